From an optimization exercise on the open Yosys and OpenROAD flow, aimed at small area and a short achievable clock period; shortcuts taken in it are not production practice.
RTL that was checked went through simulation tests only; none was proved equivalent to the original.
The runs stand in the order in which they began. Some may have run side by side, so a run need not build on the results above it, and the first need not be the original design.
Not every run is shown, and edits may drop behaviour that the tests do not exercise.
No functional check of the RTL was part of runs 2 to 5, 9, 10, 17, 24, 25 and 29.
No activity file was given, so power comes from the tool's default toggle rates.

<file path="flow/config.mk">
export PLATFORM = sky130hd
export DESIGN_NAME = hdc1080_readings_to_ascii
export DESIGN_NICKNAME = hdc1080_readings_to_ascii
export VERILOG_FILES = /design/flow/design.v
export SDC_FILE = /design/flow/constraint.sdc
export NUM_CORES = 4
export LEC_CHECK = 0
export CAP_MARGIN = 20
export CORE_MARGIN = 2
export CORE_UTILIZATION = 40
export SLEW_MARGIN = 20
</file>
<file path="flow/constraint.sdc">
create_clock -name core_clock -period 17.0 [get_ports {i_clk}]
set_input_delay 3.4000 -clock core_clock [delete_from_list [all_inputs] [get_ports {i_clk}]]
set_output_delay 3.4000 -clock core_clock [all_outputs]
set_load 0.01 [all_outputs]
</file>
<file path="flow/design.v">
module hdc1080_readings_to_ascii(
    i_clk, i_srst,
    i_display_temp, i_display_humid,
    i_hygro_op_mode, i_hygro_display_mode,
    o_txt_ascii_line1, o_txt_ascii_line2);
input wire i_clk;
input wire i_srst;
input wire [15:0] i_display_temp;
input wire [15:0] i_display_humid;
input wire [0:0] i_hygro_op_mode;
input wire [2:0] i_hygro_display_mode;
output reg [(16*8-1):0] o_txt_ascii_line1;
output reg [(16*8-1):0] o_txt_ascii_line2;
localparam [0:0] OP_NONE = 0;
localparam [0:0] OP_POLL_HYGRO = 1;
localparam [2:0] DISP_NONE = 0;
localparam [2:0] DISP_BOTH_CELCIUS = 1;
localparam [2:0] DISP_BOTH_FARH = 2;
localparam [2:0] DISP_ONLY_TEMP_C = 3;
localparam [2:0] DISP_ONLY_TEMP_F = 4;
localparam [2:0] DISP_ONLY_HUMID = 5;
localparam [2:0] DISP_UNKNOWN_A = 6;
localparam [2:0] DISP_UNKNOWN_B = 7;
function automatic [7:0] ascii_of_hdigit(input [3:0] bchex_val);
	begin
		if (bchex_val < 10) ascii_of_hdigit = 8'h30 + {4'h0, bchex_val};
		else ascii_of_hdigit = 8'h37 + {4'h0, bchex_val};
	end
endfunction
integer s_temperature_c;
integer s_temperature_f;
integer s_humidity_p;
wire [15:0] s_val_tempc_m2;
wire [15:0] s_val_tempc_m1;
wire [15:0] s_val_tempc_m0;
wire [15:0] s_val_tempc_f0;
wire [15:0] s_val_tempc_f1;
wire [15:0] s_val_tempf_m2;
wire [15:0] s_val_tempf_m1;
wire [15:0] s_val_tempf_m0;
wire [15:0] s_val_tempf_f0;
wire [15:0] s_val_tempf_f1;
wire [15:0] s_val_humidp_m2;
wire [15:0] s_val_humidp_m1;
wire [15:0] s_val_humidp_m0;
wire [15:0] s_val_humidp_f0;
wire [15:0] s_val_humidp_f1;
wire [(16*8-1):0] s_txt_ascii_line1_no_op;
wire [(16*8-1):0] s_txt_ascii_line1_no_display;
wire [(16*8-1):0] s_txt_ascii_line1_tempc;
wire [(16*8-1):0] s_txt_ascii_line1_tempf;
wire [(16*8-1):0] s_txt_ascii_line1_blank;
wire [(16*8-1):0] s_txt_ascii_line2_no_op;
wire [(16*8-1):0] s_txt_ascii_line2_no_display;
wire [(16*8-1):0] s_txt_ascii_line2_humidp;
wire [(16*8-1):0] s_txt_ascii_line2_blank;
always @(posedge i_clk)
begin: p_calc_temp_c
    s_temperature_c <= (((i_display_temp - 16384) * 125) >> 9);
end
assign s_val_tempc_m2 = (s_temperature_c / 10000) % 10;
assign s_val_tempc_m1 = (s_temperature_c / 1000) % 10;
assign s_val_tempc_m0 = (s_temperature_c / 100) % 10;
assign s_val_tempc_f0 = (s_temperature_c / 10) % 10;
assign s_val_tempc_f1 = (s_temperature_c / 1) % 10;
assign s_txt_ascii_line1_tempc = {
    8'h54, 8'h65, 8'h6D, 8'h70, 8'h20, 8'h3A, 8'h20,
    (s_val_tempc_m2[3-:4] == 4'h0) ? 8'h20 : ascii_of_hdigit(s_val_tempc_m2[3-:4]),
    ((s_val_tempc_m2[3-:4] == 4'h0) && (s_val_tempc_m1[3-:4] == 4'h0)) ? 8'h20 : ascii_of_hdigit(s_val_tempc_m1[3-:4]),
    ascii_of_hdigit(s_val_tempc_m0[3-:4]),
    8'h2E,
    ascii_of_hdigit(s_val_tempc_f0[3-:4]),
    ascii_of_hdigit(s_val_tempc_f1[3-:4]),
    8'h30, 8'h30, 8'h43
    };
always @(posedge i_clk)
begin: p_calc_temp_f
    s_temperature_f <= ((225 * i_display_temp) >> 9) - 4000;
end
assign s_val_tempf_m2 = (s_temperature_f / 10000) % 10;
assign s_val_tempf_m1 = (s_temperature_f / 1000) % 10;
assign s_val_tempf_m0 = (s_temperature_f / 100) % 10;
assign s_val_tempf_f0 = (s_temperature_f / 10) % 10;
assign s_val_tempf_f1 = (s_temperature_f / 1) % 10;
assign s_txt_ascii_line1_tempf = {
    8'h54, 8'h65, 8'h6D, 8'h70, 8'h20, 8'h3A, 8'h20,
    (s_val_tempf_m2[3-:4] == 4'h0) ? 8'h20 : ascii_of_hdigit(s_val_tempf_m2[3-:4]),
    ((s_val_tempf_m2[3-:4] == 4'h0) && (s_val_tempf_m1[3-:4] == 4'h0)) ? 8'h20 : ascii_of_hdigit(s_val_tempf_m1[3-:4]),
    ascii_of_hdigit(s_val_tempf_m0[3-:4]),
    8'h2E,
    ascii_of_hdigit(s_val_tempf_f0[3-:4]),
    ascii_of_hdigit(s_val_tempf_f1[3-:4]),
    8'h30, 8'h30, 8'h46
    };
assign s_txt_ascii_line1_blank = {
    8'h20, 8'h20, 8'h20, 8'h20, 8'h20, 8'h20, 8'h20, 8'h20,
    8'h20, 8'h20, 8'h20, 8'h20, 8'h20, 8'h20, 8'h20, 8'h20};
assign s_txt_ascii_line1_no_op = {
    8'h49, 8'h64, 8'h6C, 8'h65, 8'h2E,
    8'h20,
    8'h45, 8'h6E, 8'h61, 8'h62, 8'h6C, 8'h65,
    8'h20, 8'h20, 8'h20, 8'h20
};
assign s_txt_ascii_line1_no_display = {
    8'h49, 8'h64, 8'h6C, 8'h65, 8'h2E,
    8'h20,
    8'h50, 8'h72, 8'h65, 8'h73, 8'h73,
    8'h20, 8'h20, 8'h20, 8'h20, 8'h20
};
always @(posedge i_clk)
begin: p_choose_line1
    if (i_hygro_op_mode != OP_POLL_HYGRO)
        o_txt_ascii_line1 <= s_txt_ascii_line1_no_op;
    else
        case (i_hygro_display_mode)
            DISP_BOTH_CELCIUS: o_txt_ascii_line1 <= s_txt_ascii_line1_tempc;
            DISP_ONLY_TEMP_C: o_txt_ascii_line1 <= s_txt_ascii_line1_tempc;
            DISP_BOTH_FARH: o_txt_ascii_line1 <= s_txt_ascii_line1_tempf;
            DISP_ONLY_TEMP_F: o_txt_ascii_line1 <= s_txt_ascii_line1_tempf;
            DISP_ONLY_HUMID: o_txt_ascii_line1 <= s_txt_ascii_line1_blank;
            default: o_txt_ascii_line1 <= s_txt_ascii_line1_no_display;
        endcase
end
always @(posedge i_clk)
begin: p_calc_humidp
    s_humidity_p <= ((i_display_humid * 625) >> 12);
end
assign s_val_humidp_m2 = (s_humidity_p / 10000) % 10;
assign s_val_humidp_m1 = (s_humidity_p / 1000) % 10;
assign s_val_humidp_m0 = (s_humidity_p / 100) % 10;
assign s_val_humidp_f0 = (s_humidity_p / 10) % 10;
assign s_val_humidp_f1 = (s_humidity_p / 1) % 10;
assign s_txt_ascii_line2_humidp = {
    8'h48, 8'h75, 8'h6D, 8'h69, 8'h64, 8'h3A, 8'h20,
    (s_val_humidp_m2[3-:4] == 4'h0) ? 8'h20 : ascii_of_hdigit(s_val_humidp_m2[3-:4]),
    ((s_val_humidp_m2[3-:4] == 4'h0) && (s_val_humidp_m1[3-:4] == 4'h0)) ? 8'h20 : ascii_of_hdigit(s_val_humidp_m1[3-:4]),
    ascii_of_hdigit(s_val_humidp_m0[3-:4]),
    8'h2E,
    ascii_of_hdigit(s_val_humidp_f0[3-:4]),
    ascii_of_hdigit(s_val_humidp_f1[3-:4]),
    8'h30, 8'h30, 8'h25
    };
assign s_txt_ascii_line2_blank = {
    8'h20, 8'h20, 8'h20, 8'h20, 8'h20, 8'h20, 8'h20, 8'h20,
    8'h20, 8'h20, 8'h20, 8'h20, 8'h20, 8'h20, 8'h20, 8'h20};
assign s_txt_ascii_line2_no_op = {
    8'h73, 8'h77, 8'h69, 8'h74, 8'h63, 8'h68,
    8'h20,
    8'h7A, 8'h65, 8'h72, 8'h6F, 8'h2E,
    8'h20, 8'h20, 8'h20, 8'h20};
assign s_txt_ascii_line2_no_display = {
    8'h61,
    8'h20,
    8'h62, 8'h75, 8'h74, 8'h74, 8'h6F, 8'h6E, 8'h2E,
    8'h20, 8'h20, 8'h20, 8'h20, 8'h20, 8'h20, 8'h20};
always @(posedge i_clk)
begin: p_choose_line2
    if (i_hygro_op_mode != OP_POLL_HYGRO)
        o_txt_ascii_line2 <= s_txt_ascii_line2_no_op;
    else
        case (i_hygro_display_mode)
            DISP_BOTH_CELCIUS: o_txt_ascii_line2 <= s_txt_ascii_line2_humidp;
            DISP_ONLY_TEMP_C: o_txt_ascii_line2 <= s_txt_ascii_line2_blank;
            DISP_BOTH_FARH: o_txt_ascii_line2 <= s_txt_ascii_line2_humidp;
            DISP_ONLY_TEMP_F: o_txt_ascii_line2 <= s_txt_ascii_line2_blank;
            DISP_ONLY_HUMID: o_txt_ascii_line2 <= s_txt_ascii_line2_humidp;
            default: o_txt_ascii_line2 <= s_txt_ascii_line2_no_display;
        endcase
end
endmodule
</file>
<file path="flow/run.sh">
#!/bin/bash
# synth_recipe.tcl (not shown) runs the flow's synth.tcl, then flattens the netlist and writes it again
# the make line also repeats each setting of config.mk as NAME=value (left out here)
make -C /OpenROAD-flow-scripts/flow DESIGN_CONFIG=/design/flow/config.mk WORK_HOME=/design/flow/orfs CLKGATE_MAP_FILE= SYNTH_SCRIPT=/design/flow/synth_recipe.tcl finish
</file>
==> results of run 1 <==
==> tightest hold or removal path: cells and delay by family, from the launching register on <==
family	cells	cell delay (ns)
XOR/XNOR	1	0.17
flip-flops	1	0.38
AND/OR/NAND/NOR	1	0.08
==> Yosys cell counts (62+ instances only) <==
library cell,count
nor2_1,406
nand2_1,346
o21ai_0,290
inv_1,279
a21oi_1,252
ha_1,241
xnor2_1,201
buf_4,193
clkbuf_1,153
nor3_1,140
dfxtp_1,130
nand3_1,108
fa_1,103
o21a_1,76
xor2_1,75
a211oi_1,63
a31oi_1,63
mux2i_1,62
==> through the flow <==
stage	hold WS [ns]	setup slack, ns
after floorplan	0.5065	4.930
after global placement	0.6454	1.819
after detailed placement	0.6555	1.861
after CTS	0.6710	1.799
after global routing	0.6916	0.3263
final	0.6718	1.565
==> path summary, 6_finish.rpt <==
check,end,slack (ns)
min reg2reg,o_txt_ascii_line2[24],0.67
max,o_txt_ascii_line1[36],1.57
min,o_txt_ascii_line2[24],0.67
max reg2reg,o_txt_ascii_line1[36],1.57
==> routing by layer <==
layer / global-route usage [%] / wire length [µm] / vias to the layer above
met4: 5.714 / 1853 / 0
li1: - / - / 15520
met1: 30.07 / 42390 / 14700
met5: 0 / 0 / -
met3: 2.645 / 4736 / 109
met2: 34.79 / 40650 / 921
==> cell type report <==
class / count / area (µm²)
diodes: 1 / 2.502
clock buffers: 17 / 425.4
clock inverters: 14 / 203.9
fillers: 8030 / 43880
inverters: 287 / 1077
multi-input cells: 3604 / 25620
flip-flops and latches: 130 / 2604
well taps: 1040 / 1301
repair buffers: 250 / 2355
==> logic make-up after synthesis <==
logic type      after synthesis  synth area share [%]
simple gates               1380                 21.38
fa+ha+maj                   372                 17.13
mux                          88                 2.992
other cells                   2               0.02401
flops                       130                 8.319
xor+xnor                    282                 8.039
buf+inv                     687                 11.18
compound gates             1381                 30.95
==> flip-flops by register name, summed over array words and instances, names as in the netlist <==
name,cells
o_txt_ascii_line1,47
o_txt_ascii_line2,37
s_temperature_c,16
s_temperature_f,16
s_humidity_p,14
==> reports/metrics.yaml, run 1 <==
clk_pin_slew_ns: 0.07
critPathBufInv: 4
drc: 0
required_ns: 17.38
viasPerCell: 5.848
worstSetupPathDepth: 49
cts_tree: "yes"
syn_area_per_cell_um2: 7.239
critPathLaunchType: "register"
min_period_over_period_pct: 90.79
grt_pass1_wl_mm: 146.8
first_iter_violations: 2517
rsz0062_at_grt: "no"
ys_ff_latch: 130
crit-reg2reg-launch: "s_temperature_f[0]"
clockBufferDepth: 2
postSynth.asyncResetShare_pct: 0
synth_area_um2: 31290
yosysUniqueCellTypes: 136
design_area_um2: 33590
groute.usage.overall_pct: 21.52
fin_cells: 5343
io_buffers: 191
die-area_um2: 80470
dp_cells: 5311
areaGrowthSynthToFinish_pct: 7.367
status: "no timing/DRC/antenna violations"
worstPathArrival_ns: 15.82
num_rows: 102
mostFrequentLayoutCells: "nor2_1, nand2_1, o21ai_0"
min_from: "s_humidity_p[0]"
hp-class: "reg -> reg"
die_y_um: 283.7
avgRoutedWirePerCell_um: 16.78
max_freq_ghz: 0.06479
post-route-util_pct: 43.36
yosysTopAreaCell: "ha_1"
cts.htree.levels: 4
timing.final.max_slew_violations: 0
drive_above_1_share_pct: 6.113
grt_pass1_vias: 28080
finalHoldViolCount: 0
synth_top_area_share_pct: 9.638
synth_cells: 4322
ctsHoldBuffers: 0
root_buffer: "clkbuf_16"
dr.pass1.iters: 6
place_area_um2: 32940
crit_path_frequent_cell: "ha_1"
cts_buffers: 17
dp.final_hpwl_mm: 69.29
drt_wl_total_mm: 89.63
io_pins: 294
grt_max_degree: 61
crit_start: "s_temperature_f[0]"
cp_slowest_cell: "a21oi_1"
overflow: 0
worstSetupPathType: "reg -> reg"
ant_nets: 0
cts_resized: 0
chipWidth_um: 283.7
max_stage_delay_ns: 0.81
nets: 4672
crit_family: "compound AO/OA/AOI/OAI gates"
core_um2: 77470
final_common_cell: "nor2_1"
start_util_pct: 40.39
maxCapViolCount: 0
clock_latency_ns: 0.49
rr_worst_depth: 49
gp_congestion: 0.9133
post_cts_buffers: 0
synth_edf_count: 0
skew_ns: 0.01467
yosysSeqAreaShare_pct: 8.319
clkSinkCount: 130
min_path_cells: 2
critPathMaxFanout: 21
finalSetupTns_ns: 0
tightestPinTransition_ns: 1.068
worstSetupEndpointType: "register"
antenna_found_initial: 2
num_vias: 31250
setup_viol: 0
synth_ff_type: "dfxtp_1"
relSlewSlack_pct: 28.33
synth.area.top_cells: "ha_1, dfxtp_1, fa_1"
fin_crit_ns: 15.43
yosys_warnings: 1
Power of run 1 is not shown: default switching activity piles up to over one toggle a cycle in this logic, so the estimate is an artifact.
==> run 2, diff against run 1 <==
==> flow/design.v (replaced) <==
module hdc1080_readings_to_ascii(
    i_clk, i_srst,
    i_display_temp, i_display_humid,
    i_hygro_op_mode, i_hygro_display_mode,
    o_txt_ascii_line1, o_txt_ascii_line2);
input wire i_clk;
input wire i_srst;
input wire [15:0] i_display_temp;
input wire [15:0] i_display_humid;
input wire [0:0] i_hygro_op_mode;
input wire [2:0] i_hygro_display_mode;
output reg [(16*8-1):0] o_txt_ascii_line1;
output reg [(16*8-1):0] o_txt_ascii_line2;
localparam [0:0] OP_POLL_HYGRO = 1;
localparam [2:0] DISP_BOTH_CELCIUS = 1;
localparam [2:0] DISP_BOTH_FARH = 2;
localparam [2:0] DISP_ONLY_TEMP_C = 3;
localparam [2:0] DISP_ONLY_TEMP_F = 4;
localparam [2:0] DISP_ONLY_HUMID = 5;
function automatic [7:0] ascii_of_hdigit(input [3:0] v);
    ascii_of_hdigit = (v < 4'd10) ? {4'h3, v} : (8'h37 + {4'h0, v});
endfunction
function automatic [3:0] dig(input [3:0] a, input [2:0] b);
    dig = a - {b, 1'b0} - {b[0], 3'b000};
endfunction
function automatic [11:0] bcd_9x(input [4:0] x);
    case (x)
        5'd0: bcd_9x = 12'h000;
        5'd1: bcd_9x = 12'h009;
        5'd2: bcd_9x = 12'h018;
        5'd3: bcd_9x = 12'h027;
        5'd4: bcd_9x = 12'h036;
        5'd5: bcd_9x = 12'h045;
        5'd6: bcd_9x = 12'h054;
        5'd7: bcd_9x = 12'h063;
        5'd8: bcd_9x = 12'h072;
        5'd9: bcd_9x = 12'h081;
        5'd10: bcd_9x = 12'h090;
        5'd11: bcd_9x = 12'h099;
        5'd12: bcd_9x = 12'h108;
        5'd13: bcd_9x = 12'h117;
        5'd14: bcd_9x = 12'h126;
        5'd15: bcd_9x = 12'h135;
        5'd16: bcd_9x = 12'h144;
        5'd17: bcd_9x = 12'h153;
        5'd18: bcd_9x = 12'h162;
        5'd19: bcd_9x = 12'h171;
        5'd20: bcd_9x = 12'h180;
        5'd21: bcd_9x = 12'h189;
        5'd22: bcd_9x = 12'h198;
        5'd23: bcd_9x = 12'h207;
        5'd24: bcd_9x = 12'h216;
        5'd25: bcd_9x = 12'h225;
        5'd26: bcd_9x = 12'h234;
        5'd27: bcd_9x = 12'h243;
        5'd28: bcd_9x = 12'h252;
        5'd29: bcd_9x = 12'h261;
        5'd30: bcd_9x = 12'h270;
        5'd31: bcd_9x = 12'h279;
        default: bcd_9x = 12'h000;
    endcase
endfunction
function automatic [3:0] neg_code(input [4:0] x);
    neg_code = (x == 5'd0 || x == 5'd10) ? 4'd0 : x[3:0] + 4'd6;
endfunction
function automatic [127:0] temp_line(input [3:0] d4, input [3:0] d3, input [3:0] d2,
                                     input [3:0] d1, input [3:0] d0, input [7:0] unit);
    temp_line = {
        8'h54, 8'h65, 8'h6D, 8'h70, 8'h20, 8'h3A, 8'h20,
        (d4 == 4'h0) ? 8'h20 : ascii_of_hdigit(d4),
        ((d4 == 4'h0) && (d3 == 4'h0)) ? 8'h20 : ascii_of_hdigit(d3),
        ascii_of_hdigit(d2), 8'h2E, ascii_of_hdigit(d1), ascii_of_hdigit(d0),
        8'h30, 8'h30, unit};
endfunction
reg [15:0] r_t;
reg [15:0] r_h;
always @(posedge i_clk) begin
    r_t <= i_display_temp;
    r_h <= i_display_humid;
end
wire [11:0] c_y    = r_t[11:0];
wire [14:0] c_p1   = {c_y, 2'b00} + c_y;                   
wire [13:0] c_p2   = {c_y, 4'h0} + {c_y, 3'b000} + c_y;     
wire [12:0] c_p3   = {c_y, 7'h00} - {c_y, 2'b00} + c_y;     
wire [3:0]  c_w2   = c_p1[14:11];
wire [3:0]  c_w1   = dig(c_p2[13:10], c_p1[13:11]);
wire [3:0]  c_w0   = dig(c_p3[12:9],  c_p2[12:10]);
wire        c_pos  = r_t[15] | r_t[14];
wire [3:0]  c_th   = r_t[15:12] - 4'd4;
wire        c_ge10 = (c_th >= 4'd10);
wire        c_k0 = (c_w0 >= 4'd2);
wire [3:0]  c_n0 = c_k0 ? c_w0 - 4'd2 : c_w0 + 4'd8;
wire        c_k1 = c_k0 && (c_w1 == 4'd9);
wire [3:0]  c_n1 = c_k1 ? 4'd0 : c_w1 + {3'b000, c_k0};
wire [4:0]  c_s2 = c_w2 + 5'd6 + c_k1;
wire        c_k2 = (c_s2 >= 5'd10);
wire [3:0]  c_n2 = c_k2 ? c_s2 - 5'd10 : c_s2[3:0];
wire [3:0]  c_d4 = c_pos ? {3'b000, c_ge10} : 4'd8;
wire [3:0]  c_d3 = c_pos ? (c_ge10 ? c_th - 4'd10 : c_th)
                         : (4'd4 + {2'b00, r_t[13:12]} + {3'b000, c_k2});
wire [3:0]  c_d2 = c_pos ? c_w2 : c_n2;
wire [3:0]  c_d1 = c_pos ? c_w1 : c_n1;
wire [3:0]  c_d0 = c_pos ? c_w0 : c_n0;
wire [14:0] f_p1 = {r_t[10:0], 3'b000} + r_t[10:0];            
wire [13:0] f_p2 = {r_t, 5'h00} + {r_t, 3'b000} + {r_t, 2'b00} + r_t;  
wire [12:0] f_p3 = {r_t, 8'h00} - {r_t, 5'h00} + r_t;          
wire [3:0]  f_k  = f_p1[14:11];
wire [2:0]  f_a  = r_t[13:11] + f_k[2:0];                     
wire [11:0] f_u  = bcd_9x(r_t[15:11]);
wire [4:0]  f_s2 = f_u[3:0] + f_k;
wire        f_c2 = (f_s2 >= 5'd10);
wire        f_c3 = f_c2 && (f_u[7:4] == 4'd9);
wire [3:0]  f_v4 = f_u[11:8] + {3'b000, f_c3};
wire [3:0]  f_v3 = f_c3 ? 4'd0 : f_u[7:4] + {3'b000, f_c2};
wire [3:0]  f_v2 = f_c2 ? f_s2 - 5'd10 : f_s2[3:0];
wire [3:0]  f_v1 = dig(f_p2[13:10], f_a);
wire [3:0]  f_v0 = dig(f_p3[12:9],  f_p2[12:10]);
wire        f_neg = (f_v4 == 4'd0) && (f_v3 < 4'd4);
wire        f_ge4 = (f_v3 >= 4'd4);
wire [3:0]  f_p4 = f_ge4 ? f_v4 : f_v4 - 4'd1;
wire [3:0]  f_p3d = f_ge4 ? f_v3 - 4'd4 : f_v3 + 4'd6;
wire        f_b0 = (f_v0 != 4'd0);
wire        f_b1 = f_b0 || (f_v1 != 4'd0);
wire        f_b2 = f_b1 || (f_v2 != 4'd0);
wire [3:0]  f_n3 = f_v3 + {3'b000, f_b2} - 4'd4;
wire [3:0]  f_d4 = f_neg ? 4'd0 : f_p4;
wire [3:0]  f_d3 = f_neg ? f_n3 : f_p3d;
wire [3:0]  f_d2 = f_neg ? neg_code(f_v2 + f_b1) : f_v2;
wire [3:0]  f_d1 = f_neg ? neg_code(f_v1 + f_b0) : f_v1;
wire [3:0]  f_d0 = f_neg ? neg_code({1'b0, f_v0}) : f_v0;
wire [18:0] h_p1 = {r_h, 2'b00} + r_h;                                
wire [17:0] h_p2 = {r_h, 4'h0} + {r_h, 3'b000} + r_h;                 
wire [16:0] h_p3 = {r_h, 7'h00} - {r_h, 2'b00} + r_h;                 
wire [15:0] h_p4 = {r_h, 9'h000} + {r_h, 7'h00} - {r_h, 4'h0} + r_h;  
wire [3:0]  h_d3 = h_p1[18:15];
wire [3:0]  h_d2 = dig(h_p2[17:14], h_p1[17:15]);
wire [3:0]  h_d1 = dig(h_p3[16:13], h_p2[16:14]);
wire [3:0]  h_d0 = dig(h_p4[15:12], h_p3[15:13]);
wire [(16*8-1):0] s_txt_ascii_line1_tempc = temp_line(c_d4, c_d3, c_d2, c_d1, c_d0, 8'h43);
wire [(16*8-1):0] s_txt_ascii_line1_tempf = temp_line(f_d4, f_d3, f_d2, f_d1, f_d0, 8'h46);
wire [(16*8-1):0] s_txt_ascii_line2_humidp = {
    8'h48, 8'h75, 8'h6D, 8'h69, 8'h64, 8'h3A, 8'h20, 8'h20,
    (h_d3 == 4'h0) ? 8'h20 : ascii_of_hdigit(h_d3),
    ascii_of_hdigit(h_d2), 8'h2E, ascii_of_hdigit(h_d1), ascii_of_hdigit(h_d0),
    8'h30, 8'h30, 8'h25};
localparam [(16*8-1):0] s_txt_ascii_line1_no_op      = "Idle. Enable    ";
localparam [(16*8-1):0] s_txt_ascii_line1_no_display = "Idle. Press     ";
localparam [(16*8-1):0] s_txt_ascii_line2_no_op      = "switch zero.    ";
localparam [(16*8-1):0] s_txt_ascii_line2_no_display = "a button.       ";
localparam [(16*8-1):0] s_txt_ascii_blank            = "                ";
always @(posedge i_clk)
begin: p_choose_line1
    if (i_hygro_op_mode != OP_POLL_HYGRO)
        o_txt_ascii_line1 <= s_txt_ascii_line1_no_op;
    else
        case (i_hygro_display_mode)
            DISP_BOTH_CELCIUS: o_txt_ascii_line1 <= s_txt_ascii_line1_tempc;
            DISP_ONLY_TEMP_C: o_txt_ascii_line1 <= s_txt_ascii_line1_tempc;
            DISP_BOTH_FARH: o_txt_ascii_line1 <= s_txt_ascii_line1_tempf;
            DISP_ONLY_TEMP_F: o_txt_ascii_line1 <= s_txt_ascii_line1_tempf;
            DISP_ONLY_HUMID: o_txt_ascii_line1 <= s_txt_ascii_blank;
            default: o_txt_ascii_line1 <= s_txt_ascii_line1_no_display;
        endcase
end
always @(posedge i_clk)
begin: p_choose_line2
    if (i_hygro_op_mode != OP_POLL_HYGRO)
        o_txt_ascii_line2 <= s_txt_ascii_line2_no_op;
    else
        case (i_hygro_display_mode)
            DISP_BOTH_CELCIUS: o_txt_ascii_line2 <= s_txt_ascii_line2_humidp;
            DISP_ONLY_TEMP_C: o_txt_ascii_line2 <= s_txt_ascii_blank;
            DISP_BOTH_FARH: o_txt_ascii_line2 <= s_txt_ascii_line2_humidp;
            DISP_ONLY_TEMP_F: o_txt_ascii_line2 <= s_txt_ascii_blank;
            DISP_ONLY_HUMID: o_txt_ascii_line2 <= s_txt_ascii_line2_humidp;
            default: o_txt_ascii_line2 <= s_txt_ascii_line2_no_display;
        endcase
end
endmodule
==> run 2 against run 1 <==
Effect of this change: sequential share of layout area increased by 7.7 points; global-route usage shrank 3.1 points; setup slack better by 6.8 ns; clock-buffer cell count increased by 2; clock skew shrank 0.0070 ns; largest cell class unchanged; still clean on timing, DRC and antenna; fmax increased by 78%; worst hold slack improved by 0.089 ns.
==> reports/metrics.yaml, run 2 <==
clockBufferDepth: 2
tightestPinTransition_ns: 0.8297
largest_reg_flops: 46
yosys-top-cells-count: "ha_1, buf_4, inv_1"
synth_top_area_share_pct: 19.28
cts_resized: 0
finalSetupTns_ns: 0
areaGrowthSynthToFinish_pct: 15.07
ys_ff_latch: 123
dp.final_hpwl_mm: 25.87
ctsHoldBuffers: 0
clk_pin_slew_ns: 0.06
timing.final.max_slew_violations: 0
ir_worst_vdd_mv: 0.09758
cts.htree.levels: 4
yosysUniqueCellTypes: 97
core_um2: 34370
switching_share_pct: 46.37
fillers: 3351
pwr-share-comb_pct: 68.4
critPathLaunchType: "register"
grt_pass1_vias: 10490
synth_edf_count: 0
ant_nets: 0
synthSimpleGateAreaFrac_pct: 11.70
avgRoutedWirePerCell_um: 15.24
overflow: 0
cts_tree: "yes"
postSynth.asyncResetShare_pct: 0
num_vias: 10710
synth_cells: 1578
rr_worst_depth: 31
crit_path_frequent_cell: "ha_1"
power_density_nw_per_um2: 152.3
drive_above_1_share_pct: 4.642
final_common_cell: "ha_1"
num_rows: 68
relSlewSlack_pct: 44.61
gp_congestion: 0.8628
dr.pass1.iters: 6
p_int_mw: 1.305
synth_top_family_by_area: "adder cells"
synth_compound_area_share_pct: 15.66
yosysTopAreaCell: "ha_1"
clkSinkCount: 123
worstSetupPathType: "reg -> reg"
io_buffers: 190
power.leakage_nw: 7.383
clock_latency_ns: 0.44
diodes: 0
die_y_um: 190.3
maxCapViolCount: 0
drt_wl_total_mm: 32.87
hp-class: "reg -> reg"
rsz0062_at_grt: "no"
max_stage_delay_ns: 0.71
cts_buffers: 17
seqPwrFrac_pct: 15.0
synth_xor_area_share_pct: 7.912
min_path_cells: 2
antenna_found_initial: 0
largest_register: "o_txt_ascii_line1"
fin_cells: 2157
clkPwrFrac_pct: 16.6
root_buffer: "clkbuf_16"
synth.area.mux_share_pct: 2.226
dp_cells: 2125
worstSetupEndpointType: "register"
status: "no timing/DRC/antenna violations"
groute.usage.overall_pct: 18.39
synth.most_common_cell: "ha_1"
drc: 0
p_switching_mw: 1.129
mostFrequentLayoutCells: "ha_1, clkdlybuf4s50_1, inv_1"
cp_slowest_cell: "dfxtp_1"
required_ns: 17.32
synth.area.top_cells: "ha_1, dfxtp_1, fa_1"
yosysSeqAreaShare_pct: 17.73
yosys_warnings: 1
synth_area_um2: 13880
grt_pass1_wl_mm: 53.29
start_util_pct: 40.39
die-area_um2: 36220
post-route-util_pct: 46.48
synth_fa_ha_area_share_pct: 29.67
reg_top3: "o_txt_ascii_line1: 46 flops, o_txt_ascii_line2: 36 flops"
synth_ff_type: "dfxtp_1"
io_pins: 294
chipWidth_um: 190.3
viasPerCell: 4.967
finalHoldViolCount: 0
setup_viol: 0
fin_crit_ns: 8.648
max_freq_ghz: 0.1156
critPathMaxFanout: 11
post_cts_buffers: 0
min_period_over_period_pct: 50.87
nets: 2013
worstPathArrival_ns: 8.97
syn_area_per_cell_um2: 8.799
grt_max_degree: 36
skew_ns: 0.007649
first_iter_violations: 429
run 2: through the flow:
step	hold WS [ns]	area, µm²	setup WS (ns)	total power [mW]
2_1_floorplan	0.6148	14260	9.458	1.657
3_3_place_gp	0.7344	15340	8.568	1.984
3_5_place_dp	0.7454	15340	8.422	2.020
4_1_cts	0.7647	15980	8.404	2.443
5_1_grt	0.7966	15980	7.853	2.663
6_report	0.7609	15980	8.352	2.434
run 2: final cells by class:
class                      count  area [µm²]  share of cell area, %
tap                          455       569.3                  3.563
multi-input combinational   1176        9712                  60.79
sequential                   123        2462                  15.41
clock buffer                  19       442.9                  2.772
inverter                     176       660.6                  4.135
timing repair buffer         195        1939                  12.14
clock inverter                13       190.2                  1.190
run 2: worst max-delay path: cells and delay by family, from the launching register on:
kind,cells,cell delay [ns]
buffers and inverters,2,0.51
xor gates and xnor gates,4,0.78
and+or+nand+nor,11,2.35
adders and majority gates,7,2.34
DFF,1,0.71
muxes,1,0.24
AOI/OAI and AO/OA,6,1.59
run 2: path summary, 6_finish.rpt:
path / from / endpoint / slack [ns]
max: r_t[3] / o_txt_ascii_line1[52] / 8.35
min: r_h[15] / o_txt_ascii_line2[59] / 0.76
max reg2reg: r_t[3] / o_txt_ascii_line1[52] / 8.35
min reg2reg: r_h[15] / o_txt_ascii_line2[59] / 0.76
run 2: power by group through the flow:
stage               Clock [mW]  Combinational (mW)  Sequential [mW]
floorplan                    0                1.27            0.383
global placement             0                1.61            0.372
detailed placement           0                1.65            0.372
CTS                      0.415                1.66            0.366
global route             0.425                1.87            0.372
finish                   0.404                1.66            0.365
run 2: logic make-up after synthesis:
kind of cell,after synthesis
flops,123
fa+ha+maj,286
simple gates,329
buf+inv,380
compound gates,322
other cells,2
mux,29
xor+xnor,107
run 2: routing by layer:
metal	global-route usage, %	vias to the layer above	share of wire, %	wire length [µm]
li1	-	5331	-	-
met3	3.478	30	3.7	1231
met2	32.57	208	51	16600
met5	0	-	0	0
met4	4.741	0	1.5	505
met1	22.83	5145	44	14530
==> run 3, diff against run 2 <==
==> flow/flow/run.sh (new file) <==
#!/bin/bash
# Standard layout, with synthesis leaving adders to ABC (no full/half adder
# cell extraction).
set -euo pipefail
bash standard.sh ADDER_MAP_FILE= finish > standard_flow.log 2>&1
==> flow/standard.sh (new file) <==
#!/bin/bash
# synth_recipe.tcl (not shown) runs the flow's synth.tcl, then flattens the netlist and writes it again
# the make line also repeats each setting of config.mk as NAME=value (left out here)
make -C /OpenROAD-flow-scripts/flow DESIGN_CONFIG=/design/flow/config.mk WORK_HOME=/design/flow/orfs CLKGATE_MAP_FILE= SYNTH_SCRIPT=/design/flow/synth_recipe.tcl "${@:-finish}"
removed: flow/run.sh
==> run 3 against run 2 <==
Effect of this change: flip-flop and latch count is the same; critical path depth shrank 15; core utilization shrank 1.2 points; setup slack gained 2.3 ns; non-clock buffer count grew 21; highest routed layer is now met5; worst hold slack lost 0.26 ns; routed wire length grew 24%; still clean.
==> reports/metrics.yaml, run 3 <==
cts.htree.levels: 4
synth_fa_ha_area_share_pct: 1.834
crit_path_frequent_cell: "nor2_1"
viasPerCell: 5.683
regArea_um2: 2470
clock_latency_ns: 0.45
dp_cells: 2450
place_area_um2: 15370
groute.usage.overall_pct: 21.23
rrSetupSlack_ns: 10.66
root_buffer: "clkbuf_16"
cp_slowest_cell: "nor2_1"
cts_buffers: 17
synth.area.mux_share_pct: 1.079
fillers: 3565
min_from: "f_u[9]"
fin_crit_ns: 6.337
synth_top_family_by_area: "compound AO/OA/AOI/OAI gates"
hold_ws_ns: 0.5053
final_common_cell: "clkdlybuf4s50_1"
crit-reg2reg-launch: "r_t[5]"
min_path_cells: 2
crit_family: "simple AND/OR/NAND/NOR gates"
grt_pass1_wl_mm: 63.92
yosysTopAreaCell: "dfxtp_1"
ant_nets: 0
critPathLaunchType: "register"
ctsHoldBuffers: 0
drc: 0
gp_congestion: 0.8923
rsz0062_at_grt: "no"
max_stage_delay_ns: 0.78
clkSinkCount: 123
io_pins: 294
critPathMaxFanout: 62
worstSetupEndpointType: "register"
die_y_um: 192.8
clk_pin_slew_ns: 0.06
fin_cells: 2484
yosys-top-cells-count: "buf_4, o21ai_0, nor2_1"
timing.final.max_slew_violations: 0
multi_input_area_um2: 9990
max_freq_ghz: 0.1578
r2r-end: "o_txt_ascii_line1[33]"
syn_area_per_cell_um2: 7.169
areaGrowthSynthToFinish_pct: 12.11
hp-class: "reg -> reg"
dp_slack_ns: 10.82
power.leakage_nw: 6.003
largest_register: "o_txt_ascii_line1"
critPathBufInv: 2
largest_reg_flops: 46
relSlewSlack_pct: 39.54
avgRoutedWirePerCell_um: 16.42
dr.pass1.iters: 5
cts_tree: "yes"
grt_max_degree: 71
synth_edf_count: 0
skew_ns: 0.01815
tightestPinTransition_ns: 0.9057
antenna_found_initial: 3
yosysUniqueCellTypes: 97
total_power_mw: 1.621
core_um2: 35310
post_cts_buffers: 0
dp.final_hpwl_mm: 28.99
cts_resized: 0
synth_cells: 1989
power_density_nw_per_um2: 101.4
ys_ff_latch: 123
finalHoldViolCount: 0
grt_pass1_vias: 12230
synth.most_common_cell: "buf_4"
min_period_over_period_pct: 37.28
synth.area.top_cells: "dfxtp_1, buf_4, xnor2_1"
drive_above_1_share_pct: 5.938
maxCapViolCount: 0
yosys_warnings: 1
worst_slack_ns: 10.66
finalSetupTns_ns: 0
synth_xor_area_share_pct: 13.98
die-area_um2: 37170
ir_worst_vdd_mv: 0.08118
post-route-util_pct: 45.27
synth_ff_type: "dfxtp_1"
rr_worst_depth: 16
setup_viol: 0
io_buffers: 190
start_util_pct: 40.38
first_iter_violations: 1345
synthSimpleGateAreaFrac_pct: 21.01
nets: 2046
yosysSeqAreaShare_pct: 17.27
mostFrequentLayoutCells: "clkdlybuf4s50_1, o21ai_0, nor2_1"
required_ns: 17.38
design_area_um2: 15990
worstPathArrival_ns: 6.72
status: "no timing/DRC/antenna violations"
postSynth.asyncResetShare_pct: 0
min_to: "o_txt_ascii_line1[65]"
num_vias: 14120
num_rows: 69
reg_top3: "o_txt_ascii_line1: 46 flops, o_txt_ascii_line2: 36 flops"
synth_area_um2: 14260
chipWidth_um: 192.8
worstSetupPathType: "reg -> reg"
path_cells: "buf_4, inv_1, o22ai_2, a211oi_1, nor4_1, a2111oi_0, nor2_1, o22ai_1, nor3_1, a21boi_0, nor2_1, a31oi_1, xnor2_1, or3_1, o21ai_0, a22o_1"
synth_top_area_share_pct: 17.27
synth_compound_area_share_pct: 29.34
drt_wl_total_mm: 40.80
overflow: 0
clockBufferDepth: 2
## run 3: final cells by class
type	count	share of cell area [%]
inverters	62	1.456
repair buffers	216	13.12
well taps	461	3.608
clock inverters	14	1.158
flip-flops and latches	123	15.45
multi-input cells	1588	62.49
clock buffers	18	2.685
diodes	2	0.03131
## run 3: power by group
| part | switching, mW | internal (mW) |
|---|---|---|
| combinational | 0.506 | 0.379 |
| sequential | 0.0214 | 0.322 |
| clock | 0.159 | 0.234 |
| total | 0.686 | 0.935 |
## run 3: worst max path at each step
stage / startpoint / endpoint / slack, ns / depth (start not counted)
after CTS: r_t[5] / o_txt_ascii_line1[33] / 10.81 / 16
after global routing: r_t[5] / o_txt_ascii_line1[33] / 10.21 / 16
final: r_t[5] / o_txt_ascii_line1[33] / 10.66 / 16
after floorplan: i_hygro_display_mode[2] / o_txt_ascii_line1[57] / 11.72 / 7
after global placement: r_t[5] / o_txt_ascii_line1[33] / 10.93 / 16
after detailed placement: r_t[5] / o_txt_ascii_line1[33] / 10.82 / 16
## run 3: cells by family after synthesis
family | count (synthesis)
xor gates and xnor gates | 196
buffers and inverters | 383
other | 2
adders and majority gates | 26
AOI/OAI and AO/OA | 632
and+or+nand+nor | 612
DFF | 123
muxes | 15
## run 3: worst min-delay path: stages (launching register included)
cell and delay, ns:
dfxtp_1 0.34, nand2_1 0.06, o21ai_0 0.06
## run 3: layer usage
metal | share of wire, % | vias to the layer above | track usage, %
met2 | 44 | 619 | 33.04
met3 | 8.0 | 51 | 3.619
li1 | - | 6886 | -
met4 | 2.1 | 2 | 7.810
met5 | 0.029 | - | 0
met1 | 46 | 6559 | 29.24
==> run 4, diff against run 3 <==
--- a/flow/design.v
+++ b/flow/design.v
@@ -10,12 +10,6 @@
 input wire [0:0] i_hygro_op_mode;
 input wire [2:0] i_hygro_display_mode;
-output reg [(16*8-1):0] o_txt_ascii_line1;
-output reg [(16*8-1):0] o_txt_ascii_line2;
-localparam [0:0] OP_POLL_HYGRO = 1;
-localparam [2:0] DISP_BOTH_CELCIUS = 1;
-localparam [2:0] DISP_BOTH_FARH = 2;
-localparam [2:0] DISP_ONLY_TEMP_C = 3;
-localparam [2:0] DISP_ONLY_TEMP_F = 4;
-localparam [2:0] DISP_ONLY_HUMID = 5;
+output wire [(16*8-1):0] o_txt_ascii_line1;
+output wire [(16*8-1):0] o_txt_ascii_line2;
 function automatic [7:0] ascii_of_hdigit(input [3:0] v);
     ascii_of_hdigit = (v < 4'd10) ? {4'h3, v} : (8'h37 + {4'h0, v});
@@ -63,13 +57,4 @@
 function automatic [3:0] neg_code(input [4:0] x);
     neg_code = (x == 5'd0 || x == 5'd10) ? 4'd0 : x[3:0] + 4'd6;
-endfunction
-function automatic [127:0] temp_line(input [3:0] d4, input [3:0] d3, input [3:0] d2,
-                                     input [3:0] d1, input [3:0] d0, input [7:0] unit);
-    temp_line = {
-        8'h54, 8'h65, 8'h6D, 8'h70, 8'h20, 8'h3A, 8'h20,
-        (d4 == 4'h0) ? 8'h20 : ascii_of_hdigit(d4),
-        ((d4 == 4'h0) && (d3 == 4'h0)) ? 8'h20 : ascii_of_hdigit(d3),
-        ascii_of_hdigit(d2), 8'h2E, ascii_of_hdigit(d1), ascii_of_hdigit(d0),
-        8'h30, 8'h30, unit};
 endfunction
 reg [15:0] r_t;
@@ -137,43 +122,127 @@
 wire [3:0]  h_d1 = dig(h_p3[16:13], h_p2[16:14]);
 wire [3:0]  h_d0 = dig(h_p4[15:12], h_p3[15:13]);
-wire [(16*8-1):0] s_txt_ascii_line1_tempc = temp_line(c_d4, c_d3, c_d2, c_d1, c_d0, 8'h43);
-wire [(16*8-1):0] s_txt_ascii_line1_tempf = temp_line(f_d4, f_d3, f_d2, f_d1, f_d0, 8'h46);
-wire [(16*8-1):0] s_txt_ascii_line2_humidp = {
-    8'h48, 8'h75, 8'h6D, 8'h69, 8'h64, 8'h3A, 8'h20, 8'h20,
-    (h_d3 == 4'h0) ? 8'h20 : ascii_of_hdigit(h_d3),
-    ascii_of_hdigit(h_d2), 8'h2E, ascii_of_hdigit(h_d1), ascii_of_hdigit(h_d0),
-    8'h30, 8'h30, 8'h25};
-localparam [(16*8-1):0] s_txt_ascii_line1_no_op      = "Idle. Enable    ";
-localparam [(16*8-1):0] s_txt_ascii_line1_no_display = "Idle. Press     ";
-localparam [(16*8-1):0] s_txt_ascii_line2_no_op      = "switch zero.    ";
-localparam [(16*8-1):0] s_txt_ascii_line2_no_display = "a button.       ";
-localparam [(16*8-1):0] s_txt_ascii_blank            = "                ";
-always @(posedge i_clk)
-begin: p_choose_line1
-    if (i_hygro_op_mode != OP_POLL_HYGRO)
-        o_txt_ascii_line1 <= s_txt_ascii_line1_no_op;
-    else
-        case (i_hygro_display_mode)
-            DISP_BOTH_CELCIUS: o_txt_ascii_line1 <= s_txt_ascii_line1_tempc;
-            DISP_ONLY_TEMP_C: o_txt_ascii_line1 <= s_txt_ascii_line1_tempc;
-            DISP_BOTH_FARH: o_txt_ascii_line1 <= s_txt_ascii_line1_tempf;
-            DISP_ONLY_TEMP_F: o_txt_ascii_line1 <= s_txt_ascii_line1_tempf;
-            DISP_ONLY_HUMID: o_txt_ascii_line1 <= s_txt_ascii_blank;
-            default: o_txt_ascii_line1 <= s_txt_ascii_line1_no_display;
-        endcase
+wire       s_op = i_hygro_op_mode[0];
+wire [2:0] s_dm = i_hygro_display_mode;
+wire k_noop = ~s_op;
+wire k_nd   = s_op & ((s_dm == 3'd0) | (s_dm == 3'd6) | (s_dm == 3'd7));
+wire k_m1   = s_op & (s_dm == 3'd1);
+wire k_m2   = s_op & (s_dm == 3'd2);
+wire k_m3   = s_op & (s_dm == 3'd3);
+wire k_m4   = s_op & (s_dm == 3'd4);
+wire k_m5   = s_op & (s_dm == 3'd5);
+wire       s_sel_f = ~s_dm[0];
+wire [3:0] s_td4 = s_sel_f ? f_d4 : c_d4;
+wire [3:0] s_td3 = s_sel_f ? f_d3 : c_d3;
+wire [3:0] s_td2 = s_sel_f ? f_d2 : c_d2;
+wire [3:0] s_td1 = s_sel_f ? f_d1 : c_d1;
+wire [3:0] s_td0 = s_sel_f ? f_d0 : c_d0;
+wire [7:0] s_t7  = (s_td4 == 4'h0) ? 8'h20 : ascii_of_hdigit(s_td4);
+wire [7:0] s_t8  = ((s_td4 == 4'h0) && (s_td3 == 4'h0)) ? 8'h20 : ascii_of_hdigit(s_td3);
+wire [7:0] s_t9  = ascii_of_hdigit(s_td2);
+wire [7:0] s_t11 = ascii_of_hdigit(s_td1);
+wire [7:0] s_t12 = ascii_of_hdigit(s_td0);
+wire [7:0] s_h8  = (h_d3 == 4'h0) ? 8'h20 : ascii_of_hdigit(h_d3);
+wire [7:0] s_h9  = ascii_of_hdigit(h_d2);
+wire [7:0] s_h11 = ascii_of_hdigit(h_d1);
+wire [7:0] s_h12 = ascii_of_hdigit(h_d0);
+reg [60:0] r_o;
+always @(posedge i_clk) begin
+    r_o[0] <= (k_m1 | k_m3);
+    r_o[1] <= (k_m1 | k_m2 | k_m3 | k_m4);
+    r_o[2] <= (k_m2 | k_m4);
+    r_o[3] <= ((k_m1 | k_m2 | k_m3 | k_m4) & s_t12[0]);
+    r_o[4] <= ((k_m1 | k_m2 | k_m3 | k_m4) & s_t12[1]);
+    r_o[5] <= ((k_m1 | k_m2 | k_m3 | k_m4) & s_t12[2]);
+    r_o[6] <= ((k_m1 | k_m2 | k_m3 | k_m4) & s_t12[3]);
+    r_o[7] <= ((k_m1 | k_m2 | k_m3 | k_m4) & s_t12[4]);
+    r_o[8] <= (k_noop | k_nd | k_m5) | ((k_m1 | k_m2 | k_m3 | k_m4) & s_t12[5]);
+    r_o[9] <= k_noop | ((k_m1 | k_m2 | k_m3 | k_m4) & s_t11[0]);
+    r_o[10] <= ((k_m1 | k_m2 | k_m3 | k_m4) & s_t11[1]);
+    r_o[11] <= k_noop | ((k_m1 | k_m2 | k_m3 | k_m4) & s_t11[2]);
+    r_o[12] <= ((k_m1 | k_m2 | k_m3 | k_m4) & s_t11[3]);
+    r_o[13] <= ((k_m1 | k_m2 | k_m3 | k_m4) & s_t11[4]);
+    r_o[14] <= (k_noop | k_nd | k_m5) | ((k_m1 | k_m2 | k_m3 | k_m4) & s_t11[5]);
+    r_o[15] <= k_noop | ((k_m1 | k_m2 | k_m3 | k_m4) & s_t11[6]);
+    r_o[16] <= k_nd;
+    r_o[17] <= (k_nd | k_m1 | k_m2 | k_m3 | k_m4);
+    r_o[18] <= (k_noop | k_m1 | k_m2 | k_m3 | k_m4);
+    r_o[19] <= (k_noop | k_nd);
+    r_o[20] <= k_nd | ((k_m1 | k_m2 | k_m3 | k_m4) & s_t9[0]);
+    r_o[21] <= (k_noop | k_nd) | ((k_m1 | k_m2 | k_m3 | k_m4) & s_t9[1]);
+    r_o[22] <= ((k_m1 | k_m2 | k_m3 | k_m4) & s_t9[2]);
+    r_o[23] <= ((k_m1 | k_m2 | k_m3 | k_m4) & s_t9[3]);
+    r_o[24] <= k_nd | ((k_m1 | k_m2 | k_m3 | k_m4) & s_t9[4]);
+    r_o[25] <= (k_noop | k_nd | k_m5) | ((k_m1 | k_m2 | k_m3 | k_m4) & s_t9[5]);
+    r_o[26] <= (k_noop | k_nd) | ((k_m1 | k_m2 | k_m3 | k_m4) & s_t9[6]);
+    r_o[27] <= (k_noop | k_nd) | ((k_m1 | k_m2 | k_m3 | k_m4) & s_t8[0]);
+    r_o[28] <= ((k_m1 | k_m2 | k_m3 | k_m4) & s_t8[1]);
+    r_o[29] <= k_nd | ((k_m1 | k_m2 | k_m3 | k_m4) & s_t8[2]);
+    r_o[30] <= ((k_m1 | k_m2 | k_m3 | k_m4) & s_t8[3]);
+    r_o[31] <= ((k_m1 | k_m2 | k_m3 | k_m4) & s_t8[4]);
+    r_o[32] <= (k_noop | k_nd | k_m5) | ((k_m1 | k_m2 | k_m3 | k_m4) & s_t8[5]);
+    r_o[33] <= (k_noop | k_nd) | ((k_m1 | k_m2 | k_m3 | k_m4) & s_t8[6]);
+    r_o[34] <= ((k_m1 | k_m2 | k_m3 | k_m4) & s_t7[0]);
+    r_o[35] <= (k_noop | k_nd) | ((k_m1 | k_m2 | k_m3 | k_m4) & s_t7[1]);
+    r_o[36] <= k_noop;
+    r_o[37] <= k_noop | ((k_m1 | k_m2 | k_m3 | k_m4) & s_t7[3]);
+    r_o[38] <= k_nd | ((k_m1 | k_m2 | k_m3 | k_m4) & s_t7[4]);
+    r_o[39] <= (k_noop | k_nd | k_m1 | k_m2 | k_m3 | k_m4);
+    r_o[40] <= (k_m1 | k_m2 | k_m5);
+    r_o[41] <= ((k_m1 | k_m2 | k_m5) & s_h12[0]);
+    r_o[42] <= ((k_m1 | k_m2 | k_m5) & s_h12[1]);
+    r_o[43] <= ((k_m1 | k_m2 | k_m5) & s_h12[2]);
+    r_o[44] <= ((k_m1 | k_m2 | k_m5) & s_h12[3]);
+    r_o[45] <= ((k_m1 | k_m2 | k_m5) & s_h11[0]);
+    r_o[46] <= k_noop | ((k_m1 | k_m2 | k_m5) & s_h11[1]);
+    r_o[47] <= k_noop | ((k_m1 | k_m2 | k_m5) & s_h11[2]);
+    r_o[48] <= k_noop | ((k_m1 | k_m2 | k_m5) & s_h11[3]);
+    r_o[49] <= (k_noop | k_m1 | k_m2 | k_m5);
+    r_o[50] <= ((k_m1 | k_m2 | k_m5) & s_h9[0]);
+    r_o[51] <= k_noop | ((k_m1 | k_m2 | k_m5) & s_h9[1]);
+    r_o[52] <= ((k_m1 | k_m2 | k_m5) & s_h9[2]);
+    r_o[53] <= ((k_m1 | k_m2 | k_m5) & s_h9[3]);
+    r_o[54] <= k_noop | ((k_m1 | k_m2 | k_m5) & s_h8[0]);
+    r_o[55] <= k_nd | ((k_m1 | k_m2 | k_m5) & s_h8[1]);
+    r_o[56] <= (k_noop | k_nd) | ((k_m1 | k_m2 | k_m5) & s_h8[2]);
+    r_o[57] <= k_nd | ((k_m1 | k_m2 | k_m5) & s_h8[3]);
+    r_o[58] <= ((k_m1 | k_m2 | k_m5) & s_h8[4]);
+    r_o[59] <= (k_nd | k_m1 | k_m2 | k_m5);
+    r_o[60] <= (k_noop | k_nd | k_m1 | k_m2 | k_m5);
 end
-always @(posedge i_clk)
-begin: p_choose_line2
-    if (i_hygro_op_mode != OP_POLL_HYGRO)
-        o_txt_ascii_line2 <= s_txt_ascii_line2_no_op;
-    else
-        case (i_hygro_display_mode)
-            DISP_BOTH_CELCIUS: o_txt_ascii_line2 <= s_txt_ascii_line2_humidp;
-            DISP_ONLY_TEMP_C: o_txt_ascii_line2 <= s_txt_ascii_blank;
-            DISP_BOTH_FARH: o_txt_ascii_line2 <= s_txt_ascii_line2_humidp;
-            DISP_ONLY_TEMP_F: o_txt_ascii_line2 <= s_txt_ascii_blank;
-            DISP_ONLY_HUMID: o_txt_ascii_line2 <= s_txt_ascii_line2_humidp;
-            default: o_txt_ascii_line2 <= s_txt_ascii_line2_no_display;
-        endcase
-end
+assign o_txt_ascii_line1 = {
+    1'b0, r_o[39], ~r_o[39], r_o[1], r_o[19], r_o[1], 1'b0, r_o[19],
+    1'b0, r_o[39], 1'b1, 1'b0, 1'b0, r_o[39], 1'b0, r_o[1],
+    1'b0, r_o[39], 1'b1, 1'b0, r_o[39], r_o[39], 1'b0, r_o[1],
+    1'b0, r_o[39], 1'b1, r_o[1], 1'b0, r_o[19], 1'b0, r_o[19],
+    1'b0, 1'b0, 1'b1, 1'b0, r_o[19], r_o[19], r_o[19], 1'b0,
+    1'b0, 1'b0, 1'b1, r_o[1], r_o[1], 1'b0, r_o[1], 1'b0,
+    1'b0, r_o[19], ~r_o[19], r_o[16], 1'b0, r_o[36], 1'b0, r_o[36],
+    1'b0, r_o[19], 1'b1, r_o[38], r_o[37], r_o[36], r_o[35], r_o[34],
+    1'b0, r_o[33], r_o[32], r_o[31], r_o[30], r_o[29], r_o[28], r_o[27],
+    1'b0, r_o[26], r_o[25], r_o[24], r_o[23], r_o[22], r_o[21], r_o[20],
+    1'b0, r_o[19], 1'b1, r_o[16], r_o[18], r_o[18], r_o[17], r_o[16],
+    1'b0, r_o[15], r_o[14], r_o[13], r_o[12], r_o[11], r_o[10], r_o[9],
+    1'b0, ~r_o[8], r_o[8], r_o[7], r_o[6], r_o[5], r_o[4], r_o[3],
+    1'b0, 1'b0, 1'b1, r_o[1], 1'b0, 1'b0, 1'b0, 1'b0,
+    1'b0, 1'b0, 1'b1, r_o[1], 1'b0, 1'b0, 1'b0, 1'b0,
+    1'b0, r_o[1], ~r_o[1], 1'b0, 1'b0, r_o[2], r_o[1], r_o[0]
+};
+assign o_txt_ascii_line2 = {
+    1'b0, r_o[60], ~r_o[40], r_o[36], r_o[40], 1'b0, r_o[36], r_o[19],
+    1'b0, r_o[49], 1'b1, r_o[49], 1'b0, r_o[49], r_o[36], r_o[49],
+    1'b0, r_o[60], 1'b1, 1'b0, r_o[49], r_o[40], r_o[16], r_o[49],
+    1'b0, r_o[60], 1'b1, r_o[19], r_o[40], r_o[19], 1'b0, r_o[59],
+    1'b0, r_o[60], 1'b1, r_o[16], 1'b0, r_o[59], r_o[36], r_o[36],
+    1'b0, r_o[19], 1'b1, r_o[59], r_o[49], r_o[16], r_o[40], 1'b0,
+    1'b0, r_o[16], 1'b1, 1'b0, r_o[16], r_o[16], r_o[16], r_o[16],
+    1'b0, r_o[19], 1'b1, r_o[36], r_o[19], r_o[16], r_o[19], 1'b0,
+    1'b0, r_o[36], 1'b1, r_o[58], r_o[57], r_o[56], r_o[55], r_o[54],
+    1'b0, r_o[36], 1'b1, r_o[49], r_o[53], r_o[52], r_o[51], r_o[50],
+    1'b0, r_o[36], 1'b1, 1'b0, r_o[49], r_o[49], r_o[49], r_o[36],
+    1'b0, 1'b0, 1'b1, r_o[40], r_o[48], r_o[47], r_o[46], r_o[45],
+    1'b0, 1'b0, 1'b1, r_o[40], r_o[44], r_o[43], r_o[42], r_o[41],
+    1'b0, 1'b0, 1'b1, r_o[40], 1'b0, 1'b0, 1'b0, 1'b0,
+    1'b0, 1'b0, 1'b1, r_o[40], 1'b0, 1'b0, 1'b0, 1'b0,
+    1'b0, 1'b0, 1'b1, 1'b0, 1'b0, r_o[40], 1'b0, r_o[40]
+};
 endmodule
==> flow/flow/run.sh (replaced) <==
#!/bin/bash
# Standard layout (standard.sh) with these changes:
#  - synthesis leaves adders to ABC (no full/half adder cell extraction),
#  - ports are buffered with sky130_fd_sc_hd__buf_1.
set -euo pipefail
bash standard.sh ADDER_MAP_FILE= 'BUFFER_PORTS_ARGS=-buffer_cell sky130_fd_sc_hd__buf_1' finish > standard_flow.log 2>&1
==> run 4 against run 3 <==
Effect of this change: still clean on timing, DRC and antenna; non-clock buffer count decreased by 11; total power is 17% lower; final cell count shrank 2.7%; die area up 0.57%; combinational power is 4.8% lower.
==> reports/metrics.yaml, run 4 <==
tightestPinTransition_ns: 1.073
p_int_uw: 697.2
ir_worst_vdd_mv: 0.06400
timing.final.max_slew_violations: 0
worstSetupPathType: "in -> reg"
fillers: 3733
core_um2: 35400
yosysTopAreaCell: "dfxtp_1"
largest_reg_flops: 61
rr_worst_depth: 16
setup_viol: 0
grt_max_degree: 60
synth_ff_type: "dfxtp_1"
critPathMaxFanout: 39
synth.most_common_cell: "buf_4"
yosys_warnings: 1
yosysSeqAreaShare_pct: 14.24
cp_slowest_cell: "clkinv_1"
power.leakage_nw: 5.295
hold_ws_ns: 0.6121
clkSinkCount: 102
max_freq_ghz: 0.1679
nets: 1989
status: "no timing/DRC/antenna violations"
skew_ns: 0.009365
drive_above_1_share_pct: 7.106
clockBufferDepth: 2
power_density_nw_per_um2: 93.80
r2r-end: "r_o[27]"
ys_ff_latch: 102
dr.pass1.iters: 6
ant_nets: 0
finalSetupTns_ns: 0
rrSetupSlack_ns: 11.40
clock_latency_ns: 0.38
finalHoldViolCount: 0
clkPwrFrac_pct: 15.4
fin_crit_ns: 5.957
critPathLaunchType: "input pin"
synth_area_um2: 14340
overflow: 0
cts_buffers: 9
drt_wl_total_mm: 39.35
antenna_found_initial: 3
cts_resized: 0
worstPathArrival_ns: 6.27
endpoint: "r_o[26]"
ctsHoldBuffers: 0
regArea_um2: 2049
drc: 0
post_cts_buffers: 0
start_util_pct: 40.52
min_period_over_period_pct: 35.04
largest_register: "r_o"
die_y_um: 193.4
synth_cells: 1959
required_ns: 17.32
relSlewSlack_pct: 28.39
hp-class: "reg -> reg"
clk_pin_slew_ns: 0.07
synth_top_area_share_pct: 14.24
maxCapViolCount: 0
p_switching_uw: 642.7
grt_pass1_wl_mm: 63.74
synth_edf_count: 0
reg_top3: "r_o: 61 flops, r_h: 16 flops, r_t: 16 flops"
die-area_um2: 37380
grt_pass1_vias: 12410
seqPwrFrac_pct: 21.7
first_iter_violations: 1121
cts_tree: "yes"
avgRoutedWirePerCell_um: 16.28
num_vias: 13770
synth.area.top_cells: "dfxtp_1, buf_4, xnor2_1"
io_buffers: 183
crit_start: "i_hygro_display_mode[0]"
dp.final_hpwl_mm: 28.23
yosys-top-cells-count: "buf_4, nand2_1, nor2_1"
switching_share_pct: 47.97
yosysUniqueCellTypes: 121
cts.htree.levels: 3
root_buffer: "clkbuf_16"
final_common_cell: "buf_1"
groute.usage.overall_pct: 20.10
chipWidth_um: 193.4
rsz0062_at_grt: "no"
areaGrowthSynthToFinish_pct: -0.3923
pwr-share-comb_pct: 62.8
crit-reg2reg-launch: "r_t[10]"
gp_congestion: 0.8703
multi_input_area_um2: 10320
io_pins: 294
post-route-util_pct: 40.36
postSynth.asyncResetShare_pct: 0
path_cells: "clkbuf_2, clkinv_1, nor3_1, nor2_1, buf_4, inv_1, o211ai_1, nand2_1"
worstSetupEndpointType: "register"
diodes: 0
mostFrequentLayoutCells: "buf_1, nand2_1, nor2_1"
num_rows: 69
syn_area_per_cell_um2: 7.321
viasPerCell: 5.695
max_stage_delay_ns: 0.80
==> run 4: cell count changes in the layout (fill, tap and decap cells not counted), moves of 17 or more <==
cell,previous run,this run
buf_1,0,182
clkdlybuf4s50_1,190,0
dfxtp_1,117,96
inv_1,56,39
mux2i_1,12,31
nand2_1,153,173
o21ai_0,163,104
xnor2_1,138,118
==> run 4: power by group through the flow <==
stage	sequential, mW	combinational, mW	clock (mW)
floorplan	0.296	0.703	0
global placement	0.297	0.817	0
detailed placement	0.297	0.832	0
CTS	0.291	0.836	0.214
global route	0.296	0.931	0.223
finish	0.291	0.842	0.207
==> run 4: worst min-delay path by stage <==
stage / slack, ns / cells past startpoint / endpoint / startpoint
2_1_floorplan: 0.53 / 2 / r_o[35] / f_u[9]
3_3_place_gp: 0.60 / 2 / r_o[34] / r_t[13]
3_5_place_dp: 0.59 / 2 / r_o[34] / r_t[13]
4_1_cts: 0.61 / 2 / r_o[34] / r_t[13]
5_1_grt: 0.65 / 2 / r_o[34] / r_t[13]
6_report: 0.61 / 2 / r_o[35] / f_u[9]
==> run 4: critical path, delay by kind of cell <==
kind / cells / cell delay, ns
buffers and inverters: 4 / 2.00
and+or+nand+nor: 3 / 0.64
AOI/OAI and AO/OA: 1 / 0.22
==> run 4: per-layer routing <==
| metal | GRT usage (%) | vias to the layer above | wire length, µm |
|---|---|---|---|
| li1 | - | 6772 | - |
| met1 | 24.45 | 6509 | 16990 |
| met2 | 36.11 | 409 | 19590 |
| met3 | 2.702 | 70 | 1778 |
| met4 | 7.040 | 6 | 956 |
| met5 | 0 | - | 41 |
==> run 4: cell families (layout without fill, tap and decap cells) <==
logic type	after synthesis	count (layout)	synth area share (%)
and+or+nand+nor	634	634	22.09
xor gates and xnor gates	180	180	12.68
DFF	102	102	14.24
buffers and inverters	382	272	16.58
AOI/OAI and AO/OA	593	593	29.58
adders and majority gates	24	24	1.693
muxes	42	42	3.097
other	2	109	0.05237
==> run 4: per-stage QoR <==
step | cell area [µm²] | setup slack, ns | instances | total power [mW]
2_1_floorplan | 14740 | 12.00 | 2066 | 0.9989
3_3_place_gp | 14000 | 10.66 | 2401 | 1.114
3_5_place_dp | 14000 | 10.60 | 2401 | 1.129
4_1_cts | 14290 | 11.02 | 2417 | 1.342
5_1_grt | 14290 | 10.76 | 2417 | 1.450
6_report | 14290 | 11.04 | 2417 | 1.340
==> run 4: final cells by class <==
class	instances	share of cell area (%)
timing repair buffer	205	5.974
clock inverter	7	0.4379
inverter	51	1.358
sequential	102	14.35
multi-input combinational	1582	72.27
clock buffer	9	1.577
tap	461	4.038
==> run 5, diff against run 4 <==
==> flow/flow/run.sh (replaced) <==
#!/bin/bash
# Standard layout (standard.sh) with these changes:
#  - synthesis leaves adders to ABC (no full/half adder cell extraction),
#  - ports are buffered with sky130_fd_sc_hd__buf_1,
#  - repair_timing aims for 11 ns of setup slack.
set -euo pipefail
bash standard.sh ADDER_MAP_FILE= 'BUFFER_PORTS_ARGS=-buffer_cell sky130_fd_sc_hd__buf_1' SETUP_SLACK_MARGIN=11 finish > standard_flow.log 2>&1
==> run 5 against run 4 <==
Effect of this change: routed wire length hardly changed; via count is 0.10% higher; critical path depth is 8 higher; clock-buffer cell count stayed put; combinational power hardly changed; fmax is 6.7% higher.
==> reports/metrics.yaml, run 5 <==
status: "no timing/DRC/antenna violations"
synth_ff_type: "dfxtp_1"
synth_top_area_share_pct: 14.24
cts_buffers: 9
fillers: 3731
rrSetupSlack_ns: 11.42
dp.final_hpwl_mm: 28.23
postSynth.asyncResetShare_pct: 0
syn_area_per_cell_um2: 7.321
min_path_cells: 2
first_iter_violations: 1100
grt_pass1_vias: 12410
skew_ns: 0.008936
io_pins: 294
yosys_warnings: 1
r2r-end: "r_o[27]"
drc: 0
critPathLaunchType: "register"
max_freq_ghz: 0.1791
die_y_um: 193.4
overflow: 0
worstSetupEndpointType: "register"
place_area_um2: 14000
chipWidth_um: 193.4
dr.pass1.iters: 6
ys_ff_latch: 102
diodes: 0
yosysTopAreaCell: "dfxtp_1"
core_um2: 35400
die-area_um2: 37380
clkPwrFrac_pct: 15.4
finalSetupTns_ns: 0
hold_ws_ns: 0.6085
max_stage_delay_ns: 0.76
path_cells: "buf_4, clkinv_1, a22oi_2, a22o_1, a22oi_1, o211ai_1, xor2_1, mux2i_1, a21oi_1, nor4_2, a311oi_1, or3b_1, nand3b_1, nand2_1, xnor2_1, o21ai_0"
avgRoutedWirePerCell_um: 16.24
synth_xor_area_share_pct: 12.68
final_common_cell: "buf_1"
timing.final.max_slew_violations: 0
design_area_um2: 14330
ir_worst_vdd_mv: 0.06400
clk_pin_slew_ns: 0.07
required_ns: 17.25
synth.most_common_cell: "buf_4"
drt_wl_total_mm: 39.34
antenna_found_initial: 3
groute.usage.overall_pct: 20.10
tightestPinTransition_ns: 1.088
largest_reg_flops: 61
num_rows: 69
rsz0062_at_grt: "no"
p_int_uw: 698.0
setup_viol: 0
crit-reg2reg-launch: "r_t[10]"
synth_top_family_by_area: "compound AO/OA/AOI/OAI gates"
mostFrequentLayoutCells: "buf_1, nand2_1, nor2_1"
gp_congestion: 0.8703
hp-class: "reg -> reg"
relSlewSlack_pct: 27.37
finalHoldViolCount: 0
grt_pass1_wl_mm: 63.74
num_vias: 13780
synth_compound_area_share_pct: 29.58
io_buffers: 183
crit_family: "compound AO/OA/AOI/OAI gates"
seqPwrFrac_pct: 21.7
reg_top3: "r_o: 61 flops, r_h: 16 flops, r_t: 16 flops"
critPathMaxFanout: 39
synth_cells: 1959
maxCapViolCount: 0
clockBufferDepth: 2
min_from: "f_u[9]"
total_power_mw: 1.340
synth_fa_ha_area_share_pct: 1.693
synth_area_um2: 14340
min_period_over_period_pct: 32.84
clkSinkCount: 102
largest_register: "r_o"
power_density_nw_per_um2: 93.54
power.leakage_nw: 5.317
drive_above_1_share_pct: 7.394
ctsHoldBuffers: 0
critPathBufInv: 2
clock_latency_ns: 0.38
p_switching_uw: 642.1
cts.htree.levels: 3
root_buffer: "clkbuf_16"
rr_worst_depth: 16
synthSimpleGateAreaFrac_pct: 22.09
worstPathArrival_ns: 5.83
min_to: "r_o[35]"
fin_crit_ns: 5.582
yosysSeqAreaShare_pct: 14.24
synth.area.mux_share_pct: 3.097
switching_share_pct: 47.92
viasPerCell: 5.690
ant_nets: 0
areaGrowthSynthToFinish_pct: -0.1050
grt_max_degree: 60
worstSetupPathType: "reg -> reg"
nets: 1994
synth_edf_count: 0
cp_slowest_cell: "clkinv_1"
cts_tree: "yes"
yosys-top-cells-count: "buf_4, nand2_1, nor2_1"
synth.area.top_cells: "dfxtp_1, buf_4, xnor2_1"
yosysUniqueCellTypes: 121
pwr-share-comb_pct: 62.9
start_util_pct: 40.52
-- run 5: cell count changes in the layout (fill, tap and decap cells not counted), sizes merged --
cell,previous run,this run
clkinv,11,10
clkinvlp,0,1
buf,204,209
-- run 5: worst register-to-register path, cell delays in order (launching register included) --
cell,delay (ns)
dfxtp_1,0.31
buf_4,0.40
clkinv_1,0.78
a22oi_2,0.60
a22o_1,0.31
a22oi_1,0.13
o211ai_1,0.42
xor2_1,0.36
mux2i_1,0.24
a21oi_1,0.19
nor4_2,0.58
a311oi_1,0.17
or3b_1,0.45
nand3b_1,0.20
nand2_1,0.11
xnor2_1,0.14
o21ai_0,0.09
-- run 5: logic make-up after synthesis --
family                   Yosys count
AO/OA/AOI/OAI                    593
multiplexers                      42
XOR/XNOR                         180
adder cells (fa/ha/maj)           24
other                              2
AND/OR/NAND/NOR                  634
buffers and inverters            382
flip-flops                       102
-- run 5: worst max path at each step --
stage,slack (ns),end,from,cells after the start
detailed placement,10.60,r_o[25],i_hygro_display_mode[0],7
finish,11.42,r_o[27],r_t[10],16
global route,11.00,r_o[10],r_t[10],16
CTS,11.02,r_o[26],i_hygro_display_mode[0],8
global placement,10.66,r_o[25],i_hygro_display_mode[0],7
floorplan,12.00,r_o[4],i_hygro_display_mode[0],7
-- run 5: cell type report --
type	instances	area, µm²	area share, %
clock buffers	9	225.2	1.572
clock inverters	7	62.56	0.4367
inverters	51	197.7	1.380
multi-input cells	1582	10320	72.06
flip-flops and latches	102	2049	14.31
well taps	461	576.8	4.026
repair buffers	210	890.9	6.218
-- run 5: what timing repair did --
action,4_1_cts,5_1_grt
buffers inserted,0,5
endpoints found under the setup margin,0,22
resized for setup,0,1
endpoints found under the hold margin,0,0
-- run 5: per-stage QoR --
| step | setup WS (ns) | cells | utilization, % |
|---|---|---|---|
| after global placement | 10.66 | 2401 | 39.54 |
| after floorplan | 12.00 | 2066 | - |
| after CTS | 11.02 | 2417 | 40.36 |
| final | 11.42 | 2422 | 40.47 |
| after detailed placement | 10.60 | 2401 | 39.54 |
| after global routing | 11.00 | 2422 | 40.47 |
-- run 5: power by group through the flow --
stage	clock network (mW)	logic [mW]	registers, mW
floorplan	0	0.703	0.296
global placement	0	0.817	0.297
detailed placement	0	0.832	0.297
CTS	0.214	0.836	0.291
global route	0.223	0.932	0.296
finish	0.207	0.842	0.291
-- run 5: metal layers --
metal	wire, µm	global-route usage (%)
met4	993	7.040
met1	17100	24.45
met3	1711	2.702
met5	41	0
met2	19500	36.11
==> run 6, diff against run 5 <==
--- a/flow/design.v
+++ b/flow/design.v
@@ -65,10 +65,10 @@
 end
 wire [11:0] c_y    = r_t[11:0];
-wire [14:0] c_p1   = {c_y, 2'b00} + c_y;                   
-wire [13:0] c_p2   = {c_y, 4'h0} + {c_y, 3'b000} + c_y;     
-wire [12:0] c_p3   = {c_y, 7'h00} - {c_y, 2'b00} + c_y;     
-wire [3:0]  c_w2   = c_p1[14:11];
-wire [3:0]  c_w1   = dig(c_p2[13:10], c_p1[13:11]);
-wire [3:0]  c_w0   = dig(c_p3[12:9],  c_p2[12:10]);
+wire [14:0] c_q2   = {c_y, 2'b00} + c_y;                       
+wire [13:0] c_q1   = {c_q2[10:0], 2'b00} + c_q2[10:0];         
+wire [12:0] c_q0   = {c_q1[9:0], 2'b00} + c_q1[9:0];           
+wire [3:0]  c_w2   = c_q2[14:11];
+wire [3:0]  c_w1   = c_q1[13:10];
+wire [3:0]  c_w0   = c_q0[12:9];
 wire        c_pos  = r_t[15] | r_t[14];
 wire [3:0]  c_th   = r_t[15:12] - 4'd4;
@@ -88,8 +88,7 @@
 wire [3:0]  c_d0 = c_pos ? c_w0 : c_n0;
 wire [14:0] f_p1 = {r_t[10:0], 3'b000} + r_t[10:0];            
-wire [13:0] f_p2 = {r_t, 5'h00} + {r_t, 3'b000} + {r_t, 2'b00} + r_t;  
-wire [12:0] f_p3 = {r_t, 8'h00} - {r_t, 5'h00} + r_t;          
+wire [13:0] f_q1 = {f_p1[10:0], 2'b00} + f_p1[10:0];         
+wire [12:0] f_q0 = {f_q1[9:0], 2'b00} + f_q1[9:0];           
 wire [3:0]  f_k  = f_p1[14:11];
-wire [2:0]  f_a  = r_t[13:11] + f_k[2:0];                     
 wire [11:0] f_u  = bcd_9x(r_t[15:11]);
 wire [4:0]  f_s2 = f_u[3:0] + f_k;
@@ -99,6 +98,6 @@
 wire [3:0]  f_v3 = f_c3 ? 4'd0 : f_u[7:4] + {3'b000, f_c2};
 wire [3:0]  f_v2 = f_c2 ? f_s2 - 5'd10 : f_s2[3:0];
-wire [3:0]  f_v1 = dig(f_p2[13:10], f_a);
-wire [3:0]  f_v0 = dig(f_p3[12:9],  f_p2[12:10]);
+wire [3:0]  f_v1 = f_q1[13:10];
+wire [3:0]  f_v0 = f_q0[12:9];
 wire        f_neg = (f_v4 == 4'd0) && (f_v3 < 4'd4);
 wire        f_ge4 = (f_v3 >= 4'd4);
@@ -114,12 +113,12 @@
 wire [3:0]  f_d1 = f_neg ? neg_code(f_v1 + f_b0) : f_v1;
 wire [3:0]  f_d0 = f_neg ? neg_code({1'b0, f_v0}) : f_v0;
-wire [18:0] h_p1 = {r_h, 2'b00} + r_h;                                
-wire [17:0] h_p2 = {r_h, 4'h0} + {r_h, 3'b000} + r_h;                 
-wire [16:0] h_p3 = {r_h, 7'h00} - {r_h, 2'b00} + r_h;                 
-wire [15:0] h_p4 = {r_h, 9'h000} + {r_h, 7'h00} - {r_h, 4'h0} + r_h;  
-wire [3:0]  h_d3 = h_p1[18:15];
-wire [3:0]  h_d2 = dig(h_p2[17:14], h_p1[17:15]);
-wire [3:0]  h_d1 = dig(h_p3[16:13], h_p2[16:14]);
-wire [3:0]  h_d0 = dig(h_p4[15:12], h_p3[15:13]);
+wire [18:0] h_q3 = {r_h, 2'b00} + r_h;                       
+wire [17:0] h_q2 = {h_q3[14:0], 2'b00} + h_q3[14:0];         
+wire [16:0] h_q1 = {h_q2[13:0], 2'b00} + h_q2[13:0];         
+wire [15:0] h_q0 = {h_q1[12:0], 2'b00} + h_q1[12:0];         
+wire [3:0]  h_d3 = h_q3[18:15];
+wire [3:0]  h_d2 = h_q2[17:14];
+wire [3:0]  h_d1 = h_q1[16:13];
+wire [3:0]  h_d0 = h_q0[15:12];
 wire       s_op = i_hygro_op_mode[0];
 wire [2:0] s_dm = i_hygro_display_mode;
@@ -131,15 +130,14 @@
 wire k_m4   = s_op & (s_dm == 3'd4);
 wire k_m5   = s_op & (s_dm == 3'd5);
-wire       s_sel_f = ~s_dm[0];
-wire [3:0] s_td4 = s_sel_f ? f_d4 : c_d4;
-wire [3:0] s_td3 = s_sel_f ? f_d3 : c_d3;
-wire [3:0] s_td2 = s_sel_f ? f_d2 : c_d2;
-wire [3:0] s_td1 = s_sel_f ? f_d1 : c_d1;
-wire [3:0] s_td0 = s_sel_f ? f_d0 : c_d0;
-wire [7:0] s_t7  = (s_td4 == 4'h0) ? 8'h20 : ascii_of_hdigit(s_td4);
-wire [7:0] s_t8  = ((s_td4 == 4'h0) && (s_td3 == 4'h0)) ? 8'h20 : ascii_of_hdigit(s_td3);
-wire [7:0] s_t9  = ascii_of_hdigit(s_td2);
-wire [7:0] s_t11 = ascii_of_hdigit(s_td1);
-wire [7:0] s_t12 = ascii_of_hdigit(s_td0);
+wire [7:0] s_c7  = (c_d4 == 4'h0) ? 8'h20 : ascii_of_hdigit(c_d4);
+wire [7:0] s_c8  = ((c_d4 == 4'h0) && (c_d3 == 4'h0)) ? 8'h20 : ascii_of_hdigit(c_d3);
+wire [7:0] s_c9  = ascii_of_hdigit(c_d2);
+wire [7:0] s_c11 = ascii_of_hdigit(c_d1);
+wire [7:0] s_c12 = ascii_of_hdigit(c_d0);
+wire [7:0] s_f7  = (f_d4 == 4'h0) ? 8'h20 : ascii_of_hdigit(f_d4);
+wire [7:0] s_f8  = ((f_d4 == 4'h0) && (f_d3 == 4'h0)) ? 8'h20 : ascii_of_hdigit(f_d3);
+wire [7:0] s_f9  = ascii_of_hdigit(f_d2);
+wire [7:0] s_f11 = ascii_of_hdigit(f_d1);
+wire [7:0] s_f12 = ascii_of_hdigit(f_d0);
 wire [7:0] s_h8  = (h_d3 == 4'h0) ? 8'h20 : ascii_of_hdigit(h_d3);
 wire [7:0] s_h9  = ascii_of_hdigit(h_d2);
@@ -151,40 +149,40 @@
     r_o[1] <= (k_m1 | k_m2 | k_m3 | k_m4);
     r_o[2] <= (k_m2 | k_m4);
-    r_o[3] <= ((k_m1 | k_m2 | k_m3 | k_m4) & s_t12[0]);
-    r_o[4] <= ((k_m1 | k_m2 | k_m3 | k_m4) & s_t12[1]);
-    r_o[5] <= ((k_m1 | k_m2 | k_m3 | k_m4) & s_t12[2]);
-    r_o[6] <= ((k_m1 | k_m2 | k_m3 | k_m4) & s_t12[3]);
-    r_o[7] <= ((k_m1 | k_m2 | k_m3 | k_m4) & s_t12[4]);
-    r_o[8] <= (k_noop | k_nd | k_m5) | ((k_m1 | k_m2 | k_m3 | k_m4) & s_t12[5]);
-    r_o[9] <= k_noop | ((k_m1 | k_m2 | k_m3 | k_m4) & s_t11[0]);
-    r_o[10] <= ((k_m1 | k_m2 | k_m3 | k_m4) & s_t11[1]);
-    r_o[11] <= k_noop | ((k_m1 | k_m2 | k_m3 | k_m4) & s_t11[2]);
-    r_o[12] <= ((k_m1 | k_m2 | k_m3 | k_m4) & s_t11[3]);
-    r_o[13] <= ((k_m1 | k_m2 | k_m3 | k_m4) & s_t11[4]);
-    r_o[14] <= (k_noop | k_nd | k_m5) | ((k_m1 | k_m2 | k_m3 | k_m4) & s_t11[5]);
-    r_o[15] <= k_noop | ((k_m1 | k_m2 | k_m3 | k_m4) & s_t11[6]);
+    r_o[3] <= ((k_m1 | k_m3) & s_c12[0]) | ((k_m2 | k_m4) & s_f12[0]);
+    r_o[4] <= ((k_m1 | k_m3) & s_c12[1]) | ((k_m2 | k_m4) & s_f12[1]);
+    r_o[5] <= ((k_m1 | k_m3) & s_c12[2]) | ((k_m2 | k_m4) & s_f12[2]);
+    r_o[6] <= ((k_m1 | k_m3) & s_c12[3]) | ((k_m2 | k_m4) & s_f12[3]);
+    r_o[7] <= ((k_m1 | k_m3) & s_c12[4]) | ((k_m2 | k_m4) & s_f12[4]);
+    r_o[8] <= (k_noop | k_nd | k_m5) | ((k_m1 | k_m3) & s_c12[5]) | ((k_m2 | k_m4) & s_f12[5]);
+    r_o[9] <= k_noop | ((k_m1 | k_m3) & s_c11[0]) | ((k_m2 | k_m4) & s_f11[0]);
+    r_o[10] <= ((k_m1 | k_m3) & s_c11[1]) | ((k_m2 | k_m4) & s_f11[1]);
+    r_o[11] <= k_noop | ((k_m1 | k_m3) & s_c11[2]) | ((k_m2 | k_m4) & s_f11[2]);
+    r_o[12] <= ((k_m1 | k_m3) & s_c11[3]) | ((k_m2 | k_m4) & s_f11[3]);
+    r_o[13] <= ((k_m1 | k_m3) & s_c11[4]) | ((k_m2 | k_m4) & s_f11[4]);
+    r_o[14] <= (k_noop | k_nd | k_m5) | ((k_m1 | k_m3) & s_c11[5]) | ((k_m2 | k_m4) & s_f11[5]);
+    r_o[15] <= k_noop | ((k_m1 | k_m3) & s_c11[6]) | ((k_m2 | k_m4) & s_f11[6]);
     r_o[16] <= k_nd;
     r_o[17] <= (k_nd | k_m1 | k_m2 | k_m3 | k_m4);
     r_o[18] <= (k_noop | k_m1 | k_m2 | k_m3 | k_m4);
     r_o[19] <= (k_noop | k_nd);
-    r_o[20] <= k_nd | ((k_m1 | k_m2 | k_m3 | k_m4) & s_t9[0]);
-    r_o[21] <= (k_noop | k_nd) | ((k_m1 | k_m2 | k_m3 | k_m4) & s_t9[1]);
-    r_o[22] <= ((k_m1 | k_m2 | k_m3 | k_m4) & s_t9[2]);
-    r_o[23] <= ((k_m1 | k_m2 | k_m3 | k_m4) & s_t9[3]);
-    r_o[24] <= k_nd | ((k_m1 | k_m2 | k_m3 | k_m4) & s_t9[4]);
-    r_o[25] <= (k_noop | k_nd | k_m5) | ((k_m1 | k_m2 | k_m3 | k_m4) & s_t9[5]);
-    r_o[26] <= (k_noop | k_nd) | ((k_m1 | k_m2 | k_m3 | k_m4) & s_t9[6]);
-    r_o[27] <= (k_noop | k_nd) | ((k_m1 | k_m2 | k_m3 | k_m4) & s_t8[0]);
-    r_o[28] <= ((k_m1 | k_m2 | k_m3 | k_m4) & s_t8[1]);
-    r_o[29] <= k_nd | ((k_m1 | k_m2 | k_m3 | k_m4) & s_t8[2]);
-    r_o[30] <= ((k_m1 | k_m2 | k_m3 | k_m4) & s_t8[3]);
-    r_o[31] <= ((k_m1 | k_m2 | k_m3 | k_m4) & s_t8[4]);
-    r_o[32] <= (k_noop | k_nd | k_m5) | ((k_m1 | k_m2 | k_m3 | k_m4) & s_t8[5]);
-    r_o[33] <= (k_noop | k_nd) | ((k_m1 | k_m2 | k_m3 | k_m4) & s_t8[6]);
-    r_o[34] <= ((k_m1 | k_m2 | k_m3 | k_m4) & s_t7[0]);
-    r_o[35] <= (k_noop | k_nd) | ((k_m1 | k_m2 | k_m3 | k_m4) & s_t7[1]);
+    r_o[20] <= k_nd | ((k_m1 | k_m3) & s_c9[0]) | ((k_m2 | k_m4) & s_f9[0]);
+    r_o[21] <= (k_noop | k_nd) | ((k_m1 | k_m3) & s_c9[1]) | ((k_m2 | k_m4) & s_f9[1]);
+    r_o[22] <= ((k_m1 | k_m3) & s_c9[2]) | ((k_m2 | k_m4) & s_f9[2]);
+    r_o[23] <= ((k_m1 | k_m3) & s_c9[3]) | ((k_m2 | k_m4) & s_f9[3]);
+    r_o[24] <= k_nd | ((k_m1 | k_m3) & s_c9[4]) | ((k_m2 | k_m4) & s_f9[4]);
+    r_o[25] <= (k_noop | k_nd | k_m5) | ((k_m1 | k_m3) & s_c9[5]) | ((k_m2 | k_m4) & s_f9[5]);
+    r_o[26] <= (k_noop | k_nd) | ((k_m1 | k_m3) & s_c9[6]) | ((k_m2 | k_m4) & s_f9[6]);
+    r_o[27] <= (k_noop | k_nd) | ((k_m1 | k_m3) & s_c8[0]) | ((k_m2 | k_m4) & s_f8[0]);
+    r_o[28] <= ((k_m1 | k_m3) & s_c8[1]) | ((k_m2 | k_m4) & s_f8[1]);
+    r_o[29] <= k_nd | ((k_m1 | k_m3) & s_c8[2]) | ((k_m2 | k_m4) & s_f8[2]);
+    r_o[30] <= ((k_m1 | k_m3) & s_c8[3]) | ((k_m2 | k_m4) & s_f8[3]);
+    r_o[31] <= ((k_m1 | k_m3) & s_c8[4]) | ((k_m2 | k_m4) & s_f8[4]);
+    r_o[32] <= (k_noop | k_nd | k_m5) | ((k_m1 | k_m3) & s_c8[5]) | ((k_m2 | k_m4) & s_f8[5]);
+    r_o[33] <= (k_noop | k_nd) | ((k_m1 | k_m3) & s_c8[6]) | ((k_m2 | k_m4) & s_f8[6]);
+    r_o[34] <= ((k_m1 | k_m3) & s_c7[0]) | ((k_m2 | k_m4) & s_f7[0]);
+    r_o[35] <= (k_noop | k_nd) | ((k_m1 | k_m3) & s_c7[1]) | ((k_m2 | k_m4) & s_f7[1]);
     r_o[36] <= k_noop;
-    r_o[37] <= k_noop | ((k_m1 | k_m2 | k_m3 | k_m4) & s_t7[3]);
-    r_o[38] <= k_nd | ((k_m1 | k_m2 | k_m3 | k_m4) & s_t7[4]);
+    r_o[37] <= k_noop | ((k_m1 | k_m3) & s_c7[3]) | ((k_m2 | k_m4) & s_f7[3]);
+    r_o[38] <= k_nd | ((k_m1 | k_m3) & s_c7[4]) | ((k_m2 | k_m4) & s_f7[4]);
     r_o[39] <= (k_noop | k_nd | k_m1 | k_m2 | k_m3 | k_m4);
     r_o[40] <= (k_m1 | k_m2 | k_m5);
==> flow/flow/run.sh (replaced) <==
#!/bin/bash
# Standard layout (standard.sh) with these changes:
#  - synthesis leaves adders to ABC (no full/half adder cell extraction) and
#    uses ABC's area script,
#  - ports are buffered with sky130_fd_sc_hd__buf_1,
#  - repair_timing aims for 13 ns of setup slack.
set -euo pipefail
bash standard.sh ADDER_MAP_FILE= ABC_AREA=1 'BUFFER_PORTS_ARGS=-buffer_cell sky130_fd_sc_hd__buf_1' SETUP_SLACK_MARGIN=13 finish > standard_flow.log 2>&1
==> run 6 against run 5 <==
Effect of this change: die area decreased by 26%; clock power increased by 3%; worst hold slack got worse by 0.032 ns; final cell count decreased by 5.3%; sequential power decreased by 2%; synthesized cell count decreased by 7.4%; first-iteration DRC count decreased by 52%; setup slack improved by 1.2 ns; flip-flop and latch count unchanged; sequential share of layout area increased by 2.9 points; largest cell class unchanged.
==> reports/metrics.yaml, run 6 <==
num_rows: 59
hp-class: "reg -> reg"
largest_register: "r_o"
finalHoldViolCount: 0
ys_ff_latch: 102
timing.final.max_slew_violations: 0
drc: 0
required_ns: 13.60
dr.pass1.iters: 5
dp_slack_ns: 11.68
chipWidth_um: 165.9
final_common_cell: "nand2_1"
antenna_found_initial: 0
switching_share_pct: 49.64
clock_latency_ns: 0.36
critPathMaxFanout: 18
setup_viol: 0
tightestPinTransition_ns: 0.6341
worstPathArrival_ns: 0.97
synth_ff_type: "dfxtp_1"
design_area_um2: 12390
fin_crit_ns: 4.369
grt_pass1_vias: 9723
drt_wl_total_mm: 27.36
io_pins: 294
die_y_um: 165.9
dp_cells: 2235
max_stage_delay_ns: 0.43
root_buffer: "clkbuf_16"
clockBufferDepth: 2
mostFrequentLayoutCells: "nand2_1, inv_1, nand3_1"
fin_cells: 2293
cts_buffers: 9
power_density_nw_per_um2: 100.1
drive_above_1_share_pct: 24.51
fillers: 2663
dp.final_hpwl_mm: 21.44
skew_ns: 0.009755
clkPwrFrac_pct: 17.3
synth_top_area_share_pct: 20.87
largest_reg_flops: 61
io_buffers: 183
crit_family: "flip-flops"
regArea_um2: 2130
synth_edf_count: 0
worstSetupEndpointType: "primary output"
clk_pin_slew_ns: 0.08
pwr-share-comb_pct: 59.8
finalSetupTns_ns: 0
ctsHoldBuffers: 0
num_vias: 10760
start_util_pct: 40.47
core_um2: 25910
yosys-top-cells-count: "nand2_1, inv_1, buf_4"
status: "no timing/DRC/antenna violations"
rsz0062_at_grt: "yes"
min_period_over_period_pct: 25.70
syn_area_per_cell_um2: 5.777
power.leakage_nw: 6.977
cts_tree: "yes"
die-area_um2: 27520
ant_nets: 0
gp_congestion: 0.8539
synth_area_um2: 10490
critPathBufInv: 1
synth_cells: 1815
seqPwrFrac_pct: 22.9
critPathLaunchType: "register"
cts.htree.levels: 3
overflow: 0
synth.most_common_cell: "nand2_1"
ir_worst_vdd_mv: 0.1082
maxCapViolCount: 0
hold_ws_ns: 0.5763
synth.area.top_cells: "nand2_1, dfxtp_1, buf_4"
multi_input_area_um2: 6713
nets: 1991
viasPerCell: 4.693
worstSetupPathType: "reg -> out"
p_switching_uw: 615.7
yosysSeqAreaShare_pct: 19.47
max_freq_ghz: 0.2289
yosysUniqueCellTypes: 57
avgRoutedWirePerCell_um: 11.93
relSlewSlack_pct: 57.59
postSynth.asyncResetShare_pct: 0
grt_max_degree: 22
path_cells: "buf_1"
worst_slack_ns: 12.63
cp_slowest_cell: "dfxtp_4"
clkSinkCount: 102
first_iter_violations: 529
grt_pass1_wl_mm: 45.35
reg_top3: "r_o: 61 flops, r_h: 16 flops, r_t: 16 flops"
areaGrowthSynthToFinish_pct: 18.16
place_area_um2: 10620
yosysTopAreaCell: "nand2_1"
yosys_warnings: 1
groute.usage.overall_pct: 19.28
diodes: 0
p_int_uw: 624.6
## run 6: cell count changes after synthesis, moves of 31 or more
cell,before,now
nand2_1,173,583
inv_1,39,225
nand3_1,48,194
xnor2_1,118,2
a21oi_1,118,42
nand2_2,1,68
clkbuf_1,66,5
o21ai_0,104,47
nor3_1,52,5
nand2b_1,43,0
mux2i_1,31,0
## run 6: worst paths after layout
kind	from	end	slack, ns	cells after the start
worst max register to register	r_t[8]	r_o[24]	13.29	25
worst min-delay path	r_h[15]	r_o[57]	0.58	4
worst max-delay path	r_o[19]	o_txt_ascii_line1[46]	12.63	1
worst min register to register	r_h[15]	r_o[57]	0.58	4
## run 6: area by class of cell
| class | instances | area share [%] |
|---|---|---|
| Tap cell | 335 | 3.383 |
| Clock buffer | 9 | 1.818 |
| Multi-Input combinational cell | 1356 | 54.18 |
| Inverter | 257 | 8.624 |
| Timing Repair inverter | 3 | 0.3232 |
| Timing Repair Buffer | 224 | 13.83 |
| Clock inverter | 7 | 0.6564 |
| Sequential cell | 102 | 17.19 |
## run 6: power groups by stage
stage / Combinational (mW) / Clock [mW] / Sequential (mW)
final: 0.741 / 0.214 / 0.285
after global routing: 0.851 / 0.231 / 0.287
after CTS: 0.719 / 0.222 / 0.283
after detailed placement: 0.680 / 0 / 0.287
after global placement: 0.670 / 0 / 0.286
after floorplan: 0.582 / 0 / 0.289
## run 6: worst reg2reg max path, cell delays in order (launching register included)
cell and delay [ns]:
dfxtp_2 0.47, inv_1 0.16, nand2_1 0.12, nand2_2 0.07
inv_2 0.09, nand2_2 0.06, nor2_1 0.14, nand3_1 0.11
nand4_1 0.12, nand3_2 0.12, nand3_1 0.14, nand2_1 0.07
nand2_1 0.09, nand2_2 0.08, nand2_2 0.08, nand3_2 0.10
nand2_4 0.12, nand2_1 0.11, nand2_2 0.11, nand3_4 0.22
inv_4 0.26, nand2_2 0.09, xor2_2 0.28, nand2_1 0.19
nand2_4 0.13, nand3_1 0.07
## run 6: repair_timing
action,4_1_cts,5_1_grt
gates cloned,4,1
pin swaps,21,19
setup buffers,29,8
gates resized for setup,298,91
endpoints found under the setup margin,213,206
hold endpoints to repair,0,0
## run 6: through the flow
stage | total power [mW] | util (%)
floorplan | 0.8704 | -
global placement | 0.9565 | 40.99
detailed placement | 0.9663 | 40.99
CTS | 1.225 | 46.27
global route | 1.369 | 47.82
finish | 1.240 | 47.82
## run 6: cell families (layout without fill, tap and decap cells)
group	count (synthesis)	after routing	synth area share [%]
buffers and inverters	464	500	23.95
and+or+nand+nor	1082	1082	46.25
AOI/OAI and AO/OA	144	144	8.091
other	2	109	0.07163
adders and majority gates	1	1	0.09547
DFF	102	102	19.47
xor gates and xnor gates	20	20	2.065
## run 6: routing by layer
layer	global-route usage, %	wire length, µm	vias to the layer above
met1	25.12	12560	4762
met5	0	0	-
met2	34.31	13220	262
li1	-	-	5699
met3	1.930	1099	37
met4	4.461	472	0
==> run 7, diff against run 6 <==
==> flow/flow/run.sh (replaced) <==
#!/bin/bash
# Standard layout (standard.sh) with these changes:
#  - synthesis leaves adders to ABC (no full/half adder cell extraction) and
#    uses ABC's area script,
#  - ports are buffered with sky130_fd_sc_hd__buf_1,
#  - repair_timing aims for 12 ns of setup slack.
set -euo pipefail
bash standard.sh ADDER_MAP_FILE= ABC_AREA=1 'BUFFER_PORTS_ARGS=-buffer_cell sky130_fd_sc_hd__buf_1' SETUP_SLACK_MARGIN=12 finish > standard_flow.log 2>&1
==> run 7 against run 6 <==
Effect of this change: still clean; clock-buffer cell count did not move; setup slack got worse by 0.45 ns; clock power increased by 5%; synthesized area did not move; die area did not move; clock skew decreased by 0.00085 ns; fmax down 9.2%; final cell count is 1.7% lower; combinational power decreased by 8.6%; largest cell class unchanged.
==> reports/metrics.yaml, run 7 <==
rrSetupSlack_ns: 13.11
power.leakage_nw: 6.070
fillers: 2846
p_int_uw: 585.9
drive_above_1_share_pct: 9.119
root_buffer: "clkbuf_16"
ctsHoldBuffers: 0
synth_ff_type: "dfxtp_1"
crit-reg2reg-launch: "r_t[8]"
power_density_nw_per_um2: 109.4
rsz0062_at_grt: "no"
final_common_cell: "nand2_1"
groute.usage.overall_pct: 18.52
endpoint: "r_o[34]"
design_area_um2: 10800
num_rows: 59
setup_viol: 0
cts.htree.levels: 3
p_switching_uw: 595.5
dp_slack_ns: 11.51
critPathLaunchType: "input pin"
total_power_mw: 1.181
timing.final.max_slew_violations: 0
maxCapViolCount: 0
yosys-top-cells-count: "nand2_1, inv_1, buf_4"
yosysSeqAreaShare_pct: 19.47
seqPwrFrac_pct: 23.8
skew_ns: 0.008908
finalSetupTns_ns: 0
r2r-end: "r_o[24]"
overflow: 0
worstSetupPathType: "in -> reg"
yosys_warnings: 1
mostFrequentLayoutCells: "nand2_1, inv_1, nand3_1"
max_freq_ghz: 0.2077
ant_nets: 0
finalHoldViolCount: 0
synth_edf_count: 0
status: "no timing/DRC/antenna violations"
clk_pin_slew_ns: 0.09
gp_congestion: 0.8832
hp-class: "reg -> reg"
core_um2: 25910
ys_ff_latch: 102
die-area_um2: 27520
pwr-share-comb_pct: 57.3
synth.area.top_cells: "nand2_1, dfxtp_1, buf_4"
synth_top_area_share_pct: 20.87
antenna_found_initial: 3
chipWidth_um: 165.9
rr_worst_depth: 25
avgRoutedWirePerCell_um: 11.51
reg_top3: "r_o: 61 flops, r_h: 16 flops, r_t: 16 flops"
areaGrowthSynthToFinish_pct: 3.031
worstPathArrival_ns: 5.07
dr.pass1.iters: 6
io_pins: 294
relSlewSlack_pct: 61.60
nets: 1952
critPathMaxFanout: 17
viasPerCell: 4.685
clkPwrFrac_pct: 18.9
tightestPinTransition_ns: 0.5752
min_period_over_period_pct: 28.32
clockBufferDepth: 2
cts_tree: "yes"
post-route-util_pct: 41.69
hold_ws_ns: 0.5748
crit_start: "i_hygro_op_mode[0]"
worstSetupEndpointType: "register"
num_vias: 10570
cts_buffers: 9
ir_worst_vdd_mv: 0.07427
largest_reg_flops: 61
synth_cells: 1815
fin_crit_ns: 4.814
clock_latency_ns: 0.36
grt_max_degree: 22
fin_cells: 2255
largest_register: "r_o"
grt_pass1_vias: 9009
drc: 0
dp_cells: 2237
grt_pass1_wl_mm: 42.93
clkSinkCount: 102
first_iter_violations: 529
synth_area_um2: 10490
io_buffers: 183
die_y_um: 165.9
required_ns: 17.26
syn_area_per_cell_um2: 5.777
yosysUniqueCellTypes: 57
yosysTopAreaCell: "nand2_1"
postSynth.asyncResetShare_pct: 0
dp.final_hpwl_mm: 21.58
place_area_um2: 10480
synth.most_common_cell: "nand2_1"
drt_wl_total_mm: 25.95
start_util_pct: 40.47
worst_slack_ns: 12.19
switching_share_pct: 50.40
-- run 7: cell families (layout without fill, tap and decap cells) --
kind of cell / count (synthesis) / count (layout) / share of synthesized area (%)
simple gates: 1082 / 1082 / 46.25
buf+inv: 464 / 461 / 23.95
compound gates: 144 / 144 / 8.091
flops: 102 / 102 / 19.47
xor+xnor: 20 / 20 / 2.065
other cells: 2 / 110 / 0.07163
fa+ha+maj: 1 / 1 / 0.09547
-- run 7: timing repair --
| action | in CTS | in global routing |
|---|---|---|
| cloned | 0 | 1 |
| endpoints found under the setup margin | 5 | 6 |
| gates resized for setup | 1 | 2 |
| buffers inserted | 0 | 0 |
-- run 7: metal layers --
metal  routed length, µm  global-route usage, %  vias up
met1               12720                  24.95     4564
met4                 505                  5.293        4
li1                    -                      -     5623
met3                1526                  3.289       26
met5                  26                      0        -
met2               11170                  30.36      348
-- run 7: area by class of cell --
class                   count  area [µm²]  share of cell area [%]
clock buffers               9       225.2                   2.085
diodes                      1       2.502                 0.02316
inverters                 257       977.2                   9.046
repair buffers            187       716.9                   6.637
flip-flops and latches    102        2042                   18.90
multi-input cells        1356        6336                   58.65
clock inverters             7       78.83                  0.7297
repair inverters            1       5.005                 0.04633
well taps                 335       419.2                   3.880
-- run 7: worst min path at each step --
stage,cells after the start,to,slack (ns),from
2_1_floorplan,2,r_o[34],0.50,r_t[15]
5_1_grt,2,r_o[34],0.62,r_t[15]
3_5_place_dp,3,r_o[31],0.56,r_t[14]
6_report,4,r_o[57],0.57,r_h[15]
4_1_cts,3,r_o[31],0.58,r_t[14]
3_3_place_gp,2,r_o[34],0.57,r_t[15]
-- run 7: worst max-delay path, stage by stage --
cell        delay (ns)
buf_1             0.07
buf_4             0.22
clkinv_1          0.29
nor3_1            0.22
buf_4             0.27
clkinvlp_4        0.26
o31ai_1           0.33
-- run 7: power groups by stage --
| stage | clock network (mW) | logic (mW) | registers (mW) |
|---|---|---|---|
| global route | 0.238 | 0.783 | 0.284 |
| detailed placement | 0 | 0.673 | 0.287 |
| CTS | 0.230 | 0.675 | 0.281 |
| finish | 0.224 | 0.677 | 0.281 |
| global placement | 0 | 0.661 | 0.287 |
| floorplan | 0 | 0.576 | 0.288 |
==> run 8, diff against run 7 <==
==> flow/flow/run.sh (replaced) <==
#!/bin/bash
# Standard layout (standard.sh) with these changes:
#  - synthesis leaves adders to ABC (no full/half adder cell extraction) and
#    uses ABC's area script,
#  - ports are buffered with sky130_fd_sc_hd__buf_1,
#  - repair_timing aims for 12.5 ns of setup slack.
set -euo pipefail
bash standard.sh ADDER_MAP_FILE= ABC_AREA=1 'BUFFER_PORTS_ARGS=-buffer_cell sky130_fd_sc_hd__buf_1' SETUP_SLACK_MARGIN=12.5 finish > standard_flow.log 2>&1
==> run 8 against run 7 <==
Effect of this change: still clean; non-clock buffer count up 3; critical path depth up 3; clock skew up 0.0024 ns; global-route usage up 0.27 points.
==> reports/metrics.yaml, run 8 <==
synth_cells: 1815
reg_top3: "r_o: 61 flops, r_h: 16 flops, r_t: 16 flops"
finalSetupTns_ns: 0
power.leakage_nw: 6.095
crit_path_frequent_cell: "nor2_1"
worst_slack_ns: 12.58
ys_ff_latch: 102
yosysSeqAreaShare_pct: 19.47
nets: 1955
clock_latency_ns: 0.36
drc: 0
synth_fa_ha_area_share_pct: 0.09547
worstPathArrival_ns: 4.67
drive_above_1_share_pct: 9.990
timing.final.max_slew_violations: 0
yosys-top-cells-count: "nand2_1, inv_1, buf_4"
synth.most_common_cell: "nand2_1"
start_util_pct: 40.47
synth_xor_area_share_pct: 2.064
cp_slowest_cell: "nor2_4"
largest_reg_flops: 61
crit-reg2reg-launch: "r_t[8]"
largest_register: "r_o"
grt_max_degree: 21
dr.pass1.iters: 5
core_um2: 25910
root_buffer: "clkbuf_16"
avgRoutedWirePerCell_um: 11.49
dp_slack_ns: 11.47
synth.area.mux_share_pct: 0
viasPerCell: 4.680
grt_pass1_vias: 9294
final_common_cell: "nand2_1"
ant_nets: 0
worstSetupEndpointType: "register"
min_period_over_period_pct: 26.01
die_y_um: 165.9
worstSetupPathType: "in -> reg"
mostFrequentLayoutCells: "nand2_1, inv_1, nand3_1"
drt_wl_total_mm: 25.93
dp.final_hpwl_mm: 21.61
total_power_mw: 1.176
min_from: "r_h[15]"
synth_top_area_share_pct: 20.87
relSlewSlack_pct: 61.78
crit_start: "i_hygro_display_mode[0]"
num_vias: 10560
ctsHoldBuffers: 0
yosys_warnings: 1
grt_pass1_wl_mm: 43.95
diodes: 0
hold_ws_ns: 0.5845
io_buffers: 183
fin_crit_ns: 4.422
setup_viol: 0
hp-class: "reg -> reg"
synth_ff_type: "dfxtp_1"
skew_ns: 0.01127
clkSinkCount: 102
critPathLaunchType: "input pin"
first_iter_violations: 765
rsz0062_at_grt: "yes"
maxCapViolCount: 0
design_area_um2: 10860
synth_edf_count: 0
synth_area_um2: 10490
synthSimpleGateAreaFrac_pct: 46.25
max_freq_ghz: 0.2261
postSynth.asyncResetShare_pct: 0
cts_tree: "yes"
critPathMaxFanout: 5
overflow: 0
power_density_nw_per_um2: 108.2
die-area_um2: 27520
synth_compound_area_share_pct: 8.091
synth.area.top_cells: "nand2_1, dfxtp_1, buf_4"
gp_congestion: 0.8700
syn_area_per_cell_um2: 5.777
antenna_found_initial: 0
yosysTopAreaCell: "nand2_1"
ir_worst_vdd_mv: 0.06552
finalHoldViolCount: 0
groute.usage.overall_pct: 18.79
num_rows: 59
required_ns: 17.24
io_pins: 294
clk_pin_slew_ns: 0.08
synth_top_family_by_area: "simple AND/OR/NAND/NOR gates"
path_cells: "buf_1, inv_1, nand3_1, nor2_1, nor2_4, clkinvlp_4, nand3_1, nor2_1, nor2_1, nand2_1"
status: "no timing/DRC/antenna violations"
tightestPinTransition_ns: 0.5726
chipWidth_um: 165.9
areaGrowthSynthToFinish_pct: 3.616
clockBufferDepth: 2
max_stage_delay_ns: 0.23
place_area_um2: 10490
yosysUniqueCellTypes: 57
cts_buffers: 9
cts.htree.levels: 3
[run 8: stage by stage]
stage          std cells  util (%)
2_1_floorplan       1922         -
6_report            2257     41.93
5_1_grt             2257     41.93
3_5_place_dp        2236     40.49
3_3_place_gp        2236     40.49
4_1_cts             2257     41.89
[run 8: worst paths after layout]
path         endpoint  slack, ns  depth (start not counted)
max           r_o[21]      12.58                         10
min           r_o[57]       0.58                          4
max reg2reg   r_o[24]      13.04                         25
min reg2reg   r_o[57]       0.58                          4
[run 8: cell families (layout without fill, tap and decap cells)]
logic type | count (synthesis) | in the layout
and+or+nand+nor | 1082 | 1082
buffers and inverters | 464 | 464
AOI/OAI and AO/OA | 144 | 144
DFF | 102 | 102
xor gates and xnor gates | 20 | 20
other | 2 | 109
adders and majority gates | 1 | 1
[run 8: repair_timing]
item	in CTS	in global routing
endpoints found under the setup margin	102	15
cloned	1	0
gates resized for setup	14	4
pin swaps	1	1
setup buffers	4	0
[run 8: worst max-delay path, delay by kind of cell]
| kind | cells | cell delay [ns] |
|---|---|---|
| buffers and inverters | 3 | 0.44 |
| AND/OR/NAND/NOR | 7 | 0.83 |
[run 8: cell type report]
cell class              count  area [µm²]
clock buffers               9       225.2
clock inverters             7       75.07
fillers                  2824       15050
inverters                 257       979.7
multi-input cells        1356        6361
flip-flops and latches    102        2052
well taps                 335       419.2
repair buffers            190       744.5
repair inverters            1       7.507
[run 8: report_power, final]
group,switching (mW),internal [mW]
Sequential,0.0182,0.262
Combinational,0.463,0.218
Clock,0.110,0.105
Total,0.591,0.585
[run 8: layer usage]
layer | GRT usage [%] | share of wire, %
met5 | 0 | 0
met4 | 4.764 | 1.9
met1 | 26.02 | 50
met2 | 30.40 | 43
met3 | 3.122 | 5.8
==> run 9, diff against run 8 <==
==> flow/design.v (replaced) <==
module hdc1080_readings_to_ascii(
    i_clk, i_srst,
    i_display_temp, i_display_humid,
    i_hygro_op_mode, i_hygro_display_mode,
    o_txt_ascii_line1, o_txt_ascii_line2);
input wire i_clk;
input wire i_srst;
input wire [15:0] i_display_temp;
input wire [15:0] i_display_humid;
input wire [0:0] i_hygro_op_mode;
input wire [2:0] i_hygro_display_mode;
output wire [(16*8-1):0] o_txt_ascii_line1;
output wire [(16*8-1):0] o_txt_ascii_line2;
function automatic [7:0] ascii_of_hdigit(input [3:0] v);
    ascii_of_hdigit = (v < 4'd10) ? {4'h3, v} : (8'h37 + {4'h0, v});
endfunction
function automatic [3:0] dig(input [3:0] a, input [2:0] b);
    dig = a - {b, 1'b0} - {b[0], 3'b000};
endfunction
function automatic [3:0] neg_code(input [4:0] x);
    neg_code = (x == 5'd0 || x == 5'd10) ? 4'd0 : x[3:0] + 4'd6;
endfunction
reg [15:0] r_t;
reg [15:0] r_h;
always @(posedge i_clk) begin
    r_t <= i_display_temp;
    r_h <= i_display_humid;
end
wire [11:0] c_y    = r_t[11:0];
wire [14:0] c_q2   = {c_y, 2'b00} + c_y;                       
wire [13:0] c_q1   = {c_q2[10:0], 2'b00} + c_q2[10:0];         
wire [12:0] c_q0   = {c_q1[9:0], 2'b00} + c_q1[9:0];           
wire [3:0]  c_w2   = c_q2[14:11];
wire [3:0]  c_w1   = c_q1[13:10];
wire [3:0]  c_w0   = c_q0[12:9];
wire        c_pos  = r_t[15] | r_t[14];
wire [3:0]  c_th   = r_t[15:12] - 4'd4;
wire        c_ge10 = (c_th >= 4'd10);
wire        c_k0 = (c_w0 >= 4'd2);
wire [3:0]  c_n0 = c_k0 ? c_w0 - 4'd2 : c_w0 + 4'd8;
wire        c_k1 = c_k0 && (c_w1 == 4'd9);
wire [3:0]  c_n1 = c_k1 ? 4'd0 : c_w1 + {3'b000, c_k0};
wire [4:0]  c_s2 = c_w2 + 5'd6 + c_k1;
wire        c_k2 = (c_s2 >= 5'd10);
wire [3:0]  c_n2 = c_k2 ? c_s2 - 5'd10 : c_s2[3:0];
wire [3:0]  c_d4 = c_pos ? {3'b000, c_ge10} : 4'd8;
wire [3:0]  c_d3 = c_pos ? (c_ge10 ? c_th - 4'd10 : c_th)
                         : (4'd4 + {2'b00, r_t[13:12]} + {3'b000, c_k2});
wire [3:0]  c_d2 = c_pos ? c_w2 : c_n2;
wire [3:0]  c_d1 = c_pos ? c_w1 : c_n1;
wire [3:0]  c_d0 = c_pos ? c_w0 : c_n0;
wire [14:0] f_p1 = {r_t[10:0], 3'b000} + r_t[10:0];            
wire [13:0] f_q1 = {f_p1[10:0], 2'b00} + f_p1[10:0];         
wire [12:0] f_q0 = {f_q1[9:0], 2'b00} + f_q1[9:0];           
wire [3:0]  f_k  = f_p1[14:11];
wire [11:0] f_u;
hdc_bcd9x u_bcd9x (.i_x(r_t[15:11]), .o_bcd(f_u));               
wire [4:0]  f_s2 = f_u[3:0] + f_k;
wire        f_c2 = (f_s2 >= 5'd10);
wire        f_c3 = f_c2 && (f_u[7:4] == 4'd9);
wire [3:0]  f_v4 = f_u[11:8] + {3'b000, f_c3};
wire [3:0]  f_v3 = f_c3 ? 4'd0 : f_u[7:4] + {3'b000, f_c2};
wire [3:0]  f_v2 = f_c2 ? f_s2 - 5'd10 : f_s2[3:0];
wire [3:0]  f_v1 = f_q1[13:10];
wire [3:0]  f_v0 = f_q0[12:9];
wire        f_neg = (f_v4 == 4'd0) && (f_v3 < 4'd4);
wire        f_ge4 = (f_v3 >= 4'd4);
wire [3:0]  f_p4 = f_ge4 ? f_v4 : f_v4 - 4'd1;
wire [3:0]  f_p3d = f_ge4 ? f_v3 - 4'd4 : f_v3 + 4'd6;
wire        f_b0 = (f_v0 != 4'd0);
wire        f_b1 = f_b0 || (f_v1 != 4'd0);
wire        f_b2 = f_b1 || (f_v2 != 4'd0);
wire [3:0]  f_n3 = f_v3 + {3'b000, f_b2} - 4'd4;
wire [3:0]  f_d4 = f_neg ? 4'd0 : f_p4;
wire [3:0]  f_d3 = f_neg ? f_n3 : f_p3d;
wire [3:0]  f_d2 = f_neg ? neg_code(f_v2 + f_b1) : f_v2;
wire [3:0]  f_d1 = f_neg ? neg_code(f_v1 + f_b0) : f_v1;
wire [3:0]  f_d0 = f_neg ? neg_code({1'b0, f_v0}) : f_v0;
wire [18:0] h_q3 = {r_h, 2'b00} + r_h;                       
wire [17:0] h_q2 = {h_q3[14:0], 2'b00} + h_q3[14:0];         
wire [16:0] h_q1 = {h_q2[13:0], 2'b00} + h_q2[13:0];         
wire [15:0] h_q0 = {h_q1[12:0], 2'b00} + h_q1[12:0];         
wire [3:0]  h_d3 = h_q3[18:15];
wire [3:0]  h_d2 = h_q2[17:14];
wire [3:0]  h_d1 = h_q1[16:13];
wire [3:0]  h_d0 = h_q0[15:12];
wire [7:0] s_c7  = (c_d4 == 4'h0) ? 8'h20 : ascii_of_hdigit(c_d4);
wire [7:0] s_c8  = ((c_d4 == 4'h0) && (c_d3 == 4'h0)) ? 8'h20 : ascii_of_hdigit(c_d3);
wire [7:0] s_c9  = ascii_of_hdigit(c_d2);
wire [7:0] s_c11 = ascii_of_hdigit(c_d1);
wire [7:0] s_c12 = ascii_of_hdigit(c_d0);
wire [7:0] s_f7  = (f_d4 == 4'h0) ? 8'h20 : ascii_of_hdigit(f_d4);
wire [7:0] s_f8  = ((f_d4 == 4'h0) && (f_d3 == 4'h0)) ? 8'h20 : ascii_of_hdigit(f_d3);
wire [7:0] s_f9  = ascii_of_hdigit(f_d2);
wire [7:0] s_f11 = ascii_of_hdigit(f_d1);
wire [7:0] s_f12 = ascii_of_hdigit(f_d0);
wire [7:0] s_h8  = (h_d3 == 4'h0) ? 8'h20 : ascii_of_hdigit(h_d3);
wire [7:0] s_h9  = ascii_of_hdigit(h_d2);
wire [7:0] s_h11 = ascii_of_hdigit(h_d1);
wire [7:0] s_h12 = ascii_of_hdigit(h_d0);
reg  [60:0] r_o;
wire [60:0] s_o;
hdc_sel u_sel (
    .i_op(i_hygro_op_mode[0]), .i_dm(i_hygro_display_mode),
    .i_c7(s_c7), .i_c8(s_c8), .i_c9(s_c9), .i_c11(s_c11), .i_c12(s_c12),
    .i_f7(s_f7), .i_f8(s_f8), .i_f9(s_f9), .i_f11(s_f11), .i_f12(s_f12),
    .i_h8(s_h8), .i_h9(s_h9), .i_h11(s_h11), .i_h12(s_h12),
    .o_d(s_o));
always @(posedge i_clk) r_o <= s_o;
assign o_txt_ascii_line1 = {
    1'b0, r_o[39], ~r_o[39], r_o[1], r_o[19], r_o[1], 1'b0, r_o[19],
    1'b0, r_o[39], 1'b1, 1'b0, 1'b0, r_o[39], 1'b0, r_o[1],
    1'b0, r_o[39], 1'b1, 1'b0, r_o[39], r_o[39], 1'b0, r_o[1],
    1'b0, r_o[39], 1'b1, r_o[1], 1'b0, r_o[19], 1'b0, r_o[19],
    1'b0, 1'b0, 1'b1, 1'b0, r_o[19], r_o[19], r_o[19], 1'b0,
    1'b0, 1'b0, 1'b1, r_o[1], r_o[1], 1'b0, r_o[1], 1'b0,
    1'b0, r_o[19], ~r_o[19], r_o[16], 1'b0, r_o[36], 1'b0, r_o[36],
    1'b0, r_o[19], 1'b1, r_o[38], r_o[37], r_o[36], r_o[35], r_o[34],
    1'b0, r_o[33], r_o[32], r_o[31], r_o[30], r_o[29], r_o[28], r_o[27],
    1'b0, r_o[26], r_o[25], r_o[24], r_o[23], r_o[22], r_o[21], r_o[20],
    1'b0, r_o[19], 1'b1, r_o[16], r_o[18], r_o[18], r_o[17], r_o[16],
    1'b0, r_o[15], r_o[14], r_o[13], r_o[12], r_o[11], r_o[10], r_o[9],
    1'b0, ~r_o[8], r_o[8], r_o[7], r_o[6], r_o[5], r_o[4], r_o[3],
    1'b0, 1'b0, 1'b1, r_o[1], 1'b0, 1'b0, 1'b0, 1'b0,
    1'b0, 1'b0, 1'b1, r_o[1], 1'b0, 1'b0, 1'b0, 1'b0,
    1'b0, r_o[1], ~r_o[1], 1'b0, 1'b0, r_o[2], r_o[1], r_o[0]
};
assign o_txt_ascii_line2 = {
    1'b0, r_o[60], ~r_o[40], r_o[36], r_o[40], 1'b0, r_o[36], r_o[19],
    1'b0, r_o[49], 1'b1, r_o[49], 1'b0, r_o[49], r_o[36], r_o[49],
    1'b0, r_o[60], 1'b1, 1'b0, r_o[49], r_o[40], r_o[16], r_o[49],
    1'b0, r_o[60], 1'b1, r_o[19], r_o[40], r_o[19], 1'b0, r_o[59],
    1'b0, r_o[60], 1'b1, r_o[16], 1'b0, r_o[59], r_o[36], r_o[36],
    1'b0, r_o[19], 1'b1, r_o[59], r_o[49], r_o[16], r_o[40], 1'b0,
    1'b0, r_o[16], 1'b1, 1'b0, r_o[16], r_o[16], r_o[16], r_o[16],
    1'b0, r_o[19], 1'b1, r_o[36], r_o[19], r_o[16], r_o[19], 1'b0,
    1'b0, r_o[36], 1'b1, r_o[58], r_o[57], r_o[56], r_o[55], r_o[54],
    1'b0, r_o[36], 1'b1, r_o[49], r_o[53], r_o[52], r_o[51], r_o[50],
    1'b0, r_o[36], 1'b1, 1'b0, r_o[49], r_o[49], r_o[49], r_o[36],
    1'b0, 1'b0, 1'b1, r_o[40], r_o[48], r_o[47], r_o[46], r_o[45],
    1'b0, 1'b0, 1'b1, r_o[40], r_o[44], r_o[43], r_o[42], r_o[41],
    1'b0, 1'b0, 1'b1, r_o[40], 1'b0, 1'b0, 1'b0, 1'b0,
    1'b0, 1'b0, 1'b1, r_o[40], 1'b0, 1'b0, 1'b0, 1'b0,
    1'b0, 1'b0, 1'b1, 1'b0, 1'b0, r_o[40], 1'b0, r_o[40]
};
endmodule
module hdc_sel(
    input  wire       i_op,
    input  wire [2:0] i_dm,
    input  wire [7:0] i_c7, i_c8, i_c9, i_c11, i_c12,
    input  wire [7:0] i_f7, i_f8, i_f9, i_f11, i_f12,
    input  wire [7:0] i_h8, i_h9, i_h11, i_h12,
    output reg  [60:0] o_d);
wire k_noop = ~i_op;
wire k_nd   = i_op & ((i_dm == 3'd0) | (i_dm == 3'd6) | (i_dm == 3'd7));
wire k_m1   = i_op & (i_dm == 3'd1);
wire k_m2   = i_op & (i_dm == 3'd2);
wire k_m3   = i_op & (i_dm == 3'd3);
wire k_m4   = i_op & (i_dm == 3'd4);
wire k_m5   = i_op & (i_dm == 3'd5);
always @* begin
    o_d[0] = (k_m1 | k_m3);
    o_d[1] = (k_m1 | k_m2 | k_m3 | k_m4);
    o_d[2] = (k_m2 | k_m4);
    o_d[3] = ((k_m1 | k_m3) & i_c12[0]) | ((k_m2 | k_m4) & i_f12[0]);
    o_d[4] = ((k_m1 | k_m3) & i_c12[1]) | ((k_m2 | k_m4) & i_f12[1]);
    o_d[5] = ((k_m1 | k_m3) & i_c12[2]) | ((k_m2 | k_m4) & i_f12[2]);
    o_d[6] = ((k_m1 | k_m3) & i_c12[3]) | ((k_m2 | k_m4) & i_f12[3]);
    o_d[7] = ((k_m1 | k_m3) & i_c12[4]) | ((k_m2 | k_m4) & i_f12[4]);
    o_d[8] = (k_noop | k_nd | k_m5) | ((k_m1 | k_m3) & i_c12[5]) | ((k_m2 | k_m4) & i_f12[5]);
    o_d[9] = k_noop | ((k_m1 | k_m3) & i_c11[0]) | ((k_m2 | k_m4) & i_f11[0]);
    o_d[10] = ((k_m1 | k_m3) & i_c11[1]) | ((k_m2 | k_m4) & i_f11[1]);
    o_d[11] = k_noop | ((k_m1 | k_m3) & i_c11[2]) | ((k_m2 | k_m4) & i_f11[2]);
    o_d[12] = ((k_m1 | k_m3) & i_c11[3]) | ((k_m2 | k_m4) & i_f11[3]);
    o_d[13] = ((k_m1 | k_m3) & i_c11[4]) | ((k_m2 | k_m4) & i_f11[4]);
    o_d[14] = (k_noop | k_nd | k_m5) | ((k_m1 | k_m3) & i_c11[5]) | ((k_m2 | k_m4) & i_f11[5]);
    o_d[15] = k_noop | ((k_m1 | k_m3) & i_c11[6]) | ((k_m2 | k_m4) & i_f11[6]);
    o_d[16] = k_nd;
    o_d[17] = (k_nd | k_m1 | k_m2 | k_m3 | k_m4);
    o_d[18] = (k_noop | k_m1 | k_m2 | k_m3 | k_m4);
    o_d[19] = (k_noop | k_nd);
    o_d[20] = k_nd | ((k_m1 | k_m3) & i_c9[0]) | ((k_m2 | k_m4) & i_f9[0]);
    o_d[21] = (k_noop | k_nd) | ((k_m1 | k_m3) & i_c9[1]) | ((k_m2 | k_m4) & i_f9[1]);
    o_d[22] = ((k_m1 | k_m3) & i_c9[2]) | ((k_m2 | k_m4) & i_f9[2]);
    o_d[23] = ((k_m1 | k_m3) & i_c9[3]) | ((k_m2 | k_m4) & i_f9[3]);
    o_d[24] = k_nd | ((k_m1 | k_m3) & i_c9[4]) | ((k_m2 | k_m4) & i_f9[4]);
    o_d[25] = (k_noop | k_nd | k_m5) | ((k_m1 | k_m3) & i_c9[5]) | ((k_m2 | k_m4) & i_f9[5]);
    o_d[26] = (k_noop | k_nd) | ((k_m1 | k_m3) & i_c9[6]) | ((k_m2 | k_m4) & i_f9[6]);
    o_d[27] = (k_noop | k_nd) | ((k_m1 | k_m3) & i_c8[0]) | ((k_m2 | k_m4) & i_f8[0]);
    o_d[28] = ((k_m1 | k_m3) & i_c8[1]) | ((k_m2 | k_m4) & i_f8[1]);
    o_d[29] = k_nd | ((k_m1 | k_m3) & i_c8[2]) | ((k_m2 | k_m4) & i_f8[2]);
    o_d[30] = ((k_m1 | k_m3) & i_c8[3]) | ((k_m2 | k_m4) & i_f8[3]);
    o_d[31] = ((k_m1 | k_m3) & i_c8[4]) | ((k_m2 | k_m4) & i_f8[4]);
    o_d[32] = (k_noop | k_nd | k_m5) | ((k_m1 | k_m3) & i_c8[5]) | ((k_m2 | k_m4) & i_f8[5]);
    o_d[33] = (k_noop | k_nd) | ((k_m1 | k_m3) & i_c8[6]) | ((k_m2 | k_m4) & i_f8[6]);
    o_d[34] = ((k_m1 | k_m3) & i_c7[0]) | ((k_m2 | k_m4) & i_f7[0]);
    o_d[35] = (k_noop | k_nd) | ((k_m1 | k_m3) & i_c7[1]) | ((k_m2 | k_m4) & i_f7[1]);
    o_d[36] = k_noop;
    o_d[37] = k_noop | ((k_m1 | k_m3) & i_c7[3]) | ((k_m2 | k_m4) & i_f7[3]);
    o_d[38] = k_nd | ((k_m1 | k_m3) & i_c7[4]) | ((k_m2 | k_m4) & i_f7[4]);
    o_d[39] = (k_noop | k_nd | k_m1 | k_m2 | k_m3 | k_m4);
    o_d[40] = (k_m1 | k_m2 | k_m5);
    o_d[41] = ((k_m1 | k_m2 | k_m5) & i_h12[0]);
    o_d[42] = ((k_m1 | k_m2 | k_m5) & i_h12[1]);
    o_d[43] = ((k_m1 | k_m2 | k_m5) & i_h12[2]);
    o_d[44] = ((k_m1 | k_m2 | k_m5) & i_h12[3]);
    o_d[45] = ((k_m1 | k_m2 | k_m5) & i_h11[0]);
    o_d[46] = k_noop | ((k_m1 | k_m2 | k_m5) & i_h11[1]);
    o_d[47] = k_noop | ((k_m1 | k_m2 | k_m5) & i_h11[2]);
    o_d[48] = k_noop | ((k_m1 | k_m2 | k_m5) & i_h11[3]);
    o_d[49] = (k_noop | k_m1 | k_m2 | k_m5);
    o_d[50] = ((k_m1 | k_m2 | k_m5) & i_h9[0]);
    o_d[51] = k_noop | ((k_m1 | k_m2 | k_m5) & i_h9[1]);
    o_d[52] = ((k_m1 | k_m2 | k_m5) & i_h9[2]);
    o_d[53] = ((k_m1 | k_m2 | k_m5) & i_h9[3]);
    o_d[54] = k_noop | ((k_m1 | k_m2 | k_m5) & i_h8[0]);
    o_d[55] = k_nd | ((k_m1 | k_m2 | k_m5) & i_h8[1]);
    o_d[56] = (k_noop | k_nd) | ((k_m1 | k_m2 | k_m5) & i_h8[2]);
    o_d[57] = k_nd | ((k_m1 | k_m2 | k_m5) & i_h8[3]);
    o_d[58] = ((k_m1 | k_m2 | k_m5) & i_h8[4]);
    o_d[59] = (k_nd | k_m1 | k_m2 | k_m5);
    o_d[60] = (k_noop | k_nd | k_m1 | k_m2 | k_m5);
end
endmodule
module hdc_bcd9x(input wire [4:0] i_x, output reg [11:0] o_bcd);
always @*
    case (i_x)
        5'd0: o_bcd = 12'h000;
        5'd1: o_bcd = 12'h009;
        5'd2: o_bcd = 12'h018;
        5'd3: o_bcd = 12'h027;
        5'd4: o_bcd = 12'h036;
        5'd5: o_bcd = 12'h045;
        5'd6: o_bcd = 12'h054;
        5'd7: o_bcd = 12'h063;
        5'd8: o_bcd = 12'h072;
        5'd9: o_bcd = 12'h081;
        5'd10: o_bcd = 12'h090;
        5'd11: o_bcd = 12'h099;
        5'd12: o_bcd = 12'h108;
        5'd13: o_bcd = 12'h117;
        5'd14: o_bcd = 12'h126;
        5'd15: o_bcd = 12'h135;
        5'd16: o_bcd = 12'h144;
        5'd17: o_bcd = 12'h153;
        5'd18: o_bcd = 12'h162;
        5'd19: o_bcd = 12'h171;
        5'd20: o_bcd = 12'h180;
        5'd21: o_bcd = 12'h189;
        5'd22: o_bcd = 12'h198;
        5'd23: o_bcd = 12'h207;
        5'd24: o_bcd = 12'h216;
        5'd25: o_bcd = 12'h225;
        5'd26: o_bcd = 12'h234;
        5'd27: o_bcd = 12'h243;
        5'd28: o_bcd = 12'h252;
        5'd29: o_bcd = 12'h261;
        5'd30: o_bcd = 12'h270;
        5'd31: o_bcd = 12'h279;
        default: o_bcd = 12'h000;
    endcase
endmodule
==> flow/flow/run.sh (replaced) <==
#!/bin/bash
# Standard layout (standard.sh, with config.mk's settings) with these changes:
#  - synthesis leaves adders to ABC (no full/half adder cell extraction),
#  - ports are buffered with sky130_fd_sc_hd__buf_1,
#  - repair_timing aims for 12.5 ns of setup slack.
set -euo pipefail
bash standard.sh ADDER_MAP_FILE= 'BUFFER_PORTS_ARGS=-buffer_cell sky130_fd_sc_hd__buf_1' SETUP_SLACK_MARGIN=12.5 finish > standard_flow.log 2>&1
--- a/flow/config.mk
+++ b/flow/config.mk
@@ -6,6 +6,8 @@
 export NUM_CORES = 4
 export LEC_CHECK = 0
+export ABC_AREA = 1
 export CAP_MARGIN = 20
 export CORE_MARGIN = 2
 export CORE_UTILIZATION = 40
 export SLEW_MARGIN = 20
+export SYNTH_HIERARCHICAL = 1
==> run 9 against run 8 <==
Effect of this change: setup slack better by 0.019 ns; clock skew is 0.0051 ns lower; total power rose by 0.97%; final area down 1.6%; synthesized area fell by 0.62%; critical path type is now reg -> out; critical endpoint is now o_txt_ascii_line2[54].
==> reports/metrics.yaml, run 9 <==
crit-reg2reg-launch: "r_t[7]"
hp-class: "reg -> reg"
io_buffers: 183
largest_reg_flops: 61
place_area_um2: 10340
antenna_found_initial: 0
yosys_warnings: 9
clk_pin_slew_ns: 0.08
power_density_nw_per_um2: 111.1
post-route-util_pct: 41.37
min_from: "r_h[15]"
grt_max_degree: 33
min_to: "r_o[57]"
cts.htree.levels: 3
tightestPinTransition_ns: 0.7873
status: "no timing/DRC/antenna violations"
num_vias: 10230
ctsHoldBuffers: 0
dp_slack_ns: 11.68
worstSetupPathType: "reg -> out"
io_pins: 294
skew_ns: 0.006143
die_y_um: 165.4
cp_slowest_cell: "dfxtp_2"
max_freq_ghz: 0.2271
mostFrequentLayoutCells: "nand2_1, inv_1, buf_1"
path_cells: "buf_1"
gp_congestion: 0.8412
drive_above_1_share_pct: 6.794
maxCapViolCount: 0
groute.usage.overall_pct: 17.83
dp.final_hpwl_mm: 19.78
synth_cells: 1844
root_buffer: "clkbuf_16"
cts_buffers: 9
fin_crit_ns: 4.404
worst_slack_ns: 12.60
fillers: 2867
core_um2: 25840
viasPerCell: 4.489
critPathBufInv: 1
ir_worst_vdd_mv: 0.05243
max_stage_delay_ns: 0.46
rr_worst_depth: 28
min_period_over_period_pct: 25.90
drc: 0
switching_share_pct: 50.91
clock_latency_ns: 0.36
crit_family: "flip-flops"
drt_wl_total_mm: 24.00
worstSetupPathDepth: 1
syn_area_per_cell_um2: 5.651
finalSetupTns_ns: 0
power.leakage_nw: 6.242
largest_register: "r_o"
clockBufferDepth: 2
dr.pass1.iters: 5
overflow: 0
areaGrowthSynthToFinish_pct: 2.570
clkSinkCount: 93
grt_pass1_vias: 8806
p_int_uw: 582.6
ant_nets: 0
critPathMaxFanout: 13
clkPwrFrac_pct: 18.1
timing.final.max_slew_violations: 0
setup_viol: 0
pwr-share-comb_pct: 59.6
rsz0062_at_grt: "yes"
rrSetupSlack_ns: 13.01
final_common_cell: "nand2_1"
diodes: 0
hold_ws_ns: 0.6351
synth_area_um2: 10420
chipWidth_um: 165.4
finalHoldViolCount: 0
critPathLaunchType: "register"
nets: 1976
required_ns: 13.60
p_switching_uw: 604.3
worstSetupEndpointType: "primary output"
seqPwrFrac_pct: 22.3
avgRoutedWirePerCell_um: 10.53
start_util_pct: 40.33
relSlewSlack_pct: 47.32
first_iter_violations: 438
num_rows: 59
r2r-end: "r_o[29]"
grt_pass1_wl_mm: 39.88
reg_top3: "r_o: 61 flops, r_h: 16 flops, r_t: 16 flops"
min_path_cells: 4
worstPathArrival_ns: 1.00
design_area_um2: 10690
die-area_um2: 27360
cts_tree: "yes"
run 9: how the worst max path moves through the flow:
stage | startpoint | endpoint | slack, ns
finish | r_o[36] | o_txt_ascii_line2[54] | 12.60
global route | r_t[4] | r_o[20] | 12.48
CTS | i_hygro_op_mode[0] | r_o[23] | 12.50
detailed placement | i_hygro_op_mode[0] | r_o[23] | 11.68
global placement | i_hygro_op_mode[0] | r_o[23] | 11.68
floorplan | r_o[19] | o_txt_ascii_line1[120] | 12.78
run 9: timing repair:
| item | in CTS | in global routing |
|---|---|---|
| resized for setup | 8 | 13 |
| buffers inserted | 0 | 0 |
| endpoints found under the setup margin | 89 | 93 |
run 9: routing by layer:
metal / routed length, µm / part of all wire [%] / up-vias / global-route usage, %
met5: 0 / 0 / - / 0
li1: - / - / 5582 / -
met4: 308 / 1.3 / 0 / 4.545
met3: 1043 / 4.3 / 23 / 2.373
met2: 11020 / 46 / 239 / 31.34
met1: 11620 / 48 / 4383 / 22.98
run 9: power groups by stage:
stage	clock, mW	sequential (mW)	combinational (mW)
2_1_floorplan	0	0.270	0.608
4_1_cts	0.223	0.266	0.708
6_report	0.214	0.265	0.708
5_1_grt	0.229	0.269	0.834
3_3_place_gp	0	0.271	0.695
3_5_place_dp	0	0.271	0.704
run 9: layout make-up:
class,count,area [µm²],area share [%]
Clock buffer,9,225.2,2.107
Multi-Input combinational cell,1377,6370,59.60
Timing Repair Buffer,183,688.2,6.439
Sequential cell,93,1882,17.61
Clock inverter,7,75.07,0.7024
Inverter,274,1028,9.623
Tap cell,335,419.2,3.922
run 9: worst min-delay path: cells and delay by family, from the launching register on:
kind	cells	cell delay (ns)
AND/OR/NAND/NOR	3	0.16
flip-flops	1	0.36
buffers and inverters	1	0.07
run 9: through the flow:
step | power, mW | instances
floorplan | 0.8779 | 1963
global placement | 0.9657 | 2262
detailed placement | 0.9754 | 2262
CTS | 1.197 | 2278
global route | 1.332 | 2278
finish | 1.187 | 2278
==> run 10, diff against run 9 <==
==> flow/flow/run.sh (replaced) <==
#!/bin/bash
# Standard layout (standard.sh, with config.mk's settings) with these changes:
#  - synthesis leaves adders to ABC (no full/half adder cell extraction),
#  - ports are buffered with sky130_fd_sc_hd__buf_1,
#  - repair_timing aims for 12.8 ns of setup slack.
set -euo pipefail
bash standard.sh ADDER_MAP_FILE= 'BUFFER_PORTS_ARGS=-buffer_cell sky130_fd_sc_hd__buf_1' SETUP_SLACK_MARGIN=12.8 finish > standard_flow.log 2>&1
==> run 10 against run 9 <==
Effect of this change: still clean; sequential power about the same; total power is 4.0% higher; synthesized cell count did not move; clock power about the same; sequential share of layout area shrank 0.57 points; non-clock buffer count increased by 14; flip-flop and latch count unchanged; setup slack improved by 0.0063 ns; critical path depth increased by 1; clock skew increased by 0.0025 ns; critical path type unchanged; largest cell class unchanged.
==> reports/metrics.yaml, run 10 <==
status: "no timing/DRC/antenna violations"
grt_max_degree: 33
cts_tree: "yes"
min_from: "r_h[15]"
required_ns: 13.60
fin_cells: 2296
clock_latency_ns: 0.36
grt_pass1_vias: 8859
cts.htree.levels: 3
maxCapViolCount: 0
seqPwrFrac_pct: 21.7
dr.pass1.iters: 5
max_freq_ghz: 0.2274
total_power_mw: 1.235
chipWidth_um: 165.4
drt_wl_total_mm: 25.85
clockBufferDepth: 2
cts_buffers: 9
clkPwrFrac_pct: 17.5
dp_slack_ns: 11.61
largest_reg_flops: 61
clk_pin_slew_ns: 0.08
synth_area_um2: 10420
die-area_um2: 27360
p_switching_uw: 614.7
rr_worst_depth: 30
worstSetupPathType: "reg -> out"
num_vias: 10350
max_stage_delay_ns: 0.38
rsz0062_at_grt: "yes"
finalHoldViolCount: 0
cp_slowest_cell: "dfxtp_4"
regArea_um2: 1989
fillers: 2766
tightestPinTransition_ns: 0.8220
ir_worst_vdd_mv: 0.05795
io_pins: 294
largest_register: "r_o"
reg_top3: "r_o: 61 flops, r_h: 16 flops, r_t: 16 flops"
min_path_cells: 4
io_buffers: 183
switching_share_pct: 49.79
timing.final.max_slew_violations: 0
gp_congestion: 0.8512
root_buffer: "clkbuf_16"
r2r-end: "r_o[9]"
ant_nets: 0
post-route-util_pct: 45.20
crit-reg2reg-launch: "r_t[7]"
viasPerCell: 4.507
final_common_cell: "nand2_1"
skew_ns: 0.008663
dp_cells: 2262
relSlewSlack_pct: 45.00
nets: 1994
design_area_um2: 11680
syn_area_per_cell_um2: 5.651
clkSinkCount: 93
groute.usage.overall_pct: 17.92
drc: 0
power.leakage_nw: 6.967
synth_cells: 1844
setup_viol: 0
place_area_um2: 10340
hold_ws_ns: 0.6037
critPathMaxFanout: 9
hp-class: "reg -> reg"
worstSetupEndpointType: "primary output"
finalSetupTns_ns: 0
min_to: "r_o[57]"
core_um2: 25840
overflow: 0
die_y_um: 165.4
avgRoutedWirePerCell_um: 11.26
multi_input_area_um2: 6530
dp.final_hpwl_mm: 19.91
mostFrequentLayoutCells: "nand2_1, inv_1, nand3_1"
start_util_pct: 40.33
yosys_warnings: 9
worst_slack_ns: 12.60
worstPathArrival_ns: 1.00
diodes: 0
p_int_uw: 619.9
power_density_nw_per_um2: 105.7
path_cells: "buf_8, clkbuf_2"
drive_above_1_share_pct: 18.97
num_rows: 59
antenna_found_initial: 0
min_period_over_period_pct: 25.87
pwr-share-comb_pct: 60.7
areaGrowthSynthToFinish_pct: 12.08
grt_pass1_wl_mm: 40.40
fin_crit_ns: 4.397
rrSetupSlack_ns: 13.23
first_iter_violations: 527
critPathLaunchType: "register"
==> run 10: how the worst max path moves through the flow <==
stage	to	depth (start not counted)	start
floorplan	r_o[14]	7	i_hygro_display_mode[0]
global placement	r_o[23]	5	i_hygro_op_mode[0]
detailed placement	r_o[23]	5	i_hygro_op_mode[0]
CTS	o_txt_ascii_line2[67]	1	r_o[19]
global route	o_txt_ascii_line1[46]	2	r_o[19]
finish	o_txt_ascii_line1[46]	2	r_o[19]
==> run 10: timing repair <==
| action | in CTS | in global routing |
|---|---|---|
| endpoints found under the setup margin | 202 | 197 |
| resized for setup | 235 | 125 |
| hold buffers | 0 | 0 |
| setup buffers | 0 | 14 |
| pin swaps | 0 | 9 |
| cloned | 0 | 4 |
==> run 10: power groups by stage <==
stage | clock network [mW] | registers, mW | logic (mW)
CTS | 0.224 | 0.269 | 0.732
global placement | 0 | 0.270 | 0.696
global route | 0.232 | 0.272 | 0.871
detailed placement | 0 | 0.270 | 0.705
floorplan | 0 | 0.270 | 0.608
finish | 0.216 | 0.268 | 0.750
==> run 10: critical path, delay by kind of cell (launching register included) <==
kind / cells / cell delay [ns]
buffers and inverters: 2 / 0.25
DFF: 1 / 0.38
==> run 10: cell type report <==
class | instances | share of cell area [%]
flip-flops and latches | 93 | 17.03
repair buffers | 197 | 12.04
clock inverters | 7 | 0.6428
clock buffers | 9 | 1.928
multi-input cells | 1381 | 55.91
inverters | 274 | 8.849
well taps | 335 | 3.589
==> run 10: routing by layer <==
layer / part of all wire, % / track usage, %
met1: 47 / 23.36
met5: 0 / 0
met4: 1.1 / 3.683
met2: 47 / 32.03
met3: 4.6 / 1.823
==> run 11, diff against run 10 <==
--- a/flow/design.v
+++ b/flow/design.v
@@ -18,4 +18,32 @@
     dig = a - {b, 1'b0} - {b[0], 3'b000};
 endfunction
+function automatic [18:0] x5(input [15:0] x);
+    reg [18:0] a, b;
+    reg c;
+    integer i;
+    begin
+        a = {3'b000, x};
+        b = {1'b0, x, 2'b00};
+        c = 1'b0;
+        for (i = 0; i < 19; i = i + 1) begin
+            x5[i] = a[i] ^ b[i] ^ c;
+            c = (a[i] & b[i]) | (a[i] & c) | (b[i] & c);
+        end
+    end
+endfunction
+function automatic [19:0] x9(input [15:0] x);
+    reg [19:0] a, b;
+    reg c;
+    integer i;
+    begin
+        a = {4'b0000, x};
+        b = {1'b0, x, 3'b000};
+        c = 1'b0;
+        for (i = 0; i < 20; i = i + 1) begin
+            x9[i] = a[i] ^ b[i] ^ c;
+            c = (a[i] & b[i]) | (a[i] & c) | (b[i] & c);
+        end
+    end
+endfunction
 function automatic [3:0] neg_code(input [4:0] x);
     neg_code = (x == 5'd0 || x == 5'd10) ? 4'd0 : x[3:0] + 4'd6;
@@ -28,7 +56,7 @@
 end
 wire [11:0] c_y    = r_t[11:0];
-wire [14:0] c_q2   = {c_y, 2'b00} + c_y;                       
-wire [13:0] c_q1   = {c_q2[10:0], 2'b00} + c_q2[10:0];         
-wire [12:0] c_q0   = {c_q1[9:0], 2'b00} + c_q1[9:0];           
+wire [14:0] c_q2   = x5({4'h0, c_y});                    
+wire [13:0] c_q1   = x5({5'h00, c_q2[10:0]});            
+wire [12:0] c_q0   = x5({6'h00, c_q1[9:0]});             
 wire [3:0]  c_w2   = c_q2[14:11];
 wire [3:0]  c_w1   = c_q1[13:10];
@@ -50,7 +78,7 @@
 wire [3:0]  c_d1 = c_pos ? c_w1 : c_n1;
 wire [3:0]  c_d0 = c_pos ? c_w0 : c_n0;
-wire [14:0] f_p1 = {r_t[10:0], 3'b000} + r_t[10:0];            
-wire [13:0] f_q1 = {f_p1[10:0], 2'b00} + f_p1[10:0];         
-wire [12:0] f_q0 = {f_q1[9:0], 2'b00} + f_q1[9:0];           
+wire [14:0] f_p1 = x9({5'h00, r_t[10:0]});                
+wire [13:0] f_q1 = x5({5'h00, f_p1[10:0]});               
+wire [12:0] f_q0 = x5({6'h00, f_q1[9:0]});                
 wire [3:0]  f_k  = f_p1[14:11];
 wire [11:0] f_u;
@@ -77,8 +105,8 @@
 wire [3:0]  f_d1 = f_neg ? neg_code(f_v1 + f_b0) : f_v1;
 wire [3:0]  f_d0 = f_neg ? neg_code({1'b0, f_v0}) : f_v0;
-wire [18:0] h_q3 = {r_h, 2'b00} + r_h;                       
-wire [17:0] h_q2 = {h_q3[14:0], 2'b00} + h_q3[14:0];         
-wire [16:0] h_q1 = {h_q2[13:0], 2'b00} + h_q2[13:0];         
-wire [15:0] h_q0 = {h_q1[12:0], 2'b00} + h_q1[12:0];         
+wire [18:0] h_q3 = x5(r_h);                               
+wire [17:0] h_q2 = x5({1'b0, h_q3[14:0]});                
+wire [16:0] h_q1 = x5({2'b00, h_q2[13:0]});               
+wire [15:0] h_q0 = x5({3'b000, h_q1[12:0]});              
 wire [3:0]  h_d3 = h_q3[18:15];
 wire [3:0]  h_d2 = h_q2[17:14];
==> flow/flow/run.sh (replaced) <==
#!/bin/bash
# Standard layout (standard.sh, with config.mk's settings) with these changes:
#  - synthesis leaves adders to ABC (no full/half adder cell extraction),
#  - ports are buffered with sky130_fd_sc_hd__buf_1,
#  - repair_timing aims for 12.5 ns of setup slack.
set -euo pipefail
bash standard.sh ADDER_MAP_FILE= 'BUFFER_PORTS_ARGS=-buffer_cell sky130_fd_sc_hd__buf_1' SETUP_SLACK_MARGIN=12.5 finish > standard_flow.log 2>&1
==> run 11 against run 10 <==
Effect of this change: still clean on timing, DRC and antenna; combinational power up 3%; synthesized area down 11%; worst hold slack better by 0.0057 ns; fmax down 0.18%; largest cell class unchanged; largest power group unchanged.
==> reports/metrics.yaml, run 11 <==
max_freq_ghz: 0.2270
num_rows: 55
yosys_warnings: 9
cts_buffers: 9
rrSetupSlack_ns: 12.99
avgRoutedWirePerCell_um: 10.32
maxCapViolCount: 0
hold_ws_ns: 0.6094
nets: 1707
reg_top3: "r_o: 61 flops, r_h: 16 flops, r_t: 16 flops"
grt_max_degree: 33
fin_crit_ns: 4.405
io_pins: 294
dp_cells: 1933
max_stage_delay_ns: 0.47
syn_area_per_cell_um2: 5.919
ir_worst_vdd_mv: 0.07808
power_density_nw_per_um2: 129.3
io_buffers: 183
required_ns: 13.60
tightestPinTransition_ns: 0.8129
die-area_um2: 24330
power.leakage_nw: 5.484
drc: 0
cp_slowest_cell: "dfxtp_2"
die_y_um: 156.0
cts.htree.levels: 3
start_util_pct: 40.81
synth_cells: 1561
clockBufferDepth: 2
dr.pass1.iters: 5
setup_viol: 0
gp_congestion: 0.8220
overflow: 0
largest_reg_flops: 61
core_um2: 22640
hp-class: "reg -> reg"
timing.final.max_slew_violations: 0
clkSinkCount: 93
dp.final_hpwl_mm: 16.27
finalHoldViolCount: 0
min_path_cells: 4
drive_above_1_share_pct: 8.423
grt_pass1_wl_mm: 32.51
areaGrowthSynthToFinish_pct: 4.171
min_period_over_period_pct: 25.91
total_power_mw: 1.245
status: "no timing/DRC/antenna violations"
cts_tree: "yes"
largest_register: "r_o"
r2r-end: "r_o[27]"
synth_area_um2: 9239
worstPathArrival_ns: 1.01
crit-reg2reg-launch: "r_t[2]"
finalSetupTns_ns: 0
rr_worst_depth: 38
num_vias: 8493
worstSetupEndpointType: "primary output"
antenna_found_initial: 0
path_cells: "buf_1"
place_area_um2: 9121
min_to: "r_o[57]"
critPathMaxFanout: 18
groute.usage.overall_pct: 16.21
worstSetupPathType: "reg -> out"
drt_wl_total_mm: 20.22
ant_nets: 0
design_area_um2: 9624
fin_cells: 1959
clk_pin_slew_ns: 0.07
skew_ns: 0.01031
critPathLaunchType: "register"
rsz0062_at_grt: "no"
viasPerCell: 4.335
mostFrequentLayoutCells: "nand2_1, inv_1, buf_1"
final_common_cell: "nand2_1"
root_buffer: "clkbuf_16"
critPathBufInv: 1
worstSetupPathDepth: 1
crit_family: "flip-flops"
grt_pass1_vias: 7239
chipWidth_um: 156.0
diodes: 0
min_from: "r_h[15]"
relSlewSlack_pct: 45.60
clock_latency_ns: 0.36
first_iter_violations: 277
-- run 11: what timing repair did --
| action | in CTS | in global routing |
|---|---|---|
| pin swaps | 0 | 4 |
| setup endpoints to repair | 79 | 66 |
| hold buffers | 0 | 0 |
| gates cloned | 0 | 2 |
| setup buffers | 0 | 8 |
| resized for setup | 7 | 25 |
-- run 11: how the worst max path moves through the flow --
stage                       startpoint                endpoint  slack (ns)
floorplan                      r_o[19]  o_txt_ascii_line1[120]       12.78
global placement    i_hygro_op_mode[0]                 r_o[20]       11.56
detailed placement  i_hygro_op_mode[0]                 r_o[22]       11.92
CTS                            r_o[49]   o_txt_ascii_line2[83]       12.52
global route                    r_h[2]                 r_o[43]       12.49
finish                         r_o[19]   o_txt_ascii_line2[98]       12.59
-- run 11: metal layers --
layer / wire length, µm / vias to the layer above / global-route usage, %
met3: 681 / 23 / 2.583
met2: 9885 / 172 / 29.77
li1: - / 4629 / -
met1: 9318 / 3669 / 19.48
met4: 338 / 0 / 4.500
met5: 0 / - / 0
-- run 11: final cells by class --
type | instances | area [µm²]
inverters | 223 | 837.1
clock buffers | 10 | 239.0
clock inverters | 6 | 71.32
well taps | 285 | 356.6
multi-input cells | 1151 | 5494
repair buffers | 191 | 748.2
flip-flops and latches | 93 | 1878
fillers | 2446 | 13020
-- run 11: metrics by stage --
step / utilization [%] / setup slack (ns)
after floorplan: - / 12.78
after global placement: 40.28 / 11.56
after detailed placement: 40.29 / 11.92
after CTS: 41.75 / 12.52
after global routing: 42.51 / 12.49
final: 42.51 / 12.59
-- run 11: report_power, final --
part	internal (mW)	switching [mW]
Sequential	0.244	0.0171
Combinational	0.267	0.503
Clock	0.119	0.0947
==> run 12, diff against run 11 <==
==> flow/flow/run.sh (replaced) <==
#!/bin/bash
# Standard layout (standard.sh, with config.mk's settings) with these changes:
#  - synthesis is the standard flow's script with ABC mapping by flow/abc.script (area
#    recovery under a delay target), and adders are left to ABC (no full/half
#    adder cell extraction),
#  - ports are buffered with sky130_fd_sc_hd__buf_1,
#  - constant outputs share one tie cell per value,
#  - repair_timing aims for 12.5 ns of setup slack.
set -euo pipefail
W=$PWD
export FLOW_ABC_SCRIPT=$W/flow/abc.script
bash standard.sh SYNTH_SCRIPT=$W/flow/synth.tcl ADDER_MAP_FILE= \
  'BUFFER_PORTS_ARGS=-buffer_cell sky130_fd_sc_hd__buf_1' \
  SETUP_SLACK_MARGIN=12.5 SKIP_REPAIR_TIE_FANOUT=1 finish > standard_flow.log 2>&1
==> flow/flow/abc.script (new file) <==
strash
dch
map -D 3000
topo
stime -c
buffer -c
upsize -c
dnsize -c
==> flow/flow/synth.tcl (new file) <==
# The standard flow's synthesis script (synth_recipe.tcl), with ABC run on this flow's own
# mapping script (flow/abc.script) in place of ORFS's.
proc synth {args} { yosys synth -nofsm -noshare {*}$args }
proc abc {args} {
  set i [lsearch -exact $args -script]
  if {$i >= 0} { lset args [expr {$i + 1}] $::env(FLOW_ABC_SCRIPT) }
  yosys abc {*}$args
}
source $::env(SCRIPTS_DIR)/synth.tcl
# left out here: clear keep_hierarchy, flatten, clean up, hide names made inside functions, write 1_2_yosys.v
==> run 12 against run 11 <==
Effect of this change: sequential share of layout area decreased by 0.51 points; largest power group unchanged; critical endpoint is now r_o[21]; non-clock buffer count increased by 32; clock-buffer cell count decreased by 1; register-to-register slack got worse by 0.61 ns; synthesized cell count decreased by 8.6%.
==> reports/metrics.yaml, run 12 <==
multi_input_area_um2: 5680
worst_slack_ns: 12.38
dp.final_hpwl_mm: 17.16
critPathBufInv: 1
crit_path_frequent_cell: "nand2_2"
rrSetupSlack_ns: 12.38
die-area_um2: 24410
drt_wl_total_mm: 22.37
pwr-share-comb_pct: 66.8
synth_area_um2: 9270
worstSetupPathDepth: 29
syn_area_per_cell_um2: 6.501
antenna_found_initial: 1
synth_cells: 1426
grt_pass1_vias: 6809
largest_register: "r_o"
power.leakage_nw: 4.846
root_buffer: "clkbuf_16"
hp-class: "reg -> reg"
post-route-util_pct: 44.04
rr_worst_depth: 29
max_freq_ghz: 0.2165
seqPwrFrac_pct: 18.0
critPathLaunchType: "register"
crit_family: "simple AND/OR/NAND/NOR gates"
overflow: 0
relSlewSlack_pct: 60.70
drive_above_1_share_pct: 17.79
skew_ns: 0.008703
grt_pass1_wl_mm: 33.73
cts_buffers: 9
viasPerCell: 4.780
rsz0062_at_grt: "yes"
final_common_cell: "nand2_1"
setup_viol: 0
ctsHoldBuffers: 0
timing.final.max_slew_violations: 0
fin_crit_ns: 4.619
required_ns: 17.24
hold_ws_ns: 0.6020
clock_latency_ns: 0.35
chipWidth_um: 156.2
reg_top3: "r_o: 61 flops, r_h: 16 flops, r_t: 16 flops"
cts.htree.levels: 3
total_power_mw: 1.438
regArea_um2: 1901
clk_pin_slew_ns: 0.07
min_path_cells: 4
gp_congestion: 0.8796
grt_max_degree: 90
power_density_nw_per_um2: 143.8
largest_reg_flops: 61
areaGrowthSynthToFinish_pct: 7.882
switching_share_pct: 49.03
drc: 0
ir_worst_vdd_mv: 0.1293
num_vias: 8327
finalSetupTns_ns: 0
avgRoutedWirePerCell_um: 12.84
nets: 1489
cp_slowest_cell: "nor3_1"
ant_nets: 0
status: "no timing/DRC/antenna violations"
tightestPinTransition_ns: 0.5874
first_iter_violations: 362
finalHoldViolCount: 0
start_util_pct: 40.82
dp_slack_ns: 11.83
mostFrequentLayoutCells: "nand2_1, buf_1, nor2_1"
min_period_over_period_pct: 27.17
worstSetupPathType: "reg -> reg"
groute.usage.overall_pct: 17.28
cts_tree: "yes"
clockBufferDepth: 2
max_stage_delay_ns: 0.39
worstPathArrival_ns: 4.86
io_pins: 294
p_switching_uw: 704.9
core_um2: 22710
p_int_uw: 732.8
worstSetupEndpointType: "register"
clkSinkCount: 93
maxCapViolCount: 0
fillers: 2337
io_buffers: 183
num_rows: 55
dr.pass1.iters: 8
clkPwrFrac_pct: 15.2
die_y_um: 156.2
critPathMaxFanout: 7
yosys_warnings: 9
[run 12: repair_timing]
| action | 4_1_cts | 5_1_grt |
|---|---|---|
| cloned | 1 | 0 |
| resized for setup | 45 | 102 |
| setup buffers | 13 | 26 |
| setup endpoints to repair | 93 | 67 |
| pin swaps | 16 | 44 |
[run 12: power groups by stage]
stage	clock network, mW	registers, mW	logic, mW
2_1_floorplan	0	0.268	0.710
3_3_place_gp	0	0.265	0.817
3_5_place_dp	0	0.265	0.828
4_1_cts	0.227	0.260	0.865
5_1_grt	0.237	0.263	1.08
6_report	0.218	0.259	0.960
[run 12: path summary, 6_finish.rpt]
check | startpoint | endpoint
worst max-delay path | r_t[3] | r_o[21]
worst min-delay path | r_h[15] | r_o[56]
worst max register to register | r_t[3] | r_o[21]
worst min register to register | r_h[15] | r_o[56]
[run 12: through the flow]
stage | cell area (µm²) | instances
after floorplan | 9270 | 1426
after global placement | 8748 | 1685
after detailed placement | 8748 | 1685
after CTS | 9365 | 1715
after global routing | 10000 | 1742
final | 10000 | 1742
[run 12: final cells by class]
class / count / area share, %
Multi-Input combinational cell: 936 / 56.80
Timing Repair Buffer: 223 / 10.30
Antenna cell: 1 / 0.02502
Clock inverter: 7 / 0.9759
Tap cell: 285 / 3.566
Sequential cell: 93 / 19.00
Clock buffer: 9 / 2.252
Inverter: 188 / 7.081
[run 12: worst register-to-register path, delay by kind of cell (launching register included)]
family,cells,cell delay (ns)
simple gates,16,2.10
compound gates,12,1.84
flops,1,0.38
buf+inv,1,0.17
[run 12: per-layer routing]
metal  wire, µm  track usage (%)
met1      10510            23.49
met5          0                0
met2      10380            28.02
met4        482            5.679
met3       1001            2.659
==> run 13, diff against run 12 <==
==> flow/flow/abc.script (replaced) <==
strash
dch
map -D 3500
topo
stime -c
buffer -c
upsize -c
dnsize -c
==> run 13 against run 12 <==
Effect of this change: clock power grew 6%; non-clock buffer count is 36 higher; sequential share of layout area down 0.37 points; final area rose by 1.9%; flip-flop and latch count unchanged; total power increased by 3.7%; register-to-register slack hardly changed; synthesized area decreased by 4.4%; critical path depth grew 4; synthesized cell count decreased by 2.0%.
==> reports/metrics.yaml, run 13 <==
min_period_over_period_pct: 27.25
synth_cells: 1397
tightestPinTransition_ns: 0.6292
io_buffers: 183
power_density_nw_per_um2: 146.3
root_buffer: "clkbuf_16"
final_common_cell: "nand2_1"
grt_pass1_wl_mm: 33.83
drt_wl_total_mm: 21.98
reg_top3: "r_o: 61 flops, r_h: 16 flops, r_t: 16 flops"
fillers: 2212
power.leakage_nw: 4.872
skew_ns: 0.005020
start_util_pct: 40.73
finalHoldViolCount: 0
worstPathArrival_ns: 4.86
crit_family: "simple AND/OR/NAND/NOR gates"
status: "no timing/DRC/antenna violations"
dp.final_hpwl_mm: 15.83
critPathMaxFanout: 16
grt_max_degree: 90
yosys_warnings: 9
die-area_um2: 23360
chipWidth_um: 152.8
clock_latency_ns: 0.35
dr.pass1.iters: 5
avgRoutedWirePerCell_um: 12.64
drc: 0
max_freq_ghz: 0.2159
drive_above_1_share_pct: 23.71
critPathBufInv: 7
setup_viol: 0
dp_slack_ns: 11.73
mostFrequentLayoutCells: "nand2_1, nor2_1, buf_1"
cts_tree: "yes"
r2r-end: "r_o[21]"
rr_worst_depth: 33
syn_area_per_cell_um2: 6.343
nets: 1492
hold_ws_ns: 0.6174
worstSetupEndpointType: "register"
hp-class: "reg -> reg"
cp_slowest_cell: "dfxtp_2"
crit-reg2reg-launch: "r_t[14]"
viasPerCell: 4.755
required_ns: 17.23
min_to: "r_o[56]"
antenna_found_initial: 0
synth_area_um2: 8861
grt_pass1_vias: 7191
timing.final.max_slew_violations: 0
rsz0062_at_grt: "yes"
total_power_mw: 1.491
min_path_cells: 4
first_iter_violations: 410
crit_path_frequent_cell: "nor2_4"
cts.htree.levels: 3
clk_pin_slew_ns: 0.07
min_from: "r_h[15]"
critPathLaunchType: "register"
clockBufferDepth: 2
ir_worst_vdd_mv: 0.08948
diodes: 0
clkSinkCount: 93
largest_reg_flops: 61
rrSetupSlack_ns: 12.37
num_vias: 8269
largest_register: "r_o"
worst_slack_ns: 12.37
areaGrowthSynthToFinish_pct: 15.02
fin_crit_ns: 4.632
die_y_um: 152.8
max_stage_delay_ns: 0.53
relSlewSlack_pct: 57.83
finalSetupTns_ns: 0
gp_congestion: 0.8393
core_um2: 21760
cts_buffers: 9
maxCapViolCount: 0
io_pins: 294
groute.usage.overall_pct: 17.42
worstSetupPathType: "reg -> reg"
num_rows: 54
overflow: 0
ant_nets: 0
[run 13: layer usage]
metal | GRT usage [%] | wire length, µm | up-vias
li1 | - | - | 4247
met1 | 21.93 | 9728 | 3748
met2 | 31.50 | 10900 | 246
met3 | 2.580 | 944 | 28
met4 | 3.748 | 407 | 0
met5 | 0 | 0 | -
[run 13: cell type report]
type                       count  area, µm²  area share, %
sequential                    93       1899          18.63
clock inverter                 6      91.34         0.8961
clock buffer                  10      239.0          2.345
multi-input combinational    889       5519          54.15
timing repair buffer         259       1326          13.01
tap                          280      350.3          3.437
inverter                     202      767.0          7.525
[run 13: worst max path at each step]
stage | from | endpoint | cells after the start
final | r_t[14] | r_o[21] | 33
after global routing | r_t[0] | r_o[12] | 37
after global placement | r_t[5] | r_o[38] | 33
after CTS | r_t[5] | r_o[21] | 37
after detailed placement | r_t[14] | r_o[38] | 27
after floorplan | r_t[3] | r_o[29] | 35
[run 13: repair_timing]
item	in CTS	in global routing
hold buffers	0	0
gates resized for setup	74	172
setup endpoints to repair	58	100
pin swaps	37	62
hold endpoints to repair	0	0
buffers inserted	32	43
gates cloned	1	0
[run 13: stage by stage]
| step | utilization (%) | cells | cell area, µm² |
|---|---|---|---|
| 2_1_floorplan | - | 1397 | 8861 |
| 4_1_cts | 42.07 | 1696 | 9153 |
| 3_3_place_gp | 38.21 | 1647 | 8313 |
| 6_report | 46.85 | 1739 | 10190 |
| 5_1_grt | 46.85 | 1739 | 10190 |
| 3_5_place_dp | 38.21 | 1647 | 8313 |
[run 13: report_power, final]
| group | internal, mW | switching, mW |
|---|---|---|
| sequential | 0.242 | 0.0155 |
| combinational | 0.405 | 0.598 |
| clock | 0.134 | 0.0958 |
| total | 0.782 | 0.710 |
[run 13: tightest hold or removal path, cell delays in order, from the launching register on]
cell	delay [ns]
dfxtp_1	0.33
nor2_1	0.10
nor2_1	0.04
nand2_1	0.05
nand2_1	0.04
==> run 14, diff against run 13 <==
==> flow/flow/run.sh (replaced) <==
#!/bin/bash
# Standard layout (standard.sh, with config.mk's settings) with these changes:
#  - synthesis leaves adders to ABC (no full/half adder cell extraction),
#  - ports are buffered with sky130_fd_sc_hd__buf_1,
#  - constant outputs share one tie cell per value,
#  - repair_timing aims for 12.5 ns of setup slack.
set -euo pipefail
bash standard.sh ADDER_MAP_FILE= 'BUFFER_PORTS_ARGS=-buffer_cell sky130_fd_sc_hd__buf_1' SETUP_SLACK_MARGIN=12.5 SKIP_REPAIR_TIE_FANOUT=1 finish > standard_flow.log 2>&1
removed: flow/flow/abc.script
removed: flow/flow/synth.tcl
==> run 14 against run 13 <==
Effect of this change: first-iteration DRC count is 3.4% lower; flip-flop and latch count stayed put; still clean; sequential share of layout area is 1.6 points higher; global-route usage is 0.10 points lower; worst hold slack better by 0.026 ns; critical path type is now reg -> out; combinational power is 22% lower; sequential power is 2% higher; setup slack better by 0.22 ns; routed wire length is 3.7% lower.
==> reports/metrics.yaml, run 14 <==
num_vias: 8381
min_to: "r_o[57]"
largest_reg_flops: 61
maxCapViolCount: 0
root_buffer: "clkbuf_16"
final_common_cell: "nand2_1"
synth_area_um2: 9239
clkSinkCount: 93
clockBufferDepth: 2
ant_nets: 0
min_path_cells: 4
finalHoldViolCount: 0
overflow: 0
gp_congestion: 0.8583
critPathMaxFanout: 11
hp-class: "reg -> reg"
fin_crit_ns: 4.409
die-area_um2: 24330
worst_slack_ns: 12.59
design_area_um2: 9288
antenna_found_initial: 0
nets: 1591
dp.final_hpwl_mm: 17.13
max_freq_ghz: 0.2268
groute.usage.overall_pct: 17.32
cp_slowest_cell: "dfxtp_2"
io_pins: 294
grt_pass1_vias: 7275
die_y_um: 156.0
cts.htree.levels: 3
syn_area_per_cell_um2: 5.919
grt_pass1_wl_mm: 34.07
required_ns: 13.60
use_met1_pct: 21.57
grt_max_degree: 90
finalSetupTns_ns: 0
timing.final.max_slew_violations: 0
fillers: 2492
cts_buffers: 9
clk_pin_slew_ns: 0.07
viasPerCell: 4.547
dr.pass1.iters: 5
worstSetupEndpointType: "primary output"
mostFrequentLayoutCells: "nand2_1, inv_1, buf_1"
reg_top3: "r_o: 61 flops, r_h: 16 flops, r_t: 16 flops"
clock_latency_ns: 0.36
crit_family: "flip-flops"
chipWidth_um: 156.0
yosys_warnings: 9
drc: 0
met2_usage_pct: 30.28
cts_tree: "yes"
min_from: "r_h[15]"
dp_slack_ns: 11.63
areaGrowthSynthToFinish_pct: 0.5282
min_period_over_period_pct: 25.93
drive_above_1_share_pct: 10.27
ir_worst_vdd_mv: 0.09148
rsz0062_at_grt: "yes"
worstPathArrival_ns: 1.01
ctsHoldBuffers: 0
power.leakage_nw: 5.129
io_buffers: 183
skew_ns: 0.01331
crit-reg2reg-launch: "r_t[1]"
power_density_nw_per_um2: 136.2
core_um2: 22640
critPathBufInv: 1
path_cells: "buf_1"
tightestPinTransition_ns: 0.8032
critPathLaunchType: "register"
rrSetupSlack_ns: 12.93
top_usage_layer: "met2"
largest_register: "r_o"
rr_worst_depth: 40
diodes: 0
place_area_um2: 8687
first_iter_violations: 396
drt_wl_total_mm: 21.17
start_util_pct: 40.81
post-route-util_pct: 41.02
crit_start: "r_o[49]"
relSlewSlack_pct: 46.25
num_rows: 55
status: "no timing/DRC/antenna violations"
worstSetupPathType: "reg -> out"
r2r-end: "r_o[21]"
avgRoutedWirePerCell_um: 11.49
max_stage_delay_ns: 0.44
synth_cells: 1561
grt_util_met3_pct: 2.472
setup_viol: 0
## run 14: per-layer routing
layer | wire length (µm) | vias up
met5 | 0 | -
met4 | 525 | 0
met3 | 861 | 28
met2 | 9929 | 195
met1 | 9854 | 3641
li1 | - | 4517
## run 14: worst max-delay path by stage
stage                                   to  slack, ns  depth (start not counted)
floorplan           o_txt_ascii_line1[120]      12.78                          1
global placement                   r_o[14]      11.60                          4
detailed placement                 r_o[14]      11.63                          4
CTS                 o_txt_ascii_line2[125]      12.50                          2
global route                       r_o[29]      12.47                         28
finish              o_txt_ascii_line2[104]      12.59                          1
## run 14: where the power goes
part           internal, mW  switching, mW  total [mW]  leakage [nW]
registers             0.244         0.0184       0.262         0.777
logic                 0.271          0.513       0.783          4.20
clock network         0.118          0.101       0.220         0.149
## run 14: final cells by class
type	count	area (µm²)	share of cell area [%]
sequential	93	1883	20.27
timing repair buffer	195	779.5	8.393
clock inverter	7	92.59	0.9969
multi-input combinational	1031	5114	55.06
tap	285	356.6	3.839
clock buffer	9	225.2	2.425
inverter	223	837.1	9.013
## run 14: timing repair
item,CTS,global route
buffers inserted,0,10
endpoints found under the setup margin,104,55
gates resized for setup,9,42
gates cloned,0,1
pin swaps,0,7
## run 14: per-stage QoR
stage	total power [mW]	hold slack [ns]	instances
finish	1.265	0.6430	1843
global route	1.412	0.6904	1843
CTS	1.253	0.6371	1832
detailed placement	1.027	0.6232	1816
global placement	1.015	0.6076	1816
floorplan	0.9230	0.5431	1561
==> run 15, diff against run 14 <==
==> flow/flow/run.sh (replaced) <==
#!/bin/bash
# Standard layout (standard.sh, with config.mk's settings) with these changes:
#  - synthesis leaves adders to ABC (no full/half adder cell extraction),
#  - ports are buffered with sky130_fd_sc_hd__buf_1,
#  - repair_timing aims for 12.5 ns of setup slack.
set -euo pipefail
bash standard.sh ADDER_MAP_FILE= 'BUFFER_PORTS_ARGS=-buffer_cell sky130_fd_sc_hd__buf_1' SETUP_SLACK_MARGIN=12.5 SKIP_REPAIR_TIE_FANOUT=1 'CTS_BUF_LIST=sky130_fd_sc_hd__clkbuf_4 sky130_fd_sc_hd__clkbuf_8' finish > standard_flow.log 2>&1
==> run 15 against run 14 <==
Effect of this change: global-route usage about the same; synthesized area unchanged; routed wire length up 0.37%; flip-flop and latch count unchanged; largest cell class unchanged; largest power group unchanged.
==> reports/metrics.yaml, run 15 <==
status: "no timing/DRC/antenna violations"
areaGrowthSynthToFinish_pct: -0.4605
min_period_over_period_pct: 25.97
finalSetupTns_ns: 0
diodes: 0
io_buffers: 183
place_area_um2: 8687
core_um2: 22640
use_met1_pct: 21.50
dr.pass1.iters: 5
drive_above_1_share_pct: 10.40
cp_slowest_cell: "dfxtp_4"
viasPerCell: 4.546
groute.usage.overall_pct: 17.33
reg_top3: "r_o: 61 flops, r_h: 16 flops, r_t: 16 flops"
tightestPinTransition_ns: 0.8072
worstSetupPathType: "reg -> out"
rsz0062_at_grt: "yes"
chipWidth_um: 156.0
top_usage_layer: "met2"
synth_cells: 1561
power.leakage_nw: 5.084
critPathBufInv: 1
syn_area_per_cell_um2: 5.919
critPathLaunchType: "register"
num_rows: 55
timing.final.max_slew_violations: 0
grt_util_met3_pct: 3.222
grt_pass1_wl_mm: 34.05
maxCapViolCount: 0
mostFrequentLayoutCells: "nand2_1, inv_1, buf_1"
fillers: 2506
largest_reg_flops: 61
yosys_warnings: 9
fin_cells: 1843
start_util_pct: 40.81
num_vias: 8379
clock_latency_ns: 0.40
nets: 1591
ant_nets: 0
final_common_cell: "nand2_1"
die-area_um2: 24330
power_density_nw_per_um2: 132.0
die_y_um: 156.0
drc: 0
finalHoldViolCount: 0
gp_congestion: 0.8583
cts_tree: "yes"
max_freq_ghz: 0.2265
worstSetupEndpointType: "primary output"
ctsHoldBuffers: 0
dp_cells: 1816
met2_usage_pct: 30.34
setup_viol: 0
regArea_um2: 1896
synth_area_um2: 9239
ir_worst_vdd_mv: 0.08626
relSlewSlack_pct: 45.99
clockBufferDepth: 2
overflow: 0
skew_ns: 0.02254
root_buffer: "clkbuf_8"
drt_wl_total_mm: 21.25
multi_input_area_um2: 5111
crit_family: "flip-flops"
clk_pin_slew_ns: 0.10
critPathMaxFanout: 18
max_stage_delay_ns: 0.44
antenna_found_initial: 0
hp-class: "reg -> reg"
first_iter_violations: 431
avgRoutedWirePerCell_um: 11.53
worstPathArrival_ns: 1.02
largest_register: "r_o"
cts.htree.levels: 3
grt_max_degree: 90
dp.final_hpwl_mm: 17.13
io_pins: 294
required_ns: 13.60
grt_pass1_vias: 7297
clkSinkCount: 93
path_cells: "buf_1"
design_area_um2: 9196
fin_crit_ns: 4.415
cts_buffers: 9
[run 15: final timing paths]
kind | startpoint | to | slack (ns) | depth (start not counted)
hold reg to reg | r_h[15] | r_o[57] | 0.65 | 4
setup / recovery | r_o[19] | o_txt_ascii_line2[70] | 12.58 | 1
setup reg to reg | r_t[1] | r_o[21] | 12.92 | 40
hold / removal | r_h[15] | r_o[57] | 0.65 | 4
[run 15: layer usage]
metal | routed length [µm] | part of all wire, %
met5 | 0 | 0
met4 | 475 | 2.2
met3 | 926 | 4.4
met2 | 9990 | 47
met1 | 9857 | 46
[run 15: repair_timing]
item                       4_1_cts  5_1_grt
cloned                           0        1
gates resized for setup         12       44
setup endpoints to repair      130       72
pin swaps                        0        6
buffers inserted                 0       10
[run 15: metrics by stage]
step,setup slack (ns),util [%],power [mW],hold slack (ns)
final,12.58,40.62,1.214,0.6462
after global routing,12.49,40.62,1.361,0.6897
after CTS,12.51,39.42,1.202,0.6379
after detailed placement,11.63,38.37,1.027,0.6232
after global placement,11.60,38.37,1.015,0.6076
after floorplan,12.78,-,0.9230,0.5431
[run 15: area by class of cell]
| cell class | instances | area share [%] |
|---|---|---|
| multi-input combinational | 1031 | 55.58 |
| clock buffer | 9 | 1.347 |
| timing repair buffer | 195 | 8.476 |
| inverter | 223 | 9.102 |
| sequential | 93 | 20.61 |
| clock inverter | 7 | 1.007 |
| tap | 285 | 3.878 |
[run 15: worst reg2reg max path, delay by kind of cell, from the launching register on]
kind                   cells  cell delay [ns]
buffers and inverters      4             0.36
DFF                        1             0.40
and+or+nand+nor           36             3.18
[run 15: power by group]
part / total (mW) / internal (mW) / leakage (nW) / switching (mW)
Sequential: 0.262 / 0.243 / 0.779 / 0.0183
Combinational: 0.784 / 0.271 / 4.20 / 0.513
Clock: 0.168 / 0.0718 / 0.103 / 0.0964
==> run 16, diff against run 15 <==
==> flow/flow/run.sh (replaced) <==
#!/bin/bash
# Standard layout (standard.sh, with config.mk's settings) with these changes:
#  - synthesis leaves adders to ABC (no full/half adder cell extraction),
#  - ports are buffered with sky130_fd_sc_hd__buf_1,
#  - constant outputs share one tie cell per value,
#  - repair_timing aims for 12.5 ns of setup slack.
set -euo pipefail
bash standard.sh ADDER_MAP_FILE= 'BUFFER_PORTS_ARGS=-buffer_cell sky130_fd_sc_hd__buf_1' SETUP_SLACK_MARGIN=12.5 SKIP_REPAIR_TIE_FANOUT=1 finish > standard_flow.log 2>&1
--- a/flow/config.mk
+++ b/flow/config.mk
@@ -9,5 +9,5 @@
 export CAP_MARGIN = 20
 export CORE_MARGIN = 2
-export CORE_UTILIZATION = 40
+export CORE_UTILIZATION = 65
 export SLEW_MARGIN = 20
 export SYNTH_HIERARCHICAL = 1
==> run 16 against run 15 <==
Effect of this change: still clean; core utilization grew 25 points; die area down 38%; final cell count is 5.8% lower; via count grew 2.3%; critical endpoint is now o_txt_ascii_line2[83]; largest cell class unchanged; largest power group unchanged.
==> reports/metrics.yaml, run 16 <==
fin_cells: 1736
die_y_um: 123.2
drive_above_1_share_pct: 9.062
min_period_over_period_pct: 26.14
total_power_mw: 1.254
multi_input_area_um2: 5012
rsz0062_at_grt: "no"
overflow: 0
drc: 0
hp-class: "reg -> reg"
antenna_found_initial: 0
clk_pin_slew_ns: 0.07
wl_met2_mm: 10.18
cts_tree: "yes"
mostFrequentLayoutCells: "nand2_1, inv_1, buf_1"
setup_viol: 0
post-route-util_pct: 65.18
clockBufferDepth: 2
root_buffer: "clkbuf_16"
dp_cells: 1710
start_util_pct: 66.56
detailroute.wirelength.met3_mm: 1.456
tightestPinTransition_ns: 0.9856
num_rows: 43
largest_register: "r_o"
critPathLaunchType: "register"
crit_family: "flip-flops"
drt_wl_total_mm: 21.66
first_iter_violations: 448
finalHoldViolCount: 0
reg_top3: "r_o: 61 flops, r_h: 16 flops, r_t: 16 flops"
fillers: 1387
design_area_um2: 9047
die-area_um2: 15180
yosys_warnings: 9
grt_max_degree: 90
timing.final.max_slew_violations: 0
regArea_um2: 1891
num_vias: 8575
diodes: 0
status: "no timing/DRC/antenna violations"
io_buffers: 183
ir_worst_vdd_mv: 0.1023
largest_reg_flops: 61
final_common_cell: "nand2_1"
synth_area_um2: 9239
max_freq_ghz: 0.2250
clock_latency_ns: 0.37
synth_cells: 1561
met1Wirelength_mm: 9.490
path_cells: "buf_2"
cts.htree.levels: 3
power.leakage_nw: 5.105
viasPerCell: 4.940
skew_ns: 0.01071
power_density_nw_per_um2: 138.6
grt_pass1_vias: 7357
dr.pass1.iters: 6
maxUsedRoutingLayer: "met4"
gp_congestion: 0.9202
max_stage_delay_ns: 0.45
io_pins: 294
relSlewSlack_pct: 33.69
fin_crit_ns: 4.445
cp_slowest_cell: "dfxtp_2"
critPathBufInv: 1
nets: 1589
dp.final_hpwl_mm: 17.22
worstPathArrival_ns: 1.04
grt_pass1_wl_mm: 33.54
worstSetupPathType: "reg -> out"
chipWidth_um: 123.2
groute.usage.overall_pct: 28.37
ant_nets: 0
required_ns: 13.60
areaGrowthSynthToFinish_pct: -2.072
finalSetupTns_ns: 0
maxCapViolCount: 0
clkSinkCount: 93
core_um2: 13880
worstSetupEndpointType: "primary output"
cts_buffers: 9
avgRoutedWirePerCell_um: 12.48
ctsHoldBuffers: 0
syn_area_per_cell_um2: 5.919
place_area_um2: 8556
critPathMaxFanout: 11
-- run 16: stage by stage --
step	hold WS, ns	setup slack [ns]
2_1_floorplan	0.5431	12.78
4_1_cts	0.6237	12.51
3_3_place_gp	0.6035	11.60
5_1_grt	0.6908	12.49
3_5_place_dp	0.6107	11.86
6_report	0.6330	12.56
-- run 16: layout make-up --
| cell class | instances | area share (%) |
|---|---|---|
| multi-input cells | 1031 | 55.40 |
| flip-flops and latches | 93 | 20.90 |
| inverters | 223 | 9.252 |
| repair buffers | 193 | 8.560 |
| clock buffers | 10 | 2.641 |
| well taps | 180 | 2.489 |
| clock inverters | 6 | 0.7606 |
-- run 16: layer usage --
layer / GRT usage (%) / up-vias
li1: - / 4515
met1: 35.13 / 3751
met2: 49.59 / 280
met3: 4.613 / 29
met4: 9.943 / 0
met5: 0 / -
-- run 16: repair_timing --
item,in CTS,in global routing
buffers inserted,0,9
resized for setup,14,21
endpoints found under the setup margin,119,53
pin swaps,0,3
gates cloned,0,1
-- run 16: where the power goes --
group          switching, mW  internal [mW]  leakage [nW]
Sequential            0.0194          0.244         0.779
Combinational          0.512          0.266          4.18
Clock                 0.0938          0.119         0.149
Total                  0.625          0.629          5.10
-- run 16: path summary, 6_finish.rpt --
| path | start | to | slack, ns | cells after the start |
|---|---|---|---|---|
| hold reg to reg | r_h[15] | r_o[57] | 0.63 | 4 |
| setup reg to reg | r_t[14] | r_o[20] | 12.82 | 21 |
| hold / removal | r_h[15] | r_o[57] | 0.63 | 4 |
| setup / recovery | r_o[49] | o_txt_ascii_line2[83] | 12.56 | 1 |
==> run 17, diff against run 16 <==
--- a/flow/design.v
+++ b/flow/design.v
@@ -83,24 +83,20 @@
 wire [3:0]  f_k  = f_p1[14:11];
 wire [11:0] f_u;
-hdc_bcd9x u_bcd9x (.i_x(r_t[15:11]), .o_bcd(f_u));               
-wire [4:0]  f_s2 = f_u[3:0] + f_k;
-wire        f_c2 = (f_s2 >= 5'd10);
-wire        f_c3 = f_c2 && (f_u[7:4] == 4'd9);
-wire [3:0]  f_v4 = f_u[11:8] + {3'b000, f_c3};
-wire [3:0]  f_v3 = f_c3 ? 4'd0 : f_u[7:4] + {3'b000, f_c2};
-wire [3:0]  f_v2 = f_c2 ? f_s2 - 5'd10 : f_s2[3:0];
+hdc_bcd9x u_bcd9x (.i_x(r_t[15:11]), .o_bcd(f_u));         
+wire [4:0]  f_s0 = f_u[3:0] + f_k;
+wire        f_c0 = (f_s0 >= 5'd10);
+wire        f_c1 = f_c0 && (f_u[7:4] == 4'd9);
+wire [3:0]  f_h2 = f_c1 ? ((f_u[11:8] == 4'd9) ? 4'd0 : f_u[11:8] + 4'd1) : f_u[11:8];
+wire [3:0]  f_h1 = f_c1 ? 4'd0 : f_u[7:4] + {3'b000, f_c0};
+wire [3:0]  f_h0 = f_c0 ? f_s0 - 5'd10 : f_s0[3:0];
 wire [3:0]  f_v1 = f_q1[13:10];
 wire [3:0]  f_v0 = f_q0[12:9];
-wire        f_neg = (f_v4 == 4'd0) && (f_v3 < 4'd4);
-wire        f_ge4 = (f_v3 >= 4'd4);
-wire [3:0]  f_p4 = f_ge4 ? f_v4 : f_v4 - 4'd1;
-wire [3:0]  f_p3d = f_ge4 ? f_v3 - 4'd4 : f_v3 + 4'd6;
+wire        f_neg = (r_t < 16'd9103);
 wire        f_b0 = (f_v0 != 4'd0);
 wire        f_b1 = f_b0 || (f_v1 != 4'd0);
-wire        f_b2 = f_b1 || (f_v2 != 4'd0);
-wire [3:0]  f_n3 = f_v3 + {3'b000, f_b2} - 4'd4;
-wire [3:0]  f_d4 = f_neg ? 4'd0 : f_p4;
-wire [3:0]  f_d3 = f_neg ? f_n3 : f_p3d;
-wire [3:0]  f_d2 = f_neg ? neg_code(f_v2 + f_b1) : f_v2;
+wire        f_b2 = f_b1 || (f_h0 != 4'd0);
+wire [3:0]  f_d4 = f_neg ? 4'd0 : f_h2;
+wire [3:0]  f_d3 = f_neg ? f_h1 + 4'd6 + {3'b000, f_b2} : f_h1;
+wire [3:0]  f_d2 = f_neg ? neg_code(f_h0 + f_b1) : f_h0;
 wire [3:0]  f_d1 = f_neg ? neg_code(f_v1 + f_b0) : f_v1;
 wire [3:0]  f_d0 = f_neg ? neg_code({1'b0, f_v0}) : f_v0;
@@ -254,36 +250,36 @@
 always @*
     case (i_x)
-        5'd0: o_bcd = 12'h000;
-        5'd1: o_bcd = 12'h009;
-        5'd2: o_bcd = 12'h018;
-        5'd3: o_bcd = 12'h027;
-        5'd4: o_bcd = 12'h036;
-        5'd5: o_bcd = 12'h045;
-        5'd6: o_bcd = 12'h054;
-        5'd7: o_bcd = 12'h063;
-        5'd8: o_bcd = 12'h072;
-        5'd9: o_bcd = 12'h081;
-        5'd10: o_bcd = 12'h090;
-        5'd11: o_bcd = 12'h099;
-        5'd12: o_bcd = 12'h108;
-        5'd13: o_bcd = 12'h117;
-        5'd14: o_bcd = 12'h126;
-        5'd15: o_bcd = 12'h135;
-        5'd16: o_bcd = 12'h144;
-        5'd17: o_bcd = 12'h153;
-        5'd18: o_bcd = 12'h162;
-        5'd19: o_bcd = 12'h171;
-        5'd20: o_bcd = 12'h180;
-        5'd21: o_bcd = 12'h189;
-        5'd22: o_bcd = 12'h198;
-        5'd23: o_bcd = 12'h207;
-        5'd24: o_bcd = 12'h216;
-        5'd25: o_bcd = 12'h225;
-        5'd26: o_bcd = 12'h234;
-        5'd27: o_bcd = 12'h243;
-        5'd28: o_bcd = 12'h252;
-        5'd29: o_bcd = 12'h261;
-        5'd30: o_bcd = 12'h270;
-        5'd31: o_bcd = 12'h279;
+        5'd0: o_bcd = 12'h960;
+        5'd1: o_bcd = 12'h969;
+        5'd2: o_bcd = 12'h978;
+        5'd3: o_bcd = 12'h987;
+        5'd4: o_bcd = 12'h996;
+        5'd5: o_bcd = 12'h005;
+        5'd6: o_bcd = 12'h014;
+        5'd7: o_bcd = 12'h023;
+        5'd8: o_bcd = 12'h032;
+        5'd9: o_bcd = 12'h041;
+        5'd10: o_bcd = 12'h050;
+        5'd11: o_bcd = 12'h059;
+        5'd12: o_bcd = 12'h068;
+        5'd13: o_bcd = 12'h077;
+        5'd14: o_bcd = 12'h086;
+        5'd15: o_bcd = 12'h095;
+        5'd16: o_bcd = 12'h104;
+        5'd17: o_bcd = 12'h113;
+        5'd18: o_bcd = 12'h122;
+        5'd19: o_bcd = 12'h131;
+        5'd20: o_bcd = 12'h140;
+        5'd21: o_bcd = 12'h149;
+        5'd22: o_bcd = 12'h158;
+        5'd23: o_bcd = 12'h167;
+        5'd24: o_bcd = 12'h176;
+        5'd25: o_bcd = 12'h185;
+        5'd26: o_bcd = 12'h194;
+        5'd27: o_bcd = 12'h203;
+        5'd28: o_bcd = 12'h212;
+        5'd29: o_bcd = 12'h221;
+        5'd30: o_bcd = 12'h230;
+        5'd31: o_bcd = 12'h239;
         default: o_bcd = 12'h000;
     endcase
--- a/flow/config.mk
+++ b/flow/config.mk
@@ -9,5 +9,5 @@
 export CAP_MARGIN = 20
 export CORE_MARGIN = 2
-export CORE_UTILIZATION = 65
+export CORE_UTILIZATION = 40
 export SLEW_MARGIN = 20
 export SYNTH_HIERARCHICAL = 1
==> run 17 against run 16 <==
Effect of this change: synthesized area up 3.1%; sequential power about the same; largest cell class unchanged; core utilization down 25 points; largest power group unchanged; critical path depth unchanged; final cell count up 5.8%; global-route usage down 12 points.
==> reports/metrics.yaml, run 17 <==
status: "no timing/DRC/antenna violations"
rsz0062_at_grt: "no"
timing.final.max_slew_violations: 0
dp_slack_ns: 11.90
dp_cells: 1821
mostFrequentLayoutCells: "nand2_1, buf_1, inv_1"
largest_register: "r_o"
crit_family: "flip-flops"
dr.pass1.iters: 5
groute.usage.overall_pct: 15.99
dp.final_hpwl_mm: 16.40
grt_max_degree: 90
fin_crit_ns: 4.387
finalHoldViolCount: 0
post_cts_buffers: 0
cp_slowest_cell: "dfxtp_4"
min_path_cells: 4
post-route-util_pct: 40.02
worstPathArrival_ns: 0.99
antenna_found_initial: 0
die-area_um2: 25060
worstSetupPathType: "reg -> out"
setup_viol: 0
overflow: 0
avgRoutedWirePerCell_um: 11.07
start_util_pct: 40.70
path_cells: "buf_1"
drt_wl_total_mm: 20.34
clockBufferDepth: 2
relSlewSlack_pct: 32.04
clkSinkCount: 93
regArea_um2: 1874
num_rows: 56
grt_pass1_vias: 6705
total_power_mw: 1.263
viasPerCell: 4.457
fillers: 2527
areaGrowthSynthToFinish_pct: -1.668
clock_latency_ns: 0.36
worst_slack_ns: 12.61
gp_congestion: 0.8636
core_um2: 23400
skew_ns: 0.009827
ctsHoldBuffers: 0
min_period_over_period_pct: 25.81
drive_above_1_share_pct: 13.70
chipWidth_um: 158.3
max_stage_delay_ns: 0.45
hp-class: "reg -> reg"
synth_cells: 1529
io_pins: 294
critPathMaxFanout: 18
cts.htree.levels: 3
power.leakage_nw: 4.962
syn_area_per_cell_um2: 6.230
root_buffer: "clkbuf_16"
fin_cells: 1837
reg_top3: "r_o: 61 flops, r_h: 16 flops, r_t: 16 flops"
rr_worst_depth: 24
power_density_nw_per_um2: 134.9
diodes: 0
die_y_um: 158.3
maxCapViolCount: 0
max_freq_ghz: 0.2279
yosys_warnings: 9
cts_buffers: 9
critPathBufInv: 1
multi_input_area_um2: 5346
place_area_um2: 9059
clk_pin_slew_ns: 0.07
ant_nets: 0
first_iter_violations: 472
grt_pass1_wl_mm: 32.13
tightestPinTransition_ns: 1.016
final_common_cell: "nand2_1"
critPathLaunchType: "register"
worstSetupPathDepth: 1
design_area_um2: 9366
io_buffers: 183
nets: 1551
drc: 0
largest_reg_flops: 61
required_ns: 13.60
finalSetupTns_ns: 0
synth_area_um2: 9525
ir_worst_vdd_mv: 0.06566
worstSetupEndpointType: "primary output"
cts_tree: "yes"
hold_ws_ns: 0.6231
num_vias: 8188
run 17: final timing paths:
| kind | from | endpoint | slack [ns] |
|---|---|---|---|
| max | r_o[19] | o_txt_ascii_line2[98] | 12.61 |
| min | r_h[15] | r_o[57] | 0.62 |
| max reg2reg | r_t[2] | r_o[29] | 13.15 |
| min reg2reg | r_h[15] | r_o[57] | 0.62 |
run 17: layer usage:
layer	global-route usage [%]	part of all wire (%)
met1	21.73	49
met4	3.089	0.81
met5	0	0
met3	2.504	4.4
met2	26.96	45
run 17: final cells by class:
cell class | instances | share of cell area (%)
Clock buffer | 10 | 2.445
Timing Repair Buffer | 185 | 7.521
Clock inverter | 6 | 0.5744
Multi-Input combinational cell | 1023 | 57.08
Sequential cell | 93 | 20.01
Tap cell | 319 | 4.261
Inverter | 201 | 8.108
run 17: report_power, final:
part | total (mW) | internal [mW] | switching [mW]
logic | 0.798 | 0.274 | 0.524
clock network | 0.204 | 0.102 | 0.102
registers | 0.261 | 0.243 | 0.0178
total | 1.26 | 0.620 | 0.643
run 17: timing repair:
action	CTS	global route
pin swaps	0	0
endpoints found under the setup margin	89	57
gates resized for setup	6	6
==> run 18, diff against run 17 <==
==> flow/design.v: back to that of run 11 <==
==> flow/flow/run.sh (replaced) <==
#!/bin/bash
# Standard layout (standard.sh, with config.mk's settings) with these changes:
#  - synthesis is the standard flow's script with ABC mapping by flow/abc.script (area
#    recovery under a delay target), and adders are left to ABC (no full/half
#    adder cell extraction),
#  - ports are buffered with sky130_fd_sc_hd__buf_1,
#  - constant outputs share one tie cell per value,
#  - repair_timing aims for 12.5 ns of setup slack.
set -euo pipefail
W=$PWD
export FLOW_ABC_SCRIPT=$W/flow/abc.script
bash standard.sh SYNTH_SCRIPT=$W/flow/synth.tcl ADDER_MAP_FILE= \
  'BUFFER_PORTS_ARGS=-buffer_cell sky130_fd_sc_hd__buf_1' \
  SETUP_SLACK_MARGIN=12.5 SKIP_REPAIR_TIE_FANOUT=1 finish > standard_flow.log 2>&1
==> flow/flow/abc.script (new file) <==
strash
dc2
dch
map -B 0.9
topo
stime -c
buffer -c
upsize -c
dnsize -c
==> flow/flow/synth.tcl (new file) <==
# The standard flow's synthesis script (synth_recipe.tcl), with ABC run on this flow's own
# mapping script (flow/abc.script) in place of ORFS's.
proc synth {args} { yosys synth -nofsm -noshare {*}$args }
proc abc {args} {
  set i [lsearch -exact $args -script]
  if {$i >= 0} { lset args [expr {$i + 1}] $::env(FLOW_ABC_SCRIPT) }
  yosys abc {*}$args
}
source $::env(SCRIPTS_DIR)/synth.tcl
# left out here: clear keep_hierarchy, flatten, clean up, hide names made inside functions, write 1_2_yosys.v
==> run 18 against run 17 <==
Effect of this change: global-route usage grew 1.3 points; routed wire length is 4.1% higher; sequential share of layout area grew 0.28 points; final area is 1.2% lower; critical endpoint is now o_txt_ascii_line2[126]; largest cell class unchanged; largest power group unchanged.
==> reports/metrics.yaml, run 18 <==
critPathBufInv: 1
power.leakage_nw: 5.069
yosys_warnings: 9
worstSetupEndpointType: "primary output"
place_area_um2: 8860
first_iter_violations: 333
ctsHoldBuffers: 0
drc: 0
overflow: 0
grt_pass1_wl_mm: 34.52
rsz0062_at_grt: "no"
num_vias: 8388
design_area_um2: 9250
required_ns: 13.60
io_buffers: 183
hp-class: "reg -> reg"
die-area_um2: 24690
cts_tree: "yes"
cts_buffers: 9
clkSinkCount: 93
max_freq_ghz: 0.2248
ant_nets: 0
largest_reg_flops: 61
antenna_found_initial: 0
timing.final.max_slew_violations: 0
status: "no timing/DRC/antenna violations"
areaGrowthSynthToFinish_pct: -1.400
finalHoldViolCount: 0
clockBufferDepth: 2
die_y_um: 157.1
reg_top3: "r_o: 61 flops, r_h: 16 flops, r_t: 16 flops"
cts.htree.levels: 3
root_buffer: "clkbuf_16"
critPathLaunchType: "register"
syn_area_per_cell_um2: 5.957
largest_register: "r_o"
worstPathArrival_ns: 1.05
final_common_cell: "nand2_1"
power_density_nw_per_um2: 127.1
drt_wl_total_mm: 21.17
io_pins: 294
cp_slowest_cell: "dfxtp_1"
grt_max_degree: 90
min_period_over_period_pct: 26.16
groute.usage.overall_pct: 17.28
ir_worst_vdd_mv: 0.06765
mostFrequentLayoutCells: "nand2_1, buf_1, inv_1"
skew_ns: 0.01309
synth_cells: 1575
max_stage_delay_ns: 0.49
clock_latency_ns: 0.37
dr.pass1.iters: 5
fin_crit_ns: 4.448
diodes: 0
hold_ws_ns: 0.6555
finalSetupTns_ns: 0
path_cells: "buf_1"
grt_pass1_vias: 7289
core_um2: 23260
nets: 1596
tightestPinTransition_ns: 0.5475
crit_family: "flip-flops"
worstSetupPathType: "reg -> out"
dp.final_hpwl_mm: 16.94
avgRoutedWirePerCell_um: 11.25
num_rows: 56
maxCapViolCount: 0
setup_viol: 0
chipWidth_um: 157.1
gp_congestion: 0.8610
critPathMaxFanout: 4
relSlewSlack_pct: 63.45
synth_area_um2: 9381
clk_pin_slew_ns: 0.07
drive_above_1_share_pct: 9.533
start_util_pct: 40.33
viasPerCell: 4.457
run 18: layout make-up:
class | count | area (µm²)
timing repair buffer | 186 | 710.7
clock inverter | 7 | 71.32
sequential | 93 | 1877
multi-input combinational | 1063 | 5190
fill | 2586 | 14010
clock buffer | 9 | 225.2
inverter | 205 | 777.0
tap | 319 | 399.1
run 18: path summary, 6_finish.rpt:
path | slack (ns) | start | end | cells past startpoint
worst max-delay path | 12.55 | r_o[60] | o_txt_ascii_line2[126] | 1
worst min-delay path | 0.66 | r_h[15] | r_o[57] | 4
worst max register to register | 13.02 | r_t[14] | r_o[21] | 24
worst min register to register | 0.66 | r_h[15] | r_o[57] | 4
run 18: power breakdown:
group	switching [mW]	internal (mW)	leakage, nW
sequential	0.0177	0.242	0.777
clock	0.103	0.103	0.138
combinational	0.465	0.245	4.15
run 18: per-stage QoR:
stage	worst slack, ns	std cells	total power [mW]	utilization [%]
2_1_floorplan	12.78	1575	0.8803	-
3_3_place_gp	11.92	1863	0.9645	38.09
3_5_place_dp	11.93	1863	0.9698	38.09
4_1_cts	12.51	1882	1.182	39.52
5_1_grt	12.48	1882	1.312	39.76
6_report	12.55	1882	1.175	39.76
run 18: timing repair:
action,4_1_cts,5_1_grt
setup endpoints to repair,92,57
buffers inserted,2,0
pin swaps,1,0
gates cloned,1,0
gates resized for setup,8,12
run 18: routing by layer:
layer  routed length, µm  GRT usage (%)  share of wire (%)
met3                 771          3.056                3.6
met1                9922          22.10                 47
met5                   0              0                  0
met2               10150          29.91                 48
met4                 325          4.675                1.5
==> run 19, diff against run 18 <==
==> flow/flow/abc.script (replaced) <==
strash
dc2
dch
map -B 0.9
strash
dch
map -B 0.9
topo
stime -c
buffer -c
upsize -c
dnsize -c
==> run 19 against run 18 <==
Effect of this change: synthesized area is essentially flat; sequential share of layout area up 0.20 points; routed wire length about the same; first-iteration DRC count decreased by 18%; total power rose by 5.4%; critical path type unchanged; critical endpoint is now o_txt_ascii_line2[94]; largest cell class unchanged.
==> reports/metrics.yaml, run 19 <==
finalHoldViolCount: 0
finalSetupTns_ns: 0
clkSinkCount: 93
root_buffer: "clkbuf_16"
largest_register: "r_o"
syn_area_per_cell_um2: 6.049
worstSetupEndpointType: "primary output"
chipWidth_um: 157.1
crit_family: "flip-flops"
hp-class: "reg -> reg"
rr_worst_depth: 31
power_density_nw_per_um2: 134.7
critPathMaxFanout: 4
clock_latency_ns: 0.36
maxCapViolCount: 0
start_util_pct: 40.31
mostFrequentLayoutCells: "nand2_1, buf_1, inv_1"
tightestPinTransition_ns: 0.7548
groute.usage.overall_pct: 17.26
grt_max_degree: 90
synth_cells: 1550
die-area_um2: 24680
drc: 0
relSlewSlack_pct: 49.49
overflow: 0
areaGrowthSynthToFinish_pct: -1.868
clk_pin_slew_ns: 0.08
cts_tree: "yes"
io_pins: 294
timing.final.max_slew_violations: 0
required_ns: 13.60
dr.pass1.iters: 4
ctsHoldBuffers: 0
gp_congestion: 0.8117
viasPerCell: 4.443
dp.final_hpwl_mm: 17.47
power.leakage_nw: 4.946
largest_reg_flops: 61
max_freq_ghz: 0.2260
max_stage_delay_ns: 0.43
min_path_cells: 4
path_cells: "buf_1"
num_vias: 8241
reg_top3: "r_o: 61 flops, r_h: 16 flops, r_t: 16 flops"
skew_ns: 0.01253
fin_crit_ns: 4.425
avgRoutedWirePerCell_um: 11.41
min_period_over_period_pct: 26.03
num_rows: 56
first_iter_violations: 274
die_y_um: 157.1
worstPathArrival_ns: 1.02
yosys_warnings: 9
total_power_mw: 1.239
diodes: 0
core_um2: 23260
grt_pass1_vias: 7271
worstSetupPathType: "reg -> out"
critPathLaunchType: "register"
grt_pass1_wl_mm: 34.22
cp_slowest_cell: "dfxtp_1"
setup_viol: 0
worstSetupPathDepth: 1
drt_wl_total_mm: 21.16
nets: 1569
synth_area_um2: 9376
ir_worst_vdd_mv: 0.08213
cts.htree.levels: 3
antenna_found_initial: 0
ant_nets: 0
critPathBufInv: 1
final_common_cell: "nand2_1"
cts_buffers: 9
drive_above_1_share_pct: 10.35
status: "no timing/DRC/antenna violations"
io_buffers: 183
clockBufferDepth: 2
rsz0062_at_grt: "yes"
-- run 19: where the power goes --
part | internal, mW | leakage, nW | switching [mW]
Clock | 0.106 | 0.152 | 0.108
Sequential | 0.243 | 0.777 | 0.0178
Combinational | 0.259 | 4.02 | 0.504
-- run 19: metrics by stage --
stage	instances	setup slack [ns]	utilization, %	hold WS (ns)	cell area [µm²]
2_1_floorplan	1550	12.78	-	0.5320	9376
3_3_place_gp	1837	12.06	38.03	0.6313	8846
3_5_place_dp	1837	12.05	38.03	0.6162	8846
4_1_cts	1853	12.47	39.43	0.6336	9171
5_1_grt	1855	12.48	39.55	0.6916	9201
6_report	1855	12.58	39.55	0.6164	9201
-- run 19: worst paths after layout --
check	end	startpoint	slack [ns]
worst max-delay path	o_txt_ascii_line2[94]	r_o[60]	12.58
worst min-delay path	r_o[57]	r_h[15]	0.62
worst max register to register	r_o[4]	r_t[5]	13.04
worst min register to register	r_o[57]	r_h[15]	0.62
-- run 19: layer usage --
layer  vias to the layer above  track usage, %  wire (µm)
met2                       170           30.87      10040
met5                         -               0          0
li1                       4504               -          -
met1                      3554           21.92      10100
met4                         0           4.069        227
met3                        13           2.395        797
-- run 19: final cells by class --
type / count / area (µm²)
fill: 2578 / 14060
multi-input combinational: 1038 / 5129
sequential: 93 / 1886
inverter: 204 / 769.5
timing repair buffer: 185 / 704.4
tap: 319 / 399.1
clock buffer: 9 / 225.2
clock inverter: 7 / 88.84
-- run 19: timing repair --
action	4_1_cts	5_1_grt
setup endpoints to repair	76	31
gates resized for setup	8	10
pin swaps	0	1
hold endpoints to repair	0	0
buffers inserted	0	2
==> run 20, diff against run 19 <==
==> flow/flow/run.sh (replaced) <==
#!/bin/bash
# Standard layout (standard.sh, with config.mk's settings) with these changes:
#  - synthesis leaves adders to ABC (no full/half adder cell extraction),
#  - ports are buffered with sky130_fd_sc_hd__buf_1,
#  - constant outputs share one tie cell per value,
#  - the clock tree uses sky130_fd_sc_hd__clkbuf_8,
#  - repair_timing aims for 12.5 ns of setup slack.
set -euo pipefail
bash standard.sh ADDER_MAP_FILE= 'BUFFER_PORTS_ARGS=-buffer_cell sky130_fd_sc_hd__buf_1' SETUP_SLACK_MARGIN=12.5 SKIP_REPAIR_TIE_FANOUT=1 CTS_BUF_LIST=sky130_fd_sc_hd__clkbuf_8 finish > standard_flow.log 2>&1
--- a/flow/config.mk
+++ b/flow/config.mk
@@ -9,5 +9,5 @@
 export CAP_MARGIN = 20
 export CORE_MARGIN = 2
-export CORE_UTILIZATION = 40
+export CORE_UTILIZATION = 65
 export SLEW_MARGIN = 20
 export SYNTH_HIERARCHICAL = 1
removed: flow/flow/abc.script
removed: flow/flow/synth.tcl
==> run 20 against run 19 <==
Effect of this change: worst hold slack better by 0.016 ns; register-to-register slack worse by 0.20 ns; total power decreased by 3.3%; critical path type unchanged; critical endpoint is now o_txt_ascii_line2[28]; largest cell class unchanged.
==> reports/metrics.yaml, run 20 <==
drc: 0
areaGrowthSynthToFinish_pct: -2.858
num_rows: 43
crit_family: "flip-flops"
total_power_mw: 1.199
critPathMaxFanout: 11
skew_ns: 0.01902
min_period_over_period_pct: 26.26
setup_viol: 0
nets: 1590
timing.final.max_slew_violations: 0
yosys_warnings: 9
grt_pass1_vias: 7281
io_pins: 294
path_cells: "buf_1"
drive_above_1_share_pct: 9.249
final_common_cell: "nand2_1"
power.leakage_nw: 5.072
synth_cells: 1561
critPathBufInv: 1
largest_register: "r_o"
max_freq_ghz: 0.2240
power_density_nw_per_um2: 133.6
clock_latency_ns: 0.40
grt_pass1_wl_mm: 33.14
die-area_um2: 15180
synth_area_um2: 9239
mostFrequentLayoutCells: "nand2_1, inv_1, buf_1"
status: "no timing/DRC/antenna violations"
largest_reg_flops: 61
grt_max_degree: 90
worstSetupPathType: "reg -> out"
cp_slowest_cell: "dfxtp_4"
rsz0062_at_grt: "yes"
avgRoutedWirePerCell_um: 12.34
worstSetupEndpointType: "primary output"
num_vias: 8542
dr.pass1.iters: 4
first_iter_violations: 427
antenna_found_initial: 1
fin_crit_ns: 4.464
syn_area_per_cell_um2: 5.919
required_ns: 13.60
critPathLaunchType: "register"
reg_top3: "r_o: 61 flops, r_h: 16 flops, r_t: 16 flops"
finalSetupTns_ns: 0
groute.usage.overall_pct: 28.02
ant_nets: 0
tightestPinTransition_ns: 1.022
clockBufferDepth: 2
gp_congestion: 0.9202
hold_ws_ns: 0.6328
hp-class: "reg -> reg"
dp.final_hpwl_mm: 17.22
cts_buffers: 9
clkSinkCount: 93
post-route-util_pct: 64.66
ctsHoldBuffers: 0
cts_tree: "yes"
ir_worst_vdd_mv: 0.1042
finalHoldViolCount: 0
overflow: 0
viasPerCell: 4.915
relSlewSlack_pct: 31.25
root_buffer: "clkbuf_8"
maxCapViolCount: 0
cts.htree.levels: 3
clk_pin_slew_ns: 0.10
io_buffers: 183
start_util_pct: 66.56
core_um2: 13880
max_stage_delay_ns: 0.46
chipWidth_um: 123.2
drt_wl_total_mm: 21.45
die_y_um: 123.2
worstPathArrival_ns: 1.06
==> run 20: power by group <==
group	total (mW)	leakage [nW]	switching [mW]	internal [mW]
Clock	0.159	0.103	0.0861	0.0730
Sequential	0.263	0.779	0.0192	0.244
Combinational	0.777	4.19	0.512	0.265
Total	1.20	5.07	0.617	0.582
==> run 20: path summary, 6_finish.rpt <==
check,start,to,slack (ns),cells after the start
min reg2reg,r_h[15],r_o[57],0.63,4
max,r_o[40],o_txt_ascii_line2[28],12.54,1
min,r_h[15],r_o[57],0.63,4
max reg2reg,r_t[14],r_o[33],12.84,21
==> run 20: repair_timing <==
| item | CTS | global route |
|---|---|---|
| endpoints found under the setup margin | 110 | 74 |
| gates cloned | 0 | 1 |
| buffers inserted | 0 | 10 |
| pin swaps | 0 | 4 |
| resized for setup | 16 | 24 |
==> run 20: layout make-up <==
class	instances	area [µm²]
clock inverters	6	68.82
flip-flops and latches	93	1894
fillers	1412	4906
inverters	223	837.1
repair buffers	194	795.8
clock buffers	10	137.6
diodes	1	2.502
well taps	180	225.2
multi-input cells	1031	5014
==> run 20: per-stage QoR <==
stage / setup WS (ns) / instance area [µm²] / cells
5_1_grt: 12.45 / 8975 / 1738
2_1_floorplan: 12.78 / 9239 / 1561
3_5_place_dp: 11.86 / 8556 / 1710
6_report: 12.54 / 8975 / 1738
3_3_place_gp: 11.60 / 8541 / 1709
4_1_cts: 12.50 / 8793 / 1726
==> run 20: per-layer routing <==
layer	up-vias	global-route usage, %	routed length [µm]
met3	27	5.258	1237
met1	3730	35.10	9649
met4	0	8.523	511
li1	4524	-	-
met2	261	48.59	10050
met5	-	0	0
==> run 21, diff against run 20 <==
==> flow/flow/run.sh (replaced) <==
#!/bin/bash
# Standard layout (standard.sh, with config.mk's settings) with these changes:
#  - synthesis is the standard flow's script with ABC mapping by flow/abc.script (dc2
#    restructuring, then area-oriented mapping twice), and adders are left to
#    ABC (no full/half adder cell extraction),
#  - ports are buffered with sky130_fd_sc_hd__buf_1,
#  - constant outputs share one tie cell per value,
#  - the clock tree uses sky130_fd_sc_hd__clkbuf_8,
#  - repair_timing aims for 12.5 ns of setup slack.
set -euo pipefail
W=$PWD
export FLOW_ABC_SCRIPT=$W/flow/abc.script
bash standard.sh SYNTH_SCRIPT=$W/flow/synth.tcl ADDER_MAP_FILE= \
  'BUFFER_PORTS_ARGS=-buffer_cell sky130_fd_sc_hd__buf_1' \
  SETUP_SLACK_MARGIN=12.5 SKIP_REPAIR_TIE_FANOUT=1 \
  CTS_BUF_LIST=sky130_fd_sc_hd__clkbuf_8 finish > standard_flow.log 2>&1
==> flow/flow/abc.script (new file) <==
strash
dc2
dch
map -B 0.9
strash
dch
map -B 0.9
topo
stime -c
buffer -c
upsize -c
dnsize -c
==> flow/flow/synth.tcl (new file) <==
# The standard flow's synthesis script (synth_recipe.tcl), with ABC run on this flow's own
# mapping script (flow/abc.script) in place of ORFS's.
proc synth {args} { yosys synth -nofsm -noshare {*}$args }
proc abc {args} {
  set i [lsearch -exact $args -script]
  if {$i >= 0} { lset args [expr {$i + 1}] $::env(FLOW_ABC_SCRIPT) }
  yosys abc {*}$args
}
source $::env(SCRIPTS_DIR)/synth.tcl
# left out here: clear keep_hierarchy, flatten, clean up, hide names made inside functions, write 1_2_yosys.v
==> run 21 against run 20 <==
Effect of this change: still clean; non-clock buffer count decreased by 5; final cell count decreased by 0.92%; synthesized area increased by 1.5%; via count decreased by 2.9%; flip-flop and latch count unchanged; critical endpoint is now o_txt_ascii_line1[77].
==> reports/metrics.yaml, run 21 <==
min_period_over_period_pct: 26.35
clkPwrFrac_pct: 13.3
maxCapViolCount: 0
clkSinkCount: 93
nets: 1573
core_um2: 13990
rsz0062_at_grt: "yes"
first_iter_violations: 503
reg_top3: "r_o: 61 flops, r_h: 16 flops, r_t: 16 flops"
finalHoldViolCount: 0
clockBufferDepth: 2
num_vias: 8293
tightestPinTransition_ns: 0.6777
ctsHoldBuffers: 0
grt_max_degree: 90
clock_latency_ns: 0.40
status: "no timing/DRC/antenna violations"
avgRoutedWirePerCell_um: 12.15
mostFrequentLayoutCells: "nand2_1, inv_1, buf_1"
viasPerCell: 4.816
seqPwrFrac_pct: 22.3
pwr-share-comb_pct: 64.4
gp_congestion: 0.8843
yosys_warnings: 9
critPathLaunchType: "register"
grt_pass1_wl_mm: 32.43
syn_area_per_cell_um2: 6.049
dr.pass1.iters: 5
setup_viol: 0
io_buffers: 183
skew_ns: 0.01244
synth_area_um2: 9376
root_buffer: "clkbuf_8"
p_int_uw: 562.5
die_y_um: 124.1
timing.final.max_slew_violations: 0
design_area_um2: 8984
power_density_nw_per_um2: 130.4
ant_nets: 0
cts_tree: "yes"
total_power_mw: 1.171
worstPathArrival_ns: 1.08
drive_above_1_share_pct: 11.04
io_pins: 294
drc: 0
power.leakage_nw: 4.945
largest_register: "r_o"
overflow: 0
synth_cells: 1550
die-area_um2: 15400
ir_worst_vdd_mv: 0.06096
areaGrowthSynthToFinish_pct: -4.190
grt_pass1_vias: 6999
dp.final_hpwl_mm: 16.77
start_util_pct: 67.03
p_switching_uw: 608.9
max_freq_ghz: 0.2232
final_common_cell: "nand2_1"
chipWidth_um: 124.1
worstSetupPathType: "reg -> out"
relSlewSlack_pct: 54.65
clk_pin_slew_ns: 0.11
largest_reg_flops: 61
switching_share_pct: 51.98
cts_buffers: 9
fin_crit_ns: 4.480
finalSetupTns_ns: 0
critPathMaxFanout: 9
worstSetupEndpointType: "primary output"
groute.usage.overall_pct: 26.96
post-route-util_pct: 64.22
num_rows: 43
cts.htree.levels: 3
required_ns: 13.60
place_area_um2: 8680
drt_wl_total_mm: 20.92
hp-class: "reg -> reg"
antenna_found_initial: 2
==> run 21: layer usage <==
metal  vias up  part of all wire (%)  GRT usage [%]  wire length, µm
met4         0                   3.4          12.01              706
met3        34                   4.2          4.762              882
met5         -                     0              0                0
li1       4500                     -              -                -
met1      3580                    44          32.67             9270
met2       179                    48          46.48            10050
==> run 21: stage by stage <==
step	hold slack [ns]	std cells	worst slack [ns]
global placement	0.5753	1699	12.19
floorplan	0.5320	1550	12.78
detailed placement	0.5724	1699	12.16
finish	0.6045	1722	12.52
global route	0.6579	1722	12.47
CTS	0.5978	1715	12.51
==> run 21: area by class of cell <==
class                           instances  area [µm²]
Fill cell                            1385        5005
Sequential cell                        93        1891
Inverter                              204       769.5
Multi-Input combinational cell       1038        5129
Clock buffer                            9       123.9
Clock inverter                          7       75.07
Tap cell                              180       225.2
Timing Repair Buffer                  189       765.7
Antenna cell                            2       5.005
==> run 21: worst paths after layout <==
path / start / to / slack, ns / depth (start not counted)
max: r_o[19] / o_txt_ascii_line1[77] / 12.52 / 3
min: r_h[15] / r_o[57] / 0.60 / 4
max reg2reg: r_t[12] / r_o[4] / 12.97 / 31
min reg2reg: r_h[15] / r_o[57] / 0.60 / 4
==> run 21: what timing repair did <==
action / CTS / global route
setup buffers: 0 / 5
endpoints found under the setup margin: 90 / 64
resized for setup: 12 / 18
pin swaps: 0 / 1
==> run 21: worst max-delay path, stage by stage, from the launching register on <==
cell and delay (ns):
dfxtp_4 0.37, buf_12 0.13, inv_1 0.04, buf_1 0.14
==> run 21: power groups by stage <==
stage	registers [mW]	logic, mW	clock network, mW
6_report	0.261	0.755	0.155
5_1_grt	0.265	0.876	0.166
4_1_cts	0.262	0.749	0.160
3_5_place_dp	0.267	0.746	0
3_3_place_gp	0.267	0.738	0
2_1_floorplan	0.269	0.650	0
==> run 22, diff against run 21 <==
==> flow/flow/run.sh (replaced) <==
#!/bin/bash
# Standard layout (standard.sh, with config.mk's settings) with these changes:
#  - synthesis is the standard flow's script with ABC mapping by flow/abc.script (area
#    recovery under a delay target), and adders are left to ABC (no full/half
#    adder cell extraction),
#  - ports are buffered with sky130_fd_sc_hd__buf_1,
#  - constant outputs share one tie cell per value,
#  - repair_timing aims for 12.6 ns of setup slack.
set -euo pipefail
W=$PWD
export FLOW_ABC_SCRIPT=$W/flow/abc.script
bash standard.sh SYNTH_SCRIPT=$W/flow/synth.tcl ADDER_MAP_FILE= \
  'BUFFER_PORTS_ARGS=-buffer_cell sky130_fd_sc_hd__buf_1' \
  SETUP_SLACK_MARGIN=12.6 SKIP_REPAIR_TIE_FANOUT=1 finish > standard_flow.log 2>&1
--- a/flow/config.mk
+++ b/flow/config.mk
@@ -9,5 +9,5 @@
 export CAP_MARGIN = 20
 export CORE_MARGIN = 2
-export CORE_UTILIZATION = 65
+export CORE_UTILIZATION = 40
 export SLEW_MARGIN = 20
 export SYNTH_HIERARCHICAL = 1
==> run 22 against run 21 <==
Effect of this change: clock-buffer cell count did not move; flip-flop and latch count did not move; sequential share of layout area fell by 0.99 points; clock power rose by 39%; core utilization fell by 24 points; via count rose by 0.30%; critical endpoint unchanged; non-clock buffer count rose by 2; fmax rose by 1.3%; largest cell class unchanged; register-to-register slack improved by 0.16 ns; critical path depth did not move; routed wire length rose by 4.6%.
==> reports/metrics.yaml, run 22 <==
status: "no timing/DRC/antenna violations"
worstSetupEndpointType: "primary output"
setup_viol: 0
timing.final.max_slew_violations: 0
die_y_um: 157.1
fin_crit_ns: 4.423
fillers: 2550
avgRoutedWirePerCell_um: 11.74
ir_worst_vdd_mv: 0.08226
multi_input_area_um2: 5149
start_util_pct: 40.31
power_density_nw_per_um2: 131.8
crit_start: "r_o[19]"
finalHoldViolCount: 0
grt_pass1_wl_mm: 34.22
ant_nets: 0
synth_cells: 1550
clk_pin_slew_ns: 0.08
chipWidth_um: 157.1
hp-class: "reg -> reg"
clkSinkCount: 93
gp_congestion: 0.8117
num_rows: 56
dp.final_hpwl_mm: 17.47
die-area_um2: 24680
final_common_cell: "nand2_1"
root_buffer: "clkbuf_16"
relSlewSlack_pct: 49.74
grt_max_degree: 90
cts_buffers: 9
first_iter_violations: 333
max_freq_ghz: 0.2261
antenna_found_initial: 0
largest_register: "r_o"
critPathLaunchType: "register"
dr.pass1.iters: 4
min_from: "r_h[15]"
core_um2: 23260
drive_above_1_share_pct: 13.55
clockBufferDepth: 2
io_buffers: 183
grt_pass1_vias: 7273
overflow: 0
maxCapViolCount: 0
drt_wl_total_mm: 21.87
mostFrequentLayoutCells: "nand2_1, inv_1, buf_1"
groute.usage.overall_pct: 17.26
required_ns: 13.60
diodes: 0
drc: 0
worstSetupPathType: "reg -> out"
worstPathArrival_ns: 1.02
min_period_over_period_pct: 26.02
areaGrowthSynthToFinish_pct: 0.9874
num_vias: 8318
tightestPinTransition_ns: 0.7511
io_pins: 294
viasPerCell: 4.467
yosys_warnings: 9
clock_latency_ns: 0.36
reg_top3: "r_o: 61 flops, r_h: 16 flops, r_t: 16 flops"
nets: 1576
synth_area_um2: 9376
largest_reg_flops: 61
rsz0062_at_grt: "yes"
critPathMaxFanout: 9
post-route-util_pct: 40.71
finalSetupTns_ns: 0
crit-reg2reg-launch: "r_t[15]"
power.leakage_nw: 5.133
regArea_um2: 1899
syn_area_per_cell_um2: 6.049
cts.htree.levels: 3
skew_ns: 0.01144
rrSetupSlack_ns: 13.13
cts_tree: "yes"
## run 22: critical path, cell delays in order, from the launching register on
cell,delay (ns)
dfxtp_4,0.37
buf_12,0.12
inv_1,0.04
buf_2,0.13
## run 22: worst paths after layout
path | endpoint | depth (start not counted)
setup / recovery | o_txt_ascii_line1[77] | 3
hold / removal | r_o[57] | 4
setup reg to reg | r_o[4] | 27
hold reg to reg | r_o[57] | 4
## run 22: layout make-up
class,instances,area share (%)
multi-input cells,1039,54.37
repair buffers,191,9.910
inverters,204,8.126
clock buffers,9,2.378
clock inverters,7,0.9382
well taps,319,4.215
flip-flops and latches,93,20.06
## run 22: timing repair
| action | 4_1_cts | 5_1_grt |
|---|---|---|
| hold buffers | 0 | 0 |
| setup endpoints to repair | 98 | 92 |
| gates resized for setup | 15 | 93 |
| pin swaps | 0 | 2 |
| hold endpoints to repair | 0 | 0 |
| gates cloned | 0 | 1 |
| buffers inserted | 0 | 8 |
## run 22: layer usage
metal / global-route usage, % / share of wire (%) / vias to the layer above
met5: 0 / 0 / -
met4: 4.069 / 1.2 / 0
met3: 2.395 / 3.5 / 15
met2: 30.87 / 48 / 174
met1: 21.92 / 47 / 3609
li1: - / - / 4520
## run 22: per-stage QoR
stage	worst slack, ns	instances	hold slack, ns	total power [mW]	instance area (µm²)
after floorplan	12.78	1550	0.5320	0.9197	9376
after global placement	12.06	1837	0.6313	1.022	8846
after detailed placement	12.05	1837	0.6162	1.029	8846
after CTS	12.55	1853	0.6336	1.249	9184
after global routing	12.53	1862	0.6916	1.389	9469
final	12.58	1862	0.6210	1.248	9469
## run 22: power by group
group	internal (mW)	total, mW	switching, mW
Combinational	0.266	0.774	0.508
Sequential	0.243	0.260	0.0170
Clock	0.106	0.215	0.109
Total	0.615	1.25	0.633
==> run 23, diff against run 22 <==
--- a/flow/flow/run.sh
+++ b/flow/flow/run.sh
@@ -6,5 +6,5 @@
 #  - ports are buffered with sky130_fd_sc_hd__buf_1,
 #  - constant outputs share one tie cell per value,
-#  - repair_timing aims for 12.6 ns of setup slack.
+#  - repair_timing aims for 12.7 ns of setup slack.
 set -euo pipefail
 W=$PWD
@@ -12,3 +12,3 @@
 bash standard.sh SYNTH_SCRIPT=$W/flow/synth.tcl ADDER_MAP_FILE= \
   'BUFFER_PORTS_ARGS=-buffer_cell sky130_fd_sc_hd__buf_1' \
-  SETUP_SLACK_MARGIN=12.6 SKIP_REPAIR_TIE_FANOUT=1 finish > standard_flow.log 2>&1
+  SETUP_SLACK_MARGIN=12.7 SKIP_REPAIR_TIE_FANOUT=1 finish > standard_flow.log 2>&1
==> run 23 against run 22 <==
Effect of this change: critical path type unchanged; first-iteration DRC count down 7.5%; flip-flop and latch count unchanged; final cell count up 0.43%; global-route usage up 0.37 points; sequential power about the same.
==> reports/metrics.yaml, run 23 <==
rsz0062_at_grt: "yes"
first_iter_violations: 308
finalHoldViolCount: 0
overflow: 0
largest_reg_flops: 61
timing.final.max_slew_violations: 0
ir_worst_vdd_mv: 0.08198
largest_register: "r_o"
worst_slack_ns: 12.56
areaGrowthSynthToFinish_pct: 6.312
groute.usage.overall_pct: 17.63
relSlewSlack_pct: 49.06
diodes: 0
ant_nets: 0
worstPathArrival_ns: 1.04
dr.pass1.iters: 8
min_period_over_period_pct: 26.11
grt_max_degree: 90
switching_share_pct: 50.31
clk_pin_slew_ns: 0.08
nets: 1584
cp_slowest_cell: "dfxtp_4"
drt_wl_total_mm: 22.30
io_pins: 294
antenna_found_initial: 0
maxCapViolCount: 0
cts_buffers: 9
yosys_warnings: 9
place_area_um2: 8846
design_area_um2: 9968
core_um2: 23260
setup_viol: 0
worstSetupEndpointType: "primary output"
max_freq_ghz: 0.2253
final_common_cell: "nand2_1"
cts_tree: "yes"
finalSetupTns_ns: 0
start_util_pct: 40.31
cts.htree.levels: 3
required_ns: 13.60
power.leakage_nw: 5.487
num_vias: 8383
fin_crit_ns: 4.438
worstSetupPathType: "reg -> out"
total_power_mw: 1.266
hp-class: "reg -> reg"
critPathLaunchType: "register"
clkSinkCount: 93
root_buffer: "clkbuf_16"
status: "no timing/DRC/antenna violations"
synth_area_um2: 9376
reg_top3: "r_o: 61 flops, r_h: 16 flops, r_t: 16 flops"
p_int_uw: 629.0
syn_area_per_cell_um2: 6.049
seqPwrFrac_pct: 20.5
die-area_um2: 24680
grt_pass1_wl_mm: 34.85
grt_pass1_vias: 7385
gp_congestion: 0.8117
power_density_nw_per_um2: 127.0
num_rows: 56
tightestPinTransition_ns: 0.7613
viasPerCell: 4.483
p_switching_uw: 636.8
clockBufferDepth: 2
io_buffers: 183
skew_ns: 0.01197
dp.final_hpwl_mm: 17.47
clkPwrFrac_pct: 17.0
dp_slack_ns: 12.05
critPathMaxFanout: 5
synth_cells: 1550
mostFrequentLayoutCells: "nand2_1, inv_1, nor2_1"
die_y_um: 157.1
drive_above_1_share_pct: 19.28
clock_latency_ns: 0.36
avgRoutedWirePerCell_um: 11.93
ctsHoldBuffers: 0
max_stage_delay_ns: 0.40
drc: 0
chipWidth_um: 157.1
pwr-share-comb_pct: 62.5
path_cells: "buf_8, buf_4"
## run 23: area by class of cell
class                   instances  area (µm²)
flip-flops and latches         93        1913
clock inverters                 7       88.84
inverters                     204       770.7
fillers                      2468       13290
multi-input cells            1039        5182
repair buffers                199        1389
well taps                     319       399.1
clock buffers                   9       225.2
## run 23: worst paths after layout
kind,cells after the start,from,end,slack (ns)
hold reg to reg,4,r_h[15],r_o[57],0.62
setup reg to reg,32,r_t[0],r_o[9],13.10
setup / recovery,2,r_o[19],o_txt_ascii_line1[91],12.56
hold / removal,4,r_h[15],r_o[57],0.62
## run 23: per-layer routing
metal	vias to the layer above	track usage, %	part of all wire (%)
met5	-	0	0
met4	0	4.589	1.8
met3	19	2.395	3.6
met2	181	31.77	48
met1	3640	22.05	46
li1	4543	-	-
## run 23: power by group through the flow
| stage | clock network, mW | logic (mW) | registers, mW |
|---|---|---|---|
| 2_1_floorplan | 0 | 0.650 | 0.269 |
| 3_3_place_gp | 0 | 0.755 | 0.266 |
| 3_5_place_dp | 0 | 0.762 | 0.266 |
| 4_1_cts | 0.223 | 0.781 | 0.259 |
| 5_1_grt | 0.229 | 0.915 | 0.262 |
| 6_report | 0.215 | 0.792 | 0.259 |
## run 23: through the flow
stage	std cells	utilization, %	hold WS, ns
after floorplan	1550	-	0.5320
after global routing	1870	42.85	0.6916
final	1870	42.85	0.6215
after global placement	1837	38.03	0.6313
after detailed placement	1837	38.03	0.6162
after CTS	1860	41.44	0.6336
## run 23: repair_timing
action,CTS,global route
setup buffers,6,8
gates resized for setup,176,63
endpoints found under the setup margin,150,128
pin swaps,0,2
cloned,1,2
## run 23: critical path, delay by kind of cell, from the launching register on
family,cells,cell delay (ns)
DFF,1,0.40
buffers and inverters,2,0.27
==> run 24, diff against run 23 <==
--- a/flow/design.v
+++ b/flow/design.v
@@ -127,6 +127,6 @@
 wire [7:0] s_h11 = ascii_of_hdigit(h_d1);
 wire [7:0] s_h12 = ascii_of_hdigit(h_d0);
-reg  [60:0] r_o;
-wire [60:0] s_o;
+reg  [74:0] r_o;
+wire [74:0] s_o;
 hdc_sel u_sel (
     .i_op(i_hygro_op_mode[0]), .i_dm(i_hygro_display_mode),
@@ -137,38 +137,38 @@
 always @(posedge i_clk) r_o <= s_o;
 assign o_txt_ascii_line1 = {
-    1'b0, r_o[39], ~r_o[39], r_o[1], r_o[19], r_o[1], 1'b0, r_o[19],
-    1'b0, r_o[39], 1'b1, 1'b0, 1'b0, r_o[39], 1'b0, r_o[1],
-    1'b0, r_o[39], 1'b1, 1'b0, r_o[39], r_o[39], 1'b0, r_o[1],
-    1'b0, r_o[39], 1'b1, r_o[1], 1'b0, r_o[19], 1'b0, r_o[19],
-    1'b0, 1'b0, 1'b1, 1'b0, r_o[19], r_o[19], r_o[19], 1'b0,
-    1'b0, 1'b0, 1'b1, r_o[1], r_o[1], 1'b0, r_o[1], 1'b0,
-    1'b0, r_o[19], ~r_o[19], r_o[16], 1'b0, r_o[36], 1'b0, r_o[36],
-    1'b0, r_o[19], 1'b1, r_o[38], r_o[37], r_o[36], r_o[35], r_o[34],
-    1'b0, r_o[33], r_o[32], r_o[31], r_o[30], r_o[29], r_o[28], r_o[27],
-    1'b0, r_o[26], r_o[25], r_o[24], r_o[23], r_o[22], r_o[21], r_o[20],
-    1'b0, r_o[19], 1'b1, r_o[16], r_o[18], r_o[18], r_o[17], r_o[16],
-    1'b0, r_o[15], r_o[14], r_o[13], r_o[12], r_o[11], r_o[10], r_o[9],
-    1'b0, ~r_o[8], r_o[8], r_o[7], r_o[6], r_o[5], r_o[4], r_o[3],
+    1'b0, r_o[49], r_o[50], r_o[2], r_o[24], r_o[2], 1'b0, r_o[24],
+    1'b0, r_o[48], 1'b1, 1'b0, 1'b0, r_o[48], 1'b0, r_o[2],
+    1'b0, r_o[48], 1'b1, 1'b0, r_o[48], r_o[48], 1'b0, r_o[2],
+    1'b0, r_o[48], 1'b1, r_o[2], 1'b0, r_o[24], 1'b0, r_o[24],
+    1'b0, 1'b0, 1'b1, 1'b0, r_o[23], r_o[23], r_o[23], 1'b0,
+    1'b0, 1'b0, 1'b1, r_o[2], r_o[1], 1'b0, r_o[1], 1'b0,
+    1'b0, r_o[23], r_o[47], r_o[19], 1'b0, r_o[42], 1'b0, r_o[42],
+    1'b0, r_o[23], 1'b1, r_o[46], r_o[45], r_o[42], r_o[41], r_o[40],
+    1'b0, r_o[39], r_o[38], r_o[37], r_o[36], r_o[35], r_o[34], r_o[33],
+    1'b0, r_o[32], r_o[31], r_o[30], r_o[29], r_o[28], r_o[27], r_o[26],
+    1'b0, r_o[23], 1'b1, r_o[19], r_o[22], r_o[22], r_o[21], r_o[19],
+    1'b0, r_o[18], r_o[17], r_o[16], r_o[15], r_o[14], r_o[13], r_o[12],
+    1'b0, r_o[11], r_o[10], r_o[9], r_o[8], r_o[7], r_o[6], r_o[5],
     1'b0, 1'b0, 1'b1, r_o[1], 1'b0, 1'b0, 1'b0, 1'b0,
     1'b0, 1'b0, 1'b1, r_o[1], 1'b0, 1'b0, 1'b0, 1'b0,
-    1'b0, r_o[1], ~r_o[1], 1'b0, 1'b0, r_o[2], r_o[1], r_o[0]
+    1'b0, r_o[1], r_o[4], 1'b0, 1'b0, r_o[3], r_o[1], r_o[0]
 };
 assign o_txt_ascii_line2 = {
-    1'b0, r_o[60], ~r_o[40], r_o[36], r_o[40], 1'b0, r_o[36], r_o[19],
-    1'b0, r_o[49], 1'b1, r_o[49], 1'b0, r_o[49], r_o[36], r_o[49],
-    1'b0, r_o[60], 1'b1, 1'b0, r_o[49], r_o[40], r_o[16], r_o[49],
-    1'b0, r_o[60], 1'b1, r_o[19], r_o[40], r_o[19], 1'b0, r_o[59],
-    1'b0, r_o[60], 1'b1, r_o[16], 1'b0, r_o[59], r_o[36], r_o[36],
-    1'b0, r_o[19], 1'b1, r_o[59], r_o[49], r_o[16], r_o[40], 1'b0,
-    1'b0, r_o[16], 1'b1, 1'b0, r_o[16], r_o[16], r_o[16], r_o[16],
-    1'b0, r_o[19], 1'b1, r_o[36], r_o[19], r_o[16], r_o[19], 1'b0,
-    1'b0, r_o[36], 1'b1, r_o[58], r_o[57], r_o[56], r_o[55], r_o[54],
-    1'b0, r_o[36], 1'b1, r_o[49], r_o[53], r_o[52], r_o[51], r_o[50],
-    1'b0, r_o[36], 1'b1, 1'b0, r_o[49], r_o[49], r_o[49], r_o[36],
-    1'b0, 1'b0, 1'b1, r_o[40], r_o[48], r_o[47], r_o[46], r_o[45],
-    1'b0, 1'b0, 1'b1, r_o[40], r_o[44], r_o[43], r_o[42], r_o[41],
-    1'b0, 1'b0, 1'b1, r_o[40], 1'b0, 1'b0, 1'b0, 1'b0,
-    1'b0, 1'b0, 1'b1, r_o[40], 1'b0, 1'b0, 1'b0, 1'b0,
-    1'b0, 1'b0, 1'b1, 1'b0, 1'b0, r_o[40], 1'b0, r_o[40]
+    1'b0, r_o[73], r_o[74], r_o[44], r_o[52], 1'b0, r_o[43], r_o[25],
+    1'b0, r_o[62], 1'b1, r_o[62], 1'b0, r_o[62], r_o[43], r_o[62],
+    1'b0, r_o[73], 1'b1, 1'b0, r_o[62], r_o[52], r_o[20], r_o[61],
+    1'b0, r_o[73], 1'b1, r_o[25], r_o[52], r_o[25], 1'b0, r_o[72],
+    1'b0, r_o[73], 1'b1, r_o[20], 1'b0, r_o[72], r_o[43], r_o[43],
+    1'b0, r_o[25], 1'b1, r_o[72], r_o[61], r_o[20], r_o[52], 1'b0,
+    1'b0, r_o[20], 1'b1, 1'b0, r_o[20], r_o[20], r_o[19], r_o[19],
+    1'b0, r_o[25], 1'b1, r_o[43], r_o[24], r_o[19], r_o[24], 1'b0,
+    1'b0, r_o[43], 1'b1, r_o[71], r_o[70], r_o[69], r_o[68], r_o[67],
+    1'b0, r_o[42], 1'b1, r_o[61], r_o[66], r_o[65], r_o[64], r_o[63],
+    1'b0, r_o[42], 1'b1, 1'b0, r_o[61], r_o[61], r_o[61], r_o[42],
+    1'b0, 1'b0, 1'b1, r_o[51], r_o[60], r_o[59], r_o[58], r_o[57],
+    1'b0, 1'b0, 1'b1, r_o[51], r_o[56], r_o[55], r_o[54], r_o[53],
+    1'b0, 1'b0, 1'b1, r_o[51], 1'b0, 1'b0, 1'b0, 1'b0,
+    1'b0, 1'b0, 1'b1, r_o[51], 1'b0, 1'b0, 1'b0, 1'b0,
+    1'b0, 1'b0, 1'b1, 1'b0, 1'b0, r_o[51], 1'b0, r_o[51]
 };
 endmodule
@@ -179,5 +179,5 @@
     input  wire [7:0] i_f7, i_f8, i_f9, i_f11, i_f12,
     input  wire [7:0] i_h8, i_h9, i_h11, i_h12,
-    output reg  [60:0] o_d);
+    output reg  [74:0] o_d);
 wire k_noop = ~i_op;
 wire k_nd   = i_op & ((i_dm == 3'd0) | (i_dm == 3'd6) | (i_dm == 3'd7));
@@ -190,63 +190,77 @@
     o_d[0] = (k_m1 | k_m3);
     o_d[1] = (k_m1 | k_m2 | k_m3 | k_m4);
-    o_d[2] = (k_m2 | k_m4);
-    o_d[3] = ((k_m1 | k_m3) & i_c12[0]) | ((k_m2 | k_m4) & i_f12[0]);
-    o_d[4] = ((k_m1 | k_m3) & i_c12[1]) | ((k_m2 | k_m4) & i_f12[1]);
-    o_d[5] = ((k_m1 | k_m3) & i_c12[2]) | ((k_m2 | k_m4) & i_f12[2]);
-    o_d[6] = ((k_m1 | k_m3) & i_c12[3]) | ((k_m2 | k_m4) & i_f12[3]);
-    o_d[7] = ((k_m1 | k_m3) & i_c12[4]) | ((k_m2 | k_m4) & i_f12[4]);
-    o_d[8] = (k_noop | k_nd | k_m5) | ((k_m1 | k_m3) & i_c12[5]) | ((k_m2 | k_m4) & i_f12[5]);
-    o_d[9] = k_noop | ((k_m1 | k_m3) & i_c11[0]) | ((k_m2 | k_m4) & i_f11[0]);
-    o_d[10] = ((k_m1 | k_m3) & i_c11[1]) | ((k_m2 | k_m4) & i_f11[1]);
-    o_d[11] = k_noop | ((k_m1 | k_m3) & i_c11[2]) | ((k_m2 | k_m4) & i_f11[2]);
-    o_d[12] = ((k_m1 | k_m3) & i_c11[3]) | ((k_m2 | k_m4) & i_f11[3]);
-    o_d[13] = ((k_m1 | k_m3) & i_c11[4]) | ((k_m2 | k_m4) & i_f11[4]);
-    o_d[14] = (k_noop | k_nd | k_m5) | ((k_m1 | k_m3) & i_c11[5]) | ((k_m2 | k_m4) & i_f11[5]);
-    o_d[15] = k_noop | ((k_m1 | k_m3) & i_c11[6]) | ((k_m2 | k_m4) & i_f11[6]);
-    o_d[16] = k_nd;
-    o_d[17] = (k_nd | k_m1 | k_m2 | k_m3 | k_m4);
-    o_d[18] = (k_noop | k_m1 | k_m2 | k_m3 | k_m4);
-    o_d[19] = (k_noop | k_nd);
-    o_d[20] = k_nd | ((k_m1 | k_m3) & i_c9[0]) | ((k_m2 | k_m4) & i_f9[0]);
-    o_d[21] = (k_noop | k_nd) | ((k_m1 | k_m3) & i_c9[1]) | ((k_m2 | k_m4) & i_f9[1]);
-    o_d[22] = ((k_m1 | k_m3) & i_c9[2]) | ((k_m2 | k_m4) & i_f9[2]);
-    o_d[23] = ((k_m1 | k_m3) & i_c9[3]) | ((k_m2 | k_m4) & i_f9[3]);
-    o_d[24] = k_nd | ((k_m1 | k_m3) & i_c9[4]) | ((k_m2 | k_m4) & i_f9[4]);
-    o_d[25] = (k_noop | k_nd | k_m5) | ((k_m1 | k_m3) & i_c9[5]) | ((k_m2 | k_m4) & i_f9[5]);
-    o_d[26] = (k_noop | k_nd) | ((k_m1 | k_m3) & i_c9[6]) | ((k_m2 | k_m4) & i_f9[6]);
-    o_d[27] = (k_noop | k_nd) | ((k_m1 | k_m3) & i_c8[0]) | ((k_m2 | k_m4) & i_f8[0]);
-    o_d[28] = ((k_m1 | k_m3) & i_c8[1]) | ((k_m2 | k_m4) & i_f8[1]);
-    o_d[29] = k_nd | ((k_m1 | k_m3) & i_c8[2]) | ((k_m2 | k_m4) & i_f8[2]);
-    o_d[30] = ((k_m1 | k_m3) & i_c8[3]) | ((k_m2 | k_m4) & i_f8[3]);
-    o_d[31] = ((k_m1 | k_m3) & i_c8[4]) | ((k_m2 | k_m4) & i_f8[4]);
-    o_d[32] = (k_noop | k_nd | k_m5) | ((k_m1 | k_m3) & i_c8[5]) | ((k_m2 | k_m4) & i_f8[5]);
-    o_d[33] = (k_noop | k_nd) | ((k_m1 | k_m3) & i_c8[6]) | ((k_m2 | k_m4) & i_f8[6]);
-    o_d[34] = ((k_m1 | k_m3) & i_c7[0]) | ((k_m2 | k_m4) & i_f7[0]);
-    o_d[35] = (k_noop | k_nd) | ((k_m1 | k_m3) & i_c7[1]) | ((k_m2 | k_m4) & i_f7[1]);
-    o_d[36] = k_noop;
-    o_d[37] = k_noop | ((k_m1 | k_m3) & i_c7[3]) | ((k_m2 | k_m4) & i_f7[3]);
-    o_d[38] = k_nd | ((k_m1 | k_m3) & i_c7[4]) | ((k_m2 | k_m4) & i_f7[4]);
-    o_d[39] = (k_noop | k_nd | k_m1 | k_m2 | k_m3 | k_m4);
-    o_d[40] = (k_m1 | k_m2 | k_m5);
-    o_d[41] = ((k_m1 | k_m2 | k_m5) & i_h12[0]);
-    o_d[42] = ((k_m1 | k_m2 | k_m5) & i_h12[1]);
-    o_d[43] = ((k_m1 | k_m2 | k_m5) & i_h12[2]);
-    o_d[44] = ((k_m1 | k_m2 | k_m5) & i_h12[3]);
-    o_d[45] = ((k_m1 | k_m2 | k_m5) & i_h11[0]);
-    o_d[46] = k_noop | ((k_m1 | k_m2 | k_m5) & i_h11[1]);
-    o_d[47] = k_noop | ((k_m1 | k_m2 | k_m5) & i_h11[2]);
-    o_d[48] = k_noop | ((k_m1 | k_m2 | k_m5) & i_h11[3]);
-    o_d[49] = (k_noop | k_m1 | k_m2 | k_m5);
-    o_d[50] = ((k_m1 | k_m2 | k_m5) & i_h9[0]);
-    o_d[51] = k_noop | ((k_m1 | k_m2 | k_m5) & i_h9[1]);
-    o_d[52] = ((k_m1 | k_m2 | k_m5) & i_h9[2]);
-    o_d[53] = ((k_m1 | k_m2 | k_m5) & i_h9[3]);
-    o_d[54] = k_noop | ((k_m1 | k_m2 | k_m5) & i_h8[0]);
-    o_d[55] = k_nd | ((k_m1 | k_m2 | k_m5) & i_h8[1]);
-    o_d[56] = (k_noop | k_nd) | ((k_m1 | k_m2 | k_m5) & i_h8[2]);
-    o_d[57] = k_nd | ((k_m1 | k_m2 | k_m5) & i_h8[3]);
-    o_d[58] = ((k_m1 | k_m2 | k_m5) & i_h8[4]);
-    o_d[59] = (k_nd | k_m1 | k_m2 | k_m5);
-    o_d[60] = (k_noop | k_nd | k_m1 | k_m2 | k_m5);
+    o_d[2] = (k_m1 | k_m2 | k_m3 | k_m4);
+    o_d[3] = (k_m2 | k_m4);
+    o_d[4] = (k_noop | k_nd | k_m5);
+    o_d[5] = ((k_m1 | k_m3) & i_c12[0]) | ((k_m2 | k_m4) & i_f12[0]);
+    o_d[6] = ((k_m1 | k_m3) & i_c12[1]) | ((k_m2 | k_m4) & i_f12[1]);
+    o_d[7] = ((k_m1 | k_m3) & i_c12[2]) | ((k_m2 | k_m4) & i_f12[2]);
+    o_d[8] = ((k_m1 | k_m3) & i_c12[3]) | ((k_m2 | k_m4) & i_f12[3]);
+    o_d[9] = ((k_m1 | k_m3) & i_c12[4]) | ((k_m2 | k_m4) & i_f12[4]);
+    o_d[10] = (k_noop | k_nd | k_m5) | ((k_m1 | k_m3) & i_c12[5]) | ((k_m2 | k_m4) & i_f12[5]);
+    o_d[11] = ((k_m1 | k_m3) & i_c12[6]) | ((k_m2 | k_m4) & i_f12[6]);
+    o_d[12] = k_noop | ((k_m1 | k_m3) & i_c11[0]) | ((k_m2 | k_m4) & i_f11[0]);
+    o_d[13] = ((k_m1 | k_m3) & i_c11[1]) | ((k_m2 | k_m4) & i_f11[1]);
+    o_d[14] = k_noop | ((k_m1 | k_m3) & i_c11[2]) | ((k_m2 | k_m4) & i_f11[2]);
+    o_d[15] = ((k_m1 | k_m3) & i_c11[3]) | ((k_m2 | k_m4) & i_f11[3]);
+    o_d[16] = ((k_m1 | k_m3) & i_c11[4]) | ((k_m2 | k_m4) & i_f11[4]);
+    o_d[17] = (k_noop | k_nd | k_m5) | ((k_m1 | k_m3) & i_c11[5]) | ((k_m2 | k_m4) & i_f11[5]);
+    o_d[18] = k_noop | ((k_m1 | k_m3) & i_c11[6]) | ((k_m2 | k_m4) & i_f11[6]);
+    o_d[19] = k_nd;
+    o_d[20] = k_nd;
+    o_d[21] = (k_nd | k_m1 | k_m2 | k_m3 | k_m4);
+    o_d[22] = (k_noop | k_m1 | k_m2 | k_m3 | k_m4);
+    o_d[23] = (k_noop | k_nd);
+    o_d[24] = (k_noop | k_nd);
+    o_d[25] = (k_noop | k_nd);
+    o_d[26] = k_nd | ((k_m1 | k_m3) & i_c9[0]) | ((k_m2 | k_m4) & i_f9[0]);
+    o_d[27] = (k_noop | k_nd) | ((k_m1 | k_m3) & i_c9[1]) | ((k_m2 | k_m4) & i_f9[1]);
+    o_d[28] = ((k_m1 | k_m3) & i_c9[2]) | ((k_m2 | k_m4) & i_f9[2]);
+    o_d[29] = ((k_m1 | k_m3) & i_c9[3]) | ((k_m2 | k_m4) & i_f9[3]);
+    o_d[30] = k_nd | ((k_m1 | k_m3) & i_c9[4]) | ((k_m2 | k_m4) & i_f9[4]);
+    o_d[31] = (k_noop | k_nd | k_m5) | ((k_m1 | k_m3) & i_c9[5]) | ((k_m2 | k_m4) & i_f9[5]);
+    o_d[32] = (k_noop | k_nd) | ((k_m1 | k_m3) & i_c9[6]) | ((k_m2 | k_m4) & i_f9[6]);
+    o_d[33] = (k_noop | k_nd) | ((k_m1 | k_m3) & i_c8[0]) | ((k_m2 | k_m4) & i_f8[0]);
+    o_d[34] = ((k_m1 | k_m3) & i_c8[1]) | ((k_m2 | k_m4) & i_f8[1]);
+    o_d[35] = k_nd | ((k_m1 | k_m3) & i_c8[2]) | ((k_m2 | k_m4) & i_f8[2]);
+    o_d[36] = ((k_m1 | k_m3) & i_c8[3]) | ((k_m2 | k_m4) & i_f8[3]);
+    o_d[37] = ((k_m1 | k_m3) & i_c8[4]) | ((k_m2 | k_m4) & i_f8[4]);
+    o_d[38] = (k_noop | k_nd | k_m5) | ((k_m1 | k_m3) & i_c8[5]) | ((k_m2 | k_m4) & i_f8[5]);
+    o_d[39] = (k_noop | k_nd) | ((k_m1 | k_m3) & i_c8[6]) | ((k_m2 | k_m4) & i_f8[6]);
+    o_d[40] = ((k_m1 | k_m3) & i_c7[0]) | ((k_m2 | k_m4) & i_f7[0]);
+    o_d[41] = (k_noop | k_nd) | ((k_m1 | k_m3) & i_c7[1]) | ((k_m2 | k_m4) & i_f7[1]);
+    o_d[42] = k_noop;
+    o_d[43] = k_noop;
+    o_d[44] = k_noop;
+    o_d[45] = k_noop | ((k_m1 | k_m3) & i_c7[3]) | ((k_m2 | k_m4) & i_f7[3]);
+    o_d[46] = k_nd | ((k_m1 | k_m3) & i_c7[4]) | ((k_m2 | k_m4) & i_f7[4]);
+    o_d[47] = (k_m1 | k_m2 | k_m3 | k_m4 | k_m5);
+    o_d[48] = (k_noop | k_nd | k_m1 | k_m2 | k_m3 | k_m4);
+    o_d[49] = (k_noop | k_nd | k_m1 | k_m2 | k_m3 | k_m4);
+    o_d[50] = k_m5;
+    o_d[51] = (k_m1 | k_m2 | k_m5);
+    o_d[52] = (k_m1 | k_m2 | k_m5);
+    o_d[53] = ((k_m1 | k_m2 | k_m5) & i_h12[0]);
+    o_d[54] = ((k_m1 | k_m2 | k_m5) & i_h12[1]);
+    o_d[55] = ((k_m1 | k_m2 | k_m5) & i_h12[2]);
+    o_d[56] = ((k_m1 | k_m2 | k_m5) & i_h12[3]);
+    o_d[57] = ((k_m1 | k_m2 | k_m5) & i_h11[0]);
+    o_d[58] = k_noop | ((k_m1 | k_m2 | k_m5) & i_h11[1]);
+    o_d[59] = k_noop | ((k_m1 | k_m2 | k_m5) & i_h11[2]);
+    o_d[60] = k_noop | ((k_m1 | k_m2 | k_m5) & i_h11[3]);
+    o_d[61] = (k_noop | k_m1 | k_m2 | k_m5);
+    o_d[62] = (k_noop | k_m1 | k_m2 | k_m5);
+    o_d[63] = ((k_m1 | k_m2 | k_m5) & i_h9[0]);
+    o_d[64] = k_noop | ((k_m1 | k_m2 | k_m5) & i_h9[1]);
+    o_d[65] = ((k_m1 | k_m2 | k_m5) & i_h9[2]);
+    o_d[66] = ((k_m1 | k_m2 | k_m5) & i_h9[3]);
+    o_d[67] = k_noop | ((k_m1 | k_m2 | k_m5) & i_h8[0]);
+    o_d[68] = k_nd | ((k_m1 | k_m2 | k_m5) & i_h8[1]);
+    o_d[69] = (k_noop | k_nd) | ((k_m1 | k_m2 | k_m5) & i_h8[2]);
+    o_d[70] = k_nd | ((k_m1 | k_m2 | k_m5) & i_h8[3]);
+    o_d[71] = ((k_m1 | k_m2 | k_m5) & i_h8[4]);
+    o_d[72] = (k_nd | k_m1 | k_m2 | k_m5);
+    o_d[73] = (k_noop | k_nd | k_m1 | k_m2 | k_m5);
+    o_d[74] = (k_noop | k_nd | k_m3 | k_m4);
 end
 endmodule
==> flow/flow/run.sh (replaced) <==
#!/bin/bash
# Standard layout (standard.sh, with config.mk's settings) with these changes:
#  - synthesis leaves adders to ABC (no full/half adder cell extraction),
#  - ports are buffered with sky130_fd_sc_hd__buf_1,
#  - constant outputs share one tie cell per value,
#  - repair_timing aims for 12.7 ns of setup slack.
set -euo pipefail
bash standard.sh ADDER_MAP_FILE= 'BUFFER_PORTS_ARGS=-buffer_cell sky130_fd_sc_hd__buf_1' SETUP_SLACK_MARGIN=12.7 SKIP_REPAIR_TIE_FANOUT=1 finish > standard_flow.log 2>&1
removed: flow/flow/abc.script
removed: flow/flow/synth.tcl
==> run 24 against run 23 <==
Effect of this change: clock power rose by 6%; largest cell class unchanged; fmax rose by 2.9%; critical endpoint is now o_txt_ascii_line2[118]; core utilization rose by 1.4 points; largest power group unchanged.
==> reports/metrics.yaml, run 24 <==
status: "no timing/DRC/antenna violations"
design_area_um2: 10660
critPathMaxFanout: 5
min_period_over_period_pct: 25.36
drc: 0
nets: 1646
viasPerCell: 4.491
groute.usage.overall_pct: 16.56
worstSetupEndpointType: "primary output"
seqPwrFrac_pct: 20.3
crit_family: "flip-flops"
io_buffers: 183
worstSetupPathType: "reg -> out"
grt_pass1_wl_mm: 34.93
maxCapViolCount: 0
rrSetupSlack_ns: 12.96
ant_nets: 0
drive_above_1_share_pct: 22.13
die_y_um: 160.2
areaGrowthSynthToFinish_pct: 9.312
avgRoutedWirePerCell_um: 11.55
power.leakage_nw: 5.815
critPathBufInv: 1
start_util_pct: 40.47
gp_congestion: 0.8606
final_common_cell: "nand2_1"
grt_pass1_vias: 7522
cts_buffers: 9
finalSetupTns_ns: 0
core_um2: 24110
antenna_found_initial: 1
drt_wl_total_mm: 22.39
skew_ns: 0.01371
rr_worst_depth: 42
hp-class: "reg -> reg"
num_rows: 57
worstSetupPathDepth: 1
grt_max_degree: 91
power_density_nw_per_um2: 137.6
p_int_uw: 730.3
fillers: 2488
relSlewSlack_pct: 56.94
multi_input_area_um2: 5667
fin_crit_ns: 4.311
clk_pin_slew_ns: 0.09
syn_area_per_cell_um2: 6.089
ir_worst_vdd_mv: 0.1038
critPathLaunchType: "register"
dp.final_hpwl_mm: 17.24
clock_latency_ns: 0.37
finalHoldViolCount: 0
p_switching_uw: 736.7
switching_share_pct: 50.22
tightestPinTransition_ns: 0.6450
cp_slowest_cell: "dfxtp_4"
overflow: 0
max_freq_ghz: 0.2320
largest_reg_flops: 75
num_vias: 8704
dr.pass1.iters: 5
path_cells: "buf_6"
chipWidth_um: 160.2
regArea_um2: 2231
min_path_cells: 4
timing.final.max_slew_violations: 0
worstPathArrival_ns: 0.91
rsz0062_at_grt: "yes"
pwr-share-comb_pct: 64.2
synth_cells: 1602
synth_area_um2: 9754
largest_register: "r_o"
mostFrequentLayoutCells: "nand2_1, inv_1, nor2_1"
clockBufferDepth: 2
hold_ws_ns: 0.5849
place_area_um2: 9246
first_iter_violations: 417
required_ns: 13.60
die-area_um2: 25650
root_buffer: "clkbuf_16"
cts_tree: "yes"
max_stage_delay_ns: 0.43
clkPwrFrac_pct: 15.5
yosys_warnings: 9
io_pins: 294
reg_top3: "r_o: 75 flops, r_h: 16 flops, r_t: 16 flops"
cts.htree.levels: 3
setup_viol: 0
clkSinkCount: 107
==> run 24: repair_timing <==
action,CTS,global route
endpoints found under the setup margin,127,127
endpoints found under the hold margin,0,0
cloned,0,3
pin swaps,0,30
resized for setup,110,179
hold buffers,0,0
setup buffers,0,21
==> run 24: cell type report <==
| type | instances | area share [%] |
|---|---|---|
| Tap cell | 324 | 3.802 |
| Antenna cell | 1 | 0.02347 |
| Clock buffer | 9 | 2.112 |
| Sequential cell | 107 | 20.92 |
| Timing Repair Buffer | 205 | 11.02 |
| Multi-Input combinational cell | 1061 | 53.14 |
| Clock inverter | 7 | 0.9740 |
| Inverter | 224 | 8.003 |
==> run 24: final timing paths <==
kind	to	from
worst max-delay path	o_txt_ascii_line2[118]	r_o[62]
worst min-delay path	r_o[70]	r_h[15]
worst max register to register	r_o[5]	r_t[1]
worst min register to register	r_o[70]	r_h[15]
==> run 24: power groups by stage <==
stage	Combinational (mW)	Clock, mW	Sequential (mW)
after floorplan	0.725	0	0.308
after global placement	0.833	0	0.303
after detailed placement	0.845	0	0.303
after CTS	0.852	0.235	0.297
after global routing	1.08	0.244	0.301
final	0.941	0.228	0.298
==> run 24: metal layers <==
metal	global-route usage [%]	up-vias	wire length, µm
li1	-	4672	-
met1	19.90	3782	9588
met2	30.62	227	11250
met3	2.649	23	1082
met4	4.177	0	461
met5	0	-	0
==> run 24: stage by stage <==
stage               instances  setup slack, ns  utilization [%]  power (mW)
global placement         1897            12.09            38.36       1.136
CTS                      1913            12.62            40.42       1.385
finish                   1938            12.69            44.23       1.467
floorplan                1602            12.91                -       1.033
detailed placement       1897            12.05            38.36       1.148
global route             1938            12.62            44.23       1.625
==> run 25, diff against run 24 <==
--- a/flow/design.v
+++ b/flow/design.v
@@ -127,6 +127,6 @@
 wire [7:0] s_h11 = ascii_of_hdigit(h_d1);
 wire [7:0] s_h12 = ascii_of_hdigit(h_d0);
-reg  [74:0] r_o;
-wire [74:0] s_o;
+reg  [72:0] r_o;
+wire [72:0] s_o;
 hdc_sel u_sel (
     .i_op(i_hygro_op_mode[0]), .i_dm(i_hygro_display_mode),
@@ -137,12 +137,12 @@
 always @(posedge i_clk) r_o <= s_o;
 assign o_txt_ascii_line1 = {
-    1'b0, r_o[49], r_o[50], r_o[2], r_o[24], r_o[2], 1'b0, r_o[24],
-    1'b0, r_o[48], 1'b1, 1'b0, 1'b0, r_o[48], 1'b0, r_o[2],
-    1'b0, r_o[48], 1'b1, 1'b0, r_o[48], r_o[48], 1'b0, r_o[2],
-    1'b0, r_o[48], 1'b1, r_o[2], 1'b0, r_o[24], 1'b0, r_o[24],
+    1'b0, r_o[47], r_o[48], r_o[2], r_o[24], r_o[2], 1'b0, r_o[24],
+    1'b0, r_o[47], 1'b1, 1'b0, 1'b0, r_o[47], 1'b0, r_o[2],
+    1'b0, r_o[47], 1'b1, 1'b0, r_o[47], r_o[47], 1'b0, r_o[2],
+    1'b0, r_o[47], 1'b1, r_o[1], 1'b0, r_o[23], 1'b0, r_o[23],
     1'b0, 1'b0, 1'b1, 1'b0, r_o[23], r_o[23], r_o[23], 1'b0,
-    1'b0, 1'b0, 1'b1, r_o[2], r_o[1], 1'b0, r_o[1], 1'b0,
-    1'b0, r_o[23], r_o[47], r_o[19], 1'b0, r_o[42], 1'b0, r_o[42],
-    1'b0, r_o[23], 1'b1, r_o[46], r_o[45], r_o[42], r_o[41], r_o[40],
+    1'b0, 1'b0, 1'b1, r_o[1], r_o[1], 1'b0, r_o[1], 1'b0,
+    1'b0, r_o[23], r_o[46], r_o[19], 1'b0, r_o[42], 1'b0, r_o[42],
+    1'b0, r_o[23], 1'b1, r_o[45], r_o[44], r_o[42], r_o[41], r_o[40],
     1'b0, r_o[39], r_o[38], r_o[37], r_o[36], r_o[35], r_o[34], r_o[33],
     1'b0, r_o[32], r_o[31], r_o[30], r_o[29], r_o[28], r_o[27], r_o[26],
@@ -155,20 +155,20 @@
 };
 assign o_txt_ascii_line2 = {
-    1'b0, r_o[73], r_o[74], r_o[44], r_o[52], 1'b0, r_o[43], r_o[25],
-    1'b0, r_o[62], 1'b1, r_o[62], 1'b0, r_o[62], r_o[43], r_o[62],
-    1'b0, r_o[73], 1'b1, 1'b0, r_o[62], r_o[52], r_o[20], r_o[61],
-    1'b0, r_o[73], 1'b1, r_o[25], r_o[52], r_o[25], 1'b0, r_o[72],
-    1'b0, r_o[73], 1'b1, r_o[20], 1'b0, r_o[72], r_o[43], r_o[43],
-    1'b0, r_o[25], 1'b1, r_o[72], r_o[61], r_o[20], r_o[52], 1'b0,
-    1'b0, r_o[20], 1'b1, 1'b0, r_o[20], r_o[20], r_o[19], r_o[19],
-    1'b0, r_o[25], 1'b1, r_o[43], r_o[24], r_o[19], r_o[24], 1'b0,
-    1'b0, r_o[43], 1'b1, r_o[71], r_o[70], r_o[69], r_o[68], r_o[67],
-    1'b0, r_o[42], 1'b1, r_o[61], r_o[66], r_o[65], r_o[64], r_o[63],
-    1'b0, r_o[42], 1'b1, 1'b0, r_o[61], r_o[61], r_o[61], r_o[42],
-    1'b0, 1'b0, 1'b1, r_o[51], r_o[60], r_o[59], r_o[58], r_o[57],
-    1'b0, 1'b0, 1'b1, r_o[51], r_o[56], r_o[55], r_o[54], r_o[53],
-    1'b0, 1'b0, 1'b1, r_o[51], 1'b0, 1'b0, 1'b0, 1'b0,
-    1'b0, 1'b0, 1'b1, r_o[51], 1'b0, 1'b0, 1'b0, 1'b0,
-    1'b0, 1'b0, 1'b1, 1'b0, 1'b0, r_o[51], 1'b0, r_o[51]
+    1'b0, r_o[71], r_o[72], r_o[43], r_o[50], 1'b0, r_o[43], r_o[25],
+    1'b0, r_o[60], 1'b1, r_o[60], 1'b0, r_o[60], r_o[43], r_o[59],
+    1'b0, r_o[71], 1'b1, 1'b0, r_o[59], r_o[50], r_o[20], r_o[59],
+    1'b0, r_o[71], 1'b1, r_o[24], r_o[49], r_o[24], 1'b0, r_o[70],
+    1'b0, r_o[71], 1'b1, r_o[20], 1'b0, r_o[70], r_o[43], r_o[43],
+    1'b0, r_o[24], 1'b1, r_o[70], r_o[59], r_o[20], r_o[49], 1'b0,
+    1'b0, r_o[20], 1'b1, 1'b0, r_o[19], r_o[19], r_o[19], r_o[19],
+    1'b0, r_o[24], 1'b1, r_o[42], r_o[24], r_o[19], r_o[24], 1'b0,
+    1'b0, r_o[42], 1'b1, r_o[69], r_o[68], r_o[67], r_o[66], r_o[65],
+    1'b0, r_o[42], 1'b1, r_o[59], r_o[64], r_o[63], r_o[62], r_o[61],
+    1'b0, r_o[42], 1'b1, 1'b0, r_o[59], r_o[59], r_o[59], r_o[42],
+    1'b0, 1'b0, 1'b1, r_o[49], r_o[58], r_o[57], r_o[56], r_o[55],
+    1'b0, 1'b0, 1'b1, r_o[49], r_o[54], r_o[53], r_o[52], r_o[51],
+    1'b0, 1'b0, 1'b1, r_o[49], 1'b0, 1'b0, 1'b0, 1'b0,
+    1'b0, 1'b0, 1'b1, r_o[49], 1'b0, 1'b0, 1'b0, 1'b0,
+    1'b0, 1'b0, 1'b1, 1'b0, 1'b0, r_o[49], 1'b0, r_o[49]
 };
 endmodule
@@ -179,5 +179,5 @@
     input  wire [7:0] i_f7, i_f8, i_f9, i_f11, i_f12,
     input  wire [7:0] i_h8, i_h9, i_h11, i_h12,
-    output reg  [74:0] o_d);
+    output reg  [72:0] o_d);
 wire k_noop = ~i_op;
 wire k_nd   = i_op & ((i_dm == 3'd0) | (i_dm == 3'd6) | (i_dm == 3'd7));
@@ -232,35 +232,33 @@
     o_d[42] = k_noop;
     o_d[43] = k_noop;
-    o_d[44] = k_noop;
-    o_d[45] = k_noop | ((k_m1 | k_m3) & i_c7[3]) | ((k_m2 | k_m4) & i_f7[3]);
-    o_d[46] = k_nd | ((k_m1 | k_m3) & i_c7[4]) | ((k_m2 | k_m4) & i_f7[4]);
-    o_d[47] = (k_m1 | k_m2 | k_m3 | k_m4 | k_m5);
-    o_d[48] = (k_noop | k_nd | k_m1 | k_m2 | k_m3 | k_m4);
-    o_d[49] = (k_noop | k_nd | k_m1 | k_m2 | k_m3 | k_m4);
-    o_d[50] = k_m5;
-    o_d[51] = (k_m1 | k_m2 | k_m5);
-    o_d[52] = (k_m1 | k_m2 | k_m5);
-    o_d[53] = ((k_m1 | k_m2 | k_m5) & i_h12[0]);
-    o_d[54] = ((k_m1 | k_m2 | k_m5) & i_h12[1]);
-    o_d[55] = ((k_m1 | k_m2 | k_m5) & i_h12[2]);
-    o_d[56] = ((k_m1 | k_m2 | k_m5) & i_h12[3]);
-    o_d[57] = ((k_m1 | k_m2 | k_m5) & i_h11[0]);
-    o_d[58] = k_noop | ((k_m1 | k_m2 | k_m5) & i_h11[1]);
-    o_d[59] = k_noop | ((k_m1 | k_m2 | k_m5) & i_h11[2]);
-    o_d[60] = k_noop | ((k_m1 | k_m2 | k_m5) & i_h11[3]);
-    o_d[61] = (k_noop | k_m1 | k_m2 | k_m5);
-    o_d[62] = (k_noop | k_m1 | k_m2 | k_m5);
-    o_d[63] = ((k_m1 | k_m2 | k_m5) & i_h9[0]);
-    o_d[64] = k_noop | ((k_m1 | k_m2 | k_m5) & i_h9[1]);
-    o_d[65] = ((k_m1 | k_m2 | k_m5) & i_h9[2]);
-    o_d[66] = ((k_m1 | k_m2 | k_m5) & i_h9[3]);
-    o_d[67] = k_noop | ((k_m1 | k_m2 | k_m5) & i_h8[0]);
-    o_d[68] = k_nd | ((k_m1 | k_m2 | k_m5) & i_h8[1]);
-    o_d[69] = (k_noop | k_nd) | ((k_m1 | k_m2 | k_m5) & i_h8[2]);
-    o_d[70] = k_nd | ((k_m1 | k_m2 | k_m5) & i_h8[3]);
-    o_d[71] = ((k_m1 | k_m2 | k_m5) & i_h8[4]);
-    o_d[72] = (k_nd | k_m1 | k_m2 | k_m5);
-    o_d[73] = (k_noop | k_nd | k_m1 | k_m2 | k_m5);
-    o_d[74] = (k_noop | k_nd | k_m3 | k_m4);
+    o_d[44] = k_noop | ((k_m1 | k_m3) & i_c7[3]) | ((k_m2 | k_m4) & i_f7[3]);
+    o_d[45] = k_nd | ((k_m1 | k_m3) & i_c7[4]) | ((k_m2 | k_m4) & i_f7[4]);
+    o_d[46] = (k_m1 | k_m2 | k_m3 | k_m4 | k_m5);
+    o_d[47] = (k_noop | k_nd | k_m1 | k_m2 | k_m3 | k_m4);
+    o_d[48] = k_m5;
+    o_d[49] = (k_m1 | k_m2 | k_m5);
+    o_d[50] = (k_m1 | k_m2 | k_m5);
+    o_d[51] = ((k_m1 | k_m2 | k_m5) & i_h12[0]);
+    o_d[52] = ((k_m1 | k_m2 | k_m5) & i_h12[1]);
+    o_d[53] = ((k_m1 | k_m2 | k_m5) & i_h12[2]);
+    o_d[54] = ((k_m1 | k_m2 | k_m5) & i_h12[3]);
+    o_d[55] = ((k_m1 | k_m2 | k_m5) & i_h11[0]);
+    o_d[56] = k_noop | ((k_m1 | k_m2 | k_m5) & i_h11[1]);
+    o_d[57] = k_noop | ((k_m1 | k_m2 | k_m5) & i_h11[2]);
+    o_d[58] = k_noop | ((k_m1 | k_m2 | k_m5) & i_h11[3]);
+    o_d[59] = (k_noop | k_m1 | k_m2 | k_m5);
+    o_d[60] = (k_noop | k_m1 | k_m2 | k_m5);
+    o_d[61] = ((k_m1 | k_m2 | k_m5) & i_h9[0]);
+    o_d[62] = k_noop | ((k_m1 | k_m2 | k_m5) & i_h9[1]);
+    o_d[63] = ((k_m1 | k_m2 | k_m5) & i_h9[2]);
+    o_d[64] = ((k_m1 | k_m2 | k_m5) & i_h9[3]);
+    o_d[65] = k_noop | ((k_m1 | k_m2 | k_m5) & i_h8[0]);
+    o_d[66] = k_nd | ((k_m1 | k_m2 | k_m5) & i_h8[1]);
+    o_d[67] = (k_noop | k_nd) | ((k_m1 | k_m2 | k_m5) & i_h8[2]);
+    o_d[68] = k_nd | ((k_m1 | k_m2 | k_m5) & i_h8[3]);
+    o_d[69] = ((k_m1 | k_m2 | k_m5) & i_h8[4]);
+    o_d[70] = (k_nd | k_m1 | k_m2 | k_m5);
+    o_d[71] = (k_noop | k_nd | k_m1 | k_m2 | k_m5);
+    o_d[72] = (k_noop | k_nd | k_m3 | k_m4);
 end
 endmodule
==> run 25 against run 24 <==
Effect of this change: synthesized cell count fell by 0.12%; synthesized area fell by 0.41%; core utilization rose by 1.1 points; first-iteration DRC count fell by 14%; flip-flop and latch count fell by 2; largest power group unchanged; setup slack got worse by 0.034 ns; routed wire length rose by 4.2%; largest cell class unchanged; clock power fell by 2%; non-clock buffer count rose by 8; clock-buffer cell count did not move; global-route usage rose by 0.64 points; worst hold slack improved by 0.0095 ns; critical endpoint is now o_txt_ascii_line2[99]; still clean on timing, DRC and antenna.
==> reports/metrics.yaml, run 25 <==
dp.final_hpwl_mm: 17.65
first_iter_violations: 358
p_int_uw: 718.7
ctsHoldBuffers: 0
max_freq_ghz: 0.2302
num_vias: 8929
worstSetupEndpointType: "primary output"
largest_reg_flops: 73
r2r-end: "r_o[26]"
rrSetupSlack_ns: 12.89
cts_tree: "yes"
root_buffer: "clkbuf_16"
drc: 0
status: "no timing/DRC/antenna violations"
wl_met2_mm: 11.92
syn_area_per_cell_um2: 6.071
clockBufferDepth: 2
antenna_found_initial: 0
tightestPinTransition_ns: 0.8670
switching_share_pct: 50.67
seqPwrFrac_pct: 20.1
crit_family: "flip-flops"
maxUsedRoutingLayer: "met4"
drt_wl_total_mm: 23.33
min_period_over_period_pct: 25.56
final_common_cell: "nand2_1"
met1Wirelength_mm: 9.771
fin_crit_ns: 4.345
crit-reg2reg-launch: "r_t[3]"
timing.final.max_slew_violations: 0
reg_top3: "r_o: 73 flops, r_h: 16 flops, r_t: 16 flops"
gp_congestion: 0.8457
critPathBufInv: 1
io_buffers: 183
worstSetupPathType: "reg -> out"
hp-class: "reg -> reg"
min_from: "r_h[15]"
rsz0062_at_grt: "yes"
synth_cells: 1600
start_util_pct: 40.30
required_ns: 13.60
setup_viol: 0
num_rows: 57
mostFrequentLayoutCells: "nand2_1, inv_1, nor2_1"
detailroute.wirelength.met3_mm: 1.052
place_area_um2: 9199
pwr-share-comb_pct: 64.5
worstPathArrival_ns: 0.94
core_um2: 24110
power_density_nw_per_um2: 133.3
critPathLaunchType: "register"
io_pins: 294
worstSetupPathDepth: 1
grt_pass1_wl_mm: 35.98
ant_nets: 0
p_switching_uw: 738.2
overflow: 0
dr.pass1.iters: 8
finalHoldViolCount: 0
clkPwrFrac_pct: 15.4
rr_worst_depth: 39
relSlewSlack_pct: 41.98
clock_latency_ns: 0.37
cts.htree.levels: 3
avgRoutedWirePerCell_um: 11.99
design_area_um2: 10930
fillers: 2493
drive_above_1_share_pct: 22.89
nets: 1654
path_cells: "buf_6"
die-area_um2: 25550
grt_pass1_vias: 7786
critPathMaxFanout: 8
power.leakage_nw: 5.921
largest_register: "r_o"
ir_worst_vdd_mv: 0.08211
finalSetupTns_ns: 0
max_stage_delay_ns: 0.44
skew_ns: 0.01282
clk_pin_slew_ns: 0.09
viasPerCell: 4.591
yosys_warnings: 9
endpoint: "o_txt_ascii_line2[99]"
synth_area_um2: 9714
maxCapViolCount: 0
chipWidth_um: 159.8
cp_slowest_cell: "dfxtp_4"
crit_start: "r_o[49]"
areaGrowthSynthToFinish_pct: 12.52
clkSinkCount: 105
groute.usage.overall_pct: 17.20
grt_max_degree: 91
cts_buffers: 9
die_y_um: 159.8
diodes: 0
==> run 25: cell types whose count changed in the layout (fill, tap and decap cells not counted), moves of 4 or more <==
cell      change
dfxtp_4       -5
inv_2         -4
buf_6        +23
nand2_4      +10
buf_2        -12
clkbuf_2     -13
nand2_1       -6
xor2_2        +4
buf_4        +11
nand3_4       +4
==> run 25: area by class of cell <==
| type | count | area (µm²) | area share (%) |
|---|---|---|---|
| multi-input combinational | 1063 | 5821 | 53.25 |
| clock inverter | 7 | 93.84 | 0.8585 |
| timing repair buffer | 213 | 1355 | 12.40 |
| tap | 324 | 405.4 | 3.709 |
| sequential | 105 | 2175 | 19.89 |
| inverter | 224 | 855.8 | 7.830 |
| clock buffer | 9 | 225.2 | 2.060 |
==> run 25: worst min path at each step <==
stage | cells after the start | slack, ns | endpoint
global placement | 4 | 0.56 | r_o[68]
detailed placement | 4 | 0.57 | r_o[68]
global route | 4 | 0.65 | r_o[68]
floorplan | 4 | 0.53 | r_o[68]
CTS | 4 | 0.59 | r_o[68]
finish | 4 | 0.59 | r_o[68]
==> run 25: power groups by stage <==
| stage | Combinational [mW] | Clock, mW | Sequential (mW) |
|---|---|---|---|
| after floorplan | 0.725 | 0 | 0.303 |
| after global placement | 0.834 | 0 | 0.298 |
| after detailed placement | 0.846 | 0 | 0.297 |
| after CTS | 0.859 | 0.232 | 0.292 |
| after global routing | 1.07 | 0.243 | 0.296 |
| final | 0.940 | 0.224 | 0.293 |
==> run 25: per-stage QoR <==
| step | hold WS, ns | std cells | util, % | worst slack, ns | power [mW] |
|---|---|---|---|---|---|
| after floorplan | 0.5331 | 1600 | - | 12.91 | 1.028 |
| after detailed placement | 0.5675 | 1894 | 38.16 | 12.09 | 1.143 |
| after global routing | 0.6537 | 1945 | 45.34 | 12.58 | 1.613 |
| final | 0.5944 | 1945 | 45.34 | 12.66 | 1.457 |
| after CTS | 0.5892 | 1911 | 41.13 | 12.59 | 1.383 |
| after global placement | 0.5650 | 1894 | 38.16 | 12.12 | 1.132 |
==> run 25: tightest hold or removal path, delay by kind of cell (launching register included) <==
kind	cells	cell delay, ns
flip-flops	1	0.36
AND/OR/NAND/NOR	3	0.13
buffers and inverters	1	0.07
==> run 25: routing by layer <==
layer / GRT usage, % / up-vias
li1: - / 4686
met1: 19.76 / 3968
met2: 31.94 / 237
met3: 2.987 / 38
met4: 6.102 / 0
met5: 0 / -
==> run 25: timing repair <==
| item | CTS | global route |
|---|---|---|
| cloned | 1 | 4 |
| endpoints found under the setup margin | 135 | 109 |
| pin swaps | 1 | 39 |
| resized for setup | 153 | 172 |
| setup buffers | 0 | 30 |
==> run 26, diff against run 25 <==
==> flow/design.v: back to that of run 11 <==
==> flow/flow/run.sh (replaced) <==
#!/bin/bash
# Standard layout (standard.sh, with config.mk's settings) with these changes:
#  - synthesis is the standard flow's script with ABC mapping by flow/abc.script (dc2
#    restructuring, then area-oriented mapping twice), and adders are left to
#    ABC (no full/half adder cell extraction),
#  - ports are buffered with sky130_fd_sc_hd__buf_1,
#  - constant outputs share one tie cell per value,
#  - repair_timing aims for 12.5 ns of setup slack.
set -euo pipefail
W=$PWD
export FLOW_ABC_SCRIPT=$W/flow/abc.script
bash standard.sh SYNTH_SCRIPT=$W/flow/synth.tcl ADDER_MAP_FILE= \
  'BUFFER_PORTS_ARGS=-buffer_cell sky130_fd_sc_hd__buf_1' \
  SETUP_SLACK_MARGIN=12.5 SKIP_REPAIR_TIE_FANOUT=1 finish > standard_flow.log 2>&1
==> flow/flow/abc.script (new file) <==
strash
dc2
dch
map -B 0.9
strash
dch
map -B 0.9
topo
stime -c
buffer -c
upsize -c
dnsize -c
==> flow/flow/synth.tcl (new file) <==
# The standard flow's synthesis script (synth_recipe.tcl), with ABC run on this flow's own
# mapping script (flow/abc.script) in place of ORFS's.
proc synth {args} { yosys synth -nofsm -noshare {*}$args }
proc abc {args} {
  set i [lsearch -exact $args -script]
  if {$i >= 0} { lset args [expr {$i + 1}] $::env(FLOW_ABC_SCRIPT) }
  yosys abc {*}$args
}
source $::env(SCRIPTS_DIR)/synth.tcl
# left out here: clear keep_hierarchy, flatten, clean up, hide names made inside functions, write 1_2_yosys.v
==> run 26 against run 25 <==
Effect of this change: still clean; non-clock buffer count fell by 28; synthesized cell count fell by 3.1%; fmax fell by 1.8%.
==> reports/metrics.yaml, run 26 <==
critPathMaxFanout: 4
timing.final.max_slew_violations: 0
dr.pass1.iters: 4
io_buffers: 183
clock_latency_ns: 0.36
max_freq_ghz: 0.2260
max_stage_delay_ns: 0.43
cts_buffers: 9
r2r-end: "r_o[4]"
die_y_um: 157.1
largest_register: "r_o"
rrSetupSlack_ns: 13.04
drive_above_1_share_pct: 10.35
io_pins: 294
ant_nets: 0
cp_slowest_cell: "dfxtp_1"
relSlewSlack_pct: 49.49
cts_tree: "yes"
start_util_pct: 40.31
grt_max_degree: 90
groute.usage.overall_pct: 17.26
min_to: "r_o[57]"
gp_congestion: 0.8117
path_cells: "buf_1"
reg_top3: "r_o: 61 flops, r_h: 16 flops, r_t: 16 flops"
grt_pass1_wl_mm: 34.22
worstSetupEndpointType: "primary output"
maxCapViolCount: 0
min_from: "r_h[15]"
clk_pin_slew_ns: 0.08
worstSetupPathType: "reg -> out"
required_ns: 13.60
critPathLaunchType: "register"
drt_wl_total_mm: 21.16
core_um2: 23260
rr_worst_depth: 31
rsz0062_at_grt: "yes"
die-area_um2: 24680
synth_cells: 1550
dp_cells: 1837
power.leakage_nw: 4.946
avgRoutedWirePerCell_um: 11.41
clkSinkCount: 93
dp.final_hpwl_mm: 17.47
finalHoldViolCount: 0
clockBufferDepth: 2
diodes: 0
tightestPinTransition_ns: 0.7548
cts.htree.levels: 3
mostFrequentLayoutCells: "nand2_1, buf_1, inv_1"
critPathBufInv: 1
syn_area_per_cell_um2: 6.049
place_area_um2: 8846
antenna_found_initial: 0
chipWidth_um: 157.1
grt_pass1_vias: 7271
power_density_nw_per_um2: 134.7
viasPerCell: 4.443
drc: 0
largest_reg_flops: 61
fillers: 2578
num_rows: 56
hold_ws_ns: 0.6164
worstPathArrival_ns: 1.02
yosys_warnings: 9
worst_slack_ns: 12.58
post-route-util_pct: 39.55
min_period_over_period_pct: 26.03
synth_area_um2: 9376
num_vias: 8241
min_path_cells: 4
first_iter_violations: 274
crit_family: "flip-flops"
final_common_cell: "nand2_1"
crit-reg2reg-launch: "r_t[5]"
dp_slack_ns: 12.05
nets: 1569
fin_crit_ns: 4.425
total_power_mw: 1.239
status: "no timing/DRC/antenna violations"
fin_cells: 1855
root_buffer: "clkbuf_16"
setup_viol: 0
areaGrowthSynthToFinish_pct: -1.868
hp-class: "reg -> reg"
ir_worst_vdd_mv: 0.08213
finalSetupTns_ns: 0
overflow: 0
design_area_um2: 9201
skew_ns: 0.01253
-- run 26: power breakdown --
part / total [mW] / switching (mW) / internal [mW]
combinational: 0.764 / 0.504 / 0.259
clock: 0.215 / 0.108 / 0.106
sequential: 0.261 / 0.0178 / 0.243
-- run 26: final cells by class --
class	instances	area (µm²)	area share, %
clock inverter	7	88.84	0.9655
multi-input combinational	1038	5129	55.74
timing repair buffer	185	704.4	7.656
sequential	93	1886	20.49
tap	319	399.1	4.338
clock buffer	9	225.2	2.448
inverter	204	769.5	8.363
-- run 26: worst max path at each step --
stage | endpoint | depth (start not counted) | from
after floorplan | o_txt_ascii_line1[120] | 1 | r_o[19]
after global placement | r_o[56] | 8 | i_hygro_op_mode[0]
after CTS | o_txt_ascii_line1[91] | 1 | r_o[19]
after detailed placement | r_o[56] | 8 | i_hygro_op_mode[0]
after global routing | r_o[3] | 32 | r_t[5]
final | o_txt_ascii_line2[94] | 1 | r_o[60]
-- run 26: what timing repair did --
item | in CTS | in global routing
hold buffers | 0 | 0
pin swaps | 0 | 1
gates resized for setup | 8 | 10
hold endpoints to repair | 0 | 0
setup buffers | 0 | 2
setup endpoints to repair | 76 | 31
-- run 26: routing by layer --
layer	global-route usage (%)	up-vias	routed length [µm]
li1	-	4504	-
met1	21.92	3554	10100
met2	30.87	170	10040
met3	2.395	13	797
met4	4.069	0	227
met5	0	-	0
-- run 26: worst register-to-register path, delay by kind of cell, from the launching register on --
kind,cells,cell delay [ns]
AOI/OAI and AO/OA,4,0.64
buffers and inverters,4,0.36
and+or+nand+nor,23,2.38
DFF,1,0.49
==> run 27, diff against run 26 <==
--- a/flow/config.mk
+++ b/flow/config.mk
@@ -10,4 +10,6 @@
 export CORE_MARGIN = 2
 export CORE_UTILIZATION = 40
+export CTS_CLUSTER_DIAMETER = 200
+export CTS_CLUSTER_SIZE = 50
 export SLEW_MARGIN = 20
 export SYNTH_HIERARCHICAL = 1
==> run 27 against run 26 <==
Effect of this change: still clean; sequential power about the same; setup slack unchanged; clock power hardly changed; worst hold slack did not move; via count unchanged; final area unchanged; synthesized cell count is the same; flip-flop and latch count is the same; register-to-register slack hardly changed; global-route usage unchanged; die area did not move; largest power group unchanged; highest routed layer unchanged.
==> reports/metrics.yaml, run 27 <==
status: "no timing/DRC/antenna violations"
synth_area_um2: 9376
finalSetupTns_ns: 0
groute.usage.overall_pct: 17.26
synth_cells: 1550
seqPwrFrac_pct: 21.0
root_buffer: "clkbuf_16"
power_density_nw_per_um2: 134.7
grt_pass1_wl_mm: 34.22
worstPathArrival_ns: 1.02
worstSetupPathType: "reg -> out"
skew_ns: 0.01253
max_stage_delay_ns: 0.43
final_common_cell: "nand2_1"
clockBufferDepth: 2
drive_above_1_share_pct: 10.35
relSlewSlack_pct: 49.49
crit_family: "flip-flops"
maxCapViolCount: 0
yosys_warnings: 9
timing.final.max_slew_violations: 0
first_iter_violations: 274
overflow: 0
fin_cells: 1855
tightestPinTransition_ns: 0.7548
grt_pass1_vias: 7271
io_buffers: 183
grt_max_degree: 90
core_um2: 23260
power.leakage_nw: 4.946
avgRoutedWirePerCell_um: 11.41
critPathMaxFanout: 4
cp_slowest_cell: "dfxtp_1"
start_util_pct: 40.31
pwr-share-comb_pct: 61.7
path_cells: "buf_1"
clkPwrFrac_pct: 17.3
switching_share_pct: 50.89
ir_worst_vdd_mv: 0.08213
drt_wl_total_mm: 21.16
design_area_um2: 9201
required_ns: 13.60
setup_viol: 0
nets: 1569
fillers: 2578
cts_buffers: 9
fin_crit_ns: 4.425
p_switching_uw: 630.6
chipWidth_um: 157.1
largest_register: "r_o"
mostFrequentLayoutCells: "nand2_1, buf_1, inv_1"
dp_cells: 1837
rsz0062_at_grt: "yes"
cts.htree.levels: 3
dr.pass1.iters: 4
syn_area_per_cell_um2: 6.049
cts_tree: "yes"
critPathBufInv: 1
num_rows: 56
critPathLaunchType: "register"
io_pins: 294
place_area_um2: 8846
num_vias: 8241
dp.final_hpwl_mm: 17.47
largest_reg_flops: 61
drc: 0
gp_congestion: 0.8117
reg_top3: "r_o: 61 flops, r_h: 16 flops, r_t: 16 flops"
die-area_um2: 24680
viasPerCell: 4.443
min_period_over_period_pct: 26.03
clk_pin_slew_ns: 0.08
p_int_uw: 608.4
finalHoldViolCount: 0
max_freq_ghz: 0.2260
diodes: 0
hp-class: "reg -> reg"
areaGrowthSynthToFinish_pct: -1.868
clkSinkCount: 93
worstSetupEndpointType: "primary output"
die_y_um: 157.1
ctsHoldBuffers: 0
antenna_found_initial: 0
clock_latency_ns: 0.36
ant_nets: 0
## run 27: metal layers
layer | vias up | wire length [µm] | share of wire, % | GRT usage [%]
met5 | - | 0 | 0 | 0
met4 | 0 | 227 | 1.1 | 4.069
met3 | 13 | 797 | 3.8 | 2.395
met2 | 170 | 10040 | 47 | 30.87
met1 | 3554 | 10100 | 48 | 21.92
li1 | 4504 | - | - | -
## run 27: path summary, 6_finish.rpt
| kind | from | end | slack [ns] | cells after the start |
|---|---|---|---|---|
| worst min register to register | r_h[15] | r_o[57] | 0.62 | 4 |
| worst min-delay path | r_h[15] | r_o[57] | 0.62 | 4 |
| worst max-delay path | r_o[60] | o_txt_ascii_line2[94] | 12.58 | 1 |
| worst max register to register | r_t[5] | r_o[4] | 13.04 | 31 |
## run 27: power groups by stage
stage | Combinational, mW | Sequential, mW | Clock, mW
2_1_floorplan | 0.650 | 0.269 | 0
3_3_place_gp | 0.755 | 0.266 | 0
3_5_place_dp | 0.762 | 0.266 | 0
4_1_cts | 0.765 | 0.261 | 0.223
5_1_grt | 0.887 | 0.264 | 0.229
6_report | 0.764 | 0.261 | 0.215
## run 27: worst min-delay path, stage by stage (launching register included)
cell     delay [ns]
dfxtp_1        0.35
inv_1          0.06
nor2_1         0.04
nand2_1        0.05
nand2_1        0.06
## run 27: area by class of cell
class | instances | area, µm² | share of cell area (%)
Clock buffer | 9 | 225.2 | 2.448
Clock inverter | 7 | 88.84 | 0.9655
Inverter | 204 | 769.5 | 8.363
Multi-Input combinational cell | 1038 | 5129 | 55.74
Sequential cell | 93 | 1886 | 20.49
Tap cell | 319 | 399.1 | 4.338
Timing Repair Buffer | 185 | 704.4 | 7.656
## run 27: through the flow
step                power (mW)  hold WS, ns  setup slack [ns]  utilization (%)
floorplan               0.9197       0.5320             12.78                -
global placement         1.022       0.6313             12.06            38.03
detailed placement       1.029       0.6162             12.05            38.03
CTS                      1.249       0.6336             12.47            39.43
global route             1.380       0.6916             12.48            39.55
finish                   1.239       0.6164             12.58            39.55
## run 27: timing repair
action / CTS / global route
resized for setup: 8 / 10
setup buffers: 0 / 2
pin swaps: 0 / 1
setup endpoints to repair: 76 / 31
==> run 28, diff against run 27 <==
--- a/flow/config.mk
+++ b/flow/config.mk
@@ -9,7 +9,5 @@
 export CAP_MARGIN = 20
 export CORE_MARGIN = 2
-export CORE_UTILIZATION = 40
-export CTS_CLUSTER_DIAMETER = 200
-export CTS_CLUSTER_SIZE = 50
+export CORE_UTILIZATION = 65
 export SLEW_MARGIN = 20
 export SYNTH_HIERARCHICAL = 1
==> run 28 against run 27 <==
Effect of this change: die area fell by 38%; fmax shrank 0.70%; setup slack lost 0.031 ns; combinational power down 1%; global-route usage up 9.9 points; routed wire length down 1.6%; first-iteration DRC count up 75%; critical path depth is the same; synthesized cell count is the same; core utilization increased by 25 points; total power is 1.4% lower; critical path type unchanged; largest power group unchanged; highest routed layer unchanged.
==> reports/metrics.yaml, run 28 <==
synth_cells: 1550
fillers: 1383
drt_wl_total_mm: 20.82
fin_cells: 1720
cts.htree.levels: 3
gp_congestion: 0.8843
clockBufferDepth: 2
grt_pass1_wl_mm: 32.75
path_cells: "buf_1"
areaGrowthSynthToFinish_pct: -3.736
num_rows: 43
setup_viol: 0
num_vias: 8290
root_buffer: "clkbuf_16"
io_pins: 294
crit_family: "flip-flops"
core_um2: 13990
dp_slack_ns: 12.16
ir_worst_vdd_mv: 0.06594
place_area_um2: 8680
mostFrequentLayoutCells: "nand2_1, buf_1, inv_1"
required_ns: 13.60
worstSetupPathType: "reg -> out"
critPathMaxFanout: 4
worstPathArrival_ns: 1.06
design_area_um2: 9026
power_density_nw_per_um2: 135.4
finalSetupTns_ns: 0
power.leakage_nw: 4.946
groute.usage.overall_pct: 27.19
regArea_um2: 1879
wl_met2_mm: 10.01
first_iter_violations: 479
start_util_pct: 67.03
syn_area_per_cell_um2: 6.049
avgRoutedWirePerCell_um: 12.10
post-route-util_pct: 64.53
drc: 0
skew_ns: 0.009412
max_stage_delay_ns: 0.50
max_freq_ghz: 0.2244
chipWidth_um: 124.1
finalHoldViolCount: 0
maxCapViolCount: 0
worstSetupEndpointType: "primary output"
die-area_um2: 15400
critPathBufInv: 1
grt_max_degree: 90
worst_slack_ns: 12.54
cts_tree: "yes"
antenna_found_initial: 1
clk_pin_slew_ns: 0.08
final_common_cell: "nand2_1"
dp_cells: 1699
dr.pass1.iters: 5
nets: 1571
yosys_warnings: 9
met1Wirelength_mm: 9.181
synth_area_um2: 9376
status: "no timing/DRC/antenna violations"
grt_pass1_vias: 7079
viasPerCell: 4.820
min_period_over_period_pct: 26.21
largest_reg_flops: 61
fin_crit_ns: 4.456
relSlewSlack_pct: 55.28
reg_top3: "r_o: 61 flops, r_h: 16 flops, r_t: 16 flops"
die_y_um: 124.1
dp.final_hpwl_mm: 16.77
maxUsedRoutingLayer: "met4"
timing.final.max_slew_violations: 0
multi_input_area_um2: 5129
io_buffers: 183
largest_register: "r_o"
ctsHoldBuffers: 0
rrSetupSlack_ns: 12.98
clkSinkCount: 93
overflow: 0
detailroute.wirelength.met3_um: 858
drive_above_1_share_pct: 10.21
tightestPinTransition_ns: 0.6684
clock_latency_ns: 0.36
cts_buffers: 9
hp-class: "reg -> reg"
ant_nets: 0
rsz0062_at_grt: "no"
critPathLaunchType: "register"
cp_slowest_cell: "dfxtp_1"
-- run 28: area by class of cell --
type                    instances  area share, %
clock inverters                 7         0.8317
flip-flops and latches         93          20.82
inverters                     204          8.525
multi-input cells            1038          56.82
diodes                          2        0.05545
clock buffers                   9          2.495
well taps                     180          2.495
repair buffers                187          7.957
-- run 28: worst min-delay path, stage by stage (launching register included) --
cell and delay (ns):
dfxtp_1 0.36, inv_1 0.07, nor2_1 0.04, nand2_1 0.06
nand2_1 0.04
-- run 28: power breakdown --
group          switching (mW)  internal, mW
Combinational           0.494         0.260
Clock                   0.101         0.105
Sequential             0.0196         0.243
Total                   0.615         0.607
-- run 28: final timing paths --
kind,from,endpoint,cells past startpoint
setup / recovery,r_o[60],o_txt_ascii_line2[102],1
hold / removal,r_h[15],r_o[57],4
setup reg to reg,r_t[12],r_o[4],31
hold reg to reg,r_h[15],r_o[57],4
-- run 28: layer usage --
metal  vias up  global-route usage, %
met5         -                      0
met4         0                  12.15
met3        39                  4.670
met2       192                  47.23
met1      3565                  32.73
li1       4494                      -
-- run 28: timing repair --
item	4_1_cts	5_1_grt
setup buffers	0	3
pin swaps	0	1
gates cloned	0	0
gates resized for setup	7	6
setup endpoints to repair	68	29
-- run 28: metrics by stage --
stage | total power [mW] | hold WS, ns
after global placement | 1.005 | 0.5753
after global routing | 1.359 | 0.6456
after detailed placement | 1.013 | 0.5724
after floorplan | 0.9197 | 0.5320
final | 1.222 | 0.5933
after CTS | 1.225 | 0.5927
==> run 29, diff against run 28 <==
--- a/flow/design.v
+++ b/flow/design.v
@@ -127,6 +127,6 @@
 wire [7:0] s_h11 = ascii_of_hdigit(h_d1);
 wire [7:0] s_h12 = ascii_of_hdigit(h_d0);
-reg  [60:0] r_o;
-wire [60:0] s_o;
+reg  [65:0] r_o;
+wire [65:0] s_o;
 hdc_sel u_sel (
     .i_op(i_hygro_op_mode[0]), .i_dm(i_hygro_display_mode),
@@ -137,38 +137,38 @@
 always @(posedge i_clk) r_o <= s_o;
 assign o_txt_ascii_line1 = {
-    1'b0, r_o[39], ~r_o[39], r_o[1], r_o[19], r_o[1], 1'b0, r_o[19],
-    1'b0, r_o[39], 1'b1, 1'b0, 1'b0, r_o[39], 1'b0, r_o[1],
-    1'b0, r_o[39], 1'b1, 1'b0, r_o[39], r_o[39], 1'b0, r_o[1],
-    1'b0, r_o[39], 1'b1, r_o[1], 1'b0, r_o[19], 1'b0, r_o[19],
-    1'b0, 1'b0, 1'b1, 1'b0, r_o[19], r_o[19], r_o[19], 1'b0,
+    1'b0, r_o[42], r_o[43], r_o[1], r_o[21], r_o[1], 1'b0, r_o[21],
+    1'b0, r_o[42], 1'b1, 1'b0, 1'b0, r_o[42], 1'b0, r_o[1],
+    1'b0, r_o[42], 1'b1, 1'b0, r_o[42], r_o[42], 1'b0, r_o[1],
+    1'b0, r_o[42], 1'b1, r_o[1], 1'b0, r_o[21], 1'b0, r_o[21],
+    1'b0, 1'b0, 1'b1, 1'b0, r_o[21], r_o[21], r_o[21], 1'b0,
     1'b0, 1'b0, 1'b1, r_o[1], r_o[1], 1'b0, r_o[1], 1'b0,
-    1'b0, r_o[19], ~r_o[19], r_o[16], 1'b0, r_o[36], 1'b0, r_o[36],
-    1'b0, r_o[19], 1'b1, r_o[38], r_o[37], r_o[36], r_o[35], r_o[34],
-    1'b0, r_o[33], r_o[32], r_o[31], r_o[30], r_o[29], r_o[28], r_o[27],
-    1'b0, r_o[26], r_o[25], r_o[24], r_o[23], r_o[22], r_o[21], r_o[20],
-    1'b0, r_o[19], 1'b1, r_o[16], r_o[18], r_o[18], r_o[17], r_o[16],
-    1'b0, r_o[15], r_o[14], r_o[13], r_o[12], r_o[11], r_o[10], r_o[9],
-    1'b0, ~r_o[8], r_o[8], r_o[7], r_o[6], r_o[5], r_o[4], r_o[3],
+    1'b0, r_o[21], r_o[41], r_o[18], 1'b0, r_o[38], 1'b0, r_o[38],
+    1'b0, r_o[21], 1'b1, r_o[40], r_o[39], r_o[38], r_o[37], r_o[36],
+    1'b0, r_o[35], r_o[34], r_o[33], r_o[32], r_o[31], r_o[30], r_o[29],
+    1'b0, r_o[28], r_o[27], r_o[26], r_o[25], r_o[24], r_o[23], r_o[22],
+    1'b0, r_o[21], 1'b1, r_o[18], r_o[20], r_o[20], r_o[19], r_o[18],
+    1'b0, r_o[17], r_o[16], r_o[15], r_o[14], r_o[13], r_o[12], r_o[11],
+    1'b0, r_o[10], r_o[9], r_o[8], r_o[7], r_o[6], r_o[5], r_o[4],
     1'b0, 1'b0, 1'b1, r_o[1], 1'b0, 1'b0, 1'b0, 1'b0,
     1'b0, 1'b0, 1'b1, r_o[1], 1'b0, 1'b0, 1'b0, 1'b0,
-    1'b0, r_o[1], ~r_o[1], 1'b0, 1'b0, r_o[2], r_o[1], r_o[0]
+    1'b0, r_o[1], r_o[3], 1'b0, 1'b0, r_o[2], r_o[1], r_o[0]
 };
 assign o_txt_ascii_line2 = {
-    1'b0, r_o[60], ~r_o[40], r_o[36], r_o[40], 1'b0, r_o[36], r_o[19],
-    1'b0, r_o[49], 1'b1, r_o[49], 1'b0, r_o[49], r_o[36], r_o[49],
-    1'b0, r_o[60], 1'b1, 1'b0, r_o[49], r_o[40], r_o[16], r_o[49],
-    1'b0, r_o[60], 1'b1, r_o[19], r_o[40], r_o[19], 1'b0, r_o[59],
-    1'b0, r_o[60], 1'b1, r_o[16], 1'b0, r_o[59], r_o[36], r_o[36],
-    1'b0, r_o[19], 1'b1, r_o[59], r_o[49], r_o[16], r_o[40], 1'b0,
-    1'b0, r_o[16], 1'b1, 1'b0, r_o[16], r_o[16], r_o[16], r_o[16],
-    1'b0, r_o[19], 1'b1, r_o[36], r_o[19], r_o[16], r_o[19], 1'b0,
-    1'b0, r_o[36], 1'b1, r_o[58], r_o[57], r_o[56], r_o[55], r_o[54],
-    1'b0, r_o[36], 1'b1, r_o[49], r_o[53], r_o[52], r_o[51], r_o[50],
-    1'b0, r_o[36], 1'b1, 1'b0, r_o[49], r_o[49], r_o[49], r_o[36],
-    1'b0, 1'b0, 1'b1, r_o[40], r_o[48], r_o[47], r_o[46], r_o[45],
-    1'b0, 1'b0, 1'b1, r_o[40], r_o[44], r_o[43], r_o[42], r_o[41],
-    1'b0, 1'b0, 1'b1, r_o[40], 1'b0, 1'b0, 1'b0, 1'b0,
-    1'b0, 1'b0, 1'b1, r_o[40], 1'b0, 1'b0, 1'b0, 1'b0,
-    1'b0, 1'b0, 1'b1, 1'b0, 1'b0, r_o[40], 1'b0, r_o[40]
+    1'b0, r_o[64], r_o[65], r_o[38], r_o[44], 1'b0, r_o[38], r_o[21],
+    1'b0, r_o[53], 1'b1, r_o[53], 1'b0, r_o[53], r_o[38], r_o[53],
+    1'b0, r_o[64], 1'b1, 1'b0, r_o[53], r_o[44], r_o[18], r_o[53],
+    1'b0, r_o[64], 1'b1, r_o[21], r_o[44], r_o[21], 1'b0, r_o[63],
+    1'b0, r_o[64], 1'b1, r_o[18], 1'b0, r_o[63], r_o[38], r_o[38],
+    1'b0, r_o[21], 1'b1, r_o[63], r_o[53], r_o[18], r_o[44], 1'b0,
+    1'b0, r_o[18], 1'b1, 1'b0, r_o[18], r_o[18], r_o[18], r_o[18],
+    1'b0, r_o[21], 1'b1, r_o[38], r_o[21], r_o[18], r_o[21], 1'b0,
+    1'b0, r_o[38], 1'b1, r_o[62], r_o[61], r_o[60], r_o[59], r_o[58],
+    1'b0, r_o[38], 1'b1, r_o[53], r_o[57], r_o[56], r_o[55], r_o[54],
+    1'b0, r_o[38], 1'b1, 1'b0, r_o[53], r_o[53], r_o[53], r_o[38],
+    1'b0, 1'b0, 1'b1, r_o[44], r_o[52], r_o[51], r_o[50], r_o[49],
+    1'b0, 1'b0, 1'b1, r_o[44], r_o[48], r_o[47], r_o[46], r_o[45],
+    1'b0, 1'b0, 1'b1, r_o[44], 1'b0, 1'b0, 1'b0, 1'b0,
+    1'b0, 1'b0, 1'b1, r_o[44], 1'b0, 1'b0, 1'b0, 1'b0,
+    1'b0, 1'b0, 1'b1, 1'b0, 1'b0, r_o[44], 1'b0, r_o[44]
 };
 endmodule
@@ -179,5 +179,5 @@
     input  wire [7:0] i_f7, i_f8, i_f9, i_f11, i_f12,
     input  wire [7:0] i_h8, i_h9, i_h11, i_h12,
-    output reg  [60:0] o_d);
+    output reg  [65:0] o_d);
 wire k_noop = ~i_op;
 wire k_nd   = i_op & ((i_dm == 3'd0) | (i_dm == 3'd6) | (i_dm == 3'd7));
@@ -191,62 +191,67 @@
     o_d[1] = (k_m1 | k_m2 | k_m3 | k_m4);
     o_d[2] = (k_m2 | k_m4);
-    o_d[3] = ((k_m1 | k_m3) & i_c12[0]) | ((k_m2 | k_m4) & i_f12[0]);
-    o_d[4] = ((k_m1 | k_m3) & i_c12[1]) | ((k_m2 | k_m4) & i_f12[1]);
-    o_d[5] = ((k_m1 | k_m3) & i_c12[2]) | ((k_m2 | k_m4) & i_f12[2]);
-    o_d[6] = ((k_m1 | k_m3) & i_c12[3]) | ((k_m2 | k_m4) & i_f12[3]);
-    o_d[7] = ((k_m1 | k_m3) & i_c12[4]) | ((k_m2 | k_m4) & i_f12[4]);
-    o_d[8] = (k_noop | k_nd | k_m5) | ((k_m1 | k_m3) & i_c12[5]) | ((k_m2 | k_m4) & i_f12[5]);
-    o_d[9] = k_noop | ((k_m1 | k_m3) & i_c11[0]) | ((k_m2 | k_m4) & i_f11[0]);
-    o_d[10] = ((k_m1 | k_m3) & i_c11[1]) | ((k_m2 | k_m4) & i_f11[1]);
-    o_d[11] = k_noop | ((k_m1 | k_m3) & i_c11[2]) | ((k_m2 | k_m4) & i_f11[2]);
-    o_d[12] = ((k_m1 | k_m3) & i_c11[3]) | ((k_m2 | k_m4) & i_f11[3]);
-    o_d[13] = ((k_m1 | k_m3) & i_c11[4]) | ((k_m2 | k_m4) & i_f11[4]);
-    o_d[14] = (k_noop | k_nd | k_m5) | ((k_m1 | k_m3) & i_c11[5]) | ((k_m2 | k_m4) & i_f11[5]);
-    o_d[15] = k_noop | ((k_m1 | k_m3) & i_c11[6]) | ((k_m2 | k_m4) & i_f11[6]);
-    o_d[16] = k_nd;
-    o_d[17] = (k_nd | k_m1 | k_m2 | k_m3 | k_m4);
-    o_d[18] = (k_noop | k_m1 | k_m2 | k_m3 | k_m4);
-    o_d[19] = (k_noop | k_nd);
-    o_d[20] = k_nd | ((k_m1 | k_m3) & i_c9[0]) | ((k_m2 | k_m4) & i_f9[0]);
-    o_d[21] = (k_noop | k_nd) | ((k_m1 | k_m3) & i_c9[1]) | ((k_m2 | k_m4) & i_f9[1]);
-    o_d[22] = ((k_m1 | k_m3) & i_c9[2]) | ((k_m2 | k_m4) & i_f9[2]);
-    o_d[23] = ((k_m1 | k_m3) & i_c9[3]) | ((k_m2 | k_m4) & i_f9[3]);
-    o_d[24] = k_nd | ((k_m1 | k_m3) & i_c9[4]) | ((k_m2 | k_m4) & i_f9[4]);
-    o_d[25] = (k_noop | k_nd | k_m5) | ((k_m1 | k_m3) & i_c9[5]) | ((k_m2 | k_m4) & i_f9[5]);
-    o_d[26] = (k_noop | k_nd) | ((k_m1 | k_m3) & i_c9[6]) | ((k_m2 | k_m4) & i_f9[6]);
-    o_d[27] = (k_noop | k_nd) | ((k_m1 | k_m3) & i_c8[0]) | ((k_m2 | k_m4) & i_f8[0]);
-    o_d[28] = ((k_m1 | k_m3) & i_c8[1]) | ((k_m2 | k_m4) & i_f8[1]);
-    o_d[29] = k_nd | ((k_m1 | k_m3) & i_c8[2]) | ((k_m2 | k_m4) & i_f8[2]);
-    o_d[30] = ((k_m1 | k_m3) & i_c8[3]) | ((k_m2 | k_m4) & i_f8[3]);
-    o_d[31] = ((k_m1 | k_m3) & i_c8[4]) | ((k_m2 | k_m4) & i_f8[4]);
-    o_d[32] = (k_noop | k_nd | k_m5) | ((k_m1 | k_m3) & i_c8[5]) | ((k_m2 | k_m4) & i_f8[5]);
-    o_d[33] = (k_noop | k_nd) | ((k_m1 | k_m3) & i_c8[6]) | ((k_m2 | k_m4) & i_f8[6]);
-    o_d[34] = ((k_m1 | k_m3) & i_c7[0]) | ((k_m2 | k_m4) & i_f7[0]);
-    o_d[35] = (k_noop | k_nd) | ((k_m1 | k_m3) & i_c7[1]) | ((k_m2 | k_m4) & i_f7[1]);
-    o_d[36] = k_noop;
-    o_d[37] = k_noop | ((k_m1 | k_m3) & i_c7[3]) | ((k_m2 | k_m4) & i_f7[3]);
-    o_d[38] = k_nd | ((k_m1 | k_m3) & i_c7[4]) | ((k_m2 | k_m4) & i_f7[4]);
-    o_d[39] = (k_noop | k_nd | k_m1 | k_m2 | k_m3 | k_m4);
-    o_d[40] = (k_m1 | k_m2 | k_m5);
-    o_d[41] = ((k_m1 | k_m2 | k_m5) & i_h12[0]);
-    o_d[42] = ((k_m1 | k_m2 | k_m5) & i_h12[1]);
-    o_d[43] = ((k_m1 | k_m2 | k_m5) & i_h12[2]);
-    o_d[44] = ((k_m1 | k_m2 | k_m5) & i_h12[3]);
-    o_d[45] = ((k_m1 | k_m2 | k_m5) & i_h11[0]);
-    o_d[46] = k_noop | ((k_m1 | k_m2 | k_m5) & i_h11[1]);
-    o_d[47] = k_noop | ((k_m1 | k_m2 | k_m5) & i_h11[2]);
-    o_d[48] = k_noop | ((k_m1 | k_m2 | k_m5) & i_h11[3]);
-    o_d[49] = (k_noop | k_m1 | k_m2 | k_m5);
-    o_d[50] = ((k_m1 | k_m2 | k_m5) & i_h9[0]);
-    o_d[51] = k_noop | ((k_m1 | k_m2 | k_m5) & i_h9[1]);
-    o_d[52] = ((k_m1 | k_m2 | k_m5) & i_h9[2]);
-    o_d[53] = ((k_m1 | k_m2 | k_m5) & i_h9[3]);
-    o_d[54] = k_noop | ((k_m1 | k_m2 | k_m5) & i_h8[0]);
-    o_d[55] = k_nd | ((k_m1 | k_m2 | k_m5) & i_h8[1]);
-    o_d[56] = (k_noop | k_nd) | ((k_m1 | k_m2 | k_m5) & i_h8[2]);
-    o_d[57] = k_nd | ((k_m1 | k_m2 | k_m5) & i_h8[3]);
-    o_d[58] = ((k_m1 | k_m2 | k_m5) & i_h8[4]);
-    o_d[59] = (k_nd | k_m1 | k_m2 | k_m5);
-    o_d[60] = (k_noop | k_nd | k_m1 | k_m2 | k_m5);
+    o_d[3] = (k_noop | k_nd | k_m5);
+    o_d[4] = ((k_m1 | k_m3) & i_c12[0]) | ((k_m2 | k_m4) & i_f12[0]);
+    o_d[5] = ((k_m1 | k_m3) & i_c12[1]) | ((k_m2 | k_m4) & i_f12[1]);
+    o_d[6] = ((k_m1 | k_m3) & i_c12[2]) | ((k_m2 | k_m4) & i_f12[2]);
+    o_d[7] = ((k_m1 | k_m3) & i_c12[3]) | ((k_m2 | k_m4) & i_f12[3]);
+    o_d[8] = ((k_m1 | k_m3) & i_c12[4]) | ((k_m2 | k_m4) & i_f12[4]);
+    o_d[9] = (k_noop | k_nd | k_m5) | ((k_m1 | k_m3) & i_c12[5]) | ((k_m2 | k_m4) & i_f12[5]);
+    o_d[10] = ((k_m1 | k_m3) & i_c12[6]) | ((k_m2 | k_m4) & i_f12[6]);
+    o_d[11] = k_noop | ((k_m1 | k_m3) & i_c11[0]) | ((k_m2 | k_m4) & i_f11[0]);
+    o_d[12] = ((k_m1 | k_m3) & i_c11[1]) | ((k_m2 | k_m4) & i_f11[1]);
+    o_d[13] = k_noop | ((k_m1 | k_m3) & i_c11[2]) | ((k_m2 | k_m4) & i_f11[2]);
+    o_d[14] = ((k_m1 | k_m3) & i_c11[3]) | ((k_m2 | k_m4) & i_f11[3]);
+    o_d[15] = ((k_m1 | k_m3) & i_c11[4]) | ((k_m2 | k_m4) & i_f11[4]);
+    o_d[16] = (k_noop | k_nd | k_m5) | ((k_m1 | k_m3) & i_c11[5]) | ((k_m2 | k_m4) & i_f11[5]);
+    o_d[17] = k_noop | ((k_m1 | k_m3) & i_c11[6]) | ((k_m2 | k_m4) & i_f11[6]);
+    o_d[18] = k_nd;
+    o_d[19] = (k_nd | k_m1 | k_m2 | k_m3 | k_m4);
+    o_d[20] = (k_noop | k_m1 | k_m2 | k_m3 | k_m4);
+    o_d[21] = (k_noop | k_nd);
+    o_d[22] = k_nd | ((k_m1 | k_m3) & i_c9[0]) | ((k_m2 | k_m4) & i_f9[0]);
+    o_d[23] = (k_noop | k_nd) | ((k_m1 | k_m3) & i_c9[1]) | ((k_m2 | k_m4) & i_f9[1]);
+    o_d[24] = ((k_m1 | k_m3) & i_c9[2]) | ((k_m2 | k_m4) & i_f9[2]);
+    o_d[25] = ((k_m1 | k_m3) & i_c9[3]) | ((k_m2 | k_m4) & i_f9[3]);
+    o_d[26] = k_nd | ((k_m1 | k_m3) & i_c9[4]) | ((k_m2 | k_m4) & i_f9[4]);
+    o_d[27] = (k_noop | k_nd | k_m5) | ((k_m1 | k_m3) & i_c9[5]) | ((k_m2 | k_m4) & i_f9[5]);
+    o_d[28] = (k_noop | k_nd) | ((k_m1 | k_m3) & i_c9[6]) | ((k_m2 | k_m4) & i_f9[6]);
+    o_d[29] = (k_noop | k_nd) | ((k_m1 | k_m3) & i_c8[0]) | ((k_m2 | k_m4) & i_f8[0]);
+    o_d[30] = ((k_m1 | k_m3) & i_c8[1]) | ((k_m2 | k_m4) & i_f8[1]);
+    o_d[31] = k_nd | ((k_m1 | k_m3) & i_c8[2]) | ((k_m2 | k_m4) & i_f8[2]);
+    o_d[32] = ((k_m1 | k_m3) & i_c8[3]) | ((k_m2 | k_m4) & i_f8[3]);
+    o_d[33] = ((k_m1 | k_m3) & i_c8[4]) | ((k_m2 | k_m4) & i_f8[4]);
+    o_d[34] = (k_noop | k_nd | k_m5) | ((k_m1 | k_m3) & i_c8[5]) | ((k_m2 | k_m4) & i_f8[5]);
+    o_d[35] = (k_noop | k_nd) | ((k_m1 | k_m3) & i_c8[6]) | ((k_m2 | k_m4) & i_f8[6]);
+    o_d[36] = ((k_m1 | k_m3) & i_c7[0]) | ((k_m2 | k_m4) & i_f7[0]);
+    o_d[37] = (k_noop | k_nd) | ((k_m1 | k_m3) & i_c7[1]) | ((k_m2 | k_m4) & i_f7[1]);
+    o_d[38] = k_noop;
+    o_d[39] = k_noop | ((k_m1 | k_m3) & i_c7[3]) | ((k_m2 | k_m4) & i_f7[3]);
+    o_d[40] = k_nd | ((k_m1 | k_m3) & i_c7[4]) | ((k_m2 | k_m4) & i_f7[4]);
+    o_d[41] = (k_m1 | k_m2 | k_m3 | k_m4 | k_m5);
+    o_d[42] = (k_noop | k_nd | k_m1 | k_m2 | k_m3 | k_m4);
+    o_d[43] = k_m5;
+    o_d[44] = (k_m1 | k_m2 | k_m5);
+    o_d[45] = ((k_m1 | k_m2 | k_m5) & i_h12[0]);
+    o_d[46] = ((k_m1 | k_m2 | k_m5) & i_h12[1]);
+    o_d[47] = ((k_m1 | k_m2 | k_m5) & i_h12[2]);
+    o_d[48] = ((k_m1 | k_m2 | k_m5) & i_h12[3]);
+    o_d[49] = ((k_m1 | k_m2 | k_m5) & i_h11[0]);
+    o_d[50] = k_noop | ((k_m1 | k_m2 | k_m5) & i_h11[1]);
+    o_d[51] = k_noop | ((k_m1 | k_m2 | k_m5) & i_h11[2]);
+    o_d[52] = k_noop | ((k_m1 | k_m2 | k_m5) & i_h11[3]);
+    o_d[53] = (k_noop | k_m1 | k_m2 | k_m5);
+    o_d[54] = ((k_m1 | k_m2 | k_m5) & i_h9[0]);
+    o_d[55] = k_noop | ((k_m1 | k_m2 | k_m5) & i_h9[1]);
+    o_d[56] = ((k_m1 | k_m2 | k_m5) & i_h9[2]);
+    o_d[57] = ((k_m1 | k_m2 | k_m5) & i_h9[3]);
+    o_d[58] = k_noop | ((k_m1 | k_m2 | k_m5) & i_h8[0]);
+    o_d[59] = k_nd | ((k_m1 | k_m2 | k_m5) & i_h8[1]);
+    o_d[60] = (k_noop | k_nd) | ((k_m1 | k_m2 | k_m5) & i_h8[2]);
+    o_d[61] = k_nd | ((k_m1 | k_m2 | k_m5) & i_h8[3]);
+    o_d[62] = ((k_m1 | k_m2 | k_m5) & i_h8[4]);
+    o_d[63] = (k_nd | k_m1 | k_m2 | k_m5);
+    o_d[64] = (k_noop | k_nd | k_m1 | k_m2 | k_m5);
+    o_d[65] = (k_noop | k_nd | k_m3 | k_m4);
 end
 endmodule
--- a/flow/config.mk
+++ b/flow/config.mk
@@ -9,5 +9,5 @@
 export CAP_MARGIN = 20
 export CORE_MARGIN = 2
-export CORE_UTILIZATION = 65
+export CORE_UTILIZATION = 40
 export SLEW_MARGIN = 20
 export SYNTH_HIERARCHICAL = 1
==> run 29 against run 28 <==
Effect of this change: still clean; first-iteration DRC count grew 6.1%; critical path depth grew 3; highest routed layer is now met5; synthesized cell count grew 1.4%.
==> reports/metrics.yaml, run 29 <==
status: "no timing/DRC/antenna violations"
worstPathArrival_ns: 4.60
ctsHoldBuffers: 0
io_pins: 294
core_um2: 23400
drive_above_1_share_pct: 9.487
rrSetupSlack_ns: 12.92
cts_tree: "yes"
critPathLaunchType: "input pin"
critPathMaxFanout: 8
min_period_over_period_pct: 25.93
grt_pass1_wl_mm: 34.13
cts.htree.levels: 3
total_power_mw: 1.270
diodes: 0
die-area_um2: 24980
min_path_cells: 4
hp-class: "reg -> reg"
drc: 0
relSlewSlack_pct: 50.70
timing.final.max_slew_violations: 0
cts_buffers: 9
num_vias: 8383
antenna_found_initial: 1
grt_max_degree: 91
drt_wl_total_mm: 21.51
power.leakage_nw: 5.036
synth_cells: 1572
skew_ns: 0.01539
start_util_pct: 40.57
worstSetupEndpointType: "register"
dr.pass1.iters: 6
mostFrequentLayoutCells: "nand2_1, inv_1, buf_1"
rr_worst_depth: 26
rsz0062_at_grt: "no"
largest_register: "r_o"
clkSinkCount: 98
maxCapViolCount: 0
root_buffer: "clkbuf_16"
finalSetupTns_ns: 0
first_iter_violations: 508
viasPerCell: 4.461
fillers: 2572
num_rows: 56
tightestPinTransition_ns: 0.7367
worstSetupPathType: "in -> reg"
ir_worst_vdd_mv: 0.08153
grt_pass1_vias: 7200
post-route-util_pct: 40.04
io_buffers: 183
chipWidth_um: 158.1
reg_top3: "r_o: 66 flops, r_h: 16 flops, r_t: 16 flops"
groute.usage.overall_pct: 16.91
setup_viol: 0
largest_reg_flops: 66
die_y_um: 158.1
clockBufferDepth: 2
areaGrowthSynthToFinish_pct: -1.291
finalHoldViolCount: 0
clk_pin_slew_ns: 0.08
hold_ws_ns: 0.5753
ant_nets: 0
fin_crit_ns: 4.408
yosys_warnings: 9
max_freq_ghz: 0.2268
gp_congestion: 0.8581
dp.final_hpwl_mm: 16.99
synth_area_um2: 9494
clock_latency_ns: 0.37
avgRoutedWirePerCell_um: 11.45
final_common_cell: "nand2_1"
power_density_nw_per_um2: 135.5
overflow: 0
required_ns: 17.19
syn_area_per_cell_um2: 6.040
nets: 1593
[run 29: final timing paths]
path,from,endpoint
worst max register to register,r_t[2],r_o[23]
worst min-delay path,r_h[15],r_o[61]
worst min register to register,r_h[15],r_o[61]
worst max-delay path,i_hygro_display_mode[0],r_o[23]
[run 29: critical path: stages]
cell and delay, ns:
buf_1 0.31, o21ai_0 0.22, a21oi_2 0.45, nand3_1 0.21
[run 29: area by class of cell]
class	instances	area [µm²]	area share (%)
clock buffers	10	239.0	2.550
flip-flops and latches	98	1978	21.11
well taps	319	399.1	4.259
inverters	203	764.5	8.158
clock inverters	6	57.56	0.6142
multi-input cells	1052	5184	55.31
repair buffers	191	749.5	7.997
[run 29: report_power, final]
| group | leakage (nW) | internal (mW) | switching [mW] | total, mW |
|---|---|---|---|---|
| clock | 0.141 | 0.107 | 0.106 | 0.213 |
| combinational | 4.08 | 0.261 | 0.526 | 0.787 |
| sequential | 0.818 | 0.253 | 0.0172 | 0.270 |
| total | 5.04 | 0.621 | 0.649 | 1.27 |
[run 29: per-stage QoR]
stage / setup slack [ns] / cell area, µm² / cells
after detailed placement: 11.81 / 8960 / 1854
after global routing: 12.50 / 9371 / 1879
final: 12.59 / 9371 / 1879
after floorplan: 12.78 / 9494 / 1572
after CTS: 12.51 / 9273 / 1871
after global placement: 11.84 / 8960 / 1854
[run 29: what timing repair did]
| action | 4_1_cts | 5_1_grt |
|---|---|---|
| setup buffers | 0 | 8 |
| gates resized for setup | 7 | 13 |
| endpoints found under the hold margin | 0 | 0 |
| endpoints found under the setup margin | 89 | 50 |
| pin swaps | 1 | 4 |
| cloned | 1 | 0 |
[run 29: routing by layer]
metal / vias up / part of all wire (%) / global-route usage [%]
met5: - / 0.060 / 0
met2: 185 / 46 / 28.53
met1: 3585 / 48 / 21.99
met3: 15 / 4.9 / 3.668
li1: 4596 / - / -
met4: 2 / 1.1 / 3.947
==> run 30, diff against run 29 <==
==> flow/design.v: back to that of run 11 <==
--- a/flow/config.mk
+++ b/flow/config.mk
@@ -7,7 +7,7 @@
 export LEC_CHECK = 0
 export ABC_AREA = 1
-export CAP_MARGIN = 20
+export CAP_MARGIN = 0
 export CORE_MARGIN = 2
 export CORE_UTILIZATION = 40
-export SLEW_MARGIN = 20
+export SLEW_MARGIN = 0
 export SYNTH_HIERARCHICAL = 1
==> run 30 against run 29 <==
Effect of this change: clock-buffer cell count is 1 lower; via count is 1.7% lower; total power is 2.4% lower; global-route usage is 0.36 points higher; flip-flop and latch count is 5 lower; clock skew is 0.0029 ns lower; highest routed layer is now met4; final area is 1.8% lower.
==> reports/metrics.yaml, run 30 <==
max_stage_delay_ns: 0.43
num_rows: 56
worstPathArrival_ns: 1.02
avgRoutedWirePerCell_um: 11.41
root_buffer: "clkbuf_16"
place_area_um2: 8846
largest_reg_flops: 61
syn_area_per_cell_um2: 6.049
power_density_nw_per_um2: 134.7
p_switching_uw: 630.6
fin_crit_ns: 4.425
start_util_pct: 40.31
largest_register: "r_o"
grt_pass1_vias: 7271
io_pins: 294
post-route-util_pct: 39.55
min_from: "r_h[15]"
maxCapViolCount: 0
max_freq_ghz: 0.2260
rr_worst_depth: 31
top_usage_layer: "met2"
viasPerCell: 4.443
setup_viol: 0
drc: 0
die-area_um2: 24680
first_iter_violations: 274
clkSinkCount: 93
dp_cells: 1837
cts_buffers: 9
finalHoldViolCount: 0
dp.final_hpwl_mm: 17.47
critPathBufInv: 1
areaGrowthSynthToFinish_pct: -1.868
total_power_mw: 1.239
fillers: 2578
hp-class: "reg -> reg"
dp_slack_ns: 12.05
clkPwrFrac_pct: 17.3
met2_usage_pct: 30.87
num_vias: 8241
dr.pass1.iters: 4
finalSetupTns_ns: 0
yosys_warnings: 9
overflow: 0
min_to: "r_o[57]"
synth_area_um2: 9376
tightestPinTransition_ns: 0.7548
path_cells: "buf_1"
antenna_found_initial: 0
use_met1_pct: 21.92
core_um2: 23260
io_buffers: 183
clk_pin_slew_ns: 0.08
min_path_cells: 4
relSlewSlack_pct: 49.49
grt_util_met3_pct: 2.395
grt_max_degree: 90
critPathMaxFanout: 4
rrSetupSlack_ns: 13.04
ir_worst_vdd_mv: 0.08213
cts.htree.levels: 3
fin_cells: 1855
hold_ws_ns: 0.6164
worstSetupPathType: "reg -> out"
synth_cells: 1550
groute.usage.overall_pct: 17.26
p_int_uw: 608.4
status: "no timing/DRC/antenna violations"
crit_family: "flip-flops"
drt_wl_total_mm: 21.16
drive_above_1_share_pct: 10.35
worstSetupEndpointType: "primary output"
reg_top3: "r_o: 61 flops, r_h: 16 flops, r_t: 16 flops"
switching_share_pct: 50.89
ant_nets: 0
diodes: 0
min_period_over_period_pct: 26.03
chipWidth_um: 157.1
pwr-share-comb_pct: 61.7
power.leakage_nw: 4.946
r2r-end: "r_o[4]"
skew_ns: 0.01253
mostFrequentLayoutCells: "nand2_1, buf_1, inv_1"
design_area_um2: 9201
cts_tree: "yes"
gp_congestion: 0.8117
clockBufferDepth: 2
cp_slowest_cell: "dfxtp_1"
nets: 1569
grt_pass1_wl_mm: 34.22
crit-reg2reg-launch: "r_t[5]"
required_ns: 13.60
die_y_um: 157.1
seqPwrFrac_pct: 21.0
final_common_cell: "nand2_1"
rsz0062_at_grt: "yes"
worst_slack_ns: 12.58
clock_latency_ns: 0.36
timing.final.max_slew_violations: 0
critPathLaunchType: "register"
run 30: changes by cell type in the layout (fill, tap and decap cells not counted), sizes merged, moves of 4 or more:
cell    change
nand3b      +6
nor2       +21
or2         +7
nand2      -14
a31oi       -4
nand4       -6
dfxtp       -5
nand3      -15
o21ai       -5
clkinv      +6
buf         -6
xnor2       +6
run 30: final cells by class:
class	count	area, µm²	area share (%)
multi-input combinational	1038	5129	55.74
sequential	93	1886	20.49
inverter	204	769.5	8.363
timing repair buffer	185	704.4	7.656
tap	319	399.1	4.338
clock buffer	9	225.2	2.448
clock inverter	7	88.84	0.9655
run 30: per-layer routing:
layer / part of all wire [%] / wire [µm]
met2: 47 / 10040
met4: 1.1 / 227
met1: 48 / 10100
met5: 0 / 0
met3: 3.8 / 797
run 30: worst max-delay path by stage:
stage	start	endpoint	slack [ns]	depth (start not counted)
after floorplan	r_o[19]	o_txt_ascii_line1[120]	12.78	1
after global placement	i_hygro_op_mode[0]	r_o[56]	12.06	8
after detailed placement	i_hygro_op_mode[0]	r_o[56]	12.05	8
after CTS	r_o[19]	o_txt_ascii_line1[91]	12.47	1
after global routing	r_t[5]	r_o[3]	12.48	32
final	r_o[60]	o_txt_ascii_line2[94]	12.58	1
run 30: power groups by stage:
stage / logic (mW) / registers, mW / clock network, mW
global route: 0.887 / 0.264 / 0.229
detailed placement: 0.762 / 0.266 / 0
CTS: 0.765 / 0.261 / 0.223
finish: 0.764 / 0.261 / 0.215
global placement: 0.755 / 0.266 / 0
floorplan: 0.650 / 0.269 / 0
run 30: what timing repair did:
action,4_1_cts,5_1_grt
buffers inserted,0,2
gates resized for setup,8,10
hold buffers,0,0
pin swaps,0,1
endpoints found under the setup margin,76,31
==> run 31, diff against run 30 <==
--- a/flow/config.mk
+++ b/flow/config.mk
@@ -7,7 +7,7 @@
 export LEC_CHECK = 0
 export ABC_AREA = 1
-export CAP_MARGIN = 0
+export CAP_MARGIN = 10
 export CORE_MARGIN = 2
 export CORE_UTILIZATION = 40
-export SLEW_MARGIN = 0
+export SLEW_MARGIN = 10
 export SYNTH_HIERARCHICAL = 1
==> run 31 against run 30 <==
Effect of this change: synthesized cell count stayed put; still clean on timing, DRC and antenna; fmax stayed put; combinational power hardly changed; synthesized area stayed put; critical endpoint unchanged; critical path depth stayed put; via count stayed put; flip-flop and latch count stayed put.
==> reports/metrics.yaml, run 31 <==
cts_buffers: 9
areaGrowthSynthToFinish_pct: -1.868
worst_slack_ns: 12.58
max_stage_delay_ns: 0.43
largest_register: "r_o"
critPathLaunchType: "register"
critPathBufInv: 1
dp.final_hpwl_mm: 17.47
grt_pass1_vias: 7271
drt_wl_total_mm: 21.16
diodes: 0
root_buffer: "clkbuf_16"
clkSinkCount: 93
tightestPinTransition_ns: 0.7548
cts_tree: "yes"
dp_slack_ns: 12.05
avgRoutedWirePerCell_um: 11.41
antenna_found_initial: 0
critPathMaxFanout: 4
num_rows: 56
die-area_um2: 24680
status: "no timing/DRC/antenna violations"
finalHoldViolCount: 0
syn_area_per_cell_um2: 6.049
min_from: "r_h[15]"
worstPathArrival_ns: 1.02
power_density_nw_per_um2: 134.7
ant_nets: 0
required_ns: 13.60
worstSetupEndpointType: "primary output"
path_cells: "buf_1"
min_period_over_period_pct: 26.03
fin_crit_ns: 4.425
chipWidth_um: 157.1
setup_viol: 0
crit-reg2reg-launch: "r_t[5]"
start_util_pct: 40.31
grt_max_degree: 90
largest_reg_flops: 61
skew_ns: 0.01253
grt_pass1_wl_mm: 34.22
clk_pin_slew_ns: 0.08
core_um2: 23260
drive_above_1_share_pct: 10.35
io_pins: 294
ctsHoldBuffers: 0
cp_slowest_cell: "dfxtp_1"
gp_congestion: 0.8117
crit_family: "flip-flops"
yosys_warnings: 9
max_freq_ghz: 0.2260
rsz0062_at_grt: "yes"
final_common_cell: "nand2_1"
crit_start: "r_o[60]"
synth_area_um2: 9376
viasPerCell: 4.443
finalSetupTns_ns: 0
worstSetupPathType: "reg -> out"
synth_cells: 1550
groute.usage.overall_pct: 17.26
overflow: 0
power.leakage_nw: 4.946
dr.pass1.iters: 4
maxCapViolCount: 0
fillers: 2578
cts.htree.levels: 3
timing.final.max_slew_violations: 0
die_y_um: 157.1
clockBufferDepth: 2
ir_worst_vdd_mv: 0.08213
first_iter_violations: 274
reg_top3: "r_o: 61 flops, r_h: 16 flops, r_t: 16 flops"
io_buffers: 183
hp-class: "reg -> reg"
fin_cells: 1855
num_vias: 8241
relSlewSlack_pct: 49.49
mostFrequentLayoutCells: "nand2_1, buf_1, inv_1"
dp_cells: 1837
clock_latency_ns: 0.36
drc: 0
nets: 1569
[run 31: cell counts in the layout (fill, tap and decap cells not counted)]
No cell type changed its count.
[run 31: report_power, final]
part | switching (mW) | internal, mW
registers | 0.0178 | 0.243
clock network | 0.108 | 0.106
logic | 0.504 | 0.259
total | 0.631 | 0.608
[run 31: final timing paths]
check	cells after the start	slack, ns	endpoint
worst min register to register	4	0.62	r_o[57]
worst max register to register	31	13.04	r_o[4]
worst min-delay path	4	0.62	r_o[57]
worst max-delay path	1	12.58	o_txt_ascii_line2[94]
[run 31: cell type report]
| class | count | area, µm² | share of cell area [%] |
|---|---|---|---|
| Multi-Input combinational cell | 1038 | 5129 | 55.74 |
| Clock inverter | 7 | 88.84 | 0.9655 |
| Timing Repair Buffer | 185 | 704.4 | 7.656 |
| Tap cell | 319 | 399.1 | 4.338 |
| Clock buffer | 9 | 225.2 | 2.448 |
| Sequential cell | 93 | 1886 | 20.49 |
| Inverter | 204 | 769.5 | 8.363 |
[run 31: metrics by stage]
stage / util (%) / hold slack, ns / cell area [µm²] / total power [mW]
6_report: 39.55 / 0.6164 / 9201 / 1.239
3_3_place_gp: 38.03 / 0.6313 / 8846 / 1.022
3_5_place_dp: 38.03 / 0.6162 / 8846 / 1.029
5_1_grt: 39.55 / 0.6916 / 9201 / 1.380
2_1_floorplan: - / 0.5320 / 9376 / 0.9197
4_1_cts: 39.43 / 0.6336 / 9171 / 1.249
[run 31: repair_timing]
item                                    in CTS  in global routing
endpoints found under the setup margin      76                 31
pin swaps                                    0                  1
resized for setup                            8                 10
buffers inserted                             0                  2
[run 31: per-layer routing]
layer  GRT usage [%]  share of wire [%]  vias up
met2           30.87                 47      170
met3           2.395                3.8       13
met5               0                  0        -
li1                -                  -     4504
met4           4.069                1.1        0
met1           21.92                 48     3554
==> run 32, diff against run 31 <==
--- a/flow/design.v
+++ b/flow/design.v
@@ -14,4 +14,7 @@
 function automatic [7:0] ascii_of_hdigit(input [3:0] v);
     ascii_of_hdigit = (v < 4'd10) ? {4'h3, v} : (8'h37 + {4'h0, v});
+endfunction
+function automatic [7:0] ascii_of_digit(input [3:0] v);
+    ascii_of_digit = {4'h3, v};
 endfunction
 function automatic [3:0] dig(input [3:0] a, input [2:0] b);
@@ -113,18 +116,18 @@
 wire [3:0]  h_d1 = h_q1[16:13];
 wire [3:0]  h_d0 = h_q0[15:12];
-wire [7:0] s_c7  = (c_d4 == 4'h0) ? 8'h20 : ascii_of_hdigit(c_d4);
-wire [7:0] s_c8  = ((c_d4 == 4'h0) && (c_d3 == 4'h0)) ? 8'h20 : ascii_of_hdigit(c_d3);
-wire [7:0] s_c9  = ascii_of_hdigit(c_d2);
-wire [7:0] s_c11 = ascii_of_hdigit(c_d1);
-wire [7:0] s_c12 = ascii_of_hdigit(c_d0);
-wire [7:0] s_f7  = (f_d4 == 4'h0) ? 8'h20 : ascii_of_hdigit(f_d4);
+wire [7:0] s_c7  = (c_d4 == 4'h0) ? 8'h20 : ascii_of_digit(c_d4);
+wire [7:0] s_c8  = ((c_d4 == 4'h0) && (c_d3 == 4'h0)) ? 8'h20 : ascii_of_digit(c_d3);
+wire [7:0] s_c9  = ascii_of_digit(c_d2);
+wire [7:0] s_c11 = ascii_of_digit(c_d1);
+wire [7:0] s_c12 = ascii_of_digit(c_d0);
+wire [7:0] s_f7  = (f_d4 == 4'h0) ? 8'h20 : ascii_of_digit(f_d4);
 wire [7:0] s_f8  = ((f_d4 == 4'h0) && (f_d3 == 4'h0)) ? 8'h20 : ascii_of_hdigit(f_d3);
 wire [7:0] s_f9  = ascii_of_hdigit(f_d2);
 wire [7:0] s_f11 = ascii_of_hdigit(f_d1);
 wire [7:0] s_f12 = ascii_of_hdigit(f_d0);
-wire [7:0] s_h8  = (h_d3 == 4'h0) ? 8'h20 : ascii_of_hdigit(h_d3);
-wire [7:0] s_h9  = ascii_of_hdigit(h_d2);
-wire [7:0] s_h11 = ascii_of_hdigit(h_d1);
-wire [7:0] s_h12 = ascii_of_hdigit(h_d0);
+wire [7:0] s_h8  = (h_d3 == 4'h0) ? 8'h20 : ascii_of_digit(h_d3);
+wire [7:0] s_h9  = ascii_of_digit(h_d2);
+wire [7:0] s_h11 = ascii_of_digit(h_d1);
+wire [7:0] s_h12 = ascii_of_digit(h_d0);
 reg  [60:0] r_o;
 wire [60:0] s_o;
==> flow/flow/run.sh (replaced) <==
#!/bin/bash
# Standard layout (standard.sh, with config.mk's settings) with these changes:
#  - synthesis leaves adders to ABC (no full/half adder cell extraction),
#  - ports are buffered with sky130_fd_sc_hd__buf_1,
#  - constant outputs share one tie cell per value,
#  - repair_timing aims for 12.5 ns of setup slack.
set -euo pipefail
bash standard.sh ADDER_MAP_FILE= 'BUFFER_PORTS_ARGS=-buffer_cell sky130_fd_sc_hd__buf_1' SETUP_SLACK_MARGIN=12.5 SKIP_REPAIR_TIE_FANOUT=1 finish > standard_flow.log 2>&1
--- a/flow/config.mk
+++ b/flow/config.mk
@@ -7,7 +7,7 @@
 export LEC_CHECK = 0
 export ABC_AREA = 1
-export CAP_MARGIN = 10
+export CAP_MARGIN = 20
 export CORE_MARGIN = 2
 export CORE_UTILIZATION = 40
-export SLEW_MARGIN = 10
+export SLEW_MARGIN = 20
 export SYNTH_HIERARCHICAL = 1
removed: flow/flow/abc.script
removed: flow/flow/synth.tcl
==> run 32 against run 31 <==
Effect of this change: routed wire length increased by 4.8%; setup slack got worse by 0.0021 ns; global-route usage increased by 0.79 points; sequential share of layout area increased by 0.11 points; clock power decreased by 8%; largest power group unchanged; highest routed layer is now met5.
==> reports/metrics.yaml, run 32 <==
max_stage_delay_ns: 0.43
grt_pass1_vias: 7510
die-area_um2: 24410
critPathLaunchType: "register"
min_from: "r_h[14]"
crit_start: "r_o[60]"
ant_nets: 0
min_to: "r_o[55]"
rr_worst_depth: 39
start_util_pct: 40.82
synth_cells: 1556
root_buffer: "clkbuf_16"
overflow: 0
hold_ws_ns: 0.6671
dp.final_hpwl_mm: 17.50
largest_register: "r_o"
clock_latency_ns: 0.36
fin_crit_ns: 4.427
worstPathArrival_ns: 1.03
finalSetupTns_ns: 0
dp_slack_ns: 12.21
yosys_warnings: 9
required_ns: 13.60
dr.pass1.iters: 4
min_path_cells: 3
cts.htree.levels: 3
mostFrequentLayoutCells: "nand2_1, inv_1, buf_1"
relSlewSlack_pct: 41.72
maxCapViolCount: 0
hp-class: "reg -> reg"
areaGrowthSynthToFinish_pct: -1.336
die_y_um: 156.2
crit-reg2reg-launch: "r_t[1]"
grt_pass1_wl_mm: 35.37
rrSetupSlack_ns: 12.95
final_common_cell: "nand2_1"
setup_viol: 0
critPathMaxFanout: 4
drc: 0
skew_ns: 0.01269
tightestPinTransition_ns: 0.8662
power.leakage_nw: 5.065
diodes: 0
max_freq_ghz: 0.2259
largest_reg_flops: 61
clk_pin_slew_ns: 0.07
path_cells: "buf_1"
syn_area_per_cell_um2: 5.957
num_rows: 55
worstSetupPathType: "reg -> out"
rsz0062_at_grt: "yes"
critPathBufInv: 1
core_um2: 22710
status: "no timing/DRC/antenna violations"
finalHoldViolCount: 0
grt_max_degree: 90
r2r-end: "r_o[21]"
total_power_mw: 1.201
cp_slowest_cell: "dfxtp_2"
reg_top3: "r_o: 61 flops, r_h: 16 flops, r_t: 16 flops"
crit_family: "flip-flops"
nets: 1582
worst_slack_ns: 12.57
chipWidth_um: 156.2
antenna_found_initial: 2
num_vias: 8437
timing.final.max_slew_violations: 0
power_density_nw_per_um2: 131.4
cts_tree: "yes"
clkSinkCount: 93
groute.usage.overall_pct: 18.05
worstSetupEndpointType: "primary output"
clockBufferDepth: 2
first_iter_violations: 338
ir_worst_vdd_mv: 0.05767
min_period_over_period_pct: 26.04
synth_area_um2: 9269
design_area_um2: 9145
drt_wl_total_mm: 22.18
worstSetupPathDepth: 1
avgRoutedWirePerCell_um: 12.09
place_area_um2: 8711
gp_congestion: 0.8316
cts_buffers: 9
io_buffers: 183
drive_above_1_share_pct: 10.39
viasPerCell: 4.600
io_pins: 294
run 32: timing repair:
item                       in CTS  in global routing
hold buffers                    0                  0
gates cloned                    0                  3
setup buffers                   0                  5
pin swaps                       0                  2
setup endpoints to repair      56                 67
resized for setup               6                 23
run 32: per-layer routing:
layer	global-route usage [%]	wire (µm)
met1	23.42	10610
met2	31.54	10320
met3	2.548	961
met4	4.500	286
met5	0	12
run 32: stage by stage:
step / instances / utilization (%)
2_1_floorplan: 1556 / -
3_3_place_gp: 1810 / 38.35
3_5_place_dp: 1810 / 38.36
4_1_cts: 1826 / 39.61
5_1_grt: 1834 / 40.27
6_report: 1834 / 40.27
run 32: worst max path at each step:
| stage | endpoint |
|---|---|
| floorplan | o_txt_ascii_line1[120] |
| global placement | r_o[21] |
| detailed placement | r_o[21] |
| CTS | o_txt_ascii_line2[70] |
| global route | r_o[31] |
| finish | o_txt_ascii_line2[126] |
run 32: layout make-up:
cell class	count	area (µm²)
fillers	2469	13560
flip-flops and latches	93	1884
clock buffers	10	229.0
inverters	208	780.7
repair buffers	190	739.5
clock inverters	6	47.55
well taps	285	356.6
multi-input cells	1042	5107
run 32: power by group:
part           leakage, nW  total, mW  internal, mW  switching (mW)
clock network        0.127      0.197         0.101          0.0960
logic                 4.16      0.742         0.254           0.488
registers            0.777      0.262         0.244          0.0187
==> run 33, diff against run 32 <==
==> flow/flow/run.sh (replaced) <==
#!/bin/bash
# Standard layout (standard.sh, with config.mk's settings) with these changes:
#  - synthesis is the standard flow's script with ABC mapping by flow/abc.script (dc2
#    restructuring, then area-oriented mapping twice), and adders are left to
#    ABC (no full/half adder cell extraction),
#  - ports are buffered with sky130_fd_sc_hd__buf_1,
#  - constant outputs share one tie cell per value,
#  - repair_timing aims for 12.5 ns of setup slack.
set -euo pipefail
W=$PWD
export FLOW_ABC_SCRIPT=$W/flow/abc.script
bash standard.sh SYNTH_SCRIPT=$W/flow/synth.tcl ADDER_MAP_FILE= \
  'BUFFER_PORTS_ARGS=-buffer_cell sky130_fd_sc_hd__buf_1' \
  SETUP_SLACK_MARGIN=12.5 SKIP_REPAIR_TIE_FANOUT=1 finish > standard_flow.log 2>&1
==> flow/flow/abc.script (new file) <==
strash
dc2
dch
map -B 0.9
strash
dch
map -B 0.9
topo
stime -c
buffer -c
upsize -c
dnsize -c
==> flow/flow/synth.tcl (new file) <==
# The standard flow's synthesis script (synth_recipe.tcl), with ABC run on this flow's own
# mapping script (flow/abc.script) in place of ORFS's.
proc synth {args} { yosys synth -nofsm -noshare {*}$args }
proc abc {args} {
  set i [lsearch -exact $args -script]
  if {$i >= 0} { lset args [expr {$i + 1}] $::env(FLOW_ABC_SCRIPT) }
  yosys abc {*}$args
}
source $::env(SCRIPTS_DIR)/synth.tcl
# left out here: clear keep_hierarchy, flatten, clean up, hide names made inside functions, write 1_2_yosys.v
==> run 33 against run 32 <==
Effect of this change: first-iteration DRC count is 45% higher; synthesized area is 0.31% higher; via count is 1.1% lower; still clean on timing, DRC and antenna; setup slack better by 0.019 ns; largest power group unchanged; critical path type unchanged; critical path depth stayed put; combinational power is 2% lower; final area is 0.53% lower; clock power is 9% higher.
==> reports/metrics.yaml, run 33 <==
reg_top3: "r_o: 61 flops, r_h: 16 flops, r_t: 16 flops"
multi_input_area_um2: 5059
path_cells: "buf_1"
regArea_um2: 1883
hp-class: "reg -> reg"
num_rows: 55
fillers: 2492
skew_ns: 0.01582
io_pins: 294
clock_latency_ns: 0.35
power_density_nw_per_um2: 132.2
cp_slowest_cell: "dfxtp_2"
dr.pass1.iters: 5
largest_reg_flops: 61
start_util_pct: 40.94
post_cts_buffers: 0
worstSetupPathType: "reg -> out"
overflow: 0
drc: 0
core_um2: 22710
clk_pin_slew_ns: 0.07
crit_family: "flip-flops"
cts_buffers: 9
worstPathArrival_ns: 1.01
groute.usage.overall_pct: 17.64
final_common_cell: "nand2_1"
diodes: 0
antenna_found_initial: 0
tightestPinTransition_ns: 0.8575
critPathBufInv: 1
power.leakage_nw: 5.054
setup_viol: 0
cts_tree: "yes"
timing.final.max_slew_violations: 0
cts_resized: 5
ir_worst_vdd_mv: 0.07283
first_iter_violations: 490
die-area_um2: 24480
io_buffers: 183
ctsHoldBuffers: 0
finalSetupTns_ns: 0
grt_pass1_vias: 7221
maxCapViolCount: 0
grt_pass1_wl_mm: 34.90
status: "no timing/DRC/antenna violations"
min_period_over_period_pct: 25.93
crit_start: "r_o[49]"
clockBufferDepth: 2
nets: 1596
areaGrowthSynthToFinish_pct: -2.167
grt_max_degree: 90
critPathLaunchType: "register"
mostFrequentLayoutCells: "nand2_1, inv_1, buf_1"
drive_above_1_share_pct: 8.573
cts.htree.levels: 3
finalHoldViolCount: 0
largest_register: "r_o"
dp.final_hpwl_mm: 17.64
worstSetupEndpointType: "primary output"
die_y_um: 156.5
root_buffer: "clkbuf_16"
clkSinkCount: 93
gp_congestion: 0.8505
avgRoutedWirePerCell_um: 11.78
yosys_warnings: 9
total_power_mw: 1.203
max_stage_delay_ns: 0.46
synth_cells: 1574
chipWidth_um: 156.5
relSlewSlack_pct: 42.62
drt_wl_total_mm: 21.78
max_freq_ghz: 0.2269
required_ns: 13.60
synth_area_um2: 9298
ant_nets: 0
rsz0062_at_grt: "no"
fin_crit_ns: 4.407
critPathMaxFanout: 11
crit-reg2reg-launch: "r_t[13]"
min_from: "r_h[15]"
viasPerCell: 4.516
num_vias: 8345
syn_area_per_cell_um2: 5.907
run 33: layer usage:
metal / routed length, µm / vias up / part of all wire (%) / global-route usage, %
met1: 11690 / 3628 / 54 / 26.08
li1: - / 4556 / - / -
met4: 192 / 0 / 0.88 / 3.626
met3: 733 / 8 / 3.4 / 2.409
met2: 9165 / 153 / 42 / 27.23
met5: 0 / - / 0 / 0
run 33: where the power goes:
part           total [mW]  internal, mW  switching, mW  leakage, nW
logic               0.726         0.239          0.488         4.13
clock network       0.215         0.119         0.0960        0.149
registers           0.261         0.242         0.0184        0.777
total                1.20         0.600          0.602         5.05
run 33: cell type report:
| class | count | area share [%] |
|---|---|---|
| clock buffer | 10 | 2.627 |
| clock inverter | 6 | 0.7565 |
| inverter | 213 | 8.817 |
| multi-input combinational | 1058 | 55.61 |
| sequential | 93 | 20.70 |
| tap | 285 | 3.920 |
| timing repair buffer | 183 | 7.565 |
run 33: path summary, 6_finish.rpt:
check                            to  slack (ns)  cells after the start
max          o_txt_ascii_line2[107]       12.59                      1
min                         r_o[57]        0.59                      4
max reg2reg                 r_o[20]       12.97                     25
min reg2reg                 r_o[57]        0.59                      4
run 33: tightest hold or removal path: stages (launching register included):
cell     delay (ns)
dfxtp_1        0.36
inv_1          0.07
nor2_1         0.04
nand2_1        0.05
nand2_1        0.04
run 33: through the flow:
step | setup WS, ns | cells | hold slack (ns) | area, µm² | utilization [%]
after floorplan | 12.78 | 1574 | 0.5342 | 9298 | -
after global placement | 12.17 | 1832 | 0.5720 | 8758 | 38.57
after detailed placement | 12.15 | 1832 | 0.5807 | 8758 | 38.57
after CTS | 12.49 | 1848 | 0.5962 | 9072 | 39.95
after global routing | 12.52 | 1848 | 0.6597 | 9096 | 40.06
final | 12.59 | 1848 | 0.5930 | 9096 | 40.06
==> run 34, diff against run 33 <==
--- a/flow/config.mk
+++ b/flow/config.mk
@@ -9,5 +9,5 @@
 export CAP_MARGIN = 20
 export CORE_MARGIN = 2
-export CORE_UTILIZATION = 40
+export CORE_UTILIZATION = 65
 export SLEW_MARGIN = 20
 export SYNTH_HIERARCHICAL = 1
==> run 34 against run 33 <==
Effect of this change: non-clock buffer count unchanged; setup slack worse by 0.061 ns; critical path depth stayed put; sequential share of layout area is 0.27 points higher; largest power group unchanged; worst hold slack improved by 0.00074 ns; critical endpoint is now o_txt_ascii_line2[94]; via count grew 1.5%; largest cell class unchanged; register-to-register slack better by 0.08 ns; synthesized cell count is the same; flip-flop and latch count unchanged; die area decreased by 38%; global-route usage up 11 points.
==> reports/metrics.yaml, run 34 <==
status: "no timing/DRC/antenna violations"
crit_family: "flip-flops"
start_util_pct: 66.72
root_buffer: "clkbuf_16"
post-route-util_pct: 64.31
reg_top3: "r_o: 61 flops, r_h: 16 flops, r_t: 16 flops"
drc: 0
relSlewSlack_pct: 32.62
num_vias: 8471
yosys_warnings: 9
finalSetupTns_ns: 0
rr_worst_depth: 28
maxCapViolCount: 0
critPathBufInv: 1
worstSetupPathType: "reg -> out"
drive_above_1_share_pct: 8.637
fin_crit_ns: 4.469
areaGrowthSynthToFinish_pct: -3.620
groute.usage.overall_pct: 28.90
first_iter_violations: 496
largest_register: "r_o"
max_stage_delay_ns: 0.42
final_common_cell: "nand2_1"
syn_area_per_cell_um2: 5.907
path_cells: "buf_1"
worstPathArrival_ns: 1.07
clock_latency_ns: 0.36
critPathMaxFanout: 4
dp.final_hpwl_mm: 17.43
power_density_nw_per_um2: 132.1
setup_viol: 0
timing.final.max_slew_violations: 0
cts_tree: "yes"
dr.pass1.iters: 5
die_y_um: 123.6
power.leakage_nw: 5.058
mostFrequentLayoutCells: "nand2_1, inv_1, buf_1"
clk_pin_slew_ns: 0.08
num_rows: 43
diodes: 0
post_cts_buffers: 0
nets: 1596
worstSetupPathDepth: 1
ir_worst_vdd_mv: 0.1071
finalHoldViolCount: 0
avgRoutedWirePerCell_um: 12.39
max_freq_ghz: 0.2238
overflow: 0
ant_nets: 0
r2r-end: "r_o[9]"
cts_buffers: 9
core_um2: 13930
crit-reg2reg-launch: "r_t[12]"
rsz0062_at_grt: "yes"
skew_ns: 0.008225
grt_pass1_wl_mm: 34.56
min_period_over_period_pct: 26.29
critPathLaunchType: "register"
required_ns: 13.60
drt_wl_total_mm: 21.59
io_pins: 294
worstSetupEndpointType: "primary output"
cts.htree.levels: 3
grt_pass1_vias: 7403
largest_reg_flops: 61
gp_congestion: 0.8809
chipWidth_um: 123.6
rrSetupSlack_ns: 13.05
min_path_cells: 4
tightestPinTransition_ns: 1.007
io_buffers: 183
clockBufferDepth: 2
synth_area_um2: 9298
grt_max_degree: 90
min_from: "r_h[15]"
cp_slowest_cell: "dfxtp_1"
hp-class: "reg -> reg"
antenna_found_initial: 0
synth_cells: 1574
die-area_um2: 15280
clkSinkCount: 93
hold_ws_ns: 0.5938
viasPerCell: 4.860
min_to: "r_o[57]"
## run 34: changes by cell type in the layout (fill, tap and decap cells not counted), sizes merged
cell	previous run	this run
clkinv	5	3
inv	212	215
buf	182	181
## run 34: stage by stage
stage | setup slack [ns] | instance area, µm² | instances | total power, mW
floorplan | 12.78 | 9298 | 1574 | 0.8738
global placement | 12.00 | 8627 | 1727 | 0.9560
detailed placement | 12.00 | 8627 | 1727 | 0.9613
CTS | 12.43 | 8949 | 1743 | 1.181
global route | 12.47 | 8961 | 1743 | 1.308
finish | 12.53 | 8961 | 1743 | 1.184
## run 34: area by class of cell
class | count | area, µm²
clock buffer | 9 | 225.2
timing repair buffer | 183 | 691.9
multi-input combinational | 1058 | 5051
inverter | 213 | 802.0
sequential | 93 | 1879
tap | 180 | 225.2
clock inverter | 7 | 86.33
fill | 1420 | 4974
## run 34: tightest hold or removal path: stages (launching register included)
cell and delay [ns]:
dfxtp_1 0.36, inv_1 0.07, nor2_1 0.04, nand2_1 0.05, nand2_1 0.04
## run 34: per-layer routing
layer	wire length, µm	global-route usage, %	share of wire [%]	up-vias
li1	-	-	-	4570
met1	10220	38.18	47	3647
met2	9916	48.59	46	222
met3	903	3.526	4.2	32
met4	544	10.16	2.5	0
met5	0	0	0	-
## run 34: what timing repair did
item / CTS / global route
endpoints found under the hold margin: 0 / 0
endpoints found under the setup margin: 76 / 50
pin swaps: 0 / 0
hold buffers: 0 / 0
resized for setup: 8 / 7
## run 34: worst max path at each step
stage,start,slack [ns],to
2_1_floorplan,r_o[19],12.78,o_txt_ascii_line1[120]
3_3_place_gp,i_hygro_op_mode[0],12.00,r_o[56]
3_5_place_dp,i_hygro_op_mode[0],12.00,r_o[56]
4_1_cts,r_o[16],12.43,o_txt_ascii_line2[66]
5_1_grt,r_o[16],12.47,o_txt_ascii_line2[66]
6_report,r_o[60],12.53,o_txt_ascii_line2[94]
## run 34: report_power, final
group	switching, mW	leakage [nW]	total [mW]	internal [mW]
clock network	0.0971	0.151	0.215	0.118
logic	0.471	4.13	0.709	0.238
registers	0.0177	0.777	0.260	0.242
total	0.585	5.06	1.18	0.598
==> run 35, diff against run 34 <==
--- a/flow/flow/run.sh
+++ b/flow/flow/run.sh
@@ -6,5 +6,5 @@
 #  - ports are buffered with sky130_fd_sc_hd__buf_1,
 #  - constant outputs share one tie cell per value,
-#  - repair_timing aims for 12.5 ns of setup slack.
+#  - repair_timing aims for 12.6 ns of setup slack.
 set -euo pipefail
 W=$PWD
@@ -12,3 +12,3 @@
 bash standard.sh SYNTH_SCRIPT=$W/flow/synth.tcl ADDER_MAP_FILE= \
   'BUFFER_PORTS_ARGS=-buffer_cell sky130_fd_sc_hd__buf_1' \
-  SETUP_SLACK_MARGIN=12.5 SKIP_REPAIR_TIE_FANOUT=1 finish > standard_flow.log 2>&1
+  SETUP_SLACK_MARGIN=12.6 SKIP_REPAIR_TIE_FANOUT=1 finish > standard_flow.log 2>&1
--- a/flow/config.mk
+++ b/flow/config.mk
@@ -9,5 +9,5 @@
 export CAP_MARGIN = 20
 export CORE_MARGIN = 2
-export CORE_UTILIZATION = 65
+export CORE_UTILIZATION = 40
 export SLEW_MARGIN = 20
 export SYNTH_HIERARCHICAL = 1
==> run 35 against run 34 <==
Effect of this change: highest routed layer unchanged; non-clock buffer count increased by 4; still clean on timing, DRC and antenna; die area grew 60%; routed wire length rose by 2.0%; critical path depth up 1; core utilization is 24 points lower; flip-flop and latch count did not move.
==> reports/metrics.yaml, run 35 <==
worstPathArrival_ns: 0.99
die-area_um2: 24480
critPathMaxFanout: 6
io_buffers: 183
ir_worst_vdd_mv: 0.07292
p_int_uw: 603.9
hp-class: "reg -> reg"
design_area_um2: 9238
power.leakage_nw: 5.142
fillers: 2473
areaGrowthSynthToFinish_pct: -0.6459
pwr-share-comb_pct: 60.6
dp.final_hpwl_mm: 17.64
chipWidth_um: 156.5
clockBufferDepth: 2
diodes: 0
mostFrequentLayoutCells: "nand2_1, inv_1, buf_1"
switching_share_pct: 50.06
drc: 0
viasPerCell: 4.522
critPathLaunchType: "register"
worstSetupPathType: "reg -> out"
min_path_cells: 4
finalSetupTns_ns: 0
crit_start: "r_o[16]"
grt_max_degree: 90
dr.pass1.iters: 5
relSlewSlack_pct: 42.52
rr_worst_depth: 25
drt_wl_total_mm: 22.03
maxCapViolCount: 0
antenna_found_initial: 0
cts_buffers: 9
timing.final.max_slew_violations: 0
rsz0062_at_grt: "yes"
fin_crit_ns: 4.387
synth_cells: 1574
num_vias: 8375
cts_tree: "yes"
grt_pass1_wl_mm: 34.90
start_util_pct: 40.94
groute.usage.overall_pct: 17.64
min_period_over_period_pct: 25.81
status: "no timing/DRC/antenna violations"
first_iter_violations: 492
seqPwrFrac_pct: 21.5
required_ns: 13.60
syn_area_per_cell_um2: 5.907
max_freq_ghz: 0.2279
io_pins: 294
finalHoldViolCount: 0
root_buffer: "clkbuf_16"
ant_nets: 0
overflow: 0
core_um2: 22710
reg_top3: "r_o: 61 flops, r_h: 16 flops, r_t: 16 flops"
r2r-end: "r_o[20]"
crit-reg2reg-launch: "r_t[12]"
gp_congestion: 0.8505
nets: 1600
skew_ns: 0.01583
die_y_um: 156.5
rrSetupSlack_ns: 13.04
endpoint: "o_txt_ascii_line2[73]"
largest_register: "r_o"
worstSetupEndpointType: "primary output"
avgRoutedWirePerCell_um: 11.89
num_rows: 55
tightestPinTransition_ns: 0.8590
cts.htree.levels: 3
place_area_um2: 8758
synth_area_um2: 9298
clock_latency_ns: 0.35
largest_reg_flops: 61
setup_viol: 0
clkSinkCount: 93
clk_pin_slew_ns: 0.07
grt_pass1_vias: 7221
final_common_cell: "nand2_1"
drive_above_1_share_pct: 10.15
clkPwrFrac_pct: 17.9
p_switching_uw: 605.3
power_density_nw_per_um2: 130.9
yosys_warnings: 9
[run 35: power groups by stage]
| stage | combinational (mW) | sequential [mW] | clock, mW |
|---|---|---|---|
| 6_report | 0.732 | 0.260 | 0.217 |
| 2_1_floorplan | 0.605 | 0.269 | 0 |
| 4_1_cts | 0.724 | 0.261 | 0.222 |
| 3_3_place_gp | 0.718 | 0.266 | 0 |
| 3_5_place_dp | 0.721 | 0.266 | 0 |
| 5_1_grt | 0.846 | 0.263 | 0.233 |
[run 35: layout make-up]
type,count,area [µm²],share of cell area [%]
multi-input combinational,1058,5089,55.09
sequential,93,1892,20.48
inverter,213,802.0,8.682
timing repair buffer,187,790.8,8.560
tap,285,356.6,3.860
clock buffer,10,239.0,2.587
clock inverter,6,68.82,0.7450
[run 35: worst min-delay path by stage]
stage	from	end	slack, ns
after floorplan	r_h[14]	r_o[58]	0.53
after global placement	r_h[15]	r_o[57]	0.57
after detailed placement	r_h[15]	r_o[57]	0.58
after CTS	r_h[15]	r_o[57]	0.60
after global routing	r_h[15]	r_o[57]	0.66
final	r_h[15]	r_o[57]	0.59
[run 35: critical path, stage by stage (launching register included)]
cell and delay (ns):
dfxtp_4 0.37, buf_12 0.12, buf_1 0.15
[run 35: what timing repair did]
action | CTS | global route
endpoints found under the setup margin | 92 | 73
setup buffers | 0 | 4
resized for setup | 13 | 39
gates cloned | 0 | 0
hold buffers | 0 | 0
pin swaps | 0 | 0
[run 35: per-stage QoR]
stage / utilization [%] / std cells / setup slack (ns) / total power, mW / hold slack [ns]
floorplan: - / 1574 / 12.78 / 0.8738 / 0.5342
global placement: 38.57 / 1832 / 12.17 / 0.9837 / 0.5720
detailed placement: 38.57 / 1832 / 12.15 / 0.9878 / 0.5807
CTS: 40.02 / 1848 / 12.56 / 1.208 / 0.5961
global route: 40.68 / 1852 / 12.56 / 1.342 / 0.6587
finish: 40.68 / 1852 / 12.61 / 1.209 / 0.5930
[run 35: per-layer routing]
layer	share of wire, %	up-vias	GRT usage (%)
met1	53	3638	26.08
met4	0.85	0	3.626
met3	3.6	8	2.409
met2	42	168	27.23
li1	-	4561	-
met5	0	-	0
==> run 36, diff against run 35 <==
--- a/flow/flow/run.sh
+++ b/flow/flow/run.sh
@@ -6,5 +6,5 @@
 #  - ports are buffered with sky130_fd_sc_hd__buf_1,
 #  - constant outputs share one tie cell per value,
-#  - repair_timing aims for 12.6 ns of setup slack.
+#  - repair_timing aims for 12.65 ns of setup slack.
 set -euo pipefail
 W=$PWD
@@ -12,3 +12,3 @@
 bash standard.sh SYNTH_SCRIPT=$W/flow/synth.tcl ADDER_MAP_FILE= \
   'BUFFER_PORTS_ARGS=-buffer_cell sky130_fd_sc_hd__buf_1' \
-  SETUP_SLACK_MARGIN=12.6 SKIP_REPAIR_TIE_FANOUT=1 finish > standard_flow.log 2>&1
+  SETUP_SLACK_MARGIN=12.65 SKIP_REPAIR_TIE_FANOUT=1 finish > standard_flow.log 2>&1
==> run 36 against run 35 <==
Effect of this change: critical path type unchanged; final area up 3.6%; core utilization up 1.4 points; highest routed layer unchanged; clock-buffer cell count unchanged; via count up 0.21%; total power up 0.99%; clock power about the same; synthesized cell count unchanged; flip-flop and latch count unchanged; non-clock buffer count up 2.
==> reports/metrics.yaml, run 36 <==
clock_latency_ns: 0.35
min_to: "r_o[57]"
dr.pass1.iters: 6
cts_tree: "yes"
root_buffer: "clkbuf_16"
first_iter_violations: 458
drive_above_1_share_pct: 13.64
cts_buffers: 9
status: "no timing/DRC/antenna violations"
final_common_cell: "nand2_1"
dp.final_hpwl_mm: 17.64
grt_pass1_vias: 7277
ant_nets: 0
clockBufferDepth: 2
drc: 0
worstPathArrival_ns: 0.99
critPathMaxFanout: 6
r2r-end: "r_o[10]"
drt_wl_total_mm: 22.26
clk_pin_slew_ns: 0.07
yosys_warnings: 9
chipWidth_um: 156.5
fin_crit_ns: 4.395
min_period_over_period_pct: 25.85
tightestPinTransition_ns: 0.8289
rrSetupSlack_ns: 13.03
num_rows: 55
largest_reg_flops: 61
max_freq_ghz: 0.2275
core_um2: 22710
grt_max_degree: 90
worstSetupEndpointType: "primary output"
min_path_cells: 4
overflow: 0
mostFrequentLayoutCells: "nand2_1, inv_1, buf_1"
finalSetupTns_ns: 0
maxCapViolCount: 0
num_vias: 8393
groute.usage.overall_pct: 17.91
critPathLaunchType: "register"
start_util_pct: 40.94
finalHoldViolCount: 0
worstSetupPathType: "reg -> out"
design_area_um2: 9567
ir_worst_vdd_mv: 0.07390
power.leakage_nw: 5.368
areaGrowthSynthToFinish_pct: 2.893
crit-reg2reg-launch: "r_t[12]"
io_pins: 294
die_y_um: 156.5
hp-class: "reg -> reg"
largest_register: "r_o"
clkSinkCount: 93
relSlewSlack_pct: 44.54
nets: 1602
antenna_found_initial: 0
viasPerCell: 4.527
required_ns: 13.60
rsz0062_at_grt: "yes"
synth_area_um2: 9298
avgRoutedWirePerCell_um: 12.01
cts.htree.levels: 3
die-area_um2: 24480
fillers: 2443
io_buffers: 183
min_from: "r_h[15]"
reg_top3: "r_o: 61 flops, r_h: 16 flops, r_t: 16 flops"
syn_area_per_cell_um2: 5.907
place_area_um2: 8758
skew_ns: 0.01554
synth_cells: 1574
ctsHoldBuffers: 0
timing.final.max_slew_violations: 0
power_density_nw_per_um2: 127.7
grt_pass1_wl_mm: 35.37
gp_congestion: 0.8505
setup_viol: 0
rr_worst_depth: 24
diodes: 0
[run 36: worst max-delay path by stage]
stage	cells past startpoint	endpoint	start	slack, ns
after floorplan	1	o_txt_ascii_line1[120]	r_o[19]	12.78
after global placement	8	r_o[56]	i_hygro_op_mode[0]	12.17
after detailed placement	8	r_o[56]	i_hygro_op_mode[0]	12.15
after CTS	2	o_txt_ascii_line2[89]	r_o[36]	12.54
after global routing	2	o_txt_ascii_line1[77]	r_o[19]	12.56
final	3	o_txt_ascii_line2[125]	r_o[40]	12.61
[run 36: repair_timing]
item | in CTS | in global routing
setup buffers | 6 | 0
setup endpoints to repair | 104 | 101
pin swaps | 0 | 0
resized for setup | 71 | 86
[run 36: power by group]
part	internal, mW	switching [mW]	leakage, nW
logic	0.251	0.495	4.44
registers	0.242	0.0173	0.778
clock network	0.119	0.0958	0.149
total	0.613	0.608	5.37
[run 36: area by class of cell]
| cell class | count | area, µm² | area share, % |
|---|---|---|---|
| multi-input combinational | 1058 | 5102 | 53.34 |
| sequential | 93 | 1896 | 19.81 |
| timing repair buffer | 189 | 1100 | 11.50 |
| inverter | 213 | 804.5 | 8.410 |
| tap | 285 | 356.6 | 3.727 |
| clock buffer | 10 | 239.0 | 2.498 |
| clock inverter | 6 | 68.82 | 0.7193 |
[run 36: critical path, cell delays in order, from the launching register on]
cell	delay, ns
dfxtp_4	0.37
buf_12	0.14
inv_4	0.03
buf_6	0.11
[run 36: per-layer routing]
| metal | global-route usage (%) | vias up | share of wire, % |
|---|---|---|---|
| li1 | - | 4559 | - |
| met1 | 26.35 | 3667 | 53 |
| met2 | 28.05 | 161 | 43 |
| met3 | 2.382 | 6 | 3.4 |
| met4 | 3.320 | 0 | 0.65 |
| met5 | 0 | - | 0 |
[run 36: through the flow]
step	hold slack (ns)	utilization (%)	setup slack, ns	cells	power [mW]
floorplan	0.5342	-	12.78	1574	0.8738
global placement	0.5720	38.57	12.17	1832	0.9837
detailed placement	0.5807	38.57	12.15	1832	0.9878
CTS	0.5961	41.23	12.54	1854	1.216
global route	0.6602	42.13	12.56	1854	1.354
finish	0.5893	42.13	12.61	1854	1.221
==> run 37, diff against run 36 <==
--- a/flow/flow/run.sh
+++ b/flow/flow/run.sh
@@ -6,5 +6,5 @@
 #  - ports are buffered with sky130_fd_sc_hd__buf_1,
 #  - constant outputs share one tie cell per value,
-#  - repair_timing aims for 12.65 ns of setup slack.
+#  - repair_timing aims for 12.55 ns of setup slack.
 set -euo pipefail
 W=$PWD
@@ -12,3 +12,3 @@
 bash standard.sh SYNTH_SCRIPT=$W/flow/synth.tcl ADDER_MAP_FILE= \
   'BUFFER_PORTS_ARGS=-buffer_cell sky130_fd_sc_hd__buf_1' \
-  SETUP_SLACK_MARGIN=12.65 SKIP_REPAIR_TIE_FANOUT=1 finish > standard_flow.log 2>&1
+  SETUP_SLACK_MARGIN=12.55 SKIP_REPAIR_TIE_FANOUT=1 finish > standard_flow.log 2>&1
==> run 37 against run 36 <==
Effect of this change: still clean on timing, DRC and antenna; clock power hardly changed; flip-flop and latch count unchanged; core utilization decreased by 2.0 points; sequential share of layout area up 0.89 points; clock-buffer cell count did not move; synthesized area is the same; setup slack better by 0.013 ns; fmax grew 0.29%; via count decreased by 0.12%; total power shrank 1.5%; sequential power barely moved; final cell count is 0.32% lower; critical endpoint is now o_txt_ascii_line2[96]; largest cell class unchanged.
==> reports/metrics.yaml, run 37 <==
status: "no timing/DRC/antenna violations"
critPathMaxFanout: 3
ctsHoldBuffers: 0
dp.final_hpwl_mm: 17.64
grt_max_degree: 90
start_util_pct: 40.94
cts_tree: "yes"
num_rows: 55
reg_top3: "r_o: 61 flops, r_h: 16 flops, r_t: 16 flops"
overflow: 0
yosys_warnings: 9
root_buffer: "clkbuf_16"
clkSinkCount: 93
hp-class: "reg -> reg"
worstSetupPathType: "reg -> out"
io_buffers: 183
drt_wl_total_mm: 21.79
power_density_nw_per_um2: 132.1
cp_slowest_cell: "dfxtp_1"
critPathLaunchType: "register"
grt_pass1_wl_mm: 34.90
min_period_over_period_pct: 25.78
largest_register: "r_o"
critPathBufInv: 1
drc: 0
final_common_cell: "nand2_1"
grt_pass1_vias: 7221
core_um2: 22710
total_power_mw: 1.203
ir_worst_vdd_mv: 0.07305
areaGrowthSynthToFinish_pct: -2.046
maxCapViolCount: 0
mostFrequentLayoutCells: "nand2_1, inv_1, buf_1"
max_freq_ghz: 0.2282
gp_congestion: 0.8505
die_y_um: 156.5
place_area_um2: 8758
clock_latency_ns: 0.35
num_vias: 8383
dp_cells: 1832
nets: 1596
design_area_um2: 9107
setup_viol: 0
first_iter_violations: 461
largest_reg_flops: 61
power.leakage_nw: 5.059
crit_family: "flip-flops"
skew_ns: 0.01598
hold_ws_ns: 0.5945
ant_nets: 0
fin_crit_ns: 4.382
post_cts_buffers: 0
max_stage_delay_ns: 0.45
dr.pass1.iters: 5
worstPathArrival_ns: 0.98
chipWidth_um: 156.5
timing.final.max_slew_violations: 0
path_cells: "buf_1"
worstSetupEndpointType: "primary output"
rsz0062_at_grt: "yes"
cts_buffers: 9
avgRoutedWirePerCell_um: 11.79
tightestPinTransition_ns: 0.8465
synth_area_um2: 9298
drive_above_1_share_pct: 8.701
finalHoldViolCount: 0
io_pins: 294
finalSetupTns_ns: 0
required_ns: 13.60
viasPerCell: 4.536
antenna_found_initial: 0
syn_area_per_cell_um2: 5.907
cts.htree.levels: 3
fin_cells: 1848
clk_pin_slew_ns: 0.07
synth_cells: 1574
groute.usage.overall_pct: 17.64
diodes: 0
die-area_um2: 24480
relSlewSlack_pct: 43.36
clockBufferDepth: 2
run 37: final timing paths:
path	to	startpoint	cells after the start	slack, ns
setup / recovery	o_txt_ascii_line2[96]	r_o[59]	1	12.62
hold / removal	r_o[57]	r_h[15]	4	0.59
setup reg to reg	r_o[20]	r_t[13]	25	12.97
hold reg to reg	r_o[57]	r_h[15]	4	0.59
run 37: report_power, final:
group          total [mW]  switching (mW)  internal [mW]  leakage [nW]
Clock               0.216          0.0963          0.119         0.149
Combinational       0.727           0.488          0.239          4.13
Sequential          0.261          0.0183          0.242         0.778
Total                1.20           0.603          0.600          5.06
run 37: final cells by class:
type	count	area, µm²
fillers	2485	13600
multi-input cells	1058	5066
flip-flops and latches	93	1886
inverters	213	802.0
repair buffers	183	689.4
well taps	285	356.6
clock buffers	10	239.0
clock inverters	6	68.82
run 37: timing repair:
item | CTS | global route
resized for setup | 11 | 7
setup endpoints to repair | 79 | 19
endpoints found under the hold margin | 0 | 0
run 37: layer usage:
metal | wire [µm] | global-route usage, %
met5 | 0 | 0
met4 | 191 | 3.626
met3 | 829 | 2.409
met2 | 9200 | 27.23
met1 | 11570 | 26.08
run 37: metrics by stage:
step           worst slack, ns  util (%)
5_1_grt                  12.52     40.10
4_1_cts                  12.56     40.01
2_1_floorplan            12.78         -
6_report                 12.62     40.10
3_3_place_gp             12.17     38.57
3_5_place_dp             12.15     38.57

[separate check: timing with driven ports]
How much do the figures lean on ideal ports? The routed layouts below were timed once more, with nothing changed but the port constraints.
Step 1 sets driving cells, clkbuf_16 on the clock port and buf_2 on the other inputs (assumed; they add their load-dependent delay and slew).
Step 2 also shifts input and output timing later by t, the mid clock arrival at the registers, as if the neighbouring blocks saw the same clock.
a / b / c = no drivers / after step 1 / after step 2; a / b = the first two.
run | t (ns) | slack for setup (ns) | worst hold slack (ns)
run 1 | 0.541 | 1.565 / 1.565 / 1.565 | 0.672 / 0.672 / 0.672
run 2 | 0.489 | 8.352 / 8.352 / 8.352 | 0.761 / 0.761 / 0.761
run 3 | 0.496 | 10.663 / 10.663 / 10.663 | 0.505 / 0.505 / 0.505
run 4 | 0.425 | 11.043 / 11.070 / 10.645 | 0.612 / 0.612 / 0.612
run 5 | 0.423 | 11.418 / 11.418 / 11.217 | 0.608 / 0.608 / 0.608
run 6 | 0.401 | 12.631 / 12.583 / 12.352 | 0.576 / 0.576 / 0.576
run 7 | 0.410 | 12.186 / 12.207 / 11.796 | 0.575 / 0.575 / 0.575
run 8 | 0.401 | 12.578 / 12.552 / 12.151 | 0.585 / 0.585 / 0.585
run 9 | 0.409 | 12.596 / 12.549 / 12.388 | 0.635 / 0.635 / 0.635
run 10 | 0.398 | 12.603 / 12.557 / 12.434 | 0.604 / 0.604 / 0.604
run 11 | 0.401 | 12.595 / 12.545 / 12.346 | 0.609 / 0.609 / 0.609
run 12 | 0.394 | 12.381 / 12.381 / 12.253 | 0.602 / 0.602 / 0.602
run 13 | 0.392 | 12.368 / 12.368 / 12.154 | 0.617 / 0.617 / 0.617
run 14 | 0.397 | 12.591 / 12.547 / 12.238 | 0.643 / 0.643 / 0.643
run 15 | 0.434 | 12.585 / 12.541 / 12.182 | 0.646 / 0.646 / 0.646
run 16 | 0.402 | 12.555 / 12.513 / 12.233 | 0.633 / 0.633 / 0.633
run 17 | 0.398 | 12.613 / 12.571 / 12.272 | 0.623 / 0.623 / 0.623
run 18 | 0.412 | 12.552 / 12.502 / 12.364 | 0.656 / 0.656 / 0.656
run 19 | 0.401 | 12.576 / 12.528 / 12.289 | 0.616 / 0.616 / 0.616
run 20 | 0.425 | 12.536 / 12.497 / 12.219 | 0.633 / 0.633 / 0.633
run 21 | 0.430 | 12.520 / 12.482 / 12.322 | 0.604 / 0.604 / 0.604
run 22 | 0.403 | 12.577 / 12.530 / 12.319 | 0.621 / 0.621 / 0.621
run 23 | 0.403 | 12.562 / 12.515 / 12.343 | 0.622 / 0.622 / 0.622
run 24 | 0.408 | 12.689 / 12.642 / 12.356 | 0.585 / 0.585 / 0.585
run 25 | 0.411 | 12.655 / 12.609 / 12.349 | 0.594 / 0.594 / 0.594
run 26 | 0.401 | 12.576 / 12.528 / 12.289 | 0.616 / 0.616 / 0.616
run 27 | 0.401 | 12.576 / 12.528 / 12.289 | 0.616 / 0.616 / 0.616
run 28 | 0.398 | 12.544 / 12.501 / 12.315 | 0.593 / 0.593 / 0.593
run 29 | 0.404 | 12.592 / 12.571 / 12.207 | 0.575 / 0.575 / 0.575
run 30 | 0.401 | 12.576 / 12.528 / 12.289 | 0.616 / 0.616 / 0.616
run 31 | 0.401 | 12.576 / 12.528 / 12.289 | 0.616 / 0.616 / 0.616
run 32 | 0.403 | 12.573 / 12.525 / 12.213 | 0.667 / 0.667 / 0.667
run 33 | 0.393 | 12.593 / 12.545 / 12.367 | 0.593 / 0.593 / 0.593
run 34 | 0.401 | 12.531 / 12.489 / 12.319 | 0.594 / 0.594 / 0.594
run 35 | 0.391 | 12.613 / 12.565 / 12.394 | 0.593 / 0.593 / 0.593
run 36 | 0.392 | 12.605 / 12.557 / 12.380 | 0.589 / 0.589 / 0.589
run 37 | 0.392 | 12.618 / 12.570 / 12.384 | 0.594 / 0.594 / 0.594
After both steps setup and hold are still met in every run listed. The setup slack of run 8, which loses most, moves by -0.026 ns with the drivers and by -0.427 ns with both steps.
